This is an optimization exercise on Yosys and OpenROAD, whose aim is small area and a short achievable clock period, not a production implementation. At most, simulation tests tie the RTL to the original design; equivalence was not proved. The runs stand in the order in which they began. Some may have run side by side, so a run need not build on the results above it, and the first need not be the original design. The series may have gaps, and a smaller design here may also do less where the tests do not look. Only the layout flow was run in runs 3 to 8, 12, 14 to 19 and 22 to 26; the RTL was not checked for function there. No activity file was given, so power comes from the tool's default toggle rates.

### flow/run.sh
#!/bin/bash
# synth_recipe.tcl (not shown) runs the flow's synth.tcl, then flattens the netlist and writes it again
# the make line also repeats each setting of config.mk as NAME=value (left out here)
make -C /OpenROAD-flow-scripts/flow DESIGN_CONFIG=/design/flow/config.mk WORK_HOME=/design/flow/orfs CLKGATE_MAP_FILE= SYNTH_SCRIPT=/design/flow/synth_recipe.tcl finish
### flow/design.v
module dff (din, clk, q, se, si, so);
parameter SIZE = 1;
input	[SIZE-1:0]	din ;	 
input			clk ;	 
output	[SIZE-1:0]	q ;	 
input			se ;	 
input	[SIZE-1:0]	si ;	 
output	[SIZE-1:0]	so ;	 
reg 	[SIZE-1:0]	q ;
always @ (posedge clk)
	q[SIZE-1:0]  <= (se) ? si[SIZE-1:0]  : din[SIZE-1:0] ;
assign so[SIZE-1:0] = q[SIZE-1:0] ;
endmodule  
module mux4ds (dout, in0, in1, in2, in3, sel0, sel1, sel2, sel3) ;
parameter SIZE = 1;
output 	[SIZE-1:0] 	dout;
input	[SIZE-1:0]	in0;
input	[SIZE-1:0]	in1;
input	[SIZE-1:0]	in2;
input	[SIZE-1:0]	in3;
input			sel0;
input			sel1;
input			sel2;
input			sel3;
reg	[SIZE-1:0]	dout ;
wire [3:0] sel = {sel3,sel2,sel1,sel0};  
always @ (sel0 or sel1 or sel2 or sel3 or in0 or in1 or in2 or in3)
	case ({sel3,sel2,sel1,sel0}) 
		4'b0001 : dout = in0 ;
		4'b0010 : dout = in1 ;
		4'b0100 : dout = in2 ;
		4'b1000 : dout = in3 ;
		4'b0000 : dout = {SIZE{1'bx}} ;
		4'b0011 : dout = {SIZE{1'bx}} ;
		4'b0101 : dout = {SIZE{1'bx}} ;
		4'b0110 : dout = {SIZE{1'bx}} ;
		4'b0111 : dout = {SIZE{1'bx}} ;
		4'b1001 : dout = {SIZE{1'bx}} ;
		4'b1010 : dout = {SIZE{1'bx}} ;
		4'b1011 : dout = {SIZE{1'bx}} ;
		4'b1100 : dout = {SIZE{1'bx}} ;
		4'b1101 : dout = {SIZE{1'bx}} ;
		4'b1110 : dout = {SIZE{1'bx}} ;
		4'b1111 : dout = {SIZE{1'bx}} ;
		default : dout = {SIZE{1'bx}};
	endcase
endmodule  
module dp_mux2es (dout, in0, in1, sel) ;
parameter SIZE = 1;
output 	[SIZE-1:0] 	dout;
input	[SIZE-1:0]	in0;
input	[SIZE-1:0]	in1;
input			sel;
reg	[SIZE-1:0]	dout ;
always @ (sel or in0 or in1)
 begin
	   case (sel)
	     1'b1: dout = in1 ; 
	     1'b0: dout = in0;
	     default: 
         begin
            if (in0 == in1) begin
               dout = in0;
            end
            else
              dout = {SIZE{1'bx}};
         end
	   endcase  
 end
endmodule  
module dp_buffer(dout, in);
parameter SIZE = 1;
output 	[SIZE-1:0] 	dout;
input	[SIZE-1:0]	in;
assign dout = in;
endmodule  
module sparc_exu_aluor32
  ( 
   out, 
   in
   );
   input [31:0] in;          
   output       out;        
   wire         nor1_1;
   wire         nor1_2;
   wire         nor1_3;
   wire         nor1_4;
   wire         nor1_5;
   wire         nor1_6;
   wire         nor1_7;
   wire         nor1_8;
   wire         nor1_9;
   wire         nor1_10;
   wire         nor1_11;
   wire         nor1_12;
   wire         nor1_13;
   wire         nor1_14;
   wire         nor1_15;
   wire         nor1_16;
   wire         nand2_1;
   wire         nand2_2;
   wire         nand2_3;
   wire         nand2_4;
   wire         inv3_1;
   wire         inv3_2;
   wire         inv3_3;
   wire         inv3_4;
   assign       nor1_1 = ~(in[1] | in[0]);
   assign       nor1_2 = ~(in[3] | in[2]);
   assign       nor1_3 = ~(in[5] | in[4]);
   assign       nor1_4 = ~(in[7] | in[6]);
   assign       nor1_5 = ~(in[9] | in[8]);
   assign       nor1_6 = ~(in[11] | in[10]);
   assign       nor1_7 = ~(in[13] | in[12]);
   assign       nor1_8 = ~(in[15] | in[14]);
   assign       nor1_9 = ~(in[17] | in[16]);
   assign       nor1_10 = ~(in[19] | in[18]);
   assign       nor1_11 = ~(in[21] | in[20]);
   assign       nor1_12 = ~(in[23] | in[22]);
   assign       nor1_13 = ~(in[25] | in[24]);
   assign       nor1_14 = ~(in[27] | in[26]);
   assign       nor1_15 = ~(in[29] | in[28]);
   assign       nor1_16 = ~(in[31] | in[30]);
   assign       nand2_1 = ~(nor1_1 & nor1_2 & nor1_3 & nor1_4);
   assign       nand2_2 = ~(nor1_5 & nor1_6 & nor1_7 & nor1_8);
   assign       nand2_3 = ~(nor1_9 & nor1_10 & nor1_11 & nor1_12);
   assign       nand2_4 = ~(nor1_13 & nor1_14 & nor1_15 & nor1_16);
   assign       inv3_1 = ~nand2_1;
   assign       inv3_2 = ~nand2_2;
   assign       inv3_3 = ~nand2_3;
   assign       inv3_4 = ~nand2_4;
   assign       out = ~(inv3_1 & inv3_2 & inv3_3 & inv3_4);
endmodule  
module sparc_exu_aluadder64
  (
   rs1_data,
   rs2_data,
   cin,
   adder_out,
   cout32,
   cout64
   );
   input [63:0]  rs1_data;    
   input [63:0]  rs2_data;    
   input         cin;            
   output [63:0] adder_out;  
   output         cout32;          
   output         cout64;          
   assign      {cout32, adder_out[31:0]} = rs1_data[31:0]+rs2_data[31:0]+
                                           cin;
   assign      {cout64, adder_out[63:32]} = rs1_data[63:32] 
               + rs2_data[63:32] + cout32;
endmodule  
module sparc_exu_aluspr( 
   spr_out, nsleep_out,
   rs1_data, rs2_data, cin
   );
input [63:0] rs1_data;
input [63:0] rs2_data;
   input     cin;
output [63:0] spr_out;
output nsleep_out;  
wire [63:0] rs1_data_xor_rs2_data;
wire [62:0] rs1_data_or_rs2_data;
wire [63:0] shift_or;
assign rs1_data_xor_rs2_data[63:0] = rs1_data[63:0] ^ rs2_data[63:0];
assign rs1_data_or_rs2_data[62:0] = rs1_data[62:0] | rs2_data[62:0];
assign shift_or[63:0] = {rs1_data_or_rs2_data[62:0],cin};
assign spr_out[63:0] = rs1_data_xor_rs2_data[63:0] ^ shift_or[63:0];
endmodule   
module sparc_exu_aluspr_lo( 
   spr_out,
   rs1_data, rs2_data, cin
   );
input [63:0] rs1_data;
input [63:0] rs2_data;
   input     cin;
output [63:0] spr_out;
wire [63:0] rs1_data_xor_rs2_data;
wire [62:0] rs1_data_or_rs2_data;
wire [63:0] shift_or;
assign rs1_data_xor_rs2_data[63:0] = rs1_data[63:0] ^ rs2_data[63:0];
assign rs1_data_or_rs2_data[62:0] = rs1_data[62:0] | rs2_data[62:0];
assign shift_or[63:0] = {rs1_data_or_rs2_data[62:0],cin};
assign spr_out[63:0] = rs1_data_xor_rs2_data[63:0] ^ shift_or[63:0];
endmodule   
module sparc_exu_alu_16eql ( 
   equal, 
   in
   ) ;
   input [16:0] in;
   output       equal;
   wire [15:0]  inxor;
   wire [7:0]   nor1;
   wire [1:0]   nand2;
   assign inxor[0] = in[15] ^ in[14];
   assign inxor[1] = in[14] ^ in[13];
   assign inxor[2] = in[13] ^ in[12];
   assign inxor[3] = in[12] ^ in[11];
   assign inxor[4] = in[11] ^ in[10];
   assign inxor[5] = in[10] ^ in[9];
   assign inxor[6] = in[9] ^ in[8];
   assign inxor[7] = in[8] ^ in[7];
   assign inxor[8] = in[7] ^ in[6];
   assign inxor[9] = in[6] ^ in[5];
   assign inxor[10] = in[5] ^ in[4];
   assign inxor[11] = in[4] ^ in[3];
   assign inxor[12] = in[3] ^ in[2];
   assign inxor[13] = in[2] ^ in[1];
   assign inxor[14] = in[1] ^ in[0];
   assign inxor[15] = in[16] ^ in[15];
   assign nor1[0] = ~(inxor[15] | inxor[14]);
   assign       nor1[1] = ~(inxor[1] | inxor[0]);
   assign       nor1[2] = ~(inxor[3] | inxor[2]);
   assign       nor1[3] = ~(inxor[5] | inxor[4]);
   assign       nor1[4] = ~(inxor[7] | inxor[6]);
   assign       nor1[5] = ~(inxor[9] | inxor[8]);
   assign       nor1[6] = ~(inxor[11] | inxor[10]);
   assign       nor1[7] = ~(inxor[13] | inxor[12]);
   assign       nand2[0] = ~(nor1[1] & nor1[2] & nor1[3] & nor1[4]);
   assign       nand2[1] = ~(nor1[5] & nor1[6] & nor1[7] & nor1[0]);
   assign       equal = ~(nand2[1] | nand2[0]);
endmodule  
module sparc_exu_alulogic ( 
   logic_out, 
   rs1_data, rs2_data, isand, isor, isxor, pass_rs2_data, inv_logic, 
   ifu_exu_sethi_inst_e
   );
input [63:0] rs1_data;              
input [63:0] rs2_data;              
input isand;
input isor;
input isxor;
input pass_rs2_data;
input inv_logic;
   input ifu_exu_sethi_inst_e;        
output [63:0] logic_out;       
wire [63:0] rs1_data_bf1;                  
wire [63:0] rs2_data_bf1;                  
   wire [63:0] mov_data;
wire [63:0] result_and;               
wire [63:0] result_or;                
wire [63:0] result_xor;               
wire [63:0] rs2_xor_invert;            
   mux4ds #(64) logic_mux(.dout(logic_out[63:0]),
                        .in0(result_and[63:0]), 
                        .in1(result_or[63:0]),
                        .in2(result_xor[63:0]), 
                        .in3(mov_data[63:0]), 
                        .sel0(isand),
                        .sel1(isor), 
                        .sel2(isxor),
                        .sel3(pass_rs2_data));
dp_buffer #(64) rs1_data_buf(.dout(rs1_data_bf1[63:0]), .in(rs1_data[63:0]));
dp_buffer #(64) rs2_data_buf(.dout(rs2_data_bf1[63:0]), .in(rs2_data[63:0]));
  assign   mov_data[63:32] = rs2_data_bf1[63:32] & {32{~ifu_exu_sethi_inst_e}};
   dp_buffer #(32) rs2_data_buf2(.dout(mov_data[31:0]), .in(rs2_data_bf1[31:0]));
assign rs2_xor_invert[63:0] = rs2_data_bf1[63:0] ^ {64{inv_logic}};
assign result_and = rs1_data_bf1 & rs2_xor_invert;
assign result_or = rs1_data_bf1 | rs2_xor_invert;
assign result_xor = rs1_data_bf1 ^ rs2_xor_invert;
endmodule
module sparc_exu_aluzcmp64
  (
   in,
   zero64,
   zero32
   );
   input [63:0] in;          
   output zero64;                
   output zero32;                
   wire   low_nonzero;					 
   wire   high_nonzero;          
   sparc_exu_aluor32 lowcmp(.in(in[31:0]), .out(low_nonzero));
   sparc_exu_aluor32 highcmp(.in(in[63:32]), .out(high_nonzero));
   assign zero32 = ~low_nonzero;
   assign zero64 = ~(low_nonzero | high_nonzero);
endmodule  
module sparc_exu_aluaddsub
  ( 
   adder_out, spr_out, alu_ecl_cout64_e_l, alu_ecl_cout32_e, 
   alu_ecl_adderin2_63_e, alu_ecl_adderin2_31_e, 
   clk, byp_alu_rs1_data_e, byp_alu_rs2_data_e, ecl_alu_cin_e, 
   ifu_exu_invert_d, cen
   );
   input clk;
   input cen;
   input [63:0] byp_alu_rs1_data_e;    
   input [63:0]  byp_alu_rs2_data_e;    
   input         ecl_alu_cin_e;            
   input         ifu_exu_invert_d;      
   output [63:0] adder_out;  
   output [63:0] spr_out;    
   output         alu_ecl_cout64_e_l;
   output         alu_ecl_cout32_e;
   output       alu_ecl_adderin2_63_e;
   output       alu_ecl_adderin2_31_e;
   wire [63:0] spr_out_sw;    
   wire [63:0] spr_out_lo;    
   wire [63:0]  rs2_data;        
   wire [63:0]  rs1_data;        
   wire [63:0]  subtract_d;
   wire [63:0]  subtract_sw_e;
   wire [63:0]  subtract_lo_e;
   wire [63:0]  subtract_e;
   wire         cout64_e;
   wire [63:0]  data_out;
   reg  [63:0]  adder_pipe;
   assign       subtract_d[63:0] = {64{ifu_exu_invert_d}};
   dff #(64) sub_dff_sw(.din(subtract_d[63:0]), .clk(clk), .q(subtract_sw_e[63:0]), .se(1'b0),
                     .si(), .so());
   dff #(64) sub_dff_lo(.din(subtract_d[63:0]), .clk(clk), .q(subtract_lo_e[63:0]), .se(1'b0),
                     .si(), .so());
   assign       subtract_e[63:0] = subtract_sw_e[63:0] & subtract_lo_e[63:0];
   assign       rs1_data[63:0] = byp_alu_rs1_data_e[63:0];
   assign       rs2_data[63:0] = byp_alu_rs2_data_e[63:0] ^ subtract_e[63:0];
   assign      alu_ecl_adderin2_63_e = rs2_data[63];
   assign      alu_ecl_adderin2_31_e = rs2_data[31];
   sparc_exu_aluadder64 adder(.rs1_data(rs1_data[63:0]), .rs2_data(rs2_data[63:0]),
                              .cin(ecl_alu_cin_e), .adder_out(data_out[63:0]),
                              .cout32(alu_ecl_cout32_e), .cout64(cout64_e));
   assign      alu_ecl_cout64_e_l = ~cout64_e;
   sparc_exu_aluspr spr_sw(.rs1_data(rs1_data[63:0]), .rs2_data(rs2_data[63:0]), .cin(ecl_alu_cin_e),
                        .spr_out(spr_out_sw[63:0]), .nsleep_out());
   sparc_exu_aluspr_lo spr_lo(.rs1_data(rs1_data[63:0]), .rs2_data(rs2_data[63:0]), .cin(ecl_alu_cin_e),
                        .spr_out(spr_out_lo[63:0]));
   assign       spr_out[63:0] = spr_out_sw[63:0] & spr_out_lo[63:0];
   assign adder_out = adder_pipe;
   always @(posedge clk) begin
      if (cen == 1)
         adder_pipe <= data_out;
      else
         adder_pipe <= adder_pipe;
   end
endmodule  
module sparc_exu_alu
(
   alu_byp_rd_data_e, exu_ifu_brpc_e, exu_lsu_ldst_va_e, 
   exu_lsu_early_va_e, exu_mmu_early_va_e, alu_ecl_add_n64_e, 
   alu_ecl_add_n32_e, alu_ecl_log_n64_e, alu_ecl_log_n32_e, 
   alu_ecl_zhigh_e, alu_ecl_zlow_e, exu_ifu_regz_e,
   alu_ecl_adderin2_63_e, alu_ecl_adderin2_31_e, 
   alu_ecl_adder_out_63_e, alu_ecl_cout32_e, alu_ecl_cout64_e_l, 
   alu_ecl_mem_addr_invalid_e_l,
   cen, rclk, byp_alu_rs1_data_e, byp_alu_rs2_data_e_l, 
   byp_alu_rs3_data_e, byp_alu_rcc_data_e, ecl_alu_cin_e, 
   ifu_exu_invert_d, ecl_alu_log_sel_and_e, ecl_alu_log_sel_or_e, 
   ecl_alu_log_sel_xor_e, ecl_alu_log_sel_move_e, 
   ecl_alu_out_sel_sum_e_l, ecl_alu_out_sel_rs3_e_l, 
   ecl_alu_out_sel_shift_e_l, ecl_alu_out_sel_logic_e_l, 
   shft_alu_shift_out_e, ecl_alu_sethi_inst_e, ifu_lsu_casa_e
   );
   input cen;
   input rclk;
   input [63:0] byp_alu_rs1_data_e;    
   input [63:0] byp_alu_rs2_data_e_l;   
   input [63:0] byp_alu_rs3_data_e;   
   input [63:0] byp_alu_rcc_data_e;   
   input        ecl_alu_cin_e;             
   input        ifu_exu_invert_d;
   input  ecl_alu_log_sel_and_e; 
   input  ecl_alu_log_sel_or_e; 
   input  ecl_alu_log_sel_xor_e; 
   input  ecl_alu_log_sel_move_e;
   input  ecl_alu_out_sel_sum_e_l; 
   input  ecl_alu_out_sel_rs3_e_l; 
   input  ecl_alu_out_sel_shift_e_l; 
   input  ecl_alu_out_sel_logic_e_l;
   input [63:0] shft_alu_shift_out_e; 
   input        ecl_alu_sethi_inst_e;
   input        ifu_lsu_casa_e;
   output [63:0] alu_byp_rd_data_e;           
   output [47:0] exu_ifu_brpc_e; 
   output [47:0] exu_lsu_ldst_va_e;  
   output [10:3] exu_lsu_early_va_e;  
   output [7:0]  exu_mmu_early_va_e;
   output        alu_ecl_add_n64_e;
   output        alu_ecl_add_n32_e;
   output        alu_ecl_log_n64_e;
   output        alu_ecl_log_n32_e;
   output        alu_ecl_zhigh_e;
   output        alu_ecl_zlow_e;
   output    exu_ifu_regz_e;               
   output    alu_ecl_adderin2_63_e;
   output    alu_ecl_adderin2_31_e;
   output    alu_ecl_adder_out_63_e;
   output    alu_ecl_cout32_e;        
   output    alu_ecl_cout64_e_l;        
   output    alu_ecl_mem_addr_invalid_e_l; 
   wire         clk;
   wire [63:0] logic_out;        
   wire [63:0] adder_out;        
   wire [63:0] spr_out;          
   wire [63:0] zcomp_in;         
   wire [63:0] va_e;             
   wire [63:0] byp_alu_rs2_data_e;
   wire        invert_e;
   wire        ecl_alu_out_sel_sum_e;
   wire        ecl_alu_out_sel_rs3_e;
   wire        ecl_alu_out_sel_shift_e;
   wire        ecl_alu_out_sel_logic_e;
   assign      clk = rclk;
   assign      byp_alu_rs2_data_e[63:0] = ~byp_alu_rs2_data_e_l[63:0];
   assign      ecl_alu_out_sel_sum_e = ~ecl_alu_out_sel_sum_e_l;
   assign      ecl_alu_out_sel_rs3_e = ~ecl_alu_out_sel_rs3_e_l;
   assign      ecl_alu_out_sel_shift_e = ~ecl_alu_out_sel_shift_e_l;
   assign      ecl_alu_out_sel_logic_e = ~ecl_alu_out_sel_logic_e_l;
   sparc_exu_aluzcmp64 regzcmp(.in(byp_alu_rcc_data_e[63:0]), .zero64(exu_ifu_regz_e));
   dp_mux2es #(64)  lsu_va_mux(.dout(va_e[63:0]),
                               .in0(adder_out[63:0]),
                               .in1(byp_alu_rs1_data_e[63:0]),
                               .sel(ifu_lsu_casa_e));
   assign     exu_lsu_ldst_va_e[47:0] = va_e[47:0];
   assign     exu_lsu_early_va_e[10:3] = adder_out[10:3];
   assign     exu_mmu_early_va_e[7:0] = adder_out[7:0];
   assign     exu_ifu_brpc_e[47:0] = adder_out[47:0];
   assign     alu_ecl_adder_out_63_e = adder_out[63];
   sparc_exu_aluaddsub addsub(.adder_out(adder_out[63:0]),
                              .spr_out  (spr_out[63:0]),
                              .alu_ecl_cout64_e_l(alu_ecl_cout64_e_l),
                              .alu_ecl_cout32_e(alu_ecl_cout32_e),
                              .alu_ecl_adderin2_63_e(alu_ecl_adderin2_63_e),
                              .alu_ecl_adderin2_31_e(alu_ecl_adderin2_31_e),
                              .clk      (rclk),
                              .cen      (cen),
                              .byp_alu_rs1_data_e(byp_alu_rs1_data_e[63:0]),
                              .byp_alu_rs2_data_e(byp_alu_rs2_data_e[63:0]),
                              .ecl_alu_cin_e(ecl_alu_cin_e),
                              .ifu_exu_invert_d(ifu_exu_invert_d));
   dff invert_d2e(.din(ifu_exu_invert_d), .clk(clk), .q(invert_e), .se(1'b0), .si(), .so());
   sparc_exu_alulogic logic_blk(.rs1_data(byp_alu_rs1_data_e[63:0]),
                            .rs2_data(byp_alu_rs2_data_e[63:0]),
                            .isand(ecl_alu_log_sel_and_e),
                            .isor(ecl_alu_log_sel_or_e),
                            .isxor(ecl_alu_log_sel_xor_e),
                            .pass_rs2_data(ecl_alu_log_sel_move_e),
                            .inv_logic(invert_e), .logic_out(logic_out[63:0]),
                            .ifu_exu_sethi_inst_e(ecl_alu_sethi_inst_e));
   dp_mux2es #(64)  zcompmux(.dout(zcomp_in[63:0]),
                           .in0(logic_out[63:0]),
                           .in1(spr_out[63:0]),
                           .sel(ecl_alu_out_sel_sum_e));
   assign        alu_ecl_zlow_e = ~(|zcomp_in[31:0]);
   assign        alu_ecl_zhigh_e = ~(|zcomp_in[63:32]);
   assign   alu_ecl_add_n64_e = adder_out[63];
   assign   alu_ecl_add_n32_e = adder_out[31];
   assign   alu_ecl_log_n64_e = logic_out[63];
   assign   alu_ecl_log_n32_e = logic_out[31];
   mux4ds #(64) output_mux(.dout(alu_byp_rd_data_e[63:0]), 
                         .in0(adder_out[63:0]),
                         .in1(byp_alu_rs3_data_e[63:0]),
                         .in2(shft_alu_shift_out_e[63:0]),
                         .in3(logic_out[63:0]), 
                         .sel0(ecl_alu_out_sel_sum_e),
                         .sel1(ecl_alu_out_sel_rs3_e),
                         .sel2(ecl_alu_out_sel_shift_e),
                         .sel3(ecl_alu_out_sel_logic_e));
   sparc_exu_alu_16eql chk_mem_addr(.equal(alu_ecl_mem_addr_invalid_e_l),
                                    .in(va_e[63:47]));
endmodule   
### flow/config.mk
export PLATFORM = sky130hd
export DESIGN_NAME = sparc_exu_alu
export DESIGN_NICKNAME = sparc_exu_alu
export VERILOG_FILES = /design/flow/design.v
export SDC_FILE = /design/flow/constraint.sdc
export NUM_CORES = 4
export LEC_CHECK = 0
export CAP_MARGIN = 20
export CORE_MARGIN = 2
export CORE_UTILIZATION = 40
export SLEW_MARGIN = 20
### flow/constraint.sdc
create_clock -name core_clock -period 9.0 [get_ports {rclk}]
set_input_delay 1.8000 -clock core_clock [delete_from_list [all_inputs] [get_ports {rclk}]]
set_output_delay 1.8000 -clock core_clock [all_outputs]
set_load 0.01 [all_outputs]
==> results.toml, run 1 <==
[clock_tree]
cts_buffer_depth = 2
cts_tree = "done"
cts.clk_slew.worst_paths_ps = 60
cts_root_buf = "clkbuf_16"
clock_latency_ps = 350
clock_sinks = 65
cts_max_level = 3
numCtsBuffers = 9

[timing]
min_period_ps = 8640
max_freq_mhz = 116
timing.final.hold_violations = 0
slew_headroom_pct = 31.0
fin_tns_setup_ps = 0
skew_ps = 6.50
finalCritPeriodShare_pct = 96.0
rsz0062_at_grt = "false"
slew_violations = 0
tightestPinTransition_ps = 1030
setup_viol = 0

[grt]
antenna_found_initial = 5
grt_use_total_pct = 33.7
grt_overflow = 0
grt_pass1_vias = 13500
grt_max_degree = 66
grt_pass1_wl_mm = 80.0

[yosys]
synth_top_area_share_pct = 16.4
synth_area_sq_um = 11700
synth_cell_types = 70
synth_fp_nets = 1928
synth_area_leader_cell = "edfxtp_1"
synth.most_common_cell = "inv_1"
yosysWarnings = 5
ys_ff_latch = 65
async_reset_ff_share_pct = 0
ys_top_cells_by_count = "inv_1 (141), ha_1 (128), xnor2_1 (103)"
synth-edff-count = 64
syn_inst = 1463
avgSynthCellArea_sq_um = 8.02
synth-main-ff-cell = "edfxtp_1"
seq_area_frac_synth_pct = 16.5
synth.area.top_cells = "edfxtp_1 (16%), ha_1 (14%), xnor2_1 (7.7%)"

[setup_path]
arrival_ps = 6840
crit_buf_inv = 3
critPathLaunchType = "input pin"
crit_chain = "clkdlybuf4s50_1, xnor2_1, inv_1, fa_2, fa_1, nor2b_1, o31a_1, o31ai_4, o41ai_4, o41ai_4, nor3_2, o32ai_2, o21ai_2, fa_1, a211o_1, a211o_1, nand3_2, a21oi_1, a21o_1, a41o_1, o21a_1, nor2_1, dlymetal6s2s_1"
worstSetupStartpoint = "byp_alu_rs2_data_e_l[0]"
crit_path_max_incr_delay_ps = 450
cp_max_fo = 3
reg2reg_from = "invert_d2e.q"
cp.required_ps = 7200
worst_path_max_delay_cell = "clkdlybuf4s50_1"
critical-path-top-delay-family = "compound AO/OA/AOI/OAI gates"
path_class = "input pin to output port"
end_kind = "output port"

[final_layout]
area_delta_synth_final_pct = 47.5
finalInstanceArea_sq_um = 17300
drive_gt1_share_pct = 7.51
fillers = 2664
fin_util_pct = 60.2
multi_input_comb_area_sq_um = 8400
fin_nets = 2350
instances_no_fill = 2279
regArea_sq_um = 1950

[placed_design]
gp_congestion = 0.924
hpwl_mm = 42.5
placed_area_sq_um = 17000
portBuffers = 522
dp_cells = 2255

[status]
status = "timing/DRC/antenna clean"

[worst_hold_path]
hold_path_class = "flip-flop to flip-flop"
min_from = "invert_d2e.q"

[detailed_routing]
routed_wl_mm = 54.0
via_count = 13300
wl_per_cell_microns = 23.7
drtIter0Drc = 1108
via_per_inst = 5.85
ant_nets = 0
drtPass1Iterations = 7
drc = 0

[floorplan]
die_x_microns = 175
die_h_microns = 175
dieArea_sq_um = 30700
num_rows = 62
pin_count = 523
start_util_pct = 40.8
core_area_sq_um = 28800

[power_and_ir_drop]
p_per_area_nw_per_um2 = 128
p_leak_uw = 0.00706
vdd_drop_max_v = 0.0000930

[run]
cap_violations = 0
-- through the flow --
step / hold WS, ps / total power (uW) / setup WS (ps)
2_1_floorplan: 1040 / 1220 / 1070
3_3_place_gp: 1120 / 1850 / -139
3_5_place_dp: 1130 / 1850 / -190
4_1_cts: 1140 / 2210 / 16.8
5_1_grt: 1200 / 2330 / 71.6
6_report: 1140 / 2210 / 356
-- registers in the layout, summed over array words and instances (netlist names) --
signal	count
invert_d2e.q	1
addsub.adder_pipe	64
-- timing repair --
| action | CTS | global route |
|---|---|---|
| buffers inserted | 2 | 1 |
| hold buffers | 0 | 0 |
| gates resized for setup | 4 | 1 |
| pin swaps | 3 | 2 |
| setup endpoints to repair | 1 | 1 |
-- tightest hold or removal path, stage by stage (launching register included) --
cell and delay, ps:
dfxtp_4 460, xnor2_1 210, inv_1 90, fa_1 160, inv_1 30
-- power breakdown --
| part | leakage, uW | internal (uW) | switching [uW] |
|---|---|---|---|
| clock network | 0.000120 | 184 | 153 |
| logic | 0.00631 | 715 | 668 |
| registers | 0.000633 | 420 | 71.4 |
-- placed cells by master (no fill, tap or decap), types with 28 or more instances in the layout --
cell type and count:
nor4_1 36, o21ai_0 53, edfxtp_1 64, ha_1 128, a221oi_1 39, a21oi_1 96, buf_4 61, inv_1 141
o22ai_1 37, a222oi_1 42, nand4_1 31, clkdlybuf4s50_1 519, nor2_1 96, xnor2_1 103, o221ai_1 28, xor2_1 72
mux2_2 47, nand2_1 53
-- per-layer routing --
layer  GRT usage, %  up-vias  share of wire, %  wire [microns]
met1           42.5     6430                41           22000
met5              0        -             0.048              26
li1               -     6191                 -               -
met4           10.6        4               2.4            1300
met3           5.48       71               7.6            4110
met2           58.6      638                49           26500
-- area by class of cell --
type / count / area share (%)
Multi-Input combinational cell: 1084 / 48.5
Timing Repair Buffer: 584 / 32.9
Sequential cell: 65 / 11.2
Inverter: 141 / 3.06
Tap cell: 384 / 2.77
Clock buffer: 11 / 1.34
Clock inverter: 5 / 0.130
Antenna cell: 5 / 0.0722
-- logic make-up after synthesis --
family,count (synthesis),synth area share (%)
AOI/OAI and AO/OA,421,26.0
xor gates and xnor gates,175,13.1
adders and majority gates,131,14.2
buffers and inverters,314,12.4
DFF,65,16.5
muxes,52,4.93
and+or+nand+nor,305,13.0
-- worst paths after layout --
check,slack [ps],to,depth (start not counted)
setup / recovery,360,alu_ecl_cout64_e_l,23
setup reg to reg,3470,addsub.adder_pipe[61],22
hold / removal,1140,addsub.adder_pipe[1],4
hold reg to reg,1140,addsub.adder_pipe[1],4
==> inputs of run 2 (changes only) <==
==> flow/flow/run.sh (new file) <==
#!/bin/bash
set -euo pipefail
export BUFFER_PORTS_ARGS="-buffer_cell sky130_fd_sc_hd__buf_1"
bash standard.sh finish > standard_flow.log 2>&1
==> flow/standard.sh (new file) <==
#!/bin/bash
# synth_recipe.tcl (not shown) runs the flow's synth.tcl, then flattens the netlist and writes it again
# the make line also repeats each setting of config.mk as NAME=value (left out here)
make -C /OpenROAD-flow-scripts/flow DESIGN_CONFIG=/design/flow/config.mk WORK_HOME=/design/flow/orfs CLKGATE_MAP_FILE= SYNTH_SCRIPT=/design/flow/synth_recipe.tcl "${@:-finish}"
removed: flow/run.sh
==> run 2 against run 1 <==
Net effect:
- clock skew is 3.5 ps higher
- synthesized cell count stayed put
- flip-flop and latch count did not move
- non-clock buffer count fell by 40
- global-route usage fell by 2.4 points
- cell area decreased by 21%
- critical endpoint unchanged
- die area unchanged
- area after synthesis unchanged
- hold slack improved by 6.3 ps
- worst setup slack better by 21 ps
- register-to-register slack lost 400 ps
==> results.toml, run 2 <==
[setup_path]
reg2reg_from = "invert_d2e.q"
cp.required_ps = 7200
worst_r2r_endpoint = "addsub.adder_pipe[61]"
worstSetupStartpoint = "byp_alu_rs2_data_e_l[0]"
r2r_cells = 21
path_class = "input pin to output port"
cp_max_fo = 4
rrSetupSlack_ps = 3070
critPathLaunchType = "input pin"
end_kind = "output port"
crit_chain = "buf_1, xnor2_1, inv_1, fa_1, fa_1, nor2b_1, o31a_1, o31ai_4, o41ai_2, o41ai_4, nor3_2, o32ai_2, o21ai_2, fa_1, a211o_1, a211o_1, nand3_1, a21oi_1, a21o_1, a41o_1, o21a_1, nor2_1, buf_1"
crit_path_max_incr_delay_ps = 460
cpMostUsedCell = "fa_1"
worst_path_max_delay_cell = "fa_1"
arrival_ps = 6820
setup.worst_path.end = "alu_ecl_cout64_e_l"

[detailed_routing]
wl_per_cell_microns = 22.4
drtPass1Iterations = 9
drc = 0
routed_wl_mm = 50.0
ant_nets = 0
via_count = 13200
via_per_inst = 5.92
drtIter0Drc = 1358

[clock_tree]
cts_buffer_depth = 2
clock_sinks = 65
cts_max_level = 3
clock_latency_ps = 350
numCtsBuffers = 9
cts_tree = "done"
cts_root_buf = "clkbuf_16"
cts.clk_slew.worst_paths_ps = 60

[grt]
antenna_found_initial = 4
grt_use_total_pct = 31.2
grt_max_degree = 66
grt_pass1_vias = 12800
grt_overflow = 0
grt_pass1_wl_mm = 74.1

[timing]
setup_viol = 0
timing.final.hold_violations = 0
rsz0062_at_grt = "false"
max_freq_mhz = 116
min_period_ps = 8620
finalCritPeriodShare_pct = 95.8
tightestPinTransition_ps = 1080
slew_headroom_pct = 28.2
skew_ps = 9.95
slew_violations = 0
fin_tns_setup_ps = 0

[yosys]
syn_inst = 1463
seq_area_frac_synth_pct = 16.5
synth_fp_nets = 1928
avgSynthCellArea_sq_um = 8.02
yosysWarnings = 5
ys_top_cells_by_count = "inv_1 (141), ha_1 (128), xnor2_1 (103)"
synth_area_leader_cell = "edfxtp_1"
synth_cell_types = 70
synth_area_sq_um = 11700
synth-edff-count = 64
synth-main-ff-cell = "edfxtp_1"
synth.area.top_cells = "edfxtp_1 (16%), ha_1 (14%), xnor2_1 (7.7%)"
ys_ff_latch = 65
synth.most_common_cell = "inv_1"
synth_top_area_share_pct = 16.4
async_reset_ff_share_pct = 0

[final_layout]
largestRegisters = "addsub.adder_pipe: 64 flops, invert_d2e.q: 1 flops"
fin_nets = 2310
final_cell_mix = "buf_1 (520), inv_1 (141), ha_1 (128), xnor2_1 (103)"
fin_util_pct = 47.8
regMostFlops = "addsub.adder_pipe"
finalInstanceArea_sq_um = 13700
area_delta_synth_final_pct = 17.1
drive_gt1_share_pct = 5.51
final_common_cell = "buf_1"
largest_reg_flops = 64

[placed_design]
hpwl_mm = 38.9
gp_congestion = 0.904
portBuffers = 522
placed_area_sq_um = 13500

[floorplan]
start_util_pct = 40.8
die_h_microns = 175
num_rows = 62
core_area_sq_um = 28800
pin_count = 523
die_x_microns = 175
dieArea_sq_um = 30700

[power_and_ir_drop]
p_leak_uw = 0.00544
p_per_area_nw_per_um2 = 139
vdd_drop_max_v = 0.0000732

[worst_hold_path]
hold_path_class = "flip-flop to flip-flop"
min_from = "invert_d2e.q"

[run]
cap_violations = 0

[status]
status = "timing/DRC/antenna clean"
[run 2: worst min path at each step]
stage | end | slack [ps] | cells after the start
finish | addsub.adder_pipe[32] | 1150 | 2
global route | addsub.adder_pipe[32] | 1240 | 2
CTS | addsub.adder_pipe[32] | 1160 | 2
detailed placement | addsub.adder_pipe[32] | 1150 | 2
global placement | addsub.adder_pipe[32] | 1130 | 2
floorplan | addsub.adder_pipe[32] | 1040 | 3
[run 2: stage by stage]
step                      power (uW)  hold WS, ps  instances  setup slack, ps
after CTS                       1910         1160       2233              193
after detailed placement        1540         1150       2217              223
after global placement          1540         1130       2217              321
after floorplan                 1220         1040       1463             1070
final                           1920         1150       2236              377
after global routing            2040         1240       2235             65.4
[run 2: routing by layer]
layer	vias up	wire, microns	GRT usage, %
met1	6325	21100	41.0
met2	683	23100	51.1
li1	6112	-	-
met5	-	21	0
met3	113	3650	4.50
met4	4	2090	13.5
[run 2: cell type report]
type	instances	area, sq um
Multi-Input combinational cell	1084	8380
Sequential cell	65	1950
Antenna cell	2	5.00
Timing Repair Buffer	544	2130
Clock inverter	5	46.3
Inverter	141	529
Fill cell	2952	15000
Tap cell	384	480
Clock buffer	11	233
[run 2: logic make-up (layout without fill, tap and decap cells)]
kind of cell / Yosys count / in the layout / synth area share (%)
xor gates and xnor gates: 175 / 175 / 13.1
DFF: 65 / 65 / 16.5
AOI/OAI and AO/OA: 421 / 421 / 26.0
adders and majority gates: 131 / 131 / 14.2
buffers and inverters: 314 / 701 / 12.4
and+or+nand+nor: 305 / 305 / 13.0
muxes: 52 / 52 / 4.93
other: 0 / 2 / 0
[run 2: what timing repair did]
action	4_1_cts	5_1_grt
resized for setup	0	1
hold buffers	0	0
endpoints found under the setup margin	0	1
buffers inserted	0	1
[run 2: critical path, delay by kind of cell]
kind                       cells  cell delay [ps]
adders and majority gates      3              950
AOI/OAI and AO/OA             12             3070
and+or+nand+nor                4              490
xor gates and xnor gates       1              150
buffers and inverters          3              370
[run 2: report_power, final]
group	switching (uW)	internal, uW	leakage (uW)	total [uW]
registers	68.8	419	0.000633	488
logic	645	418	0.00467	1060
clock network	152	212	0.000136	365
==> inputs of run 3 (changes only) <==
==> flow/design.v (replaced) <==
module sparc_exu_alu
(
   alu_byp_rd_data_e, exu_ifu_brpc_e, exu_lsu_ldst_va_e,
   exu_lsu_early_va_e, exu_mmu_early_va_e, alu_ecl_add_n64_e,
   alu_ecl_add_n32_e, alu_ecl_log_n64_e, alu_ecl_log_n32_e,
   alu_ecl_zhigh_e, alu_ecl_zlow_e, exu_ifu_regz_e,
   alu_ecl_adderin2_63_e, alu_ecl_adderin2_31_e,
   alu_ecl_adder_out_63_e, alu_ecl_cout32_e, alu_ecl_cout64_e_l,
   alu_ecl_mem_addr_invalid_e_l,
   cen, rclk, byp_alu_rs1_data_e, byp_alu_rs2_data_e_l,
   byp_alu_rs3_data_e, byp_alu_rcc_data_e, ecl_alu_cin_e,
   ifu_exu_invert_d, ecl_alu_log_sel_and_e, ecl_alu_log_sel_or_e,
   ecl_alu_log_sel_xor_e, ecl_alu_log_sel_move_e,
   ecl_alu_out_sel_sum_e_l, ecl_alu_out_sel_rs3_e_l,
   ecl_alu_out_sel_shift_e_l, ecl_alu_out_sel_logic_e_l,
   shft_alu_shift_out_e, ecl_alu_sethi_inst_e, ifu_lsu_casa_e
   );
   input cen;
   input rclk;
   input [63:0] byp_alu_rs1_data_e;
   input [63:0] byp_alu_rs2_data_e_l;
   input [63:0] byp_alu_rs3_data_e;
   input [63:0] byp_alu_rcc_data_e;
   input        ecl_alu_cin_e;
   input        ifu_exu_invert_d;
   input        ecl_alu_log_sel_and_e;
   input        ecl_alu_log_sel_or_e;
   input        ecl_alu_log_sel_xor_e;
   input        ecl_alu_log_sel_move_e;
   input        ecl_alu_out_sel_sum_e_l;
   input        ecl_alu_out_sel_rs3_e_l;
   input        ecl_alu_out_sel_shift_e_l;
   input        ecl_alu_out_sel_logic_e_l;
   input [63:0] shft_alu_shift_out_e;
   input        ecl_alu_sethi_inst_e;
   input        ifu_lsu_casa_e;
   output [63:0] alu_byp_rd_data_e;
   output [47:0] exu_ifu_brpc_e;
   output [47:0] exu_lsu_ldst_va_e;
   output [10:3] exu_lsu_early_va_e;
   output [7:0]  exu_mmu_early_va_e;
   output        alu_ecl_add_n64_e;
   output        alu_ecl_add_n32_e;
   output        alu_ecl_log_n64_e;
   output        alu_ecl_log_n32_e;
   output        alu_ecl_zhigh_e;
   output        alu_ecl_zlow_e;
   output        exu_ifu_regz_e;
   output        alu_ecl_adderin2_63_e;
   output        alu_ecl_adderin2_31_e;
   output        alu_ecl_adder_out_63_e;
   output        alu_ecl_cout32_e;
   output        alu_ecl_cout64_e_l;
   output        alu_ecl_mem_addr_invalid_e_l;
   wire [63:0] a = byp_alu_rs1_data_e;
   wire [63:0] rs2 = ~byp_alu_rs2_data_e_l;
   reg invert_e;
   always @(posedge rclk) invert_e <= ifu_exu_invert_d;
   wire [63:0] b = rs2 ^ {64{invert_e}};
   wire [63:0] g = a & b;
   wire [63:0] t = a | b;
   wire [63:0] p = t & ~g;
   wire bg0_0 = g[0];
   wire bt0_0 = t[0];
   wire bg0_1 = g[1];
   wire bt0_1 = t[1];
   wire bg0_2 = g[2];
   wire bt0_2 = t[2];
   wire bg0_3 = g[3];
   wire bt0_3 = t[3];
   wire bg0_4 = g[4];
   wire bt0_4 = t[4];
   wire bg0_5 = g[5];
   wire bt0_5 = t[5];
   wire bg0_6 = g[6];
   wire bt0_6 = t[6];
   wire bg0_7 = g[7];
   wire bt0_7 = t[7];
   wire bg0_8 = g[8];
   wire bt0_8 = t[8];
   wire bg0_9 = g[9];
   wire bt0_9 = t[9];
   wire bg0_10 = g[10];
   wire bt0_10 = t[10];
   wire bg0_11 = g[11];
   wire bt0_11 = t[11];
   wire bg0_12 = g[12];
   wire bt0_12 = t[12];
   wire bg0_13 = g[13];
   wire bt0_13 = t[13];
   wire bg0_14 = g[14];
   wire bt0_14 = t[14];
   wire bg0_15 = g[15];
   wire bt0_15 = t[15];
   wire bg0_16 = g[16];
   wire bt0_16 = t[16];
   wire bg0_17 = g[17];
   wire bt0_17 = t[17];
   wire bg0_18 = g[18];
   wire bt0_18 = t[18];
   wire bg0_19 = g[19];
   wire bt0_19 = t[19];
   wire bg0_20 = g[20];
   wire bt0_20 = t[20];
   wire bg0_21 = g[21];
   wire bt0_21 = t[21];
   wire bg0_22 = g[22];
   wire bt0_22 = t[22];
   wire bg0_23 = g[23];
   wire bt0_23 = t[23];
   wire bg0_24 = g[24];
   wire bt0_24 = t[24];
   wire bg0_25 = g[25];
   wire bt0_25 = t[25];
   wire bg0_26 = g[26];
   wire bt0_26 = t[26];
   wire bg0_27 = g[27];
   wire bt0_27 = t[27];
   wire bg0_28 = g[28];
   wire bt0_28 = t[28];
   wire bg0_29 = g[29];
   wire bt0_29 = t[29];
   wire bg0_30 = g[30];
   wire bt0_30 = t[30];
   wire bg0_31 = g[31];
   wire bt0_31 = t[31];
   wire bg0_32 = g[32];
   wire bt0_32 = t[32];
   wire bg0_33 = g[33];
   wire bt0_33 = t[33];
   wire bg0_34 = g[34];
   wire bt0_34 = t[34];
   wire bg0_35 = g[35];
   wire bt0_35 = t[35];
   wire bg0_36 = g[36];
   wire bt0_36 = t[36];
   wire bg0_37 = g[37];
   wire bt0_37 = t[37];
   wire bg0_38 = g[38];
   wire bt0_38 = t[38];
   wire bg0_39 = g[39];
   wire bt0_39 = t[39];
   wire bg0_40 = g[40];
   wire bt0_40 = t[40];
   wire bg0_41 = g[41];
   wire bt0_41 = t[41];
   wire bg0_42 = g[42];
   wire bt0_42 = t[42];
   wire bg0_43 = g[43];
   wire bt0_43 = t[43];
   wire bg0_44 = g[44];
   wire bt0_44 = t[44];
   wire bg0_45 = g[45];
   wire bt0_45 = t[45];
   wire bg0_46 = g[46];
   wire bt0_46 = t[46];
   wire bg0_47 = g[47];
   wire bt0_47 = t[47];
   wire bg0_48 = g[48];
   wire bt0_48 = t[48];
   wire bg0_49 = g[49];
   wire bt0_49 = t[49];
   wire bg0_50 = g[50];
   wire bt0_50 = t[50];
   wire bg0_51 = g[51];
   wire bt0_51 = t[51];
   wire bg0_52 = g[52];
   wire bt0_52 = t[52];
   wire bg0_53 = g[53];
   wire bt0_53 = t[53];
   wire bg0_54 = g[54];
   wire bt0_54 = t[54];
   wire bg0_55 = g[55];
   wire bt0_55 = t[55];
   wire bg0_56 = g[56];
   wire bt0_56 = t[56];
   wire bg0_57 = g[57];
   wire bt0_57 = t[57];
   wire bg0_58 = g[58];
   wire bt0_58 = t[58];
   wire bg0_59 = g[59];
   wire bt0_59 = t[59];
   wire bg0_60 = g[60];
   wire bt0_60 = t[60];
   wire bg0_61 = g[61];
   wire bt0_61 = t[61];
   wire bg0_62 = g[62];
   wire bt0_62 = t[62];
   wire bg0_63 = g[63];
   wire bt0_63 = t[63];
   wire bg1_1 = bg0_1 | (bt0_1 & bg0_0);
   wire bt1_1 = bt0_1 & bt0_0;
   wire bg1_3 = bg0_3 | (bt0_3 & bg0_2);
   wire bt1_3 = bt0_3 & bt0_2;
   wire bg1_5 = bg0_5 | (bt0_5 & bg0_4);
   wire bt1_5 = bt0_5 & bt0_4;
   wire bg1_7 = bg0_7 | (bt0_7 & bg0_6);
   wire bt1_7 = bt0_7 & bt0_6;
   wire bg1_9 = bg0_9 | (bt0_9 & bg0_8);
   wire bt1_9 = bt0_9 & bt0_8;
   wire bg1_11 = bg0_11 | (bt0_11 & bg0_10);
   wire bt1_11 = bt0_11 & bt0_10;
   wire bg1_13 = bg0_13 | (bt0_13 & bg0_12);
   wire bt1_13 = bt0_13 & bt0_12;
   wire bg1_15 = bg0_15 | (bt0_15 & bg0_14);
   wire bt1_15 = bt0_15 & bt0_14;
   wire bg1_17 = bg0_17 | (bt0_17 & bg0_16);
   wire bt1_17 = bt0_17 & bt0_16;
   wire bg1_19 = bg0_19 | (bt0_19 & bg0_18);
   wire bt1_19 = bt0_19 & bt0_18;
   wire bg1_21 = bg0_21 | (bt0_21 & bg0_20);
   wire bt1_21 = bt0_21 & bt0_20;
   wire bg1_23 = bg0_23 | (bt0_23 & bg0_22);
   wire bt1_23 = bt0_23 & bt0_22;
   wire bg1_25 = bg0_25 | (bt0_25 & bg0_24);
   wire bt1_25 = bt0_25 & bt0_24;
   wire bg1_27 = bg0_27 | (bt0_27 & bg0_26);
   wire bt1_27 = bt0_27 & bt0_26;
   wire bg1_29 = bg0_29 | (bt0_29 & bg0_28);
   wire bt1_29 = bt0_29 & bt0_28;
   wire bg1_31 = bg0_31 | (bt0_31 & bg0_30);
   wire bt1_31 = bt0_31 & bt0_30;
   wire bg1_33 = bg0_33 | (bt0_33 & bg0_32);
   wire bt1_33 = bt0_33 & bt0_32;
   wire bg1_35 = bg0_35 | (bt0_35 & bg0_34);
   wire bt1_35 = bt0_35 & bt0_34;
   wire bg1_37 = bg0_37 | (bt0_37 & bg0_36);
   wire bt1_37 = bt0_37 & bt0_36;
   wire bg1_39 = bg0_39 | (bt0_39 & bg0_38);
   wire bt1_39 = bt0_39 & bt0_38;
   wire bg1_41 = bg0_41 | (bt0_41 & bg0_40);
   wire bt1_41 = bt0_41 & bt0_40;
   wire bg1_43 = bg0_43 | (bt0_43 & bg0_42);
   wire bt1_43 = bt0_43 & bt0_42;
   wire bg1_45 = bg0_45 | (bt0_45 & bg0_44);
   wire bt1_45 = bt0_45 & bt0_44;
   wire bg1_47 = bg0_47 | (bt0_47 & bg0_46);
   wire bt1_47 = bt0_47 & bt0_46;
   wire bg1_49 = bg0_49 | (bt0_49 & bg0_48);
   wire bt1_49 = bt0_49 & bt0_48;
   wire bg1_51 = bg0_51 | (bt0_51 & bg0_50);
   wire bt1_51 = bt0_51 & bt0_50;
   wire bg1_53 = bg0_53 | (bt0_53 & bg0_52);
   wire bt1_53 = bt0_53 & bt0_52;
   wire bg1_55 = bg0_55 | (bt0_55 & bg0_54);
   wire bt1_55 = bt0_55 & bt0_54;
   wire bg1_57 = bg0_57 | (bt0_57 & bg0_56);
   wire bt1_57 = bt0_57 & bt0_56;
   wire bg1_59 = bg0_59 | (bt0_59 & bg0_58);
   wire bt1_59 = bt0_59 & bt0_58;
   wire bg1_61 = bg0_61 | (bt0_61 & bg0_60);
   wire bt1_61 = bt0_61 & bt0_60;
   wire bg1_63 = bg0_63 | (bt0_63 & bg0_62);
   wire bt1_63 = bt0_63 & bt0_62;
   wire bg2_3 = bg1_3 | (bt1_3 & bg1_1);
   wire bt2_3 = bt1_3 & bt1_1;
   wire bg2_7 = bg1_7 | (bt1_7 & bg1_5);
   wire bt2_7 = bt1_7 & bt1_5;
   wire bg2_11 = bg1_11 | (bt1_11 & bg1_9);
   wire bt2_11 = bt1_11 & bt1_9;
   wire bg2_15 = bg1_15 | (bt1_15 & bg1_13);
   wire bt2_15 = bt1_15 & bt1_13;
   wire bg2_19 = bg1_19 | (bt1_19 & bg1_17);
   wire bt2_19 = bt1_19 & bt1_17;
   wire bg2_23 = bg1_23 | (bt1_23 & bg1_21);
   wire bt2_23 = bt1_23 & bt1_21;
   wire bg2_27 = bg1_27 | (bt1_27 & bg1_25);
   wire bt2_27 = bt1_27 & bt1_25;
   wire bg2_31 = bg1_31 | (bt1_31 & bg1_29);
   wire bt2_31 = bt1_31 & bt1_29;
   wire bg2_35 = bg1_35 | (bt1_35 & bg1_33);
   wire bt2_35 = bt1_35 & bt1_33;
   wire bg2_39 = bg1_39 | (bt1_39 & bg1_37);
   wire bt2_39 = bt1_39 & bt1_37;
   wire bg2_43 = bg1_43 | (bt1_43 & bg1_41);
   wire bt2_43 = bt1_43 & bt1_41;
   wire bg2_47 = bg1_47 | (bt1_47 & bg1_45);
   wire bt2_47 = bt1_47 & bt1_45;
   wire bg2_51 = bg1_51 | (bt1_51 & bg1_49);
   wire bt2_51 = bt1_51 & bt1_49;
   wire bg2_55 = bg1_55 | (bt1_55 & bg1_53);
   wire bt2_55 = bt1_55 & bt1_53;
   wire bg2_59 = bg1_59 | (bt1_59 & bg1_57);
   wire bt2_59 = bt1_59 & bt1_57;
   wire bg2_63 = bg1_63 | (bt1_63 & bg1_61);
   wire bt2_63 = bt1_63 & bt1_61;
   wire bg3_7 = bg2_7 | (bt2_7 & bg2_3);
   wire bt3_7 = bt2_7 & bt2_3;
   wire bg3_15 = bg2_15 | (bt2_15 & bg2_11);
   wire bt3_15 = bt2_15 & bt2_11;
   wire bg3_23 = bg2_23 | (bt2_23 & bg2_19);
   wire bt3_23 = bt2_23 & bt2_19;
   wire bg3_31 = bg2_31 | (bt2_31 & bg2_27);
   wire bt3_31 = bt2_31 & bt2_27;
   wire bg3_39 = bg2_39 | (bt2_39 & bg2_35);
   wire bt3_39 = bt2_39 & bt2_35;
   wire bg3_47 = bg2_47 | (bt2_47 & bg2_43);
   wire bt3_47 = bt2_47 & bt2_43;
   wire bg3_55 = bg2_55 | (bt2_55 & bg2_51);
   wire bt3_55 = bt2_55 & bt2_51;
   wire bg3_63 = bg2_63 | (bt2_63 & bg2_59);
   wire bt3_63 = bt2_63 & bt2_59;
   wire bg4_15 = bg3_15 | (bt3_15 & bg3_7);
   wire bt4_15 = bt3_15 & bt3_7;
   wire bg4_31 = bg3_31 | (bt3_31 & bg3_23);
   wire bt4_31 = bt3_31 & bt3_23;
   wire bg4_47 = bg3_47 | (bt3_47 & bg3_39);
   wire bt4_47 = bt3_47 & bt3_39;
   wire bg4_63 = bg3_63 | (bt3_63 & bg3_55);
   wire bt4_63 = bt3_63 & bt3_55;
   wire bg5_31 = bg4_31 | (bt4_31 & bg4_15);
   wire bt5_31 = bt4_31 & bt4_15;
   wire bg5_63 = bg4_63 | (bt4_63 & bg4_47);
   wire bt5_63 = bt4_63 & bt4_47;
   wire bg6_63 = bg5_63 | (bt5_63 & bg5_31);
   wire bt6_63 = bt5_63 & bt5_31;
   wire bg7_47 = bg4_47 | (bt4_47 & bg5_31);
   wire bt7_47 = bt4_47 & bt5_31;
   wire bg8_23 = bg3_23 | (bt3_23 & bg4_15);
   wire bt8_23 = bt3_23 & bt4_15;
   wire bg8_39 = bg3_39 | (bt3_39 & bg5_31);
   wire bt8_39 = bt3_39 & bt5_31;
   wire bg8_55 = bg3_55 | (bt3_55 & bg7_47);
   wire bt8_55 = bt3_55 & bt7_47;
   wire bg9_11 = bg2_11 | (bt2_11 & bg3_7);
   wire bt9_11 = bt2_11 & bt3_7;
   wire bg9_19 = bg2_19 | (bt2_19 & bg4_15);
   wire bt9_19 = bt2_19 & bt4_15;
   wire bg9_27 = bg2_27 | (bt2_27 & bg8_23);
   wire bt9_27 = bt2_27 & bt8_23;
   wire bg9_35 = bg2_35 | (bt2_35 & bg5_31);
   wire bt9_35 = bt2_35 & bt5_31;
   wire bg9_43 = bg2_43 | (bt2_43 & bg8_39);
   wire bt9_43 = bt2_43 & bt8_39;
   wire bg9_51 = bg2_51 | (bt2_51 & bg7_47);
   wire bt9_51 = bt2_51 & bt7_47;
   wire bg9_59 = bg2_59 | (bt2_59 & bg8_55);
   wire bt9_59 = bt2_59 & bt8_55;
   wire bg10_5 = bg1_5 | (bt1_5 & bg2_3);
   wire bt10_5 = bt1_5 & bt2_3;
   wire bg10_9 = bg1_9 | (bt1_9 & bg3_7);
   wire bt10_9 = bt1_9 & bt3_7;
   wire bg10_13 = bg1_13 | (bt1_13 & bg9_11);
   wire bt10_13 = bt1_13 & bt9_11;
   wire bg10_17 = bg1_17 | (bt1_17 & bg4_15);
   wire bt10_17 = bt1_17 & bt4_15;
   wire bg10_21 = bg1_21 | (bt1_21 & bg9_19);
   wire bt10_21 = bt1_21 & bt9_19;
   wire bg10_25 = bg1_25 | (bt1_25 & bg8_23);
   wire bt10_25 = bt1_25 & bt8_23;
   wire bg10_29 = bg1_29 | (bt1_29 & bg9_27);
   wire bt10_29 = bt1_29 & bt9_27;
   wire bg10_33 = bg1_33 | (bt1_33 & bg5_31);
   wire bt10_33 = bt1_33 & bt5_31;
   wire bg10_37 = bg1_37 | (bt1_37 & bg9_35);
   wire bt10_37 = bt1_37 & bt9_35;
   wire bg10_41 = bg1_41 | (bt1_41 & bg8_39);
   wire bt10_41 = bt1_41 & bt8_39;
   wire bg10_45 = bg1_45 | (bt1_45 & bg9_43);
   wire bt10_45 = bt1_45 & bt9_43;
   wire bg10_49 = bg1_49 | (bt1_49 & bg7_47);
   wire bt10_49 = bt1_49 & bt7_47;
   wire bg10_53 = bg1_53 | (bt1_53 & bg9_51);
   wire bt10_53 = bt1_53 & bt9_51;
   wire bg10_57 = bg1_57 | (bt1_57 & bg8_55);
   wire bt10_57 = bt1_57 & bt8_55;
   wire bg10_61 = bg1_61 | (bt1_61 & bg9_59);
   wire bt10_61 = bt1_61 & bt9_59;
   wire bg11_2 = bg0_2 | (bt0_2 & bg1_1);
   wire bt11_2 = bt0_2 & bt1_1;
   wire bg11_4 = bg0_4 | (bt0_4 & bg2_3);
   wire bt11_4 = bt0_4 & bt2_3;
   wire bg11_6 = bg0_6 | (bt0_6 & bg10_5);
   wire bt11_6 = bt0_6 & bt10_5;
   wire bg11_8 = bg0_8 | (bt0_8 & bg3_7);
   wire bt11_8 = bt0_8 & bt3_7;
   wire bg11_10 = bg0_10 | (bt0_10 & bg10_9);
   wire bt11_10 = bt0_10 & bt10_9;
   wire bg11_12 = bg0_12 | (bt0_12 & bg9_11);
   wire bt11_12 = bt0_12 & bt9_11;
   wire bg11_14 = bg0_14 | (bt0_14 & bg10_13);
   wire bt11_14 = bt0_14 & bt10_13;
   wire bg11_16 = bg0_16 | (bt0_16 & bg4_15);
   wire bt11_16 = bt0_16 & bt4_15;
   wire bg11_18 = bg0_18 | (bt0_18 & bg10_17);
   wire bt11_18 = bt0_18 & bt10_17;
   wire bg11_20 = bg0_20 | (bt0_20 & bg9_19);
   wire bt11_20 = bt0_20 & bt9_19;
   wire bg11_22 = bg0_22 | (bt0_22 & bg10_21);
   wire bt11_22 = bt0_22 & bt10_21;
   wire bg11_24 = bg0_24 | (bt0_24 & bg8_23);
   wire bt11_24 = bt0_24 & bt8_23;
   wire bg11_26 = bg0_26 | (bt0_26 & bg10_25);
   wire bt11_26 = bt0_26 & bt10_25;
   wire bg11_28 = bg0_28 | (bt0_28 & bg9_27);
   wire bt11_28 = bt0_28 & bt9_27;
   wire bg11_30 = bg0_30 | (bt0_30 & bg10_29);
   wire bt11_30 = bt0_30 & bt10_29;
   wire bg11_32 = bg0_32 | (bt0_32 & bg5_31);
   wire bt11_32 = bt0_32 & bt5_31;
   wire bg11_34 = bg0_34 | (bt0_34 & bg10_33);
   wire bt11_34 = bt0_34 & bt10_33;
   wire bg11_36 = bg0_36 | (bt0_36 & bg9_35);
   wire bt11_36 = bt0_36 & bt9_35;
   wire bg11_38 = bg0_38 | (bt0_38 & bg10_37);
   wire bt11_38 = bt0_38 & bt10_37;
   wire bg11_40 = bg0_40 | (bt0_40 & bg8_39);
   wire bt11_40 = bt0_40 & bt8_39;
   wire bg11_42 = bg0_42 | (bt0_42 & bg10_41);
   wire bt11_42 = bt0_42 & bt10_41;
   wire bg11_44 = bg0_44 | (bt0_44 & bg9_43);
   wire bt11_44 = bt0_44 & bt9_43;
   wire bg11_46 = bg0_46 | (bt0_46 & bg10_45);
   wire bt11_46 = bt0_46 & bt10_45;
   wire bg11_48 = bg0_48 | (bt0_48 & bg7_47);
   wire bt11_48 = bt0_48 & bt7_47;
   wire bg11_50 = bg0_50 | (bt0_50 & bg10_49);
   wire bt11_50 = bt0_50 & bt10_49;
   wire bg11_52 = bg0_52 | (bt0_52 & bg9_51);
   wire bt11_52 = bt0_52 & bt9_51;
   wire bg11_54 = bg0_54 | (bt0_54 & bg10_53);
   wire bt11_54 = bt0_54 & bt10_53;
   wire bg11_56 = bg0_56 | (bt0_56 & bg8_55);
   wire bt11_56 = bt0_56 & bt8_55;
   wire bg11_58 = bg0_58 | (bt0_58 & bg10_57);
   wire bt11_58 = bt0_58 & bt10_57;
   wire bg11_60 = bg0_60 | (bt0_60 & bg9_59);
   wire bt11_60 = bt0_60 & bt9_59;
   wire bg11_62 = bg0_62 | (bt0_62 & bg10_61);
   wire bt11_62 = bt0_62 & bt10_61;
   wire [64:0] c;
   assign c[0] = ecl_alu_cin_e;
   assign c[1] = bg0_0 | (bt0_0 & ecl_alu_cin_e);
   assign c[2] = bg1_1 | (bt1_1 & ecl_alu_cin_e);
   assign c[3] = bg11_2 | (bt11_2 & ecl_alu_cin_e);
   assign c[4] = bg2_3 | (bt2_3 & ecl_alu_cin_e);
   assign c[5] = bg11_4 | (bt11_4 & ecl_alu_cin_e);
   assign c[6] = bg10_5 | (bt10_5 & ecl_alu_cin_e);
   assign c[7] = bg11_6 | (bt11_6 & ecl_alu_cin_e);
   assign c[8] = bg3_7 | (bt3_7 & ecl_alu_cin_e);
   assign c[9] = bg11_8 | (bt11_8 & ecl_alu_cin_e);
   assign c[10] = bg10_9 | (bt10_9 & ecl_alu_cin_e);
   assign c[11] = bg11_10 | (bt11_10 & ecl_alu_cin_e);
   assign c[12] = bg9_11 | (bt9_11 & ecl_alu_cin_e);
   assign c[13] = bg11_12 | (bt11_12 & ecl_alu_cin_e);
   assign c[14] = bg10_13 | (bt10_13 & ecl_alu_cin_e);
   assign c[15] = bg11_14 | (bt11_14 & ecl_alu_cin_e);
   assign c[16] = bg4_15 | (bt4_15 & ecl_alu_cin_e);
   assign c[17] = bg11_16 | (bt11_16 & ecl_alu_cin_e);
   assign c[18] = bg10_17 | (bt10_17 & ecl_alu_cin_e);
   assign c[19] = bg11_18 | (bt11_18 & ecl_alu_cin_e);
   assign c[20] = bg9_19 | (bt9_19 & ecl_alu_cin_e);
   assign c[21] = bg11_20 | (bt11_20 & ecl_alu_cin_e);
   assign c[22] = bg10_21 | (bt10_21 & ecl_alu_cin_e);
   assign c[23] = bg11_22 | (bt11_22 & ecl_alu_cin_e);
   assign c[24] = bg8_23 | (bt8_23 & ecl_alu_cin_e);
   assign c[25] = bg11_24 | (bt11_24 & ecl_alu_cin_e);
   assign c[26] = bg10_25 | (bt10_25 & ecl_alu_cin_e);
   assign c[27] = bg11_26 | (bt11_26 & ecl_alu_cin_e);
   assign c[28] = bg9_27 | (bt9_27 & ecl_alu_cin_e);
   assign c[29] = bg11_28 | (bt11_28 & ecl_alu_cin_e);
   assign c[30] = bg10_29 | (bt10_29 & ecl_alu_cin_e);
   assign c[31] = bg11_30 | (bt11_30 & ecl_alu_cin_e);
   assign c[32] = bg5_31 | (bt5_31 & ecl_alu_cin_e);
   assign c[33] = bg11_32 | (bt11_32 & ecl_alu_cin_e);
   assign c[34] = bg10_33 | (bt10_33 & ecl_alu_cin_e);
   assign c[35] = bg11_34 | (bt11_34 & ecl_alu_cin_e);
   assign c[36] = bg9_35 | (bt9_35 & ecl_alu_cin_e);
   assign c[37] = bg11_36 | (bt11_36 & ecl_alu_cin_e);
   assign c[38] = bg10_37 | (bt10_37 & ecl_alu_cin_e);
   assign c[39] = bg11_38 | (bt11_38 & ecl_alu_cin_e);
   assign c[40] = bg8_39 | (bt8_39 & ecl_alu_cin_e);
   assign c[41] = bg11_40 | (bt11_40 & ecl_alu_cin_e);
   assign c[42] = bg10_41 | (bt10_41 & ecl_alu_cin_e);
   assign c[43] = bg11_42 | (bt11_42 & ecl_alu_cin_e);
   assign c[44] = bg9_43 | (bt9_43 & ecl_alu_cin_e);
   assign c[45] = bg11_44 | (bt11_44 & ecl_alu_cin_e);
   assign c[46] = bg10_45 | (bt10_45 & ecl_alu_cin_e);
   assign c[47] = bg11_46 | (bt11_46 & ecl_alu_cin_e);
   assign c[48] = bg7_47 | (bt7_47 & ecl_alu_cin_e);
   assign c[49] = bg11_48 | (bt11_48 & ecl_alu_cin_e);
   assign c[50] = bg10_49 | (bt10_49 & ecl_alu_cin_e);
   assign c[51] = bg11_50 | (bt11_50 & ecl_alu_cin_e);
   assign c[52] = bg9_51 | (bt9_51 & ecl_alu_cin_e);
   assign c[53] = bg11_52 | (bt11_52 & ecl_alu_cin_e);
   assign c[54] = bg10_53 | (bt10_53 & ecl_alu_cin_e);
   assign c[55] = bg11_54 | (bt11_54 & ecl_alu_cin_e);
   assign c[56] = bg8_55 | (bt8_55 & ecl_alu_cin_e);
   assign c[57] = bg11_56 | (bt11_56 & ecl_alu_cin_e);
   assign c[58] = bg10_57 | (bt10_57 & ecl_alu_cin_e);
   assign c[59] = bg11_58 | (bt11_58 & ecl_alu_cin_e);
   assign c[60] = bg9_59 | (bt9_59 & ecl_alu_cin_e);
   assign c[61] = bg11_60 | (bt11_60 & ecl_alu_cin_e);
   assign c[62] = bg10_61 | (bt10_61 & ecl_alu_cin_e);
   assign c[63] = bg11_62 | (bt11_62 & ecl_alu_cin_e);
   assign c[64] = bg6_63 | (bt6_63 & ecl_alu_cin_e);
   wire [63:0] sum = p ^ c[63:0];
   wire c32 = c[32];
   wire c64 = c[64];
   reg [63:0] sum_q;
   always @(posedge rclk) if (cen) sum_q <= sum;
   wire [63:0] spr = p ^ {t[62:0], ecl_alu_cin_e};
   wire s_and = ecl_alu_log_sel_and_e, s_or = ecl_alu_log_sel_or_e;
   wire s_xor = ecl_alu_log_sel_xor_e, s_mov = ecl_alu_log_sel_move_e;
   wire [63:0] mv = {rs2[63:32] & {32{~ecl_alu_sethi_inst_e}}, rs2[31:0]};
   wire [63:0] lg = (g & {64{s_and | s_or}}) | (p & {64{s_or | s_xor}}) |
                    (mv & {64{s_mov}});
   wire o_sum = ~ecl_alu_out_sel_sum_e_l;
   wire o_rs3 = ~ecl_alu_out_sel_rs3_e_l;
   wire o_sh  = ~ecl_alu_out_sel_shift_e_l;
   wire o_lg  = ~ecl_alu_out_sel_logic_e_l;
   assign alu_byp_rd_data_e = (sum_q & {64{o_sum}}) |
                              (byp_alu_rs3_data_e & {64{o_rs3}}) |
                              (shft_alu_shift_out_e & {64{o_sh}}) |
                              (lg & {64{o_lg}});
   wire [63:0] z = o_sum ? spr : lg;
   assign alu_ecl_zlow_e  = ~(|z[31:0]);
   assign alu_ecl_zhigh_e = ~(|z[63:32]);
   wire [63:0] va = ifu_lsu_casa_e ? a : sum_q;
   assign exu_lsu_ldst_va_e = va[47:0];
   assign alu_ecl_mem_addr_invalid_e_l = (&va[63:47]) | ~(|va[63:47]);
   assign exu_ifu_brpc_e = sum_q[47:0];
   assign exu_lsu_early_va_e = sum_q[10:3];
   assign exu_mmu_early_va_e = sum_q[7:0];
   assign alu_ecl_add_n64_e = sum_q[63];
   assign alu_ecl_adder_out_63_e = sum_q[63];
   assign alu_ecl_add_n32_e = sum_q[31];
   assign alu_ecl_log_n64_e = lg[63];
   assign alu_ecl_log_n32_e = lg[31];
   assign exu_ifu_regz_e = ~(|byp_alu_rcc_data_e);
   assign alu_ecl_adderin2_63_e = b[63];
   assign alu_ecl_adderin2_31_e = b[31];
   assign alu_ecl_cout32_e = c32;
   assign alu_ecl_cout64_e_l = ~c64;
endmodule
==> flow/flow/run.sh (replaced) <==
#!/bin/bash
# The standard layout (standard.sh), with the smallest buffer (buf_1) on
# every port and these extra ORFS settings: 
set -euo pipefail
export BUFFER_PORTS_ARGS="-buffer_cell sky130_fd_sc_hd__buf_1"
bash standard.sh  finish > standard_flow.log 2>&1
--- a/flow/config.mk
+++ b/flow/config.mk
@@ -5,6 +5,7 @@
 export SDC_FILE = /design/flow/constraint.sdc
 export NUM_CORES = 4
 export LEC_CHECK = 0
+export ABC_AREA = 1
 export CAP_MARGIN = 20
 export CORE_MARGIN = 2
 export CORE_UTILIZATION = 40
==> run 3 against run 2 <==
Net effect:
- maximum frequency rose by 31%
- wire length down 0.53%
- via count rose by 0.49%
- largest cell class unchanged
==> results.toml, run 3 <==
[status]
status = "timing/DRC/antenna clean"

[yosys]
synth_area_sq_um = 11400
synth_fp_nets = 2150
synth_top_area_share_pct = 16.8
synth_cell_types = 49
synth-main-ff-cell = "edfxtp_1"
seq_area_frac_synth_pct = 17.0
synth_xor_area_share_pct = 11.9
synth_compound_area_share_pct = 18.1
synth_top_family_by_area = "simple AND/OR/NAND/NOR gates"
synthMuxAreaShare_pct = 0
synth_area_leader_cell = "edfxtp_1"
avgSynthCellArea_sq_um = 6.79
ys_top_cells_by_count = "nand2_1 (353), inv_1 (276), ha_1 (128)"
ys_ff_latch = 65
yosys.area_share.simple_pct = 22.9
synth.most_common_cell = "nand2_1"
synth-edff-count = 64
syn_inst = 1687
synth_fa_ha_area_share_pct = 14.2
async_reset_ff_share_pct = 0
yosysWarnings = 1
synth.area.top_cells = "edfxtp_1 (17%), ha_1 (14%), nand2_1 (12%)"

[run]
cap_violations = 0

[floorplan]
pin_count = 523
dieArea_sq_um = 30000
core_area_sq_um = 28000
start_util_pct = 40.9
num_rows = 61
die_x_microns = 173
die_h_microns = 173

[grt]
grt_max_degree = 75
grt_use_total_pct = 31.6
antenna_found_initial = 3
grt_pass1_wl_mm = 73.5
grt_overflow = 0
grt_pass1_vias = 12700

[worst_hold_path]
hold_path_class = "flip-flop to flip-flop"

[clock_tree]
hold_buffers = 0
post_cts_resized = 0
cts_buffer_depth = 2
post-cts-setup-buffer-count = 0
cts_max_level = 3
cts_tree = "done"
cts_root_buf = "clkbuf_16"
cts.clk_slew.worst_paths_ps = 60
clock_sinks = 65
numCtsBuffers = 9
clock_latency_ps = 340

[placed_design]
hpwl_mm = 39.9
portBuffers = 522
gp_congestion = 0.942

[setup_path]
cp_max_fo = 31
worst_path_max_delay_cell = "nor2_4"
path_class = "input pin to output port"
crit_path_max_incr_delay_ps = 670
critPathLaunchType = "input pin"
critical-path-top-delay-family = "simple AND/OR/NAND/NOR gates"
end_kind = "output port"
crit_buf_inv = 4
crit_chain = "buf_1, nor2_4, inv_2, a22oi_1, o21a_1, inv_1, nor4_1, nand2_1, o31ai_1, nand2_1, nor2_1, buf_1"
arrival_ps = 4800
cp.required_ps = 7200

[timing]
skew_ps = 9.26
fin_tns_setup_ps = 0
slew_headroom_pct = 26.0
max_freq_mhz = 152
slew_violations = 0
tightestPinTransition_ps = 1110
timing.final.hold_violations = 0
finalCritPeriodShare_pct = 73.3
setup_viol = 0
rsz0062_at_grt = "false"
min_period_ps = 6600
hold_slack_ps = 1290

[power_and_ir_drop]
p_per_area_nw_per_um2 = 139
total_power_uw = 1870
p_leak_uw = 0.00609
vdd_drop_max_v = 0.0000886

[detailed_routing]
ant_nets = 0
routed_wl_mm = 49.7
via_per_inst = 5.35
drc = 0
drtPass1Iterations = 6
wl_per_cell_microns = 20.0
drtIter0Drc = 1107
via_count = 13300

[final_layout]
final_common_cell = "buf_1"
regMostFlops = "sum_q"
final_cell_mix = "buf_1 (518), nand2_1 (353), inv_1 (275), ha_1 (128), nor2_1 (116)"
area_delta_synth_final_pct = 18.2
drive_gt1_share_pct = 3.47
fin_util_pct = 48.3
fin_nets = 2564
largestRegisters = "sum_q: 64 flops, invert_e: 1 flops"
largest_reg_flops = 64
run 3: cell type report:
class / count / area [sq um]
fillers: 3004 / 14500
clock buffers: 11 / 233
inverters: 288 / 1080
diodes: 3 / 7.51
clock inverters: 4 / 68.8
well taps: 378 / 473
repair buffers: 533 / 2050
multi-input cells: 1204 / 7670
flip-flops and latches: 65 / 1950
run 3: cell families (layout without fill, tap and decap cells):
logic type                 after synthesis  in the layout
other                                    0              3
xor gates and xnor gates               156            156
DFF                                     65             65
and+or+nand+nor                        605            605
buffers and inverters                  418            836
AOI/OAI and AO/OA                      314            314
adders and majority gates              129            129
run 3: power by group:
part / internal, uW / switching (uW)
Clock: 240 / 144
Combinational: 361 / 654
Sequential: 423 / 52.5
run 3: worst paths after layout:
check	to	cells after the start	start	slack [ps]
worst max-delay path	alu_ecl_zlow_e	12	ecl_alu_log_sel_or_e	2400
worst min-delay path	sum_q[0]	3	invert_e	1290
worst max register to register	sum_q[55]	20	invert_e	4980
worst min register to register	sum_q[0]	3	invert_e	1290
run 3: stage by stage:
step	cells	setup WS, ps	area (sq um)
after floorplan	1687	3690	11400
after global placement	2468	2600	13200
after detailed placement	2468	2540	13200
after CTS	2483	2560	13500
after global routing	2486	2340	13500
final	2486	2400	13500
run 3: metal layers:
metal,GRT usage (%),vias up,part of all wire [%]
met4,11.7,0,3.6
li1,-,6369,-
met1,38.7,6166,41
met2,56.5,690,49
met3,3.74,77,6.6
met5,0,-,0
run 3: worst reg2reg max path: stages, from the launching register on:
cell and delay, ps:
dfxtp_4 830, buf_4 620, xnor2_1 230, inv_1 70
ha_1 210, inv_2 60, nand2_1 60, nor3_1 330
nand3_1 180, nor2_2 180, nand3_1 150, nand2_1 90
nor2_1 60, nand2_4 110, nand2_1 70, nand2_2 110
nand2_1 60, nand2_1 130, nand2_1 90, nand3_1 70
nand2_1 80
==> run 4: too many edits to list; what changed since run 3 <==
flow/design.v: 535 -> 679 lines; modules unchanged: 0
  sparc_exu_alu: edited, 535 -> 679 lines, shown in part
==> module sparc_exu_alu, changes in run 4, first 45 of 563 lines <==
@@ -252,247 +252,391 @@
    wire bt1_61 = bt0_61 & bt0_60;
    wire bg1_63 = bg0_63 | (bt0_63 & bg0_62);
    wire bt1_63 = bt0_63 & bt0_62;
+   wire bg2_2 = bg0_2 | (bt0_2 & bg1_1);
+   wire bt2_2 = bt0_2 & bt1_1;
    wire bg2_3 = bg1_3 | (bt1_3 & bg1_1);
    wire bt2_3 = bt1_3 & bt1_1;
+   wire bg2_6 = bg0_6 | (bt0_6 & bg1_5);
+   wire bt2_6 = bt0_6 & bt1_5;
    wire bg2_7 = bg1_7 | (bt1_7 & bg1_5);
    wire bt2_7 = bt1_7 & bt1_5;
+   wire bg2_10 = bg0_10 | (bt0_10 & bg1_9);
+   wire bt2_10 = bt0_10 & bt1_9;
    wire bg2_11 = bg1_11 | (bt1_11 & bg1_9);
    wire bt2_11 = bt1_11 & bt1_9;
+   wire bg2_14 = bg0_14 | (bt0_14 & bg1_13);
+   wire bt2_14 = bt0_14 & bt1_13;
    wire bg2_15 = bg1_15 | (bt1_15 & bg1_13);
    wire bt2_15 = bt1_15 & bt1_13;
+   wire bg2_18 = bg0_18 | (bt0_18 & bg1_17);
+   wire bt2_18 = bt0_18 & bt1_17;
    wire bg2_19 = bg1_19 | (bt1_19 & bg1_17);
    wire bt2_19 = bt1_19 & bt1_17;
+   wire bg2_22 = bg0_22 | (bt0_22 & bg1_21);
+   wire bt2_22 = bt0_22 & bt1_21;
    wire bg2_23 = bg1_23 | (bt1_23 & bg1_21);
    wire bt2_23 = bt1_23 & bt1_21;
+   wire bg2_26 = bg0_26 | (bt0_26 & bg1_25);
+   wire bt2_26 = bt0_26 & bt1_25;
    wire bg2_27 = bg1_27 | (bt1_27 & bg1_25);
    wire bt2_27 = bt1_27 & bt1_25;
+   wire bg2_30 = bg0_30 | (bt0_30 & bg1_29);
+   wire bt2_30 = bt0_30 & bt1_29;
    wire bg2_31 = bg1_31 | (bt1_31 & bg1_29);
    wire bt2_31 = bt1_31 & bt1_29;
+   wire bg2_34 = bg0_34 | (bt0_34 & bg1_33);
+   wire bt2_34 = bt0_34 & bt1_33;
    wire bg2_35 = bg1_35 | (bt1_35 & bg1_33);
    wire bt2_35 = bt1_35 & bt1_33;
+   wire bg2_38 = bg0_38 | (bt0_38 & bg1_37);
+   wire bt2_38 = bt0_38 & bt1_37;
    wire bg2_39 = bg1_39 | (bt1_39 & bg1_37);
    wire bt2_39 = bt1_39 & bt1_37;
+   wire bg2_42 = bg0_42 | (bt0_42 & bg1_41);
--- a/flow/config.mk
+++ b/flow/config.mk
@@ -5,7 +5,6 @@
 export SDC_FILE = /design/flow/constraint.sdc
 export NUM_CORES = 4
 export LEC_CHECK = 0
-export ABC_AREA = 1
 export CAP_MARGIN = 20
 export CORE_MARGIN = 2
 export CORE_UTILIZATION = 40
==> run 4 against run 3 <==
Net effect:
- sequential share of layout area increased by 0.68 points
- core utilization shrank 0.083 points
- worst setup slack got worse by 270 ps
- synthesized cell count down 20%
- non-clock buffer count up 2
- critical path type unchanged
- critical endpoint is now alu_ecl_cout64_e_l
==> results.toml, run 4 <==
[grt]
grt_use_total_pct = 30.4
antenna_found_initial = 3
grt_overflow = 0
grt_max_degree = 65
grt_pass1_wl_mm = 66.7
grt_pass1_vias = 11700

[setup_path]
worst_r2r_endpoint = "sum_q[58]"
critPathLaunchType = "input pin"
r2r_cells = 10
worst_path_max_delay_cell = "o31ai_1"
cp_num_cells = 13
crit_chain = "buf_1, xnor2_1, inv_1, ha_1, nor4_1, a21boi_0, nor3_1, o31ai_1, nor2_2, o221ai_2, o31ai_2, o21ba_1, buf_1"
path_class = "input pin to output port"
cpMostUsedCell = "buf_1"
end_kind = "output port"
arrival_ps = 5060
crit_path_max_incr_delay_ps = 700
cp.required_ps = 7200
reg2reg_from = "invert_e"
rrSetupSlack_ps = 3960
crit_buf_inv = 3
critical-path-top-delay-family = "compound AO/OA/AOI/OAI gates"
cp_max_fo = 9

[worst_hold_path]
min_delay_path_depth = 4
hold_path_end = "sum_q[62]"
hold_path_class = "flip-flop to flip-flop"
min_from = "invert_e"

[clock_tree]
post-cts-setup-buffer-count = 0
clock_sinks = 65
cts_buffer_depth = 2
clock_latency_ps = 340
post_cts_resized = 0
cts.clk_slew.worst_paths_ps = 60
cts_max_level = 3
numCtsBuffers = 9
hold_buffers = 0
cts_tree = "done"
cts_root_buf = "clkbuf_16"

[detailed_routing]
routed_wl_mm = 45.7
ant_nets = 0
drtPass1Iterations = 10
drc = 0
via_per_inst = 5.74
wl_met2_mm = 23.1
drtIter0Drc = 1216
wl_per_cell_microns = 21.6
via_count = 12200
top_layer_used = "met4"
met3_length_mm = 3.27
m1WireLength_mm = 17.2

[yosys]
synth-edff-count = 64
avgSynthCellArea_sq_um = 8.07
synth-main-ff-cell = "edfxtp_1"
synth_cell_types = 63
seq_area_frac_synth_pct = 17.8
ys_ff_latch = 65
synth_top_area_share_pct = 17.7
synth_fp_nets = 1812
syn_inst = 1349
ys_top_cells_by_count = "inv_1 (176), ha_1 (128), o21ai_0 (109)"
synth_area_sq_um = 10900
synth.area.top_cells = "edfxtp_1 (18%), ha_1 (15%), xor2_1 (8.2%)"
synth.most_common_cell = "inv_1"
yosysWarnings = 1
synth_area_leader_cell = "edfxtp_1"
async_reset_ff_share_pct = 0

[final_layout]
multi_input_comb_area_sq_um = 7560
largest_reg_flops = 64
regMostFlops = "sum_q"
regArea_sq_um = 1950
final_cell_mix = "buf_1 (519), inv_1 (176), ha_1 (128), o21ai_0 (109), xor2_1 (102)"
largestRegisters = "sum_q: 64 flops, invert_e: 1 flops"
fin_nets = 2233
drive_gt1_share_pct = 5.52
area_delta_synth_final_pct = 18.7
final_common_cell = "buf_1"
instances_no_fill = 2118
fin_util_pct = 48.2
fillers = 2806

[status]
status = "timing/DRC/antenna clean"

[timing]
rsz0062_at_grt = "false"
max_freq_mhz = 146
hold_slack_ps = 1300
setup_viol = 0
slew_headroom_pct = 32.0
timing.final.hold_violations = 0
finalCritPeriodShare_pct = 76.2
fin_tns_setup_ps = 0
slew_violations = 0
tightestPinTransition_ps = 1010
skew_ps = 10.3
min_period_ps = 6860

[placed_design]
gp_congestion = 0.960
portBuffers = 522
dp_cells = 2100
hpwl_mm = 36.3

[floorplan]
die_h_microns = 169
num_rows = 60
start_util_pct = 40.6
core_area_sq_um = 26800
pin_count = 523
die_x_microns = 169
dieArea_sq_um = 28500

[power_and_ir_drop]
vdd_drop_max_v = 0.0000635
p_per_area_nw_per_um2 = 140
p_leak_uw = 0.00513
total_power_uw = 1800

[run]
cap_violations = 0
[run 4: cell types whose count changed in the layout (fill, tap and decap cells not counted), moves of 10 or more]
cell / previous run / this run
mux2_2: 0 / 49
nor4_1: 31 / 46
nand2_1: 353 / 55
o221ai_1: 33 / 1
nor2_1: 116 / 65
inv_2: 13 / 3
o21ai_0: 94 / 109
a222oi_1: 0 / 64
xnor2_1: 67 / 86
inv_1: 275 / 176
o2111ai_1: 24 / 2
xor2_1: 89 / 102
nand2_2: 15 / 0
[run 4: cell families after synthesis]
family | count (synthesis) | share of synthesized area [%]
compound gates | 345 | 21.6
buf+inv | 304 | 12.7
simple gates | 269 | 12.7
xor+xnor | 188 | 15.1
fa+ha+maj | 129 | 14.9
flops | 65 | 17.8
mux | 49 | 5.07
[run 4: worst min-delay path: cells and delay by family (launching register included)]
| family | cells | cell delay (ps) |
|---|---|---|
| XOR/XNOR | 2 | 380 |
| adder cells (fa/ha/maj) | 1 | 170 |
| flip-flops | 1 | 540 |
| buffers and inverters | 1 | 60 |
[run 4: report_power, final]
part           switching [uW]  internal (uW)  leakage [uW]
Sequential               72.0            427      0.000635
Clock                     146            184      0.000124
Combinational             589            386       0.00437
[run 4: area by class of cell]
type / count / share of cell area [%]
diodes: 2 / 0.0387
clock buffers: 11 / 1.80
repair buffers: 535 / 15.9
well taps: 341 / 3.30
flip-flops and latches: 65 / 15.1
multi-input cells: 980 / 58.5
inverters: 179 / 5.20
clock inverters: 5 / 0.194
[run 4: per-stage QoR]
step | worst slack, ps | instance area [sq um]
after floorplan | 2710 | 10900
after global placement | 2250 | 12700
after detailed placement | 2180 | 12700
after CTS | 2160 | 12900
after global routing | 1940 | 12900
final | 2140 | 12900
[run 4: worst max-delay path by stage]
stage | from | end | slack (ps)
3_3_place_gp | byp_alu_rs2_data_e_l[23] | alu_ecl_cout64_e_l | 2250
4_1_cts | byp_alu_rs2_data_e_l[23] | alu_ecl_cout64_e_l | 2160
5_1_grt | byp_alu_rs2_data_e_l[23] | alu_ecl_cout64_e_l | 1940
2_1_floorplan | byp_alu_rs2_data_e_l[39] | alu_ecl_cout64_e_l | 2710
3_5_place_dp | byp_alu_rs2_data_e_l[23] | alu_ecl_cout64_e_l | 2180
6_report | byp_alu_rs2_data_e_l[23] | alu_ecl_cout64_e_l | 2140
[run 4: metal layers]
| metal | GRT usage, % | vias to the layer above |
|---|---|---|
| li1 | - | 5683 |
| met1 | 34.9 | 5727 |
| met2 | 56.0 | 658 |
| met3 | 3.86 | 92 |
| met4 | 14.2 | 0 |
| met5 | 0 | - |
==> inputs of run 5 (changes only) <==
==> flow/design.v (replaced) <==
module sparc_exu_alu
(
   alu_byp_rd_data_e, exu_ifu_brpc_e, exu_lsu_ldst_va_e,
   exu_lsu_early_va_e, exu_mmu_early_va_e, alu_ecl_add_n64_e,
   alu_ecl_add_n32_e, alu_ecl_log_n64_e, alu_ecl_log_n32_e,
   alu_ecl_zhigh_e, alu_ecl_zlow_e, exu_ifu_regz_e,
   alu_ecl_adderin2_63_e, alu_ecl_adderin2_31_e,
   alu_ecl_adder_out_63_e, alu_ecl_cout32_e, alu_ecl_cout64_e_l,
   alu_ecl_mem_addr_invalid_e_l,
   cen, rclk, byp_alu_rs1_data_e, byp_alu_rs2_data_e_l,
   byp_alu_rs3_data_e, byp_alu_rcc_data_e, ecl_alu_cin_e,
   ifu_exu_invert_d, ecl_alu_log_sel_and_e, ecl_alu_log_sel_or_e,
   ecl_alu_log_sel_xor_e, ecl_alu_log_sel_move_e,
   ecl_alu_out_sel_sum_e_l, ecl_alu_out_sel_rs3_e_l,
   ecl_alu_out_sel_shift_e_l, ecl_alu_out_sel_logic_e_l,
   shft_alu_shift_out_e, ecl_alu_sethi_inst_e, ifu_lsu_casa_e
   );
   input cen;
   input rclk;
   input [63:0] byp_alu_rs1_data_e;
   input [63:0] byp_alu_rs2_data_e_l;
   input [63:0] byp_alu_rs3_data_e;
   input [63:0] byp_alu_rcc_data_e;
   input        ecl_alu_cin_e;
   input        ifu_exu_invert_d;
   input        ecl_alu_log_sel_and_e;
   input        ecl_alu_log_sel_or_e;
   input        ecl_alu_log_sel_xor_e;
   input        ecl_alu_log_sel_move_e;
   input        ecl_alu_out_sel_sum_e_l;
   input        ecl_alu_out_sel_rs3_e_l;
   input        ecl_alu_out_sel_shift_e_l;
   input        ecl_alu_out_sel_logic_e_l;
   input [63:0] shft_alu_shift_out_e;
   input        ecl_alu_sethi_inst_e;
   input        ifu_lsu_casa_e;
   output [63:0] alu_byp_rd_data_e;
   output [47:0] exu_ifu_brpc_e;
   output [47:0] exu_lsu_ldst_va_e;
   output [10:3] exu_lsu_early_va_e;
   output [7:0]  exu_mmu_early_va_e;
   output        alu_ecl_add_n64_e;
   output        alu_ecl_add_n32_e;
   output        alu_ecl_log_n64_e;
   output        alu_ecl_log_n32_e;
   output        alu_ecl_zhigh_e;
   output        alu_ecl_zlow_e;
   output        exu_ifu_regz_e;
   output        alu_ecl_adderin2_63_e;
   output        alu_ecl_adderin2_31_e;
   output        alu_ecl_adder_out_63_e;
   output        alu_ecl_cout32_e;
   output        alu_ecl_cout64_e_l;
   output        alu_ecl_mem_addr_invalid_e_l;
   wire [63:0] a = byp_alu_rs1_data_e;
   wire [63:0] rs2 = ~byp_alu_rs2_data_e_l;
   reg invert_e;
   always @(posedge rclk) invert_e <= ifu_exu_invert_d;
   wire [63:0] b = rs2 ^ {64{invert_e}};
   wire [63:0] g = a & b;
   wire [63:0] t = a | b;
   wire [63:0] p;
   alu_xor64 pxor (.a(a), .b(b), .y(p));
   wire bg0_0 = (g[3] | (t[3] & (g[2] | (t[2] & (g[1] | (t[1] & g[0]))))));
   wire bt0_0 = t[0] & t[1] & t[2] & t[3];
   wire bg0_1 = (g[7] | (t[7] & (g[6] | (t[6] & (g[5] | (t[5] & g[4]))))));
   wire bt0_1 = t[4] & t[5] & t[6] & t[7];
   wire bg0_2 = (g[11] | (t[11] & (g[10] | (t[10] & (g[9] | (t[9] & g[8]))))));
   wire bt0_2 = t[8] & t[9] & t[10] & t[11];
   wire bg0_3 = (g[15] | (t[15] & (g[14] | (t[14] & (g[13] | (t[13] & g[12]))))));
   wire bt0_3 = t[12] & t[13] & t[14] & t[15];
   wire bg0_4 = (g[19] | (t[19] & (g[18] | (t[18] & (g[17] | (t[17] & g[16]))))));
   wire bt0_4 = t[16] & t[17] & t[18] & t[19];
   wire bg0_5 = (g[23] | (t[23] & (g[22] | (t[22] & (g[21] | (t[21] & g[20]))))));
   wire bt0_5 = t[20] & t[21] & t[22] & t[23];
   wire bg0_6 = (g[27] | (t[27] & (g[26] | (t[26] & (g[25] | (t[25] & g[24]))))));
   wire bt0_6 = t[24] & t[25] & t[26] & t[27];
   wire bg0_7 = (g[31] | (t[31] & (g[30] | (t[30] & (g[29] | (t[29] & g[28]))))));
   wire bt0_7 = t[28] & t[29] & t[30] & t[31];
   wire bg0_8 = (g[35] | (t[35] & (g[34] | (t[34] & (g[33] | (t[33] & g[32]))))));
   wire bt0_8 = t[32] & t[33] & t[34] & t[35];
   wire bg0_9 = (g[39] | (t[39] & (g[38] | (t[38] & (g[37] | (t[37] & g[36]))))));
   wire bt0_9 = t[36] & t[37] & t[38] & t[39];
   wire bg0_10 = (g[43] | (t[43] & (g[42] | (t[42] & (g[41] | (t[41] & g[40]))))));
   wire bt0_10 = t[40] & t[41] & t[42] & t[43];
   wire bg0_11 = (g[47] | (t[47] & (g[46] | (t[46] & (g[45] | (t[45] & g[44]))))));
   wire bt0_11 = t[44] & t[45] & t[46] & t[47];
   wire bg0_12 = (g[51] | (t[51] & (g[50] | (t[50] & (g[49] | (t[49] & g[48]))))));
   wire bt0_12 = t[48] & t[49] & t[50] & t[51];
   wire bg0_13 = (g[55] | (t[55] & (g[54] | (t[54] & (g[53] | (t[53] & g[52]))))));
   wire bt0_13 = t[52] & t[53] & t[54] & t[55];
   wire bg0_14 = (g[59] | (t[59] & (g[58] | (t[58] & (g[57] | (t[57] & g[56]))))));
   wire bt0_14 = t[56] & t[57] & t[58] & t[59];
   wire bg0_15 = (g[63] | (t[63] & (g[62] | (t[62] & (g[61] | (t[61] & g[60]))))));
   wire bt0_15 = t[60] & t[61] & t[62] & t[63];
   wire bg1_1 = bg0_1 | (bt0_1 & bg0_0);
   wire bt1_1 = bt0_1 & bt0_0;
   wire bg1_3 = bg0_3 | (bt0_3 & bg0_2);
   wire bt1_3 = bt0_3 & bt0_2;
   wire bg1_5 = bg0_5 | (bt0_5 & bg0_4);
   wire bt1_5 = bt0_5 & bt0_4;
   wire bg1_7 = bg0_7 | (bt0_7 & bg0_6);
   wire bt1_7 = bt0_7 & bt0_6;
   wire bg1_9 = bg0_9 | (bt0_9 & bg0_8);
   wire bt1_9 = bt0_9 & bt0_8;
   wire bg1_11 = bg0_11 | (bt0_11 & bg0_10);
   wire bt1_11 = bt0_11 & bt0_10;
   wire bg1_13 = bg0_13 | (bt0_13 & bg0_12);
   wire bt1_13 = bt0_13 & bt0_12;
   wire bg1_15 = bg0_15 | (bt0_15 & bg0_14);
   wire bt1_15 = bt0_15 & bt0_14;
   wire bg2_3 = bg1_3 | (bt1_3 & bg1_1);
   wire bt2_3 = bt1_3 & bt1_1;
   wire bg2_7 = bg1_7 | (bt1_7 & bg1_5);
   wire bt2_7 = bt1_7 & bt1_5;
   wire bg2_11 = bg1_11 | (bt1_11 & bg1_9);
   wire bt2_11 = bt1_11 & bt1_9;
   wire bg2_15 = bg1_15 | (bt1_15 & bg1_13);
   wire bt2_15 = bt1_15 & bt1_13;
   wire bg3_7 = bg2_7 | (bt2_7 & bg2_3);
   wire bt3_7 = bt2_7 & bt2_3;
   wire bg3_15 = bg2_15 | (bt2_15 & bg2_11);
   wire bt3_15 = bt2_15 & bt2_11;
   wire bg4_15 = bg3_15 | (bt3_15 & bg3_7);
   wire bt4_15 = bt3_15 & bt3_7;
   wire bg5_11 = bg2_11 | (bt2_11 & bg3_7);
   wire bt5_11 = bt2_11 & bt3_7;
   wire bg6_5 = bg1_5 | (bt1_5 & bg2_3);
   wire bt6_5 = bt1_5 & bt2_3;
   wire bg6_9 = bg1_9 | (bt1_9 & bg3_7);
   wire bt6_9 = bt1_9 & bt3_7;
   wire bg6_13 = bg1_13 | (bt1_13 & bg5_11);
   wire bt6_13 = bt1_13 & bt5_11;
   wire bg7_2 = bg0_2 | (bt0_2 & bg1_1);
   wire bt7_2 = bt0_2 & bt1_1;
   wire bg7_4 = bg0_4 | (bt0_4 & bg2_3);
   wire bt7_4 = bt0_4 & bt2_3;
   wire bg7_6 = bg0_6 | (bt0_6 & bg6_5);
   wire bt7_6 = bt0_6 & bt6_5;
   wire bg7_8 = bg0_8 | (bt0_8 & bg3_7);
   wire bt7_8 = bt0_8 & bt3_7;
   wire bg7_10 = bg0_10 | (bt0_10 & bg6_9);
   wire bt7_10 = bt0_10 & bt6_9;
   wire bg7_12 = bg0_12 | (bt0_12 & bg5_11);
   wire bt7_12 = bt0_12 & bt5_11;
   wire bg7_14 = bg0_14 | (bt0_14 & bg6_13);
   wire bt7_14 = bt0_14 & bt6_13;
   wire [64:0] c;
   assign c[0] = ecl_alu_cin_e;
   assign c[4] = bg0_0 | (bt0_0 & ecl_alu_cin_e);
   assign c[8] = bg1_1 | (bt1_1 & ecl_alu_cin_e);
   assign c[12] = bg7_2 | (bt7_2 & ecl_alu_cin_e);
   assign c[16] = bg2_3 | (bt2_3 & ecl_alu_cin_e);
   assign c[20] = bg7_4 | (bt7_4 & ecl_alu_cin_e);
   assign c[24] = bg6_5 | (bt6_5 & ecl_alu_cin_e);
   assign c[28] = bg7_6 | (bt7_6 & ecl_alu_cin_e);
   assign c[32] = bg3_7 | (bt3_7 & ecl_alu_cin_e);
   assign c[36] = bg7_8 | (bt7_8 & ecl_alu_cin_e);
   assign c[40] = bg6_9 | (bt6_9 & ecl_alu_cin_e);
   assign c[44] = bg7_10 | (bt7_10 & ecl_alu_cin_e);
   assign c[48] = bg5_11 | (bt5_11 & ecl_alu_cin_e);
   assign c[52] = bg7_12 | (bt7_12 & ecl_alu_cin_e);
   assign c[56] = bg6_13 | (bt6_13 & ecl_alu_cin_e);
   assign c[60] = bg7_14 | (bt7_14 & ecl_alu_cin_e);
   assign c[64] = bg4_15 | (bt4_15 & ecl_alu_cin_e);
   assign c[1] = g[0] | (t[0] & c[0]);
   assign c[2] = g[1] | (t[1] & c[1]);
   assign c[3] = g[2] | (t[2] & c[2]);
   assign c[5] = g[4] | (t[4] & c[4]);
   assign c[6] = g[5] | (t[5] & c[5]);
   assign c[7] = g[6] | (t[6] & c[6]);
   assign c[9] = g[8] | (t[8] & c[8]);
   assign c[10] = g[9] | (t[9] & c[9]);
   assign c[11] = g[10] | (t[10] & c[10]);
   assign c[13] = g[12] | (t[12] & c[12]);
   assign c[14] = g[13] | (t[13] & c[13]);
   assign c[15] = g[14] | (t[14] & c[14]);
   assign c[17] = g[16] | (t[16] & c[16]);
   assign c[18] = g[17] | (t[17] & c[17]);
   assign c[19] = g[18] | (t[18] & c[18]);
   assign c[21] = g[20] | (t[20] & c[20]);
   assign c[22] = g[21] | (t[21] & c[21]);
   assign c[23] = g[22] | (t[22] & c[22]);
   assign c[25] = g[24] | (t[24] & c[24]);
   assign c[26] = g[25] | (t[25] & c[25]);
   assign c[27] = g[26] | (t[26] & c[26]);
   assign c[29] = g[28] | (t[28] & c[28]);
   assign c[30] = g[29] | (t[29] & c[29]);
   assign c[31] = g[30] | (t[30] & c[30]);
   assign c[33] = g[32] | (t[32] & c[32]);
   assign c[34] = g[33] | (t[33] & c[33]);
   assign c[35] = g[34] | (t[34] & c[34]);
   assign c[37] = g[36] | (t[36] & c[36]);
   assign c[38] = g[37] | (t[37] & c[37]);
   assign c[39] = g[38] | (t[38] & c[38]);
   assign c[41] = g[40] | (t[40] & c[40]);
   assign c[42] = g[41] | (t[41] & c[41]);
   assign c[43] = g[42] | (t[42] & c[42]);
   assign c[45] = g[44] | (t[44] & c[44]);
   assign c[46] = g[45] | (t[45] & c[45]);
   assign c[47] = g[46] | (t[46] & c[46]);
   assign c[49] = g[48] | (t[48] & c[48]);
   assign c[50] = g[49] | (t[49] & c[49]);
   assign c[51] = g[50] | (t[50] & c[50]);
   assign c[53] = g[52] | (t[52] & c[52]);
   assign c[54] = g[53] | (t[53] & c[53]);
   assign c[55] = g[54] | (t[54] & c[54]);
   assign c[57] = g[56] | (t[56] & c[56]);
   assign c[58] = g[57] | (t[57] & c[57]);
   assign c[59] = g[58] | (t[58] & c[58]);
   assign c[61] = g[60] | (t[60] & c[60]);
   assign c[62] = g[61] | (t[61] & c[61]);
   assign c[63] = g[62] | (t[62] & c[62]);
   wire [63:0] sum = p ^ c[63:0];
   wire c32 = c[32];
   wire c64 = c[64];
   reg [63:0] sum_q;
   always @(posedge rclk) if (cen) sum_q <= sum;
   wire [63:0] spr = p ^ {t[62:0], ecl_alu_cin_e};
   wire s_and = ecl_alu_log_sel_and_e, s_or = ecl_alu_log_sel_or_e;
   wire s_xor = ecl_alu_log_sel_xor_e, s_mov = ecl_alu_log_sel_move_e;
   wire [63:0] mv = {rs2[63:32] & {32{~ecl_alu_sethi_inst_e}}, rs2[31:0]};
   wire [63:0] lg = (g & {64{s_and | s_or}}) | (p & {64{s_or | s_xor}}) |
                    (mv & {64{s_mov}});
   wire o_sum = ~ecl_alu_out_sel_sum_e_l;
   wire o_rs3 = ~ecl_alu_out_sel_rs3_e_l;
   wire o_sh  = ~ecl_alu_out_sel_shift_e_l;
   wire o_lg  = ~ecl_alu_out_sel_logic_e_l;
   assign alu_byp_rd_data_e = (sum_q & {64{o_sum}}) |
                              (byp_alu_rs3_data_e & {64{o_rs3}}) |
                              (shft_alu_shift_out_e & {64{o_sh}}) |
                              (lg & {64{o_lg}});
   wire spr_zlo = ~(|spr[31:0]);
   wire spr_zhi = ~(|spr[63:32]);
   wire lg_zlo = ~(|lg[31:0]);
   wire lg_zhi = ~(|lg[63:32]);
   assign alu_ecl_zlow_e  = o_sum ? spr_zlo : lg_zlo;
   assign alu_ecl_zhigh_e = o_sum ? spr_zhi : lg_zhi;
   assign exu_lsu_ldst_va_e = ifu_lsu_casa_e ? a[47:0] : sum_q[47:0];
   wire a_hi_ok = (&a[63:47]) | ~(|a[63:47]);
   wire s_hi_ok = (&sum_q[63:47]) | ~(|sum_q[63:47]);
   assign alu_ecl_mem_addr_invalid_e_l = ifu_lsu_casa_e ? a_hi_ok : s_hi_ok;
   assign exu_ifu_brpc_e = sum_q[47:0];
   assign exu_lsu_early_va_e = sum_q[10:3];
   assign exu_mmu_early_va_e = sum_q[7:0];
   assign alu_ecl_add_n64_e = sum_q[63];
   assign alu_ecl_adder_out_63_e = sum_q[63];
   assign alu_ecl_add_n32_e = sum_q[31];
   assign alu_ecl_log_n64_e = lg[63];
   assign alu_ecl_log_n32_e = lg[31];
   assign exu_ifu_regz_e = ~(|byp_alu_rcc_data_e);
   assign alu_ecl_adderin2_63_e = b[63];
   assign alu_ecl_adderin2_31_e = b[31];
   assign alu_ecl_cout32_e = c32;
   assign alu_ecl_cout64_e_l = ~c64;
endmodule
module alu_xor64 (a, b, y);
   input [63:0] a, b;
   output [63:0] y;
   assign y = a ^ b;
endmodule
--- a/flow/config.mk
+++ b/flow/config.mk
@@ -8,4 +8,6 @@
 export CAP_MARGIN = 20
 export CORE_MARGIN = 2
 export CORE_UTILIZATION = 40
+export SETUP_SLACK_MARGIN = 3.0
 export SLEW_MARGIN = 20
+export SYNTH_HIERARCHICAL = 1
==> run 5 against run 4 <==
Net effect:
- still clean
- flip-flop and latch count unchanged
- clock power increased by about 30%
- die area increased by 0.24%
- register-to-register slack got worse by 1100 ps
- maximum frequency increased by 8.6%
- clock skew decreased by 0.91 ps
- critical path type unchanged
- largest cell class unchanged
==> results.toml, run 5 <==
[setup_path]
path_class = "input pin to output port"
worst_path_max_delay_cell = "or3_4"
worst_r2r_endpoint = "sum_q[61]"
setup.worst_path.end = "alu_ecl_cout64_e_l"
arrival_ps = 4520
crit_path_max_incr_delay_ps = 400
critPathLaunchType = "input pin"
cp_num_cells = 14
end_kind = "output port"
r2r_cells = 31
rrSetupSlack_ps = 2860
critical-path-top-delay-family = "compound AO/OA/AOI/OAI gates"
cp.required_ps = 7200
crit_buf_inv = 2
cp_max_fo = 5
reg2reg_from = "invert_e"
worstSetupStartpoint = "byp_alu_rs2_data_e_l[20]"
crit_chain = "buf_1, xnor2_2, nor2_2, or3_4, o2111a_1, o2111a_2, or3_4, o211ai_4, a31oi_4, nand2_2, o21ai_2, a21oi_2, o21ai_2, buf_2"

[final_layout]
final_cell_mix = "buf_1 (486), xor2_1 (128), o21ai_0 (113), nand2_1 (99), xnor2_1 (93)"
final_common_cell = "buf_1"
regMostFlops = "sum_q"
drive_gt1_share_pct = 18.3
area_delta_synth_final_pct = 29.7
fillers = 2696
largest_reg_flops = 64
fin_nets = 2156
largestRegisters = "sum_q: 64 flops, invert_e: 1 flops"

[timing]
setup_viol = 0
fin_tns_setup_ps = 0
timing.final.hold_violations = 0
max_freq_mhz = 158
slew_headroom_pct = 29.6
min_period_ps = 6320
skew_ps = 9.37
finalCritPeriodShare_pct = 70.2
slew_violations = 0
tightestPinTransition_ps = 1060
rsz0062_at_grt = "true"

[floorplan]
start_util_pct = 40.6
core_area_sq_um = 26900
dieArea_sq_um = 28600
die_x_microns = 169
pin_count = 523
die_h_microns = 169
num_rows = 60

[clock_tree]
clock_sinks = 65
cts_tree = "done"
cts_max_level = 3
numCtsBuffers = 9
cts.clk_slew.worst_paths_ps = 70
cts_root_buf = "clkbuf_16"
clock_latency_ps = 350
cts_buffer_depth = 2

[power_and_ir_drop]
p_per_area_nw_per_um2 = 148
vdd_drop_max_v = 0.0000678
total_power_uw = 2090
p_leak_uw = 0.00494

[yosys]
yosys.area_share.simple_pct = 16.3
synth.most_common_cell = "xor2_1"
synth_top_area_share_pct = 17.6
synth-main-ff-cell = "edfxtp_1"
synth-edff-count = 64
synth.area.top_cells = "edfxtp_1 (18%), xor2_1 (10%), xnor2_1 (8.3%)"
ys_top_cells_by_count = "xor2_1 (130), o21ai_0 (118), xnor2_1 (104)"
seq_area_frac_synth_pct = 17.8
synth_compound_area_share_pct = 25.0
synth_area_sq_um = 10900
synth_top_family_by_area = "compound AO/OA/AOI/OAI gates"
synthMuxAreaShare_pct = 5.14
ys_ff_latch = 65
syn_inst = 1350
async_reset_ff_share_pct = 0
synth_cell_types = 83
yosysWarnings = 7
synth_xor_area_share_pct = 21.9
synth_fa_ha_area_share_pct = 4.30
avgSynthCellArea_sq_um = 8.08
synth_area_leader_cell = "edfxtp_1"
synth_fp_nets = 1684

[detailed_routing]
ant_nets = 0
drtPass1Iterations = 8
routed_wl_mm = 51.7
wl_per_cell_microns = 23.8
drtIter0Drc = 1395
via_count = 13300
drc = 0
via_per_inst = 6.13

[grt]
antenna_found_initial = 9
grt_max_degree = 65
grt_overflow = 0
grt_pass1_vias = 12000
grt_use_total_pct = 33.6
grt_pass1_wl_mm = 72.9

[worst_hold_path]
hold_path_class = "flip-flop to flip-flop"
min_from = "invert_e"
min_delay_path_depth = 3

[placed_design]
hpwl_mm = 39.2
portBuffers = 522
gp_congestion = 0.961

[run]
cap_violations = 0

[status]
status = "timing/DRC/antenna clean"
[run 5: cell types whose count changed in the layout (fill, tap and decap cells not counted), sizes merged, moves of 23 or more]
cell / change
a21oi: -52
a31oi: +34
buf: +62
ha: -128
inv: -126
maj3: +46
nand2: +45
nor2: +25
o21ai: +23
xnor2: +38
xor2: +29
[run 5: per-module statistics from Yosys, one instance, submodules excluded]
module | times used | cells | cell area (sq um)
alu_xor64 | 1 | 64 | 561
sparc_exu_alu | 1 | 1286 | 10300
[run 5: timing repair]
action                     in CTS  in global routing
gates resized for setup        79                 61
pin swaps                      46                 33
hold buffers                    0                  0
buffers inserted               50                 19
setup endpoints to repair       4                  7
[run 5: where the power goes]
group	switching, uW	total, uW	internal, uW
logic	705	1180	475
registers	60.5	483	422
clock network	159	430	271
total	925	2090	1170
[run 5: tightest hold or removal path: stages, from the launching register on]
cell and delay, ps:
dfxtp_4 490, xnor2_2 260, xor2_1 220, xor2_1 150
[run 5: kinds of logic (layout without fill, tap and decap cells)]
| family | after synthesis | after routing |
|---|---|---|
| xor gates and xnor gates | 255 | 255 |
| buffers and inverters | 195 | 672 |
| other | 0 | 7 |
| AOI/OAI and AO/OA | 374 | 374 |
| adders and majority gates | 46 | 46 |
| and+or+nand+nor | 365 | 365 |
| DFF | 65 | 65 |
| muxes | 50 | 50 |
[run 5: cell type report]
class                           instances  area [sq um]  share of cell area [%]
Tap cell                              341           427                    3.02
Inverter                               53           201                    1.42
Clock buffer                            9           225                    1.59
Multi-Input combinational cell       1090          8550                    60.4
Clock inverter                          7           119                   0.840
Sequential cell                        65          1950                    13.8
Timing Repair Buffer                  603          2670                    18.9
Antenna cell                            7          17.5                   0.124
[run 5: per-stage QoR]
| stage | utilization (%) | area, sq um | setup WS (ps) | hold slack, ps | std cells |
|---|---|---|---|---|---|
| 3_5_place_dp | 47.2 | 12700 | 2200 | 1220 | 2083 |
| 5_1_grt | 52.6 | 14100 | 2560 | 1300 | 2174 |
| 2_1_floorplan | - | 11000 | 2980 | 988 | 1350 |
| 4_1_cts | 51.0 | 13700 | 2710 | 1240 | 2149 |
| 6_report | 52.6 | 14100 | 2680 | 1260 | 2175 |
| 3_3_place_gp | 47.2 | 12700 | 2340 | 1220 | 2083 |
[run 5: routing by layer]
metal,wire [microns],GRT usage (%),vias to the layer above,part of all wire (%)
li1,-,-,6025,-
met1,20300,44.1,6346,39
met2,23900,54.2,842,46
met3,4840,4.36,117,9.4
met4,2630,17.5,2,5.1
met5,9,0,-,0.017
[run 5: worst min path at each step]
stage / endpoint / slack [ps]
2_1_floorplan: sum_q[25] / 990
3_3_place_gp: sum_q[17] / 1220
3_5_place_dp: sum_q[51] / 1220
4_1_cts: sum_q[51] / 1240
5_1_grt: sum_q[18] / 1300
6_report: sum_q[18] / 1260
==> inputs of run 6 (changes only) <==
==> flow/design.v: back to that of run 3 <==
--- a/flow/config.mk
+++ b/flow/config.mk
@@ -5,9 +5,9 @@
 export SDC_FILE = /design/flow/constraint.sdc
 export NUM_CORES = 4
 export LEC_CHECK = 0
+export ABC_AREA = 1
 export CAP_MARGIN = 20
 export CORE_MARGIN = 2
 export CORE_UTILIZATION = 40
 export SETUP_SLACK_MARGIN = 3.0
 export SLEW_MARGIN = 20
-export SYNTH_HIERARCHICAL = 1
==> run 6 against run 5 <==
Net effect:
- still clean
- combinational power fell by 13%
- hold slack improved by 29 ps
- worst setup slack improved by 470 ps
- via count rose by 0.31%
- maximum frequency rose by 8.1%
- first-iteration DRC count fell by 19%
- critical path type unchanged
- highest routed layer is now met4
==> results.toml, run 6 <==
[setup_path]
cp.required_ps = 7200
cp_max_fo = 5
r2r_cells = 20
cp_num_cells = 19
path_class = "input pin to output port"
critical-path-top-delay-family = "simple AND/OR/NAND/NOR gates"
critPathLaunchType = "input pin"
crit_path_max_incr_delay_ps = 220
crit_buf_inv = 4
arrival_ps = 4050
worst_path_max_delay_cell = "ha_1"
crit_chain = "buf_1, xnor2_2, inv_1, ha_1, nor2_1, nand2_1, nor2_2, nand2_1, inv_1, nand3_1, nand2_1, nor2_2, nand2_4, nand2_2, nand2_4, nand2_2, nand2_4, a211oi_2, buf_2"
end_kind = "output port"

[yosys]
synth_area_sq_um = 11400
seq_area_frac_synth_pct = 17.0
synth_area_leader_cell = "edfxtp_1"
yosysWarnings = 1
synth.area.top_cells = "edfxtp_1 (17%), ha_1 (14%), nand2_1 (12%)"
synth_cell_types = 49
synth.most_common_cell = "nand2_1"
ys_ff_latch = 65
synth-main-ff-cell = "edfxtp_1"
syn_inst = 1687
synth_top_area_share_pct = 16.8
synth_fp_nets = 2150
ys_top_cells_by_count = "nand2_1 (353), inv_1 (276), ha_1 (128)"
avgSynthCellArea_sq_um = 6.79
synth-edff-count = 64
async_reset_ff_share_pct = 0

[clock_tree]
hold_buffers = 0
cts_max_level = 3
clock_sinks = 65
numCtsBuffers = 9
cts_root_buf = "clkbuf_16"
cts_tree = "done"
clock_latency_ps = 330
cts.clk_slew.worst_paths_ps = 60
cts_buffer_depth = 2

[power_and_ir_drop]
p_leak_uw = 0.00618
total_power_uw = 1890
internal_power_uw = 1030
p_sw_uw = 856
vdd_drop_max_v = 0.0000860
seqPwrFrac_pct = 25.2
p_clk_share_pct = 20.3
p_per_area_nw_per_um2 = 138
p_comb_share_pct = 54.5
switching_share_pct = 45.3

[detailed_routing]
ant_nets = 0
via_count = 13400
routed_wl_mm = 50.4
wl_per_cell_microns = 20.2
drtIter0Drc = 1127
drc = 0
drtPass1Iterations = 6
via_per_inst = 5.36

[timing]
hold_slack_ps = 1290
finalCritPeriodShare_pct = 65.0
slew_headroom_pct = 33.5
rsz0062_at_grt = "false"
slew_violations = 0
skew_ps = 8.89
fin_tns_setup_ps = 0
setup_viol = 0
timing.final.hold_violations = 0
max_freq_mhz = 171
min_period_ps = 5850
tightestPinTransition_ps = 998

[floorplan]
num_rows = 61
start_util_pct = 40.9
dieArea_sq_um = 30000
die_x_microns = 173
core_area_sq_um = 28000
pin_count = 523
die_h_microns = 173

[grt]
grt_pass1_vias = 12800
grt_overflow = 0
grt_pass1_wl_mm = 74.4
antenna_found_initial = 3
grt_use_total_pct = 32.0
grt_max_degree = 75

[final_layout]
largest_reg_flops = 64
final_cell_mix = "buf_1 (513), nand2_1 (352), inv_1 (275), ha_1 (125), nor2_1 (114)"
largestRegisters = "sum_q: 64 flops, invert_e: 1 flops"
fin_util_pct = 49.0
drive_gt1_share_pct = 4.82
final_common_cell = "buf_1"
fin_nets = 2574
multi_input_comb_area_sq_um = 7750
regArea_sq_um = 1950
fillers = 2989
area_delta_synth_final_pct = 19.9
instances_no_fill = 2496
regMostFlops = "sum_q"

[placed_design]
portBuffers = 522
hpwl_mm = 39.9
gp_congestion = 0.942
dp_cells = 2468

[run]
cap_violations = 0

[status]
status = "timing/DRC/antenna clean"

[worst_hold_path]
min_delay_path_depth = 3
hold_path_class = "flip-flop to flip-flop"
-- run 6: cell types whose count changed after synthesis, sizes merged, moves of 32 or more --
cell    before  now
mux2        48    0
a21oi       26   70
inv         53  288
a31oi       43    0
o21ai      132   98
maj3        46    0
ha           0  128
xnor2      124   67
nand2      100  370
nor2        91  123
xor2       131   89
a222oi      65    0
-- run 6: timing repair --
item | CTS | global route
gates cloned | 1 | 0
pin swaps | 2 | 4
setup endpoints to repair | 3 | 4
setup buffers | 6 | 3
resized for setup | 3 | 30
-- run 6: final cells by class --
cell class,count,area share [%]
inverters,288,7.94
flip-flops and latches,65,14.2
diodes,3,0.0547
multi-input cells,1205,56.5
clock buffers,11,1.70
well taps,378,3.45
repair buffers,542,15.7
clock inverters,4,0.501
-- run 6: kinds of logic after synthesis --
logic type / synth area share (%)
AO/OA/AOI/OAI: 18.1
XOR/XNOR: 11.9
adder cells (fa/ha/maj): 14.2
buffers and inverters: 16.0
flip-flops: 17.0
AND/OR/NAND/NOR: 22.9
-- run 6: metal layers --
| metal | up-vias | GRT usage [%] | part of all wire [%] |
|---|---|---|---|
| met4 | 0 | 12.1 | 3.6 |
| met1 | 6219 | 39.2 | 41 |
| met2 | 679 | 57.4 | 49 |
| met3 | 75 | 3.74 | 6.4 |
| met5 | - | 0 | 0 |
| li1 | 6400 | - | - |
-- run 6: power by group through the flow --
| stage | clock [uW] | sequential, uW | combinational, uW |
|---|---|---|---|
| final | 383 | 476 | 1030 |
| after global routing | 404 | 482 | 1130 |
| after global placement | 0 | 480 | 995 |
| after floorplan | 0 | 455 | 724 |
| after detailed placement | 0 | 481 | 997 |
| after CTS | 393 | 475 | 1010 |
-- run 6: final timing paths --
| path | startpoint | end | slack, ps |
|---|---|---|---|
| worst max-delay path | byp_alu_rs2_data_e_l[26] | alu_ecl_cout64_e_l | 3150 |
| worst min-delay path | invert_e | sum_q[0] | 1290 |
| worst max register to register | invert_e | sum_q[55] | 5070 |
| worst min register to register | invert_e | sum_q[0] | 1290 |
-- run 6: stage by stage --
stage	setup WS, ps	area, sq um
after floorplan	3690	11400
after global placement	2600	13200
after detailed placement	2540	13200
after CTS	2860	13600
after global routing	2960	13700
final	3150	13700
-- run 6: worst register-to-register path, stage by stage, from the launching register on --
cell,delay [ps]
dfxtp_4,840
buf_4,630
xnor2_1,230
inv_1,70
ha_1,210
inv_2,60
nand2_1,90
nor3_4,190
nand3_1,140
nor2_2,180
nand3_1,150
nand2_1,110
nor2_2,50
nand2_4,110
nand2_1,70
nand2_2,110
nand2_1,50
nand2_1,130
nand2_1,90
nand3_1,80
nand2_1,80
==> inputs of run 7 (changes only) <==
--- a/flow/config.mk
+++ b/flow/config.mk
@@ -8,6 +8,6 @@
 export ABC_AREA = 1
 export CAP_MARGIN = 20
 export CORE_MARGIN = 2
-export CORE_UTILIZATION = 40
-export SETUP_SLACK_MARGIN = 3.0
+export CORE_UTILIZATION = 60
+export SETUP_SLACK_MARGIN = 3.3
 export SLEW_MARGIN = 20
==> run 7 against run 6 <==
Net effect:
- synthesized cell count unchanged
- area after synthesis unchanged
- the run now fails in 3_2_place_iop
==> results.toml, run 7 <==
[yosys]
avgSynthCellArea_sq_um = 6.79
synth_area_leader_cell = "edfxtp_1"
synth-main-ff-cell = "edfxtp_1"
ys_top_cells_by_count = "nand2_1 (353), inv_1 (276), ha_1 (128)"
synth-edff-count = 64
synth_area_sq_um = 11400
async_reset_ff_share_pct = 0
synth.most_common_cell = "nand2_1"
syn_inst = 1687
synth.area.top_cells = "edfxtp_1 (17%), ha_1 (14%), nand2_1 (12%)"
seq_area_frac_synth_pct = 17.0
synth_fp_nets = 2150
synth_cell_types = 49
ys_ff_latch = 65
synth_top_area_share_pct = 16.8
yosysWarnings = 1

[floorplan]
die_h_microns = 142
start_util_pct = 61.2
num_rows = 50
die_x_microns = 142

[status]
status = "did not finish"
lastStage = "3_2_place_iop"
error_message = "[ERROR PPL-0024] Number of IO pins (523) exceeds maximum number of available positions (508). Increase the die perimeter from 568.50um to 711.28um."
## run 7: cell counts after synthesis
Identical to the previous run, type by type.
## run 7: kinds of logic after synthesis
logic type               share of synthesized area, %
XOR/XNOR                                         11.9
flip-flops                                       17.0
AO/OA/AOI/OAI                                    18.1
buffers and inverters                            16.0
AND/OR/NAND/NOR                                  22.9
adder cells (fa/ha/maj)                          14.2
==> inputs of run 8 (changes only) <==
--- a/flow/config.mk
+++ b/flow/config.mk
@@ -8,6 +8,6 @@
 export ABC_AREA = 1
 export CAP_MARGIN = 20
 export CORE_MARGIN = 2
-export CORE_UTILIZATION = 60
-export SETUP_SLACK_MARGIN = 3.3
+export CORE_UTILIZATION = 40
+export SETUP_SLACK_MARGIN = 3.7
 export SLEW_MARGIN = 20
==> run 8 against run 7 <==
Net effect:
- the run now finishes clean
- synthesized cell count unchanged
- area after synthesis unchanged
==> results.toml, run 8 <==
[status]
status = "timing/DRC/antenna clean"

[timing]
min_period_ps = 5670
rsz0062_at_grt = "true"
fin_tns_setup_ps = 0
finalCritPeriodShare_pct = 63.0
slew_violations = 0
skew_ps = 7.28
slew_headroom_pct = 27.2
setup_viol = 0
timing.final.hold_violations = 0
hold_slack_ps = 1200
tightestPinTransition_ps = 1090
max_freq_mhz = 176

[detailed_routing]
ant_nets = 0
via_per_inst = 5.46
via_count = 14000
drtPass1Iterations = 6
routed_wl_mm = 52.8
drc = 0
wl_per_cell_microns = 20.6
drtIter0Drc = 1440

[clock_tree]
numCtsBuffers = 9
cts_max_level = 3
cts_tree = "done"
clock_latency_ps = 330
clock_sinks = 65
cts_root_buf = "clkbuf_16"
cts_buffer_depth = 2
cts.clk_slew.worst_paths_ps = 60

[worst_hold_path]
min_delay_path_depth = 4
min_from = "invert_e"
hold_path_class = "flip-flop to flip-flop"
hold_path_end = "sum_q[18]"

[power_and_ir_drop]
p_leak_uw = 0.00686
p_clk_share_pct = 19.3
p_per_area_nw_per_um2 = 133
p_sw_uw = 915
p_comb_share_pct = 57.5
internal_power_uw = 1130
switching_share_pct = 44.8
seqPwrFrac_pct = 23.2
vdd_drop_max_v = 0.0000801

[grt]
antenna_found_initial = 8
grt_use_total_pct = 33.0
grt_pass1_vias = 13500
grt_max_degree = 72
grt_overflow = 0
grt_pass1_wl_mm = 76.5

[yosys]
synth-main-ff-cell = "edfxtp_1"
ys_ff_latch = 65
yosysWarnings = 1
syn_inst = 1687
synth_area_sq_um = 11400
synth_fp_nets = 2150
synth.area.top_cells = "edfxtp_1 (17%), ha_1 (14%), nand2_1 (12%)"
ys_top_cells_by_count = "nand2_1 (353), inv_1 (276), ha_1 (128)"
async_reset_ff_share_pct = 0
avgSynthCellArea_sq_um = 6.79
seq_area_frac_synth_pct = 17.0
synth_top_area_share_pct = 16.8
synth-edff-count = 64
synth.most_common_cell = "nand2_1"
synth_cell_types = 49
synth_area_leader_cell = "edfxtp_1"

[setup_path]
worst_path_max_delay_cell = "a211oi_2"
cp.required_ps = 7200
end_kind = "output port"
path_class = "input pin to output port"
rrSetupSlack_ps = 4160
reg2reg_from = "invert_e"
r2r_cells = 34
crit_path_max_incr_delay_ps = 240
crit_chain = "buf_2, xor2_2, inv_1, ha_1, inv_1, o21ai_1, a21oi_2, nand2_2, a21oi_2, nand2_2, nand2_4, nand2_4, nand2_4, nand2_4, nand2_4, nand2_4, a211oi_2, buf_2"
critPathLaunchType = "input pin"
cpMostUsedCell = "nand2_4"
cp_max_fo = 2
worst_r2r_endpoint = "sum_q[31]"
arrival_ps = 3870

[final_layout]
regMostFlops = "sum_q"
largestRegisters = "sum_q: 64 flops, invert_e: 1 flops"
final_cell_mix = "buf_1 (472), nand2_1 (336), inv_1 (261), nor2_1 (99), o21ai_0 (85)"
drive_gt1_share_pct = 17.1
final_common_cell = "buf_1"
fin_nets = 2640
largest_reg_flops = 64
fillers = 2891
area_delta_synth_final_pct = 33.9
instances_no_fill = 2565

[placed_design]
gp_congestion = 0.945
hpwl_mm = 38.8
portBuffers = 522
dp_cells = 2470

[floorplan]
start_util_pct = 40.9
core_area_sq_um = 28000
num_rows = 61
pin_count = 523
dieArea_sq_um = 30000
die_h_microns = 173
die_x_microns = 173

[run]
cap_violations = 0
## run 8: cell counts after synthesis
No cell type changed its count.
## run 8: how the worst max path moves through the flow
stage	startpoint	endpoint	cells past startpoint
after floorplan	byp_alu_rs2_data_e_l[17]	alu_ecl_cout64_e_l	19
after global placement	ecl_alu_log_sel_or_e	alu_ecl_zhigh_e	12
after detailed placement	ecl_alu_log_sel_or_e	alu_ecl_zhigh_e	12
after CTS	byp_alu_rs2_data_e_l[25]	alu_ecl_cout64_e_l	19
after global routing	byp_alu_rs2_data_e_l[23]	alu_ecl_cout64_e_l	18
final	byp_alu_rs2_data_e_l[23]	alu_ecl_cout64_e_l	18
## run 8: cell families (layout without fill, tap and decap cells)
family / after synthesis / after routing / share of synthesized area [%]
fa+ha+maj: 129 / 129 / 14.2
simple gates: 605 / 606 / 22.9
flops: 65 / 65 / 17.0
xor+xnor: 156 / 156 / 11.9
other cells: 0 / 5 / 0
compound gates: 314 / 314 / 18.1
buf+inv: 418 / 912 / 16.0
## run 8: critical path, delay by kind of cell
family / cells / cell delay, ps
buf+inv: 4 / 450
compound gates: 4 / 660
fa+ha+maj: 1 / 190
xor+xnor: 1 / 200
simple gates: 8 / 560
## run 8: cell type report
| type | count | area, sq um | area share [%] |
|---|---|---|---|
| Multi-Input combinational cell | 1205 | 8570 | 55.9 |
| Timing Repair Buffer | 608 | 2920 | 19.1 |
| Sequential cell | 65 | 1950 | 12.7 |
| Inverter | 288 | 1090 | 7.14 |
| Tap cell | 378 | 473 | 3.09 |
| Clock buffer | 9 | 225 | 1.47 |
| Clock inverter | 7 | 85.1 | 0.555 |
| Antenna cell | 5 | 12.5 | 0.0816 |
## run 8: what timing repair did
action | 4_1_cts | 5_1_grt
endpoints found under the setup margin | 72 | 15
buffers inserted | 49 | 20
resized for setup | 137 | 167
hold buffers | 0 | 0
pin swaps | 48 | 56
cloned | 3 | 2
## run 8: power groups by stage
stage / clock, uW / combinational, uW / sequential (uW)
4_1_cts: 397 / 1090 / 473
5_1_grt: 408 / 1280 / 479
3_3_place_gp: 0 / 990 / 476
3_5_place_dp: 0 / 996 / 478
6_report: 394 / 1170 / 473
2_1_floorplan: 0 / 725 / 455
## run 8: routing by layer
metal,global-route usage [%],part of all wire (%),up-vias
met1,40.1,39,6618
met2,58.2,48,748
met5,0,0.025,-
met4,14.0,4.4,2
met3,4.71,7.9,116
li1,-,-,6523
## run 8: metrics by stage
| step | setup slack (ps) | instance area [sq um] | util [%] | power [uW] |
|---|---|---|---|---|
| floorplan | 3700 | 11500 | - | 1180 |
| global placement | 2210 | 13300 | 47.3 | 1470 |
| detailed placement | 2160 | 13300 | 47.3 | 1470 |
| CTS | 3400 | 14500 | 51.9 | 1960 |
| global route | 3210 | 15300 | 54.7 | 2160 |
| finish | 3330 | 15300 | 54.7 | 2040 |
==> inputs of run 9 (changes only) <==
--- a/flow/design.v
+++ b/flow/design.v
@@ -54,12 +54,131 @@
    output        alu_ecl_mem_addr_invalid_e_l;
    wire [63:0] a = byp_alu_rs1_data_e;
    wire [63:0] rs2 = ~byp_alu_rs2_data_e_l;
+   wire        cin = ecl_alu_cin_e;
    reg invert_e;
    always @(posedge rclk) invert_e <= ifu_exu_invert_d;
-   wire [63:0] b = rs2 ^ {64{invert_e}};
-   wire [63:0] g = a & b;
-   wire [63:0] t = a | b;
-   wire [63:0] p = t & ~g;
+   wire [63:0] b;
+   alu_bx bx (.rs2_l(byp_alu_rs2_data_e_l), .inv(invert_e), .b(b));
+   wire [63:0] p, gn, tn;
+   alu_pgen pgen (.a(a), .b(b), .p(p));
+   alu_gt gtgen (.a(a), .b(b), .gn(gn), .tn(tn));
+   wire [63:0] g = ~gn, t = ~tn;
+   wire [64:0] c;
+   alu_carry carry (.gn(gn), .tn(tn), .cin(cin), .c(c));
+   wire [63:0] sum;
+   alu_sum sumx (.p(p), .c(c[63:0]), .s(sum));
+   reg [63:0] sum_q;
+   always @(posedge rclk) if (cen) sum_q <= sum;
+   wire [63:0] lgn;
+   alu_logic logic_blk (.gn(gn), .p(p), .rs2(rs2), .sel_and(ecl_alu_log_sel_and_e),
+                        .sel_or(ecl_alu_log_sel_or_e), .sel_xor(ecl_alu_log_sel_xor_e),
+                        .sel_mov(ecl_alu_log_sel_move_e), .sethi(ecl_alu_sethi_inst_e),
+                        .lgn(lgn));
+   wire [63:0] lg = ~lgn;
+   alu_outmux outmux (.sum_q(sum_q), .rs3(byp_alu_rs3_data_e), .sh(shft_alu_shift_out_e),
+                      .lgn(lgn), .sel_sum(~ecl_alu_out_sel_sum_e_l),
+                      .sel_rs3(~ecl_alu_out_sel_rs3_e_l),
+                      .sel_sh(~ecl_alu_out_sel_shift_e_l),
+                      .sel_lg_l(ecl_alu_out_sel_logic_e_l), .rd(alu_byp_rd_data_e));
+   wire spr_zlo, spr_zhi, lg_zlo, lg_zhi;
+   alu_sprz sprz (.p(p), .tn(tn), .cin(cin), .zlo(spr_zlo), .zhi(spr_zhi));
+   alu_o64 lgz (.x(lgn), .olo(lg_zlo), .ohi(lg_zhi));
+   assign alu_ecl_zlow_e  = ecl_alu_out_sel_sum_e_l ? lg_zlo : spr_zlo;
+   assign alu_ecl_zhigh_e = ecl_alu_out_sel_sum_e_l ? lg_zhi : spr_zhi;
+   alu_va va (.a(a), .sum_q(sum_q), .casa(ifu_lsu_casa_e), .va(exu_lsu_ldst_va_e),
+              .ok_l(alu_ecl_mem_addr_invalid_e_l));
+   alu_z64 rccz (.x(byp_alu_rcc_data_e), .zlo(), .zhi(), .z(exu_ifu_regz_e));
+   assign exu_ifu_brpc_e = sum_q[47:0];
+   assign exu_lsu_early_va_e = sum_q[10:3];
+   assign exu_mmu_early_va_e = sum_q[7:0];
+   assign alu_ecl_add_n64_e = sum_q[63];
+   assign alu_ecl_adder_out_63_e = sum_q[63];
+   assign alu_ecl_add_n32_e = sum_q[31];
+   assign alu_ecl_log_n64_e = lg[63];
+   assign alu_ecl_log_n32_e = lg[31];
+   assign alu_ecl_adderin2_63_e = b[63];
+   assign alu_ecl_adderin2_31_e = b[31];
+   assign alu_ecl_cout32_e = c[32];
+   assign alu_ecl_cout64_e_l = ~c[64];
+endmodule
+module alu_bx (rs2_l, inv, b);
+   input [63:0] rs2_l;
+   input inv;
+   output [63:0] b;
+   assign b = ~rs2_l ^ {64{inv}};
+endmodule
+module alu_pgen (a, b, p);
+   input [63:0] a, b;
+   output [63:0] p;
+   assign p = a ^ b;
+endmodule
+module alu_gt (a, b, gn, tn);
+   input [63:0] a, b;
+   output [63:0] gn, tn;
+   assign gn = ~(a & b);
+   assign tn = ~(a | b);
+endmodule
+module alu_sum (p, c, s);
+   input [63:0] p, c;
+   output [63:0] s;
+   assign s = p ^ c;
+endmodule
+module alu_logic (gn, p, rs2, sel_and, sel_or, sel_xor, sel_mov, sethi, lgn);
+   input [63:0] gn, p, rs2;
+   wire [63:0] g = ~gn;
+   input sel_and, sel_or, sel_xor, sel_mov, sethi;
+   output [63:0] lgn;
+   wire s_g = sel_and | sel_or;
+   wire s_p = sel_or | sel_xor;
+   wire s_mlo = sel_mov;
+   wire s_mhi = sel_mov & ~sethi;
+   assign lgn = ~((g & {64{s_g}}) | (p & {64{s_p}}) |
+                  (rs2 & {{32{s_mhi}}, {32{s_mlo}}}));
+endmodule
+module alu_outmux (sum_q, rs3, sh, lgn, sel_sum, sel_rs3, sel_sh, sel_lg_l, rd);
+   input [63:0] sum_q, rs3, sh, lgn;
+   input sel_sum, sel_rs3, sel_sh, sel_lg_l;
+   output [63:0] rd;
+   wire [63:0] y0n = ~((sum_q & {64{sel_sum}}) | (rs3 & {64{sel_rs3}}));
+   wire [63:0] y1n = ~((~lgn & ~{64{sel_lg_l}}) | (sh & {64{sel_sh}}));
+   assign rd = ~(y0n & y1n);
+endmodule
+module alu_sprz (p, tn, cin, zlo, zhi);
+   input [63:0] p, tn;
+   input cin;
+   output zlo, zhi;
+   wire [63:0] spr = p ^ {~tn[62:0], cin};
+   assign zlo = ~(|spr[31:0]);
+   assign zhi = ~(|spr[63:32]);
+endmodule
+module alu_z64 (x, zlo, zhi, z);
+   input [63:0] x;
+   output zlo, zhi, z;
+   assign zlo = ~(|x[31:0]);
+   assign zhi = ~(|x[63:32]);
+   assign z = ~(|x);
+endmodule
+module alu_o64 (x, olo, ohi);
+   input [63:0] x;
+   output olo, ohi;
+   assign olo = &x[31:0];
+   assign ohi = &x[63:32];
+endmodule
+module alu_va (a, sum_q, casa, va, ok_l);
+   input [63:0] a, sum_q;
+   input casa;
+   output [47:0] va;
+   output ok_l;
+   assign va = casa ? a[47:0] : sum_q[47:0];
+   wire a_ok = (&a[63:47]) | ~(|a[63:47]);
+   wire s_ok = (&sum_q[63:47]) | ~(|sum_q[63:47]);
+   assign ok_l = casa ? a_ok : s_ok;
+endmodule
+module alu_carry (gn, tn, cin, c);
+   input [63:0] gn, tn;
+   wire [63:0] g = ~gn, t = ~tn;
+   input cin;
+   output [64:0] c;    
    wire bg0_0 = g[0];
    wire bt0_0 = t[0];
    wire bg0_1 = g[1];
@@ -428,108 +547,69 @@
    wire bt11_60 = bt0_60 & bt9_59;
    wire bg11_62 = bg0_62 | (bt0_62 & bg10_61);
    wire bt11_62 = bt0_62 & bt10_61;
-   wire [64:0] c;
-   assign c[0] = ecl_alu_cin_e;
-   assign c[1] = bg0_0 | (bt0_0 & ecl_alu_cin_e);
-   assign c[2] = bg1_1 | (bt1_1 & ecl_alu_cin_e);
-   assign c[3] = bg11_2 | (bt11_2 & ecl_alu_cin_e);
-   assign c[4] = bg2_3 | (bt2_3 & ecl_alu_cin_e);
-   assign c[5] = bg11_4 | (bt11_4 & ecl_alu_cin_e);
-   assign c[6] = bg10_5 | (bt10_5 & ecl_alu_cin_e);
-   assign c[7] = bg11_6 | (bt11_6 & ecl_alu_cin_e);
-   assign c[8] = bg3_7 | (bt3_7 & ecl_alu_cin_e);
-   assign c[9] = bg11_8 | (bt11_8 & ecl_alu_cin_e);
-   assign c[10] = bg10_9 | (bt10_9 & ecl_alu_cin_e);
-   assign c[11] = bg11_10 | (bt11_10 & ecl_alu_cin_e);
-   assign c[12] = bg9_11 | (bt9_11 & ecl_alu_cin_e);
-   assign c[13] = bg11_12 | (bt11_12 & ecl_alu_cin_e);
-   assign c[14] = bg10_13 | (bt10_13 & ecl_alu_cin_e);
-   assign c[15] = bg11_14 | (bt11_14 & ecl_alu_cin_e);
-   assign c[16] = bg4_15 | (bt4_15 & ecl_alu_cin_e);
-   assign c[17] = bg11_16 | (bt11_16 & ecl_alu_cin_e);
-   assign c[18] = bg10_17 | (bt10_17 & ecl_alu_cin_e);
-   assign c[19] = bg11_18 | (bt11_18 & ecl_alu_cin_e);
-   assign c[20] = bg9_19 | (bt9_19 & ecl_alu_cin_e);
-   assign c[21] = bg11_20 | (bt11_20 & ecl_alu_cin_e);
-   assign c[22] = bg10_21 | (bt10_21 & ecl_alu_cin_e);
-   assign c[23] = bg11_22 | (bt11_22 & ecl_alu_cin_e);
-   assign c[24] = bg8_23 | (bt8_23 & ecl_alu_cin_e);
-   assign c[25] = bg11_24 | (bt11_24 & ecl_alu_cin_e);
-   assign c[26] = bg10_25 | (bt10_25 & ecl_alu_cin_e);
-   assign c[27] = bg11_26 | (bt11_26 & ecl_alu_cin_e);
-   assign c[28] = bg9_27 | (bt9_27 & ecl_alu_cin_e);
-   assign c[29] = bg11_28 | (bt11_28 & ecl_alu_cin_e);
-   assign c[30] = bg10_29 | (bt10_29 & ecl_alu_cin_e);
-   assign c[31] = bg11_30 | (bt11_30 & ecl_alu_cin_e);
-   assign c[32] = bg5_31 | (bt5_31 & ecl_alu_cin_e);
-   assign c[33] = bg11_32 | (bt11_32 & ecl_alu_cin_e);
-   assign c[34] = bg10_33 | (bt10_33 & ecl_alu_cin_e);
-   assign c[35] = bg11_34 | (bt11_34 & ecl_alu_cin_e);
-   assign c[36] = bg9_35 | (bt9_35 & ecl_alu_cin_e);
-   assign c[37] = bg11_36 | (bt11_36 & ecl_alu_cin_e);
-   assign c[38] = bg10_37 | (bt10_37 & ecl_alu_cin_e);
-   assign c[39] = bg11_38 | (bt11_38 & ecl_alu_cin_e);
-   assign c[40] = bg8_39 | (bt8_39 & ecl_alu_cin_e);
-   assign c[41] = bg11_40 | (bt11_40 & ecl_alu_cin_e);
-   assign c[42] = bg10_41 | (bt10_41 & ecl_alu_cin_e);
-   assign c[43] = bg11_42 | (bt11_42 & ecl_alu_cin_e);
-   assign c[44] = bg9_43 | (bt9_43 & ecl_alu_cin_e);
-   assign c[45] = bg11_44 | (bt11_44 & ecl_alu_cin_e);
-   assign c[46] = bg10_45 | (bt10_45 & ecl_alu_cin_e);
-   assign c[47] = bg11_46 | (bt11_46 & ecl_alu_cin_e);
-   assign c[48] = bg7_47 | (bt7_47 & ecl_alu_cin_e);
-   assign c[49] = bg11_48 | (bt11_48 & ecl_alu_cin_e);
-   assign c[50] = bg10_49 | (bt10_49 & ecl_alu_cin_e);
-   assign c[51] = bg11_50 | (bt11_50 & ecl_alu_cin_e);
-   assign c[52] = bg9_51 | (bt9_51 & ecl_alu_cin_e);
-   assign c[53] = bg11_52 | (bt11_52 & ecl_alu_cin_e);
-   assign c[54] = bg10_53 | (bt10_53 & ecl_alu_cin_e);
-   assign c[55] = bg11_54 | (bt11_54 & ecl_alu_cin_e);
-   assign c[56] = bg8_55 | (bt8_55 & ecl_alu_cin_e);
-   assign c[57] = bg11_56 | (bt11_56 & ecl_alu_cin_e);
-   assign c[58] = bg10_57 | (bt10_57 & ecl_alu_cin_e);
-   assign c[59] = bg11_58 | (bt11_58 & ecl_alu_cin_e);
-   assign c[60] = bg9_59 | (bt9_59 & ecl_alu_cin_e);
-   assign c[61] = bg11_60 | (bt11_60 & ecl_alu_cin_e);
-   assign c[62] = bg10_61 | (bt10_61 & ecl_alu_cin_e);
-   assign c[63] = bg11_62 | (bt11_62 & ecl_alu_cin_e);
-   assign c[64] = bg6_63 | (bt6_63 & ecl_alu_cin_e);
-   wire [63:0] sum = p ^ c[63:0];
-   wire c32 = c[32];
-   wire c64 = c[64];
-   reg [63:0] sum_q;
-   always @(posedge rclk) if (cen) sum_q <= sum;
-   wire [63:0] spr = p ^ {t[62:0], ecl_alu_cin_e};
-   wire s_and = ecl_alu_log_sel_and_e, s_or = ecl_alu_log_sel_or_e;
-   wire s_xor = ecl_alu_log_sel_xor_e, s_mov = ecl_alu_log_sel_move_e;
-   wire [63:0] mv = {rs2[63:32] & {32{~ecl_alu_sethi_inst_e}}, rs2[31:0]};
-   wire [63:0] lg = (g & {64{s_and | s_or}}) | (p & {64{s_or | s_xor}}) |
-                    (mv & {64{s_mov}});
-   wire o_sum = ~ecl_alu_out_sel_sum_e_l;
-   wire o_rs3 = ~ecl_alu_out_sel_rs3_e_l;
-   wire o_sh  = ~ecl_alu_out_sel_shift_e_l;
-   wire o_lg  = ~ecl_alu_out_sel_logic_e_l;
-   assign alu_byp_rd_data_e = (sum_q & {64{o_sum}}) |
-                              (byp_alu_rs3_data_e & {64{o_rs3}}) |
-                              (shft_alu_shift_out_e & {64{o_sh}}) |
-                              (lg & {64{o_lg}});
-   wire [63:0] z = o_sum ? spr : lg;
-   assign alu_ecl_zlow_e  = ~(|z[31:0]);
-   assign alu_ecl_zhigh_e = ~(|z[63:32]);
-   wire [63:0] va = ifu_lsu_casa_e ? a : sum_q;
-   assign exu_lsu_ldst_va_e = va[47:0];
-   assign alu_ecl_mem_addr_invalid_e_l = (&va[63:47]) | ~(|va[63:47]);
-   assign exu_ifu_brpc_e = sum_q[47:0];
-   assign exu_lsu_early_va_e = sum_q[10:3];
-   assign exu_mmu_early_va_e = sum_q[7:0];
-   assign alu_ecl_add_n64_e = sum_q[63];
-   assign alu_ecl_adder_out_63_e = sum_q[63];
-   assign alu_ecl_add_n32_e = sum_q[31];
-   assign alu_ecl_log_n64_e = lg[63];
-   assign alu_ecl_log_n32_e = lg[31];
-   assign exu_ifu_regz_e = ~(|byp_alu_rcc_data_e);
-   assign alu_ecl_adderin2_63_e = b[63];
-   assign alu_ecl_adderin2_31_e = b[31];
-   assign alu_ecl_cout32_e = c32;
-   assign alu_ecl_cout64_e_l = ~c64;
+   assign c[0] = cin;
+   assign c[1] = bg0_0 | (bt0_0 & cin);
+   assign c[2] = bg1_1 | (bt1_1 & cin);
+   assign c[3] = bg11_2 | (bt11_2 & cin);
+   assign c[4] = bg2_3 | (bt2_3 & cin);
+   assign c[5] = bg11_4 | (bt11_4 & cin);
+   assign c[6] = bg10_5 | (bt10_5 & cin);
+   assign c[7] = bg11_6 | (bt11_6 & cin);
+   assign c[8] = bg3_7 | (bt3_7 & cin);
+   assign c[9] = bg11_8 | (bt11_8 & cin);
+   assign c[10] = bg10_9 | (bt10_9 & cin);
+   assign c[11] = bg11_10 | (bt11_10 & cin);
+   assign c[12] = bg9_11 | (bt9_11 & cin);
+   assign c[13] = bg11_12 | (bt11_12 & cin);
+   assign c[14] = bg10_13 | (bt10_13 & cin);
+   assign c[15] = bg11_14 | (bt11_14 & cin);
+   assign c[16] = bg4_15 | (bt4_15 & cin);
+   assign c[17] = bg11_16 | (bt11_16 & cin);
+   assign c[18] = bg10_17 | (bt10_17 & cin);
+   assign c[19] = bg11_18 | (bt11_18 & cin);
+   assign c[20] = bg9_19 | (bt9_19 & cin);
+   assign c[21] = bg11_20 | (bt11_20 & cin);
+   assign c[22] = bg10_21 | (bt10_21 & cin);
+   assign c[23] = bg11_22 | (bt11_22 & cin);
+   assign c[24] = bg8_23 | (bt8_23 & cin);
+   assign c[25] = bg11_24 | (bt11_24 & cin);
+   assign c[26] = bg10_25 | (bt10_25 & cin);
+   assign c[27] = bg11_26 | (bt11_26 & cin);
+   assign c[28] = bg9_27 | (bt9_27 & cin);
+   assign c[29] = bg11_28 | (bt11_28 & cin);
+   assign c[30] = bg10_29 | (bt10_29 & cin);
+   assign c[31] = bg11_30 | (bt11_30 & cin);
+   assign c[32] = bg5_31 | (bt5_31 & cin);
+   assign c[33] = bg11_32 | (bt11_32 & cin);
+   assign c[34] = bg10_33 | (bt10_33 & cin);
+   assign c[35] = bg11_34 | (bt11_34 & cin);
+   assign c[36] = bg9_35 | (bt9_35 & cin);
+   assign c[37] = bg11_36 | (bt11_36 & cin);
+   assign c[38] = bg10_37 | (bt10_37 & cin);
+   assign c[39] = bg11_38 | (bt11_38 & cin);
+   assign c[40] = bg8_39 | (bt8_39 & cin);
+   assign c[41] = bg11_40 | (bt11_40 & cin);
+   assign c[42] = bg10_41 | (bt10_41 & cin);
+   assign c[43] = bg11_42 | (bt11_42 & cin);
+   assign c[44] = bg9_43 | (bt9_43 & cin);
+   assign c[45] = bg11_44 | (bt11_44 & cin);
+   assign c[46] = bg10_45 | (bt10_45 & cin);
+   assign c[47] = bg11_46 | (bt11_46 & cin);
+   assign c[48] = bg7_47 | (bt7_47 & cin);
+   assign c[49] = bg11_48 | (bt11_48 & cin);
+   assign c[50] = bg10_49 | (bt10_49 & cin);
+   assign c[51] = bg11_50 | (bt11_50 & cin);
+   assign c[52] = bg9_51 | (bt9_51 & cin);
+   assign c[53] = bg11_52 | (bt11_52 & cin);
+   assign c[54] = bg10_53 | (bt10_53 & cin);
+   assign c[55] = bg11_54 | (bt11_54 & cin);
+   assign c[56] = bg8_55 | (bt8_55 & cin);
+   assign c[57] = bg11_56 | (bt11_56 & cin);
+   assign c[58] = bg10_57 | (bt10_57 & cin);
+   assign c[59] = bg11_58 | (bt11_58 & cin);
+   assign c[60] = bg9_59 | (bt9_59 & cin);
+   assign c[61] = bg11_60 | (bt11_60 & cin);
+   assign c[62] = bg10_61 | (bt10_61 & cin);
+   assign c[63] = bg11_62 | (bt11_62 & cin);
+   assign c[64] = bg6_63 | (bt6_63 & cin);
 endmodule
--- a/flow/config.mk
+++ b/flow/config.mk
@@ -5,9 +5,9 @@
 export SDC_FILE = /design/flow/constraint.sdc
 export NUM_CORES = 4
 export LEC_CHECK = 0
-export ABC_AREA = 1
 export CAP_MARGIN = 20
 export CORE_MARGIN = 2
 export CORE_UTILIZATION = 40
-export SETUP_SLACK_MARGIN = 3.7
+export SETUP_SLACK_MARGIN = 3.4
 export SLEW_MARGIN = 20
+export SYNTH_HIERARCHICAL = 1
==> run 9 against run 8 <==
Net effect:
- still clean
- area after synthesis decreased by 5.3%
- wire length decreased by 6.3%
- flip-flop and latch count unchanged
- clock skew about the same
- combinational power about the same
- sequential share of layout area increased by 1.4 points
- core utilization decreased by 3.0 points
- sequential power increased by 7.2%
- hold slack improved by 61 ps
- total power decreased by 3.1%
- worst setup slack got worse by 400 ps
- critical path type unchanged
- highest routed layer unchanged
==> results.toml, run 9 <==
[grt]
grt_use_total_pct = 33.3
antenna_found_initial = 5
grt_pass1_wl_mm = 72.0
grt_max_degree = 65
grt_pass1_vias = 12100
grt_overflow = 0

[floorplan]
die_h_microns = 169
die_x_microns = 169
core_area_sq_um = 26800
num_rows = 60
pin_count = 523
start_util_pct = 40.4
dieArea_sq_um = 28400

[timing]
tightestPinTransition_ps = 1000
setup_viol = 0
max_freq_mhz = 165
rsz0062_at_grt = "true"
min_period_ps = 6070
skew_ps = 7.44
finalCritPeriodShare_pct = 67.5
slew_violations = 0
slew_headroom_pct = 33.0
fin_tns_setup_ps = 0
timing.final.hold_violations = 0

[clock_tree]
cts_tree = "done"
hold_buffers = 0
clock_sinks = 65
cts_buffer_depth = 2
clock_latency_ps = 340
cts_max_level = 3
cts.clk_slew.worst_paths_ps = 60
cts_root_buf = "clkbuf_16"
numCtsBuffers = 9

[setup_path]
rrSetupSlack_ps = 4250
arrival_ps = 4270
reg2reg_from = "invert_e"
end_kind = "output port"
worst_path_max_delay_cell = "or4_4"
worstSetupStartpoint = "ecl_alu_log_sel_move_e"
critPathLaunchType = "input pin"
worst_r2r_endpoint = "sum_q[31]"
crit_chain = "buf_1, buf_8, nor2b_2, buf_6, a222oi_1, nand4_1, or4_4, nor2_1, mux2_2, clkbuf_2"
path_class = "input pin to output port"
setup.worst_path.end = "alu_ecl_zhigh_e"
crit_path_max_incr_delay_ps = 590
r2r_cells = 17
cp_max_fo = 33
cp.required_ps = 7200

[yosys]
yosysWarnings = 7
synth_area_sq_um = 10800
synth_fp_nets = 1679
avgSynthCellArea_sq_um = 8.06
syn_inst = 1345

[power_and_ir_drop]
p_clk_share_pct = 16.9
switching_share_pct = 45.6
internal_power_uw = 1080
p_sw_uw = 901
vdd_drop_max_v = 0.0000870
seqPwrFrac_pct = 25.6
p_comb_share_pct = 57.5
p_leak_uw = 0.00538
p_per_area_nw_per_um2 = 143

[final_layout]
largest_reg_flops = 64
fillers = 2721
final_cell_mix = "buf_1 (505), inv_1 (155), nand2_1 (152), xor2_1 (129), xnor2_1 (98)"
regMostFlops = "sum_q"
area_delta_synth_final_pct = 27.8
largestRegisters = "sum_q: 64 flops, invert_e: 1 flops"
fin_nets = 2178
instances_no_fill = 2193
final_common_cell = "buf_1"
drive_gt1_share_pct = 17.9

[detailed_routing]
drtIter0Drc = 1258
via_per_inst = 5.73
routed_wl_mm = 49.5
wl_per_cell_microns = 22.6
drc = 0
ant_nets = 0
drtPass1Iterations = 8
via_count = 12600

[placed_design]
gp_congestion = 0.976
portBuffers = 522
dp_cells = 2092
hpwl_mm = 38.1

[worst_hold_path]
hold_path_class = "flip-flop to flip-flop"
min_from = "invert_e"

[run]
cap_violations = 0

[status]
status = "timing/DRC/antenna clean"
-- run 9: per-layer routing --
metal / wire length [microns] / global-route usage, % / part of all wire (%)
met5: 13 / 0 / 0.026
met4: 2040 / 14.5 / 4.1
met3: 3190 / 3.41 / 6.5
met2: 25600 / 62.7 / 52
met1: 18600 / 38.0 / 38
-- run 9: per-stage QoR --
stage / hold slack (ps) / setup WS [ps] / total power [uW] / utilization (%) / cell area (sq um)
final: 1260 / 2930 / 1980 / 51.7 / 13800
after CTS: 1240 / 2970 / 1950 / 50.8 / 13600
after global placement: 1270 / 2590 / 1520 / 46.6 / 12500
after detailed placement: 1270 / 2610 / 1520 / 46.6 / 12500
after global routing: 1280 / 2860 / 2080 / 51.7 / 13800
after floorplan: 1010 / 3390 / 1220 / - / 11000
-- run 9: timing repair --
item	CTS	global route
pin swaps	45	17
buffers inserted	68	12
endpoints found under the hold margin	0	0
cloned	2	0
endpoints found under the setup margin	5	4
resized for setup	81	25
-- run 9: final cells by class --
cell class / instances / area, sq um / share of cell area [%]
multi-input combinational: 994 / 7800 / 56.3
timing repair buffer: 616 / 2810 / 20.3
sequential: 65 / 1950 / 14.1
inverter: 158 / 599 / 4.33
tap: 341 / 427 / 3.08
clock buffer: 9 / 225 / 1.63
clock inverter: 7 / 37.5 / 0.271
antenna: 3 / 7.51 / 0.0542
-- run 9: how the worst min path moves through the flow --
stage,endpoint,slack [ps],cells past startpoint
floorplan,sum_q[0],1010,4
global placement,sum_q[32],1270,3
detailed placement,sum_q[32],1270,3
CTS,sum_q[47],1240,3
global route,sum_q[43],1280,3
finish,sum_q[47],1260,3
-- run 9: critical path, delay by kind of cell --
family,cells,cell delay [ps]
buffers and inverters,4,600
AND/OR/NAND/NOR,4,1060
AO/OA/AOI/OAI,1,570
multiplexers,1,180
-- run 9: power by group through the flow --
stage | Clock, uW | Combinational (uW) | Sequential, uW
3_3_place_gp | 0 | 1000 | 512
2_1_floorplan | 0 | 745 | 477
5_1_grt | 347 | 1220 | 515
4_1_cts | 341 | 1100 | 506
6_report | 335 | 1140 | 507
3_5_place_dp | 0 | 1010 | 513
==> inputs of run 10 (changes only) <==
--- a/flow/config.mk
+++ b/flow/config.mk
@@ -8,6 +8,6 @@
 export CAP_MARGIN = 20
 export CORE_MARGIN = 2
 export CORE_UTILIZATION = 40
-export SETUP_SLACK_MARGIN = 3.4
+export SETUP_SLACK_MARGIN = 3.0
 export SLEW_MARGIN = 20
 export SYNTH_HIERARCHICAL = 1
==> run 10 against run 9 <==
Net effect:
- area after synthesis is the same
- via count decreased by 1.7%
- sequential share of layout area up 0.56 points
- sequential power hardly changed
- synthesized cell count unchanged
- cell area is 3.8% lower
- critical endpoint is now alu_ecl_cout32_e
- largest cell class unchanged
==> results.toml, run 10 <==
[final_layout]
regMostFlops = "sum_q"
area_delta_synth_final_pct = 22.9
finalInstanceArea_sq_um = 13300
regArea_sq_um = 1950
fillers = 2792
drive_gt1_share_pct = 13.8
largestRegisters = "sum_q: 64 flops, invert_e: 1 flops"
largest_reg_flops = 64
final_cell_mix = "buf_1 (515), inv_1 (155), nand2_1 (154), xor2_1 (129), xnor2_1 (113)"
multi_input_comb_area_sq_um = 7580
fin_nets = 2146
final_common_cell = "buf_1"

[yosys]
yosysWarnings = 7
syn_inst = 1345
synth_area_sq_um = 10800
synth_fp_nets = 1679
avgSynthCellArea_sq_um = 8.06

[clock_tree]
clock_sinks = 65
numCtsBuffers = 9
cts.clk_slew.worst_paths_ps = 60
cts_buffer_depth = 2
clock_latency_ps = 360
cts_root_buf = "clkbuf_16"
cts_max_level = 3
cts_tree = "done"
hold_buffers = 0

[status]
status = "timing/DRC/antenna clean"

[timing]
tightestPinTransition_ps = 981
setup_viol = 0
finalCritPeriodShare_pct = 67.2
timing.final.hold_violations = 0
skew_ps = 9.21
min_period_ps = 6040
slew_headroom_pct = 34.6
fin_tns_setup_ps = 0
max_freq_mhz = 165
rsz0062_at_grt = "true"
slew_violations = 0

[floorplan]
num_rows = 60
pin_count = 523
die_x_microns = 169
start_util_pct = 40.4
core_area_sq_um = 26800
dieArea_sq_um = 28400
die_h_microns = 169

[setup_path]
end_kind = "output port"
worstSetupStartpoint = "byp_alu_rs2_data_e_l[1]"
reg2reg_from = "invert_e"
critPathLaunchType = "input pin"
worst_r2r_endpoint = "sum_q[27]"
r2r_cells = 13
cp.required_ps = 7200
arrival_ps = 4240
rrSetupSlack_ps = 4640
cp_max_fo = 4
path_class = "input pin to output port"

[run]
cap_violations = 0

[placed_design]
hpwl_mm = 38.3
gp_congestion = 0.936
placed_area_sq_um = 12300
portBuffers = 522

[power_and_ir_drop]
p_clk_share_pct = 20.1
vdd_drop_max_v = 0.000101
switching_share_pct = 44.6
p_leak_uw = 0.00507
seqPwrFrac_pct = 25.6
p_comb_share_pct = 54.3
p_per_area_nw_per_um2 = 149
p_sw_uw = 886
internal_power_uw = 1100

[detailed_routing]
drtIter0Drc = 1311
drc = 0
via_per_inst = 5.70
wl_per_cell_microns = 22.8
routed_wl_mm = 49.3
met3_length_mm = 3.10
via_count = 12300
m1WireLength_mm = 18.5
drtPass1Iterations = 10
wl_met2_mm = 25.2
ant_nets = 0
top_layer_used = "met5"

[worst_hold_path]
hold_path_end = "sum_q[62]"
min_from = "invert_e"
min_delay_path_depth = 3
hold_path_class = "flip-flop to flip-flop"

[grt]
grt_overflow = 0
antenna_found_initial = 13
grt_pass1_wl_mm = 70.9
grt_use_total_pct = 33.1
grt_max_degree = 65
grt_pass1_vias = 11800
run 10: changes by cell type in the layout (fill, tap and decap cells not counted), moves of 6 or more:
| cell | before | now |
|---|---|---|
| nor2_2 | 20 | 12 |
| buf_2 | 10 | 4 |
| buf_1 | 505 | 515 |
| xnor2_2 | 25 | 14 |
| buf_4 | 87 | 52 |
| nor2_1 | 67 | 79 |
| xnor2_1 | 98 | 113 |
run 10: cell type report:
| type | instances | share of cell area [%] |
|---|---|---|
| antenna | 8 | 0.150 |
| clock buffer | 12 | 1.78 |
| clock inverter | 4 | 0.517 |
| inverter | 158 | 4.50 |
| multi-input combinational | 998 | 56.9 |
| sequential | 65 | 14.6 |
| tap | 341 | 3.20 |
| timing repair buffer | 580 | 18.3 |
run 10: stage by stage:
step                      util (%)  std cells  total power (uW)  setup slack, ps  hold slack [ps]
after floorplan                  -       1345              1220             3180             1010
final                         49.7       2166              1980             2960             1320
after detailed placement      46.1       2090              1510             2390             1280
after global routing          49.7       2166              2090             2790             1360
after CTS                     48.4       2128              1940             2890             1310
after global placement        46.1       2090              1510             2440             1270
run 10: per-layer routing:
layer | vias up | track usage (%)
met5 | - | 0
met4 | 6 | 16.8
met3 | 119 | 3.86
met2 | 639 | 61.2
met1 | 5843 | 37.7
li1 | 5737 | -
run 10: repair_timing:
item,in CTS,in global routing
pin swaps,19,29
endpoints found under the setup margin,19,4
setup buffers,18,30
cloned,4,0
gates resized for setup,29,25
run 10: how the worst max path moves through the flow:
stage | endpoint
detailed placement | alu_ecl_zlow_e
finish | alu_ecl_cout32_e
CTS | alu_ecl_zlow_e
global route | alu_ecl_cout64_e_l
global placement | alu_ecl_zlow_e
floorplan | alu_ecl_cout64_e_l
run 10: power groups by stage:
stage          Sequential, uW  Combinational (uW)  Clock, uW
6_report                  508                1080        399
5_1_grt                   514                1160        411
4_1_cts                   506                1040        399
3_5_place_dp              511                1000          0
3_3_place_gp              511                 998          0
2_1_floorplan             477                 738          0
run 10: critical path, stage by stage:
cell and delay, ps:
buf_1 230, xnor2_2 130, nor2_1 230, a21o_1 140, a31o_2 130, a31o_2 200
a32oi_4 160, a211oi_1 570, and2_1 350, inv_1 140, buf_1 150
==> inputs of run 11 (changes only) <==
==> flow/flow/run.sh (replaced) <==
#!/bin/bash
# The standard layout (standard.sh) with two changes:
#  - the smallest buffer (buf_1) on every port;
#  - synthesis maps with ABC script flow/abc.script (in a copy of ORFS's
#    scripts folder, where it replaces abc_speed.script).
# Extra ORFS settings: 
# Each ORFS step writes its full log under orfs/logs/; make's output goes to
# standard_flow.log.
set -euo pipefail
rm -rf scripts_abc
cp -r "$FLOW_HOME/scripts" scripts_abc
cp flow/abc.script scripts_abc/abc_speed.script
export BUFFER_PORTS_ARGS="-buffer_cell sky130_fd_sc_hd__buf_1"
bash standard.sh SCRIPTS_DIR="$PWD/scripts_abc"  finish > standard_flow.log 2>&1
==> flow/flow/abc.script (new file) <==
&get -n
&st
&syn2
&dch -f
&nf -p -R 10
&put
buffer -c
topo
stime -c
dnsize -c
==> run 11 against run 10 <==
Net effect:
- area after synthesis fell by 6.8%
- critical path depth down 2
- total power decreased by 6.0%
- global-route usage down 2.4 points
- via count fell by 3.5%
- sequential share of layout area up 0.85 points
- hold slack worse by 160 ps
- clock skew is 3.7 ps lower
- largest power group unchanged
- clock power is 8.8% lower
- sequential power decreased by 2%
- highest routed layer is now met4
==> results.toml, run 11 <==
[yosys]
synth.most_common_cell = "inv_1"
synth_fa_ha_area_share_pct = 0
seq_area_frac_synth_pct = 19.2
synth_fp_nets = 1654
synth_cell_types = 38
synth-edff-count = 64
synthMuxAreaShare_pct = 5.57
synth.area.top_cells = "edfxtp_1 (19%), xor2_1 (11%), xnor2_1 (11%)"
avgSynthCellArea_sq_um = 7.66
syn_inst = 1320
synth_area_leader_cell = "edfxtp_1"
synth_top_family_by_area = "XOR/XNOR gates"
yosys.area_share.simple_pct = 16.0
synth-main-ff-cell = "edfxtp_1"
synth_compound_area_share_pct = 21.9
yosysWarnings = 7
synth_xor_area_share_pct = 22.2
ys_top_cells_by_count = "inv_1 (162), nand2_1 (153), xor2_1 (129)"
synth_area_sq_um = 10100
async_reset_ff_share_pct = 0
ys_ff_latch = 65
synth_top_area_share_pct = 19.0

[status]
status = "timing/DRC/antenna clean"

[setup_path]
cp.required_ps = 7200
worst_path_max_delay_cell = "or4_4"
cp_max_fo = 64
crit_chain = "buf_1, or2_2, buf_8, a222oi_1, nand4_1, or4_4, nor2_1, mux2_2, buf_1"
arrival_ps = 4120
reg2reg_from = "invert_e"
critPathLaunchType = "input pin"
path_class = "input pin to output port"
end_kind = "output port"
worst_r2r_endpoint = "sum_q[63]"
cpMostUsedCell = "buf_1"
rrSetupSlack_ps = 5030
crit_path_max_incr_delay_ps = 600
r2r_cells = 17

[timing]
finalCritPeriodShare_pct = 65.7
tightestPinTransition_ps = 985
max_freq_mhz = 169
skew_ps = 5.56
slew_violations = 0
setup_viol = 0
fin_tns_setup_ps = 0
min_period_ps = 5920
worst_slack_ps = 3080
timing.final.hold_violations = 0
slew_headroom_pct = 34.3
rsz0062_at_grt = "true"

[grt]
grt_overflow = 0
grt_use_total_pct = 30.7
grt_pass1_wl_mm = 62.1
antenna_found_initial = 3
grt_max_degree = 65
grt_pass1_vias = 10700

[detailed_routing]
drtPass1Iterations = 10
drc = 0
ant_nets = 0
routed_wl_mm = 44.3
via_count = 11900
via_per_inst = 5.60
wl_per_cell_microns = 20.9
drtIter0Drc = 1339

[clock_tree]
cts_max_level = 3
numCtsBuffers = 9
cts.clk_slew.worst_paths_ps = 70
cts_buffer_depth = 2
clock_latency_ps = 340
hold_buffers = 0
cts_tree = "done"
cts_root_buf = "clkbuf_16"
clock_sinks = 65

[power_and_ir_drop]
vdd_drop_max_v = 0.0000646
p_per_area_nw_per_um2 = 148
p_leak_uw = 0.00502

[floorplan]
num_rows = 58
die_x_microns = 163
core_area_sq_um = 25000
die_h_microns = 163
dieArea_sq_um = 26500
start_util_pct = 40.5
pin_count = 523

[placed_design]
gp_congestion = 0.913
placed_area_sq_um = 11600
pre_cts_ws_ps = 2440
portBuffers = 522
hpwl_mm = 33.9

[final_layout]
regMostFlops = "sum_q"
finalInstanceArea_sq_um = 12600
fin_nets = 2121
largest_reg_flops = 64
largestRegisters = "sum_q: 64 flops, invert_e: 1 flops"
final_cell_mix = "buf_1 (516), inv_1 (158), nand2_1 (152), xor2_1 (129), xnor2_1 (112)"
fillers = 2553
final_common_cell = "buf_1"
area_delta_synth_final_pct = 24.6
drive_gt1_share_pct = 9.93

[worst_hold_path]
min_from = "invert_e"
hold_path_end = "sum_q[0]"
min_delay_path_depth = 3
hold_path_class = "flip-flop to flip-flop"

[run]
cap_violations = 0
## run 11: final cells by class
class	instances	area (sq um)	area share, %
multi-input combinational	965	6830	54.3
timing repair buffer	584	2490	19.8
sequential	65	1950	15.5
inverter	162	608	4.83
tap	330	413	3.28
clock buffer	9	225	1.79
clock inverter	7	61.3	0.487
antenna	4	10.0	0.0795
## run 11: worst max path at each step
stage,startpoint,end,depth (start not counted)
global placement,ecl_alu_log_sel_or_e,alu_ecl_zlow_e,9
finish,ecl_alu_log_sel_or_e,alu_ecl_zlow_e,9
CTS,byp_alu_rs2_data_e_l[16],alu_ecl_cout64_e_l,16
global route,byp_alu_rs2_data_e_l[9],alu_ecl_cout64_e_l,14
floorplan,byp_alu_rs2_data_e_l[17],alu_ecl_cout64_e_l,14
detailed placement,byp_alu_rs2_data_e_l[17],alu_ecl_cout64_e_l,16
## run 11: layer usage
metal | global-route usage [%] | routed length [microns] | part of all wire [%]
met5 | 0 | 0 | 0
met4 | 10.5 | 1440 | 3.3
met3 | 4.38 | 3490 | 7.9
met2 | 55.5 | 22300 | 50
met1 | 37.1 | 17100 | 39
## run 11: report_power, final
| group | leakage, uW | internal, uW | switching, uW |
|---|---|---|---|
| Clock | 0.000144 | 212 | 152 |
| Sequential | 0.000635 | 427 | 72.5 |
| Combinational | 0.00424 | 396 | 607 |
## run 11: critical path, delay by kind of cell
family	cells	cell delay, ps
compound gates	1	400
buf+inv	3	490
mux	1	190
simple gates	4	1210
## run 11: through the flow
step                cells  power, uW  util, %  hold slack (ps)
finish               2126       1870     50.4             1160
global placement     2055       1420     46.7             1250
floorplan            1320       1150        -              990
CTS                  2095       1820     48.8             1270
detailed placement   2055       1430     46.7             1260
global route         2124       1970     50.4             1210
## run 11: cell families after synthesis
kind of cell           count (synthesis)
multiplexers                          50
flip-flops                            65
XOR/XNOR                             256
AO/OA/AOI/OAI                        300
AND/OR/NAND/NOR                      359
buffers and inverters                290
## run 11: repair_timing
item	CTS	global route
endpoints found under the setup margin	3	3
gates cloned	0	1
resized for setup	16	38
setup buffers	24	26
pin swaps	19	39
## run 11: modules after synthesis, one instance, submodules excluded
module / cells inside / flip-flops and latches / times used
alu_z64: 23 / 0 / 1
alu_carry: 209 / 0 / 1
alu_bx: 71 / 0 / 1
alu_sum: 64 / 0 / 1
alu_va: 79 / 0 / 1
alu_gt: 128 / 0 / 1
alu_o64: 22 / 0 / 1
alu_sprz: 86 / 0 / 1
alu_pgen: 64 / 0 / 1
alu_logic: 152 / 0 / 1
alu_outmux: 220 / 0 / 1
sparc_exu_alu: 202 / 65 / 1
==> inputs of run 12 (changes only) <==
==> flow/design.v (replaced) <==
module sparc_exu_alu
(
   alu_byp_rd_data_e, exu_ifu_brpc_e, exu_lsu_ldst_va_e,
   exu_lsu_early_va_e, exu_mmu_early_va_e, alu_ecl_add_n64_e,
   alu_ecl_add_n32_e, alu_ecl_log_n64_e, alu_ecl_log_n32_e,
   alu_ecl_zhigh_e, alu_ecl_zlow_e, exu_ifu_regz_e,
   alu_ecl_adderin2_63_e, alu_ecl_adderin2_31_e,
   alu_ecl_adder_out_63_e, alu_ecl_cout32_e, alu_ecl_cout64_e_l,
   alu_ecl_mem_addr_invalid_e_l,
   cen, rclk, byp_alu_rs1_data_e, byp_alu_rs2_data_e_l,
   byp_alu_rs3_data_e, byp_alu_rcc_data_e, ecl_alu_cin_e,
   ifu_exu_invert_d, ecl_alu_log_sel_and_e, ecl_alu_log_sel_or_e,
   ecl_alu_log_sel_xor_e, ecl_alu_log_sel_move_e,
   ecl_alu_out_sel_sum_e_l, ecl_alu_out_sel_rs3_e_l,
   ecl_alu_out_sel_shift_e_l, ecl_alu_out_sel_logic_e_l,
   shft_alu_shift_out_e, ecl_alu_sethi_inst_e, ifu_lsu_casa_e
   );
   input cen;
   input rclk;
   input [63:0] byp_alu_rs1_data_e;
   input [63:0] byp_alu_rs2_data_e_l;
   input [63:0] byp_alu_rs3_data_e;
   input [63:0] byp_alu_rcc_data_e;
   input        ecl_alu_cin_e;
   input        ifu_exu_invert_d;
   input        ecl_alu_log_sel_and_e;
   input        ecl_alu_log_sel_or_e;
   input        ecl_alu_log_sel_xor_e;
   input        ecl_alu_log_sel_move_e;
   input        ecl_alu_out_sel_sum_e_l;
   input        ecl_alu_out_sel_rs3_e_l;
   input        ecl_alu_out_sel_shift_e_l;
   input        ecl_alu_out_sel_logic_e_l;
   input [63:0] shft_alu_shift_out_e;
   input        ecl_alu_sethi_inst_e;
   input        ifu_lsu_casa_e;
   output [63:0] alu_byp_rd_data_e;
   output [47:0] exu_ifu_brpc_e;
   output [47:0] exu_lsu_ldst_va_e;
   output [10:3] exu_lsu_early_va_e;
   output [7:0]  exu_mmu_early_va_e;
   output        alu_ecl_add_n64_e;
   output        alu_ecl_add_n32_e;
   output        alu_ecl_log_n64_e;
   output        alu_ecl_log_n32_e;
   output        alu_ecl_zhigh_e;
   output        alu_ecl_zlow_e;
   output        exu_ifu_regz_e;
   output        alu_ecl_adderin2_63_e;
   output        alu_ecl_adderin2_31_e;
   output        alu_ecl_adder_out_63_e;
   output        alu_ecl_cout32_e;
   output        alu_ecl_cout64_e_l;
   output        alu_ecl_mem_addr_invalid_e_l;
   wire [63:0] a = byp_alu_rs1_data_e;
   wire [63:0] rs2 = ~byp_alu_rs2_data_e_l;
   wire        cin = ecl_alu_cin_e;
   reg invert_e;
   always @(posedge rclk) invert_e <= ifu_exu_invert_d;
   wire [63:0] b;
   alu_bx bx (.rs2_l(byp_alu_rs2_data_e_l), .inv(invert_e), .b(b));
   wire [63:0] p, gn, tn;
   alu_pgen pgen (.a(a), .b(b), .p(p));
   alu_gt gtgen (.a(a), .b(b), .gn(gn), .tn(tn));
   wire [63:0] g = ~gn, t = ~tn;
   wire [64:0] c;
   alu_carry carry (.gn(gn), .tn(tn), .cin(cin), .c(c));
   wire [63:0] sum;
   alu_sum sumx (.p(p), .c(c[63:0]), .s(sum));
   reg [63:0] sum_q;
   always @(posedge rclk) if (cen) sum_q <= sum;
   wire [63:0] lgn;
   alu_logic logic_blk (.gn(gn), .p(p), .rs2(rs2), .sel_and(ecl_alu_log_sel_and_e),
                        .sel_or(ecl_alu_log_sel_or_e), .sel_xor(ecl_alu_log_sel_xor_e),
                        .sel_mov(ecl_alu_log_sel_move_e), .sethi(ecl_alu_sethi_inst_e),
                        .lgn(lgn));
   wire [63:0] lg = ~lgn;
   alu_outmux outmux (.sum_q(sum_q), .rs3(byp_alu_rs3_data_e), .sh(shft_alu_shift_out_e),
                      .lgn(lgn), .sel_sum(~ecl_alu_out_sel_sum_e_l),
                      .sel_rs3(~ecl_alu_out_sel_rs3_e_l),
                      .sel_sh(~ecl_alu_out_sel_shift_e_l),
                      .sel_lg_l(ecl_alu_out_sel_logic_e_l), .rd(alu_byp_rd_data_e));
   wire spr_zlo, spr_zhi, lg_zlo, lg_zhi;
   alu_sprz sprz (.p(p), .tn(tn), .cin(cin), .zlo(spr_zlo), .zhi(spr_zhi));
   alu_o64 lgz (.x(lgn), .olo(lg_zlo), .ohi(lg_zhi));
   assign alu_ecl_zlow_e  = ecl_alu_out_sel_sum_e_l ? lg_zlo : spr_zlo;
   assign alu_ecl_zhigh_e = ecl_alu_out_sel_sum_e_l ? lg_zhi : spr_zhi;
   alu_va va (.a(a), .sum_q(sum_q), .casa(ifu_lsu_casa_e), .va(exu_lsu_ldst_va_e),
              .ok_l(alu_ecl_mem_addr_invalid_e_l));
   alu_z64 rccz (.x(byp_alu_rcc_data_e), .zlo(), .zhi(), .z(exu_ifu_regz_e));
   assign exu_ifu_brpc_e = sum_q[47:0];
   assign exu_lsu_early_va_e = sum_q[10:3];
   assign exu_mmu_early_va_e = sum_q[7:0];
   assign alu_ecl_add_n64_e = sum_q[63];
   assign alu_ecl_adder_out_63_e = sum_q[63];
   assign alu_ecl_add_n32_e = sum_q[31];
   assign alu_ecl_log_n64_e = lg[63];
   assign alu_ecl_log_n32_e = lg[31];
   assign alu_ecl_adderin2_63_e = b[63];
   assign alu_ecl_adderin2_31_e = b[31];
   assign alu_ecl_cout32_e = c[32];
   assign alu_ecl_cout64_e_l = ~c[64];
endmodule
module alu_bx (rs2_l, inv, b);
   input [63:0] rs2_l;
   input inv;
   output [63:0] b;
   assign b = ~rs2_l ^ {64{inv}};
endmodule
module alu_pgen (a, b, p);
   input [63:0] a, b;
   output [63:0] p;
   assign p = a ^ b;
endmodule
module alu_gt (a, b, gn, tn);
   input [63:0] a, b;
   output [63:0] gn, tn;
   assign gn = ~(a & b);
   assign tn = ~(a | b);
endmodule
module alu_sum (p, c, s);
   input [63:0] p, c;
   output [63:0] s;
   assign s = p ^ c;
endmodule
module alu_logic (gn, p, rs2, sel_and, sel_or, sel_xor, sel_mov, sethi, lgn);
   input [63:0] gn, p, rs2;
   wire [63:0] g = ~gn;
   input sel_and, sel_or, sel_xor, sel_mov, sethi;
   output [63:0] lgn;
   wire s_g = sel_and | sel_or;
   wire s_p = sel_or | sel_xor;
   wire s_mlo = sel_mov;
   wire s_mhi = sel_mov & ~sethi;
   assign lgn = ~((g & {64{s_g}}) | (p & {64{s_p}}) |
                  (rs2 & {{32{s_mhi}}, {32{s_mlo}}}));
endmodule
module alu_outmux (sum_q, rs3, sh, lgn, sel_sum, sel_rs3, sel_sh, sel_lg_l, rd);
   input [63:0] sum_q, rs3, sh, lgn;
   input sel_sum, sel_rs3, sel_sh, sel_lg_l;
   output [63:0] rd;
   wire [63:0] y0n = ~((sum_q & {64{sel_sum}}) | (rs3 & {64{sel_rs3}}));
   wire [63:0] y1n = ~((~lgn & ~{64{sel_lg_l}}) | (sh & {64{sel_sh}}));
   assign rd = ~(y0n & y1n);
endmodule
module alu_sprz (p, tn, cin, zlo, zhi);
   input [63:0] p, tn;
   input cin;
   output zlo, zhi;
   wire [63:0] spr = p ^ {~tn[62:0], cin};
   assign zlo = ~(|spr[31:0]);
   assign zhi = ~(|spr[63:32]);
endmodule
module alu_z64 (x, zlo, zhi, z);
   input [63:0] x;
   output zlo, zhi, z;
   assign zlo = ~(|x[31:0]);
   assign zhi = ~(|x[63:32]);
   assign z = ~(|x);
endmodule
module alu_o64 (x, olo, ohi);
   input [63:0] x;
   output olo, ohi;
   assign olo = &x[31:0];
   assign ohi = &x[63:32];
endmodule
module alu_va (a, sum_q, casa, va, ok_l);
   input [63:0] a, sum_q;
   input casa;
   output [47:0] va;
   output ok_l;
   assign va = casa ? a[47:0] : sum_q[47:0];
   wire a_ok = (&a[63:47]) | ~(|a[63:47]);
   wire s_ok = (&sum_q[63:47]) | ~(|sum_q[63:47]);
   assign ok_l = casa ? a_ok : s_ok;
endmodule
module alu_carry (gn, tn, cin, c);
   input [63:0] gn, tn;
   wire [63:0] g = ~gn, t = ~tn;
   input cin;
   output [64:0] c;    
   wire bg0_0 = (g[1] | (t[1] & g[0]));
   wire bt0_0 = t[0] & t[1];
   wire bg0_1 = (g[3] | (t[3] & g[2]));
   wire bt0_1 = t[2] & t[3];
   wire bg0_2 = (g[5] | (t[5] & g[4]));
   wire bt0_2 = t[4] & t[5];
   wire bg0_3 = (g[7] | (t[7] & g[6]));
   wire bt0_3 = t[6] & t[7];
   wire bg0_4 = (g[9] | (t[9] & g[8]));
   wire bt0_4 = t[8] & t[9];
   wire bg0_5 = (g[11] | (t[11] & g[10]));
   wire bt0_5 = t[10] & t[11];
   wire bg0_6 = (g[13] | (t[13] & g[12]));
   wire bt0_6 = t[12] & t[13];
   wire bg0_7 = (g[15] | (t[15] & g[14]));
   wire bt0_7 = t[14] & t[15];
   wire bg0_8 = (g[17] | (t[17] & g[16]));
   wire bt0_8 = t[16] & t[17];
   wire bg0_9 = (g[19] | (t[19] & g[18]));
   wire bt0_9 = t[18] & t[19];
   wire bg0_10 = (g[21] | (t[21] & g[20]));
   wire bt0_10 = t[20] & t[21];
   wire bg0_11 = (g[23] | (t[23] & g[22]));
   wire bt0_11 = t[22] & t[23];
   wire bg0_12 = (g[25] | (t[25] & g[24]));
   wire bt0_12 = t[24] & t[25];
   wire bg0_13 = (g[27] | (t[27] & g[26]));
   wire bt0_13 = t[26] & t[27];
   wire bg0_14 = (g[29] | (t[29] & g[28]));
   wire bt0_14 = t[28] & t[29];
   wire bg0_15 = (g[31] | (t[31] & g[30]));
   wire bt0_15 = t[30] & t[31];
   wire bg0_16 = (g[33] | (t[33] & g[32]));
   wire bt0_16 = t[32] & t[33];
   wire bg0_17 = (g[35] | (t[35] & g[34]));
   wire bt0_17 = t[34] & t[35];
   wire bg0_18 = (g[37] | (t[37] & g[36]));
   wire bt0_18 = t[36] & t[37];
   wire bg0_19 = (g[39] | (t[39] & g[38]));
   wire bt0_19 = t[38] & t[39];
   wire bg0_20 = (g[41] | (t[41] & g[40]));
   wire bt0_20 = t[40] & t[41];
   wire bg0_21 = (g[43] | (t[43] & g[42]));
   wire bt0_21 = t[42] & t[43];
   wire bg0_22 = (g[45] | (t[45] & g[44]));
   wire bt0_22 = t[44] & t[45];
   wire bg0_23 = (g[47] | (t[47] & g[46]));
   wire bt0_23 = t[46] & t[47];
   wire bg0_24 = (g[49] | (t[49] & g[48]));
   wire bt0_24 = t[48] & t[49];
   wire bg0_25 = (g[51] | (t[51] & g[50]));
   wire bt0_25 = t[50] & t[51];
   wire bg0_26 = (g[53] | (t[53] & g[52]));
   wire bt0_26 = t[52] & t[53];
   wire bg0_27 = (g[55] | (t[55] & g[54]));
   wire bt0_27 = t[54] & t[55];
   wire bg0_28 = (g[57] | (t[57] & g[56]));
   wire bt0_28 = t[56] & t[57];
   wire bg0_29 = (g[59] | (t[59] & g[58]));
   wire bt0_29 = t[58] & t[59];
   wire bg0_30 = (g[61] | (t[61] & g[60]));
   wire bt0_30 = t[60] & t[61];
   wire bg0_31 = (g[63] | (t[63] & g[62]));
   wire bt0_31 = t[62] & t[63];
   wire bg1_1 = bg0_1 | (bt0_1 & bg0_0);
   wire bt1_1 = bt0_1 & bt0_0;
   wire bg1_3 = bg0_3 | (bt0_3 & bg0_2);
   wire bt1_3 = bt0_3 & bt0_2;
   wire bg1_5 = bg0_5 | (bt0_5 & bg0_4);
   wire bt1_5 = bt0_5 & bt0_4;
   wire bg1_7 = bg0_7 | (bt0_7 & bg0_6);
   wire bt1_7 = bt0_7 & bt0_6;
   wire bg1_9 = bg0_9 | (bt0_9 & bg0_8);
   wire bt1_9 = bt0_9 & bt0_8;
   wire bg1_11 = bg0_11 | (bt0_11 & bg0_10);
   wire bt1_11 = bt0_11 & bt0_10;
   wire bg1_13 = bg0_13 | (bt0_13 & bg0_12);
   wire bt1_13 = bt0_13 & bt0_12;
   wire bg1_15 = bg0_15 | (bt0_15 & bg0_14);
   wire bt1_15 = bt0_15 & bt0_14;
   wire bg1_17 = bg0_17 | (bt0_17 & bg0_16);
   wire bt1_17 = bt0_17 & bt0_16;
   wire bg1_19 = bg0_19 | (bt0_19 & bg0_18);
   wire bt1_19 = bt0_19 & bt0_18;
   wire bg1_21 = bg0_21 | (bt0_21 & bg0_20);
   wire bt1_21 = bt0_21 & bt0_20;
   wire bg1_23 = bg0_23 | (bt0_23 & bg0_22);
   wire bt1_23 = bt0_23 & bt0_22;
   wire bg1_25 = bg0_25 | (bt0_25 & bg0_24);
   wire bt1_25 = bt0_25 & bt0_24;
   wire bg1_27 = bg0_27 | (bt0_27 & bg0_26);
   wire bt1_27 = bt0_27 & bt0_26;
   wire bg1_29 = bg0_29 | (bt0_29 & bg0_28);
   wire bt1_29 = bt0_29 & bt0_28;
   wire bg1_31 = bg0_31 | (bt0_31 & bg0_30);
   wire bt1_31 = bt0_31 & bt0_30;
   wire bg2_3 = bg1_3 | (bt1_3 & bg1_1);
   wire bt2_3 = bt1_3 & bt1_1;
   wire bg2_7 = bg1_7 | (bt1_7 & bg1_5);
   wire bt2_7 = bt1_7 & bt1_5;
   wire bg2_11 = bg1_11 | (bt1_11 & bg1_9);
   wire bt2_11 = bt1_11 & bt1_9;
   wire bg2_15 = bg1_15 | (bt1_15 & bg1_13);
   wire bt2_15 = bt1_15 & bt1_13;
   wire bg2_19 = bg1_19 | (bt1_19 & bg1_17);
   wire bt2_19 = bt1_19 & bt1_17;
   wire bg2_23 = bg1_23 | (bt1_23 & bg1_21);
   wire bt2_23 = bt1_23 & bt1_21;
   wire bg2_27 = bg1_27 | (bt1_27 & bg1_25);
   wire bt2_27 = bt1_27 & bt1_25;
   wire bg2_31 = bg1_31 | (bt1_31 & bg1_29);
   wire bt2_31 = bt1_31 & bt1_29;
   wire bg3_7 = bg2_7 | (bt2_7 & bg2_3);
   wire bt3_7 = bt2_7 & bt2_3;
   wire bg3_15 = bg2_15 | (bt2_15 & bg2_11);
   wire bt3_15 = bt2_15 & bt2_11;
   wire bg3_23 = bg2_23 | (bt2_23 & bg2_19);
   wire bt3_23 = bt2_23 & bt2_19;
   wire bg3_31 = bg2_31 | (bt2_31 & bg2_27);
   wire bt3_31 = bt2_31 & bt2_27;
   wire bg4_15 = bg3_15 | (bt3_15 & bg3_7);
   wire bt4_15 = bt3_15 & bt3_7;
   wire bg4_31 = bg3_31 | (bt3_31 & bg3_23);
   wire bt4_31 = bt3_31 & bt3_23;
   wire bg5_31 = bg4_31 | (bt4_31 & bg4_15);
   wire bt5_31 = bt4_31 & bt4_15;
   wire bg6_23 = bg3_23 | (bt3_23 & bg4_15);
   wire bt6_23 = bt3_23 & bt4_15;
   wire bg7_11 = bg2_11 | (bt2_11 & bg3_7);
   wire bt7_11 = bt2_11 & bt3_7;
   wire bg7_19 = bg2_19 | (bt2_19 & bg4_15);
   wire bt7_19 = bt2_19 & bt4_15;
   wire bg7_27 = bg2_27 | (bt2_27 & bg6_23);
   wire bt7_27 = bt2_27 & bt6_23;
   wire bg8_5 = bg1_5 | (bt1_5 & bg2_3);
   wire bt8_5 = bt1_5 & bt2_3;
   wire bg8_9 = bg1_9 | (bt1_9 & bg3_7);
   wire bt8_9 = bt1_9 & bt3_7;
   wire bg8_13 = bg1_13 | (bt1_13 & bg7_11);
   wire bt8_13 = bt1_13 & bt7_11;
   wire bg8_17 = bg1_17 | (bt1_17 & bg4_15);
   wire bt8_17 = bt1_17 & bt4_15;
   wire bg8_21 = bg1_21 | (bt1_21 & bg7_19);
   wire bt8_21 = bt1_21 & bt7_19;
   wire bg8_25 = bg1_25 | (bt1_25 & bg6_23);
   wire bt8_25 = bt1_25 & bt6_23;
   wire bg8_29 = bg1_29 | (bt1_29 & bg7_27);
   wire bt8_29 = bt1_29 & bt7_27;
   wire bg9_2 = bg0_2 | (bt0_2 & bg1_1);
   wire bt9_2 = bt0_2 & bt1_1;
   wire bg9_4 = bg0_4 | (bt0_4 & bg2_3);
   wire bt9_4 = bt0_4 & bt2_3;
   wire bg9_6 = bg0_6 | (bt0_6 & bg8_5);
   wire bt9_6 = bt0_6 & bt8_5;
   wire bg9_8 = bg0_8 | (bt0_8 & bg3_7);
   wire bt9_8 = bt0_8 & bt3_7;
   wire bg9_10 = bg0_10 | (bt0_10 & bg8_9);
   wire bt9_10 = bt0_10 & bt8_9;
   wire bg9_12 = bg0_12 | (bt0_12 & bg7_11);
   wire bt9_12 = bt0_12 & bt7_11;
   wire bg9_14 = bg0_14 | (bt0_14 & bg8_13);
   wire bt9_14 = bt0_14 & bt8_13;
   wire bg9_16 = bg0_16 | (bt0_16 & bg4_15);
   wire bt9_16 = bt0_16 & bt4_15;
   wire bg9_18 = bg0_18 | (bt0_18 & bg8_17);
   wire bt9_18 = bt0_18 & bt8_17;
   wire bg9_20 = bg0_20 | (bt0_20 & bg7_19);
   wire bt9_20 = bt0_20 & bt7_19;
   wire bg9_22 = bg0_22 | (bt0_22 & bg8_21);
   wire bt9_22 = bt0_22 & bt8_21;
   wire bg9_24 = bg0_24 | (bt0_24 & bg6_23);
   wire bt9_24 = bt0_24 & bt6_23;
   wire bg9_26 = bg0_26 | (bt0_26 & bg8_25);
   wire bt9_26 = bt0_26 & bt8_25;
   wire bg9_28 = bg0_28 | (bt0_28 & bg7_27);
   wire bt9_28 = bt0_28 & bt7_27;
   wire bg9_30 = bg0_30 | (bt0_30 & bg8_29);
   wire bt9_30 = bt0_30 & bt8_29;
   assign c[0] = cin;
   assign c[2] = bg0_0 | (bt0_0 & cin);
   assign c[4] = bg1_1 | (bt1_1 & cin);
   assign c[6] = bg9_2 | (bt9_2 & cin);
   assign c[8] = bg2_3 | (bt2_3 & cin);
   assign c[10] = bg9_4 | (bt9_4 & cin);
   assign c[12] = bg8_5 | (bt8_5 & cin);
   assign c[14] = bg9_6 | (bt9_6 & cin);
   assign c[16] = bg3_7 | (bt3_7 & cin);
   assign c[18] = bg9_8 | (bt9_8 & cin);
   assign c[20] = bg8_9 | (bt8_9 & cin);
   assign c[22] = bg9_10 | (bt9_10 & cin);
   assign c[24] = bg7_11 | (bt7_11 & cin);
   assign c[26] = bg9_12 | (bt9_12 & cin);
   assign c[28] = bg8_13 | (bt8_13 & cin);
   assign c[30] = bg9_14 | (bt9_14 & cin);
   assign c[32] = bg4_15 | (bt4_15 & cin);
   assign c[34] = bg9_16 | (bt9_16 & cin);
   assign c[36] = bg8_17 | (bt8_17 & cin);
   assign c[38] = bg9_18 | (bt9_18 & cin);
   assign c[40] = bg7_19 | (bt7_19 & cin);
   assign c[42] = bg9_20 | (bt9_20 & cin);
   assign c[44] = bg8_21 | (bt8_21 & cin);
   assign c[46] = bg9_22 | (bt9_22 & cin);
   assign c[48] = bg6_23 | (bt6_23 & cin);
   assign c[50] = bg9_24 | (bt9_24 & cin);
   assign c[52] = bg8_25 | (bt8_25 & cin);
   assign c[54] = bg9_26 | (bt9_26 & cin);
   assign c[56] = bg7_27 | (bt7_27 & cin);
   assign c[58] = bg9_28 | (bt9_28 & cin);
   assign c[60] = bg8_29 | (bt8_29 & cin);
   assign c[62] = bg9_30 | (bt9_30 & cin);
   assign c[64] = bg5_31 | (bt5_31 & cin);
   assign c[1] = g[0] | (t[0] & c[0]);
   assign c[3] = g[2] | (t[2] & c[2]);
   assign c[5] = g[4] | (t[4] & c[4]);
   assign c[7] = g[6] | (t[6] & c[6]);
   assign c[9] = g[8] | (t[8] & c[8]);
   assign c[11] = g[10] | (t[10] & c[10]);
   assign c[13] = g[12] | (t[12] & c[12]);
   assign c[15] = g[14] | (t[14] & c[14]);
   assign c[17] = g[16] | (t[16] & c[16]);
   assign c[19] = g[18] | (t[18] & c[18]);
   assign c[21] = g[20] | (t[20] & c[20]);
   assign c[23] = g[22] | (t[22] & c[22]);
   assign c[25] = g[24] | (t[24] & c[24]);
   assign c[27] = g[26] | (t[26] & c[26]);
   assign c[29] = g[28] | (t[28] & c[28]);
   assign c[31] = g[30] | (t[30] & c[30]);
   assign c[33] = g[32] | (t[32] & c[32]);
   assign c[35] = g[34] | (t[34] & c[34]);
   assign c[37] = g[36] | (t[36] & c[36]);
   assign c[39] = g[38] | (t[38] & c[38]);
   assign c[41] = g[40] | (t[40] & c[40]);
   assign c[43] = g[42] | (t[42] & c[42]);
   assign c[45] = g[44] | (t[44] & c[44]);
   assign c[47] = g[46] | (t[46] & c[46]);
   assign c[49] = g[48] | (t[48] & c[48]);
   assign c[51] = g[50] | (t[50] & c[50]);
   assign c[53] = g[52] | (t[52] & c[52]);
   assign c[55] = g[54] | (t[54] & c[54]);
   assign c[57] = g[56] | (t[56] & c[56]);
   assign c[59] = g[58] | (t[58] & c[58]);
   assign c[61] = g[60] | (t[60] & c[60]);
   assign c[63] = g[62] | (t[62] & c[62]);
endmodule
==> run 12 against run 11 <==
Net effect:
- still clean
- clock skew is 0.56 ps higher
- combinational power hardly changed
- maximum frequency is 0.87% lower
- critical path depth is 1 higher
- register-to-register slack worse by 480 ps
- sequential power hardly changed
- clock-buffer cell count stayed put
- cell area is 0.43% higher
- largest cell class unchanged
==> results.toml, run 12 <==
[timing]
fin_tns_setup_ps = 0
slew_headroom_pct = 29.1
max_freq_mhz = 168
slew_violations = 0
setup_viol = 0
skew_ps = 6.12
min_period_ps = 5970
rsz0062_at_grt = "true"
tightestPinTransition_ps = 1060
timing.final.hold_violations = 0
finalCritPeriodShare_pct = 66.3

[power_and_ir_drop]
p_leak_uw = 0.00500
vdd_drop_max_v = 0.0000758
p_per_area_nw_per_um2 = 152

[yosys]
synth.most_common_cell = "inv_1"
async_reset_ff_share_pct = 0
yosysWarnings = 7
ys_ff_latch = 65
synth_top_area_share_pct = 18.9
synth_cell_types = 44
synth-main-ff-cell = "edfxtp_1"
synth.area.top_cells = "edfxtp_1 (19%), xor2_1 (11%), xnor2_1 (11%)"
synth_area_leader_cell = "edfxtp_1"
syn_inst = 1337
avgSynthCellArea_sq_um = 7.62
ys_top_cells_by_count = "inv_1 (162), nand2_1 (151), xor2_1 (129)"
synth_area_sq_um = 10200
synth_fp_nets = 1671
synth-edff-count = 64
seq_area_frac_synth_pct = 19.1

[setup_path]
cp_max_fo = 64
end_kind = "output port"
crit_chain = "buf_1, or2_2, buf_12, a222oi_1, buf_4, nand4_1, or4_4, nor2_1, mux2_2, buf_2"
crit_path_max_incr_delay_ps = 580
critPathLaunchType = "input pin"
reg2reg_from = "invert_e"
arrival_ps = 4170
cp.required_ps = 7200
worstSetupStartpoint = "ecl_alu_log_sel_or_e"
worst_path_max_delay_cell = "or4_4"
path_class = "input pin to output port"

[clock_tree]
hold_buffers = 0
cts_max_level = 3
numCtsBuffers = 9
cts_buffer_depth = 2
cts.clk_slew.worst_paths_ps = 60
clock_sinks = 65
cts_root_buf = "clkbuf_16"
cts_tree = "done"
clock_latency_ps = 350

[floorplan]
num_rows = 58
dieArea_sq_um = 26800
die_x_microns = 164
pin_count = 523
core_area_sq_um = 25100
die_h_microns = 164
start_util_pct = 40.6

[final_layout]
regMostFlops = "sum_q"
fin_nets = 2122
finalInstanceArea_sq_um = 12600
drive_gt1_share_pct = 9.48
largestRegisters = "sum_q: 64 flops, invert_e: 1 flops"
final_cell_mix = "buf_1 (516), inv_1 (159), nand2_1 (151), xor2_1 (129), xnor2_1 (112)"
final_common_cell = "buf_1"
largest_reg_flops = 64
fin_util_pct = 50.3
area_delta_synth_final_pct = 24.1

[run]
cap_violations = 0

[detailed_routing]
drtIter0Drc = 1105
wl_per_cell_microns = 20.8
drc = 0
via_per_inst = 5.62
drtPass1Iterations = 9
ant_nets = 0
routed_wl_mm = 44.2
via_count = 12000

[grt]
grt_overflow = 0
grt_use_total_pct = 30.9
grt_pass1_vias = 11000
antenna_found_initial = 4
grt_max_degree = 65
grt_pass1_wl_mm = 63.2

[worst_hold_path]
min_from = "invert_e"
hold_path_class = "flip-flop to flip-flop"

[placed_design]
gp_congestion = 0.935
portBuffers = 522
placed_area_sq_um = 11700
hpwl_mm = 34.4

[status]
status = "timing/DRC/antenna clean"
==> run 12: changes by cell type in the layout (fill, tap and decap cells not counted), sizes merged, moves of 3 or more <==
| cell | previous run | this run |
|---|---|---|
| nor2 | 99 | 104 |
| or2 | 2 | 5 |
| o21a | 8 | 3 |
| or3 | 0 | 3 |
| buf | 578 | 563 |
| o21ai | 56 | 63 |
| nand3 | 5 | 1 |
| o211ai | 69 | 64 |
| a21bo | 0 | 4 |
| nor3 | 0 | 7 |
| a21oi | 26 | 30 |
| clkinv | 6 | 2 |
==> run 12: final timing paths <==
path | end | slack (ps) | cells past startpoint
worst max register to register | sum_q[61] | 4550 | 14
worst min-delay path | sum_q[18] | 1310 | 3
worst min register to register | sum_q[18] | 1310 | 3
worst max-delay path | alu_ecl_zlow_e | 3030 | 10
==> run 12: logic make-up after synthesis <==
group | after synthesis | synth area share, %
AOI/OAI and AO/OA | 303 | 21.8
xor gates and xnor gates | 256 | 22.0
buffers and inverters | 290 | 15.0
DFF | 65 | 19.1
muxes | 50 | 5.53
and+or+nand+nor | 373 | 16.7
==> run 12: cell type report <==
type,count,area [sq um]
antenna,4,10.0
multi-input combinational,982,6950
inverter,162,608
timing repair buffer,568,2370
clock inverter,7,119
sequential,65,1950
fill,2616,12500
tap,330,413
clock buffer,9,225
==> run 12: power breakdown <==
| group | internal (uW) | switching (uW) | leakage [uW] | total (uW) |
|---|---|---|---|---|
| Clock | 271 | 159 | 0.000162 | 431 |
| Sequential | 427 | 71.8 | 0.000635 | 499 |
| Combinational | 384 | 610 | 0.00421 | 994 |
| Total | 1080 | 841 | 0.00500 | 1920 |
==> run 12: per-layer routing <==
| metal | GRT usage, % | wire (microns) | share of wire [%] |
|---|---|---|---|
| met5 | 0 | 0 | 0 |
| met4 | 12.2 | 1570 | 3.6 |
| met3 | 3.96 | 3140 | 7.1 |
| met2 | 54.6 | 21700 | 49 |
| met1 | 38.0 | 17800 | 40 |
==> run 12: stage by stage <==
step	hold slack (ps)	cells	setup slack, ps	power (uW)
finish	1310	2127	3030	1920
global route	1370	2126	2940	2030
CTS	1290	2113	3000	1900
detailed placement	1280	2071	2470	1430
global placement	1270	2071	2530	1430
floorplan	990	1337	3460	1160
==> run 12: worst max-delay path, delay by kind of cell <==
family	cells	cell delay [ps]
and+or+nand+nor	4	1110
buffers and inverters	4	640
AOI/OAI and AO/OA	1	370
muxes	1	180
==> run 12: what timing repair did <==
| action | CTS | global route |
|---|---|---|
| gates resized for setup | 21 | 36 |
| gates cloned | 0 | 1 |
| endpoints found under the setup margin | 4 | 4 |
| pin swaps | 22 | 15 |
| setup buffers | 26 | 9 |
==> run 12: Yosys stat by module, one instance, submodules excluded <==
module / flops+latches / area, sq um / cells
alu_gt: 0 / 480 / 128
alu_va: 0 / 719 / 79
alu_outmux: 0 / 1380 / 220
sparc_exu_alu: 65 / 2720 / 202
alu_sprz: 0 / 693 / 86
alu_carry: 0 / 1120 / 226
alu_logic: 0 / 1010 / 152
alu_pgen: 0 / 561 / 64
alu_sum: 0 / 561 / 64
alu_z64: 0 / 140 / 23
alu_bx: 0 / 662 / 71
alu_o64: 0 / 138 / 22
==> inputs of run 13 (changes only) <==
==> flow/design.v: back to that of run 9 <==
==> flow/flow/run.sh (replaced) <==
#!/bin/bash
# The standard layout (standard.sh) with these changes:
#  - the smallest buffer (buf_1) on every port;
#  - in a copy of ORFS's scripts folder, synthesis maps the adder's carry
#    network (module alu_carry) with ABC script flow/abc_fast.script and the
#    rest with flow/abc.script (patch_synth.py edits synth.tcl to do so).
# Extra ORFS settings: 
# Each ORFS step writes its full log under orfs/logs/; make's output goes to
# standard_flow.log.
set -euo pipefail
rm -rf scripts_abc
cp -r "$FLOW_HOME/scripts" scripts_abc
cp flow/abc.script scripts_abc/abc_speed.script
cp flow/abc_fast.script scripts_abc/abc_fast.script
python3 flow/patch_synth.py scripts_abc/synth.tcl
export BUFFER_PORTS_ARGS="-buffer_cell sky130_fd_sc_hd__buf_1"
bash standard.sh SCRIPTS_DIR="$PWD/scripts_abc"  finish > standard_flow.log 2>&1
==> flow/flow/abc_fast.script (new file) <==
strash
dch
map -B 0.9
topo
stime -c
buffer -c
upsize -c
dnsize -c
==> flow/flow/patch_synth.py (new file) <==
"""Patch a copy of ORFS's synth.tcl: map module alu_carry with
abc_fast.script, and the rest of the design with the usual ABC script."""
import sys
p = sys.argv[1]
s = open(p).read()
old = '  log_cmd abc {*}$abc_args\n'
assert s.count(old) == 1, "synth.tcl: abc call not found"
new = '''  set fast_args [lreplace $abc_args 1 1 $::env(SCRIPTS_DIR)/abc_fast.script]
  if {[llength [tee -q -s result.string select -list-mod alu_carry]]} {
    log_cmd abc {*}$fast_args alu_carry
    log_cmd abc {*}$abc_args * alu_carry %d
  } else {
    log_cmd abc {*}$abc_args
  }
'''
open(p, 'w').write(s.replace(old, new))
==> run 13 against run 12 <==
Net effect:
- sequential power is essentially flat
- total power shrank 3.3%
- register-to-register slack gained 610 ps
- sequential share of layout area is essentially flat
- combinational power is essentially flat
- wire length shrank 0.41%
- critical path depth is the same
- die area grew 3.4%
- final cell count grew 3.6%
==> results.toml, run 13 <==
[status]
status = "timing/DRC/antenna clean"

[floorplan]
start_util_pct = 40.6
dieArea_sq_um = 27700
die_h_microns = 166
die_x_microns = 166
num_rows = 59
pin_count = 523
core_area_sq_um = 26000

[power_and_ir_drop]
switching_share_pct = 45.3
internal_power_uw = 1020
p_clk_share_pct = 19.4
p_sw_uw = 842
p_per_area_nw_per_um2 = 147
p_comb_share_pct = 53.6
seqPwrFrac_pct = 27.0
p_leak_uw = 0.00516
vdd_drop_max_v = 0.0000868

[worst_hold_path]
hold_path_class = "flip-flop to flip-flop"

[grt]
grt_max_degree = 65
grt_pass1_wl_mm = 64.4
grt_pass1_vias = 11200
grt_overflow = 0
antenna_found_initial = 0
grt_use_total_pct = 29.8

[detailed_routing]
ant_nets = 0
routed_wl_mm = 44.1
drc = 0
drtIter0Drc = 1260
via_per_inst = 5.45
wl_per_cell_microns = 20.0
via_count = 12000
drtPass1Iterations = 9

[final_layout]
fin_nets = 2197
fin_util_pct = 48.5
instances_no_fill = 2204
largestRegisters = "sum_q: 64 flops, invert_e: 1 flops"
largest_reg_flops = 64
area_delta_synth_final_pct = 19.6
final_common_cell = "buf_1"
final_cell_mix = "buf_1 (518), nand2_1 (210), inv_1 (195), xor2_1 (129), xnor2_1 (127)"
drive_gt1_share_pct = 8.46
fillers = 2734
regMostFlops = "sum_q"

[yosys]
synth_fp_nets = 1758
seq_area_frac_synth_pct = 18.4
synth_top_area_share_pct = 18.2
synth_compound_area_share_pct = 19.3
synth_top_family_by_area = "XOR/XNOR gates"
synth_area_sq_um = 10500
ys_ff_latch = 65
synthMuxAreaShare_pct = 5.34
yosys.area_share.simple_pct = 19.7
synth_fa_ha_area_share_pct = 0
async_reset_ff_share_pct = 0
syn_inst = 1424
synth.most_common_cell = "nand2_1"
avgSynthCellArea_sq_um = 7.40
synth_xor_area_share_pct = 21.3
ys_top_cells_by_count = "nand2_1 (210), inv_1 (198), xor2_1 (129)"
synth.area.top_cells = "edfxtp_1 (18%), xor2_1 (11%), xnor2_1 (11%)"
yosysWarnings = 7
synth_cell_types = 41
synth-main-ff-cell = "edfxtp_1"
synth-edff-count = 64
synth_area_leader_cell = "edfxtp_1"

[setup_path]
path_class = "input pin to output port"
arrival_ps = 4150
cp.required_ps = 7200
crit_chain = "buf_1, buf_6, nor2b_2, buf_6, a222oi_1, nand4_1, or4_4, nor2_1, mux2_2, clkbuf_2"
crit_buf_inv = 4
critPathLaunchType = "input pin"
worst_path_max_delay_cell = "or4_4"
cpMostUsedCell = "buf_6"
crit_path_max_incr_delay_ps = 550
end_kind = "output port"
critical-path-top-delay-family = "simple AND/OR/NAND/NOR gates"
cp_max_fo = 33

[run]
cap_violations = 0

[placed_design]
pre_cts_ws_ps = 2820
dp_cells = 2166
portBuffers = 522
hpwl_mm = 34.9
gp_congestion = 0.926

[timing]
tightestPinTransition_ps = 1010
fin_tns_setup_ps = 0
setup_viol = 0
min_period_ps = 5950
worst_slack_ps = 3050
slew_headroom_pct = 32.5
skew_ps = 7.03
hold_slack_ps = 1260
slew_violations = 0
finalCritPeriodShare_pct = 66.1
timing.final.hold_violations = 0
max_freq_mhz = 168
rsz0062_at_grt = "true"

[clock_tree]
clock_latency_ps = 350
cts_buffer_depth = 2
cts_root_buf = "clkbuf_16"
cts_max_level = 3
cts_tree = "done"
clock_sinks = 65
cts.clk_slew.worst_paths_ps = 60
numCtsBuffers = 9
run 13: area by class of cell:
cell class | instances | area [sq um] | share of cell area [%]
antenna | 1 | 2.50 | 0.0198
clock inverter | 4 | 43.8 | 0.347
clock buffer | 12 | 236 | 1.88
tap | 335 | 419 | 3.32
sequential | 65 | 1950 | 15.4
inverter | 202 | 758 | 6.01
timing repair buffer | 556 | 2260 | 18.0
multi-input combinational | 1029 | 6940 | 55.0
run 13: timing repair:
item,in CTS,in global routing
cloned,0,1
setup endpoints to repair,2,2
buffers inserted,11,9
endpoints found under the hold margin,0,0
gates resized for setup,2,12
hold buffers,0,0
pin swaps,17,10
run 13: per-module statistics from Yosys (local to each module, per instance):
module         cell area, sq um  flip-flops and latches
alu_pgen                    561                       0
alu_sprz                    693                       0
alu_logic                  1010                       0
alu_bx                      662                       0
alu_sum                     561                       0
alu_carry                  1480                       0
alu_z64                     140                       0
sparc_exu_alu              2720                      65
alu_outmux                 1380                       0
alu_o64                     138                       0
alu_va                      719                       0
alu_gt                      480                       0
run 13: final timing paths:
check	from	end	slack [ps]	depth (start not counted)
max	ecl_alu_log_sel_move_e	alu_ecl_zhigh_e	3050	10
min	invert_e	sum_q[11]	1260	4
max reg2reg	invert_e	sum_q[27]	5160	13
min reg2reg	invert_e	sum_q[11]	1260	4
run 13: stage by stage:
| step | power (uW) | area, sq um |
|---|---|---|
| finish | 1860 | 12600 |
| detailed placement | 1470 | 12100 |
| global placement | 1470 | 12100 |
| floorplan | 1180 | 10500 |
| global route | 1970 | 12600 |
| CTS | 1850 | 12500 |
run 13: tightest hold or removal path: cells and delay by family (launching register included):
kind,cells,cell delay (ps)
flip-flops,1,520
XOR/XNOR,2,400
AND/OR/NAND/NOR,2,180
run 13: kinds of logic after synthesis:
kind of cell / after synthesis
AO/OA/AOI/OAI: 268
XOR/XNOR: 256
buffers and inverters: 330
flip-flops: 65
multiplexers: 50
AND/OR/NAND/NOR: 455
run 13: routing by layer:
metal	vias to the layer above	global-route usage (%)	share of wire [%]
li1	5771	-	-
met1	5593	37.6	41
met2	574	51.8	49
met3	79	3.81	6.7
met4	0	11.7	3.5
met5	-	0	0
run 13: power by group through the flow:
stage,Clock [uW],Sequential [uW],Combinational [uW]
after floorplan,0,467,716
after global placement,0,505,966
after detailed placement,0,506,965
after CTS,365,500,981
after global routing,371,509,1090
final,361,501,997
==> inputs of run 14 (changes only) <==
--- a/flow/design.v
+++ b/flow/design.v
@@ -82,10 +82,20 @@
                       .sel_lg_l(ecl_alu_out_sel_logic_e_l), .rd(alu_byp_rd_data_e));
    wire spr_zlo, spr_zhi, lg_zlo, lg_zhi;
    alu_sprz sprz (.p(p), .tn(tn), .cin(cin), .zlo(spr_zlo), .zhi(spr_zhi));
-   alu_o64 lgz (.x(lgn), .olo(lg_zlo), .ohi(lg_zhi));
+   wire zg_lo, zg_hi, zt_lo, zt_hi, zp_lo, zp_hi, zm_lo, zm_hi;
+   alu_o64 gz (.x(gn), .olo(zg_lo), .ohi(zg_hi));
+   alu_o64 tz (.x(tn), .olo(zt_lo), .ohi(zt_hi));
+   alu_z64 pz (.x(p), .zlo(zp_lo), .zhi(zp_hi), .z());
+   alu_o64 mz (.x(byp_alu_rs2_data_e_l), .olo(zm_lo), .ohi(zm_hi));
+   assign lg_zlo = (ecl_alu_log_sel_and_e & zg_lo) | (ecl_alu_log_sel_or_e & zt_lo) |
+                   (ecl_alu_log_sel_xor_e & zp_lo) | (ecl_alu_log_sel_move_e & zm_lo);
+   assign lg_zhi = (ecl_alu_log_sel_and_e & zg_hi) | (ecl_alu_log_sel_or_e & zt_hi) |
+                   (ecl_alu_log_sel_xor_e & zp_hi) |
+                   (ecl_alu_log_sel_move_e & (zm_hi | ecl_alu_sethi_inst_e));
    assign alu_ecl_zlow_e  = ecl_alu_out_sel_sum_e_l ? lg_zlo : spr_zlo;
    assign alu_ecl_zhigh_e = ecl_alu_out_sel_sum_e_l ? lg_zhi : spr_zhi;
-   alu_va va (.a(a), .sum_q(sum_q), .casa(ifu_lsu_casa_e), .va(exu_lsu_ldst_va_e),
+   alu_va va (.a(a), .sum_q(sum_q), .casa(ifu_lsu_casa_e), .ncasa(~ifu_lsu_casa_e),
+              .va(exu_lsu_ldst_va_e),
               .ok_l(alu_ecl_mem_addr_invalid_e_l));
    alu_z64 rccz (.x(byp_alu_rcc_data_e), .zlo(), .zhi(), .z(exu_ifu_regz_e));
    assign exu_ifu_brpc_e = sum_q[47:0];
@@ -164,15 +174,15 @@
    assign olo = &x[31:0];
    assign ohi = &x[63:32];
 endmodule
-module alu_va (a, sum_q, casa, va, ok_l);
+module alu_va (a, sum_q, casa, ncasa, va, ok_l);
    input [63:0] a, sum_q;
-   input casa;
+   input casa, ncasa;    
    output [47:0] va;
    output ok_l;
-   assign va = casa ? a[47:0] : sum_q[47:0];
+   assign va = (a[47:0] & {48{casa}}) | (sum_q[47:0] & {48{ncasa}});
    wire a_ok = (&a[63:47]) | ~(|a[63:47]);
    wire s_ok = (&sum_q[63:47]) | ~(|sum_q[63:47]);
-   assign ok_l = casa ? a_ok : s_ok;
+   assign ok_l = (casa & a_ok) | (ncasa & s_ok);
 endmodule
 module alu_carry (gn, tn, cin, c);
    input [63:0] gn, tn;
--- a/flow/config.mk
+++ b/flow/config.mk
@@ -8,6 +8,6 @@
 export CAP_MARGIN = 20
 export CORE_MARGIN = 2
 export CORE_UTILIZATION = 40
-export SETUP_SLACK_MARGIN = 3.0
+export SETUP_SLACK_MARGIN = 3.3
 export SLEW_MARGIN = 20
 export SYNTH_HIERARCHICAL = 1
==> run 14 against run 13 <==
Net effect:
- core utilization increased by 6.6 points
- clock skew increased by 2.1 ps
- total power increased by 9.3%
- cell area increased by 17%
- via count increased by 13%
- synthesized cell count increased by 5.5%
- area after synthesis increased by 3.2%
- critical path depth decreased by 4
- critical path type unchanged
- highest routed layer unchanged
==> results.toml, run 14 <==
[status]
status = "timing/DRC/antenna clean"

[timing]
timing.final.hold_violations = 0
setup_viol = 0
finalCritPeriodShare_pct = 63.2
max_freq_mhz = 176
slew_violations = 0
fin_tns_setup_ps = 0
slew_headroom_pct = 25.8
rsz0062_at_grt = "true"
skew_ps = 9.15
tightestPinTransition_ps = 1110
min_period_ps = 5690

[clock_tree]
cts_max_level = 3
cts_tree = "done"
cts.clk_slew.worst_paths_ps = 70
clock_latency_ps = 340
clock_sinks = 65
cts_root_buf = "clkbuf_16"
cts_buffer_depth = 2
numCtsBuffers = 9

[setup_path]
end_kind = "output port"
worstSetupStartpoint = "ecl_alu_log_sel_move_e"
cp_max_fo = 35
worst_path_max_delay_cell = "clkbuf_2"
worst_r2r_endpoint = "sum_q[63]"
reg2reg_from = "invert_e"
crit_buf_inv = 3
r2r_cells = 21
arrival_ps = 3890
cp_num_cells = 6
crit_path_max_incr_delay_ps = 670
setup.worst_path.end = "alu_byp_rd_data_e[55]"
critPathLaunchType = "input pin"
critical-path-top-delay-family = "buffers and inverters"
cp.required_ps = 7200
crit_chain = "clkbuf_2, nor2b_2, buf_4, a222oi_1, o211ai_1, buf_1"
rrSetupSlack_ps = 5320
path_class = "input pin to output port"

[power_and_ir_drop]
vdd_drop_max_v = 0.0000869
p_clk_share_pct = 17.9
p_sw_uw = 941
p_per_area_nw_per_um2 = 137
internal_power_uw = 1090
seqPwrFrac_pct = 24.7
p_leak_uw = 0.00601
switching_share_pct = 46.3
p_comb_share_pct = 57.4

[yosys]
avgSynthCellArea_sq_um = 7.24
synth_fp_nets = 1837
yosysWarnings = 7
syn_inst = 1503
synth_area_sq_um = 10900

[placed_design]
gp_congestion = 0.929
hpwl_mm = 37.5
portBuffers = 522
placed_area_sq_um = 12400

[run]
cap_violations = 0

[final_layout]
regArea_sq_um = 1950
multi_input_comb_area_sq_um = 8760
largestRegisters = "sum_q: 64 flops, invert_e: 1 flops"
drive_gt1_share_pct = 20.0
finalInstanceArea_sq_um = 14800
final_common_cell = "buf_1"
fillers = 2648
fin_nets = 2313
final_cell_mix = "buf_1 (484), inv_1 (194), nand2_1 (193), xor2_1 (80)"
largest_reg_flops = 64
area_delta_synth_final_pct = 35.8
regMostFlops = "sum_q"

[floorplan]
pin_count = 523
start_util_pct = 40.6
core_area_sq_um = 26800
num_rows = 60
dieArea_sq_um = 28500
die_x_microns = 169
die_h_microns = 169

[detailed_routing]
routed_wl_mm = 49.9
drtPass1Iterations = 10
ant_nets = 0
wl_per_cell_microns = 21.4
drtIter0Drc = 1619
via_count = 13600
via_per_inst = 5.82
drc = 0

[grt]
antenna_found_initial = 2
grt_pass1_vias = 12300
grt_pass1_wl_mm = 70.3
grt_overflow = 0
grt_max_degree = 65
grt_use_total_pct = 31.7

[worst_hold_path]
hold_path_class = "flip-flop to flip-flop"
==> run 14: area by class of cell <==
class	instances	share of cell area, %
Clock buffer	12	1.60
Inverter	205	5.21
Sequential cell	65	13.2
Clock inverter	4	0.313
Timing Repair Buffer	596	17.5
Antenna cell	2	0.0339
Multi-Input combinational cell	1102	59.3
Tap cell	341	2.89
==> run 14: worst min-delay path by stage <==
stage                        start  depth (start not counted)  slack, ps         to
after detailed placement  invert_e                          4       1270  sum_q[21]
after global routing      invert_e                          3       1300  sum_q[13]
after floorplan           invert_e                          4       1020   sum_q[0]
after global placement    invert_e                          3       1260   sum_q[0]
after CTS                 invert_e                          3       1350   sum_q[0]
final                     invert_e                          4       1230   sum_q[9]
==> run 14: power groups by stage <==
stage,combinational (uW),clock (uW),sequential (uW)
finish,1170,363,502
global route,1250,380,508
CTS,999,369,502
detailed placement,980,0,504
global placement,975,0,506
floorplan,725,0,469
==> run 14: tightest hold or removal path, stage by stage, from the launching register on <==
cell     delay, ps
dfxtp_4        530
xnor2_2        260
nand2_2         80
o21ai_0        100
xor2_1          80
==> run 14: what timing repair did <==
item | CTS | global route
gates resized for setup | 53 | 272
endpoints found under the hold margin | 0 | 0
hold buffers | 0 | 0
pin swaps | 2 | 81
endpoints found under the setup margin | 35 | 12
buffers inserted | 1 | 63
gates cloned | 0 | 1
==> run 14: metal layers <==
metal | vias to the layer above | GRT usage (%) | part of all wire (%)
met4 | 0 | 10.4 | 2.9
met2 | 780 | 54.8 | 49
li1 | 6210 | - | -
met1 | 6458 | 40.4 | 40
met5 | - | 0 | 0
met3 | 103 | 4.84 | 8.1
==> run 14: per-stage QoR <==
stage	hold slack (ps)	worst slack (ps)	cells	util, %	total power (uW)
final	1230	3310	2327	55.1	2030
after global routing	1300	3240	2327	55.1	2140
after CTS	1350	3220	2261	48.3	1870
after detailed placement	1270	3130	2244	46.3	1480
after global placement	1260	3100	2244	46.3	1480
after floorplan	1020	3800	1503	-	1190
==> inputs of run 15 (changes only) <==
--- a/flow/design.v
+++ b/flow/design.v
@@ -82,16 +82,7 @@
                       .sel_lg_l(ecl_alu_out_sel_logic_e_l), .rd(alu_byp_rd_data_e));
    wire spr_zlo, spr_zhi, lg_zlo, lg_zhi;
    alu_sprz sprz (.p(p), .tn(tn), .cin(cin), .zlo(spr_zlo), .zhi(spr_zhi));
-   wire zg_lo, zg_hi, zt_lo, zt_hi, zp_lo, zp_hi, zm_lo, zm_hi;
-   alu_o64 gz (.x(gn), .olo(zg_lo), .ohi(zg_hi));
-   alu_o64 tz (.x(tn), .olo(zt_lo), .ohi(zt_hi));
-   alu_z64 pz (.x(p), .zlo(zp_lo), .zhi(zp_hi), .z());
-   alu_o64 mz (.x(byp_alu_rs2_data_e_l), .olo(zm_lo), .ohi(zm_hi));
-   assign lg_zlo = (ecl_alu_log_sel_and_e & zg_lo) | (ecl_alu_log_sel_or_e & zt_lo) |
-                   (ecl_alu_log_sel_xor_e & zp_lo) | (ecl_alu_log_sel_move_e & zm_lo);
-   assign lg_zhi = (ecl_alu_log_sel_and_e & zg_hi) | (ecl_alu_log_sel_or_e & zt_hi) |
-                   (ecl_alu_log_sel_xor_e & zp_hi) |
-                   (ecl_alu_log_sel_move_e & (zm_hi | ecl_alu_sethi_inst_e));
+   alu_o64 lgz (.x(lgn), .olo(lg_zlo), .ohi(lg_zhi));
    assign alu_ecl_zlow_e  = ecl_alu_out_sel_sum_e_l ? lg_zlo : spr_zlo;
    assign alu_ecl_zhigh_e = ecl_alu_out_sel_sum_e_l ? lg_zhi : spr_zhi;
    alu_va va (.a(a), .sum_q(sum_q), .casa(ifu_lsu_casa_e), .ncasa(~ifu_lsu_casa_e),
==> flow/flow/run.sh (replaced) <==
#!/bin/bash
# The standard layout (standard.sh) with two changes:
#  - the smallest buffer (buf_1) on every port;
#  - synthesis maps with ABC script flow/abc.script (in a copy of ORFS's
#    scripts folder, where it replaces abc_speed.script).
# Extra ORFS settings: 
# Each ORFS step writes its full log under orfs/logs/; make's output goes to
# standard_flow.log.
set -euo pipefail
rm -rf scripts_abc
cp -r "$FLOW_HOME/scripts" scripts_abc
cp flow/abc.script scripts_abc/abc_speed.script
export BUFFER_PORTS_ARGS="-buffer_cell sky130_fd_sc_hd__buf_1"
bash standard.sh SCRIPTS_DIR="$PWD/scripts_abc"  finish > standard_flow.log 2>&1
--- a/flow/config.mk
+++ b/flow/config.mk
@@ -8,6 +8,9 @@
 export CAP_MARGIN = 20
 export CORE_MARGIN = 2
 export CORE_UTILIZATION = 40
-export SETUP_SLACK_MARGIN = 3.3
+export CTS_BUF_LIST = sky130_fd_sc_hd__clkbuf_8
+export CTS_CLUSTER_DIAMETER = 100
+export CTS_CLUSTER_SIZE = 30
+export SETUP_SLACK_MARGIN = 3.0
 export SLEW_MARGIN = 20
 export SYNTH_HIERARCHICAL = 1
removed: flow/flow/abc_fast.script
removed: flow/flow/patch_synth.py
==> run 15 against run 14 <==
Net effect:
- still clean
- via count is 9.9% lower
- first-iteration DRC count fell by 7.5%
- worst setup slack lost 280 ps
- hold slack improved by 53 ps
- flip-flop and latch count is the same
- global-route usage increased by 2.0 points
- synthesized cell count down 12%
- maximum frequency decreased by 4.7%
- register-to-register slack worse by 460 ps
- total power shrank 14%
- critical path type unchanged
- highest routed layer is now met5
==> results.toml, run 15 <==
[timing]
skew_ps = 5.79
slew_headroom_pct = 24.7
tightestPinTransition_ps = 1130
hold_slack_ps = 1280
timing.final.hold_violations = 0
finalCritPeriodShare_pct = 66.4
slew_violations = 0
min_period_ps = 5970
max_freq_mhz = 167
rsz0062_at_grt = "true"
setup_viol = 0
fin_tns_setup_ps = 0

[setup_path]
crit_chain = "buf_1, or2_4, buf_6, a222oi_1, nand4_1, or4_4, nor2_1, mux2_2, buf_1"
r2r_cells = 15
worstSetupStartpoint = "ecl_alu_log_sel_and_e"
critPathLaunchType = "input pin"
cp.required_ps = 7200
crit_path_max_incr_delay_ps = 570
cpMostUsedCell = "buf_1"
worst_path_max_delay_cell = "or4_4"
reg2reg_from = "invert_e"
path_class = "input pin to output port"
rrSetupSlack_ps = 4860
cp_max_fo = 25
setup.worst_path.end = "alu_ecl_zlow_e"
worst_r2r_endpoint = "sum_q[39]"
end_kind = "output port"
arrival_ps = 4170

[detailed_routing]
routed_wl_mm = 48.1
drtIter0Drc = 1497
drc = 0
via_count = 12200
ant_nets = 0
via_per_inst = 5.77
drtPass1Iterations = 10
wl_per_cell_microns = 22.7

[power_and_ir_drop]
p_leak_uw = 0.00493
vdd_drop_max_v = 0.0000595
p_per_area_nw_per_um2 = 142

[final_layout]
largest_reg_flops = 64
final_common_cell = "buf_1"
regMostFlops = "sum_q"
final_cell_mix = "buf_1 (516), inv_1 (162), nand2_1 (152), xor2_1 (129), xnor2_1 (115)"
finalInstanceArea_sq_um = 12300
area_delta_synth_final_pct = 22.6
fillers = 2576
fin_nets = 2117
largestRegisters = "sum_q: 64 flops, invert_e: 1 flops"
drive_gt1_share_pct = 6.71

[yosys]
synth-main-ff-cell = "edfxtp_1"
synth-edff-count = 64
synth_fp_nets = 1661
ys_top_cells_by_count = "inv_1 (165), nand2_1 (153), xor2_1 (129)"
syn_inst = 1327
synth_top_area_share_pct = 19.2
synth_area_sq_um = 10000
ys_ff_latch = 65
yosysWarnings = 7
synth.most_common_cell = "inv_1"
synth.area.top_cells = "edfxtp_1 (19%), xor2_1 (11%), xnor2_1 (11%)"
synth_area_leader_cell = "edfxtp_1"
synth_cell_types = 41
seq_area_frac_synth_pct = 19.4
async_reset_ff_share_pct = 0
avgSynthCellArea_sq_um = 7.54

[clock_tree]
numCtsBuffers = 9
cts_buffer_depth = 2
clock_sinks = 65
cts.clk_slew.worst_paths_ps = 90
cts_tree = "done"
cts_root_buf = "clkbuf_8"
clock_latency_ps = 380
cts_max_level = 3

[worst_hold_path]
min_delay_path_depth = 3
hold_path_class = "flip-flop to flip-flop"

[floorplan]
pin_count = 523
start_util_pct = 40.9
die_x_microns = 162
num_rows = 57
die_h_microns = 162
core_area_sq_um = 24500
dieArea_sq_um = 26300

[status]
status = "timing/DRC/antenna clean"

[placed_design]
hpwl_mm = 36.6
portBuffers = 522
gp_congestion = 0.904
placed_area_sq_um = 11500

[grt]
antenna_found_initial = 8
grt_overflow = 0
grt_pass1_wl_mm = 66.8
grt_max_degree = 65
grt_pass1_vias = 11300
grt_use_total_pct = 33.7

[run]
cap_violations = 0
[run 15: cell count changes in the layout (fill, tap and decap cells not counted), sizes merged, moves of 6 or more]
cell and change:
a21oi +10, nor2 -22, nor4 -9, nand2b +7, inv -38, nand2 -81
or4 -8, nand4 -37, clkbuf -27, nand3 -10, nor3 -6, o21ai +14
[run 15: how the worst min path moves through the flow]
stage          startpoint   endpoint  slack, ps
2_1_floorplan    invert_e   sum_q[1]        990
3_3_place_gp     invert_e  sum_q[27]       1240
3_5_place_dp     invert_e   sum_q[1]       1220
4_1_cts          invert_e  sum_q[10]       1270
5_1_grt          invert_e   sum_q[0]       1360
6_report         invert_e  sum_q[14]       1280
[run 15: logic make-up after synthesis]
group | Yosys count | share of synthesized area [%]
compound gates | 348 | 26.3
xor+xnor | 256 | 22.4
simple gates | 359 | 16.2
buf+inv | 297 | 15.5
mux | 2 | 0.225
flops | 65 | 19.4
[run 15: worst max-delay path, delay by kind of cell]
kind	cells	cell delay, ps
buffers and inverters	3	530
multiplexers	1	160
AO/OA/AOI/OAI	1	470
AND/OR/NAND/NOR	4	1200
[run 15: modules after synthesis, one instance, submodules excluded, excerpt]
module	flip-flops and latches	cells inside	times used	area, sq um
alu_z64	0	23	1	140
alu_sum	0	64	1	561
alu_gt	0	128	1	480
alu_pgen	0	64	1	561
alu_logic	0	152	1	1010
alu_va	0	85	1	621
alu_sprz	0	86	1	693
sparc_exu_alu	65	203	1	2720
[run 15: stage by stage]
step / utilization [%] / total power [uW] / setup WS [ps] / instances
after floorplan: - / 1140 / 3300 / 1327
final: 50.2 / 1740 / 3030 / 2118
after global placement: 47.1 / 1430 / 2550 / 2051
after CTS: 49.0 / 1700 / 3000 / 2098
after detailed placement: 47.1 / 1430 / 2530 / 2051
after global routing: 50.1 / 1830 / 2990 / 2116
[run 15: timing repair]
| action | CTS | global route |
|---|---|---|
| gates cloned | 2 | 2 |
| endpoints found under the hold margin | 0 | 0 |
| buffers inserted | 29 | 12 |
| resized for setup | 14 | 40 |
| hold buffers | 0 | 0 |
| endpoints found under the setup margin | 3 | 3 |
| pin swaps | 25 | 28 |
[run 15: final cells by class]
| type | instances | area [sq um] | share of cell area, % |
|---|---|---|---|
| antenna | 6 | 15.0 | 0.122 |
| inverter | 165 | 619 | 5.05 |
| sequential | 65 | 1950 | 15.9 |
| clock inverter | 7 | 31.3 | 0.255 |
| multi-input combinational | 968 | 6720 | 54.8 |
| clock buffer | 9 | 124 | 1.01 |
| timing repair buffer | 574 | 2410 | 19.6 |
| tap | 324 | 405 | 3.30 |
[run 15: where the power goes]
group	total (uW)	leakage [uW]	switching, uW	internal [uW]
registers	509	0.000635	82.7	426
clock network	233	0.0000842	139	95.0
logic	999	0.00421	619	379
total	1740	0.00493	840	901
[run 15: metal layers]
layer / GRT usage (%) / part of all wire (%) / vias up
li1: - / - / 5628
met1: 39.6 / 38 / 5765
met2: 59.0 / 49 / 712
met3: 6.59 / 8.8 / 102
met4: 15.6 / 4.4 / 4
met5: 0 / 0.050 / -
==> inputs of run 16 (changes only) <==
--- a/flow/config.mk
+++ b/flow/config.mk
@@ -8,9 +8,6 @@
 export CAP_MARGIN = 20
 export CORE_MARGIN = 2
 export CORE_UTILIZATION = 40
-export CTS_BUF_LIST = sky130_fd_sc_hd__clkbuf_8
-export CTS_CLUSTER_DIAMETER = 100
-export CTS_CLUSTER_SIZE = 30
-export SETUP_SLACK_MARGIN = 3.0
+export SETUP_SLACK_MARGIN = 3.2
 export SLEW_MARGIN = 20
 export SYNTH_HIERARCHICAL = 1
==> run 16 against run 15 <==
Net effect:
- still clean on timing, DRC and antenna
- clock-buffer cell count rose by 2
- total power increased by 8.3%
- sequential power about the same
- combinational power increased by 4%
- critical path depth increased by 1
- hold slack gained 1.4 ps
- area after synthesis is the same
- cell area up 4.8%
- highest routed layer unchanged
==> results.toml, run 16 <==
[status]
status = "timing/DRC/antenna clean"

[yosys]
synth_fp_nets = 1661
synth-edff-count = 64
synth-main-ff-cell = "edfxtp_1"
synth.most_common_cell = "inv_1"
synth_cell_types = 41
ys_ff_latch = 65
synth_area_sq_um = 10000
synth.area.top_cells = "edfxtp_1 (19%), xor2_1 (11%), xnor2_1 (11%)"
syn_inst = 1327
seq_area_frac_synth_pct = 19.4
ys_top_cells_by_count = "inv_1 (165), nand2_1 (153), xor2_1 (129)"
synth_top_area_share_pct = 19.2
async_reset_ff_share_pct = 0
avgSynthCellArea_sq_um = 7.54
yosysWarnings = 7
synth_area_leader_cell = "edfxtp_1"

[detailed_routing]
drtIter0Drc = 1515
ant_nets = 0
via_per_inst = 5.81
wl_per_cell_microns = 23.0
drc = 0
drtPass1Iterations = 10
via_count = 12500
routed_wl_mm = 49.4

[power_and_ir_drop]
seqPwrFrac_pct = 27.0
p_sw_uw = 867
internal_power_uw = 1020
vdd_drop_max_v = 0.0000737
p_comb_share_pct = 55.1
total_power_uw = 1890
p_leak_uw = 0.00523
p_clk_share_pct = 17.9
switching_share_pct = 46.0
p_per_area_nw_per_um2 = 147

[clock_tree]
clock_latency_ps = 360
numCtsBuffers = 9
clock_sinks = 65
cts_root_buf = "clkbuf_16"
cts_buffer_depth = 2
cts.clk_slew.worst_paths_ps = 60
cts_max_level = 3
cts_tree = "done"
hold_buffers = 0

[placed_design]
gp_congestion = 0.904
pre_cts_ws_ps = 2530
portBuffers = 522
dp_cells = 2051
hpwl_mm = 36.6

[setup_path]
cp.required_ps = 7200
reg2reg_from = "invert_e"
rrSetupSlack_ps = 4850
arrival_ps = 4080
critPathLaunchType = "input pin"
worst_path_max_delay_cell = "or4_4"
cpMostUsedCell = "buf_6"
crit_path_max_incr_delay_ps = 560
cp_max_fo = 8
worst_r2r_endpoint = "sum_q[39]"
crit_chain = "buf_8, or2_4, buf_6, buf_16, a222oi_1, nand4_1, or4_4, nor2_4, mux2_4, buf_6"
end_kind = "output port"
path_class = "input pin to output port"
r2r_cells = 16

[final_layout]
instances_no_fill = 2148
final_common_cell = "buf_1"
largest_reg_flops = 64
multi_input_comb_area_sq_um = 6840
fillers = 2509
regArea_sq_um = 1950
drive_gt1_share_pct = 9.62
area_delta_synth_final_pct = 28.4
regMostFlops = "sum_q"
fin_nets = 2148
largestRegisters = "sum_q: 64 flops, invert_e: 1 flops"
final_cell_mix = "buf_1 (511), inv_1 (160), nand2_1 (152), xor2_1 (128), xnor2_1 (110)"

[floorplan]
die_x_microns = 162
core_area_sq_um = 24500
die_h_microns = 162
num_rows = 57
start_util_pct = 40.9
pin_count = 523
dieArea_sq_um = 26300

[grt]
grt_max_degree = 65
grt_pass1_wl_mm = 69.6
grt_overflow = 0
antenna_found_initial = 7
grt_pass1_vias = 11600
grt_use_total_pct = 35.2

[timing]
fin_tns_setup_ps = 0
tightestPinTransition_ps = 1150
hold_slack_ps = 1280
rsz0062_at_grt = "true"
min_period_ps = 5880
slew_headroom_pct = 23.0
timing.final.hold_violations = 0
worst_slack_ps = 3120
max_freq_mhz = 170
slew_violations = 0
setup_viol = 0
finalCritPeriodShare_pct = 65.4
skew_ps = 7.05

[worst_hold_path]
hold_path_end = "sum_q[8]"
min_delay_path_depth = 3
hold_path_class = "flip-flop to flip-flop"
min_from = "invert_e"

[run]
cap_violations = 0
[run 16: changes by cell type in the layout (fill, tap and decap cells not counted), moves of 3 or more]
| cell | before | now |
|---|---|---|
| buf_4 | 47 | 71 |
| clkbuf_8 | 9 | 0 |
| clkbuf_16 | 1 | 9 |
| nor2_1 | 88 | 80 |
| buf_1 | 516 | 511 |
| buf_16 | 0 | 5 |
| nor2_2 | 11 | 16 |
| xnor2_1 | 115 | 110 |
| xnor2_2 | 12 | 17 |
| buf_2 | 1 | 4 |
| nor2_4 | 0 | 3 |
[run 16: timing repair]
action                                  4_1_cts  5_1_grt
pin swaps                                    68       33
hold endpoints to repair                      0        0
gates resized for setup                      55       42
buffers inserted                             58        9
endpoints found under the setup margin        3        4
cloned                                        8        1
[run 16: modules after synthesis (local to each module, per instance)]
module         cells  area [sq um]
alu_bx            71           662
alu_va            85           621
sparc_exu_alu    203          2720
alu_pgen          64           561
alu_carry        209          1040
alu_outmux       220          1380
alu_gt           128           480
alu_sum           64           561
alu_z64           23           140
alu_logic        152          1010
alu_sprz          86           693
alu_o64           22           138
[run 16: how the worst max path moves through the flow]
stage                         endpoint  slack, ps                startpoint  depth (start not counted)
floorplan           alu_ecl_cout64_e_l       3300  byp_alu_rs2_data_e_l[17]                         14
global placement    alu_ecl_cout64_e_l       2550  byp_alu_rs2_data_e_l[17]                         16
detailed placement  alu_ecl_cout64_e_l       2530  byp_alu_rs2_data_e_l[17]                         16
CTS                     alu_ecl_zlow_e       3200     ecl_alu_log_sel_and_e                          9
global route        alu_ecl_cout64_e_l       3070  byp_alu_rs2_data_e_l[29]                         14
finish                 alu_ecl_zhigh_e       3120      ecl_alu_log_sel_or_e                         10
[run 16: cell families after synthesis]
family,count (synthesis),share of synthesized area (%)
DFF,65,19.4
AOI/OAI and AO/OA,348,26.3
muxes,2,0.225
buffers and inverters,297,15.5
and+or+nand+nor,359,16.2
xor gates and xnor gates,256,22.4
[run 16: power groups by stage]
stage	clock (uW)	combinational, uW	sequential (uW)
finish	338	1040	510
global route	350	1120	515
CTS	340	1010	506
detailed placement	0	922	511
global placement	0	920	510
floorplan	0	674	469
[run 16: final cells by class]
type                            instances  area share (%)
Multi-Input combinational cell        969            53.2
Clock inverter                          5           0.185
Timing Repair Buffer                  604            21.5
Clock buffer                           11            1.81
Inverter                              165            4.82
Sequential cell                        65            15.1
Antenna cell                            5          0.0974
Tap cell                              324            3.15
[run 16: metrics by stage]
stage	utilization, %	instance area (sq um)
after floorplan	-	10000
after global placement	47.1	11500
after detailed placement	47.1	11500
after CTS	51.5	12600
after global routing	52.5	12800
final	52.5	12900
[run 16: worst max-delay path: cells and delay by family]
family	cells	cell delay, ps
multiplexers	1	170
AND/OR/NAND/NOR	4	1170
buffers and inverters	4	500
AO/OA/AOI/OAI	1	420
[run 16: routing by layer]
layer	wire length [microns]	track usage (%)	share of wire (%)
met1	18900	42.3	38
met2	24500	62.0	50
met3	4110	5.52	8.3
met4	1900	15.2	3.8
met5	26	0	0.053
==> inputs of run 17 (changes only) <==
--- a/flow/design.v
+++ b/flow/design.v
@@ -69,20 +69,29 @@
    alu_sum sumx (.p(p), .c(c[63:0]), .s(sum));
    reg [63:0] sum_q;
    always @(posedge rclk) if (cen) sum_q <= sum;
-   wire [63:0] lgn;
-   alu_logic logic_blk (.gn(gn), .p(p), .rs2(rs2), .sel_and(ecl_alu_log_sel_and_e),
-                        .sel_or(ecl_alu_log_sel_or_e), .sel_xor(ecl_alu_log_sel_xor_e),
-                        .sel_mov(ecl_alu_log_sel_move_e), .sethi(ecl_alu_sethi_inst_e),
-                        .lgn(lgn));
-   wire [63:0] lg = ~lgn;
-   alu_outmux outmux (.sum_q(sum_q), .rs3(byp_alu_rs3_data_e), .sh(shft_alu_shift_out_e),
-                      .lgn(lgn), .sel_sum(~ecl_alu_out_sel_sum_e_l),
-                      .sel_rs3(~ecl_alu_out_sel_rs3_e_l),
-                      .sel_sh(~ecl_alu_out_sel_shift_e_l),
-                      .sel_lg_l(ecl_alu_out_sel_logic_e_l), .rd(alu_byp_rd_data_e));
+   wire [63:0] lg;
+   alu_lgout lgout (.gn(gn), .p(p), .rs2_l(byp_alu_rs2_data_e_l),
+                    .sel_and(ecl_alu_log_sel_and_e),
+                    .sel_or(ecl_alu_log_sel_or_e), .sel_xor(ecl_alu_log_sel_xor_e),
+                    .sel_mov(ecl_alu_log_sel_move_e), .sethi(ecl_alu_sethi_inst_e),
+                    .sum_q(sum_q), .rs3(byp_alu_rs3_data_e), .sh(shft_alu_shift_out_e),
+                    .sel_sum(~ecl_alu_out_sel_sum_e_l),
+                    .sel_rs3(~ecl_alu_out_sel_rs3_e_l),
+                    .sel_sh(~ecl_alu_out_sel_shift_e_l),
+                    .sel_lg(~ecl_alu_out_sel_logic_e_l), .rd(alu_byp_rd_data_e),
+                    .lg63(alu_ecl_log_n64_e), .lg31(alu_ecl_log_n32_e));
+   wire zg_lo, zg_hi, zt_lo, zt_hi, zp_lo, zp_hi, zm_lo, zm_hi;
+   alu_o64 gz (.x(gn), .olo(zg_lo), .ohi(zg_hi));
+   alu_o64 tz (.x(tn), .olo(zt_lo), .ohi(zt_hi));
+   alu_z64 pz (.x(p), .zlo(zp_lo), .zhi(zp_hi), .z());
+   alu_o64 mz (.x(byp_alu_rs2_data_e_l), .olo(zm_lo), .ohi(zm_hi));
+   assign lg_zlo = (ecl_alu_log_sel_and_e & zg_lo) | (ecl_alu_log_sel_or_e & zt_lo) |
+                   (ecl_alu_log_sel_xor_e & zp_lo) | (ecl_alu_log_sel_move_e & zm_lo);
+   assign lg_zhi = (ecl_alu_log_sel_and_e & zg_hi) | (ecl_alu_log_sel_or_e & zt_hi) |
+                   (ecl_alu_log_sel_xor_e & zp_hi) |
+                   (ecl_alu_log_sel_move_e & (zm_hi | ecl_alu_sethi_inst_e));
    wire spr_zlo, spr_zhi, lg_zlo, lg_zhi;
    alu_sprz sprz (.p(p), .tn(tn), .cin(cin), .zlo(spr_zlo), .zhi(spr_zhi));
-   alu_o64 lgz (.x(lgn), .olo(lg_zlo), .ohi(lg_zhi));
    assign alu_ecl_zlow_e  = ecl_alu_out_sel_sum_e_l ? lg_zlo : spr_zlo;
    assign alu_ecl_zhigh_e = ecl_alu_out_sel_sum_e_l ? lg_zhi : spr_zhi;
    alu_va va (.a(a), .sum_q(sum_q), .casa(ifu_lsu_casa_e), .ncasa(~ifu_lsu_casa_e),
@@ -95,8 +104,6 @@
    assign alu_ecl_add_n64_e = sum_q[63];
    assign alu_ecl_adder_out_63_e = sum_q[63];
    assign alu_ecl_add_n32_e = sum_q[31];
-   assign alu_ecl_log_n64_e = lg[63];
-   assign alu_ecl_log_n32_e = lg[31];
    assign alu_ecl_adderin2_63_e = b[63];
    assign alu_ecl_adderin2_31_e = b[31];
    assign alu_ecl_cout32_e = c[32];
@@ -136,6 +143,23 @@
    assign lgn = ~((g & {64{s_g}}) | (p & {64{s_p}}) |
                   (rs2 & {{32{s_mhi}}, {32{s_mlo}}}));
 endmodule
+module alu_lgout (gn, p, rs2_l, sel_and, sel_or, sel_xor, sel_mov, sethi,
+                  sum_q, rs3, sh, sel_sum, sel_rs3, sel_sh, sel_lg, rd, lg63, lg31);
+   input [63:0] gn, p, rs2_l, sum_q, rs3, sh;
+   input sel_and, sel_or, sel_xor, sel_mov, sethi, sel_sum, sel_rs3, sel_sh, sel_lg;
+   output [63:0] rd;
+   output lg63, lg31;
+   wire s_g = sel_and | sel_or;
+   wire s_p = sel_or | sel_xor;
+   wire s_mlo = sel_mov;
+   wire s_mhi = sel_mov & ~sethi;
+   wire [63:0] lg = (~gn & {64{s_g}}) | (p & {64{s_p}}) |
+                    (~rs2_l & {{32{s_mhi}}, {32{s_mlo}}});
+   assign rd = (sum_q & {64{sel_sum}}) | (rs3 & {64{sel_rs3}}) |
+               (sh & {64{sel_sh}}) | (lg & {64{sel_lg}});
+   assign lg63 = lg[63];
+   assign lg31 = lg[31];
+endmodule
 module alu_outmux (sum_q, rs3, sh, lgn, sel_sum, sel_rs3, sel_sh, sel_lg_l, rd);
    input [63:0] sum_q, rs3, sh, lgn;
    input sel_sum, sel_rs3, sel_sh, sel_lg_l;
==> run 17 against run 16 <==
Net effect:
- still clean
- flip-flop and latch count is the same
- synthesized cell count shrank 3.6%
- wire length grew 0.64%
- total power grew 0.47%
- final cell count shrank 4.6%
- combinational power is essentially flat
- critical path type unchanged
- largest power group unchanged
==> results.toml, run 17 <==
[detailed_routing]
ant_nets = 0
drc = 0
routed_wl_mm = 49.7
drtPass1Iterations = 6
drtIter0Drc = 1179
via_per_inst = 6.28
wl_per_cell_microns = 24.2
via_count = 12900

[final_layout]
finalInstanceArea_sq_um = 13000
instances_no_fill = 2050
final_cell_mix = "buf_1 (505), o21ai_0 (136), xor2_1 (114), xnor2_1 (92), nand2_1 (82)"
final_common_cell = "buf_1"
fillers = 2537
fin_nets = 2042
largest_reg_flops = 64
largestRegisters = "sum_q: 64 flops, invert_e: 1 flops"
drive_gt1_share_pct = 14.7
regMostFlops = "sum_q"
area_delta_synth_final_pct = 28.5

[grt]
antenna_found_initial = 7
grt_overflow = 0
grt_max_degree = 67
grt_pass1_vias = 11900
grt_pass1_wl_mm = 70.4
grt_use_total_pct = 34.9

[setup_path]
cp.required_ps = 7200
path_class = "input pin to output port"
cp_max_fo = 5
critPathLaunchType = "input pin"
end_kind = "output port"
arrival_ps = 3950

[yosys]
yosysWarnings = 7
syn_inst = 1279
synth_area_sq_um = 10100
synth_fp_nets = 1613
avgSynthCellArea_sq_um = 7.91

[floorplan]
core_area_sq_um = 25000
num_rows = 58
die_x_microns = 163
die_h_microns = 163
pin_count = 523
start_util_pct = 40.4
dieArea_sq_um = 26600

[clock_tree]
cts_root_buf = "clkbuf_16"
cts.clk_slew.worst_paths_ps = 70
cts_tree = "done"
cts_max_level = 3
clock_latency_ps = 350
numCtsBuffers = 9
cts_buffer_depth = 2
clock_sinks = 65
hold_buffers = 0

[timing]
min_period_ps = 5750
fin_tns_setup_ps = 0
worst_slack_ps = 3250
slew_headroom_pct = 27.8
setup_viol = 0
slew_violations = 0
rsz0062_at_grt = "true"
skew_ps = 9.40
max_freq_mhz = 174
finalCritPeriodShare_pct = 63.9
tightestPinTransition_ps = 1080
timing.final.hold_violations = 0
hold_slack_ps = 1220

[worst_hold_path]
hold_path_class = "flip-flop to flip-flop"

[power_and_ir_drop]
vdd_drop_max_v = 0.0000682
p_leak_uw = 0.00426
p_sw_uw = 880
internal_power_uw = 1020
seqPwrFrac_pct = 26.2
p_clk_share_pct = 18.2
p_comb_share_pct = 55.7
p_per_area_nw_per_um2 = 146
switching_share_pct = 46.4

[placed_design]
dp_cells = 2006
hpwl_mm = 37.6
pre_cts_ws_ps = 2360
gp_congestion = 0.928
portBuffers = 522
placed_area_sq_um = 11800

[run]
cap_violations = 0

[status]
status = "timing/DRC/antenna clean"
[run 17: per-stage QoR]
stage	utilization (%)	total power, uW
after floorplan	-	1160
after detailed placement	47.0	1460
after global routing	51.9	1990
after global placement	46.9	1460
after CTS	48.8	1820
final	51.9	1900
[run 17: layer usage]
| layer | track usage, % | vias to the layer above | share of wire [%] |
|---|---|---|---|
| li1 | - | 5754 | - |
| met1 | 40.4 | 6201 | 36 |
| met3 | 4.49 | 155 | 7.7 |
| met2 | 63.0 | 768 | 51 |
| met4 | 17.9 | 2 | 5.3 |
| met5 | 0 | - | 0.024 |
[run 17: power by group through the flow]
stage,Sequential (uW),Clock (uW),Combinational (uW)
finish,496,344,1060
global route,501,354,1140
CTS,496,342,982
detailed placement,501,0,959
global placement,501,0,958
floorplan,469,0,695
[run 17: timing repair]
item                       in CTS  in global routing
cloned                          1                  0
pin swaps                      10                 38
setup endpoints to repair      10                  4
buffers inserted                8                 12
gates resized for setup        32                151
[run 17: critical path, cell delays in order]
cell,delay (ps)
clkbuf_2,140
xnor2_4,230
nor2_4,60
buf_4,150
nor2_2,110
nand2_2,90
o21ai_2,130
nand2_1,60
o211ai_1,90
buf_4,160
nand3_1,130
nand3_4,150
a21oi_4,80
inv_4,100
a31oi_4,90
o21ai_2,190
inv_1,60
clkbuf_2,120
[run 17: final timing paths]
path	to	cells past startpoint	slack (ps)	start
worst max-delay path	alu_ecl_cout64_e_l	18	3250	byp_alu_rs2_data_e_l[5]
worst min-delay path	sum_q[5]	3	1220	invert_e
worst max register to register	sum_q[39]	18	4900	invert_e
worst min register to register	sum_q[5]	3	1220	invert_e
[run 17: area by class of cell]
cell class | count | area (sq um) | share of cell area [%]
Sequential cell | 65 | 1950 | 15.0
Timing Repair Buffer | 554 | 2260 | 17.4
Tap cell | 330 | 413 | 3.18
Clock buffer | 12 | 236 | 1.82
Multi-Input combinational cell | 1040 | 7970 | 61.3
Clock inverter | 4 | 21.3 | 0.164
Inverter | 38 | 145 | 1.12
Antenna cell | 7 | 17.5 | 0.135
==> inputs of run 18 (changes only) <==
==> flow/flow/run.sh (replaced) <==
#!/bin/bash
# The standard layout (standard.sh) with these changes:
#  - the smallest buffer (buf_1) on every port;
#  - in a copy of ORFS's scripts folder, synthesis maps the adder's carry
#    network (module alu_carry) with ABC script flow/abc_fast.script and the
#    rest with flow/abc.script (patch_synth.py edits synth.tcl to do so).
# Extra ORFS settings: 
# Each ORFS step writes its full log under orfs/logs/; make's output goes to
# standard_flow.log.
set -euo pipefail
rm -rf scripts_abc
cp -r "$FLOW_HOME/scripts" scripts_abc
cp flow/abc.script scripts_abc/abc_speed.script
cp flow/abc_fast.script scripts_abc/abc_fast.script
python3 flow/patch_synth.py scripts_abc/synth.tcl
export BUFFER_PORTS_ARGS="-buffer_cell sky130_fd_sc_hd__buf_1"
bash standard.sh SCRIPTS_DIR="$PWD/scripts_abc"  finish > standard_flow.log 2>&1
==> flow/flow/abc_fast.script (new file) <==
strash
dch
map -B 0.9
topo
stime -c
buffer -c
upsize -c
dnsize -c
==> flow/flow/patch_synth.py (new file) <==
"""Patch a copy of ORFS's synth.tcl: map module alu_carry with
abc_fast.script, and the rest of the design with the usual ABC script."""
import sys
p = sys.argv[1]
s = open(p).read()
old = '  log_cmd abc {*}$abc_args\n'
assert s.count(old) == 1, "synth.tcl: abc call not found"
new = '''  set fast_args [lreplace $abc_args 1 1 $::env(SCRIPTS_DIR)/abc_fast.script]
  if {[llength [tee -q -s result.string select -list-mod alu_carry]]} {
    log_cmd abc {*}$fast_args alu_carry
    log_cmd abc {*}$abc_args * alu_carry %d
  } else {
    log_cmd abc {*}$abc_args
  }
'''
open(p, 'w').write(s.replace(old, new))
--- a/flow/config.mk
+++ b/flow/config.mk
@@ -8,6 +8,9 @@
 export CAP_MARGIN = 20
 export CORE_MARGIN = 2
 export CORE_UTILIZATION = 40
-export SETUP_SLACK_MARGIN = 3.2
+export CTS_BUF_LIST = sky130_fd_sc_hd__clkbuf_8
+export CTS_CLUSTER_DIAMETER = 100
+export CTS_CLUSTER_SIZE = 30
+export SETUP_SLACK_MARGIN = 3.3
 export SLEW_MARGIN = 20
 export SYNTH_HIERARCHICAL = 1
==> run 18 against run 17 <==
Net effect:
- still clean on timing, DRC and antenna
- clock power decreased by 31%
- final cell count rose by 4.9%
- clock skew barely moved
==> results.toml, run 18 <==
[placed_design]
portBuffers = 522
gp_congestion = 0.923
hpwl_mm = 37.2
pre_cts_ws_ps = 2850

[final_layout]
regMostFlops = "sum_q"
final_common_cell = "buf_1"
final_cell_mix = "buf_1 (504), nand2_1 (143), o21ai_0 (126), xor2_1 (99), xnor2_1 (79)"
largest_reg_flops = 64
fin_nets = 2144
fillers = 2623
area_delta_synth_final_pct = 27.2
drive_gt1_share_pct = 17.1
largestRegisters = "sum_q: 64 flops, invert_e: 1 flops"

[timing]
rsz0062_at_grt = "true"
finalCritPeriodShare_pct = 64.1
hold_slack_ps = 1510
setup_viol = 0
timing.final.hold_violations = 0
max_freq_mhz = 173
worst_slack_ps = 3230
skew_ps = 9.13
slew_violations = 0
slew_headroom_pct = 12.1
min_period_ps = 5770
tightestPinTransition_ps = 1320
fin_tns_setup_ps = 0

[floorplan]
pin_count = 523
num_rows = 59
core_area_sq_um = 26000
dieArea_sq_um = 27700
start_util_pct = 40.6
die_x_microns = 166
die_h_microns = 166

[power_and_ir_drop]
p_sw_uw = 891
p_per_area_nw_per_um2 = 136
vdd_drop_max_v = 0.0000661
internal_power_uw = 935
p_comb_share_pct = 59.7
p_clk_share_pct = 13.1
p_leak_uw = 0.00465
switching_share_pct = 48.8
seqPwrFrac_pct = 27.2

[setup_path]
arrival_ps = 3970
reg2reg_from = "invert_e"
worstSetupStartpoint = "byp_alu_rs2_data_e_l[19]"
cp_max_fo = 4
path_class = "input pin to output port"
critPathLaunchType = "input pin"
end_kind = "output port"
cp.required_ps = 7200

[clock_tree]
cts_root_buf = "clkbuf_8"
numCtsBuffers = 9
cts_tree = "done"
clock_latency_ps = 380
cts_buffer_depth = 2
clock_sinks = 65
cts.clk_slew.worst_paths_ps = 80
cts_max_level = 3

[detailed_routing]
wl_per_cell_microns = 22.9
via_count = 13100
routed_wl_mm = 49.3
drtPass1Iterations = 9
via_per_inst = 6.09
drtIter0Drc = 1303
ant_nets = 0
drc = 0

[grt]
grt_use_met2_pct = 59.3
met3_usage_pct = 4.66
antenna_found_initial = 1
grt_pass1_wl_mm = 73.0
grt_max_degree = 69
grt_overflow = 0
busiest_layer = "met2"
use_met1_pct = 41.7
grt_use_total_pct = 33.3
grt_pass1_vias = 12400

[yosys]
synth_fp_nets = 1717
synth_area_sq_um = 10600
yosysWarnings = 7
avgSynthCellArea_sq_um = 7.63
syn_inst = 1383

[status]
status = "timing/DRC/antenna clean"

[run]
cap_violations = 0

[worst_hold_path]
min_from = "ifu_exu_invert_d"
hold_path_class = "input pin to flip-flop"
[run 18: metal layers]
layer / vias up / wire (microns)
met5: - / 0
met4: 0 / 1520
met2: 762 / 24400
met1: 6286 / 19600
met3: 85 / 3730
li1: 5952 / -
[run 18: area by class of cell]
cell class,count,area (sq um),share of cell area [%]
timing repair buffer,551,2200,16.4
inverter,78,293,2.18
tap,335,419,3.12
antenna,1,2.50,0.0186
sequential,65,1950,14.5
clock inverter,6,27.5,0.205
multi-input combinational,1105,8400,62.6
clock buffer,9,124,0.923
[run 18: repair_timing]
action | 4_1_cts | 5_1_grt
gates cloned | 1 | 1
gates resized for setup | 59 | 129
buffers inserted | 4 | 12
setup endpoints to repair | 48 | 10
pin swaps | 6 | 18
hold buffers | 0 | 0
[run 18: worst paths after layout]
path	endpoint	slack, ps	cells after the start
max	alu_ecl_zlow_e	3230	9
min	invert_e	1510	1
max reg2reg	sum_q[23]	5250	14
min reg2reg	sum_q[9]	1610	4
[run 18: metrics by stage]
| step | std cells | area (sq um) | total power [uW] | utilization, % |
|---|---|---|---|---|
| 5_1_grt | 2150 | 13400 | 1930 | 51.6 |
| 3_3_place_gp | 2116 | 12200 | 1490 | 47.0 |
| 3_5_place_dp | 2116 | 12200 | 1500 | 47.0 |
| 6_report | 2150 | 13400 | 1830 | 51.6 |
| 4_1_cts | 2136 | 12700 | 1750 | 48.7 |
| 2_1_floorplan | 1383 | 10600 | 1200 | - |
[run 18: power by group through the flow]
| stage | Sequential (uW) | Clock, uW | Combinational (uW) |
|---|---|---|---|
| after global placement | 500 | 0 | 994 |
| after floorplan | 469 | 0 | 730 |
| after global routing | 503 | 254 | 1180 |
| after CTS | 493 | 241 | 1020 |
| final | 497 | 239 | 1090 |
| after detailed placement | 500 | 0 | 996 |
[run 18: worst max-delay path, cell delays in order]
cell and delay [ps]:
buf_1 240, xnor2_2 140, nor2_2 290, nand4_1 120
or4_1 600, nor2_1 150, a22oi_1 100, a31oi_2 350
clkbuf_2 200
==> inputs of run 19 (changes only) <==
==> flow/flow/run.sh (replaced) <==
#!/bin/bash
# The standard layout (standard.sh) with two changes:
#  - the smallest buffer (buf_1) on every port;
#  - synthesis maps with ABC script flow/abc.script (in a copy of ORFS's
#    scripts folder, where it replaces abc_speed.script).
# Extra ORFS settings: 
# Each ORFS step writes its full log under orfs/logs/; make's output goes to
# standard_flow.log.
set -euo pipefail
rm -rf scripts_abc
cp -r "$FLOW_HOME/scripts" scripts_abc
cp flow/abc.script scripts_abc/abc_speed.script
export BUFFER_PORTS_ARGS="-buffer_cell sky130_fd_sc_hd__buf_1"
bash standard.sh SCRIPTS_DIR="$PWD/scripts_abc"  finish > standard_flow.log 2>&1
==> flow/flow/abc.script (replaced) <==
&get -n
&st
&syn2
&dch -f
&nf -p -R 10
&put
topo
stime -c
dnsize -c
--- a/flow/config.mk
+++ b/flow/config.mk
@@ -11,6 +11,6 @@
 export CTS_BUF_LIST = sky130_fd_sc_hd__clkbuf_8
 export CTS_CLUSTER_DIAMETER = 100
 export CTS_CLUSTER_SIZE = 30
-export SETUP_SLACK_MARGIN = 3.3
+export SETUP_SLACK_MARGIN = 3.0
 export SLEW_MARGIN = 20
 export SYNTH_HIERARCHICAL = 1
removed: flow/flow/abc_fast.script
removed: flow/flow/patch_synth.py
==> run 19 against run 18 <==
Net effect:
- die area shrank 7.3%
- global-route usage grew 1.1 points
- core utilization shrank 1.0 points
- critical path type unchanged
- total power shrank 4.3%
- worst setup slack lost 170 ps
- sequential share of layout area grew 1.4 points
==> results.toml, run 19 <==
[grt]
met3_usage_pct = 4.83
busiest_layer = "met2"
antenna_found_initial = 5
grt_overflow = 0
use_met1_pct = 44.1
grt_use_total_pct = 34.5
grt_pass1_vias = 11600
grt_use_met2_pct = 60.0
grt_pass1_wl_mm = 69.1
grt_max_degree = 67

[setup_path]
worstSetupStartpoint = "ecl_alu_log_sel_and_e"
crit_path_max_incr_delay_ps = 600
reg2reg_from = "invert_e"
critPathLaunchType = "input pin"
cp.required_ps = 7200
crit_buf_inv = 3
critical-path-top-delay-family = "buffers and inverters"
cpMostUsedCell = "buf_1"
worst_path_max_delay_cell = "buf_4"
cp_max_fo = 48
arrival_ps = 4140
crit_chain = "buf_1, nor2_4, buf_4, o221ai_1, a221o_1, buf_1"
path_class = "input pin to output port"
end_kind = "output port"

[timing]
tightestPinTransition_ps = 1060
skew_ps = 11.9
finalCritPeriodShare_pct = 66.0
setup_viol = 0
slew_headroom_pct = 29.3
hold_slack_ps = 1250
max_freq_mhz = 168
rsz0062_at_grt = "true"
slew_violations = 0
fin_tns_setup_ps = 0
timing.final.hold_violations = 0
min_period_ps = 5940

[clock_tree]
clock_latency_ps = 380
hold_buffers = 0
cts_buffer_depth = 2
cts.clk_slew.worst_paths_ps = 90
cts_root_buf = "clkbuf_8"
numCtsBuffers = 9
clock_sinks = 65
cts_max_level = 3
cts_tree = "done"

[run]
cap_violations = 0

[final_layout]
final_cell_mix = "buf_1 (516), o21ai_0 (145), xor2_1 (129), xnor2_1 (118), nor2_1 (92)"
multi_input_comb_area_sq_um = 7350
fillers = 2456
final_common_cell = "buf_1"
regArea_sq_um = 1950
fin_nets = 2035
regMostFlops = "sum_q"
largestRegisters = "sum_q: 64 flops, invert_e: 1 flops"
fin_util_pct = 50.6
area_delta_synth_final_pct = 25.0
instances_no_fill = 2032
largest_reg_flops = 64
drive_gt1_share_pct = 4.98

[detailed_routing]
drtIter0Drc = 1406
ant_nets = 0
drtPass1Iterations = 7
wl_per_cell_microns = 22.9
routed_wl_mm = 46.6
via_per_inst = 6.19
via_count = 12600
drc = 0

[power_and_ir_drop]
p_clk_share_pct = 15.2
total_power_uw = 1750
switching_share_pct = 47.3
p_sw_uw = 828
vdd_drop_max_v = 0.0000637
p_per_area_nw_per_um2 = 143
p_comb_share_pct = 56.4
seqPwrFrac_pct = 28.4
internal_power_uw = 921
p_leak_uw = 0.00386

[floorplan]
pin_count = 523
die_h_microns = 160
num_rows = 57
core_area_sq_um = 24100
dieArea_sq_um = 25700
start_util_pct = 40.5
die_x_microns = 160

[yosys]
avgSynthCellArea_sq_um = 8.08
syn_inst = 1208
yosysWarnings = 7
synth_fp_nets = 1542
synth_area_sq_um = 9760

[worst_hold_path]
min_from = "invert_e"
hold_path_class = "flip-flop to flip-flop"

[status]
status = "timing/DRC/antenna clean"

[placed_design]
gp_congestion = 0.980
hpwl_mm = 35.8
dp_cells = 2000
portBuffers = 522
==> run 19: tightest hold or removal path: cells and delay by family (launching register included) <==
kind,cells,cell delay [ps]
XOR/XNOR,3,580
flip-flops,1,510
==> run 19: layout make-up <==
cell class,instances,share of cell area [%]
timing repair buffer,548,17.7
clock buffer,9,1.02
antenna,2,0.0410
tap,324,3.32
clock inverter,7,0.451
multi-input combinational,1039,60.3
sequential,65,15.9
inverter,38,1.21
==> run 19: final timing paths <==
kind,endpoint,slack (ps),depth (start not counted)
setup / recovery,alu_byp_rd_data_e[2],3060,6
hold / removal,sum_q[0],1250,3
setup reg to reg,sum_q[55],4840,17
hold reg to reg,sum_q[0],1250,3
==> run 19: power by group through the flow <==
stage | Clock [uW] | Combinational (uW) | Sequential, uW
global placement | 0 | 945 | 499
CTS | 268 | 960 | 494
global route | 277 | 1070 | 504
detailed placement | 0 | 944 | 500
floorplan | 0 | 667 | 474
finish | 265 | 986 | 497
==> run 19: timing repair <==
item / in CTS / in global routing
endpoints found under the setup margin: 1 / 4
gates cloned: 0 / 0
pin swaps: 10 / 14
gates resized for setup: 13 / 34
buffers inserted: 8 / 6
==> run 19: layer usage <==
metal	share of wire (%)	vias up
li1	-	5735
met1	40	6024
met2	48	732
met3	8.3	87
met4	2.8	6
met5	0.088	-
==> run 19: metrics by stage <==
step	setup WS [ps]	instance area [sq um]
final	3060	12200
after global placement	2300	11700
after detailed placement	2140	11700
after CTS	3010	12000
after global routing	2950	12200
after floorplan	3100	9770
==> inputs of run 20 (changes only) <==
--- a/flow/design.v
+++ b/flow/design.v
@@ -69,17 +69,20 @@
    alu_sum sumx (.p(p), .c(c[63:0]), .s(sum));
    reg [63:0] sum_q;
    always @(posedge rclk) if (cen) sum_q <= sum;
-   wire [63:0] lg;
-   alu_lgout lgout (.gn(gn), .p(p), .rs2_l(byp_alu_rs2_data_e_l),
-                    .sel_and(ecl_alu_log_sel_and_e),
-                    .sel_or(ecl_alu_log_sel_or_e), .sel_xor(ecl_alu_log_sel_xor_e),
-                    .sel_mov(ecl_alu_log_sel_move_e), .sethi(ecl_alu_sethi_inst_e),
-                    .sum_q(sum_q), .rs3(byp_alu_rs3_data_e), .sh(shft_alu_shift_out_e),
-                    .sel_sum(~ecl_alu_out_sel_sum_e_l),
-                    .sel_rs3(~ecl_alu_out_sel_rs3_e_l),
-                    .sel_sh(~ecl_alu_out_sel_shift_e_l),
-                    .sel_lg(~ecl_alu_out_sel_logic_e_l), .rd(alu_byp_rd_data_e),
-                    .lg63(alu_ecl_log_n64_e), .lg31(alu_ecl_log_n32_e));
+   wire s_g = ecl_alu_log_sel_and_e | ecl_alu_log_sel_or_e;
+   wire s_p = ecl_alu_log_sel_or_e | ecl_alu_log_sel_xor_e;
+   wire s_mlo = ecl_alu_log_sel_move_e;
+   wire s_mhi = ecl_alu_log_sel_move_e & ~ecl_alu_sethi_inst_e;
+   wire o_lg = ~ecl_alu_out_sel_logic_e_l;
+   wire [63:0] gk, mk;
+   alu_lterm lterm (.gn(gn), .rs2_l(byp_alu_rs2_data_e_l), .kgn(~(s_g & o_lg)),
+                    .kmn_lo(~(s_mlo & o_lg)), .kmn_hi(~(s_mhi & o_lg)), .gk(gk), .mk(mk));
+   alu_rdmux rdmux (.sum_q(sum_q), .rs3(byp_alu_rs3_data_e), .sh(shft_alu_shift_out_e),
+                    .p(p), .gk(gk), .mk(mk), .sel_sum(~ecl_alu_out_sel_sum_e_l),
+                    .sel_rs3(~ecl_alu_out_sel_rs3_e_l), .sel_sh(~ecl_alu_out_sel_shift_e_l),
+                    .kp(s_p & o_lg), .rd(alu_byp_rd_data_e));
+   assign alu_ecl_log_n64_e = (~gn[63] & s_g) | (p[63] & s_p) | (rs2[63] & s_mhi);
+   assign alu_ecl_log_n32_e = (~gn[31] & s_g) | (p[31] & s_p) | (rs2[31] & s_mlo);
    wire zg_lo, zg_hi, zt_lo, zt_hi, zp_lo, zp_hi, zm_lo, zm_hi;
    alu_o64 gz (.x(gn), .olo(zg_lo), .ohi(zg_hi));
    alu_o64 tz (.x(tn), .olo(zt_lo), .ohi(zt_hi));
@@ -143,22 +146,20 @@
    assign lgn = ~((g & {64{s_g}}) | (p & {64{s_p}}) |
                   (rs2 & {{32{s_mhi}}, {32{s_mlo}}}));
 endmodule
-module alu_lgout (gn, p, rs2_l, sel_and, sel_or, sel_xor, sel_mov, sethi,
-                  sum_q, rs3, sh, sel_sum, sel_rs3, sel_sh, sel_lg, rd, lg63, lg31);
-   input [63:0] gn, p, rs2_l, sum_q, rs3, sh;
-   input sel_and, sel_or, sel_xor, sel_mov, sethi, sel_sum, sel_rs3, sel_sh, sel_lg;
+module alu_lterm (gn, rs2_l, kgn, kmn_lo, kmn_hi, gk, mk);
+   input [63:0] gn, rs2_l;
+   input kgn, kmn_lo, kmn_hi;
+   output [63:0] gk, mk;
+   assign gk = ~(gn | {64{kgn}});
+   assign mk = ~(rs2_l | {{32{kmn_hi}}, {32{kmn_lo}}});
+endmodule
+module alu_rdmux (sum_q, rs3, sh, p, gk, mk, sel_sum, sel_rs3, sel_sh, kp, rd);
+   input [63:0] sum_q, rs3, sh, p, gk, mk;
+   input sel_sum, sel_rs3, sel_sh, kp;
    output [63:0] rd;
-   output lg63, lg31;
-   wire s_g = sel_and | sel_or;
-   wire s_p = sel_or | sel_xor;
-   wire s_mlo = sel_mov;
-   wire s_mhi = sel_mov & ~sethi;
-   wire [63:0] lg = (~gn & {64{s_g}}) | (p & {64{s_p}}) |
-                    (~rs2_l & {{32{s_mhi}}, {32{s_mlo}}});
-   assign rd = (sum_q & {64{sel_sum}}) | (rs3 & {64{sel_rs3}}) |
-               (sh & {64{sel_sh}}) | (lg & {64{sel_lg}});
-   assign lg63 = lg[63];
-   assign lg31 = lg[31];
+   wire [63:0] y0n = ~((sum_q & {64{sel_sum}}) | (rs3 & {64{sel_rs3}}) | (sh & {64{sel_sh}}));
+   wire [63:0] y1n = ~((p & {64{kp}}) | gk | mk);
+   assign rd = ~(y0n & y1n);
 endmodule
 module alu_outmux (sum_q, rs3, sh, lgn, sel_sum, sel_rs3, sel_sh, sel_lg_l, rd);
    input [63:0] sum_q, rs3, sh, lgn;
==> flow/flow/abc.script (replaced) <==
&get -n
&st
&syn2
&dch -f
&nf -p -R 10
&put
buffer -c
topo
stime -c
dnsize -c
==> run 20 against run 19 <==
Net effect:
- largest power group unchanged
- sequential power hardly changed
- critical path type unchanged
- worst setup slack got worse by 26 ps
- core utilization decreased by 0.59 points
- non-clock buffer count fell by 2
==> results.toml, run 20 <==
[clock_tree]
clock_latency_ps = 370
cts_root_buf = "clkbuf_8"
cts.clk_slew.worst_paths_ps = 90
cts_buffer_depth = 2
cts_max_level = 3
numCtsBuffers = 9
cts_tree = "done"
clock_sinks = 65

[timing]
skew_ps = 7.95
max_freq_mhz = 168
slew_violations = 0
tightestPinTransition_ps = 1150
fin_tns_setup_ps = 0
finalCritPeriodShare_pct = 66.3
min_period_ps = 5970
timing.final.hold_violations = 0
slew_headroom_pct = 23.1
rsz0062_at_grt = "false"
setup_viol = 0
worst_slack_ps = 3030

[placed_design]
hpwl_mm = 38.7
gp_congestion = 0.986
portBuffers = 522
dp_cells = 2067
pre_cts_ws_ps = 2450

[setup_path]
setup.worst_path.end = "alu_ecl_zhigh_e"
r2r_cells = 17
critPathLaunchType = "input pin"
cp_max_fo = 4
cp_num_cells = 9
critical-path-top-delay-family = "simple AND/OR/NAND/NOR gates"
arrival_ps = 4170
path_class = "input pin to output port"
worstSetupStartpoint = "byp_alu_rs2_data_e_l[55]"
cp.required_ps = 7200
end_kind = "output port"
worst_path_max_delay_cell = "or4_1"
rrSetupSlack_ps = 4940
crit_buf_inv = 2
worst_r2r_endpoint = "sum_q[55]"
crit_path_max_incr_delay_ps = 580
reg2reg_from = "invert_e"
crit_chain = "buf_1, xnor2_1, nor2_1, nand4_1, or4_1, nor2_1, a222oi_1, a31oi_1, buf_1"

[power_and_ir_drop]
total_power_uw = 1790
p_per_area_nw_per_um2 = 146
p_leak_uw = 0.00410
vdd_drop_max_v = 0.0000715

[grt]
use_met1_pct = 39.0
met3_usage_pct = 4.48
antenna_found_initial = 11
busiest_layer = "met2"
grt_pass1_vias = 12100
grt_use_total_pct = 35.4
grt_overflow = 0
grt_pass1_wl_mm = 70.9
grt_max_degree = 65
grt_use_met2_pct = 64.8

[detailed_routing]
ant_nets = 0
via_per_inst = 5.99
routed_wl_mm = 49.8
drtIter0Drc = 1337
drtPass1Iterations = 7
via_count = 12600
drc = 0
wl_per_cell_microns = 23.6

[final_layout]
regMostFlops = "sum_q"
drive_gt1_share_pct = 6.82
largest_reg_flops = 64
fin_nets = 2103
area_delta_synth_final_pct = 21.9
largestRegisters = "sum_q: 64 flops, invert_e: 1 flops"
instances_no_fill = 2109
final_cell_mix = "buf_1 (512), nor2_1 (217), nand2_1 (152), xor2_1 (121), xnor2_1 (109)"
final_common_cell = "buf_1"

[floorplan]
start_util_pct = 41.0
num_rows = 57
die_x_microns = 162
die_h_microns = 162
dieArea_sq_um = 26400
core_area_sq_um = 24500
pin_count = 523

[status]
status = "timing/DRC/antenna clean"

[yosys]
synth_fp_nets = 1670
syn_inst = 1336
yosysWarnings = 7
synth_area_sq_um = 10000
avgSynthCellArea_sq_um = 7.51

[run]
cap_violations = 0

[worst_hold_path]
hold_path_class = "flip-flop to flip-flop"
==> run 20: cell count changes in the layout (fill, tap and decap cells not counted), sizes merged, moves of 9 or more <==
| cell | delta |
|---|---|
| o21ai | -91 |
| a211oi | +64 |
| a221o | -16 |
| o221a | -31 |
| diode | +9 |
| a21bo | -17 |
| inv | +29 |
| nand2 | +65 |
| clkinv | -32 |
| nor2 | +130 |
| o221ai | -32 |
| a222oi | +16 |
| a22o | -15 |
==> run 20: report_power, final <==
group / internal [uW] / total (uW) / leakage (uW) / switching [uW]
sequential: 426 / 499 / 0.000635 / 72.7
clock: 156 / 308 / 0.000109 / 152
combinational: 355 / 983 / 0.00336 / 628
==> run 20: metal layers <==
metal | vias to the layer above | routed length (microns)
met2 | 742 | 25500
met4 | 0 | 2880
li1 | 5772 | -
met5 | - | 0
met1 | 5973 | 17700
met3 | 136 | 3680
==> run 20: worst min path at each step <==
stage	startpoint	endpoint	slack, ps	cells past startpoint
4_1_cts	invert_e	sum_q[5]	1320	4
5_1_grt	invert_e	sum_q[17]	1220	3
3_5_place_dp	invert_e	sum_q[27]	1270	4
3_3_place_gp	invert_e	sum_q[31]	1260	4
6_report	invert_e	sum_q[3]	1190	4
2_1_floorplan	invert_e	sum_q[1]	1010	5
==> run 20: final cells by class <==
type                       count  area, sq um
antenna                       11         27.5
clock buffer                   9          124
clock inverter                 7         95.1
fill                        2574        12200
inverter                      36          135
multi-input combinational   1111         7340
sequential                    65         1950
tap                          324          405
timing repair buffer         546         2160
==> run 20: what timing repair did <==
| action | in CTS | in global routing |
|---|---|---|
| resized for setup | 23 | 56 |
| setup buffers | 4 | 11 |
| hold buffers | 0 | 0 |
| setup endpoints to repair | 2 | 3 |
| pin swaps | 8 | 14 |
==> run 20: worst min-delay path, stage by stage, from the launching register on <==
cell	delay, ps
dfxtp_4	500
xnor2_2	210
nand2_1	120
nand2_1	100
xor2_1	70
==> run 20: stage by stage <==
step                hold slack [ps]  util, %  area [sq um]
global placement               1260     47.1         11500
finish                         1190     50.0         12200
floorplan                      1010        -         10000
detailed placement             1270     47.1         11500
CTS                            1320     48.5         11900
global route                   1220     50.0         12200
==> inputs of run 21 (changes only) <==
==> flow/flow/run.sh (replaced) <==
#!/bin/bash
# The standard layout (standard.sh) with two changes:
#  - the smallest buffer (buf_1) on every port;
#  - synthesis maps with ABC script flow/abc.script (in a copy of ORFS's
#    scripts folder, where it replaces abc_speed.script).
# Extra ORFS settings: 'CTS_ARGS=-sink_clustering_enable -repair_clock_nets -sink_clustering_size 30 -sink_clustering_max_diameter 100 -buf_list sky130_fd_sc_hd__clkbuf_8 -dont_use_dummy_load'
# Each ORFS step writes its full log under orfs/logs/; make's output goes to
# standard_flow.log.
set -euo pipefail
rm -rf scripts_abc
cp -r "$FLOW_HOME/scripts" scripts_abc
cp flow/abc.script scripts_abc/abc_speed.script
export BUFFER_PORTS_ARGS="-buffer_cell sky130_fd_sc_hd__buf_1"
bash standard.sh SCRIPTS_DIR="$PWD/scripts_abc" 'CTS_ARGS=-sink_clustering_enable -repair_clock_nets -sink_clustering_size 30 -sink_clustering_max_diameter 100 -buf_list sky130_fd_sc_hd__clkbuf_8 -dont_use_dummy_load' finish > standard_flow.log 2>&1
==> flow/flow/abc.script (replaced) <==
&get -n
&st
&syn2
&dch -f
&nf -p -R 10
&put
topo
stime -c
dnsize -c
==> run 21 against run 20 <==
Net effect:
- clock skew rose by 12 ps
- register-to-register slack worse by 80 ps
- critical endpoint is now alu_ecl_cout64_e_l
- final cell count is 1.1% lower
- sequential share of layout area increased by 0.36 points
- non-clock buffer count decreased by 3
- via count grew 0.56%
- critical path depth is 7 higher
- flip-flop and latch count did not move
==> results.toml, run 21 <==
[grt]
grt_pass1_vias = 11600
grt_overflow = 0
grt_max_degree = 65
antenna_found_initial = 6
grt_use_total_pct = 36.6
grt_pass1_wl_mm = 68.8

[floorplan]
die_x_microns = 159
pin_count = 523
die_h_microns = 159
start_util_pct = 40.8
dieArea_sq_um = 25200
num_rows = 56
core_area_sq_um = 23500

[final_layout]
drive_gt1_share_pct = 4.65
regMostFlops = "sum_q"
area_delta_synth_final_pct = 25.1
final_common_cell = "buf_1"
fin_nets = 2100
largestRegisters = "sum_q: 64 flops, invert_e: 1 flops"
instances_no_fill = 2086
final_cell_mix = "buf_1 (516), nor2_1 (222), nand2_1 (153), xor2_1 (125), xnor2_1 (119)"
largest_reg_flops = 64

[detailed_routing]
via_count = 12700
routed_wl_mm = 48.9
drtPass1Iterations = 8
drc = 0
wl_per_cell_microns = 23.4
ant_nets = 0
drtIter0Drc = 1773
via_per_inst = 6.09

[yosys]
synth_area_sq_um = 9570
syn_inst = 1278
yosysWarnings = 7
synth_fp_nets = 1612
avgSynthCellArea_sq_um = 7.49

[timing]
setup_viol = 0
min_period_ps = 5940
max_freq_mhz = 168
hold_slack_ps = 1270
finalCritPeriodShare_pct = 66.0
slew_headroom_pct = 23.1
slew_violations = 0
rsz0062_at_grt = "true"
skew_ps = 20.4
fin_tns_setup_ps = 0
timing.final.hold_violations = 0
tightestPinTransition_ps = 1150

[clock_tree]
clock_latency_ps = 390
numCtsBuffers = 9
cts_tree = "done"
cts_root_buf = "clkbuf_8"
cts_buffer_depth = 2
cts.clk_slew.worst_paths_ps = 90
clock_sinks = 65
cts_max_level = 3

[power_and_ir_drop]
p_comb_share_pct = 57.6
switching_share_pct = 49.0
p_clk_share_pct = 12.9
p_leak_uw = 0.00386
vdd_drop_max_v = 0.0000553
total_power_uw = 1690
internal_power_uw = 863
seqPwrFrac_pct = 29.5
p_per_area_nw_per_um2 = 141
p_sw_uw = 829

[setup_path]
r2r_cells = 18
setup.worst_path.end = "alu_ecl_cout64_e_l"
rrSetupSlack_ps = 4860
cp.required_ps = 7200
cp_max_fo = 5
path_class = "input pin to output port"
critPathLaunchType = "input pin"
reg2reg_from = "invert_e"
worst_r2r_endpoint = "sum_q[63]"
end_kind = "output port"
worstSetupStartpoint = "byp_alu_rs2_data_e_l[19]"
arrival_ps = 4140

[status]
status = "timing/DRC/antenna clean"

[placed_design]
portBuffers = 522
gp_congestion = 0.926
dp_cells = 2063
hpwl_mm = 37.6

[run]
cap_violations = 0

[worst_hold_path]
hold_path_class = "flip-flop to flip-flop"
-- run 21: worst min path at each step --
| stage | from | to | depth (start not counted) | slack, ps |
|---|---|---|---|---|
| final | invert_e | sum_q[33] | 3 | 1270 |
| after global routing | invert_e | sum_q[33] | 3 | 1330 |
| after CTS | invert_e | sum_q[6] | 3 | 1350 |
| after detailed placement | invert_e | sum_q[1] | 4 | 1320 |
| after global placement | invert_e | sum_q[1] | 4 | 1320 |
| after floorplan | invert_e | sum_q[3] | 4 | 1530 |
-- run 21: critical path: stages --
cell and delay [ps]:
clkbuf_2 120, xnor2_2 180, nor2_2 200, o21ai_0 140
a21oi_1 160, nor2_1 80, a211oi_2 230, o21ai_1 100
a21oi_1 160, nand3_2 160, a21oi_4 230, clkinv_4 110
a31oi_4 200, o21ai_2 100, clkinv_1 50, clkbuf_2 120
-- run 21: through the flow --
stage / setup WS (ps) / util, % / instance area, sq um
2_1_floorplan: 3050 / - / 9570
3_3_place_gp: 2310 / 49.1 / 11500
3_5_place_dp: 2090 / 49.1 / 11500
4_1_cts: 3020 / 50.2 / 11800
5_1_grt: 2920 / 51.0 / 12000
6_report: 3060 / 51.0 / 12000
-- run 21: repair_timing --
action | 4_1_cts | 5_1_grt
endpoints found under the hold margin | 0 | 0
setup buffers | 5 | 6
hold buffers | 0 | 0
pin swaps | 7 | 10
gates resized for setup | 30 | 26
endpoints found under the setup margin | 1 | 6
-- run 21: final cells by class --
| class | count | area, sq um |
|---|---|---|
| repair buffers | 543 | 2140 |
| clock buffers | 9 | 124 |
| fillers | 2471 | 11500 |
| flip-flops and latches | 65 | 1950 |
| diodes | 3 | 7.51 |
| well taps | 319 | 399 |
| multi-input cells | 1111 | 7210 |
| inverters | 36 | 140 |
-- run 21: per-layer routing --
metal  vias up  global-route usage [%]  part of all wire (%)
met3       128                    8.17                   9.5
met4         6                    15.7                   4.1
met2       812                    62.2                    48
met1      6008                    44.4                    38
met5         -                       0                 0.076
li1       5740                       -                     -
-- run 21: power groups by stage --
stage                     Combinational [uW]  Sequential, uW  Clock (uW)
after floorplan                          648             474           0
after global placement                   923             503           0
after detailed placement                 926             503           0
after CTS                                944             498         218
after global routing                    1060             506         229
final                                    975             499         218
==> inputs of run 22 (changes only) <==
--- a/flow/design.v
+++ b/flow/design.v
@@ -85,8 +85,9 @@
    assign alu_ecl_log_n32_e = (~gn[31] & s_g) | (p[31] & s_p) | (rs2[31] & s_mlo);
    wire zg_lo, zg_hi, zt_lo, zt_hi, zp_lo, zp_hi, zm_lo, zm_hi;
    alu_o64 gz (.x(gn), .olo(zg_lo), .ohi(zg_hi));
-   alu_o64 tz (.x(tn), .olo(zt_lo), .ohi(zt_hi));
    alu_z64 pz (.x(p), .zlo(zp_lo), .zhi(zp_hi), .z());
+   assign zt_lo = zg_lo & zp_lo;
+   assign zt_hi = zg_hi & zp_hi;
    alu_o64 mz (.x(byp_alu_rs2_data_e_l), .olo(zm_lo), .ohi(zm_hi));
    assign lg_zlo = (ecl_alu_log_sel_and_e & zg_lo) | (ecl_alu_log_sel_or_e & zt_lo) |
                    (ecl_alu_log_sel_xor_e & zp_lo) | (ecl_alu_log_sel_move_e & zm_lo);
==> run 22 against run 21 <==
Net effect:
- area after synthesis fell by 1.4%
- total power fell by 0.97%
- cell area fell by 1.8%
- wire length barely moved
- via count fell by 2.5%
- critical path depth fell by 2
- first-iteration DRC count fell by 17%
- sequential share of layout area rose by 0.30 points
- die area fell by 1.3%
- final cell count fell by 0.77%
==> results.toml, run 22 <==
[power_and_ir_drop]
internal_power_uw = 861
switching_share_pct = 48.6
vdd_drop_max_v = 0.0000699
p_comb_share_pct = 56.9
p_sw_uw = 815
p_per_area_nw_per_um2 = 143
p_leak_uw = 0.00384
total_power_uw = 1680
p_clk_share_pct = 13.0
seqPwrFrac_pct = 30.0

[timing]
rsz0062_at_grt = "true"
tightestPinTransition_ps = 1080
max_freq_mhz = 166
setup_viol = 0
min_period_ps = 6020
slew_headroom_pct = 28.0
timing.final.hold_violations = 0
finalCritPeriodShare_pct = 66.9
fin_tns_setup_ps = 0
slew_violations = 0
skew_ps = 30.8

[setup_path]
arrival_ps = 4220
cp.required_ps = 7200
worst_r2r_endpoint = "sum_q[39]"
crit_path_max_incr_delay_ps = 440
worst_path_max_delay_cell = "xnor2_1"
critical-path-top-delay-family = "simple AND/OR/NAND/NOR gates"
end_kind = "output port"
crit_buf_inv = 5
cp_max_fo = 5
critPathLaunchType = "input pin"
path_class = "input pin to output port"
rrSetupSlack_ps = 4770
reg2reg_from = "invert_e"
crit_chain = "buf_1, xnor2_1, nor2_1, nor4_1, nand2_1, clkinv_1, nand3_1, nand3_2, a21oi_4, clkinv_4, a31oi_4, o21ai_0, clkinv_1, buf_1"
r2r_cells = 17

[final_layout]
area_delta_synth_final_pct = 24.5
regArea_sq_um = 1950
largest_reg_flops = 64
final_cell_mix = "buf_1 (516), nor2_1 (230), nand2_1 (156), xor2_1 (127), xnor2_1 (120)"
largestRegisters = "sum_q: 64 flops, invert_e: 1 flops"
drive_gt1_share_pct = 3.61
multi_input_comb_area_sq_um = 7000
fin_nets = 2079
fillers = 2460
regMostFlops = "sum_q"
final_common_cell = "buf_1"

[floorplan]
die_h_microns = 158
die_x_microns = 158
dieArea_sq_um = 24800
start_util_pct = 40.5
core_area_sq_um = 23300
num_rows = 56
pin_count = 523

[clock_tree]
cts.clk_slew.worst_paths_ps = 100
clock_sinks = 65
clock_latency_ps = 390
cts_buffer_depth = 2
cts_max_level = 3
hold_buffers = 0
cts_root_buf = "clkbuf_8"
numCtsBuffers = 9
cts_tree = "done"

[placed_design]
portBuffers = 522
hpwl_mm = 38.2
gp_congestion = 0.956

[yosys]
synth_fp_nets = 1592
yosysWarnings = 7
syn_inst = 1258
avgSynthCellArea_sq_um = 7.50
synth_area_sq_um = 9440

[run]
cap_violations = 0

[grt]
grt_pass1_vias = 11200
grt_max_degree = 65
grt_use_total_pct = 37.4
grt_pass1_wl_mm = 69.4
grt_overflow = 0
antenna_found_initial = 15

[detailed_routing]
drtPass1Iterations = 8
met3_length_mm = 5.10
ant_nets = 0
drc = 0
routed_wl_mm = 48.9
top_layer_used = "met5"
wl_per_cell_microns = 23.6
drtIter0Drc = 1466
via_count = 12400
m1WireLength_mm = 18.9
via_per_inst = 5.98
wl_met2_mm = 23.0

[worst_hold_path]
min_delay_path_depth = 4
hold_path_end = "sum_q[63]"
min_from = "invert_e"
hold_path_class = "flip-flop to flip-flop"

[status]
status = "timing/DRC/antenna clean"
-- run 22: power by group through the flow --
stage / combinational, uW / sequential, uW / clock [uW]
floorplan: 644 / 474 / 0
global placement: 915 / 504 / 0
detailed placement: 917 / 505 / 0
CTS: 934 / 500 / 220
global route: 1040 / 507 / 228
finish: 954 / 504 / 218
-- run 22: cell type report --
| type | instances | share of cell area, % |
|---|---|---|
| Sequential cell | 65 | 16.6 |
| Tap cell | 319 | 3.40 |
| Clock buffer | 9 | 1.05 |
| Multi-Input combinational cell | 1091 | 59.6 |
| Inverter | 36 | 1.19 |
| Timing Repair Buffer | 542 | 18.0 |
| Antenna cell | 8 | 0.170 |
-- run 22: how the worst max path moves through the flow --
stage                                  start              endpoint  cells after the start
finish              byp_alu_rs2_data_e_l[31]    alu_ecl_cout64_e_l                     14
global route        byp_alu_rs2_data_e_l[31]    alu_ecl_cout64_e_l                     14
detailed placement  byp_alu_rs2_data_e_l[17]    alu_ecl_cout64_e_l                     16
floorplan               ecl_alu_log_sel_or_e  alu_byp_rd_data_e[0]                      5
global placement    byp_alu_rs2_data_e_l[17]    alu_ecl_cout64_e_l                     16
CTS                 byp_alu_rs2_data_e_l[17]    alu_ecl_cout64_e_l                     16
-- run 22: timing repair --
item	in CTS	in global routing
setup endpoints to repair	1	7
buffers inserted	6	4
pin swaps	7	9
gates resized for setup	20	13
hold endpoints to repair	0	0
-- run 22: metrics by stage --
stage,cells,cell area [sq um],utilization (%),worst slack (ps),hold slack [ps]
floorplan,1258,9440,-,3050,1530
global placement,2043,11400,48.8,2230,1360
detailed placement,2043,11400,48.8,2120,1370
CTS,2058,11600,49.9,3010,1410
global route,2063,11700,50.3,2790,1480
finish,2070,11700,50.4,2980,1410
-- run 22: worst min-delay path, cell delays in order, from the launching register on --
cell and delay, ps:
dfxtp_4 610, xnor2_1 280, nand2_1 130, o21ai_0 120, xor2_1 150
-- run 22: metal layers --
layer | track usage (%) | vias up
li1 | - | 5663
met1 | 45.5 | 5806
met2 | 62.9 | 756
met3 | 11.4 | 136
met4 | 12.8 | 20
met5 | 0 | -
==> inputs of run 23 (changes only) <==
--- a/flow/config.mk
+++ b/flow/config.mk
@@ -11,6 +11,6 @@
 export CTS_BUF_LIST = sky130_fd_sc_hd__clkbuf_8
 export CTS_CLUSTER_DIAMETER = 100
 export CTS_CLUSTER_SIZE = 30
-export SETUP_SLACK_MARGIN = 3.0
+export SETUP_SLACK_MARGIN = 2.85
 export SLEW_MARGIN = 20
 export SYNTH_HIERARCHICAL = 1
==> run 23 against run 22 <==
Net effect:
- clock-buffer cell count unchanged
- area after synthesis stayed put
- total power shrank 0.82%
- worst setup slack got worse by 20 ps
- critical path depth is 2 higher
- flip-flop and latch count is the same
- via count fell by 0.61%
- final cell count barely moved
- clock power is essentially flat
- non-clock buffer count decreased by 7
- critical path type unchanged
- largest power group unchanged
- highest routed layer unchanged
==> results.toml, run 23 <==
[setup_path]
reg2reg_from = "invert_e"
path_class = "input pin to output port"
arrival_ps = 4240
worstSetupStartpoint = "byp_alu_rs2_data_e_l[6]"
critPathLaunchType = "input pin"
end_kind = "output port"
cp_max_fo = 5
cp.required_ps = 7200
r2r_cells = 17

[final_layout]
regMostFlops = "sum_q"
finalInstanceArea_sq_um = 11700
fin_util_pct = 50.0
fillers = 2514
drive_gt1_share_pct = 2.53
instances_no_fill = 2069
largest_reg_flops = 64
fin_nets = 2072
largestRegisters = "sum_q: 64 flops, invert_e: 1 flops"
final_cell_mix = "buf_1 (519), nor2_1 (233), nand2_1 (156), xor2_1 (128), xnor2_1 (123)"
area_delta_synth_final_pct = 23.5
final_common_cell = "buf_1"

[detailed_routing]
wl_per_cell_microns = 23.5
drtPass1Iterations = 10
via_count = 12300
drc = 0
via_per_inst = 5.95
ant_nets = 0
routed_wl_mm = 48.6
drtIter0Drc = 1531

[yosys]
avgSynthCellArea_sq_um = 7.50
synth_area_sq_um = 9440
syn_inst = 1258
yosysWarnings = 7
synth_fp_nets = 1592

[timing]
finalCritPeriodShare_pct = 67.2
tightestPinTransition_ps = 1120
rsz0062_at_grt = "true"
setup_viol = 0
timing.final.hold_violations = 0
min_period_ps = 6040
slew_headroom_pct = 25.6
slew_violations = 0
fin_tns_setup_ps = 0
skew_ps = 15.9
max_freq_mhz = 165

[power_and_ir_drop]
p_per_area_nw_per_um2 = 143
p_leak_uw = 0.00377
total_power_uw = 1660
vdd_drop_max_v = 0.0000489

[clock_tree]
numCtsBuffers = 9
clock_sinks = 65
cts_max_level = 3
clock_latency_ps = 370
cts_root_buf = "clkbuf_8"
cts_buffer_depth = 2
cts_tree = "done"
cts.clk_slew.worst_paths_ps = 80
hold_buffers = 0

[run]
cap_violations = 0

[grt]
grt_use_total_pct = 37.4
grt_pass1_wl_mm = 68.9
grt_overflow = 0
grt_pass1_vias = 11300
antenna_found_initial = 23
grt_max_degree = 65

[placed_design]
placed_area_sq_um = 11400
gp_congestion = 0.921
hpwl_mm = 38.4
dp_cells = 2043
portBuffers = 522

[floorplan]
start_util_pct = 40.5
core_area_sq_um = 23300
die_x_microns = 158
num_rows = 56
die_h_microns = 158
pin_count = 523
dieArea_sq_um = 24800

[status]
status = "timing/DRC/antenna clean"

[worst_hold_path]
min_delay_path_depth = 3
min_from = "invert_e"
hold_path_class = "flip-flop to flip-flop"
[run 23: cell count changes in the layout (fill, tap and decap cells not counted), moves of 2 or more]
cell,previous run,this run
buf_4,20,13
diode_2,8,14
buf_1,516,519
buf_2,4,1
nor2_1,230,233
nor2_2,5,2
xnor2_1,120,123
xnor2_2,7,4
o21ai_0,56,58
o21ai_1,4,2
[run 23: critical path, stage by stage]
cell	delay (ps)
buf_1	110
xnor2_1	270
nor2_1	150
nor2_1	200
nand2_1	150
o21ai_0	230
nand2_1	80
o211ai_1	180
nand3_1	140
nand3_2	170
a21oi_4	90
inv_4	110
a31oi_4	90
o21ai_0	220
clkinv_1	110
buf_1	140
[run 23: final timing paths]
| check | endpoint | slack [ps] |
|---|---|---|
| setup / recovery | alu_ecl_cout64_e_l | 2960 |
| hold reg to reg | sum_q[11] | 1420 |
| hold / removal | sum_q[11] | 1420 |
| setup reg to reg | sum_q[63] | 4920 |
[run 23: what timing repair did]
action	4_1_cts	5_1_grt
gates resized for setup	7	12
setup endpoints to repair	1	3
pin swaps	2	3
gates cloned	0	0
buffers inserted	2	1
[run 23: metrics by stage]
stage | hold slack, ps | setup slack [ps]
after floorplan | 1530 | 2880
after global placement | 1370 | 2270
after detailed placement | 1390 | 2170
after CTS | 1400 | 2860
after global routing | 1470 | 2760
final | 1420 | 2960
[run 23: area by class of cell]
type                       count  area (sq um)  area share [%]
antenna                       14          35.0           0.301
clock buffer                   9           124            1.06
inverter                      36           138            1.18
multi-input combinational   1091          6960            59.7
sequential                    65          1950            16.7
tap                          319           399            3.42
timing repair buffer         535          2060            17.7
[run 23: layer usage]
layer | up-vias | share of wire (%) | global-route usage [%]
met4 | 22 | 3.6 | 14.4
li1 | 5646 | - | -
met2 | 726 | 47 | 62.5
met5 | - | 0.30 | 0
met1 | 5783 | 38 | 44.8
met3 | 129 | 11 | 11.9
[run 23: power breakdown]
group          total, uW  leakage (uW)  internal (uW)  switching [uW]
sequential           506      0.000635            426            79.3
combinational        940       0.00307            338             602
clock                216     0.0000648           89.6             127
==> inputs of run 24 (changes only) <==
--- a/flow/config.mk
+++ b/flow/config.mk
@@ -11,6 +11,6 @@
 export CTS_BUF_LIST = sky130_fd_sc_hd__clkbuf_8
 export CTS_CLUSTER_DIAMETER = 100
 export CTS_CLUSTER_SIZE = 30
-export SETUP_SLACK_MARGIN = 2.85
+export SETUP_SLACK_MARGIN = 3.15
 export SLEW_MARGIN = 20
 export SYNTH_HIERARCHICAL = 1
==> run 24 against run 23 <==
Net effect:
- first-iteration DRC count fell by 11%
- die area did not move
- clock power down 2%
- highest routed layer unchanged
- combinational power increased by 9.6%
- largest cell class unchanged
- critical path depth fell by 6
- hold slack worse by 200 ps
- flip-flop and latch count unchanged
- synthesized cell count unchanged
==> results.toml, run 24 <==
[timing]
max_freq_mhz = 171
fin_tns_setup_ps = 0
finalCritPeriodShare_pct = 64.9
min_period_ps = 5840
setup_viol = 0
slew_violations = 0
timing.final.hold_violations = 0
skew_ps = 14.9
tightestPinTransition_ps = 1090
slew_headroom_pct = 27.2
rsz0062_at_grt = "true"

[power_and_ir_drop]
switching_share_pct = 48.3
vdd_drop_max_v = 0.0000571
p_per_area_nw_per_um2 = 137
p_comb_share_pct = 59.3
seqPwrFrac_pct = 28.6
p_leak_uw = 0.00428
p_clk_share_pct = 12.1
internal_power_uw = 902
p_sw_uw = 842
total_power_uw = 1740

[clock_tree]
cts_root_buf = "clkbuf_8"
cts_max_level = 3
cts_tree = "done"
hold_buffers = 0
clock_sinks = 65
numCtsBuffers = 9
clock_latency_ps = 360
cts_buffer_depth = 2
cts.clk_slew.worst_paths_ps = 80

[final_layout]
final_common_cell = "buf_1"
area_delta_synth_final_pct = 34.7
largest_reg_flops = 64
drive_gt1_share_pct = 12.2
final_cell_mix = "buf_1 (502), nor2_1 (205), nand2_1 (153), xor2_1 (91), xnor2_1 (78)"
fin_nets = 2097
largestRegisters = "sum_q: 64 flops, invert_e: 1 flops"
regMostFlops = "sum_q"

[yosys]
synth_area_sq_um = 9440
synth_fp_nets = 1592
avgSynthCellArea_sq_um = 7.50
yosysWarnings = 7
syn_inst = 1258

[grt]
grt_pass1_vias = 11300
antenna_found_initial = 13
grt_pass1_wl_mm = 67.9
met3_usage_pct = 7.99
busiest_layer = "met2"
grt_overflow = 0
grt_max_degree = 65
use_met1_pct = 45.0
grt_use_total_pct = 36.4
grt_use_met2_pct = 62.2

[placed_design]
portBuffers = 522
hpwl_mm = 37.4
gp_congestion = 0.938

[setup_path]
crit_buf_inv = 2
cp_max_fo = 4
end_kind = "output port"
worst_path_max_delay_cell = "xor2_1"
arrival_ps = 4040
crit_path_max_incr_delay_ps = 520
crit_chain = "buf_1, xnor2_2, xor2_1, xnor2_1, nor4_1, nand4_1, nor2_1, nor2_1, a31oi_1, buf_1"
cp.required_ps = 7200
critical-path-top-delay-family = "XOR/XNOR gates"
path_class = "input pin to output port"
critPathLaunchType = "input pin"

[detailed_routing]
ant_nets = 0
drtIter0Drc = 1368
routed_wl_mm = 48.4
drtPass1Iterations = 9
via_per_inst = 6.00
wl_per_cell_microns = 23.2
drc = 0
via_count = 12500

[floorplan]
die_x_microns = 158
pin_count = 523
dieArea_sq_um = 24800
start_util_pct = 40.5
core_area_sq_um = 23300
num_rows = 56
die_h_microns = 158

[run]
cap_violations = 0

[worst_hold_path]
hold_path_class = "flip-flop to flip-flop"

[status]
status = "timing/DRC/antenna clean"
## run 24: area by class of cell
cell class | instances | area, sq um
Fill cell | 2378 | 10600
Clock buffer | 9 | 124
Inverter | 36 | 140
Tap cell | 319 | 399
Timing Repair Buffer | 560 | 2290
Sequential cell | 65 | 1950
Multi-Input combinational cell | 1091 | 7800
Antenna cell | 7 | 17.5
## run 24: worst paths after layout
| kind | start | endpoint | slack (ps) | cells after the start |
|---|---|---|---|---|
| worst max-delay path | byp_alu_rs2_data_e_l[16] | alu_ecl_zlow_e | 3160 | 10 |
| worst min-delay path | invert_e | sum_q[18] | 1220 | 3 |
| worst max register to register | invert_e | sum_q[39] | 4690 | 16 |
| worst min register to register | invert_e | sum_q[18] | 1220 | 3 |
## run 24: stage by stage
stage                     setup WS, ps  hold slack [ps]  instances  utilization [%]  area (sq um)
after floorplan                   3140             1530       1258                -          9440
after global placement            2240             1190       2043             48.8         11400
after detailed placement          2110             1200       2043             48.8         11400
after CTS                         3130             1250       2062             50.4         11800
after global routing              3120             1260       2082             54.4         12700
final                             3160             1220       2087             54.5         12700
## run 24: timing repair
action | CTS | global route
setup endpoints to repair | 5 | 4
resized for setup | 40 | 146
pin swaps | 14 | 33
buffers inserted | 10 | 18
## run 24: worst min-delay path, cell delays in order, from the launching register on
cell     delay (ps)
dfxtp_4         510
xnor2_4         270
xor2_2          140
xor2_1          140
## run 24: power by group through the flow
stage / clock, uW / sequential, uW / combinational [uW]
6_report: 212 / 498 / 1030
3_5_place_dp: 0 / 502 / 920
3_3_place_gp: 0 / 503 / 916
4_1_cts: 213 / 497 / 947
5_1_grt: 226 / 503 / 1110
2_1_floorplan: 0 / 474 / 643
## run 24: layer usage
| layer | wire [microns] | vias up |
|---|---|---|
| li1 | - | 5673 |
| met1 | 18700 | 5971 |
| met2 | 23400 | 725 |
| met3 | 4470 | 131 |
| met4 | 1690 | 18 |
| met5 | 101 | - |
==> inputs of run 25 (changes only) <==
==> flow/flow/run.sh (replaced) <==
#!/bin/bash
# The standard layout (standard.sh) with these changes:
#  - the smallest buffer (buf_1) on every port;
#  - in a copy of ORFS's scripts folder, synthesis maps the adder's carry
#    network (module alu_carry) with ABC script flow/abc_fast.script and the
#    rest with flow/abc.script (patch_synth.py edits synth.tcl to do so).
# Extra ORFS settings: 'CTS_ARGS=-sink_clustering_enable -repair_clock_nets -sink_clustering_size 30 -sink_clustering_max_diameter 100 -buf_list sky130_fd_sc_hd__clkbuf_8 -dont_use_dummy_load'
# Each ORFS step writes its full log under orfs/logs/; make's output goes to
# standard_flow.log.
set -euo pipefail
rm -rf scripts_abc
cp -r "$FLOW_HOME/scripts" scripts_abc
cp flow/abc.script scripts_abc/abc_speed.script
cp flow/abc_fast.script scripts_abc/abc_fast.script
python3 flow/patch_synth.py scripts_abc/synth.tcl
export BUFFER_PORTS_ARGS="-buffer_cell sky130_fd_sc_hd__buf_1"
bash standard.sh SCRIPTS_DIR="$PWD/scripts_abc" 'CTS_ARGS=-sink_clustering_enable -repair_clock_nets -sink_clustering_size 30 -sink_clustering_max_diameter 100 -buf_list sky130_fd_sc_hd__clkbuf_8 -dont_use_dummy_load' finish > standard_flow.log 2>&1
==> flow/flow/abc_fast.script (new file) <==
&get -n
&st
&syn2
&dch -f
&nf -p -R 10
&put
buffer -c
topo
stime -c
upsize -c
dnsize -c
==> flow/flow/patch_synth.py (new file) <==
"""Patch a copy of ORFS's synth.tcl: map module alu_carry with
abc_fast.script, and the rest of the design with the usual ABC script."""
import sys
p = sys.argv[1]
s = open(p).read()
old = '  log_cmd abc {*}$abc_args\n'
assert s.count(old) == 1, "synth.tcl: abc call not found"
new = '''  set fast_args [lreplace $abc_args 1 1 $::env(SCRIPTS_DIR)/abc_fast.script]
  if {[llength [tee -q -s result.string select -list-mod alu_carry]]} {
    log_cmd abc {*}$fast_args alu_carry
    log_cmd abc {*}$abc_args * alu_carry %d
  } else {
    log_cmd abc {*}$abc_args
  }
'''
open(p, 'w').write(s.replace(old, new))
--- a/flow/config.mk
+++ b/flow/config.mk
@@ -11,6 +11,6 @@
 export CTS_BUF_LIST = sky130_fd_sc_hd__clkbuf_8
 export CTS_CLUSTER_DIAMETER = 100
 export CTS_CLUSTER_SIZE = 30
-export SETUP_SLACK_MARGIN = 3.15
+export SETUP_SLACK_MARGIN = 3.0
 export SLEW_MARGIN = 20
 export SYNTH_HIERARCHICAL = 1
==> run 25 against run 24 <==
Net effect:
- flip-flop and latch count did not move
- final cell count down 1.1%
- still clean
- clock skew decreased by 3.9 ps
- total power shrank 2.5%
==> results.toml, run 25 <==
[status]
status = "timing/DRC/antenna clean"

[setup_path]
cp_num_cells = 16
crit_buf_inv = 4
arrival_ps = 4080
critical-path-top-delay-family = "compound AO/OA/AOI/OAI gates"
cp_max_fo = 5
worst_r2r_endpoint = "sum_q[63]"
worst_path_max_delay_cell = "nor2_2"
crit_path_max_incr_delay_ps = 240
path_class = "input pin to output port"
crit_chain = "clkbuf_2, xnor2_2, nor2_2, nor2_1, a21oi_2, nor2_1, a211oi_2, o21ai_1, a21oi_2, nand3_4, a21oi_4, inv_4, a31oi_4, o21ai_2, clkinv_1, clkbuf_2"
rrSetupSlack_ps = 4950
worstSetupStartpoint = "byp_alu_rs2_data_e_l[19]"
cp.required_ps = 7200
setup.worst_path.end = "alu_ecl_cout64_e_l"
end_kind = "output port"
reg2reg_from = "invert_e"
critPathLaunchType = "input pin"
r2r_cells = 17

[final_layout]
instances_no_fill = 2064
largestRegisters = "sum_q: 64 flops, invert_e: 1 flops"
fillers = 2453
final_common_cell = "buf_1"
fin_nets = 2077
drive_gt1_share_pct = 8.21
area_delta_synth_final_pct = 28.3
regMostFlops = "sum_q"
largest_reg_flops = 64
final_cell_mix = "buf_1 (508), nor2_1 (221), nand2_1 (153), xor2_1 (105), xnor2_1 (96)"

[floorplan]
pin_count = 523
core_area_sq_um = 23400
start_util_pct = 40.6
die_h_microns = 158
die_x_microns = 158
dieArea_sq_um = 25000
num_rows = 56

[detailed_routing]
wl_per_cell_microns = 22.8
routed_wl_mm = 47.1
drtIter0Drc = 1426
ant_nets = 0
drc = 0
via_per_inst = 5.96
drtPass1Iterations = 10
via_count = 12300

[clock_tree]
hold_buffers = 0
numCtsBuffers = 9
cts_tree = "done"
clock_latency_ps = 370
cts_max_level = 3
clock_sinks = 65
cts_root_buf = "clkbuf_8"
cts.clk_slew.worst_paths_ps = 70
cts_buffer_depth = 2

[yosys]
synth_area_sq_um = 9510
synth_fp_nets = 1592
yosysWarnings = 7
syn_inst = 1258
avgSynthCellArea_sq_um = 7.56

[power_and_ir_drop]
p_per_area_nw_per_um2 = 139
p_leak_uw = 0.00412
vdd_drop_max_v = 0.0000548

[grt]
grt_overflow = 0
grt_pass1_vias = 10800
grt_pass1_wl_mm = 65.3
grt_use_total_pct = 34.8
grt_max_degree = 65
antenna_found_initial = 8

[timing]
timing.final.hold_violations = 0
setup_viol = 0
skew_ps = 11.0
finalCritPeriodShare_pct = 65.3
rsz0062_at_grt = "true"
fin_tns_setup_ps = 0
tightestPinTransition_ps = 1060
max_freq_mhz = 170
hold_slack_ps = 1220
slew_headroom_pct = 29.3
slew_violations = 0
min_period_ps = 5880

[placed_design]
hpwl_mm = 36.7
dp_cells = 2043
portBuffers = 522
gp_congestion = 0.938

[run]
cap_violations = 0

[worst_hold_path]
hold_path_class = "flip-flop to flip-flop"
==> run 25: worst min path at each step <==
stage / start / endpoint / slack, ps / depth (start not counted)
after floorplan: invert_e / sum_q[63] / 1520 / 4
after global placement: invert_e / sum_q[39] / 1220 / 4
after detailed placement: invert_e / sum_q[62] / 1230 / 3
after CTS: invert_e / sum_q[33] / 1250 / 3
after global routing: invert_e / sum_q[13] / 1290 / 3
final: invert_e / sum_q[12] / 1220 / 3
==> run 25: area by class of cell <==
class / count / area [sq um] / share of cell area, %
flip-flops and latches: 65 / 1950 / 16.0
inverters: 36 / 138 / 1.13
well taps: 319 / 399 / 3.27
clock buffers: 9 / 124 / 1.02
diodes: 4 / 10.0 / 0.0821
repair buffers: 540 / 2120 / 17.3
multi-input cells: 1091 / 7460 / 61.2
==> run 25: layer usage <==
metal	up-vias	GRT usage [%]	part of all wire [%]
met5	-	0	0.11
li1	5636	-	-
met4	8	13.3	3.7
met1	5822	43.3	39
met3	110	5.47	8.6
met2	719	60.6	48
==> run 25: where the power goes <==
part	internal (uW)	total [uW]	switching, uW	leakage [uW]
Clock	89.5	214	125	0.0000647
Combinational	360	987	627	0.00342
Sequential	426	500	73.3	0.000635
Total	876	1700	825	0.00412
==> run 25: per-stage QoR <==
stage	total power (uW)	area (sq um)	utilization, %	setup slack, ps
after global placement	1430	11500	49.0	2870
after floorplan	1130	9510	-	3050
after CTS	1650	11700	49.9	3000
after global routing	1800	12200	52.1	2990
after detailed placement	1430	11500	49.0	2780
final	1700	12200	52.1	3120
==> run 25: worst register-to-register path, delay by kind of cell (launching register included) <==
family                 cells  cell delay [ps]
buffers and inverters      3              850
XOR/XNOR                   2              390
flip-flops                 1              720
AND/OR/NAND/NOR            4              540
AO/OA/AOI/OAI              8             1280
==> run 25: timing repair <==
item | 4_1_cts | 5_1_grt
pin swaps | 3 | 14
resized for setup | 19 | 83
setup buffers | 0 | 8
setup endpoints to repair | 1 | 3
==> inputs of run 26 (changes only) <==
==> flow/flow/run.sh (replaced) <==
#!/bin/bash
# The standard layout (standard.sh) with two changes:
#  - the smallest buffer (buf_1) on every port;
#  - synthesis maps with ABC script flow/abc.script (in a copy of ORFS's
#    scripts folder, where it replaces abc_speed.script).
# Extra ORFS settings: 'CTS_ARGS=-sink_clustering_enable -repair_clock_nets -sink_clustering_size 30 -sink_clustering_max_diameter 100 -buf_list sky130_fd_sc_hd__clkbuf_8 -dont_use_dummy_load'
# Each ORFS step writes its full log under orfs/logs/; make's output goes to
# standard_flow.log.
set -euo pipefail
rm -rf scripts_abc
cp -r "$FLOW_HOME/scripts" scripts_abc
cp flow/abc.script scripts_abc/abc_speed.script
export BUFFER_PORTS_ARGS="-buffer_cell sky130_fd_sc_hd__buf_1"
bash standard.sh SCRIPTS_DIR="$PWD/scripts_abc" 'CTS_ARGS=-sink_clustering_enable -repair_clock_nets -sink_clustering_size 30 -sink_clustering_max_diameter 100 -buf_list sky130_fd_sc_hd__clkbuf_8 -dont_use_dummy_load' finish > standard_flow.log 2>&1
--- a/flow/config.mk
+++ b/flow/config.mk
@@ -11,6 +11,7 @@
 export CTS_BUF_LIST = sky130_fd_sc_hd__clkbuf_8
 export CTS_CLUSTER_DIAMETER = 100
 export CTS_CLUSTER_SIZE = 30
+export PLACE_DENSITY = 0.75
 export SETUP_SLACK_MARGIN = 3.0
 export SLEW_MARGIN = 20
 export SYNTH_HIERARCHICAL = 1
removed: flow/flow/abc_fast.script
removed: flow/flow/patch_synth.py
==> run 26 against run 25 <==
Net effect:
- still clean on timing, DRC and antenna
- final cell count barely moved
- non-clock buffer count fell by 1
- maximum frequency fell by 0.85%
- register-to-register slack got worse by 330 ps
==> results.toml, run 26 <==
[status]
status = "timing/DRC/antenna clean"

[grt]
grt_use_met2_pct = 60.8
busiest_layer = "met2"
grt_use_total_pct = 36.0
met3_usage_pct = 8.62
use_met1_pct = 41.8
grt_overflow = 0
grt_pass1_vias = 11400
grt_pass1_wl_mm = 67.5
grt_max_degree = 65
antenna_found_initial = 3

[clock_tree]
cts_tree = "done"
cts_buffer_depth = 2
clock_sinks = 65
clock_latency_ps = 370
cts.clk_slew.worst_paths_ps = 80
numCtsBuffers = 9
cts_max_level = 3
cts_root_buf = "clkbuf_8"

[floorplan]
pin_count = 523
die_x_microns = 158
core_area_sq_um = 23300
num_rows = 56
die_h_microns = 158
dieArea_sq_um = 24800
start_util_pct = 40.5

[detailed_routing]
wl_per_cell_microns = 23.1
via_per_inst = 6.15
drtPass1Iterations = 10
drtIter0Drc = 1944
ant_nets = 0
via_count = 12700
routed_wl_mm = 47.7
drc = 0

[timing]
tightestPinTransition_ps = 1190
rsz0062_at_grt = "true"
max_freq_mhz = 169
fin_tns_setup_ps = 0
min_period_ps = 5930
setup_viol = 0
timing.final.hold_violations = 0
finalCritPeriodShare_pct = 65.9
slew_violations = 0
skew_ps = 17.1
slew_headroom_pct = 20.3

[final_layout]
instances_no_fill = 2065
fillers = 2444
drive_gt1_share_pct = 4.25
final_common_cell = "buf_1"
multi_input_comb_area_sq_um = 7090
regMostFlops = "sum_q"
regArea_sq_um = 1950
fin_nets = 2076
final_cell_mix = "buf_1 (516), nor2_1 (228), nand2_1 (156), xor2_1 (127), xnor2_1 (111)"
largest_reg_flops = 64
area_delta_synth_final_pct = 25.1
largestRegisters = "sum_q: 64 flops, invert_e: 1 flops"

[yosys]
avgSynthCellArea_sq_um = 7.50
yosysWarnings = 7
syn_inst = 1258
synth_area_sq_um = 9440
synth_fp_nets = 1592

[placed_design]
gp_congestion = 0.930
hpwl_mm = 36.6
portBuffers = 522
dp_cells = 2043

[setup_path]
crit_chain = "buf_1, xnor2_1, nor2_2, o21ai_0, a21oi_2, nor2_1, a211oi_2, o21ai_0, a21oi_1, nand3_2, a21oi_4, inv_4, a31oi_4, o21ai_1, clkinv_1, clkbuf_2"
cp_num_cells = 16
cp.required_ps = 7200
critPathLaunchType = "input pin"
r2r_cells = 17
critical-path-top-delay-family = "compound AO/OA/AOI/OAI gates"
crit_path_max_incr_delay_ps = 240
reg2reg_from = "invert_e"
worstSetupStartpoint = "byp_alu_rs2_data_e_l[19]"
arrival_ps = 4130
worst_path_max_delay_cell = "a211oi_2"
setup.worst_path.end = "alu_ecl_cout64_e_l"
cpMostUsedCell = "o21ai_0"
crit_buf_inv = 4
cp_max_fo = 5
path_class = "input pin to output port"
end_kind = "output port"
rrSetupSlack_ps = 4620
worst_r2r_endpoint = "sum_q[39]"

[power_and_ir_drop]
total_power_uw = 1680
vdd_drop_max_v = 0.0000584
p_per_area_nw_per_um2 = 143
p_leak_uw = 0.00388

[worst_hold_path]
hold_path_class = "flip-flop to flip-flop"
min_from = "invert_e"

[run]
cap_violations = 0
## run 26: cell count changes in the layout (fill, tap and decap cells not counted), sizes merged
cell	previous run	this run
inv	32	5
clkinv	4	31
diode	4	6
buf	528	534
clkbuf	21	14
## run 26: power by group
part           leakage [uW]  switching [uW]  internal [uW]  total (uW)
Clock             0.0000647             119           89.4         208
Combinational       0.00318             627            346         973
Sequential         0.000635            76.5            426         503
## run 26: worst min path at each step
stage	endpoint	slack, ps	cells past startpoint
2_1_floorplan	sum_q[3]	1530	4
3_3_place_gp	sum_q[25]	1190	4
3_5_place_dp	sum_q[25]	1190	4
4_1_cts	sum_q[0]	1210	3
5_1_grt	sum_q[7]	1310	3
6_report	sum_q[5]	1250	3
## run 26: metrics by stage
| step | hold WS (ps) | setup WS (ps) | cell area, sq um | util (%) |
|---|---|---|---|---|
| final | 1250 | 3070 | 11800 | 50.6 |
| after global placement | 1190 | 2240 | 11400 | 48.8 |
| after global routing | 1310 | 2900 | 11800 | 50.6 |
| after CTS | 1210 | 2910 | 11600 | 49.6 |
| after floorplan | 1530 | 3050 | 9440 | - |
| after detailed placement | 1190 | 2260 | 11400 | 48.8 |
## run 26: per-layer routing
metal | vias to the layer above | part of all wire [%]
met5 | - | 0.13
met1 | 5926 | 37
met3 | 176 | 10
met4 | 2 | 5.5
met2 | 942 | 48
li1 | 5650 | -
## run 26: worst min-delay path, delay by kind of cell (launching register included)
kind	cells	cell delay, ps
xor gates and xnor gates	3	590
DFF	1	520
## run 26: timing repair
| action | in CTS | in global routing |
|---|---|---|
| pin swaps | 4 | 7 |
| setup endpoints to repair | 2 | 3 |
| resized for setup | 11 | 37 |
| hold buffers | 0 | 0 |
| buffers inserted | 2 | 5 |
## run 26: layout make-up
type / instances / area share, %
clock buffer: 9 / 1.05
antenna: 6 / 0.127
timing repair buffer: 539 / 17.8
multi-input combinational: 1091 / 60.0
tap: 319 / 3.38
inverter: 36 / 1.17
sequential: 65 / 16.5
==> inputs of run 27 (changes only) <==
--- a/flow/design.v
+++ b/flow/design.v
@@ -60,7 +60,7 @@
    wire [63:0] b;
    alu_bx bx (.rs2_l(byp_alu_rs2_data_e_l), .inv(invert_e), .b(b));
    wire [63:0] p, gn, tn;
-   alu_pgen pgen (.a(a), .b(b), .p(p));
+   alu_pgen pgen (.gn(gn), .tn(tn), .p(p));
    alu_gt gtgen (.a(a), .b(b), .gn(gn), .tn(tn));
    wire [63:0] g = ~gn, t = ~tn;
    wire [64:0] c;
@@ -74,11 +74,11 @@
    wire s_mlo = ecl_alu_log_sel_move_e;
    wire s_mhi = ecl_alu_log_sel_move_e & ~ecl_alu_sethi_inst_e;
    wire o_lg = ~ecl_alu_out_sel_logic_e_l;
-   wire [63:0] gk, mk;
+   wire [63:0] lk;
    alu_lterm lterm (.gn(gn), .rs2_l(byp_alu_rs2_data_e_l), .kgn(~(s_g & o_lg)),
-                    .kmn_lo(~(s_mlo & o_lg)), .kmn_hi(~(s_mhi & o_lg)), .gk(gk), .mk(mk));
+                    .kmn_lo(~(s_mlo & o_lg)), .kmn_hi(~(s_mhi & o_lg)), .lk(lk));
    alu_rdmux rdmux (.sum_q(sum_q), .rs3(byp_alu_rs3_data_e), .sh(shft_alu_shift_out_e),
-                    .p(p), .gk(gk), .mk(mk), .sel_sum(~ecl_alu_out_sel_sum_e_l),
+                    .p(p), .lk(lk), .sel_sum(~ecl_alu_out_sel_sum_e_l),
                     .sel_rs3(~ecl_alu_out_sel_rs3_e_l), .sel_sh(~ecl_alu_out_sel_shift_e_l),
                     .kp(s_p & o_lg), .rd(alu_byp_rd_data_e));
    assign alu_ecl_log_n64_e = (~gn[63] & s_g) | (p[63] & s_p) | (rs2[63] & s_mhi);
@@ -119,10 +119,10 @@
    output [63:0] b;
    assign b = ~rs2_l ^ {64{inv}};
 endmodule
-module alu_pgen (a, b, p);
-   input [63:0] a, b;
+module alu_pgen (gn, tn, p);
+   input [63:0] gn, tn;
    output [63:0] p;
-   assign p = a ^ b;
+   assign p = gn & ~tn;
 endmodule
 module alu_gt (a, b, gn, tn);
    input [63:0] a, b;
@@ -147,19 +147,18 @@
    assign lgn = ~((g & {64{s_g}}) | (p & {64{s_p}}) |
                   (rs2 & {{32{s_mhi}}, {32{s_mlo}}}));
 endmodule
-module alu_lterm (gn, rs2_l, kgn, kmn_lo, kmn_hi, gk, mk);
+module alu_lterm (gn, rs2_l, kgn, kmn_lo, kmn_hi, lk);
    input [63:0] gn, rs2_l;
    input kgn, kmn_lo, kmn_hi;
-   output [63:0] gk, mk;
-   assign gk = ~(gn | {64{kgn}});
-   assign mk = ~(rs2_l | {{32{kmn_hi}}, {32{kmn_lo}}});
+   output [63:0] lk;
+   assign lk = ~((gn | {64{kgn}}) & (rs2_l | {{32{kmn_hi}}, {32{kmn_lo}}}));
 endmodule
-module alu_rdmux (sum_q, rs3, sh, p, gk, mk, sel_sum, sel_rs3, sel_sh, kp, rd);
-   input [63:0] sum_q, rs3, sh, p, gk, mk;
+module alu_rdmux (sum_q, rs3, sh, p, lk, sel_sum, sel_rs3, sel_sh, kp, rd);
+   input [63:0] sum_q, rs3, sh, p, lk;
    input sel_sum, sel_rs3, sel_sh, kp;
    output [63:0] rd;
    wire [63:0] y0n = ~((sum_q & {64{sel_sum}}) | (rs3 & {64{sel_rs3}}) | (sh & {64{sel_sh}}));
-   wire [63:0] y1n = ~((p & {64{kp}}) | gk | mk);
+   wire [63:0] y1n = ~((p & {64{kp}}) | lk);
    assign rd = ~(y0n & y1n);
 endmodule
 module alu_outmux (sum_q, rs3, sh, lgn, sel_sum, sel_rs3, sel_sh, sel_lg_l, rd);
==> flow/flow/run.sh (replaced) <==
#!/bin/bash
# The standard layout (standard.sh) with these changes:
#  - the smallest buffer (buf_1) on every port;
#  - in a copy of ORFS's scripts folder, synthesis maps the adder's carry
#    network (module alu_carry) with ABC script flow/abc_fast.script and the
#    rest with flow/abc.script (patch_synth.py edits synth.tcl to do so).
# Extra ORFS settings: 'CTS_ARGS=-sink_clustering_enable -repair_clock_nets -sink_clustering_size 30 -sink_clustering_max_diameter 100 -buf_list sky130_fd_sc_hd__clkbuf_8 -dont_use_dummy_load'
# Each ORFS step writes its full log under orfs/logs/; make's output goes to
# standard_flow.log.
set -euo pipefail
rm -rf scripts_abc
cp -r "$FLOW_HOME/scripts" scripts_abc
cp flow/abc.script scripts_abc/abc_speed.script
cp flow/abc_fast.script scripts_abc/abc_fast.script
python3 flow/patch_synth.py scripts_abc/synth.tcl
export BUFFER_PORTS_ARGS="-buffer_cell sky130_fd_sc_hd__buf_1"
bash standard.sh SCRIPTS_DIR="$PWD/scripts_abc" 'CTS_ARGS=-sink_clustering_enable -repair_clock_nets -sink_clustering_size 30 -sink_clustering_max_diameter 100 -buf_list sky130_fd_sc_hd__clkbuf_8 -dont_use_dummy_load' finish > standard_flow.log 2>&1
==> flow/flow/abc_fast.script (new file) <==
&get -n
&st
&syn2
&dch -f
&nf -p -R 10
&put
buffer -c
topo
stime -c
upsize -c
dnsize -c
==> flow/flow/patch_synth.py (new file) <==
"""Patch a copy of ORFS's synth.tcl: map module alu_carry with
abc_fast.script, and the rest of the design with the usual ABC script."""
import sys
p = sys.argv[1]
s = open(p).read()
old = '  log_cmd abc {*}$abc_args\n'
assert s.count(old) == 1, "synth.tcl: abc call not found"
new = '''  set fast_args [lreplace $abc_args 1 1 $::env(SCRIPTS_DIR)/abc_fast.script]
  if {[llength [tee -q -s result.string select -list-mod alu_carry]]} {
    log_cmd abc {*}$fast_args alu_carry
    log_cmd abc {*}$abc_args * alu_carry %d
  } else {
    log_cmd abc {*}$abc_args
  }
'''
open(p, 'w').write(s.replace(old, new))
--- a/flow/config.mk
+++ b/flow/config.mk
@@ -12,6 +12,6 @@
 export CTS_CLUSTER_DIAMETER = 100
 export CTS_CLUSTER_SIZE = 30
 export PLACE_DENSITY = 0.75
-export SETUP_SLACK_MARGIN = 3.0
+export SETUP_SLACK_MARGIN = 2.95
 export SLEW_MARGIN = 20
 export SYNTH_HIERARCHICAL = 1
==> run 27 against run 26 <==
Net effect:
- first-iteration DRC count shrank 12%
- final cell count shrank 5.0%
- flip-flop and latch count is the same
- clock-buffer cell count is the same
- critical path type unchanged
- highest routed layer is now met4
==> results.toml, run 27 <==
[final_layout]
largest_reg_flops = 64
regArea_sq_um = 1950
fin_util_pct = 49.9
final_common_cell = "buf_1"
fillers = 2385
final_cell_mix = "buf_1 (518), nand2_1 (155), xnor2_1 (125), nor2_1 (91), a21oi_1 (84)"
drive_gt1_share_pct = 4.01
fin_nets = 2006
area_delta_synth_final_pct = 23.4
regMostFlops = "sum_q"
largestRegisters = "sum_q: 64 flops, invert_e: 1 flops"
multi_input_comb_area_sq_um = 6610

[power_and_ir_drop]
total_power_uw = 1590
vdd_drop_max_v = 0.0000544
p_leak_uw = 0.00358
p_per_area_nw_per_um2 = 141

[worst_hold_path]
hold_path_end = "sum_q[9]"
hold_path_class = "flip-flop to flip-flop"
min_from = "invert_e"
min_delay_path_depth = 4

[timing]
finalCritPeriodShare_pct = 66.3
max_freq_mhz = 168
tightestPinTransition_ps = 1120
rsz0062_at_grt = "true"
timing.final.hold_violations = 0
fin_tns_setup_ps = 0
min_period_ps = 5960
slew_headroom_pct = 25.6
setup_viol = 0
skew_ps = 17.0
slew_violations = 0

[setup_path]
crit_chain = "buf_1, xnor2_1, nor2_1, nor2b_1, nor4_1, nand4_1, nor2_1, a222oi_1, a31oi_1, buf_1"
reg2reg_from = "invert_e"
worstSetupStartpoint = "byp_alu_rs2_data_e_l[29]"
worst_path_max_delay_cell = "nor2_1"
cp.required_ps = 7200
worst_r2r_endpoint = "sum_q[55]"
end_kind = "output port"
cp_max_fo = 5
arrival_ps = 4160
path_class = "input pin to output port"
critPathLaunchType = "input pin"
rrSetupSlack_ps = 5070
crit_path_max_incr_delay_ps = 410
r2r_cells = 16

[clock_tree]
cts_tree = "done"
clock_latency_ps = 380
clock_sinks = 65
cts_max_level = 3
numCtsBuffers = 9
cts_buffer_depth = 2
cts.clk_slew.worst_paths_ps = 90
cts_root_buf = "clkbuf_8"

[floorplan]
dieArea_sq_um = 24000
pin_count = 523
start_util_pct = 40.5
die_h_microns = 155
num_rows = 55
die_x_microns = 155
core_area_sq_um = 22500

[detailed_routing]
drtIter0Drc = 1707
drtPass1Iterations = 11
ant_nets = 0
drc = 0
routed_wl_mm = 47.7
via_per_inst = 6.30
wl_per_cell_microns = 24.3
via_count = 12400

[yosys]
synth_fp_nets = 1528
syn_inst = 1194
synth_area_sq_um = 9110
avgSynthCellArea_sq_um = 7.63
yosysWarnings = 7

[grt]
grt_pass1_wl_mm = 69.1
grt_use_total_pct = 37.9
grt_pass1_vias = 11700
grt_max_degree = 65
grt_overflow = 0
antenna_found_initial = 6

[placed_design]
gp_congestion = 0.955
portBuffers = 522
hpwl_mm = 37.3

[run]
cap_violations = 0

[status]
status = "timing/DRC/antenna clean"
## run 27: area by class of cell
cell class              instances  share of cell area, %
inverters                      36                   1.22
clock buffers                   9                   1.10
diodes                          6                  0.134
well taps                     285                   3.17
flip-flops and latches         65                   17.3
multi-input cells            1027                   58.8
repair buffers                533                   18.2
## run 27: metrics by stage
stage	setup slack, ps	hold WS (ps)	instance area, sq um	instances
detailed placement	2870	1360	11000	1945
floorplan	3040	1490	9110	1194
finish	3040	1420	11200	1961
CTS	2910	1410	11100	1954
global route	2900	1470	11200	1961
global placement	2890	1340	11000	1945
## run 27: worst max path at each step
stage	to	slack (ps)	cells after the start
2_1_floorplan	alu_byp_rd_data_e[0]	3040	5
3_3_place_gp	alu_ecl_zlow_e	2890	10
3_5_place_dp	alu_ecl_cout64_e_l	2870	16
4_1_cts	alu_ecl_cout64_e_l	2910	16
5_1_grt	alu_ecl_zlow_e	2900	11
6_report	alu_ecl_zlow_e	3040	10
## run 27: repair_timing
item | in CTS | in global routing
resized for setup | 3 | 24
hold buffers | 0 | 0
setup endpoints to repair | 2 | 3
buffers inserted | 0 | 1
gates cloned | 0 | 0
pin swaps | 0 | 5
## run 27: critical path: cells and delay by family
family,cells,cell delay (ps)
AND/OR/NAND/NOR,5,1460
buffers and inverters,2,310
AO/OA/AOI/OAI,2,440
XOR/XNOR,1,150
## run 27: routing by layer
metal	routed length [microns]	vias to the layer above	global-route usage [%]	part of all wire, %
met2	24100	890	68.3	51
met1	16400	5793	41.5	34
met4	3100	0	24.8	6.5
met5	0	-	0	0
met3	4130	166	5.52	8.7
li1	-	5508	-	-
## run 27: power by group
group	internal (uW)	switching [uW]
Combinational	315	569
Sequential	417	71.4
Clock	89.5	124
Total	821	765
==> inputs of run 28 (changes only) <==
==> flow/flow/run.sh (replaced) <==
#!/bin/bash
# The standard layout (standard.sh) with two changes:
#  - the smallest buffer (buf_1) on every port;
#  - synthesis maps with ABC script flow/abc.script (in a copy of ORFS's
#    scripts folder, where it replaces abc_speed.script).
# Extra ORFS settings: 'CTS_ARGS=-sink_clustering_enable -repair_clock_nets -sink_clustering_size 30 -sink_clustering_max_diameter 100 -buf_list sky130_fd_sc_hd__clkbuf_8 -dont_use_dummy_load'
# Each ORFS step writes its full log under orfs/logs/; make's output goes to
# standard_flow.log.
set -euo pipefail
rm -rf scripts_abc
cp -r "$FLOW_HOME/scripts" scripts_abc
cp flow/abc.script scripts_abc/abc_speed.script
export BUFFER_PORTS_ARGS="-buffer_cell sky130_fd_sc_hd__buf_1"
bash standard.sh SCRIPTS_DIR="$PWD/scripts_abc" 'CTS_ARGS=-sink_clustering_enable -repair_clock_nets -sink_clustering_size 30 -sink_clustering_max_diameter 100 -buf_list sky130_fd_sc_hd__clkbuf_8 -dont_use_dummy_load' finish > standard_flow.log 2>&1
--- a/flow/config.mk
+++ b/flow/config.mk
@@ -11,7 +11,7 @@
 export CTS_BUF_LIST = sky130_fd_sc_hd__clkbuf_8
 export CTS_CLUSTER_DIAMETER = 100
 export CTS_CLUSTER_SIZE = 30
-export PLACE_DENSITY = 0.75
+export PLACE_DENSITY = 0.88
 export SETUP_SLACK_MARGIN = 2.95
 export SLEW_MARGIN = 20
 export SYNTH_HIERARCHICAL = 1
removed: flow/flow/abc_fast.script
removed: flow/flow/patch_synth.py
==> run 28 against run 27 <==
Net effect:
- still clean
- via count up 4.2%
- cell area up 0.27%
- clock power decreased by 2%
- critical path type unchanged
- highest routed layer is now met5
==> results.toml, run 28 <==
[timing]
slew_headroom_pct = 30.6
fin_tns_setup_ps = 0
finalCritPeriodShare_pct = 66.5
max_freq_mhz = 167
tightestPinTransition_ps = 1040
slew_violations = 0
rsz0062_at_grt = "false"
hold_slack_ps = 1230
timing.final.hold_violations = 0
min_period_ps = 5980
setup_viol = 0
skew_ps = 16.5

[final_layout]
regArea_sq_um = 1950
finalInstanceArea_sq_um = 11300
largestRegisters = "sum_q: 64 flops, invert_e: 1 flops"
fin_nets = 2013
drive_gt1_share_pct = 4.00
multi_input_comb_area_sq_um = 6600
regMostFlops = "sum_q"
largest_reg_flops = 64
area_delta_synth_final_pct = 24.7
final_cell_mix = "buf_1 (519), nand2_1 (154), xnor2_1 (126), nor2_1 (90), a21oi_1 (88)"
fillers = 2336
final_common_cell = "buf_1"

[clock_tree]
clock_latency_ps = 370
cts.clk_slew.worst_paths_ps = 80
cts_tree = "done"
cts_max_level = 3
cts_root_buf = "clkbuf_8"
clock_sinks = 65
numCtsBuffers = 9
cts_buffer_depth = 2

[detailed_routing]
drtIter0Drc = 2116
ant_nets = 0
drc = 0
wl_per_cell_microns = 23.8
routed_wl_mm = 46.8
via_count = 12900
via_per_inst = 6.55
drtPass1Iterations = 10

[setup_path]
critPathLaunchType = "input pin"
end_kind = "output port"
arrival_ps = 4180
path_class = "input pin to output port"
cp.required_ps = 7200
cp_max_fo = 6

[floorplan]
start_util_pct = 40.3
pin_count = 523
dieArea_sq_um = 23800
die_x_microns = 154
core_area_sq_um = 22400
num_rows = 55
die_h_microns = 154

[grt]
grt_max_degree = 65
grt_pass1_vias = 11900
antenna_found_initial = 4
grt_pass1_wl_mm = 67.6
grt_overflow = 0
grt_use_total_pct = 36.7

[power_and_ir_drop]
p_leak_uw = 0.00352
p_per_area_nw_per_um2 = 141
total_power_uw = 1590
vdd_drop_max_v = 0.0000519

[yosys]
syn_inst = 1194
avgSynthCellArea_sq_um = 7.57
yosysWarnings = 7
synth_fp_nets = 1528
synth_area_sq_um = 9040

[worst_hold_path]
hold_path_class = "flip-flop to flip-flop"

[status]
status = "timing/DRC/antenna clean"

[placed_design]
placed_area_sq_um = 11000
portBuffers = 522
hpwl_mm = 36.2
gp_congestion = 1.01

[run]
cap_violations = 0
-- run 28: critical path, cell delays in order --
cell and delay (ps):
buf_1 250, xnor2_1 150, nor2_1 450, nor2b_1 260, nor4_1 320, nand4_1 200, nor2_1 190, a222oi_1 110
a31oi_1 270, buf_1 180
-- run 28: power breakdown --
group / switching (uW) / total, uW / internal, uW / leakage, uW
Combinational: 578 / 894 / 316 / 0.00281
Clock: 121 / 210 / 89.5 / 0.0000647
Sequential: 68.8 / 485 / 417 / 0.000637
-- run 28: final timing paths --
| path | start | depth (start not counted) | slack (ps) | end |
|---|---|---|---|---|
| setup / recovery | byp_alu_rs2_data_e_l[31] | 10 | 3020 | alu_ecl_zlow_e |
| hold reg to reg | invert_e | 4 | 1230 | sum_q[1] |
| setup reg to reg | invert_e | 15 | 4860 | sum_q[39] |
| hold / removal | invert_e | 4 | 1230 | sum_q[1] |
-- run 28: final cells by class --
| type | count | share of cell area, % |
|---|---|---|
| Multi-Input combinational cell | 1027 | 58.5 |
| Timing Repair Buffer | 540 | 18.7 |
| Sequential cell | 65 | 17.3 |
| Tap cell | 285 | 3.16 |
| Inverter | 36 | 1.22 |
| Clock buffer | 9 | 1.10 |
| Antenna cell | 3 | 0.0666 |
-- run 28: timing repair --
item	CTS	global route
hold buffers	0	0
setup endpoints to repair	5	2
pin swaps	3	13
resized for setup	16	26
setup buffers	3	4
endpoints found under the hold margin	0	0
-- run 28: per-stage QoR --
step | util [%] | instances | setup WS [ps]
floorplan | - | 1194 | 3040
global placement | 48.8 | 1946 | 2170
detailed placement | 48.8 | 1946 | 2080
CTS | 49.7 | 1958 | 2930
global route | 50.2 | 1963 | 2860
finish | 50.2 | 1965 | 3020
-- run 28: metal layers --
layer | global-route usage, % | vias up | share of wire, % | wire [microns]
met2 | 63.3 | 1166 | 47 | 22200
met3 | 6.98 | 248 | 11 | 5200
met5 | 0 | - | 0.036 | 17
met4 | 20.6 | 2 | 6.7 | 3130
met1 | 42.9 | 5940 | 35 | 16300
li1 | - | 5519 | - | -
==> inputs of run 29 (changes only) <==
--- a/flow/config.mk
+++ b/flow/config.mk
@@ -11,7 +11,7 @@
 export CTS_BUF_LIST = sky130_fd_sc_hd__clkbuf_8
 export CTS_CLUSTER_DIAMETER = 100
 export CTS_CLUSTER_SIZE = 30
-export PLACE_DENSITY = 0.88
+export PLACE_DENSITY = 0.75
 export SETUP_SLACK_MARGIN = 2.95
 export SLEW_MARGIN = 20
 export SYNTH_HIERARCHICAL = 1
==> run 29 against run 28 <==
Net effect:
- area after synthesis did not move
- still clean
- largest cell class unchanged
- combinational power about the same
- die area unchanged
- clock skew up 2.4 ps
- via count decreased by 4.2%
==> results.toml, run 29 <==
[status]
status = "timing/DRC/antenna clean"

[timing]
tightestPinTransition_ps = 1160
slew_violations = 0
worst_slack_ps = 3050
finalCritPeriodShare_pct = 66.2
timing.final.hold_violations = 0
slew_headroom_pct = 22.9
fin_tns_setup_ps = 0
max_freq_mhz = 168
rsz0062_at_grt = "false"
min_period_ps = 5950
setup_viol = 0
skew_ps = 18.9

[floorplan]
num_rows = 55
core_area_sq_um = 22400
die_h_microns = 154
dieArea_sq_um = 23800
start_util_pct = 40.3
pin_count = 523
die_x_microns = 154

[setup_path]
arrival_ps = 4150
crit_buf_inv = 3
path_class = "input pin to output port"
crit_chain = "buf_1, nor2_1, or2_4, buf_4, o22ai_1, a21oi_1, nand2_1, buf_1"
rrSetupSlack_ps = 4800
cp.required_ps = 7200
cpMostUsedCell = "buf_1"
worst_path_max_delay_cell = "buf_4"
critPathLaunchType = "input pin"
crit_path_max_incr_delay_ps = 530
end_kind = "output port"
cp_max_fo = 40
critical-path-top-delay-family = "buffers and inverters"

[detailed_routing]
drtIter0Drc = 1613
drc = 0
routed_wl_mm = 47.6
ant_nets = 0
via_count = 12300
via_per_inst = 6.29
wl_per_cell_microns = 24.3
drtPass1Iterations = 10

[power_and_ir_drop]
p_per_area_nw_per_um2 = 142
vdd_drop_max_v = 0.0000519
p_leak_uw = 0.00349

[grt]
grt_pass1_wl_mm = 69.0
grt_use_total_pct = 37.9
grt_max_degree = 65
grt_overflow = 0
grt_pass1_vias = 11600
antenna_found_initial = 3

[final_layout]
fin_nets = 2009
final_cell_mix = "buf_1 (519), nand2_1 (155), xnor2_1 (127), a21oi_1 (88), nor2_1 (85)"
final_common_cell = "buf_1"
instances_no_fill = 1962
area_delta_synth_final_pct = 24.4
largest_reg_flops = 64
drive_gt1_share_pct = 3.95
fin_util_pct = 50.1
largestRegisters = "sum_q: 64 flops, invert_e: 1 flops"
regMostFlops = "sum_q"

[yosys]
avgSynthCellArea_sq_um = 7.57
yosysWarnings = 7
syn_inst = 1194
synth_area_sq_um = 9040
synth_fp_nets = 1528

[placed_design]
dp_cells = 1945
hpwl_mm = 37.0
portBuffers = 522
pre_cts_ws_ps = 2240
gp_congestion = 1.01

[clock_tree]
cts_buffer_depth = 2
cts.clk_slew.worst_paths_ps = 70
cts_tree = "done"
hold_buffers = 0
numCtsBuffers = 9
cts_max_level = 3
clock_latency_ps = 390
clock_sinks = 65
cts_root_buf = "clkbuf_8"

[worst_hold_path]
hold_path_class = "flip-flop to flip-flop"

[run]
cap_violations = 0
-- run 29: changes by cell type in the layout (fill, tap and decap cells not counted), sizes merged --
| cell | change |
|---|---|
| clkinv | -1 |
| inv | +1 |
| buf | -4 |
| diode | +1 |
-- run 29: where the power goes --
| part | internal [uW] | leakage [uW] | total [uW] | switching (uW) |
|---|---|---|---|---|
| registers | 416 | 0.000637 | 479 | 62.8 |
| clock network | 89.7 | 0.0000647 | 222 | 132 |
| logic | 315 | 0.00279 | 894 | 580 |
| total | 821 | 0.00349 | 1600 | 775 |
-- run 29: area by class of cell --
| type | instances | area, sq um |
|---|---|---|
| diodes | 4 | 10.0 |
| well taps | 285 | 357 |
| clock buffers | 9 | 124 |
| multi-input cells | 1027 | 6600 |
| inverters | 36 | 138 |
| fillers | 2368 | 11200 |
| repair buffers | 536 | 2070 |
| flip-flops and latches | 65 | 1950 |
-- run 29: stage by stage --
step	hold slack (ps)	power, uW	area [sq um]
after floorplan	1510	1050	9040
after global placement	1230	1330	10900
after detailed placement	1250	1340	10900
after CTS	1260	1570	11100
after global routing	1340	1670	11200
final	1290	1600	11200
-- run 29: layer usage --
layer | vias to the layer above | GRT usage, % | wire length (microns)
met2 | 845 | 68.1 | 24000
li1 | 5507 | - | -
met1 | 5826 | 42.8 | 17000
met3 | 155 | 6.28 | 4100
met4 | 2 | 20.7 | 2560
met5 | - | 0 | 16
-- run 29: final timing paths --
check | from | endpoint | cells past startpoint
max | ecl_alu_log_sel_or_e | alu_byp_rd_data_e[48] | 8
min | invert_e | sum_q[1] | 4
max reg2reg | invert_e | sum_q[63] | 17
min reg2reg | invert_e | sum_q[1] | 4
-- run 29: worst register-to-register path: stages, from the launching register on --
cell and delay [ps]:
dfxtp_4 750, buf_4 590, xnor2_1 230, nor2_2 240
o21ai_0 140, a21oi_1 220, o21ai_2 110, nand2_1 70
nand3_1 90, nand2_1 120, o211ai_1 220, a21oi_4 230
inv_4 80, a31oi_4 170, clkinv_1 170, a21oi_1 200
o21ai_0 130, xor2_1 180
-- run 29: timing repair --
action                     in CTS  in global routing
hold endpoints to repair        0                  0
resized for setup              11                 34
setup buffers                   3                  1
pin swaps                       4                  4
setup endpoints to repair       3                  2
==> inputs of run 30 (changes only) <==
--- a/flow/config.mk
+++ b/flow/config.mk
@@ -11,7 +11,6 @@
 export CTS_BUF_LIST = sky130_fd_sc_hd__clkbuf_8
 export CTS_CLUSTER_DIAMETER = 100
 export CTS_CLUSTER_SIZE = 30
-export PLACE_DENSITY = 0.75
-export SETUP_SLACK_MARGIN = 2.95
+export SETUP_SLACK_MARGIN = 2.85
 export SLEW_MARGIN = 20
 export SYNTH_HIERARCHICAL = 1
==> run 30 against run 29 <==
Net effect:
- clock-buffer cell count unchanged
- largest power group unchanged
- area after synthesis unchanged
- sequential share of layout area rose by 0.11 points
- combinational power decreased by 2.6%
- still clean on timing, DRC and antenna
==> results.toml, run 30 <==
[setup_path]
crit_chain = "buf_1, xnor2_1, nand2_1, nor2b_1, nor4_1, nand4_1, nor2_1, a21o_1, nand2_1, a41oi_1, buf_1"
end_kind = "output port"
critPathLaunchType = "input pin"
cp_max_fo = 4
worst_path_max_delay_cell = "nor4_1"
crit_path_max_incr_delay_ps = 490
arrival_ps = 4180
path_class = "input pin to output port"
cp.required_ps = 7200

[clock_tree]
cts_root_buf = "clkbuf_8"
clock_sinks = 65
cts.clk_slew.worst_paths_ps = 80
clock_latency_ps = 370
cts_buffer_depth = 2
hold_buffers = 0
cts_tree = "done"
numCtsBuffers = 9
cts_max_level = 3

[floorplan]
num_rows = 55
dieArea_sq_um = 23800
die_h_microns = 154
core_area_sq_um = 22400
pin_count = 523
die_x_microns = 154
start_util_pct = 40.3

[power_and_ir_drop]
p_per_area_nw_per_um2 = 140
p_leak_uw = 0.00348
switching_share_pct = 47.9
p_sw_uw = 751
seqPwrFrac_pct = 30.7
vdd_drop_max_v = 0.0000745
internal_power_uw = 818
p_comb_share_pct = 55.5
p_clk_share_pct = 13.9

[detailed_routing]
drtPass1Iterations = 10
routed_wl_mm = 46.2
wl_per_cell_microns = 23.5
via_count = 12100
drc = 0
ant_nets = 0
drtIter0Drc = 1639
via_per_inst = 6.19

[placed_design]
portBuffers = 522
hpwl_mm = 36.0
pre_cts_ws_ps = 2140
gp_congestion = 0.963

[status]
status = "timing/DRC/antenna clean"

[timing]
slew_violations = 0
finalCritPeriodShare_pct = 66.5
rsz0062_at_grt = "false"
worst_slack_ps = 3020
skew_ps = 8.94
setup_viol = 0
fin_tns_setup_ps = 0
max_freq_mhz = 167
hold_slack_ps = 1270
timing.final.hold_violations = 0
min_period_ps = 5980
slew_headroom_pct = 26.6
tightestPinTransition_ps = 1100

[run]
cap_violations = 0

[grt]
grt_max_degree = 65
antenna_found_initial = 6
grt_pass1_wl_mm = 66.4
grt_overflow = 0
grt_pass1_vias = 11100
grt_use_total_pct = 36.5

[yosys]
synth_fp_nets = 1528
yosysWarnings = 7
syn_inst = 1194
synth_area_sq_um = 9040
avgSynthCellArea_sq_um = 7.57

[worst_hold_path]
hold_path_class = "flip-flop to flip-flop"

[final_layout]
final_cell_mix = "buf_1 (520), nand2_1 (155), xnor2_1 (126), nor2_1 (98), a21oi_1 (89)"
fin_util_pct = 49.8
final_common_cell = "buf_1"
fillers = 2443
area_delta_synth_final_pct = 23.6
largest_reg_flops = 64
regMostFlops = "sum_q"
fin_nets = 2007
drive_gt1_share_pct = 2.75
largestRegisters = "sum_q: 64 flops, invert_e: 1 flops"
run 30: changes by cell type in the layout (fill, tap and decap cells not counted), sizes merged:
cell / before / now
clkbuf: 11 / 10
diode: 4 / 6
buf: 534 / 533
run 30: cell type report:
class                   count  area, sq um  area share, %
clock buffers               9          124           1.11
well taps                 285          357           3.19
flip-flops and latches     65         1950           17.4
multi-input cells        1027         6540           58.6
inverters                  36          138           1.23
repair buffers            534         2050           18.4
diodes                      6         15.0          0.134
run 30: routing by layer:
layer / wire length, microns / global-route usage (%)
met1: 17100 / 43.2
met2: 22800 / 65.0
met3: 4200 / 6.16
met4: 2030 / 15.9
met5: 0 / 0
run 30: power groups by stage:
stage,registers [uW],clock network (uW),logic (uW)
after floorplan,461,0,586
after global placement,485,0,842
after detailed placement,486,0,843
after CTS,479,221,853
after global routing,486,229,940
final,481,217,871
run 30: worst paths after layout:
kind / start / to / slack [ps] / cells past startpoint
max: byp_alu_rs2_data_e_l[49] / alu_ecl_zhigh_e / 3020 / 11
min: invert_e / sum_q[27] / 1270 / 4
max reg2reg: invert_e / sum_q[39] / 4690 / 16
min reg2reg: invert_e / sum_q[27] / 1270 / 4
run 30: worst max-delay path: cells and delay by family:
family,cells,cell delay [ps]
buf+inv,2,400
compound gates,2,320
xor+xnor,1,220
simple gates,6,1460
run 30: timing repair:
item	CTS	global route
pin swaps	2	3
resized for setup	8	14
endpoints found under the setup margin	1	2
buffers inserted	1	1
run 30: through the flow:
step                      instances  instance area, sq um  power, uW
after global placement         1945                 10900       1330
final                          1962                 11200       1570
after floorplan                1194                  9040       1050
after CTS                      1955                 11100       1550
after global routing           1960                 11200       1650
after detailed placement       1945                 10900       1330
==> inputs of run 31 (changes only) <==
--- a/flow/config.mk
+++ b/flow/config.mk
@@ -11,6 +11,7 @@
 export CTS_BUF_LIST = sky130_fd_sc_hd__clkbuf_8
 export CTS_CLUSTER_DIAMETER = 100
 export CTS_CLUSTER_SIZE = 30
+export GPL_ROUTABILITY_DRIVEN = 0
 export SETUP_SLACK_MARGIN = 2.85
 export SLEW_MARGIN = 20
 export SYNTH_HIERARCHICAL = 1
==> run 31 against run 30 <==
Net effect:
- still clean
- area after synthesis unchanged
- wire length shrank 1.7%
- synthesized cell count unchanged
- register-to-register slack improved by 220 ps
- worst setup slack worse by 42 ps
- global-route usage down 0.76 points
- non-clock buffer count increased by 8
==> results.toml, run 31 <==
[status]
status = "timing/DRC/antenna clean"

[power_and_ir_drop]
p_leak_uw = 0.00352
p_per_area_nw_per_um2 = 140
vdd_drop_max_v = 0.0000556
total_power_uw = 1570

[final_layout]
largest_reg_flops = 64
fin_util_pct = 50.1
final_common_cell = "buf_1"
largestRegisters = "sum_q: 64 flops, invert_e: 1 flops"
final_cell_mix = "buf_1 (519), nand2_1 (155), xnor2_1 (127), nor2_1 (100), a21oi_1 (89)"
regMostFlops = "sum_q"
drive_gt1_share_pct = 3.10
finalInstanceArea_sq_um = 11200
fin_nets = 2015
instances_no_fill = 1971
area_delta_synth_final_pct = 24.4

[detailed_routing]
ant_nets = 0
via_count = 12100
drc = 0
drtPass1Iterations = 9
wl_per_cell_microns = 23.0
routed_wl_mm = 45.4
drtIter0Drc = 1392
via_per_inst = 6.15

[floorplan]
die_h_microns = 154
core_area_sq_um = 22400
pin_count = 523
start_util_pct = 40.3
dieArea_sq_um = 23800
die_x_microns = 154
num_rows = 55

[timing]
min_period_ps = 6030
rsz0062_at_grt = "true"
slew_headroom_pct = 25.6
slew_violations = 0
skew_ps = 19.7
finalCritPeriodShare_pct = 66.9
fin_tns_setup_ps = 0
max_freq_mhz = 166
setup_viol = 0
timing.final.hold_violations = 0
tightestPinTransition_ps = 1110

[setup_path]
critical-path-top-delay-family = "simple AND/OR/NAND/NOR gates"
end_kind = "output port"
path_class = "input pin to output port"
crit_buf_inv = 3
arrival_ps = 4230
cp.required_ps = 7200
cp_max_fo = 33
crit_chain = "buf_1, nor2_1, or2_2, buf_4, o22ai_1, a21oi_1, nand2_1, buf_1"
cpMostUsedCell = "buf_1"
worst_path_max_delay_cell = "or2_2"
rrSetupSlack_ps = 4910
crit_path_max_incr_delay_ps = 730
critPathLaunchType = "input pin"

[clock_tree]
cts_tree = "done"
cts_max_level = 3
cts_root_buf = "clkbuf_8"
cts_buffer_depth = 2
clock_sinks = 65
clock_latency_ps = 360
hold_buffers = 0
cts.clk_slew.worst_paths_ps = 90
numCtsBuffers = 9

[grt]
grt_pass1_wl_mm = 65.1
grt_pass1_vias = 11200
antenna_found_initial = 8
grt_max_degree = 65
grt_use_total_pct = 35.7
grt_overflow = 0

[yosys]
synth_area_sq_um = 9040
yosysWarnings = 7
synth_fp_nets = 1528
avgSynthCellArea_sq_um = 7.57
syn_inst = 1194

[placed_design]
hpwl_mm = 35.6
placed_area_sq_um = 11000
dp_cells = 1946
portBuffers = 522

[run]
cap_violations = 0

[worst_hold_path]
hold_path_class = "flip-flop to flip-flop"
run 31: area by class of cell:
class,instances,area [sq um]
Antenna cell,7,17.5
Sequential cell,65,1950
Clock buffer,9,124
Fill cell,2444,11200
Timing Repair Buffer,542,2130
Tap cell,285,357
Inverter,36,138
Multi-Input combinational cell,1027,6530
run 31: path summary, 6_finish.rpt:
| kind | cells past startpoint | startpoint | end |
|---|---|---|---|
| min reg2reg | 4 | invert_e | sum_q[11] |
| min | 4 | invert_e | sum_q[11] |
| max reg2reg | 16 | invert_e | sum_q[59] |
| max | 8 | ecl_alu_log_sel_or_e | alu_byp_rd_data_e[47] |
run 31: power by group:
group          internal [uW]  switching [uW]
Combinational            317             558
Sequential               416            64.4
Clock                   89.6             125
run 31: metrics by stage:
step / hold slack [ps] / worst slack [ps]
6_report: 1260 / 2970
3_3_place_gp: 1230 / 2240
2_1_floorplan: 1510 / 2900
4_1_cts: 1260 / 2850
3_5_place_dp: 1220 / 2120
5_1_grt: 1340 / 2790
run 31: metal layers:
layer	global-route usage, %	share of wire [%]	vias up
met1	41.8	37	5696
met3	6.14	8.9	125
met5	0	0.029	-
li1	-	-	5520
met2	63.2	49	776
met4	17.5	4.5	2
run 31: what timing repair did:
item / 4_1_cts / 5_1_grt
setup endpoints to repair: 1 / 2
buffers inserted: 1 / 8
pin swaps: 1 / 10
resized for setup: 9 / 10
run 31: worst register-to-register path: cells and delay by family (launching register included):
| kind | cells | cell delay (ps) |
|---|---|---|
| flip-flops | 1 | 740 |
| AO/OA/AOI/OAI | 7 | 1260 |
| buffers and inverters | 2 | 690 |
| XOR/XNOR | 2 | 410 |
| AND/OR/NAND/NOR | 5 | 730 |
==> inputs of run 32 (changes only) <==
==> flow/flow/run.sh (replaced) <==
#!/bin/bash
# The standard layout (standard.sh) with these changes:
#  - the smallest buffer (buf_1) on every port;
#  - in a copy of ORFS's scripts folder, synthesis maps the adder's carry
#    network (module alu_carry) with ABC script flow/abc_fast.script and the
#    rest with flow/abc.script (patch_synth.py edits synth.tcl to do so).
# Extra ORFS settings: 'CTS_ARGS=-sink_clustering_enable -repair_clock_nets -sink_clustering_size 30 -sink_clustering_max_diameter 100 -buf_list sky130_fd_sc_hd__clkbuf_8 -dont_use_dummy_load'
# Each ORFS step writes its full log under orfs/logs/; make's output goes to
# standard_flow.log.
set -euo pipefail
rm -rf scripts_abc
cp -r "$FLOW_HOME/scripts" scripts_abc
cp flow/abc.script scripts_abc/abc_speed.script
cp flow/abc_fast.script scripts_abc/abc_fast.script
python3 flow/patch_synth.py scripts_abc/synth.tcl
export BUFFER_PORTS_ARGS="-buffer_cell sky130_fd_sc_hd__buf_1"
bash standard.sh SCRIPTS_DIR="$PWD/scripts_abc" 'CTS_ARGS=-sink_clustering_enable -repair_clock_nets -sink_clustering_size 30 -sink_clustering_max_diameter 100 -buf_list sky130_fd_sc_hd__clkbuf_8 -dont_use_dummy_load' finish > standard_flow.log 2>&1
==> flow/flow/abc_fast.script (new file) <==
&get -n
&st
&syn2
&dch -f
&nf -p -R 10
&put
buffer -c
topo
stime -c
upsize -c
dnsize -c
==> flow/flow/patch_synth.py (new file) <==
"""Patch a copy of ORFS's synth.tcl: map module alu_carry with
abc_fast.script, and the rest of the design with the usual ABC script."""
import sys
p = sys.argv[1]
s = open(p).read()
old = '  log_cmd abc {*}$abc_args\n'
assert s.count(old) == 1, "synth.tcl: abc call not found"
new = '''  set fast_args [lreplace $abc_args 1 1 $::env(SCRIPTS_DIR)/abc_fast.script]
  if {[llength [tee -q -s result.string select -list-mod alu_carry]]} {
    log_cmd abc {*}$fast_args alu_carry
    log_cmd abc {*}$abc_args * alu_carry %d
  } else {
    log_cmd abc {*}$abc_args
  }
'''
open(p, 'w').write(s.replace(old, new))
--- a/flow/config.mk
+++ b/flow/config.mk
@@ -11,7 +11,6 @@
 export CTS_BUF_LIST = sky130_fd_sc_hd__clkbuf_8
 export CTS_CLUSTER_DIAMETER = 100
 export CTS_CLUSTER_SIZE = 30
-export GPL_ROUTABILITY_DRIVEN = 0
 export SETUP_SLACK_MARGIN = 2.85
 export SLEW_MARGIN = 20
 export SYNTH_HIERARCHICAL = 1
==> run 32 against run 31 <==
Net effect:
- critical endpoint is now alu_ecl_cout64_e_l
- global-route usage is 0.96 points higher
- clock-buffer cell count stayed put
- highest routed layer is now met4
- first-iteration DRC count is 18% lower
- critical path type unchanged
- still clean on timing, DRC and antenna
- critical path depth is 8 higher
- die area is 0.76% higher
- synthesized cell count stayed put
==> results.toml, run 32 <==
[status]
status = "timing/DRC/antenna clean"

[floorplan]
pin_count = 523
die_x_microns = 155
core_area_sq_um = 22500
num_rows = 55
dieArea_sq_um = 24000
die_h_microns = 155
start_util_pct = 40.5

[worst_hold_path]
min_from = "invert_e"
hold_path_class = "flip-flop to flip-flop"
min_delay_path_depth = 4

[clock_tree]
clock_sinks = 65
clock_latency_ps = 360
cts_root_buf = "clkbuf_8"
numCtsBuffers = 9
cts_tree = "done"
cts_max_level = 3
cts.clk_slew.worst_paths_ps = 80
cts_buffer_depth = 2

[setup_path]
r2r_cells = 17
path_class = "input pin to output port"
critPathLaunchType = "input pin"
reg2reg_from = "invert_e"
worstSetupStartpoint = "byp_alu_rs2_data_e_l[19]"
cp_max_fo = 7
rrSetupSlack_ps = 5000
end_kind = "output port"
cp.required_ps = 7200
arrival_ps = 4240

[placed_design]
gp_congestion = 0.978
portBuffers = 522
hpwl_mm = 37.3
placed_area_sq_um = 11000

[final_layout]
area_delta_synth_final_pct = 22.8
largest_reg_flops = 64
regArea_sq_um = 1950
multi_input_comb_area_sq_um = 6570
final_cell_mix = "buf_1 (520), nand2_1 (154), xnor2_1 (127), nor2_1 (101), a21oi_1 (84)"
finalInstanceArea_sq_um = 11200
final_common_cell = "buf_1"
fin_nets = 2006
regMostFlops = "sum_q"
largestRegisters = "sum_q: 64 flops, invert_e: 1 flops"
drive_gt1_share_pct = 3.11
fillers = 2443

[timing]
timing.final.hold_violations = 0
fin_tns_setup_ps = 0
rsz0062_at_grt = "true"
hold_slack_ps = 1250
max_freq_mhz = 166
min_period_ps = 6040
setup_viol = 0
slew_headroom_pct = 29.8
skew_ps = 13.8
slew_violations = 0
tightestPinTransition_ps = 1050
finalCritPeriodShare_pct = 67.1

[power_and_ir_drop]
switching_share_pct = 47.8
p_sw_uw = 750
p_clk_share_pct = 13.4
seqPwrFrac_pct = 30.9
vdd_drop_max_v = 0.0000517
internal_power_uw = 818
p_comb_share_pct = 55.6
p_per_area_nw_per_um2 = 140
p_leak_uw = 0.00357

[yosys]
synth_fp_nets = 1528
synth_area_sq_um = 9110
yosysWarnings = 7
syn_inst = 1194
avgSynthCellArea_sq_um = 7.63

[grt]
grt_pass1_vias = 11300
antenna_found_initial = 3
grt_overflow = 0
grt_max_degree = 65
grt_pass1_wl_mm = 67.2
grt_use_total_pct = 36.7

[detailed_routing]
drtIter0Drc = 1147
via_count = 12100
drtPass1Iterations = 10
routed_wl_mm = 46.6
wl_per_cell_microns = 23.8
drc = 0
via_per_inst = 6.18
ant_nets = 0

[run]
cap_violations = 0
-- run 32: cell types whose count changed in the layout (fill, tap and decap cells not counted), sizes merged --
cell,previous run,this run
clkbuf,11,10
diode,7,3
clkinv,31,4
buf,540,532
inv,5,32
-- run 32: power by group through the flow --
| stage | clock [uW] | combinational, uW | sequential, uW |
|---|---|---|---|
| after global placement | 0 | 854 | 488 |
| after CTS | 213 | 860 | 483 |
| final | 211 | 873 | 485 |
| after global routing | 224 | 943 | 489 |
| after floorplan | 0 | 596 | 461 |
| after detailed placement | 0 | 858 | 488 |
-- run 32: worst paths after layout --
check / end
min reg2reg: sum_q[1]
min: sum_q[1]
max reg2reg: sum_q[63]
max: alu_ecl_cout64_e_l
-- run 32: cell type report --
| type | instances | area share, % |
|---|---|---|
| multi-input combinational | 1027 | 58.7 |
| clock buffer | 9 | 1.11 |
| sequential | 65 | 17.4 |
| antenna | 3 | 0.0671 |
| tap | 285 | 3.19 |
| inverter | 36 | 1.23 |
| timing repair buffer | 533 | 18.3 |
-- run 32: worst max-delay path, stage by stage --
cell,delay (ps)
buf_1,130
xnor2_1,170
nor2_1,290
nor2_1,110
a21oi_2,160
nor2_1,60
a211oi_2,230
o21ai_1,120
a21oi_2,190
nand3_4,170
a21oi_4,230
inv_4,80
a31oi_4,200
o21ai_2,110
clkinv_1,50
buf_1,140
-- run 32: metrics by stage --
step	setup slack (ps)	instances	util [%]	power (uW)
final	2960	1958	49.7	1570
after global placement	2870	1945	49.0	1340
after global routing	2810	1958	49.7	1660
after detailed placement	2850	1945	49.0	1350
after floorplan	2900	1194	-	1060
after CTS	2870	1954	49.5	1560
-- run 32: metal layers --
layer	track usage (%)	up-vias	part of all wire, %
li1	-	5490	-
met1	41.2	5767	36
met2	68.5	741	52
met3	4.54	109	7.4
met4	17.6	0	4.8
met5	0	-	0
-- run 32: repair_timing --
action / 4_1_cts / 5_1_grt
resized for setup: 1 / 10
endpoints found under the setup margin: 1 / 3
setup buffers: 0 / 1
pin swaps: 0 / 1
hold buffers: 0 / 0
==> inputs of run 33 (changes only) <==
==> flow/flow/run.sh (replaced) <==
#!/bin/bash
# The standard layout (standard.sh) with two changes:
#  - the smallest buffer (buf_1) on every port;
#  - synthesis maps with ABC script flow/abc.script (in a copy of ORFS's
#    scripts folder, where it replaces abc_speed.script).
# Extra ORFS settings: 'CTS_ARGS=-sink_clustering_enable -repair_clock_nets -sink_clustering_size 30 -sink_clustering_max_diameter 100 -buf_list sky130_fd_sc_hd__clkbuf_8 -dont_use_dummy_load'
# Each ORFS step writes its full log under orfs/logs/; make's output goes to
# standard_flow.log.
set -euo pipefail
rm -rf scripts_abc
cp -r "$FLOW_HOME/scripts" scripts_abc
cp flow/abc.script scripts_abc/abc_speed.script
export BUFFER_PORTS_ARGS="-buffer_cell sky130_fd_sc_hd__buf_1"
bash standard.sh SCRIPTS_DIR="$PWD/scripts_abc" 'CTS_ARGS=-sink_clustering_enable -repair_clock_nets -sink_clustering_size 30 -sink_clustering_max_diameter 100 -buf_list sky130_fd_sc_hd__clkbuf_8 -dont_use_dummy_load' finish > standard_flow.log 2>&1
--- a/flow/config.mk
+++ b/flow/config.mk
@@ -11,6 +11,7 @@
 export CTS_BUF_LIST = sky130_fd_sc_hd__clkbuf_8
 export CTS_CLUSTER_DIAMETER = 100
 export CTS_CLUSTER_SIZE = 30
-export SETUP_SLACK_MARGIN = 2.85
+export SETUP_SLACK_MARGIN = 3.0
 export SLEW_MARGIN = 20
 export SYNTH_HIERARCHICAL = 1
+export TNS_END_PERCENT = 0
removed: flow/flow/abc_fast.script
removed: flow/flow/patch_synth.py
==> run 33 against run 32 <==
Net effect:
- clock power grew 3%
- critical path depth decreased by 2
- non-clock buffer count is 6 higher
- synthesized cell count unchanged
- largest cell class unchanged
==> results.toml, run 33 <==
[placed_design]
gp_congestion = 0.963
placed_area_sq_um = 10900
hpwl_mm = 36.0
dp_cells = 1945
portBuffers = 522

[power_and_ir_drop]
p_comb_share_pct = 55.7
internal_power_uw = 822
p_per_area_nw_per_um2 = 140
p_clk_share_pct = 13.8
total_power_uw = 1580
seqPwrFrac_pct = 30.5
p_sw_uw = 756
switching_share_pct = 47.9
vdd_drop_max_v = 0.0000745
p_leak_uw = 0.00352

[grt]
grt_use_total_pct = 36.6
grt_pass1_wl_mm = 66.6
grt_max_degree = 65
antenna_found_initial = 6
grt_overflow = 0
grt_pass1_vias = 11100

[yosys]
synth_fp_nets = 1528
avgSynthCellArea_sq_um = 7.57
syn_inst = 1194
yosysWarnings = 7
synth_area_sq_um = 9040

[setup_path]
crit_chain = "buf_1, xnor2_1, nor2_2, buf_4, nor4_1, and4b_1, nand3_1, nand3_2, a21oi_4, inv_4, a31oi_4, o21ai_1, clkinv_1, buf_1"
worstSetupStartpoint = "byp_alu_rs2_data_e_l[1]"
crit_path_max_incr_delay_ps = 500
cp.required_ps = 7200
cpMostUsedCell = "buf_1"
cp_num_cells = 14
crit_buf_inv = 5
worst_path_max_delay_cell = "nor4_1"
end_kind = "output port"
path_class = "input pin to output port"
r2r_cells = 17
critPathLaunchType = "input pin"
rrSetupSlack_ps = 4710
setup.worst_path.end = "alu_ecl_cout64_e_l"
reg2reg_from = "invert_e"
cp_max_fo = 5
critical-path-top-delay-family = "simple AND/OR/NAND/NOR gates"
worst_r2r_endpoint = "sum_q[39]"
arrival_ps = 4200

[clock_tree]
cts_root_buf = "clkbuf_8"
clock_latency_ps = 370
cts_buffer_depth = 2
numCtsBuffers = 9
cts_max_level = 3
hold_buffers = 0
clock_sinks = 65
cts_tree = "done"
cts.clk_slew.worst_paths_ps = 80

[detailed_routing]
met3_length_mm = 4.07
ant_nets = 0
drtIter0Drc = 1565
drtPass1Iterations = 10
drc = 0
via_per_inst = 6.22
top_layer_used = "met4"
routed_wl_mm = 46.4
wl_met2_mm = 23.2
via_count = 12200
m1WireLength_mm = 17.3
wl_per_cell_microns = 23.6

[final_layout]
regMostFlops = "sum_q"
final_common_cell = "buf_1"
instances_no_fill = 1967
finalInstanceArea_sq_um = 11300
largest_reg_flops = 64
area_delta_synth_final_pct = 24.8
fin_nets = 2012
drive_gt1_share_pct = 4.18
fillers = 2451
largestRegisters = "sum_q: 64 flops, invert_e: 1 flops"
final_cell_mix = "buf_1 (518), nand2_1 (154), xnor2_1 (123), a21oi_1 (89), nor2_1 (87)"

[status]
status = "timing/DRC/antenna clean"

[floorplan]
start_util_pct = 40.3
die_h_microns = 154
die_x_microns = 154
dieArea_sq_um = 23800
core_area_sq_um = 22400
num_rows = 55
pin_count = 523

[worst_hold_path]
min_delay_path_depth = 4
hold_path_class = "flip-flop to flip-flop"

[timing]
min_period_ps = 6000
setup_viol = 0
slew_headroom_pct = 25.1
hold_slack_ps = 1230
finalCritPeriodShare_pct = 66.6
skew_ps = 7.09
rsz0062_at_grt = "true"
fin_tns_setup_ps = 0
timing.final.hold_violations = 0
tightestPinTransition_ps = 1120
slew_violations = 0
max_freq_mhz = 167

[run]
cap_violations = 0
run 33: changes by cell type in the layout (fill, tap and decap cells not counted), moves of 3 or more:
| cell | before | now |
|---|---|---|
| clkinv_1 | 4 | 31 |
| a21oi_1 | 84 | 89 |
| a21oi_2 | 5 | 0 |
| inv_1 | 26 | 0 |
| nor2_1 | 101 | 87 |
| xnor2_1 | 127 | 123 |
| xnor2_2 | 0 | 4 |
| o21ai_1 | 9 | 5 |
| buf_4 | 11 | 17 |
| nor2_2 | 6 | 20 |
| diode_2 | 3 | 6 |
| o21ai_0 | 49 | 55 |
run 33: timing repair:
action                     in CTS  in global routing
setup endpoints to repair       1                  3
gates resized for setup        13                 30
setup buffers                   5                  2
hold endpoints to repair        0                  0
pin swaps                       5                  7
run 33: worst min-delay path by stage:
stage,from,to,slack [ps]
floorplan,invert_e,sum_q[3],1510
global placement,invert_e,sum_q[1],1210
finish,invert_e,sum_q[1],1230
CTS,invert_e,sum_q[27],1240
global route,invert_e,sum_q[1],1280
detailed placement,invert_e,sum_q[27],1210
run 33: layout make-up:
| cell class | instances | area, sq um | share of cell area [%] |
|---|---|---|---|
| well taps | 285 | 357 | 3.16 |
| diodes | 6 | 15.0 | 0.133 |
| clock buffers | 9 | 124 | 1.10 |
| multi-input cells | 1027 | 6610 | 58.6 |
| repair buffers | 539 | 2090 | 18.5 |
| flip-flops and latches | 65 | 1950 | 17.3 |
| inverters | 36 | 138 | 1.22 |
run 33: worst min-delay path, delay by kind of cell, from the launching register on:
family / cells / cell delay [ps]
xor+xnor: 2 / 350
flops: 1 / 530
simple gates: 2 / 170
run 33: power groups by stage:
stage / registers (uW) / logic (uW) / clock network [uW]
final: 482 / 880 / 217
after floorplan: 461 / 586 / 0
after detailed placement: 486 / 843 / 0
after CTS: 479 / 856 / 221
after global placement: 485 / 842 / 0
after global routing: 487 / 948 / 229
run 33: stage by stage:
step	worst slack [ps]	util, %
after floorplan	2900	-
after global routing	2960	50.3
after global placement	2260	48.8
after detailed placement	2140	48.8
after CTS	3000	49.7
final	3000	50.3
run 33: layer usage:
layer / track usage, % / vias to the layer above
met5: 0 / -
met4: 15.7 / 0
met3: 6.11 / 109
met2: 65.1 / 776
met1: 43.5 / 5834
li1: - / 5516
==> inputs of run 34 (changes only) <==
==> flow/flow/run.sh (replaced) <==
#!/bin/bash
# The standard layout (standard.sh) with two changes:
#  - the smallest buffer (buf_1) on every port;
#  - synthesis maps with ABC script flow/abc.script (in a copy of ORFS's
#    scripts folder, where it replaces abc_speed.script).
# Extra ORFS settings: 'CTS_ARGS=-sink_clustering_enable -repair_clock_nets -sink_clustering_size 60 -sink_clustering_max_diameter 250 -buf_list sky130_fd_sc_hd__clkbuf_8 -dont_use_dummy_load'
# Each ORFS step writes its full log under orfs/logs/; make's output goes to
# standard_flow.log.
set -euo pipefail
rm -rf scripts_abc
cp -r "$FLOW_HOME/scripts" scripts_abc
cp flow/abc.script scripts_abc/abc_speed.script
export BUFFER_PORTS_ARGS="-buffer_cell sky130_fd_sc_hd__buf_1"
bash standard.sh SCRIPTS_DIR="$PWD/scripts_abc" 'CTS_ARGS=-sink_clustering_enable -repair_clock_nets -sink_clustering_size 60 -sink_clustering_max_diameter 250 -buf_list sky130_fd_sc_hd__clkbuf_8 -dont_use_dummy_load' finish > standard_flow.log 2>&1
--- a/flow/config.mk
+++ b/flow/config.mk
@@ -9,9 +9,8 @@
 export CORE_MARGIN = 2
 export CORE_UTILIZATION = 40
 export CTS_BUF_LIST = sky130_fd_sc_hd__clkbuf_8
-export CTS_CLUSTER_DIAMETER = 100
-export CTS_CLUSTER_SIZE = 30
-export SETUP_SLACK_MARGIN = 3.0
+export CTS_CLUSTER_DIAMETER = 250
+export CTS_CLUSTER_SIZE = 60
+export SETUP_SLACK_MARGIN = 2.85
 export SLEW_MARGIN = 20
 export SYNTH_HIERARCHICAL = 1
-export TNS_END_PERCENT = 0
==> run 34 against run 33 <==
Net effect:
- worst setup slack improved by 15 ps
- total power fell by 0.59%
- register-to-register slack got worse by 20 ps
- sequential power barely moved
- critical endpoint is now alu_ecl_zhigh_e
- largest cell class unchanged
- area after synthesis did not move
- critical path type unchanged
- sequential share of layout area rose by 0.16 points
- die area did not move
- still clean on timing, DRC and antenna
- largest power group unchanged
- wire length fell by 0.57%
- cell area fell by 0.93%
==> results.toml, run 34 <==
[grt]
grt_pass1_wl_mm = 66.4
met3_usage_pct = 6.16
grt_overflow = 0
grt_use_total_pct = 36.5
grt_use_met2_pct = 65.0
antenna_found_initial = 6
grt_pass1_vias = 11100
grt_max_degree = 65
use_met1_pct = 43.2
busiest_layer = "met2"

[final_layout]
fillers = 2443
fin_nets = 2007
fin_util_pct = 49.8
area_delta_synth_final_pct = 23.6
largestRegisters = "sum_q: 64 flops, invert_e: 1 flops"
final_cell_mix = "buf_1 (520), nand2_1 (155), xnor2_1 (126), nor2_1 (98), a21oi_1 (89)"
largest_reg_flops = 64
regArea_sq_um = 1950
multi_input_comb_area_sq_um = 6540
final_common_cell = "buf_1"
drive_gt1_share_pct = 2.75
regMostFlops = "sum_q"

[floorplan]
pin_count = 523
dieArea_sq_um = 23800
die_h_microns = 154
num_rows = 55
core_area_sq_um = 22400
start_util_pct = 40.3
die_x_microns = 154

[setup_path]
critPathLaunchType = "input pin"
crit_chain = "buf_1, xnor2_1, nand2_1, nor2b_1, nor4_1, nand4_1, nor2_1, a21o_1, nand2_1, a41oi_1, buf_1"
setup.worst_path.end = "alu_ecl_zhigh_e"
crit_buf_inv = 2
path_class = "input pin to output port"
cp_num_cells = 11
end_kind = "output port"
cp_max_fo = 4
worst_path_max_delay_cell = "nor4_1"
r2r_cells = 16
cp.required_ps = 7200
worst_r2r_endpoint = "sum_q[39]"
reg2reg_from = "invert_e"
crit_path_max_incr_delay_ps = 490
worstSetupStartpoint = "byp_alu_rs2_data_e_l[49]"
critical-path-top-delay-family = "simple AND/OR/NAND/NOR gates"
rrSetupSlack_ps = 4690
arrival_ps = 4180

[clock_tree]
cts_root_buf = "clkbuf_8"
cts_buffer_depth = 2
numCtsBuffers = 9
cts_tree = "done"
cts_max_level = 3
clock_latency_ps = 370
clock_sinks = 65
cts.clk_slew.worst_paths_ps = 80

[timing]
slew_violations = 0
max_freq_mhz = 167
finalCritPeriodShare_pct = 66.5
min_period_ps = 5980
tightestPinTransition_ps = 1100
hold_slack_ps = 1270
worst_slack_ps = 3020
skew_ps = 8.94
slew_headroom_pct = 26.6
rsz0062_at_grt = "false"
fin_tns_setup_ps = 0
setup_viol = 0
timing.final.hold_violations = 0

[detailed_routing]
via_per_inst = 6.19
drtIter0Drc = 1639
wl_per_cell_microns = 23.5
routed_wl_mm = 46.2
drtPass1Iterations = 10
ant_nets = 0
drc = 0
via_count = 12100

[power_and_ir_drop]
vdd_drop_max_v = 0.0000745
p_leak_uw = 0.00348
p_per_area_nw_per_um2 = 140
total_power_uw = 1570

[status]
status = "timing/DRC/antenna clean"

[run]
cap_violations = 0

[worst_hold_path]
hold_path_class = "flip-flop to flip-flop"
min_from = "invert_e"

[placed_design]
pre_cts_ws_ps = 2140
portBuffers = 522
hpwl_mm = 36.0
gp_congestion = 0.963

[yosys]
synth_area_sq_um = 9040
yosysWarnings = 7
synth_fp_nets = 1528
syn_inst = 1194
avgSynthCellArea_sq_um = 7.57
run 34: layout make-up:
type | count | area share, %
multi-input cells | 1027 | 58.6
repair buffers | 534 | 18.4
flip-flops and latches | 65 | 17.4
well taps | 285 | 3.19
inverters | 36 | 1.23
clock buffers | 9 | 1.11
diodes | 6 | 0.134
run 34: how the worst min path moves through the flow:
| stage | end | slack (ps) | depth (start not counted) |
|---|---|---|---|
| global route | sum_q[25] | 1320 | 4 |
| floorplan | sum_q[3] | 1510 | 4 |
| global placement | sum_q[1] | 1210 | 4 |
| CTS | sum_q[27] | 1240 | 4 |
| finish | sum_q[27] | 1270 | 4 |
| detailed placement | sum_q[27] | 1210 | 4 |
run 34: what timing repair did:
| action | CTS | global route |
|---|---|---|
| endpoints found under the setup margin | 1 | 2 |
| hold buffers | 0 | 0 |
| buffers inserted | 1 | 1 |
| gates resized for setup | 8 | 14 |
| pin swaps | 2 | 3 |
run 34: layer usage:
| layer | routed length (microns) | up-vias |
|---|---|---|
| met2 | 22800 | 797 |
| met3 | 4200 | 115 |
| met4 | 2030 | 0 |
| met5 | 0 | - |
| met1 | 17100 | 5722 |
| li1 | - | 5505 |
run 34: power by group:
part	internal (uW)	total [uW]	switching [uW]
clock	89.6	217	128
sequential	416	481	64.8
combinational	312	871	558
run 34: worst reg2reg max path, delay by kind of cell (launching register included):
family,cells,cell delay (ps)
xor+xnor,2,300
simple gates,7,1150
compound gates,3,820
flops,1,720
buf+inv,4,1040
run 34: metrics by stage:
stage	cell area, sq um	std cells
floorplan	9040	1194
global placement	10900	1945
detailed placement	10900	1945
CTS	11100	1955
global route	11200	1960
finish	11200	1962
==> inputs of run 35 (changes only) <==
==> flow/flow/run.sh (replaced) <==
#!/bin/bash
# The standard layout (standard.sh) with two changes:
#  - the smallest buffer (buf_1) on every port;
#  - synthesis maps with ABC script flow/abc.script (in a copy of ORFS's
#    scripts folder, where it replaces abc_speed.script).
# Extra ORFS settings: 'CTS_ARGS=-sink_clustering_enable -repair_clock_nets -sink_clustering_size 30 -sink_clustering_max_diameter 100 -buf_list sky130_fd_sc_hd__clkbuf_8 -dont_use_dummy_load'
# Each ORFS step writes its full log under orfs/logs/; make's output goes to
# standard_flow.log.
set -euo pipefail
rm -rf scripts_abc
cp -r "$FLOW_HOME/scripts" scripts_abc
cp flow/abc.script scripts_abc/abc_speed.script
export BUFFER_PORTS_ARGS="-buffer_cell sky130_fd_sc_hd__buf_1"
bash standard.sh SCRIPTS_DIR="$PWD/scripts_abc" 'CTS_ARGS=-sink_clustering_enable -repair_clock_nets -sink_clustering_size 30 -sink_clustering_max_diameter 100 -buf_list sky130_fd_sc_hd__clkbuf_8 -dont_use_dummy_load' finish > standard_flow.log 2>&1
==> flow/config.mk (replaced) <==
export PLATFORM = sky130hd
export DESIGN_NAME = sparc_exu_alu
export DESIGN_NICKNAME = sparc_exu_alu
export VERILOG_FILES = /design/flow/design.v
export SDC_FILE = /design/flow/constraint.sdc
export NUM_CORES = 4
export LEC_CHECK = 0
export CAP_MARGIN = 5
export CORE_MARGIN = 2
export CORE_UTILIZATION = 40
export CTS_BUF_LIST = sky130_fd_sc_hd__clkbuf_8
export CTS_CLUSTER_DIAMETER = 100
export CTS_CLUSTER_SIZE = 30
export SETUP_SLACK_MARGIN = 2.85
export SLEW_MARGIN = 5
export SYNTH_HIERARCHICAL = 1
==> run 35 against run 34 <==
Net effect:
- clock-buffer cell count unchanged
- flip-flop and latch count unchanged
- critical path type unchanged
- register-to-register slack hardly changed
- hold slack is the same
- clock power about the same
- worst setup slack stayed put
- cell area is the same
- still clean on timing, DRC and antenna
- clock skew unchanged
==> results.toml, run 35 <==
[status]
status = "timing/DRC/antenna clean"

[setup_path]
rrSetupSlack_ps = 4690
cp_max_fo = 4
end_kind = "output port"
worstSetupStartpoint = "byp_alu_rs2_data_e_l[49]"
cp_num_cells = 11
crit_path_max_incr_delay_ps = 490
critical-path-top-delay-family = "simple AND/OR/NAND/NOR gates"
crit_buf_inv = 2
cp.required_ps = 7200
critPathLaunchType = "input pin"
r2r_cells = 16
crit_chain = "buf_1, xnor2_1, nand2_1, nor2b_1, nor4_1, nand4_1, nor2_1, a21o_1, nand2_1, a41oi_1, buf_1"
worst_path_max_delay_cell = "nor4_1"
path_class = "input pin to output port"
arrival_ps = 4180
reg2reg_from = "invert_e"

[detailed_routing]
drtPass1Iterations = 10
drc = 0
routed_wl_mm = 46.2
wl_per_cell_microns = 23.5
via_count = 12100
ant_nets = 0
drtIter0Drc = 1639
via_per_inst = 6.19

[power_and_ir_drop]
p_leak_uw = 0.00348
p_per_area_nw_per_um2 = 140
vdd_drop_max_v = 0.0000745

[yosys]
synth_area_sq_um = 9040
syn_inst = 1194
yosysWarnings = 7
avgSynthCellArea_sq_um = 7.57
synth_fp_nets = 1528

[timing]
setup_viol = 0
min_period_ps = 5980
max_freq_mhz = 167
timing.final.hold_violations = 0
rsz0062_at_grt = "false"
fin_tns_setup_ps = 0
slew_violations = 0
tightestPinTransition_ps = 1100
slew_headroom_pct = 26.6
skew_ps = 8.94
finalCritPeriodShare_pct = 66.5

[floorplan]
die_h_microns = 154
dieArea_sq_um = 23800
start_util_pct = 40.3
core_area_sq_um = 22400
pin_count = 523
num_rows = 55
die_x_microns = 154

[grt]
antenna_found_initial = 6
grt_pass1_vias = 11100
grt_overflow = 0
grt_max_degree = 65
grt_use_total_pct = 36.5
grt_pass1_wl_mm = 66.4

[run]
cap_violations = 0

[clock_tree]
cts_tree = "done"
cts_max_level = 3
clock_sinks = 65
clock_latency_ps = 370
hold_buffers = 0
cts_root_buf = "clkbuf_8"
cts_buffer_depth = 2
numCtsBuffers = 9
cts.clk_slew.worst_paths_ps = 80

[placed_design]
hpwl_mm = 36.0
portBuffers = 522
gp_congestion = 0.963
placed_area_sq_um = 10900

[final_layout]
regArea_sq_um = 1950
fillers = 2443
finalInstanceArea_sq_um = 11200
largestRegisters = "sum_q: 64 flops, invert_e: 1 flops"
multi_input_comb_area_sq_um = 6540
regMostFlops = "sum_q"
largest_reg_flops = 64
fin_nets = 2007
area_delta_synth_final_pct = 23.6
final_cell_mix = "buf_1 (520), nand2_1 (155), xnor2_1 (126), nor2_1 (98), a21oi_1 (89)"
final_common_cell = "buf_1"
drive_gt1_share_pct = 2.75

[worst_hold_path]
hold_path_class = "flip-flop to flip-flop"
min_delay_path_depth = 4
min_from = "invert_e"
==> run 35: cell counts in the layout (fill, tap and decap cells not counted) <==
Identical to the previous run, type by type.
==> run 35: final timing paths <==
path | endpoint
setup / recovery | alu_ecl_zhigh_e
hold / removal | sum_q[27]
setup reg to reg | sum_q[39]
hold reg to reg | sum_q[27]
==> run 35: cell type report <==
type,count,area share [%]
Tap cell,285,3.19
Antenna cell,6,0.134
Inverter,36,1.23
Clock buffer,9,1.11
Multi-Input combinational cell,1027,58.6
Sequential cell,65,17.4
Timing Repair Buffer,534,18.4
==> run 35: per-stage QoR <==
| stage | utilization, % | setup slack, ps | total power [uW] | cells | hold WS (ps) |
|---|---|---|---|---|---|
| after floorplan | - | 2900 | 1050 | 1194 | 1510 |
| after global placement | 48.8 | 2260 | 1330 | 1945 | 1210 |
| after detailed placement | 48.8 | 2140 | 1330 | 1945 | 1210 |
| after CTS | 49.5 | 2850 | 1550 | 1955 | 1240 |
| after global routing | 49.8 | 2870 | 1650 | 1960 | 1320 |
| final | 49.8 | 3020 | 1570 | 1962 | 1270 |
==> run 35: per-layer routing <==
layer  up-vias  track usage [%]  share of wire [%]
met5         -                0                  0
met1      5722             43.2                 37
li1       5505                -                  -
met3       115             6.16                9.1
met2       797             65.0                 49
met4         0             15.9                4.4
==> run 35: power by group <==
part | switching (uW) | internal (uW)
clock | 128 | 89.6
sequential | 64.8 | 416
combinational | 558 | 312
==> run 35: worst register-to-register path, stage by stage (launching register included) <==
cell and delay, ps:
dfxtp_4 720, buf_4 660, xnor2_1 210, nor2_1 130, nor2_1 180, nand2_1 90, nor2_1 220, and4b_1 270
nand3_1 100, nand3_2 160, buf_4 120, buf_4 160, clkinv_1 100, o21ai_0 410, a21oi_1 170, o21ai_0 240
xor2_1 90
==> run 35: repair_timing <==
action	4_1_cts	5_1_grt
hold endpoints to repair	0	0
buffers inserted	1	1
gates resized for setup	8	14
gates cloned	0	0
pin swaps	2	3
endpoints found under the setup margin	1	2
==> inputs of run 36 (changes only) <==
==> flow/config.mk (replaced) <==
export PLATFORM = sky130hd
export DESIGN_NAME = sparc_exu_alu
export DESIGN_NICKNAME = sparc_exu_alu
export VERILOG_FILES = /design/flow/design.v
export SDC_FILE = /design/flow/constraint.sdc
export NUM_CORES = 4
export LEC_CHECK = 0
export CAP_MARGIN = 20
export CORE_MARGIN = 2
export CORE_UTILIZATION = 40
export CTS_BUF_LIST = sky130_fd_sc_hd__clkbuf_8
export CTS_CLUSTER_DIAMETER = 100
export CTS_CLUSTER_SIZE = 30
export SETUP_SLACK_MARGIN = 2.7
export SLEW_MARGIN = 20
export SYNTH_HIERARCHICAL = 1
==> run 36 against run 35 <==
Net effect:
- die area did not move
- clock skew shrank 0.96 ps
- critical path type unchanged
- worst setup slack got worse by 170 ps
- sequential share of layout area grew 0.078 points
- core utilization decreased by 0.22 points
- still clean on timing, DRC and antenna
- hold slack improved by 0.68 ps
- cell area down 0.45%
- largest cell class unchanged
- clock power about the same
==> results.toml, run 36 <==
[setup_path]
cp.required_ps = 7200
arrival_ps = 4360
crit_chain = "buf_1, xnor2_1, nor2_1, nor2b_1, nor4_1, nand4_1, nor2_1, a21o_1, nand2_1, a41oi_1, buf_1"
setup.worst_path.end = "alu_ecl_zhigh_e"
reg2reg_from = "invert_e"
path_class = "input pin to output port"
crit_path_max_incr_delay_ps = 500
worstSetupStartpoint = "byp_alu_rs2_data_e_l[49]"
critical-path-top-delay-family = "simple AND/OR/NAND/NOR gates"
critPathLaunchType = "input pin"
r2r_cells = 17
end_kind = "output port"
crit_buf_inv = 2
worst_path_max_delay_cell = "nor4_1"
cp_num_cells = 11
cp_max_fo = 5
worst_r2r_endpoint = "sum_q[63]"
rrSetupSlack_ps = 4740

[clock_tree]
clock_latency_ps = 370
hold_buffers = 0
cts_max_level = 3
clock_sinks = 65
cts.clk_slew.worst_paths_ps = 80
cts_buffer_depth = 2
cts_tree = "done"
cts_root_buf = "clkbuf_8"
numCtsBuffers = 9

[grt]
grt_overflow = 0
grt_pass1_vias = 11100
grt_pass1_wl_mm = 66.4
grt_use_total_pct = 36.5
grt_max_degree = 65
antenna_found_initial = 6

[timing]
slew_violations = 0
tightestPinTransition_ps = 1110
skew_ps = 7.98
timing.final.hold_violations = 0
min_period_ps = 6160
slew_headroom_pct = 26.0
finalCritPeriodShare_pct = 68.4
fin_tns_setup_ps = 0
rsz0062_at_grt = "false"
worst_slack_ps = 2840
setup_viol = 0
max_freq_mhz = 162

[final_layout]
area_delta_synth_final_pct = 23.1
finalInstanceArea_sq_um = 11100
fin_nets = 2006
final_common_cell = "buf_1"
final_cell_mix = "buf_1 (520), nand2_1 (156), xnor2_1 (127), nor2_1 (104), a21oi_1 (89)"
largestRegisters = "sum_q: 64 flops, invert_e: 1 flops"
regMostFlops = "sum_q"
drive_gt1_share_pct = 2.22
fillers = 2453
largest_reg_flops = 64

[detailed_routing]
routed_wl_mm = 46.3
drtPass1Iterations = 10
via_count = 12200
wl_per_cell_microns = 23.6
ant_nets = 0
drc = 0
drtIter0Drc = 1516
via_per_inst = 6.20

[floorplan]
start_util_pct = 40.3
die_x_microns = 154
dieArea_sq_um = 23800
core_area_sq_um = 22400
die_h_microns = 154
num_rows = 55
pin_count = 523

[run]
cap_violations = 0

[status]
status = "timing/DRC/antenna clean"

[worst_hold_path]
hold_path_class = "flip-flop to flip-flop"

[power_and_ir_drop]
p_per_area_nw_per_um2 = 141
vdd_drop_max_v = 0.0000741
p_leak_uw = 0.00346

[placed_design]
pre_cts_ws_ps = 2140
gp_congestion = 0.963
placed_area_sq_um = 10900
hpwl_mm = 36.0
portBuffers = 522

[yosys]
syn_inst = 1194
synth_area_sq_um = 9040
yosysWarnings = 7
synth_fp_nets = 1528
avgSynthCellArea_sq_um = 7.57
-- run 36: routing by layer --
metal  track usage [%]  vias to the layer above  routed length, microns  share of wire (%)
li1                  -                     5502                       -                  -
met1              43.2                     5727                   17100                 37
met2              65.0                      813                   23000                 50
met3              6.16                      117                    4220                9.1
met4              15.9                        0                    1990                4.3
met5                 0                        -                       0                  0
-- run 36: through the flow --
step                hold slack (ps)  power [uW]  utilization, %  cells
global placement               1210        1330            48.8   1945
finish                         1270        1560            49.6   1961
floorplan                      1510        1050               -   1194
CTS                            1240        1550            49.5   1955
detailed placement             1210        1330            48.8   1945
global route                   1320        1650            49.6   1959
-- run 36: how the worst min path moves through the flow --
stage                        start         to  slack, ps  depth (start not counted)
after global routing      invert_e  sum_q[25]       1320                          4
after CTS                 invert_e  sum_q[27]       1240                          4
after floorplan           invert_e   sum_q[3]       1510                          4
final                     invert_e  sum_q[25]       1270                          4
after global placement    invert_e   sum_q[1]       1210                          4
after detailed placement  invert_e  sum_q[27]       1210                          4
-- run 36: layout make-up --
| cell class | instances | area, sq um | share of cell area (%) |
|---|---|---|---|
| Multi-Input combinational cell | 1027 | 6500 | 58.4 |
| Timing Repair Buffer | 533 | 2040 | 18.4 |
| Sequential cell | 65 | 1950 | 17.5 |
| Tap cell | 285 | 357 | 3.21 |
| Inverter | 36 | 136 | 1.23 |
| Clock buffer | 9 | 124 | 1.11 |
| Antenna cell | 6 | 15.0 | 0.135 |
-- run 36: power by group --
part | internal [uW] | switching [uW]
Clock | 89.6 | 127
Sequential | 416 | 65.1
Combinational | 309 | 556
-- run 36: tightest hold or removal path: stages (launching register included) --
cell and delay [ps]:
dfxtp_4 520, xnor2_1 270, nand2_1 110, nand2_1 90, xor2_1 70
-- run 36: repair_timing --
item / CTS / global route
setup buffers: 1 / 0
resized for setup: 6 / 4
pin swaps: 1 / 1
setup endpoints to repair: 1 / 1
cloned: 0 / 0
==> inputs of run 37 (changes only) <==
--- a/flow/config.mk
+++ b/flow/config.mk
@@ -7,10 +7,10 @@
 export LEC_CHECK = 0
 export CAP_MARGIN = 20
 export CORE_MARGIN = 2
-export CORE_UTILIZATION = 40
+export CORE_UTILIZATION = 47
 export CTS_BUF_LIST = sky130_fd_sc_hd__clkbuf_8
 export CTS_CLUSTER_DIAMETER = 100
 export CTS_CLUSTER_SIZE = 30
-export SETUP_SLACK_MARGIN = 2.7
+export SETUP_SLACK_MARGIN = 2.85
 export SLEW_MARGIN = 20
 export SYNTH_HIERARCHICAL = 1
==> run 37 against run 36 <==
Net effect:
- the run now fails in 3_2_place_iop
- synthesized cell count is the same
- area after synthesis is the same
==> results.toml, run 37 <==
[yosys]
yosysWarnings = 7
avgSynthCellArea_sq_um = 7.57
synth_fp_nets = 1528
syn_inst = 1194
synth_area_sq_um = 9040

[status]
error_message = "[ERROR PPL-0024] Number of IO pins (523) exceeds maximum number of available positions (508). Increase the die perimeter from 570.70um to 711.28um."
lastStage = "3_2_place_iop"
status = "did not finish"

[floorplan]
start_util_pct = 48.2
num_rows = 50
die_x_microns = 143
die_h_microns = 143
==> inputs of run 38 (changes only) <==
--- a/flow/config.mk
+++ b/flow/config.mk
@@ -7,7 +7,7 @@
 export LEC_CHECK = 0
 export CAP_MARGIN = 20
 export CORE_MARGIN = 2
-export CORE_UTILIZATION = 47
+export CORE_UTILIZATION = 43
 export CTS_BUF_LIST = sky130_fd_sc_hd__clkbuf_8
 export CTS_CLUSTER_DIAMETER = 100
 export CTS_CLUSTER_SIZE = 30
==> run 38 against run 37 <==
Net effect:
- now clean on timing, DRC and antenna
- synthesized cell count unchanged
- area after synthesis unchanged
==> results.toml, run 38 <==
[detailed_routing]
drtIter0Drc = 1825
routed_wl_mm = 49.3
ant_nets = 0
via_per_inst = 6.26
wl_per_cell_microns = 25.0
drtPass1Iterations = 9
drc = 0
via_count = 12300

[final_layout]
final_cell_mix = "buf_1 (519), nand2_1 (156), xnor2_1 (127), nor2_1 (98), a21oi_1 (88)"
final_common_cell = "buf_1"
area_delta_synth_final_pct = 24.2
drive_gt1_share_pct = 2.99
fin_nets = 2011
fin_util_pct = 53.9
regMostFlops = "sum_q"
largestRegisters = "sum_q: 64 flops, invert_e: 1 flops"
fillers = 2258
largest_reg_flops = 64

[floorplan]
start_util_pct = 43.4
num_rows = 53
die_h_microns = 149
dieArea_sq_um = 22200
pin_count = 523
core_area_sq_um = 20800
die_x_microns = 149

[setup_path]
end_kind = "output port"
crit_chain = "buf_1, xnor2_1, nor2_1, nor2b_1, xnor2_1, nor4_1, nand4_1, nor2_1, nor2_1, a41oi_1, buf_1"
critical-path-top-delay-family = "simple AND/OR/NAND/NOR gates"
cpMostUsedCell = "nor2_1"
critPathLaunchType = "input pin"
path_class = "input pin to output port"
crit_path_max_incr_delay_ps = 410
arrival_ps = 4150
cp.required_ps = 7200
worst_path_max_delay_cell = "xnor2_1"
cp_max_fo = 5
crit_buf_inv = 2

[timing]
slew_violations = 0
max_freq_mhz = 168
tightestPinTransition_ps = 1040
rsz0062_at_grt = "false"
min_period_ps = 5950
finalCritPeriodShare_pct = 66.1
setup_viol = 0
skew_ps = 21.1
fin_tns_setup_ps = 0
slew_headroom_pct = 30.9
timing.final.hold_violations = 0

[clock_tree]
cts_root_buf = "clkbuf_8"
numCtsBuffers = 9
cts.clk_slew.worst_paths_ps = 80
cts_tree = "done"
hold_buffers = 0
cts_buffer_depth = 2
clock_sinks = 65
clock_latency_ps = 370
cts_max_level = 3

[yosys]
yosysWarnings = 7
synth_area_sq_um = 9040
synth_fp_nets = 1528
avgSynthCellArea_sq_um = 7.57
syn_inst = 1194

[power_and_ir_drop]
p_leak_uw = 0.00349
switching_share_pct = 48.1
p_sw_uw = 760
p_clk_share_pct = 13.8
p_per_area_nw_per_um2 = 141
p_comb_share_pct = 55.8
seqPwrFrac_pct = 30.4
vdd_drop_max_v = 0.0000680
internal_power_uw = 820

[grt]
grt_use_total_pct = 41.8
antenna_found_initial = 32
grt_overflow = 0
grt_pass1_vias = 11200
grt_max_degree = 65
grt_pass1_wl_mm = 69.1

[status]
status = "timing/DRC/antenna clean"

[placed_design]
portBuffers = 522
gp_congestion = 0.964
hpwl_mm = 38.7

[run]
cap_violations = 0

[worst_hold_path]
hold_path_class = "flip-flop to flip-flop"
run 38: final cells by class:
cell class	instances	area (sq um)	area share [%]
repair buffers	538	2080	18.6
clock buffers	9	124	1.10
multi-input cells	1027	6540	58.2
diodes	22	55.1	0.490
inverters	36	139	1.24
flip-flops and latches	65	1950	17.3
well taps	275	344	3.06
run 38: worst paths after layout:
check | depth (start not counted) | start | slack [ps] | endpoint
min reg2reg | 4 | invert_e | 1300 | sum_q[1]
min | 4 | invert_e | 1300 | sum_q[1]
max | 11 | byp_alu_rs2_data_e_l[63] | 3050 | alu_ecl_zhigh_e
max reg2reg | 16 | invert_e | 4750 | sum_q[39]
run 38: power by group through the flow:
| stage | Combinational, uW | Clock, uW | Sequential (uW) |
|---|---|---|---|
| after floorplan | 586 | 0 | 461 |
| after global placement | 842 | 0 | 483 |
| after detailed placement | 844 | 0 | 483 |
| after CTS | 855 | 217 | 478 |
| after global routing | 943 | 227 | 485 |
| final | 881 | 218 | 480 |
run 38: layer usage:
layer	GRT usage [%]	routed length, microns	vias up	part of all wire (%)
met5	0	107	-	0.22
met4	23.5	2640	16	5.3
met3	11.4	5560	151	11
met2	66.6	22600	852	46
met1	51.0	18400	5790	37
li1	-	-	5540	-
run 38: through the flow:
| stage | cells | cell area [sq um] | hold WS (ps) | worst slack, ps | power [uW] |
|---|---|---|---|---|---|
| 6_report | 1972 | 11200 | 1300 | 3050 | 1580 |
| 5_1_grt | 1968 | 11200 | 1360 | 2870 | 1650 |
| 4_1_cts | 1947 | 11100 | 1290 | 2840 | 1550 |
| 3_5_place_dp | 1936 | 10900 | 1260 | 2080 | 1330 |
| 3_3_place_gp | 1936 | 10900 | 1250 | 2300 | 1330 |
| 2_1_floorplan | 1194 | 9040 | 1510 | 2900 | 1050 |
run 38: worst reg2reg max path: stages, from the launching register on:
cell,delay [ps]
dfxtp_4,810
buf_4,600
xnor2_1,220
nor2_1,130
nor2_1,170
nand2_1,100
nor2_1,220
nand2_1,90
o211ai_1,170
nand3_1,140
nand3_2,160
buf_4,190
clkinv_1,100
o21ai_0,390
a21oi_1,170
o21ai_0,220
xor2_1,90
run 38: repair_timing:
item | CTS | global route
pin swaps | 2 | 6
endpoints found under the setup margin | 6 | 1
setup buffers | 2 | 3
gates resized for setup | 10 | 14

==> separate check: timing with driven ports <==
In the flow no input, the clock included, has a driving cell. The finished layouts below were timed again as built, in two steps. Step 1: set_driving_cell puts a clkbuf_16 on rclk and a buf_2 on each other input, an assumption about the parent block. Step 2 times the ports against the registers' clock, not the clock port: input delays grow and output delays shrink by t, the midpoint of the rising clock arrivals with the driver on. a / b / c = no drivers / after step 1 / after step 2; a / b = the first two.
run | shift t [ns] | slack for setup (ns) | worst setup path at the end | worst register clock-pin slew, ns | worst data-port slew with drivers (ns)
run 1 | 0.399 | 0.356 / 0.292 / 0.292 | input to output | 0.06 / 0.06 | 0.13
run 2 | 0.392 | 0.377 / 0.269 / 0.269 | input to output | 0.07 / 0.07 | 0.12
run 3 | 0.388 | 2.405 / 2.382 / 2.382 | input to output | 0.07 / 0.07 | 0.15
run 4 | 0.392 | 2.139 / 2.107 / 2.107 | input to output | 0.06 / 0.06 | 0.12
run 5 | 0.392 | 2.679 / 2.648 / 2.331 | input to register | 0.07 / 0.07 | 0.12
run 6 | 0.384 | 3.151 / 3.120 / 3.120 | input to output | 0.07 / 0.07 | 0.15
run 8 | 0.386 | 3.326 / 3.286 / 3.059 | input to register | 0.07 / 0.07 | 0.22
run 9 | 0.388 | 2.927 / 2.897 / 2.897 | input to output | 0.06 / 0.06 | 0.11
run 10 | 0.397 | 2.956 / 2.885 / 2.885 | input to output | 0.07 / 0.07 | 0.12
run 11 | 0.388 | 3.083 / 3.062 / 3.062 | input to output | 0.07 / 0.07 | 0.11
run 12 | 0.393 | 3.031 / 2.993 / 2.993 | input to output | 0.07 / 0.07 | 0.10
run 13 | 0.389 | 3.051 / 3.029 / 3.029 | input to output | 0.06 / 0.06 | 0.09
run 14 | 0.391 | 3.308 / 3.251 / 3.251 | input to output | 0.07 / 0.07 | 0.10
run 15 | 0.418 | 3.026 / 2.984 / 2.984 | input to output | 0.09 / 0.09 | 0.13
run 16 | 0.401 | 3.118 / 3.078 / 3.078 | input to output | 0.07 / 0.07 | 0.12
run 17 | 0.401 | 3.248 / 3.207 / 3.207 | input to output | 0.07 / 0.07 | 0.12
run 18 | 0.419 | 3.228 / 3.205 / 3.205 | input to output | 0.09 / 0.09 | 0.10
run 19 | 0.423 | 3.057 / 3.034 / 3.034 | input to output | 0.09 / 0.09 | 0.12
run 20 | 0.412 | 3.030 / 3.006 / 3.006 | input to output | 0.09 / 0.09 | 0.13
run 21 | 0.418 | 3.062 / 3.010 / 3.010 | input to output | 0.09 / 0.09 | 0.14
run 22 | 0.418 | 2.976 / 2.949 / 2.949 | input to output | 0.10 / 0.10 | 0.18
run 23 | 0.414 | 2.956 / 2.931 / 2.931 | input to output | 0.09 / 0.09 | 0.16
run 24 | 0.401 | 3.160 / 3.134 / 3.134 | input to output | 0.09 / 0.09 | 0.14
run 25 | 0.412 | 3.119 / 3.085 / 3.085 | input to output | 0.08 / 0.08 | 0.16
run 26 | 0.406 | 3.068 / 3.048 / 3.048 | input to output | 0.08 / 0.08 | 0.10
run 27 | 0.416 | 3.037 / 3.005 / 3.005 | input to output | 0.09 / 0.09 | 0.12
run 28 | 0.403 | 3.018 / 2.986 / 2.986 | input to output | 0.08 / 0.08 | 0.09
run 29 | 0.418 | 3.046 / 3.018 / 3.018 | input to output | 0.09 / 0.09 | 0.11
run 30 | 0.408 | 3.017 / 2.996 / 2.996 | input to output | 0.08 / 0.08 | 0.14
run 31 | 0.407 | 2.975 / 2.951 / 2.951 | input to output | 0.09 / 0.09 | 0.12
run 32 | 0.401 | 2.964 / 2.932 / 2.932 | input to output | 0.09 / 0.09 | 0.13
run 33 | 0.408 | 3.002 / 2.966 / 2.966 | input to output | 0.08 / 0.08 | 0.13
run 34 | 0.408 | 3.017 / 2.996 / 2.996 | input to output | 0.08 / 0.08 | 0.14
run 35 | 0.408 | 3.017 / 2.996 / 2.996 | input to output | 0.08 / 0.08 | 0.14
run 36 | 0.408 | 2.845 / 2.824 / 2.824 | input to output | 0.08 / 0.08 | 0.13
run 38 | 0.413 | 3.052 / 3.005 / 3.005 | input to output | 0.09 / 0.09 | 0.17
After both steps every run listed still meets setup and hold. The setup slack of run 5, which loses most, moves by -0.031 ns with the drivers and by -0.348 ns with both steps.
